Background: an optimization exercise with open tools, aiming at small area and a short achievable clock period. Do not read the settings as production practice.
RTL that was checked went through simulation tests only; none was proved equivalent to the original.
The runs stand in the order in which they began. Some may have run side by side, so a run need not build on the results above it, and the first need not be the original design.
The series may have gaps, and a smaller design here may also do less where the tests do not look.
The RTL of runs 2, 5, 7, 11, 23, 25, 34, 35 and 38 was laid out without a check of its function.
No activity file was given, so power comes from the tool's default toggle rates.

**design/flow/design.v**
```verilog
module output_timing#(
  parameter HFP_WIDTH=8,
  parameter HSW_WIDTH=4,
  parameter HBP_WIDTH=8,
  parameter HACTIVE_WIDTH=16,
  parameter DATA_WIDTH=8,
  parameter VFP_WIDTH=8,
  parameter VSW_WIDTH=4,
  parameter VBP_WIDTH=8,
  parameter VACTIVE_WIDTH=16
)(
  input                       clk,
  input                       rst_n,
  input                       sync_en,
  input                       hpol_i,
  input [HFP_WIDTH-1:0]       hfp_i,
  input [HSW_WIDTH-1:0]       hsw_i,
  input [HBP_WIDTH-1:0]       hbp_i,
  input [HACTIVE_WIDTH-1:0]   hactive_i,
  input [VFP_WIDTH-1:0]       vfp_i,
  input [VSW_WIDTH-1:0]       vsw_i,
  input [VBP_WIDTH-1:0]       vbp_i,
  input [VACTIVE_WIDTH-1:0]   vactive_i,
  input [DATA_WIDTH-1:0]      datar_i,
  input [DATA_WIDTH-1:0]      datag_i,
  input [DATA_WIDTH-1:0]      datab_i,
  output [DATA_WIDTH-1:0]     datar_o,
  output [DATA_WIDTH-1:0]     datag_o,
  output [DATA_WIDTH-1:0]     datab_o,
  output                      hsync_o,
  output                      vsync_o,
  output                      de_o
);
reg  [HACTIVE_WIDTH:0]  h_cnt_r;
reg                     hsync_r;
reg                     de_r;
wire [HACTIVE_WIDTH:0]  h_cnt_nxt_c;
wire [HACTIVE_WIDTH:0]  htt_c;
wire [HFP_WIDTH:0]      hsw_end_c;
wire [HFP_WIDTH:0]      hbp_end_c;
wire [HFP_WIDTH:0]      hfp_end_c;
assign hfp_end_c =  hfp_i;
assign hsw_end_c = hfp_end_c + hsw_i;
assign hbp_end_c = hsw_end_c + hbp_i;
assign htt_c =  hbp_end_c + hactive_i ;
assign h_cnt_nxt_c = (sync_en)?(h_cnt_r+1'b1):1'b0;
always @(posedge clk)begin
  if(!rst_n)
      h_cnt_r <= {(HACTIVE_WIDTH+1){1'b0}}+1'b1;
  else
      h_cnt_r <= (h_cnt_r<htt_c)?h_cnt_nxt_c:{{(HACTIVE_WIDTH){1'b0}},1'b1};
end
always @(posedge clk)begin
  if(!rst_n)
    hsync_r <= 1'b0;
  else if(sync_en & h_cnt_r < hfp_end_c)
    hsync_r <=1'b0;
  else if(sync_en & h_cnt_r < hsw_end_c)
    hsync_r <= 1'b1;
  else
    hsync_r <= 1'b0;
end
always @(posedge clk)begin
  if(!rst_n)
    de_r <= 1'b0;
  else if(sync_en & h_cnt_r < hbp_end_c )
    de_r <= 1'b0;
  else if(sync_en & h_cnt_r < htt_c)
    de_r <= 1'b1;
  else
    de_r <= 1'b0;
end
assign hsync_o = hsync_r;
assign de_o=de_r;
reg  [VACTIVE_WIDTH:0]  v_cnt_r;
wire [VACTIVE_WIDTH:0]  v_cnt_nxt_c;
wire [VACTIVE_WIDTH:0]  v_cnt_c;
reg                     vsync_r;
wire                    h_end_c;
wire [VACTIVE_WIDTH:0]  vtt_c;
wire [VFP_WIDTH:0]      vsw_end_c;
wire [VFP_WIDTH:0]      vbp_end_c;
wire [VFP_WIDTH:0]      vfp_end_c;
assign h_end_c =( h_cnt_r == htt_c -1'b1) ? 1'b1:1'b0;
assign v_cnt_nxt_c =(h_end_c)?(v_cnt_r+1'b1):v_cnt_r;
assign v_cnt_c = (v_cnt_r < vtt_c)?v_cnt_nxt_c:{{(VACTIVE_WIDTH){1'b0}},{1'b1}};
assign vfp_end_c = vfp_i;
assign vsw_end_c = vfp_end_c + vsw_i;
assign vbp_end_c = vsw_end_c + vbp_i;
assign vtt_c =  vbp_end_c + vactive_i ;
always @ (posedge clk) begin
  if(!rst_n) begin
    v_cnt_r <= {{(VACTIVE_WIDTH){1'b0}},{1'b1}};
    end
  else
      v_cnt_r <= v_cnt_c;
  end
always @(posedge clk) begin
  if(!rst_n)
    vsync_r <= 1'b0;
  else if(v_cnt_r < vfp_end_c+1'b1)
    vsync_r <= 1'b0;
  else if(v_cnt_r < vsw_end_c+1'b1)
    vsync_r <= 1'b1;
  else if(v_cnt_r < vbp_end_c+1'b1)
    vsync_r <= 1'b0;
  else if(v_cnt_r < vtt_c+1'b1)
    vsync_r <= 1'b1;
  else
    vsync_r <= 1'b0;
end
assign vsync_o=vsync_r;
reg[DATA_WIDTH-1:0] datar_r;
reg[DATA_WIDTH-1:0] datag_r;
reg[DATA_WIDTH-1:0] datab_r;
assign datar_o=datar_r;
assign datag_o=datag_r;
assign datab_o=datab_r;
always @ (posedge clk) begin
  if(!rst_n) begin 
    datar_r <={ DATA_WIDTH{1'b0}};
    datag_r <={ DATA_WIDTH{1'b0}};
    datab_r <={ DATA_WIDTH{1'b0}};
    end
  else begin
    datar_r <= datar_i;
    datag_r <= datag_i;
    datab_r <= datab_i;
    end
end
endmodule
```
**design/flow/run.sh**
```bash
#!/bin/bash
# synth_recipe.tcl (not shown) runs the flow's synth.tcl, then flattens the netlist and writes it again
# the make line also repeats each setting of config.mk as NAME=value (left out here)
make -C /OpenROAD-flow-scripts/flow DESIGN_CONFIG=/design/flow/config.mk WORK_HOME=/design/flow/orfs CLKGATE_MAP_FILE= SYNTH_SCRIPT=/design/flow/synth_recipe.tcl finish
```
**design/flow/config.mk**
```make
export PLATFORM = sky130hd
export DESIGN_NAME = output_timing
export DESIGN_NICKNAME = output_timing
export VERILOG_FILES = /design/flow/design.v
export SDC_FILE = /design/flow/constraint.sdc
export NUM_CORES = 4
export LEC_CHECK = 0
export CAP_MARGIN = 20
export CORE_MARGIN = 2
export CORE_UTILIZATION = 40
export SLEW_MARGIN = 20
```
**design/flow/constraint.sdc**
```tcl
create_clock -name core_clock -period 8.0 [get_ports {clk}]
set_input_delay 1.6000 -clock core_clock [delete_from_list [all_inputs] [get_ports {clk}]]
set_output_delay 1.6000 -clock core_clock [all_outputs]
set_load 0.01 [all_outputs]
```
==> reports/results.tsv, run 1 <==
metric	value	unit
critical path's top delay family	simple AND/OR/NAND/NOR gates	
most frequent cells in the layout	ha_1 (148), clkdlybuf4s50_1 (125), xnor2_1 (80)	
min-delay src	v_cnt_r[16]	
measured slew at the worst slew-check pin	720.7	ps
WP data arrival	7820	ps
post-detail-place hpwl	15.79	mm
part of the power in the clock network	23.0	%
IO Count	127	
Post-synth EDFFs	0	
DP Cell Count	1396	
post-CTS setup buffers	0	
TritonCTS clock tree	yes	
Netlist cell types	77	
maximum single-stage delay on the critical path	600	ps
asr flop ratio synth	0	%
clk_skew	9.814	ps
antenna violations before repair	0	
Num CTS Buffers	9	
CTS clk-pin slew, worst paths	60	ps
Rows	52	
most common cell after layout, fill and taps aside	ha_1	
core area	0.02010	mm^2
max_cap viols	0	
total routed wirelength	19.00	mm
Syn Nets	1241	
CP bufs+invs	3	
Setup crit start	vfp_i[0]	
prevailing post-synth register cell	dfxtp_1	
Setup crit end kind	register	
hold path cells	3	
total number of vias	7226	
Comb power frac	60.1	%
share of cells above drive strength 1	8.494	%
number of diodes	0	
Peak VDD IR	0.08631	mV
Final min period	7538	ps
Reg2Reg Depth	13	
CP Max Fanout	4	
initial DRC count	204	
Crit path depth	27	
chip height	146.7	um
post-synthesis mux area share	0.1229	%
post-DR wirelength/cell	13.45	um
simple-gate share of the synthesized area	21.26	%
CTS sink cnt	61	
Switching Share	38.66	%
dpl ws	-8.805	ps
Placer Congestion	0.8156	
P&R area growth vs syn	26.21	%
main combinational cell family by area after synthesis	adder cells	
Layout Nets	1391	
Pint	1.154	mW
RSZ-0062 raised after global routing	false	
H-tree depth	3	
Seq/Total Area, Yosys	14.99	%
Starting Density	40.51	%
Fmax	0.1327	GHz
Clock Latency Late Sink	330	ps
CP startpoint kind	input pin	
vias in the first global route	6882	
largest net degree at the start of global routing	29	
die width	146.7	um
Net Switching	727.4	uW
root buf cell	clkbuf_16	
Total Die Area	0.02152	mm^2
Worst slew margin	51.80	%
setup violators final	0	
Power Density	183.1	mW/mm^2
Clock Tree Buf Depth	2	
Seq pwr share	16.9	%
Final ANT Viol Nets	0	
Slew Limit Fails	0	
Setup Crit Path Kind	input pin to register	
fin cells	1412	
slowest CP cell	or4_1	
leakage	4.784	nW
FF+latch count, synth	61	
total grt overflow	0	
Cell Area, Synth	0.008144	mm^2
post-synthesis adder-cell area fraction	24.21	%
status	finished clean	
period utilization	94.22	%
Residual DRC	0	
Hold Fails Final Rpt	0	
via/cell ratio	5.118	
Compound-Gate Fraction of Synth Area	19.97	%
GRT Overall Usage	17.90	%
Avg Cell Area, Syn	8.251	um^2
RR Startpoint	v_cnt_r[1]	
Min-Delay Path Class	register to register	
# port buffers	125	
post-route worst setup slack	462.2	ps
Crit path top cell by count	ha_1	
first-pass GRT wire length	32.46	mm
Worst EP required	8280	ps
Synth Area in XOR/XNOR	14.01	%
post-synthesis cell count	987	
DR pass1 iterations	4	
synth warn	1	
[path summary, 6_finish.rpt]
path / to / slack (ps)
worst max-delay path: vsync_r / 460
worst min-delay path: v_cnt_r[16] / 610
worst max register to register: vsync_r / 4970
worst min register to register: v_cnt_r[16] / 610
[worst reg2reg max path: cells and delay by family (launching register included)]
kind                     cells  cell delay, ps
AO/OA/AOI/OAI               11            1910
adder cells (fa/ha/maj)      1             300
buffers and inverters        1             170
flip-flops                   1             530
[power groups by stage]
stage          logic [mW]  registers (mW)  clock network, mW
2_1_floorplan       0.811           0.326                  0
3_3_place_gp         1.12           0.325                  0
3_5_place_dp         1.13           0.325                  0
4_1_cts              1.13           0.318              0.444
5_1_grt              1.28           0.319              0.460
6_report             1.13           0.318              0.434
[area by class of cell]
class                   instances  area [um^2]
well taps                     270        337.8
inverters                      77        294.0
flip-flops and latches         61         1221
clock buffers                  11        252.7
clock inverters                 5        82.58
fillers                      1939         9826
repair buffers                168         1587
multi-input cells             820         6504
[sequential cells by signal (all words and copies together), names as in the netlist]
| signal | count |
|---|---|
| datag_r | 8 |
| vsync_r | 1 |
| datar_r | 8 |
| h_cnt_r | 17 |
| datab_r | 8 |
| de_r | 1 |
| hsync_r | 1 |
| v_cnt_r | 17 |
[per-layer routing]
layer	vias to the layer above	GRT usage [%]	share of wire, %
li1	3832	-	-
met1	3285	24.95	50
met2	97	30.14	46
met3	12	1.770	2.8
met4	0	3.689	0.71
met5	-	0	0
[cell usage after synthesis (3+ instances only)]
library cell    n  area share [%]
or3_1           3            0.23
nor3b_1         8            0.74
o21a_1         26             2.4
xnor2_1        81             8.7
nand2b_1       19             1.5
and4_1          9            0.97
ha_1          148              23
nand2_1        50             2.3
o211a_1         3            0.37
a21boi_0        6            0.55
nor3_1         16            0.98
or4_1           5            0.46
o2111ai_1       5            0.54
nand4b_1        3            0.32
a31oi_1         3            0.23
o311ai_0        3            0.32
o21bai_1        5            0.46
xnor3_1         3            0.83
nand4_1        12            0.92
nor4_1          6            0.46
inv_1          76             3.5
and3_1         30             2.3
a21bo_2         7            0.86
clkbuf_1       18            0.83
dfxtp_1        61              15
a31o_2          6            0.65
a21oi_1        56             3.4
fa_1            6             1.5
nand3b_1       11             1.0
o21ai_0        33             2.0
xor2_1         37             4.0
o211ai_1        6            0.55
buf_6           3            0.41
or2_2           3            0.23
a211oi_1        7            0.65
and2_1         27             2.1
nand3_1        37             2.3
nor2_1         51             2.4
buf_2           4            0.25
nor2b_1        18             1.4
a21o_1         33             3.0
[kinds of logic after synthesis]
family / after synthesis
compound gates: 226
fa+ha+maj: 154
xor+xnor: 123
other cells: 1
simple gates: 315
mux: 1
flops: 61
buf+inv: 106
[through the flow]
step / cell area (um^2) / setup TNS, ps / hold WS [ps] / total power [mW] / utilization, %
floorplan: 8144 / 0 / 530.2 / 1.137 / -
global placement: 9925 / 0 / 597.8 / 1.443 / 49.37
detailed placement: 9925 / -8.805 / 607.3 / 1.455 / 49.37
CTS: 10260 / 0 / 615.7 / 1.896 / 51.03
global route: 10280 / 0 / 644.7 / 2.055 / 51.13
finish: 10280 / 0 / 610.4 / 1.882 / 51.13
[repair_timing]
action	4_1_cts	5_1_grt
gates resized for setup	0	4
hold buffers	0	0
setup endpoints to repair	0	1
==> run 2, diff against run 1 <==
==> design/flow/design.v (replaced) <==
module output_timing#(
  parameter HFP_WIDTH=8,
  parameter HSW_WIDTH=4,
  parameter HBP_WIDTH=8,
  parameter HACTIVE_WIDTH=16,
  parameter DATA_WIDTH=8,
  parameter VFP_WIDTH=8,
  parameter VSW_WIDTH=4,
  parameter VBP_WIDTH=8,
  parameter VACTIVE_WIDTH=16
)(
  input                       clk,
  input                       rst_n,
  input                       sync_en,
  input                       hpol_i,
  input [HFP_WIDTH-1:0]       hfp_i,
  input [HSW_WIDTH-1:0]       hsw_i,
  input [HBP_WIDTH-1:0]       hbp_i,
  input [HACTIVE_WIDTH-1:0]   hactive_i,
  input [VFP_WIDTH-1:0]       vfp_i,
  input [VSW_WIDTH-1:0]       vsw_i,
  input [VBP_WIDTH-1:0]       vbp_i,
  input [VACTIVE_WIDTH-1:0]   vactive_i,
  input [DATA_WIDTH-1:0]      datar_i,
  input [DATA_WIDTH-1:0]      datag_i,
  input [DATA_WIDTH-1:0]      datab_i,
  output [DATA_WIDTH-1:0]     datar_o,
  output [DATA_WIDTH-1:0]     datag_o,
  output [DATA_WIDTH-1:0]     datab_o,
  output                      hsync_o,
  output                      vsync_o,
  output                      de_o
);
localparam [1:0] FP = 2'd0, SW = 2'd1, BP = 2'd2, POST = 2'd3;
localparam [1:0] PRE = 2'd0, ACT = 2'd1, END = 2'd2, UNR = 2'd3;
wire [5:0] hlow = hfp_i[3:0] + hbp_i[3:0] + hsw_i;
wire [5:0] vlow = vfp_i[3:0] + vbp_i[3:0] + vsw_i;
reg       hw_r, vw_r;
reg [3:0] hcw_r, vcw_r;
always @(posedge clk) begin
  hw_r  <= (&hfp_i[7:4]) & (&hbp_i[7:4]) & hlow[5];
  hcw_r <= hlow[3:0];
  vw_r  <= (&vfp_i[7:4]) & (&vbp_i[7:4]) & vlow[5];
  vcw_r <= vlow[3:0];
end
wire hfp_z  = ~|hfp_i;
wire hsw_z  = ~|hsw_i;
wire hbp_z  = ~|hbp_i;
wire hact_z = ~|hactive_i;
wire hfp_1  = (hfp_i == 8'd1);
wire hsw_1  = (hsw_i == 4'd1);
wire hbp_1  = (hbp_i == 8'd1);
wire hact_1 = (hactive_i == 16'd1);
reg  [1:0]  hsp_r;    
reg  [7:0]  hsk_r;    
reg         hss_r;    
reg  [1:0]  hep_r;    
reg  [15:0] hke_r;    
reg         hes_r;    
wire [1:0] hp0   = !hfp_z ? FP : !hsw_z ? SW : !hbp_z ? BP : POST;
wire [1:0] hp0n  = (hp0 == FP) ? (!hsw_z ? SW : !hbp_z ? BP : POST)
                 : (hp0 == SW) ? (!hbp_z ? BP : POST) : POST;
wire       hl0_1 = (hp0 == FP) ? hfp_1 : (hp0 == SW) ? hsw_1 : hbp_1;
wire [1:0] hp1   = hl0_1 ? hp0n : hp0;
wire       hs1_s = !hl0_1;
wire       hs_last = hss_r ? (hsk_r == 8'd2) : (hsk_r == 8'd1);
wire [1:0] hsn     = (hsp_r == FP) ? (!hsw_z ? SW : !hbp_z ? BP : POST)
                   : (hsp_r == SW) ? (!hbp_z ? BP : POST) : POST;
wire       hsa_post = (hsp_r == POST) | (hs_last & (hsn == POST));
wire       hc0    = hw_r ? (hcw_r == 4'd0) : (hp0 == POST);
wire       hc1    = hw_r ? (hcw_r == 4'd1) : (!hc0 & (hp1 == POST));
wire [1:0] he0_p  = hc0 ? (hact_z ? END : ACT) : PRE;
wire [1:0] he1_p  = hc0 ? ((hact_z | hact_1) ? END : ACT)
                  : hc1 ? (hact_z ? END : ACT) : PRE;
wire       he1_s  = hc0 | !hc1;
wire        hunr   = (hep_r == UNR);
wire [1:0]  he_p   = hunr ? he1_p : hep_r;
wire        he_s   = hunr ? he1_s : hes_r;
wire [3:0]  he_klo = (hunr & (he1_p == PRE)) ? hcw_r : hke_r[3:0];
wire he_last_lo = (he_klo == {2'b00, he_s, !he_s});
wire he_last    = he_last_lo & ((he_p == PRE) | ~|hke_r[15:4]);
wire h_reach_c  = hw_r ? he_last : hsa_post;
wire h_at_end = (he_p == END);
wire h_end    = ((he_p == ACT) & he_last) | ((he_p == PRE) & h_reach_c & hact_z);
reg hsync_r, de_r;
wire       hs_ld  = !rst_n | h_at_end | !sync_en | hs_last;
wire [1:0] hs_t   = (!rst_n | h_at_end) ? hp1 : !sync_en ? hp0 : hsn;
wire [7:0] hs_len = (hs_t == FP) ? hfp_i : (hs_t == SW) ? {4'd0, hsw_i} : hbp_i;
always @(posedge clk) begin
  if (hs_ld) begin
    hsp_r <= hs_t;
    hsk_r <= hs_len;
    hss_r <= (!rst_n | h_at_end) & hs1_s;
  end else begin
    hsk_r <= hsk_r - 8'd1;
  end
end
wire       he_adv = ((he_p == PRE) & h_reach_c) | ((he_p == ACT) & he_last);
wire       he_ld  = !rst_n | h_at_end | !sync_en | he_adv;
wire [1:0] he_t   = !rst_n ? UNR : h_at_end ? he1_p : !sync_en ? he0_p
                  : ((he_p == ACT) | hact_z) ? END : ACT;
wire       he_ts  = h_at_end & he1_s;
always @(posedge clk) begin
  if (he_ld) begin
    hep_r <= he_t;
    hke_r <= (he_t == PRE) ? {12'd0, hcw_r} : hactive_i;
    hes_r <= he_ts;
  end else begin
    hep_r <= he_p;
    hke_r <= {hke_r[15:4], he_klo} - 16'd1;
    hes_r <= he_s;
  end
end
always @(posedge clk) begin
  hsync_r <= rst_n & sync_en & (hsp_r == SW);
  de_r    <= rst_n & sync_en & (he_p == ACT);
end
assign hsync_o = hsync_r;
assign de_o    = de_r;
wire vfp_z  = ~|vfp_i;
wire vsw_z  = ~|vsw_i;
wire vbp_z  = ~|vbp_i;
wire vact_z = ~|vactive_i;
reg  [1:0]  vsp_r;
reg  [7:0]  vsk_r;
reg  [1:0]  vep_r;    
reg  [15:0] vke_r;
wire [1:0] vp0 = !vfp_z ? FP : !vsw_z ? SW : !vbp_z ? BP : POST;
wire       vs_last = (vsk_r == 8'd1);
wire [1:0] vsn     = (vsp_r == FP) ? (!vsw_z ? SW : !vbp_z ? BP : POST)
                   : (vsp_r == SW) ? (!vbp_z ? BP : POST) : POST;
wire       vsa_post = (vsp_r == POST) | (vs_last & (vsn == POST));
wire       vc0   = vw_r ? (vcw_r == 4'd0) : (vp0 == POST);
wire [1:0] ve0_p = vc0 ? (vact_z ? END : ACT) : PRE;
wire        vunr   = (vep_r == UNR);
wire [1:0]  ve_p   = vunr ? ve0_p : vep_r;
wire [3:0]  ve_klo = (vunr & !vc0) ? vcw_r : vke_r[3:0];
wire ve_last_lo = (ve_klo == 4'd1);
wire ve_last    = ve_last_lo & ((ve_p == PRE) | ~|vke_r[15:4]);
wire v_reach_c  = vw_r ? ve_last : vsa_post;
wire v_last = (ve_p == END) | ((ve_p == ACT) & ve_last)
            | ((ve_p == PRE) & v_reach_c & vact_z);
reg vsync_r;
wire       vs_ld  = !rst_n | v_last | (h_end & vs_last);
wire [1:0] vs_t   = (!rst_n | v_last) ? vp0 : vsn;
wire [7:0] vs_len = (vs_t == FP) ? vfp_i : (vs_t == SW) ? {4'd0, vsw_i} : vbp_i;
always @(posedge clk) begin
  if (vs_ld) begin
    vsp_r <= vs_t;
    vsk_r <= vs_len;
  end else if (h_end) begin
    vsk_r <= vsk_r - 8'd1;
  end
end
wire       ve_ld = !rst_n | v_last | (h_end & (ve_p == PRE) & v_reach_c);
wire [1:0] ve_t  = !rst_n ? UNR : v_last ? ve0_p : ACT;
always @(posedge clk) begin
  if (ve_ld) begin
    vep_r <= ve_t;
    vke_r <= (ve_t == PRE) ? {12'd0, vcw_r} : vactive_i;
  end else if (h_end) begin
    vep_r <= ve_p;
    vke_r <= {vke_r[15:4], ve_klo} - 16'd1;
  end
end
always @(posedge clk) begin
  vsync_r <= rst_n & (vw_r ? (vsp_r != FP) : ((vsp_r == SW) | (ve_p == ACT)));
end
assign vsync_o = vsync_r;
reg [DATA_WIDTH-1:0] datar_r;
reg [DATA_WIDTH-1:0] datag_r;
reg [DATA_WIDTH-1:0] datab_r;
always @(posedge clk) begin
  if (!rst_n) begin
    datar_r <= {DATA_WIDTH{1'b0}};
    datag_r <= {DATA_WIDTH{1'b0}};
    datab_r <= {DATA_WIDTH{1'b0}};
  end else begin
    datar_r <= datar_i;
    datag_r <= datag_i;
    datab_r <= datab_i;
  end
end
assign datar_o = datar_r;
assign datag_o = datag_r;
assign datab_o = datab_r;
endmodule
--- a/design/flow/config.mk
+++ b/design/flow/config.mk
@@ -9,3 +9,4 @@
 export CORE_MARGIN = 2
 export CORE_UTILIZATION = 40
+export SETUP_SLACK_MARGIN = 5
 export SLEW_MARGIN = 20
==> run 2 against run 1 <==
Setup slack improved by 2900 ps. Hold slack got worse by 130 ps. Area after synthesis fell by 27%. Clock power fell by 2%. Routed wire length fell by 4.7%. Non-clock buffer count rose by 63. Combinational power fell by 56%. Critical endpoint is now vsk_r[2]. Critical path depth fell by 12. Synthesized cell count fell by 36%. Die area fell by 27%. Largest cell class unchanged. Via count fell by 19%.
==> reports/results.tsv, run 2 <==
metric	value	unit	change
status	finished clean		unchanged
Hold WS	475.5	ps	was 610.4 ps
Rows	44		was 52
total routed wirelength	18.10	mm	was 19.00 mm
CTS clk-pin slew, worst paths	70	ps	was 60 ps
Switching Share	32.46	%	was 38.66%
FF+latch count, synth	95		was 61
part of the power in the clock network	27.3	%	was 23.0%
Worst slew margin	44.54	%	was 51.80%
Comb power frac	31.7	%	was 60.1%
Layout Nets	975		was 1,391
die width	125.7	um	was 146.7 um
Worst EP required	8180	ps	was 8280 ps
core area	0.01448	mm^2	was 0.02010 mm^2
DR pass1 iterations	5		was 4
Synth top area share	21.64	%	was 22.74%
total number of vias	5843		was 7,226
Final min period	4622	ps	was 7538 ps
Cell Area, Synth	0.005919	mm^2	was 0.008144 mm^2
post-detail-place hpwl	11.98	mm	was 15.79 mm
leakage	3.700	nW	was 4.784 nW
vias in the first global route	5783		was 6,882
post-DR wirelength/cell	17.37	um	was 13.45 um
via/cell ratio	5.607		was 5.118
# port buffers	125		unchanged
CTS sink cnt	95		was 61
WP data arrival	4800	ps	was 7820 ps
most common cell in the netlist	dfxtp_1		was ha_1
first-pass GRT wire length	28.70	mm	was 32.46 mm
Peak VDD IR	0.1445	mV	was 0.08631 mV
Net Switching	503.7	uW	was 727.4 uW
CP Max Fanout	4		unchanged
Setup crit end kind	register		unchanged
share of cells above drive strength 1	34.97	%	was 8.494%
synth top area cells	dfxtp_1 (22%), edfxtp_1 (16%), mux2i_1 (5.1%)		was ha_1 (23%), dfxtp_1 (15%), xnor2_1 (8.7%)
Syn Nets	758		was 1,241
post-synthesis cell count	636		was 987
total grt overflow	0		unchanged
antenna violations before repair	0		unchanged
measured slew at the worst slew-check pin	824.2	ps	was 720.7 ps
chip height	125.7	um	was 146.7 um
Netlist cell types	81		was 77
Starting Density	40.88	%	was 40.51%
RSZ-0062 raised after global routing	true		was false
Reg2Reg Depth	10		was 13
Final ANT Viol Nets	0		unchanged
hold path cells	2		was 3
Avg Cell Area, Syn	9.307	um^2	was 8.251 um^2
Slew Limit Fails	0		unchanged
most common cell after layout, fill and taps aside	clkdlybuf4s50_1		was ha_1
IO Count	127		unchanged
most frequent cells in the layout	clkdlybuf4s50_1 (70), buf_4 (68), dfxtp_1 (64)		was ha_1 (148), clkdlybuf4s50_1 (125), xnor2_1 (80)
Clock Latency Late Sink	350	ps	was 330 ps
Num CTS Buffers	9		unchanged
TritonCTS clock tree	yes		unchanged
Top Registers	hke_r: 16 flops, vke_r: 16 flops		was h_cnt_r: 17 flops, v_cnt_r: 17 flops
CTS Hold Bufs	0		unchanged
Total Die Area	0.01579	mm^2	was 0.02152 mm^2
period utilization	57.77	%	was 94.22%
CP startpoint kind	input pin		unchanged
R2R Setup Slk	4510	ps	was 4970 ps
setup TNS	0	ps	unchanged
Post-synth EDFFs	31		was 0
initial DRC count	358		was 204
Seq pwr share	41.0	%	was 16.9%
Power Density	165.8	mW/mm^2	was 183.1 mW/mm^2
clk_skew	6.849	ps	was 9.814 ps
max_cap viols	0		unchanged
Setup Crit Path Kind	input pin to register		unchanged
setup violators final	0		unchanged
Placer Congestion	0.8459		was 0.8156
root buf cell	clkbuf_16		unchanged
Fmax	0.2164	GHz	was 0.1327 GHz
P&R area growth vs syn	58.11	%	was 26.21%
Seq/Total Area, Yosys	37.37	%	was 14.99%
Pint	1.048	mW	was 1.154 mW
prevailing post-synth register cell	dfxtp_1		unchanged
Clock Tree Buf Depth	2		unchanged
commonest cells in the netlist	dfxtp_1 (64), nand2_1 (62), nor2_1 (47), inv_1 (32), edfxtp_1 (31)		was ha_1 (148), xnor2_1 (81), inv_1 (76), dfxtp_1 (61), a21oi_1 (56)
number of diodes	0		unchanged
Min-Delay Path Class	register to register		unchanged
GRT Overall Usage	22.26	%	was 17.90%
synth warn	1		unchanged
H-tree depth	3		unchanged
Hold Fails Final Rpt	0		unchanged
Residual DRC	0		unchanged
largest net degree at the start of global routing	37		was 29
area leader, netlist	dfxtp_1		was ha_1
asr flop ratio synth	0	%	unchanged
-- run 2: cell types whose count changed after synthesis, moves of 14 or more --
cell,before,now
edfxtp_1,0,31
inv_1,76,32
o21ai_0,33,18
nand3_1,37,16
nand2b_1,19,5
a21o_1,33,1
ha_1,148,12
a21oi_1,56,19
xnor2_1,81,27
mux2i_1,1,30
xor2_1,37,13
o21a_1,26,2
nor4_1,6,23
and3_1,30,3
-- run 2: timing repair --
item                                    4_1_cts  5_1_grt
gates resized for setup                     270       59
gates cloned                                  3        1
pin swaps                                    63       30
buffers inserted                             81       19
endpoints found under the setup margin       97       93
-- run 2: path summary, 6_finish.rpt --
check / start / endpoint
max reg2reg: hke_r[6] / vsk_r[1]
min reg2reg: hes_r / hes_r
min: hes_r / hes_r
max: vbp_i[2] / vsk_r[2]
-- run 2: cells by family after synthesis --
group                    Yosys count  share of synthesized area [%]
multiplexers                      37                          6.468
AND/OR/NAND/NOR                  261                          23.29
flip-flops                        95                          37.37
buffers and inverters             57                          4.375
adder cells (fa/ha/maj)           23                          6.087
XOR/XNOR                          40                          5.918
AO/OA/AOI/OAI                    123                          16.49
-- run 2: area by class of cell --
type / instances / area [um^2]
fill: 1140 / 5120
multi-input combinational: 484 / 4189
timing repair buffer: 231 / 2312
sequential: 95 / 2212
tap: 184 / 230.2
clock buffer: 9 / 225.2
inverter: 32 / 128.9
clock inverter: 7 / 61.31
-- run 2: worst max-delay path, stage by stage --
cell      delay [ps]
buf_8            100
or4_4            550
or2_4            280
o31ai_4          280
mux2i_2          290
inv_2             90
ha_4             180
nand3_2           60
a21oi_2           40
a221oi_2         340
nand2_2          160
buf_6            160
a21oi_4          150
and2b_2          280
a221oi_2         250
-- run 2: power groups by stage --
stage / Sequential, mW / Clock (mW) / Combinational, mW
floorplan: 0.627 / 0 / 0.260
global placement: 0.640 / 0 / 0.370
detailed placement: 0.642 / 0 / 0.376
CTS: 0.634 / 0.432 / 0.459
global route: 0.646 / 0.451 / 0.533
finish: 0.636 / 0.424 / 0.492
-- run 2: stage by stage --
stage | cells | power [mW] | worst slack, ps | instance area, um^2 | utilization (%)
after detailed placement | 922 | 1.018 | 1836 | 7511 | 51.88
after global routing | 1042 | 1.630 | 3323 | 9359 | 64.64
after floorplan | 636 | 0.8865 | 3072 | 6225 | -
final | 1042 | 1.552 | 3378 | 9359 | 64.64
after global placement | 922 | 1.010 | 1878 | 7511 | 51.88
after CTS | 1022 | 1.525 | 3446 | 8999 | 62.15
-- run 2: routing by layer --
layer	global-route usage, %	up-vias	part of all wire [%]
li1	-	2767	-
met1	28.21	2822	42
met2	38.89	209	50
met3	3.951	45	5.0
met4	6.536	0	2.4
met5	0	-	0
==> run 3, diff against run 2 <==
==> design/flow/design.v (replaced) <==
module output_timing#(
  parameter HFP_WIDTH=8,
  parameter HSW_WIDTH=4,
  parameter HBP_WIDTH=8,
  parameter HACTIVE_WIDTH=16,
  parameter DATA_WIDTH=8,
  parameter VFP_WIDTH=8,
  parameter VSW_WIDTH=4,
  parameter VBP_WIDTH=8,
  parameter VACTIVE_WIDTH=16
)(
  input                       clk,
  input                       rst_n,
  input                       sync_en,
  input                       hpol_i,
  input [HFP_WIDTH-1:0]       hfp_i,
  input [HSW_WIDTH-1:0]       hsw_i,
  input [HBP_WIDTH-1:0]       hbp_i,
  input [HACTIVE_WIDTH-1:0]   hactive_i,
  input [VFP_WIDTH-1:0]       vfp_i,
  input [VSW_WIDTH-1:0]       vsw_i,
  input [VBP_WIDTH-1:0]       vbp_i,
  input [VACTIVE_WIDTH-1:0]   vactive_i,
  input [DATA_WIDTH-1:0]      datar_i,
  input [DATA_WIDTH-1:0]      datag_i,
  input [DATA_WIDTH-1:0]      datab_i,
  output [DATA_WIDTH-1:0]     datar_o,
  output [DATA_WIDTH-1:0]     datag_o,
  output [DATA_WIDTH-1:0]     datab_o,
  output                      hsync_o,
  output                      vsync_o,
  output                      de_o
);
localparam [1:0] FP = 2'd0, SW = 2'd1, BP = 2'd2, POST = 2'd3;
localparam [1:0] PRE = 2'd0, ACT = 2'd1, END = 2'd2, UNR = 2'd3;
function [6:0] wrapinfo;
  input [7:0] fp;
  input [3:0] sw;
  input [7:0] bp;
  reg   [5:0] n;
  begin
    n = fp[3:0] + bp[3:0] + sw;
    wrapinfo = {(&fp[7:4]) & (&bp[7:4]) & n[5], n == 6'd32, n == 6'd33, n[3:0]};
  end
endfunction
wire hfp_z = ~|hfp_i;
wire hsw_z = ~|hsw_i;
wire hbp_z = ~|hbp_i;
wire hfp_1 = (hfp_i == 8'd1);
wire hsw_1 = (hsw_i == 4'd1);
wire hbp_1 = (hbp_i == 8'd1);
wire hfp_2 = (hfp_i == 8'd2);
wire hsw_2 = (hsw_i == 4'd2);
wire hbp_2 = (hbp_i == 8'd2);
wire ha_z  = ~|hactive_i;
wire ha_1  = (hactive_i == 16'd1);
wire ha_2  = (hactive_i == 16'd2);
wire [6:0] hwi = wrapinfo(hfp_i, hsw_i, hbp_i);
reg       hw_r, hc0_r, hc1_r, hsw_zr, hbp_zr, ha_zr, ha_1r, ha_2r;
reg [3:0] hcw_r;
always @(posedge clk) begin
  hw_r   <= hwi[6];
  hcw_r  <= hwi[3:0];
  hc0_r  <= (hwi[6] & hwi[5]) | (hfp_z & hsw_z & hbp_z);
  hc1_r  <= (hwi[6] & hwi[4]) | (hfp_1 & hsw_z & hbp_z) | (hfp_z & hsw_1 & hbp_z)
          | (hfp_z & hsw_z & hbp_1);
  hsw_zr <= hsw_z;
  hbp_zr <= hbp_z;
  ha_zr  <= ha_z;
  ha_1r  <= ha_1;
  ha_2r  <= ha_2;
end
wire [1:0] he0_p = hc0_r ? (ha_zr ? END : ACT) : PRE;
wire       he0_l = hc0_r ? ha_1r : (hcw_r == 4'd1);
wire [1:0] he1_p = hc0_r ? ((ha_zr | ha_1r) ? END : ACT)
                 : hc1_r ? (ha_zr ? END : ACT) : PRE;
wire       he1_l = hc0_r ? ha_2r : hc1_r ? ha_1r : (hcw_r == 4'd2);
wire       he1_s = !hc1_r;
reg [1:0] hsp_r;
reg [7:0] hsk_r;
reg       hss_r;     
reg       hsl_r;     
wire [1:0] hp0   = !hfp_z ? FP : !hsw_z ? SW : !hbp_z ? BP : POST;
wire [1:0] hp0n  = !hfp_z ? (!hsw_z ? SW : !hbp_z ? BP : POST)
                 : !hsw_z ? (!hbp_z ? BP : POST) : POST;
wire       hl0_1 = !hfp_z ? hfp_1 : !hsw_z ? hsw_1 : hbp_1;
wire       hl0_2 = !hfp_z ? hfp_2 : !hsw_z ? hsw_2 : hbp_2;
wire       hl0n1 = !hfp_z ? (!hsw_z ? hsw_1 : hbp_1) : hbp_1;
wire [1:0] hp1   = hl0_1 ? hp0n : hp0;
wire       hs1_s = !hl0_1;
wire       hs1_l = hl0_1 ? hl0n1 : hl0_2;
wire [1:0] hsn = (hsp_r == FP) ? (!hsw_zr ? SW : !hbp_zr ? BP : POST)
               : (hsp_r == SW) ? (!hbp_zr ? BP : POST) : POST;
wire       hsa_post = (hsp_r == POST) | (hsl_r & (hsn == POST));
reg [1:0]  hep_r;
reg [15:0] hke_r;
reg        hes_r;
reg        hel_r;
wire        hunr  = (hep_r == UNR);
wire [1:0]  he_p  = hunr ? he1_p : hep_r;
wire        he_s  = hunr ? he1_s : hes_r;
wire        he_l  = hunr ? he1_l : hel_r;
wire [3:0]  he_kl = (hunr & (he1_p == PRE)) ? hcw_r : hke_r[3:0];
wire h_reach_c = hw_r ? he_l : hsa_post;
wire h_at_end  = (he_p == END);
wire h_end     = ((he_p == ACT) & he_l) | ((he_p == PRE) & h_reach_c & ha_zr);
wire       hs_ld = !rst_n | h_at_end | !sync_en | hsl_r;
wire [1:0] hs_t  = (!rst_n | h_at_end) ? hp1 : !sync_en ? hp0 : hsn;
wire [7:0] hs_v  = (hs_t == FP) ? hfp_i : (hs_t == SW) ? {4'd0, hsw_i} : hbp_i;
wire       hs_tl = (!rst_n | h_at_end) ? hs1_l : !sync_en ? hl0_1
                 : (hsn == SW) ? hsw_1 : hbp_1;
always @(posedge clk) begin
  if (hs_ld) begin
    hsp_r <= hs_t;
    hsk_r <= hs_v;
    hss_r <= (!rst_n | h_at_end) & hs1_s;
    hsl_r <= hs_tl;
  end else begin
    hsk_r <= hsk_r - 8'd1;
    hsl_r <= (hsk_r[7:2] == 6'd0) & (hsk_r[1:0] == {1'b1, hss_r});
  end
end
wire       he_go = ((he_p == PRE) & h_reach_c) | ((he_p == ACT) & he_l);
wire       he_ld = !rst_n | h_at_end | !sync_en | he_go;
wire [1:0] he_t  = !rst_n ? UNR : h_at_end ? he1_p : !sync_en ? he0_p
                 : ((he_p == ACT) | ha_zr) ? END : ACT;
wire       he_tl = h_at_end ? he1_l : !sync_en ? he0_l : ha_1;
always @(posedge clk) begin
  if (he_ld) begin
    hep_r <= he_t;
    hke_r <= (he_t == PRE) ? {12'd0, hcw_r} : hactive_i;
    hes_r <= h_at_end & he1_s;
    hel_r <= he_tl;
  end else begin
    hep_r <= he_p;
    hke_r <= {hke_r[15:4], he_kl} - 16'd1;
    hes_r <= he_s;
    hel_r <= (he_kl == {2'b00, 1'b1, he_s}) & ((he_p == PRE) | (hke_r[15:4] == 12'd0));
  end
end
reg hsync_r, de_r;
always @(posedge clk) begin
  hsync_r <= rst_n & sync_en & (hsp_r == SW);
  de_r    <= rst_n & sync_en & (he_p == ACT);
end
assign hsync_o = hsync_r;
assign de_o    = de_r;
wire vfp_z = ~|vfp_i;
wire vsw_z = ~|vsw_i;
wire vbp_z = ~|vbp_i;
wire vfp_1 = (vfp_i == 8'd1);
wire vsw_1 = (vsw_i == 4'd1);
wire vbp_1 = (vbp_i == 8'd1);
wire va_z  = ~|vactive_i;
wire va_1  = (vactive_i == 16'd1);
wire [6:0] vwi = wrapinfo(vfp_i, vsw_i, vbp_i);
reg       vw_r, vc0_r, vsw_zr, vbp_zr, va_zr, va_1r;
reg [3:0] vcw_r;
always @(posedge clk) begin
  vw_r   <= vwi[6];
  vcw_r  <= vwi[3:0];
  vc0_r  <= (vwi[6] & vwi[5]) | (vfp_z & vsw_z & vbp_z);
  vsw_zr <= vsw_z;
  vbp_zr <= vbp_z;
  va_zr  <= va_z;
  va_1r  <= va_1;
end
wire [1:0] ve0_p = vc0_r ? (va_zr ? END : ACT) : PRE;
wire       ve0_l = vc0_r ? va_1r : (vcw_r == 4'd1);
reg [1:0] vsp_r;
reg [7:0] vsk_r;
reg       vsl_r;
wire [1:0] vp0   = !vfp_z ? FP : !vsw_z ? SW : !vbp_z ? BP : POST;
wire       vl0_1 = !vfp_z ? vfp_1 : !vsw_z ? vsw_1 : vbp_1;
wire [1:0] vsn = (vsp_r == FP) ? (!vsw_zr ? SW : !vbp_zr ? BP : POST)
               : (vsp_r == SW) ? (!vbp_zr ? BP : POST) : POST;
wire       vsa_post = (vsp_r == POST) | (vsl_r & (vsn == POST));
reg [1:0]  vep_r;
reg [15:0] vke_r;
reg        vel_r;
wire        vunr  = (vep_r == UNR);
wire [1:0]  ve_p  = vunr ? ve0_p : vep_r;
wire        ve_l  = vunr ? ve0_l : vel_r;
wire [3:0]  ve_kl = (vunr & !vc0_r) ? vcw_r : vke_r[3:0];
wire v_reach_c = vw_r ? ve_l : vsa_post;
wire v_last    = (ve_p == END) | ((ve_p == ACT) & ve_l)
               | ((ve_p == PRE) & v_reach_c & va_zr);
wire       vs_ld = !rst_n | v_last | (h_end & vsl_r);
wire [1:0] vs_t  = (!rst_n | v_last) ? vp0 : vsn;
wire [7:0] vs_v  = (vs_t == FP) ? vfp_i : (vs_t == SW) ? {4'd0, vsw_i} : vbp_i;
wire       vs_tl = (!rst_n | v_last) ? vl0_1 : (vsn == SW) ? vsw_1 : vbp_1;
always @(posedge clk) begin
  if (vs_ld) begin
    vsp_r <= vs_t;
    vsk_r <= vs_v;
    vsl_r <= vs_tl;
  end else if (h_end) begin
    vsk_r <= vsk_r - 8'd1;
    vsl_r <= (vsk_r == 8'd2);
  end
end
wire       ve_ld = !rst_n | v_last | (h_end & (ve_p == PRE) & v_reach_c);
wire [1:0] ve_t  = !rst_n ? UNR : v_last ? ve0_p : ACT;
wire       ve_tl = v_last ? ve0_l : va_1;
always @(posedge clk) begin
  if (ve_ld) begin
    vep_r <= ve_t;
    vke_r <= (ve_t == PRE) ? {12'd0, vcw_r} : vactive_i;
    vel_r <= ve_tl;
  end else if (h_end) begin
    vep_r <= ve_p;
    vke_r <= {vke_r[15:4], ve_kl} - 16'd1;
    vel_r <= (ve_kl == 4'd2) & ((ve_p == PRE) | (vke_r[15:4] == 12'd0));
  end
end
reg vsync_r;
always @(posedge clk) begin
  vsync_r <= rst_n & (vw_r ? (vsp_r != FP) : ((vsp_r == SW) | (ve_p == ACT)));
end
assign vsync_o = vsync_r;
reg [DATA_WIDTH-1:0] datar_r;
reg [DATA_WIDTH-1:0] datag_r;
reg [DATA_WIDTH-1:0] datab_r;
always @(posedge clk) begin
  if (!rst_n) begin
    datar_r <= {DATA_WIDTH{1'b0}};
    datag_r <= {DATA_WIDTH{1'b0}};
    datab_r <= {DATA_WIDTH{1'b0}};
  end else begin
    datar_r <= datar_i;
    datag_r <= datag_i;
    datab_r <= datab_i;
  end
end
assign datar_o = datar_r;
assign datag_o = datag_r;
assign datab_o = datab_r;
endmodule
--- a/design/flow/config.mk
+++ b/design/flow/config.mk
@@ -9,4 +9,3 @@
 export CORE_MARGIN = 2
 export CORE_UTILIZATION = 40
-export SETUP_SLACK_MARGIN = 5
 export SLEW_MARGIN = 20
==> run 3 against run 2 <==
Clock power grew 7.1%. Routed wire length shrank 13%. Critical endpoint is now vsk_r[0]. Area after synthesis grew 7.3%. Largest power group unchanged. Global-route usage shrank 3.2 points. Still clean. Core utilization is 13 points lower. Sequential share of layout area rose by 8.0 points. Via count down 9.2%. Total power grew 17%. Critical path depth shrank 7. Clock skew shrank 0.79 ps. Fmax is 16% higher.
==> reports/results.tsv, run 3 <==
metric	value	unit	change
CP startpoint kind	input pin		unchanged
clk_skew	6.064	ps	was 6.849 ps
CP Cell Sequence	clkdlybuf4s50_1 > or4_1 > nor4_1 > and2_1 > nand2_1 > mux2i_4 > a221oi_1 > a22o_1		was buf_8 > or4_4 > or2_4 > o31ai_4 > mux2i_2 > inv_2 > ha_4 > nand3_2 > a21oi_2 > a221oi_2 > nand2_2 > buf_6 > a21oi_4 > and2b_2 > a221oi_2
commonest cells in the netlist	dfxtp_1 (78), nor2_1 (52), nand2_1 (41), mux2i_1 (35), inv_1 (34)		was dfxtp_1 (64), nand2_1 (62), nor2_1 (47), inv_1 (32), edfxtp_1 (31)
footprint of the multi-input gates	0.003562	mm^2	was 0.004189 mm^2
CTS sink cnt	111		was 95
prevailing post-synth register cell	dfxtp_1		unchanged
setup TNS	0	ps	unchanged
first-pass GRT wire length	25.88	mm	was 28.70 mm
Compound-Gate Fraction of Synth Area	16.73	%	was 16.49%
FILL cells	1433		was 1,140
Fmax	0.2506	GHz	was 0.2164 GHz
maximum single-stage delay on the critical path	560	ps	was 550 ps
most common cell in the netlist	dfxtp_1		unchanged
Min-Delay Path Class	register to register		unchanged
FF+latch count, synth	111		was 95
number of diodes	0		unchanged
post-CTS setup buffers	0		was 81
P&R area growth vs syn	27.01	%	was 58.11%
core area	0.01571	mm^2	was 0.01448 mm^2
post-DR wirelength/cell	15.84	um	was 17.37 um
Hold Fails Final Rpt	0		unchanged
status	finished clean		unchanged
slowest CP cell	or4_1		was or4_4
total power	1.822	mW	was 1.552 mW
TritonCTS clock tree	yes		unchanged
Reg2Reg Depth	7		was 10
post-CTS sizing	0		was 270
DR pass1 iterations	5		unchanged
total routed wirelength	15.72	mm	was 18.10 mm
Worst EP required	8100	ps	was 8180 ps
Reg-to-Reg End	hke_r[13]		was vsk_r[1]
CTS clk-pin slew, worst paths	70	ps	about the same
Final min period	3990	ps	was 4622 ps
Avg Cell Area, Syn	9.680	um^2	was 9.307 um^2
antenna violations before repair	0		unchanged
post-synthesis adder-cell area fraction	5.517	%	was 6.088%
asr flop ratio synth	0	%	unchanged
Netlist cell types	82		was 81
Starting Density	40.41	%	was 40.88%
chip height	130.0	um	was 125.7 um
period utilization	49.88	%	was 57.77%
WP data arrival	4090	ps	was 4800 ps
R2R Setup Slk	4730	ps	was 4510 ps
simple-gate share of the synthesized area	20.28	%	was 23.29%
post-detail-place hpwl	11.99	mm	was 11.98 mm
IO Count	127		unchanged
Power Density	225.9	mW/mm^2	was 165.8 mW/mm^2
# port buffers	125		unchanged
Synth Area in XOR/XNOR	6.207	%	was 5.918%
Util after Layout	51.33	%	was 64.64%
via/cell ratio	5.347		was 5.607
max_cap viols	0		unchanged
CP Max Fanout	8		was 4
Total Die Area	0.01690	mm^2	was 0.01579 mm^2
CTS Hold Bufs	0		unchanged
Setup crit end kind	register		unchanged
Syn Nets	778		was 758
area leader, netlist	dfxtp_1		unchanged
hold path cells	2		unchanged
die width	130.0	um	was 125.7 um
post-synthesis cell count	656		was 636
total number of vias	5304		was 5,843
Peak VDD IR	0.1285	mV	was 0.1445 mV
synth warn	1		unchanged
register area	0.002552	mm^2	was 0.002212 mm^2
Layout Nets	893		was 975
Clock Tree Buf Depth	2		unchanged
Worst slew margin	35.00	%	was 44.54%
Rows	46		was 44
Hold WS	478.4	ps	was 475.5 ps
leakage	2.972	nW	was 3.700 nW
most frequent cells in the layout	clkdlybuf4s50_1 (124), dfxtp_1 (78), nor2_1 (52)		was clkdlybuf4s50_1 (70), buf_4 (68), dfxtp_1 (64)
root buf cell	clkbuf_16		unchanged
measured slew at the worst slew-check pin	972.3	ps	was 824.2 ps
Hold Path Sink	hes_r		unchanged
min-delay src	hes_r		unchanged
main combinational cell family by area after synthesis	simple AND/OR/NAND/NOR gates		unchanged
Slew Limit Fails	0		unchanged
largest net degree at the start of global routing	34		was 37
Post-synth EDFFs	33		was 31
initial DRC count	393		was 358
Num CTS Buffers	9		unchanged
total grt overflow	0		unchanged
share of cells above drive strength 1	5.670	%	was 34.97%
synth top area cells	dfxtp_1 (25%), edfxtp_1 (16%), mux2i_1 (5.5%)		was dfxtp_1 (22%), edfxtp_1 (16%), mux2i_1 (5.1%)
Setup Crit Path Kind	input pin to register		unchanged
Cell Area, Synth	0.006350	mm^2	was 0.005919 mm^2
most common cell after layout, fill and taps aside	clkdlybuf4s50_1		unchanged
RSZ-0062 raised after global routing	false		was true
Clock Latency Late Sink	350	ps	about the same
Residual DRC	0		unchanged
vias in the first global route	5394		was 5,783
Seq/Total Area, Yosys	40.20	%	was 37.37%
Final ANT Viol Nets	0		unchanged
post-synthesis mux area share	7.074	%	was 6.468%
Synth top area share	24.59	%	was 21.64%
setup violators final	0		unchanged
Placer Congestion	0.8373		was 0.8459
GRT Overall Usage	19.05	%	was 22.26%
Top Registers	hke_r: 16 flops, vke_r: 16 flops		unchanged
RR Startpoint	hc0_r		was hke_r[6]
H-tree depth	3		unchanged
-- run 3: worst max-delay path by stage --
| stage | start | endpoint | slack, ps | cells after the start |
|---|---|---|---|---|
| after global routing | vsw_i[0] | vc0_r | 3830 | 12 |
| after detailed placement | rst_n | vke_r[0] | 3230 | 5 |
| final | vfp_i[5] | vsk_r[0] | 4010 | 8 |
| after CTS | rst_n | vke_r[0] | 3620 | 5 |
| after floorplan | hfp_i[1] | hc1_r | 4450 | 7 |
| after global placement | rst_n | vke_r[0] | 3300 | 5 |
-- run 3: cell families (layout without fill, tap and decap cells) --
kind of cell | after synthesis | count (layout)
buf+inv | 56 | 176
fa+ha+maj | 22 | 22
simple gates | 235 | 235
flops | 111 | 111
xor+xnor | 45 | 45
mux | 42 | 42
compound gates | 145 | 145
-- run 3: layout make-up --
class                           count  share of cell area, %
Tap cell                          216                  3.351
Inverter                           34                  1.582
Clock inverter                      1                 0.1086
Multi-Input combinational cell    489                  44.17
Clock buffer                       15                  3.599
Sequential cell                   111                  31.65
Timing Repair Buffer              126                  15.54
-- run 3: per-layer routing --
metal | vias to the layer above | track usage, % | share of wire (%)
met5 | - | 0 | 0
met2 | 133 | 31.94 | 48
met4 | 0 | 6.072 | 1.2
li1 | 2641 | - | -
met1 | 2517 | 24.51 | 46
met3 | 13 | 4.305 | 5.2
-- run 3: per-stage QoR --
stage	setup slack, ps	std cells	cell area, um^2
5_1_grt	3833	992	8065
2_1_floorplan	4454	656	6350
3_3_place_gp	3302	976	7756
4_1_cts	3622	992	8063
6_report	4010	992	8065
3_5_place_dp	3231	976	7764
-- run 3: worst max-delay path, delay by kind of cell --
kind                   cells  cell delay, ps
buffers and inverters      1             460
AND/OR/NAND/NOR            4            1290
AO/OA/AOI/OAI              2             390
multiplexers               1             340
-- run 3: report_power, final --
group | switching [mW] | internal [mW] | total [mW]
combinational | 0.298 | 0.267 | 0.565
clock | 0.203 | 0.251 | 0.454
sequential | 0.0915 | 0.711 | 0.803
total | 0.593 | 1.23 | 1.82
==> run 4, diff against run 3 <==
--- a/design/flow/config.mk
+++ b/design/flow/config.mk
@@ -9,3 +9,4 @@
 export CORE_MARGIN = 2
 export CORE_UTILIZATION = 40
+export SETUP_SLACK_MARGIN = 5
 export SLEW_MARGIN = 20
==> run 4 against run 3 <==
Global-route usage rose by 0.62 points. Cell count rose by 4.0%. Hold slack got worse by 3.1 ps. Setup slack improved by 590 ps. First-iteration DRC count fell by 20%. Area after synthesis did not move. Routed wire length rose by 3.8%. Cell area rose by 8.8%. Largest power group unchanged. Highest routed layer unchanged.
==> reports/results.tsv, run 4 <==
metric	value	unit	change
status	finished clean		unchanged
Post-synth EDFFs	33		unchanged
fin cells	1032		was 992
share of cells above drive strength 1	20.71	%	was 5.670%
clk_skew	8.236	ps	was 6.064 ps
RSZ-0062 raised after global routing	true		was false
largest net degree at the start of global routing	34		unchanged
max_cap viols	0		unchanged
metal2 WL	7.968	mm	was 7.507 mm
setup violators final	0		unchanged
DR pass1 iterations	4		was 5
Residual DRC	0		unchanged
Fmax	0.2943	GHz	was 0.2506 GHz
placed inst area	0.007859	mm^2	was 0.007764 mm^2
Avg Cell Area, Syn	9.680	um^2	unchanged
CP Max Fanout	8		unchanged
Top Registers	hke_r: 16 flops, vke_r: 16 flops		unchanged
post-synthesis mux area share	7.074	%	unchanged
CP startpoint kind	input pin		unchanged
Worst slew margin	46.50	%	was 35.00%
Final min period	3398	ps	was 3990 ps
Compound-Gate Fraction of Synth Area	16.73	%	unchanged
Slew Limit Fails	0		unchanged
Seq/Total Area, Yosys	40.20	%	unchanged
Peak VDD IR	0.1284	mV	was 0.1285 mV
leakage	3.402	nW	was 2.972 nW
post-route cell area	0.008778	mm^2	was 0.008065 mm^2
setup TNS	0	ps	unchanged
Worst EP required	8230	ps	was 8100 ps
measured slew at the worst slew-check pin	796.3	ps	was 972.3 ps
GRT Overall Usage	19.68	%	was 19.05%
P&R area growth vs syn	38.25	%	was 27.01%
WP data arrival	3630	ps	was 4090 ps
Total Die Area	0.01690	mm^2	unchanged
vias in the first global route	5457		was 5,394
Starting Density	40.41	%	unchanged
CP bufs+invs	2		was 1
Power Density	218.5	mW/mm^2	was 225.9 mW/mm^2
first-pass GRT wire length	26.79	mm	was 25.88 mm
FILL cells	1417		was 1,433
post-DR wirelength/cell	15.81	um	was 15.84 um
Min-Delay Path Class	register to register		unchanged
simple-gate share of the synthesized area	20.28	%	unchanged
Setup Crit Path Kind	input pin to register		unchanged
via/cell ratio	5.302		was 5.347
Syn Nets	778		unchanged
number of diodes	0		unchanged
register area	0.002552	mm^2	unchanged
Cell Area, Synth	0.006350	mm^2	unchanged
Placer Congestion	0.8829		was 0.8373
Rows	46		unchanged
# port buffers	125		unchanged
total number of vias	5472		was 5,304
max layer used	met4		unchanged
H-tree depth	3		unchanged
area leader, netlist	dfxtp_1		unchanged
CTS sink cnt	111		unchanged
post-synthesis adder-cell area fraction	5.517	%	unchanged
part of the power in the clock network	24.2	%	was 24.9%
total grt overflow	0		unchanged
main combinational cell family by area after synthesis	simple AND/OR/NAND/NOR gates		unchanged
synth top area cells	dfxtp_1 (25%), edfxtp_1 (16%), mux2i_1 (5.5%)		unchanged
CP Cell Sequence	buf_8 > or4_4 > or4_4 > a221oi_4 > buf_4 > o21ai_4 > a32oi_1 > mux2i_1		was clkdlybuf4s50_1 > or4_1 > nor4_1 > and2_1 > nand2_1 > mux2i_4 > a221oi_1 > a22o_1
Pint	1.281	mW	was 1.229 mW
asr flop ratio synth	0	%	unchanged
total routed wirelength	16.32	mm	was 15.72 mm
core area	0.01571	mm^2	unchanged
slowest CP cell	or4_4		was or4_1
Hold Fails Final Rpt	0		unchanged
Comb power frac	33.8	%	was 31.0%
post-detail-place hpwl	12.04	mm	was 11.99 mm
critical path's top delay family	simple AND/OR/NAND/NOR gates		unchanged
total power	1.918	mW	was 1.822 mW
prevailing post-synth register cell	dfxtp_1		unchanged
post-synthesis cell count	656		unchanged
Seq pwr share	42.0	%	was 44.1%
Switching Share	33.18	%	was 32.53%
die width	130.0	um	unchanged
met3 routed WL	893	um	was 819 um
Clock Tree Buf Depth	2		unchanged
Setup crit end kind	register		unchanged
FF+latch count, synth	111		unchanged
period utilization	42.48	%	was 49.88%
Net Switching	636.4	uW	was 592.7 uW
Synth Area in XOR/XNOR	6.207	%	unchanged
footprint of the multi-input gates	0.003910	mm^2	was 0.003562 mm^2
chip height	130.0	um	unchanged
most frequent cells in the layout	clkdlybuf4s50_1 (81), dfxtp_1 (78), nor2_1 (50)		was clkdlybuf4s50_1 (124), dfxtp_1 (78), nor2_1 (52)
most common cell in the netlist	dfxtp_1		unchanged
commonest cells in the netlist	dfxtp_1 (78), nor2_1 (52), nand2_1 (41), mux2i_1 (35), inv_1 (34)		unchanged
DP Cell Count	977		was 976
synth warn	1		unchanged
antenna violations before repair	0		unchanged
initial DRC count	315		was 393
Synth top area share	24.59	%	unchanged
wl on met1	7.325	mm	was 7.194 mm
root buf cell	clkbuf_16		unchanged
Num CTS Buffers	9		unchanged
Clock Latency Late Sink	350	ps	about the same
IO Count	127		unchanged
Netlist cell types	82		unchanged
Final ANT Viol Nets	0		unchanged
CTS clk-pin slew, worst paths	70	ps	about the same
most common cell after layout, fill and taps aside	clkdlybuf4s50_1		unchanged
TritonCTS clock tree	yes		unchanged
maximum single-stage delay on the critical path	570	ps	was 560 ps
Crit path top cell by count	or4_4		
Layout Nets	933		was 893
-- run 4: cell counts after synthesis --
Identical to the previous run, type by type.
-- run 4: metal layers --
layer | track usage (%) | vias to the layer above
met4 | 4.364 | 0
li1 | - | 2720
met5 | 0 | -
met1 | 25.51 | 2604
met3 | 5.166 | 10
met2 | 33.11 | 138
-- run 4: metrics by stage --
step                worst slack (ps)  utilization, %  hold WS, ps
global placement                3271           50.02        458.7
detailed placement              3220           50.02        467.9
finish                          4602           55.87        475.3
global route                    4554           55.87        528.1
CTS                             4609           54.21        480.0
floorplan                       4571               -        447.3
-- run 4: cells by family after synthesis --
| family | count (synthesis) |
|---|---|
| AND/OR/NAND/NOR | 235 |
| XOR/XNOR | 45 |
| adder cells (fa/ha/maj) | 22 |
| multiplexers | 42 |
| AO/OA/AOI/OAI | 145 |
| flip-flops | 111 |
| buffers and inverters | 56 |
-- run 4: path summary, 6_finish.rpt --
check,startpoint,to,slack [ps],cells after the start
worst min register to register,hes_r,hes_r,480,2
worst min-delay path,hes_r,hes_r,480,2
worst max register to register,vc0_r,vsk_r[6],5190,8
worst max-delay path,hfp_i[3],hsk_r[6],4600,8
-- run 4: layout make-up --
class	instances	share of cell area [%]
Clock buffer	11	3.136
Clock inverter	5	0.3991
Inverter	34	1.454
Multi-Input combinational cell	489	44.54
Sequential cell	111	29.08
Tap cell	216	3.079
Timing Repair Buffer	166	18.32
-- run 4: power by group through the flow --
stage / combinational [mW] / clock [mW] / sequential [mW]
after floorplan: 0.421 / 0 / 0.790
after global placement: 0.563 / 0 / 0.808
after detailed placement: 0.576 / 0 / 0.813
after CTS: 0.613 / 0.481 / 0.803
after global routing: 0.721 / 0.500 / 0.820
final: 0.649 / 0.464 / 0.805
-- run 4: timing repair --
item                                    CTS  global route
pin swaps                                30            32
cloned                                    0             0
hold buffers                              0             0
endpoints found under the setup margin  105            60
buffers inserted                         28            11
resized for setup                       173            47
-- run 4: tightest hold or removal path: cells and delay by family (launching register included) --
family          cells  cell delay [ps]
compound gates      1               70
flops               1              300
simple gates        1               60
==> run 5, diff against run 4 <==
==> design/flow/design.v (replaced) <==
module output_timing#(
  parameter HFP_WIDTH=8,
  parameter HSW_WIDTH=4,
  parameter HBP_WIDTH=8,
  parameter HACTIVE_WIDTH=16,
  parameter DATA_WIDTH=8,
  parameter VFP_WIDTH=8,
  parameter VSW_WIDTH=4,
  parameter VBP_WIDTH=8,
  parameter VACTIVE_WIDTH=16
)(
  input                       clk,
  input                       rst_n,
  input                       sync_en,
  input                       hpol_i,
  input [HFP_WIDTH-1:0]       hfp_i,
  input [HSW_WIDTH-1:0]       hsw_i,
  input [HBP_WIDTH-1:0]       hbp_i,
  input [HACTIVE_WIDTH-1:0]   hactive_i,
  input [VFP_WIDTH-1:0]       vfp_i,
  input [VSW_WIDTH-1:0]       vsw_i,
  input [VBP_WIDTH-1:0]       vbp_i,
  input [VACTIVE_WIDTH-1:0]   vactive_i,
  input [DATA_WIDTH-1:0]      datar_i,
  input [DATA_WIDTH-1:0]      datag_i,
  input [DATA_WIDTH-1:0]      datab_i,
  output [DATA_WIDTH-1:0]     datar_o,
  output [DATA_WIDTH-1:0]     datag_o,
  output [DATA_WIDTH-1:0]     datab_o,
  output                      hsync_o,
  output                      vsync_o,
  output                      de_o
);
localparam [1:0] FP = 2'd0, SW = 2'd1, BP = 2'd2, POST = 2'd3;
localparam [1:0] PRE = 2'd0, ACT = 2'd1, END = 2'd2, UNR = 2'd3;
function [6:0] wrapinfo;
  input [7:0] fp;
  input [3:0] sw;
  input [7:0] bp;
  reg   [3:0] s, k, g, p;
  reg         c2, c3, c4;
  reg   [5:0] n;
  begin
    s  = fp[3:0] ^ bp[3:0] ^ sw;
    k  = (fp[3:0] & bp[3:0]) | (fp[3:0] & sw) | (bp[3:0] & sw);
    g  = {s[3:1] & k[2:0], 1'b0};
    p  = {s[3:1] ^ k[2:0], s[0]};
    c2 = g[1];
    c3 = g[2] | (p[2] & g[1]);
    c4 = g[3] | (p[3] & g[2]) | (p[3] & p[2] & g[1]);
    n  = {k[3] & c4, k[3] ^ c4, p[3] ^ c3, p[2] ^ c2, p[1], p[0]};
    wrapinfo = {(&fp[7:4]) & (&bp[7:4]) & n[5], n == 6'd32, n == 6'd33, n[3:0]};
  end
endfunction
wire hfp_z = ~|hfp_i;
wire hsw_z = ~|hsw_i;
wire hbp_z = ~|hbp_i;
wire hfp_1 = (hfp_i == 8'd1);
wire hsw_1 = (hsw_i == 4'd1);
wire hbp_1 = (hbp_i == 8'd1);
wire hfp_2 = (hfp_i == 8'd2);
wire hsw_2 = (hsw_i == 4'd2);
wire hbp_2 = (hbp_i == 8'd2);
wire ha_z  = ~|hactive_i;
wire ha_1  = (hactive_i == 16'd1);
wire ha_2  = (hactive_i == 16'd2);
wire [6:0] hwi = wrapinfo(hfp_i, hsw_i, hbp_i);
reg       hw_r, hc0_r, hc1_r, ha_zr, ha_1r, ha_2r, hpfp_r, hpsw_r;
reg [3:0] hcw_r;
always @(posedge clk) begin
  hw_r   <= hwi[6];
  hcw_r  <= hwi[3:0];
  hc0_r  <= (hwi[6] & hwi[5]) | (hfp_z & hsw_z & hbp_z);
  hc1_r  <= (hwi[6] & hwi[4]) | (hfp_1 & hsw_z & hbp_z) | (hfp_z & hsw_1 & hbp_z)
          | (hfp_z & hsw_z & hbp_1);
  ha_zr  <= ha_z;
  ha_1r  <= ha_1;
  ha_2r  <= ha_2;
  hpfp_r <= hsw_z & hbp_z;
  hpsw_r <= hbp_z;
end
wire [1:0] he0_p = hc0_r ? (ha_zr ? END : ACT) : PRE;
wire       he0_l = hc0_r ? ha_1r : (hcw_r == 4'd1);
wire [1:0] he1_p = hc0_r ? ((ha_zr | ha_1r) ? END : ACT)
                 : hc1_r ? (ha_zr ? END : ACT) : PRE;
wire       he1_l = hc0_r ? ha_2r : hc1_r ? ha_1r : (hcw_r == 4'd2);
wire       he1_3 = !hc1_r;      
reg [1:0] hsp_r;
reg [7:0] hsk_r;     
reg       hsl_r;     
wire [1:0] hp0   = !hfp_z ? FP : !hsw_z ? SW : !hbp_z ? BP : POST;
wire [1:0] hp0n  = !hfp_z ? (!hsw_z ? SW : !hbp_z ? BP : POST)
                 : !hsw_z ? (!hbp_z ? BP : POST) : POST;
wire       hl0_1 = !hfp_z ? hfp_1 : !hsw_z ? hsw_1 : hbp_1;
wire       hl0_2 = !hfp_z ? hfp_2 : !hsw_z ? hsw_2 : hbp_2;
wire       hl0n1 = !hfp_z ? (!hsw_z ? hsw_1 : hbp_1) : hbp_1;
wire [1:0] hp1   = hl0_1 ? hp0n : hp0;
wire       hs1_3 = !hl0_1;
wire       hs1_l = hl0_1 ? hl0n1 : hl0_2;
wire [1:0] hsn = (hsp_r == FP) ? (!hsw_z ? SW : !hbp_z ? BP : POST)
               : (hsp_r == SW) ? (!hbp_z ? BP : POST) : POST;
wire       hsn_1 = (hsp_r == FP) ? (!hsw_z ? hsw_1 : hbp_1) : hbp_1;
wire       hsa_post = (hsp_r == POST)
                    | (hsl_r & ((hsp_r == BP) | ((hsp_r == FP) & hpfp_r) | ((hsp_r == SW) & hpsw_r)));
wire [7:0] hs_len = (hsp_r == FP) ? hfp_i : (hsp_r == SW) ? {4'd0, hsw_i} : hbp_i;
reg [1:0]  hep_r;
reg [15:0] hke_r;    
reg        hel_r;
wire        hunr  = (hep_r == UNR);
wire [1:0]  he_p  = hunr ? he1_p : hep_r;
wire        he_l  = hunr ? he1_l : hel_r;
wire [15:0] he_k  = {hke_r[15:2], hke_r[1] | hunr, hke_r[0] | (hunr & he1_3)};
wire h_reach_c = hw_r ? he_l : hsa_post;
wire h_at_end  = (he_p == END);
wire h_end     = ((he_p == ACT) & he_l) | ((he_p == PRE) & h_reach_c & ha_zr);
always @(posedge clk) begin
  if (!rst_n | h_at_end) begin
    hsp_r <= hp1;
    hsk_r <= {6'd1, hs1_3};
    hsl_r <= hs1_l;
  end else if (!sync_en) begin
    hsp_r <= hp0;
    hsk_r <= 8'd2;
    hsl_r <= hl0_1;
  end else if (hsl_r) begin
    hsp_r <= hsn;
    hsk_r <= 8'd2;
    hsl_r <= hsn_1;
  end else begin
    hsk_r <= hsk_r + 8'd1;
    hsl_r <= (hsk_r == hs_len);
  end
end
always @(posedge clk) begin
  if (!rst_n) begin
    hep_r <= UNR;
    hke_r <= 16'd0;
  end else if (h_at_end) begin
    hep_r <= he1_p;
    hke_r <= {15'd1, he1_3};
    hel_r <= he1_l;
  end else if (!sync_en) begin
    hep_r <= he0_p;
    hke_r <= 16'd2;
    hel_r <= he0_l;
  end else if ((he_p == PRE) & h_reach_c) begin
    hep_r <= ha_zr ? END : ACT;
    hke_r <= 16'd2;
    hel_r <= ha_1r;
  end else if ((he_p == ACT) & he_l) begin
    hep_r <= END;
  end else begin
    hep_r <= he_p;
    hke_r <= he_k + 16'd1;
    hel_r <= (he_p == PRE) ? (he_k[3:0] == hcw_r) : (he_k == hactive_i);
  end
end
reg hsync_r, de_r;
always @(posedge clk) begin
  hsync_r <= rst_n & sync_en & (hsp_r == SW);
  de_r    <= rst_n & sync_en & (he_p == ACT);
end
assign hsync_o = hsync_r;
assign de_o    = de_r;
wire vfp_z = ~|vfp_i;
wire vsw_z = ~|vsw_i;
wire vbp_z = ~|vbp_i;
wire vfp_1 = (vfp_i == 8'd1);
wire vsw_1 = (vsw_i == 4'd1);
wire vbp_1 = (vbp_i == 8'd1);
wire va_z  = ~|vactive_i;
wire va_1  = (vactive_i == 16'd1);
wire [6:0] vwi = wrapinfo(vfp_i, vsw_i, vbp_i);
reg       vw_r, vc0_r, va_zr, va_1r, vpfp_r, vpsw_r;
reg [3:0] vcw_r;
always @(posedge clk) begin
  vw_r   <= vwi[6];
  vcw_r  <= vwi[3:0];
  vc0_r  <= (vwi[6] & vwi[5]) | (vfp_z & vsw_z & vbp_z);
  va_zr  <= va_z;
  va_1r  <= va_1;
  vpfp_r <= vsw_z & vbp_z;
  vpsw_r <= vbp_z;
end
wire [1:0] ve0_p = vc0_r ? (va_zr ? END : ACT) : PRE;
wire       ve0_l = vc0_r ? va_1r : (vcw_r == 4'd1);
reg [1:0] vsp_r;
reg [7:0] vsk_r;
reg       vsl_r;
wire [1:0] vp0   = !vfp_z ? FP : !vsw_z ? SW : !vbp_z ? BP : POST;
wire       vl0_1 = !vfp_z ? vfp_1 : !vsw_z ? vsw_1 : vbp_1;
wire [1:0] vsn = (vsp_r == FP) ? (!vsw_z ? SW : !vbp_z ? BP : POST)
               : (vsp_r == SW) ? (!vbp_z ? BP : POST) : POST;
wire       vsn_1 = (vsp_r == FP) ? (!vsw_z ? vsw_1 : vbp_1) : vbp_1;
wire       vsa_post = (vsp_r == POST)
                    | (vsl_r & ((vsp_r == BP) | ((vsp_r == FP) & vpfp_r) | ((vsp_r == SW) & vpsw_r)));
wire [7:0] vs_len = (vsp_r == FP) ? vfp_i : (vsp_r == SW) ? {4'd0, vsw_i} : vbp_i;
reg [1:0]  vep_r;
reg [15:0] vke_r;
reg        vel_r;
wire        vunr  = (vep_r == UNR);
wire [1:0]  ve_p  = vunr ? ve0_p : vep_r;
wire        ve_l  = vunr ? ve0_l : vel_r;
wire [15:0] ve_k  = {vke_r[15:2], vke_r[1] | vunr, vke_r[0]};
wire v_reach_c = vw_r ? ve_l : vsa_post;
wire v_last    = (ve_p == END) | ((ve_p == ACT) & ve_l)
               | ((ve_p == PRE) & v_reach_c & va_zr);
always @(posedge clk) begin
  if (!rst_n | v_last) begin
    vsp_r <= vp0;
    vsk_r <= 8'd2;
    vsl_r <= vl0_1;
  end else if (h_end) begin
    if (vsl_r) begin
      vsp_r <= vsn;
      vsk_r <= 8'd2;
      vsl_r <= vsn_1;
    end else begin
      vsk_r <= vsk_r + 8'd1;
      vsl_r <= (vsk_r == vs_len);
    end
  end
end
always @(posedge clk) begin
  if (!rst_n) begin
    vep_r <= UNR;
    vke_r <= 16'd0;
  end else if (v_last) begin
    vep_r <= ve0_p;
    vke_r <= 16'd2;
    vel_r <= ve0_l;
  end else if (h_end) begin
    if ((ve_p == PRE) & v_reach_c) begin
      vep_r <= ACT;
      vke_r <= 16'd2;
      vel_r <= va_1r;
    end else begin
      vep_r <= ve_p;
      vke_r <= ve_k + 16'd1;
      vel_r <= (ve_p == PRE) ? (ve_k[3:0] == vcw_r) : (ve_k == vactive_i);
    end
  end
end
reg vsync_r;
always @(posedge clk) begin
  vsync_r <= rst_n & (vw_r ? (vsp_r != FP) : ((vsp_r == SW) | (ve_p == ACT)));
end
assign vsync_o = vsync_r;
reg [DATA_WIDTH-1:0] datar_r;
reg [DATA_WIDTH-1:0] datag_r;
reg [DATA_WIDTH-1:0] datab_r;
always @(posedge clk) begin
  if (!rst_n) begin
    datar_r <= {DATA_WIDTH{1'b0}};
    datag_r <= {DATA_WIDTH{1'b0}};
    datab_r <= {DATA_WIDTH{1'b0}};
  end else begin
    datar_r <= datar_i;
    datag_r <= datag_i;
    datab_r <= datab_i;
  end
end
assign datar_o = datar_r;
assign datag_o = datag_r;
assign datab_o = datab_r;
endmodule
==> design/flow/flow/run.sh (new file) <==
#!/bin/bash
# Standard ORFS layout, with plain buf_2 cells as the port buffers instead of
# the default delay-buffer cells, and timing repair aiming at 5.5 ns of setup
# slack.  Each tool's log is under orfs/logs/; make's output is in flow_make.log.
set -euo pipefail
bash standard.sh "BUFFER_PORTS_ARGS=-buffer_cell sky130_fd_sc_hd__buf_2" SETUP_SLACK_MARGIN=5.5 finish > flow_make.log 2>&1
==> design/flow/standard.sh (new file) <==
#!/bin/bash
# synth_recipe.tcl (not shown) runs the flow's synth.tcl, then flattens the netlist and writes it again
# the make line also repeats each setting of config.mk as NAME=value (left out here)
make -C /OpenROAD-flow-scripts/flow DESIGN_CONFIG=/design/flow/config.mk WORK_HOME=/design/flow/orfs CLKGATE_MAP_FILE= SYNTH_SCRIPT=/design/flow/synth_recipe.tcl "${@:-finish}"
--- a/design/flow/config.mk
+++ b/design/flow/config.mk
@@ -9,4 +9,3 @@
 export CORE_MARGIN = 2
 export CORE_UTILIZATION = 40
-export SETUP_SLACK_MARGIN = 5
 export SLEW_MARGIN = 20
removed: design/flow/run.sh
==> run 5 against run 4 <==
Count of clock-buffer cells in the layout down 1. Total power down 26%. Combinational power down 43%. Die area down 1.8%. Synthesized cell count up 8.2%. Largest cell class unchanged.
==> reports/results.tsv, run 5 <==
metric	value	unit	change
status	finished clean		unchanged
vias in the first global route	5620		was 5,457
total number of vias	5718		was 5,472
Power Density	177.0	mW/mm^2	was 218.5 mW/mm^2
Switching Share	31.26	%	was 33.18%
largest net degree at the start of global routing	33		was 34
clk_skew	8.166	ps	was 8.236 ps
Peak VDD IR	0.1009	mV	was 0.1284 mV
total routed wirelength	16.29	mm	was 16.32 mm
Hold Fails Final Rpt	0		unchanged
Reg2Reg Depth	5		was 8
commonest cells in the netlist	dfxtp_1 (102), nor2_1 (72), xnor2_1 (59), nand2_1 (42), xor2_1 (33)		was dfxtp_1 (78), nor2_1 (52), nand2_1 (41), mux2i_1 (35), inv_1 (34)
CP Cell Sequence	buf_8 > fa_1 > ha_1 > a21o_1 > a21oi_2 > nor4_4 > or4b_4 > o221ai_2		was buf_8 > or4_4 > or4_4 > a221oi_4 > buf_4 > o21ai_4 > a32oi_1 > mux2i_1
Fmax	0.2962	GHz	was 0.2943 GHz
leakage	3.217	nW	was 3.402 nW
M1 GR Usage	24.40	%	was 25.51%
chip height	128.8	um	was 130.0 um
Placer Congestion	0.8882		was 0.8829
Clock Tree Buf Depth	2		unchanged
area leader, netlist	dfxtp_1		unchanged
post-route worst setup slack	4624	ps	was 4602 ps
setup violators final	0		unchanged
Util after Layout	52.80	%	was 55.87%
M3 GR Usage	2.911	%	was 5.166%
DP Cell Count	997		was 977
die width	128.8	um	was 130.0 um
maximum single-stage delay on the critical path	510	ps	was 570 ps
Slew Limit Fails	0		unchanged
synth warn	1		unchanged
fin cells	1057		was 1,032
placed inst area	0.007086	mm^2	was 0.007859 mm^2
setup TNS	0	ps	unchanged
core area	0.01520	mm^2	was 0.01571 mm^2
Seq pwr share	44.5	%	was 42.0%
most common cell in the netlist	dfxtp_1		unchanged
post-detail-place hpwl	11.76	mm	was 12.04 mm
max_cap viols	0		unchanged
register area	0.002252	mm^2	was 0.002552 mm^2
GRT Overall Usage	19.23	%	was 19.68%
RSZ-0062 raised after global routing	true		unchanged
total grt overflow	0		unchanged
footprint of the multi-input gates	0.003989	mm^2	was 0.003910 mm^2
part of the power in the clock network	29.3	%	was 24.2%
period utilization	42.20	%	was 42.48%
Worst EP required	8270	ps	was 8230 ps
Final ANT Viol Nets	0		unchanged
share of cells above drive strength 1	30.26	%	was 20.71%
most frequent cells in the layout	buf_2 (111), dfxtp_1 (102), nor2_1 (68)		was clkdlybuf4s50_1 (81), dfxtp_1 (78), nor2_1 (50)
CP startpoint kind	input pin		unchanged
Total Die Area	0.01659	mm^2	was 0.01690 mm^2
Residual DRC	0		unchanged
Clock Latency Late Sink	350	ps	about the same
initial DRC count	297		was 315
Syn Nets	830		was 778
Worst slew margin	38.94	%	was 46.50%
total power	1.421	mW	was 1.918 mW
CP Max Fanout	2		was 8
number of diodes	0		unchanged
met2 usage	32.93	%	was 33.11%
H-tree depth	3		unchanged
Setup crit end kind	register		unchanged
CTS clk-pin slew, worst paths	70	ps	about the same
first-pass GRT wire length	26.07	mm	was 26.79 mm
slowest CP cell	or4b_4		was or4_4
Rows	45		was 46
Post-synth EDFFs	7		was 33
min-delay src	hsk_r[0]		was hes_r
Num CTS Buffers	9		unchanged
Reg-to-Reg End	hsp_r[0]		was vsk_r[6]
Net Switching	444.1	uW	was 636.4 uW
# port buffers	125		unchanged
FF+latch count, synth	109		was 111
P&R area growth vs syn	28.82	%	was 38.25%
post-route cell area	0.008026	mm^2	was 0.008778 mm^2
Avg Cell Area, Syn	8.776	um^2	was 9.680 um^2
Cell Area, Synth	0.006231	mm^2	was 0.006350 mm^2
root buf cell	clkbuf_16		unchanged
via/cell ratio	5.410		was 5.302
Pint	976.7	uW	was 1.281 mW
CTS sink cnt	109		was 111
Synth top area share	32.77	%	was 24.59%
most common cell after layout, fill and taps aside	buf_2		was clkdlybuf4s50_1
R2R Setup Slk	5580	ps	was 5190 ps
GR peak layer	met2		unchanged
measured slew at the worst slew-check pin	911.6	ps	was 796.3 ps
asr flop ratio synth	0	%	unchanged
Starting Density	40.99	%	was 40.41%
Layout Nets	984		was 933
RR Startpoint	hc0_r		was vc0_r
Min-Delay Path Class	register to register		unchanged
Setup crit start	hfp_i[2]		was hfp_i[3]
Top Registers	hke_r: 16 flops, vke_r: 16 flops		unchanged
DR pass1 iterations	5		was 4
Seq/Total Area, Yosys	36.14	%	was 40.20%
Hold WS	489.5	ps	was 475.3 ps
Final min period	3376	ps	was 3398 ps
synth top area cells	dfxtp_1 (33%), xnor2_1 (8.3%), xor2_1 (4.6%)		was dfxtp_1 (25%), edfxtp_1 (16%), mux2i_1 (5.5%)
FILL cells	1385		was 1,417
Setup Crit Path Kind	input pin to register		unchanged
Netlist cell types	69		was 82
prevailing post-synth register cell	dfxtp_1		unchanged
post-DR wirelength/cell	15.41	um	was 15.81 um
post-synthesis cell count	710		was 656
dpl ws	4054	ps	was 3220 ps
TritonCTS clock tree	yes		unchanged
WP data arrival	3650	ps	was 3630 ps
IO Count	127		unchanged
crit path to	hc1_r		was hsk_r[6]
antenna violations before repair	0		unchanged
Comb power frac	26.3	%	was 33.8%
[run 5: layer usage]
metal,vias up,part of all wire [%]
met4,0,2.3
met5,-,0
met2,184,48
met3,37,5.0
met1,2663,45
li1,2834,-
[run 5: cell families (layout without fill, tap and decap cells)]
| group | Yosys count | count (layout) | synth area share [%] |
|---|---|---|---|
| buffers and inverters | 59 | 218 | 3.875 |
| AND/OR/NAND/NOR | 291 | 291 | 25.82 |
| flip-flops | 109 | 109 | 36.14 |
| multiplexers | 13 | 13 | 2.108 |
| XOR/XNOR | 92 | 92 | 12.93 |
| AO/OA/AOI/OAI | 126 | 126 | 13.90 |
| adder cells (fa/ha/maj) | 20 | 20 | 5.221 |
[run 5: timing repair]
item	in CTS	in global routing
cloned	0	1
resized for setup	59	21
hold buffers	0	0
pin swaps	22	19
setup buffers	27	16
endpoints found under the setup margin	69	47
[run 5: power groups by stage]
stage	combinational [mW]	sequential, mW	clock (mW)
6_report	0.373	0.632	0.416
5_1_grt	0.414	0.637	0.451
4_1_cts	0.342	0.636	0.431
3_5_place_dp	0.313	0.650	0
3_3_place_gp	0.306	0.648	0
2_1_floorplan	0.246	0.620	0
[run 5: layout make-up]
type	instances	share of cell area (%)
clock buffer	10	2.853
clock inverter	6	0.5612
inverter	32	1.574
multi-input combinational	542	49.70
sequential	109	28.06
tap	188	2.931
timing repair buffer	170	14.33
[run 5: worst min path at each step]
| stage | endpoint | slack [ps] | cells past startpoint |
|---|---|---|---|
| 2_1_floorplan | hsk_r[0] | 450 | 1 |
| 3_3_place_gp | vke_r[1] | 470 | 2 |
| 3_5_place_dp | vke_r[1] | 480 | 2 |
| 4_1_cts | vke_r[1] | 480 | 2 |
| 5_1_grt | vke_r[1] | 500 | 2 |
| 6_report | hsk_r[0] | 490 | 1 |
[run 5: critical path: cells and delay by family]
kind | cells | cell delay (ps)
AO/OA/AOI/OAI | 3 | 320
adder cells (fa/ha/maj) | 2 | 790
buffers and inverters | 1 | 100
AND/OR/NAND/NOR | 2 | 830
==> run 6, diff against run 5 <==
--- a/design/flow/design.v
+++ b/design/flow/design.v
@@ -38,16 +38,7 @@
   input [3:0] sw;
   input [7:0] bp;
-  reg   [3:0] s, k, g, p;
-  reg         c2, c3, c4;
   reg   [5:0] n;
   begin
-    s  = fp[3:0] ^ bp[3:0] ^ sw;
-    k  = (fp[3:0] & bp[3:0]) | (fp[3:0] & sw) | (bp[3:0] & sw);
-    g  = {s[3:1] & k[2:0], 1'b0};
-    p  = {s[3:1] ^ k[2:0], s[0]};
-    c2 = g[1];
-    c3 = g[2] | (p[2] & g[1]);
-    c4 = g[3] | (p[3] & g[2]) | (p[3] & p[2] & g[1]);
-    n  = {k[3] & c4, k[3] ^ c4, p[3] ^ c3, p[2] ^ c2, p[1], p[0]};
+    n = fp[3:0] + bp[3:0] + sw;
     wrapinfo = {(&fp[7:4]) & (&bp[7:4]) & n[5], n == 6'd32, n == 6'd33, n[3:0]};
   end
==> run 6 against run 5 <==
Fmax up 8.0%. Critical path type unchanged. Combinational power up 9.9%. Via count about the same. Area after synthesis down 0.26%. Synthesized cell count up 2.4%. Largest cell class unchanged. Sequential share of layout area up 0.67 points. Critical path depth up 1. Core utilization down 1.2 points. Still clean. Non-clock buffer count down 23.
==> reports/results.tsv, run 6 <==
metric	value	unit	change
status	finished clean		unchanged
Placer Congestion	0.9125		was 0.8882
Clock Latency Late Sink	360	ps	was 350 ps
clk_skew	7.467	ps	was 8.166 ps
Setup Crit Path Kind	input pin to register		unchanged
total routed wirelength	16.08	mm	was 16.29 mm
Switching Share	31.51	%	was 31.26%
# port buffers	125		unchanged
number of diodes	0		unchanged
Rows	45		unchanged
Cell Area, Synth	0.006215	mm^2	was 0.006231 mm^2
Pint	1.018	mW	was 976.7 uW
WP data arrival	3380	ps	was 3650 ps
synth top area cells	dfxtp_1 (33%), xnor2_1 (8.5%), xor2_1 (4.5%)		was dfxtp_1 (33%), xnor2_1 (8.3%), xor2_1 (4.6%)
Setup crit end kind	register		unchanged
most common cell after layout, fill and taps aside	buf_2		unchanged
Peak VDD IR	0.1178	mV	was 0.1009 mV
largest net degree at the start of global routing	32		was 33
total number of vias	5720		was 5,718
antenna violations before repair	0		unchanged
total power	1.486	mW	was 1.421 mW
post-synthesis cell count	727		was 710
IO Count	127		unchanged
Net Switching	468.4	uW	was 444.1 uW
initial DRC count	300		was 297
period utilization	39.07	%	was 42.20%
FILL cells	1431		was 1,385
Power Density	189.5	mW/mm^2	was 177.0 mW/mm^2
Comb power frac	27.6	%	was 26.3%
post-detail-place hpwl	11.91	mm	was 11.76 mm
Avg Cell Area, Syn	8.548	um^2	was 8.776 um^2
H-tree depth	3		unchanged
CP Max Fanout	2		unchanged
Synth top area share	32.86	%	was 32.77%
chip height	128.6	um	was 128.8 um
GRT Overall Usage	19.18	%	was 19.23%
area leader, netlist	dfxtp_1		unchanged
R2R Setup Slk	5650	ps	was 5580 ps
register area	0.002253	mm^2	was 0.002252 mm^2
root buf cell	clkbuf_16		unchanged
Netlist cell types	65		was 69
setup violators final	0		unchanged
total grt overflow	0		unchanged
asr flop ratio synth	0	%	unchanged
Seq pwr share	42.5	%	was 44.5%
Final ANT Viol Nets	0		unchanged
core area	0.01520	mm^2	unchanged
most frequent cells in the layout	buf_2 (111), dfxtp_1 (101), nor2_1 (63)		was buf_2 (111), dfxtp_1 (102), nor2_1 (68)
Post-synth EDFFs	7		unchanged
via/cell ratio	5.479		was 5.410
Starting Density	40.88	%	was 40.99%
most common cell in the netlist	dfxtp_1		unchanged
Residual DRC	0		unchanged
Hold Fails Final Rpt	0		unchanged
share of cells above drive strength 1	26.40	%	was 30.26%
part of the power in the clock network	29.9	%	was 29.3%
CTS Hold Bufs	0		unchanged
Syn Nets	847		was 830
Fmax	0.3199	GHz	was 0.2962 GHz
CTS clk-pin slew, worst paths	70	ps	about the same
Seq/Total Area, Yosys	36.24	%	was 36.14%
vias in the first global route	5539		was 5,620
Worst slew margin	55.03	%	was 38.94%
measured slew at the worst slew-check pin	672.4	ps	was 911.6 ps
Final min period	3126	ps	was 3376 ps
Util after Layout	51.59	%	was 52.80%
Min-Delay Path Class	register to register		unchanged
RSZ-0062 raised after global routing	true		unchanged
Slew Limit Fails	0		unchanged
CTS sink cnt	109		unchanged
post-DR wirelength/cell	15.41	um	about the same
DR pass1 iterations	5		unchanged
prevailing post-synth register cell	dfxtp_1		unchanged
Total Die Area	0.01655	mm^2	was 0.01659 mm^2
setup TNS	0	ps	unchanged
P&R area growth vs syn	26.19	%	was 28.82%
Layout Nets	971		was 984
commonest cells in the netlist	dfxtp_1 (102), nor2_1 (67), xnor2_1 (60), a21oi_1 (45), nand2_1 (45)		was dfxtp_1 (102), nor2_1 (72), xnor2_1 (59), nand2_1 (42), xor2_1 (33)
synth warn	1		unchanged
Hold WS	479.4	ps	was 489.5 ps
TritonCTS clock tree	yes		unchanged
Clock Tree Buf Depth	2		unchanged
die width	128.6	um	was 128.8 um
Num CTS Buffers	9		unchanged
CP startpoint kind	input pin		unchanged
Top Registers	hke_r: 16 flops, vke_r: 16 flops		unchanged
FF+latch count, synth	109		unchanged
Worst EP required	8250	ps	was 8270 ps
footprint of the multi-input gates	0.004060	mm^2	was 0.003989 mm^2
leakage	2.974	nW	was 3.217 nW
max_cap viols	0		unchanged
first-pass GRT wire length	26.04	mm	was 26.07 mm
## run 6: worst max-delay path, stage by stage
cell     delay [ps]
buf_8           100
fa_1            520
ha_4            190
fa_2            350
a21oi_2         170
nor4_2           60
o21ai_1         110
nor4_2           70
a32o_1          210
## run 6: final timing paths
kind | depth (start not counted) | startpoint | endpoint
min | 2 | vke_r[1] | vke_r[1]
max | 9 | hsw_i[1] | hc0_r
max reg2reg | 6 | hc1_r | hke_r[11]
min reg2reg | 2 | vke_r[1] | vke_r[1]
## run 6: final cells by class
| cell class | instances | area share (%) |
|---|---|---|
| clock buffers | 12 | 3.414 |
| clock inverters | 4 | 0.3510 |
| inverters | 20 | 1.069 |
| multi-input cells | 564 | 51.77 |
| flip-flops and latches | 109 | 28.73 |
| well taps | 188 | 2.999 |
| repair buffers | 147 | 11.66 |
## run 6: power by group through the flow
stage	logic, mW	registers [mW]	clock network [mW]
2_1_floorplan	0.265	0.623	0
3_3_place_gp	0.332	0.651	0
3_5_place_dp	0.338	0.653	0
4_1_cts	0.378	0.637	0.457
5_1_grt	0.452	0.638	0.476
6_report	0.410	0.632	0.445
## run 6: cells by family (layout without fill, tap and decap cells)
| family | count (synthesis) | count (layout) | synth area share [%] |
|---|---|---|---|
| AO/OA/AOI/OAI | 150 | 150 | 15.84 |
| AND/OR/NAND/NOR | 291 | 291 | 24.54 |
| multiplexers | 11 | 11 | 1.792 |
| buffers and inverters | 54 | 183 | 3.382 |
| adder cells (fa/ha/maj) | 20 | 20 | 5.235 |
| flip-flops | 109 | 109 | 36.24 |
| XOR/XNOR | 92 | 92 | 12.97 |
## run 6: per-stage QoR
| stage | setup WS, ps | cells | instance area, um^2 |
|---|---|---|---|
| after floorplan | 4587 | 727 | 6381 |
| after global placement | 4215 | 1006 | 7062 |
| after detailed placement | 4151 | 1006 | 7062 |
| after CTS | 4868 | 1036 | 7641 |
| after global routing | 4836 | 1044 | 7843 |
| final | 4874 | 1044 | 7843 |
## run 6: what timing repair did
action                                  in CTS  in global routing
resized for setup                           45                 34
endpoints found under the hold margin        0                  0
setup buffers                               14                  8
endpoints found under the setup margin      67                 40
pin swaps                                   17                 13
## run 6: layer usage
metal,track usage [%],share of wire (%)
met1,25.14,47
met2,31.93,48
met3,4.200,4.4
met4,5.435,1.2
met5,0,0
==> run 7, diff against run 6 <==
--- a/design/flow/design.v
+++ b/design/flow/design.v
@@ -38,8 +38,19 @@
   input [3:0] sw;
   input [7:0] bp;
+  reg   [3:0] s, k;
+  reg   [4:1] g, t;
+  reg   [5:2] c;
   reg   [5:0] n;
   begin
-    n = fp[3:0] + bp[3:0] + sw;
-    wrapinfo = {(&fp[7:4]) & (&bp[7:4]) & n[5], n == 6'd32, n == 6'd33, n[3:0]};
+    s = fp[3:0] ^ bp[3:0] ^ sw;
+    k = (fp[3:0] & bp[3:0]) | (fp[3:0] & sw) | (bp[3:0] & sw);
+    g = {1'b0, s[3:1] & k[2:0]};
+    t = {k[3], s[3:1] | k[2:0]};
+    c[2] = g[1];
+    c[3] = g[2] | (t[2] & g[1]);
+    c[4] = g[3] | (t[3] & g[2]) | (t[3] & t[2] & g[1]);
+    c[5] = (t[4] & g[3]) | (t[4] & t[3] & g[2]) | (t[4] & t[3] & t[2] & g[1]);
+    n = {c[5], k[3] ^ c[4], s[3] ^ k[2] ^ c[3], s[2] ^ k[1] ^ c[2], s[1] ^ k[0], s[0]};
+    wrapinfo = {(&fp[7:4]) & (&bp[7:4]) & c[5], n == 6'd32, n == 6'd33, n[3:0]};
   end
 endfunction
==> run 7 against run 6 <==
Still clean on timing, DRC and antenna. Die area rose by 2.5%. Highest routed layer unchanged. Cell count rose by 6.3%. Critical path depth fell by 2. Routed wire length rose by 2.0%. Critical endpoint is now vsl_r. Setup slack got worse by 31 ps. Clock skew rose by 2.8 ps. Sequential share of layout area fell by 1.7 points. Largest cell class unchanged.
==> reports/results.tsv, run 7 <==
metric	value	unit	change
period utilization	39.46	%	was 39.07%
Layout Nets	1013		was 971
Power Density	191.5	mW/mm^2	was 189.5 mW/mm^2
M1 GR Usage	25.92	%	was 25.14%
Cell Area, Synth	0.006372	mm^2	was 0.006215 mm^2
Netlist cell types	69		was 65
Util after Layout	53.01	%	was 51.59%
total grt overflow	0		unchanged
most common cell after layout, fill and taps aside	buf_2		unchanged
CP Cell Sequence	buf_6 > or4_4 > or4_4 > or2_4 > a21oi_1 > o2111ai_1 > o21ai_1		was buf_8 > fa_1 > ha_4 > fa_2 > a21oi_2 > nor4_2 > o21ai_1 > nor4_2 > a32o_1
max_cap viols	0		unchanged
core area	0.01571	mm^2	was 0.01520 mm^2
Min-Delay Path Class	register to register		unchanged
GR peak layer	met2		unchanged
CP bufs+invs	1		unchanged
synth warn	1		unchanged
CP Max Fanout	2		unchanged
asr flop ratio synth	0	%	unchanged
CTS clk-pin slew, worst paths	80	ps	was 70 ps
FF+latch count, synth	109		unchanged
Starting Density	40.56	%	was 40.88%
post-DR wirelength/cell	14.78	um	was 15.41 um
setup violators final	0		unchanged
Peak VDD IR	0.1228	mV	was 0.1178 mV
Clock Latency Late Sink	360	ps	about the same
FILL cells	1479		was 1,431
die width	130.2	um	was 128.6 um
total number of vias	5833		was 5,720
area leader, netlist	dfxtp_1		unchanged
maximum single-stage delay on the critical path	510	ps	was 520 ps
WP data arrival	3350	ps	was 3380 ps
post-route worst setup slack	4843	ps	was 4874 ps
H-tree depth	3		unchanged
Seq/Total Area, Yosys	35.34	%	was 36.24%
via/cell ratio	5.255		was 5.479
clk_skew	10.30	ps	was 7.467 ps
antenna violations before repair	0		unchanged
initial DRC count	373		was 300
root buf cell	clkbuf_16		unchanged
Num CTS Buffers	9		unchanged
critical path's top delay family	simple AND/OR/NAND/NOR gates		was adder cells
TritonCTS clock tree	yes		unchanged
largest net degree at the start of global routing	20		was 32
fin cells	1110		was 1,044
CTS sink cnt	109		unchanged
Final min period	3157	ps	was 3126 ps
Syn Nets	871		was 847
Placer Congestion	0.8272		was 0.9125
GRT Overall Usage	19.19	%	was 19.18%
vias in the first global route	5356		was 5,539
M3 GR Usage	3.403	%	was 4.200%
total power	1.595	mW	was 1.486 mW
synth top area cells	dfxtp_1 (32%), xor2_1 (7.4%), edfxtp_1 (3.3%)		was dfxtp_1 (33%), xnor2_1 (8.5%), xor2_1 (4.5%)
Hold WS	500.8	ps	was 479.4 ps
IO Count	127		unchanged
Worst slew margin	42.40	%	was 55.03%
post-synthesis cell count	747		was 727
most common cell in the netlist	dfxtp_1		unchanged
prevailing post-synth register cell	dfxtp_1		unchanged
placed inst area	0.007338	mm^2	was 0.007062 mm^2
Post-synth EDFFs	7		unchanged
share of cells above drive strength 1	30.09	%	was 26.40%
post-detail-place hpwl	11.68	mm	was 11.91 mm
met2 usage	31.81	%	was 31.93%
Final ANT Viol Nets	0		unchanged
most frequent cells in the layout	buf_2 (106), dfxtp_1 (102), xor2_1 (54)		was buf_2 (111), dfxtp_1 (101), nor2_1 (63)
Slew Limit Fails	0		unchanged
setup TNS	0	ps	unchanged
Hold Fails Final Rpt	0		unchanged
chip height	130.2	um	was 128.6 um
post-route cell area	0.008329	mm^2	was 0.007843 mm^2
measured slew at the worst slew-check pin	858.3	ps	was 672.4 ps
Setup crit end kind	register		unchanged
Clock Tree Buf Depth	2		unchanged
DP Cell Count	1055		was 1,006
dpl ws	4216	ps	was 4151 ps
CP startpoint kind	input pin		unchanged
register area	0.002252	mm^2	was 0.002253 mm^2
Avg Cell Area, Syn	8.531	um^2	was 8.548 um^2
slowest CP cell	or4_4		was fa_1
status	finished clean		unchanged
Top Registers	hke_r: 16 flops, vke_r: 16 flops		unchanged
Fmax	0.3168	GHz	was 0.3199 GHz
first-pass GRT wire length	26.19	mm	was 26.04 mm
DR pass1 iterations	5		unchanged
number of diodes	0		unchanged
Residual DRC	0		unchanged
Rows	46		was 45
# port buffers	125		unchanged
CTS Hold Bufs	0		unchanged
footprint of the multi-input gates	0.004192	mm^2	was 0.004060 mm^2
Total Die Area	0.01696	mm^2	was 0.01655 mm^2
Synth top area share	32.04	%	was 32.86%
P&R area growth vs syn	30.71	%	was 26.19%
total routed wirelength	16.41	mm	was 16.08 mm
commonest cells in the netlist	dfxtp_1 (102), xor2_1 (54), nor2_1 (52), inv_1 (50), nand2_1 (47)		was dfxtp_1 (102), nor2_1 (67), xnor2_1 (60), a21oi_1 (45), nand2_1 (45)
RSZ-0062 raised after global routing	true		unchanged
Setup Crit Path Kind	input pin to register		unchanged
Crit path top cell by count	or4_4		was nor4_2
leakage	3.412	nW	was 2.974 nW
Worst EP required	8190	ps	was 8250 ps
run 7: cell types whose count changed after synthesis, moves of 7 or more:
cell and change:
inv_1 +30, o2111ai_1 +7, xor2_1 +22, or3_1 +9, nor4_1 -12, nor2_1 -15, a21oi_1 -10, nand3_1 +13
o21ai_0 +7, xnor2_1 -41, nand4_1 -12
run 7: final cells by class:
| cell class | count | area share [%] |
|---|---|---|
| multi-input cells | 555 | 50.32 |
| flip-flops and latches | 109 | 27.04 |
| repair buffers | 164 | 13.35 |
| well taps | 216 | 3.245 |
| clock buffers | 10 | 2.749 |
| inverters | 50 | 2.629 |
| clock inverters | 6 | 0.6610 |
run 7: worst min-delay path: stages, from the launching register on:
cell and delay [ps]:
dfxtp_1 330, o21ai_0 70, a21oi_1 60
run 7: what timing repair did:
| action | in CTS | in global routing |
|---|---|---|
| endpoints found under the setup margin | 73 | 52 |
| gates resized for setup | 64 | 43 |
| gates cloned | 2 | 0 |
| setup buffers | 19 | 18 |
| pin swaps | 30 | 22 |
run 7: path summary, 6_finish.rpt:
check                 start        end  slack [ps]  cells after the start
setup / recovery   vbp_i[4]      vsl_r        4840                      7
hold / removal    hke_r[15]  hke_r[15]         500                      2
setup reg to reg   hcw_r[0]   vke_r[7]        5620                      7
hold reg to reg   hke_r[15]  hke_r[15]         500                      2
run 7: where the power goes:
part / total, mW / internal [mW] / switching, mW
Clock: 0.441 / 0.219 / 0.222
Combinational: 0.504 / 0.237 / 0.267
Sequential: 0.650 / 0.593 / 0.0578
Total: 1.60 / 1.05 / 0.547
run 7: layer usage:
metal	routed length [um]	vias to the layer above
met5	0	-
li1	-	2970
met3	617	19
met1	7680	2728
met4	202	0
met2	7910	116
run 7: logic make-up after synthesis:
kind of cell | after synthesis | synth area share (%)
compound gates | 163 | 17.67
xor+xnor | 73 | 10.03
fa+ha+maj | 24 | 5.890
buf+inv | 84 | 5.321
flops | 109 | 35.34
mux | 17 | 2.768
simple gates | 277 | 22.97
==> run 8, diff against run 7 <==
--- a/design/flow/design.v
+++ b/design/flow/design.v
@@ -38,19 +38,8 @@
   input [3:0] sw;
   input [7:0] bp;
-  reg   [3:0] s, k;
-  reg   [4:1] g, t;
-  reg   [5:2] c;
   reg   [5:0] n;
   begin
-    s = fp[3:0] ^ bp[3:0] ^ sw;
-    k = (fp[3:0] & bp[3:0]) | (fp[3:0] & sw) | (bp[3:0] & sw);
-    g = {1'b0, s[3:1] & k[2:0]};
-    t = {k[3], s[3:1] | k[2:0]};
-    c[2] = g[1];
-    c[3] = g[2] | (t[2] & g[1]);
-    c[4] = g[3] | (t[3] & g[2]) | (t[3] & t[2] & g[1]);
-    c[5] = (t[4] & g[3]) | (t[4] & t[3] & g[2]) | (t[4] & t[3] & t[2] & g[1]);
-    n = {c[5], k[3] ^ c[4], s[3] ^ k[2] ^ c[3], s[2] ^ k[1] ^ c[2], s[1] ^ k[0], s[0]};
-    wrapinfo = {(&fp[7:4]) & (&bp[7:4]) & c[5], n == 6'd32, n == 6'd33, n[3:0]};
+    n = fp[3:0] + bp[3:0] + sw;
+    wrapinfo = {(&fp[7:4]) & (&bp[7:4]) & n[5], n == 6'd32, n == 6'd33, n[3:0]};
   end
 endfunction
==> design/flow/flow/run.sh (replaced) <==
#!/bin/bash
# Standard ORFS layout, with plain buf_2 cells as the port buffers instead of
# the default delay-buffer cells.  Each tool's output is in the ORFS logs under
# orfs/logs/; make's own output is in flow_make.log.
set -euo pipefail
bash standard.sh "BUFFER_PORTS_ARGS=-buffer_cell sky130_fd_sc_hd__buf_2" finish > flow_make.log 2>&1
--- a/design/flow/config.mk
+++ b/design/flow/config.mk
@@ -9,3 +9,4 @@
 export CORE_MARGIN = 2
 export CORE_UTILIZATION = 40
+export SETUP_SLACK_MARGIN = 5
 export SLEW_MARGIN = 20
==> run 8 against run 7 <==
Total power decreased by 11%. Via count down 2.4%. Non-clock buffer count fell by 24. Hold slack lost 21 ps. Synthesized cell count decreased by 2.7%. Clock power down 4%. Sequential power is 2% lower. Count of clock-buffer cells in the layout increased by 1. Routed wire length down 3.6%.
==> reports/results.tsv, run 8 <==
metric	value	unit	change
Avg Cell Area, Syn	8.548	um^2	was 8.531 um^2
post-detail-place hpwl	11.85	mm	was 11.68 mm
total number of vias	5694		was 5,833
Layout Nets	964		was 1,013
Residual DRC	0		unchanged
measured slew at the worst slew-check pin	854.5	ps	was 858.3 ps
Final ANT Viol Nets	0		unchanged
M1 GR Usage	25.17	%	was 25.92%
Post-synth EDFFs	7		unchanged
synth warn	1		unchanged
CTS sink cnt	109		unchanged
total grt overflow	0		unchanged
number of diodes	0		unchanged
simple-gate share of the synthesized area	24.54	%	was 22.97%
Placer Congestion	0.8711		was 0.8272
root buf cell	clkbuf_16		unchanged
most common cell in the netlist	dfxtp_1		unchanged
leakage	2.868	nW	was 3.412 nW
most common cell after layout, fill and taps aside	buf_2		unchanged
post-synthesis mux area share	1.792	%	was 2.769%
TritonCTS clock tree	yes		unchanged
Worst slew margin	42.77	%	was 42.40%
Seq/Total Area, Yosys	36.24	%	was 35.34%
Setup Crit Path Kind	input pin to register		unchanged
Top Registers	hke_r: 16 flops, vke_r: 16 flops		unchanged
Final min period	3217	ps	was 3157 ps
most frequent cells in the layout	buf_2 (116), dfxtp_1 (102), nor2_1 (67)		was buf_2 (106), dfxtp_1 (102), xor2_1 (54)
Util after Layout	49.35	%	was 53.01%
CP Max Fanout	2		unchanged
first-pass GRT wire length	26.11	mm	was 26.19 mm
post-synthesis cell count	727		was 747
Power Density	189.0	mW/mm^2	was 191.5 mW/mm^2
FF+latch count, synth	109		unchanged
status	finished clean		unchanged
WP data arrival	3510	ps	was 3350 ps
H-tree depth	3		unchanged
GRT Overall Usage	19.23	%	was 19.19%
R2R Setup Slk	5170	ps	was 5620 ps
Peak VDD IR	0.1064	mV	was 0.1228 mV
main combinational cell family by area after synthesis	simple AND/OR/NAND/NOR gates		unchanged
Min-Delay Path Class	register to register		unchanged
P&R area growth vs syn	20.72	%	was 30.71%
Cell Area, Synth	0.006215	mm^2	was 0.006372 mm^2
commonest cells in the netlist	dfxtp_1 (102), nor2_1 (67), xnor2_1 (60), a21oi_1 (45), nand2_1 (45)		was dfxtp_1 (102), xor2_1 (54), nor2_1 (52), inv_1 (50), nand2_1 (47)
largest net degree at the start of global routing	32		was 20
Rows	45		was 46
Synth Area in XOR/XNOR	12.97	%	was 10.03%
Starting Density	40.88	%	was 40.56%
core area	0.01520	mm^2	was 0.01571 mm^2
die width	128.6	um	was 130.2 um
Setup crit end kind	register		unchanged
post-synthesis adder-cell area fraction	5.235	%	was 5.890%
initial DRC count	365		was 373
Worst EP required	8290	ps	was 8190 ps
Total Die Area	0.01655	mm^2	was 0.01696 mm^2
CP startpoint kind	input pin		unchanged
total routed wirelength	15.81	mm	was 16.41 mm
# port buffers	125		unchanged
post-route cell area	0.007502	mm^2	was 0.008329 mm^2
FILL cells	1474		was 1,479
placed inst area	0.006967	mm^2	was 0.007338 mm^2
setup violators final	0		unchanged
Compound-Gate Fraction of Synth Area	15.84	%	was 17.67%
GR peak layer	met2		unchanged
CTS Hold Bufs	0		unchanged
Netlist cell types	65		was 69
Hold WS	479.4	ps	was 500.8 ps
max_cap viols	0		unchanged
Fmax	0.3109	GHz	was 0.3168 GHz
DR pass1 iterations	5		unchanged
met2 usage	32.09	%	was 31.81%
share of cells above drive strength 1	22.14	%	was 30.09%
Synth top area share	32.86	%	was 32.04%
chip height	128.6	um	was 130.2 um
min-delay src	vke_r[1]		was hke_r[15]
RSZ-0062 raised after global routing	true		unchanged
Slew Limit Fails	0		unchanged
M3 GR Usage	3.909	%	was 3.403%
Syn Nets	847		was 871
prevailing post-synth register cell	dfxtp_1		unchanged
antenna violations before repair	0		unchanged
asr flop ratio synth	0	%	unchanged
RR Startpoint	hsp_r[0]		was hcw_r[0]
via/cell ratio	5.491		was 5.255
Hold Fails Final Rpt	0		unchanged
area leader, netlist	dfxtp_1		unchanged
period utilization	40.21	%	was 39.46%
Clock Latency Late Sink	350	ps	was 360 ps
vias in the first global route	5542		was 5,356
setup TNS	0	ps	unchanged
IO Count	127		unchanged
synth top area cells	dfxtp_1 (33%), xnor2_1 (8.5%), xor2_1 (4.5%)		was dfxtp_1 (32%), xor2_1 (7.4%), edfxtp_1 (3.3%)
total power	1.418	mW	was 1.595 mW
Clock Tree Buf Depth	2		unchanged
CTS clk-pin slew, worst paths	70	ps	was 80 ps
post-DR wirelength/cell	15.25	um	was 14.78 um
Num CTS Buffers	9		unchanged
Setup crit start	hsw_i[1]		was vbp_i[4]
clk_skew	7.435	ps	was 10.30 ps
[run 8: cells by family (layout without fill, tap and decap cells)]
kind of cell | count (synthesis) | in the layout
buf+inv | 54 | 176
compound gates | 150 | 150
simple gates | 291 | 291
fa+ha+maj | 20 | 20
mux | 11 | 11
xor+xnor | 92 | 92
flops | 109 | 109
[run 8: final cells by class]
class                      instances  area, um^2  share of cell area [%]
tap                              188       235.2                   3.135
sequential                       109        2252                   30.02
clock inverter                     5       36.28                  0.4837
inverter                          20       81.33                   1.084
clock buffer                      11       242.7                   3.235
timing repair buffer             140       794.5                   10.59
multi-input combinational        564        3860                   51.45
[run 8: worst paths after layout]
path	end	cells after the start
min	vke_r[1]	2
min reg2reg	vke_r[1]	2
max reg2reg	vke_r[4]	5
max	hc0_r	9
[run 8: worst max-delay path, cell delays in order]
cell	delay [ps]
buf_8	100
fa_1	530
ha_2	190
fa_2	220
a21oi_2	80
nor4_4	150
o21ai_1	120
nor4_2	360
a32o_1	160
[run 8: power by group]
| part | switching [mW] | leakage (nW) | total, mW | internal [mW] |
|---|---|---|---|---|
| registers | 0.0512 | 0.910 | 0.640 | 0.588 |
| logic | 0.196 | 1.83 | 0.356 | 0.160 |
| clock network | 0.203 | 0.128 | 0.423 | 0.220 |
[run 8: stage by stage]
| step | cells | setup WS [ps] |
|---|---|---|
| 2_1_floorplan | 727 | 4562 |
| 3_3_place_gp | 1006 | 4034 |
| 3_5_place_dp | 1006 | 4016 |
| 4_1_cts | 1026 | 4783 |
| 5_1_grt | 1037 | 4695 |
| 6_report | 1037 | 4783 |
[run 8: repair_timing]
action / 4_1_cts / 5_1_grt
cloned: 0 / 0
pin swaps: 9 / 11
gates resized for setup: 19 / 16
hold endpoints to repair: 0 / 0
setup endpoints to repair: 37 / 36
setup buffers: 4 / 11
[run 8: metal layers]
metal | up-vias | wire length (um)
li1 | 2840 | -
met1 | 2662 | 7243
met2 | 167 | 7500
met3 | 25 | 801
met4 | 0 | 267
met5 | - | 0
==> run 9, diff against run 8 <==
--- a/design/flow/design.v
+++ b/design/flow/design.v
@@ -34,12 +34,43 @@
 localparam [1:0] FP = 2'd0, SW = 2'd1, BP = 2'd2, POST = 2'd3;
 localparam [1:0] PRE = 2'd0, ACT = 2'd1, END = 2'd2, UNR = 2'd3;
-function [6:0] wrapinfo;
+function [7:0] csa;
   input [7:0] fp;
   input [3:0] sw;
   input [7:0] bp;
-  reg   [5:0] n;
   begin
-    n = fp[3:0] + bp[3:0] + sw;
-    wrapinfo = {(&fp[7:4]) & (&bp[7:4]) & n[5], n == 6'd32, n == 6'd33, n[3:0]};
+    csa = {fp[3:0] ^ bp[3:0] ^ sw,
+           (fp[3:0] & bp[3:0]) | (fp[3:0] & sw) | (bp[3:0] & sw)};
+  end
+endfunction
+function eqk;
+  input [7:0] sk;
+  input [5:0] c;
+  reg   [5:0] x, y, g;
+  begin
+    x   = {2'b00, sk[7:4]};
+    y   = {1'b0, sk[3:0], 1'b0};
+    g   = (x & y) | ((x | y) & ~c);
+    eqk = ((x ^ y ^ c) == {g[4:0], 1'b0});
+  end
+endfunction
+function [4:0] wrapinfo;
+  input [7:0] fp;
+  input [3:0] sw;
+  input [7:0] bp;
+  reg   [7:0] sk;
+  reg   [3:0] s, k;
+  reg         g1, g2, g3, t2, t3, c3;
+  begin
+    sk = csa(fp, sw, bp);
+    s  = sk[7:4];
+    k  = sk[3:0];
+    g1 = s[1] & k[0];
+    g2 = s[2] & k[1];
+    g3 = s[3] & k[2];
+    t2 = s[2] | k[1];
+    t3 = s[3] | k[2];
+    c3 = g2 | (t2 & g1);
+    wrapinfo = {(&fp[7:4]) & (&bp[7:4]) & k[3] & (g3 | (t3 & c3)),
+                s[3] ^ k[2] ^ c3, s[2] ^ k[1] ^ g1, s[1] ^ k[0], s[0]};
   end
 endfunction
@@ -56,12 +87,14 @@
 wire ha_1  = (hactive_i == 16'd1);
 wire ha_2  = (hactive_i == 16'd2);
-wire [6:0] hwi = wrapinfo(hfp_i, hsw_i, hbp_i);
+wire [4:0] hwi = wrapinfo(hfp_i, hsw_i, hbp_i);
+wire [7:0] hcs = csa(hfp_i, hsw_i, hbp_i);
+wire       hff = (&hfp_i[7:4]) & (&hbp_i[7:4]);
 reg       hw_r, hc0_r, hc1_r, ha_zr, ha_1r, ha_2r, hpfp_r, hpsw_r;
 reg [3:0] hcw_r;
 always @(posedge clk) begin
-  hw_r   <= hwi[6];
+  hw_r   <= hwi[4];
   hcw_r  <= hwi[3:0];
-  hc0_r  <= (hwi[6] & hwi[5]) | (hfp_z & hsw_z & hbp_z);
-  hc1_r  <= (hwi[6] & hwi[4]) | (hfp_1 & hsw_z & hbp_z) | (hfp_z & hsw_1 & hbp_z)
+  hc0_r  <= (hff & eqk(hcs, 6'd32)) | (hfp_z & hsw_z & hbp_z);
+  hc1_r  <= (hff & eqk(hcs, 6'd33)) | (hfp_1 & hsw_z & hbp_z) | (hfp_z & hsw_1 & hbp_z)
           | (hfp_z & hsw_z & hbp_1);
   ha_zr  <= ha_z;
@@ -162,15 +195,22 @@
 wire va_z  = ~|vactive_i;
 wire va_1  = (vactive_i == 16'd1);
-wire [6:0] vwi = wrapinfo(vfp_i, vsw_i, vbp_i);
-reg       vw_r, vc0_r, va_zr, va_1r, vpfp_r, vpsw_r;
+wire [1:0] vp0   = !vfp_z ? FP : !vsw_z ? SW : !vbp_z ? BP : POST;
+wire       vl0_1 = !vfp_z ? vfp_1 : !vsw_z ? vsw_1 : vbp_1;
+wire [4:0] vwi = wrapinfo(vfp_i, vsw_i, vbp_i);
+wire [7:0] vcs = csa(vfp_i, vsw_i, vbp_i);
+wire       vff = (&vfp_i[7:4]) & (&vbp_i[7:4]);
+reg       vw_r, vc0_r, va_zr, va_1r, vpfp_r, vpsw_r, vl0_1r;
+reg [1:0] vp0_r;
 reg [3:0] vcw_r;
 always @(posedge clk) begin
-  vw_r   <= vwi[6];
+  vw_r   <= vwi[4];
   vcw_r  <= vwi[3:0];
-  vc0_r  <= (vwi[6] & vwi[5]) | (vfp_z & vsw_z & vbp_z);
+  vc0_r  <= (vff & eqk(vcs, 6'd32)) | (vfp_z & vsw_z & vbp_z);
   va_zr  <= va_z;
   va_1r  <= va_1;
   vpfp_r <= vsw_z & vbp_z;
   vpsw_r <= vbp_z;
+  vp0_r  <= vp0;
+  vl0_1r <= vl0_1;
 end
 wire [1:0] ve0_p = vc0_r ? (va_zr ? END : ACT) : PRE;
@@ -179,16 +219,17 @@
 reg [7:0] vsk_r;
 reg       vsl_r;
-wire [1:0] vp0   = !vfp_z ? FP : !vsw_z ? SW : !vbp_z ? BP : POST;
-wire       vl0_1 = !vfp_z ? vfp_1 : !vsw_z ? vsw_1 : vbp_1;
-wire [1:0] vsn = (vsp_r == FP) ? (!vsw_z ? SW : !vbp_z ? BP : POST)
-               : (vsp_r == SW) ? (!vbp_z ? BP : POST) : POST;
-wire       vsn_1 = (vsp_r == FP) ? (!vsw_z ? vsw_1 : vbp_1) : vbp_1;
-wire       vsa_post = (vsp_r == POST)
-                    | (vsl_r & ((vsp_r == BP) | ((vsp_r == FP) & vpfp_r) | ((vsp_r == SW) & vpsw_r)));
-wire [7:0] vs_len = (vsp_r == FP) ? vfp_i : (vsp_r == SW) ? {4'd0, vsw_i} : vbp_i;
+wire       vunr  = (vep_r == UNR);
+wire [1:0] vsp_e = vunr ? vp0_r : vsp_r;
+wire       vsl_e = vunr ? vl0_1r : vsl_r;
+wire [7:0] vsk_e = {vsk_r[7:2], vsk_r[1] | vunr, vsk_r[0]};
+wire [1:0] vsn = (vsp_e == FP) ? (!vsw_z ? SW : !vbp_z ? BP : POST)
+               : (vsp_e == SW) ? (!vbp_z ? BP : POST) : POST;
+wire       vsn_1 = (vsp_e == FP) ? (!vsw_z ? vsw_1 : vbp_1) : vbp_1;
+wire       vsa_post = (vsp_e == POST)
+                    | (vsl_e & ((vsp_e == BP) | ((vsp_e == FP) & vpfp_r) | ((vsp_e == SW) & vpsw_r)));
+wire [7:0] vs_len = (vsp_e == FP) ? vfp_i : (vsp_e == SW) ? {4'd0, vsw_i} : vbp_i;
 reg [1:0]  vep_r;
 reg [15:0] vke_r;
 reg        vel_r;
-wire        vunr  = (vep_r == UNR);
 wire [1:0]  ve_p  = vunr ? ve0_p : vep_r;
 wire        ve_l  = vunr ? ve0_l : vel_r;
@@ -199,15 +240,14 @@
 always @(posedge clk) begin
   if (!rst_n | v_last) begin
-    vsp_r <= vp0;
-    vsk_r <= 8'd2;
-    vsl_r <= vl0_1;
+    vsk_r <= 8'd0;
   end else if (h_end) begin
-    if (vsl_r) begin
+    if (vsl_e) begin
       vsp_r <= vsn;
       vsk_r <= 8'd2;
       vsl_r <= vsn_1;
     end else begin
-      vsk_r <= vsk_r + 8'd1;
-      vsl_r <= (vsk_r == vs_len);
+      vsp_r <= vsp_e;
+      vsk_r <= vsk_e + 8'd1;
+      vsl_r <= (vsk_e == vs_len);
     end
   end
@@ -218,7 +258,6 @@
     vke_r <= 16'd0;
   end else if (v_last) begin
-    vep_r <= ve0_p;
-    vke_r <= 16'd2;
-    vel_r <= ve0_l;
+    vep_r <= UNR;
+    vke_r <= 16'd0;
   end else if (h_end) begin
     if ((ve_p == PRE) & v_reach_c) begin
@@ -235,5 +274,5 @@
 reg vsync_r;
 always @(posedge clk) begin
-  vsync_r <= rst_n & (vw_r ? (vsp_r != FP) : ((vsp_r == SW) | (ve_p == ACT)));
+  vsync_r <= rst_n & (vw_r ? (vsp_e != FP) : ((vsp_e == SW) | (ve_p == ACT)));
 end
 assign vsync_o = vsync_r;
==> design/flow/flow/run.sh (replaced) <==
#!/bin/bash
# Standard ORFS layout, with plain buf_2 cells as the port buffers instead of
# the default delay-buffer cells, and timing repair aiming at 5.5 ns of setup
# slack.  Each tool's log is under orfs/logs/; make's output is in flow_make.log.
set -euo pipefail
bash standard.sh "BUFFER_PORTS_ARGS=-buffer_cell sky130_fd_sc_hd__buf_2" SETUP_SLACK_MARGIN=5.5 finish > flow_make.log 2>&1
--- a/design/flow/config.mk
+++ b/design/flow/config.mk
@@ -9,4 +9,3 @@
 export CORE_MARGIN = 2
 export CORE_UTILIZATION = 40
-export SETUP_SLACK_MARGIN = 5
 export SLEW_MARGIN = 20
==> run 9 against run 8 <==
Combinational power fell by 7.6%. Synthesized cell count shrank 2.8%. Critical path depth fell by 2. Clock skew rose by 1.4 ps. Sequential power down 3.1%. Flip-flop and latch count rose by 3. Register-to-register slack better by 450 ps. Via count down 3.8%. Largest power group unchanged. Global-route usage decreased by 0.87 points. Routed wire length down 5.1%.
==> reports/results.tsv, run 9 <==
metric	value	unit	change
total power	1.384	mW	was 1.418 mW
post-detail-place hpwl	11.42	mm	was 11.85 mm
CP Max Fanout	3		was 2
WP data arrival	3270	ps	was 3510 ps
TritonCTS clock tree	yes		unchanged
DR pass1 iterations	4		was 5
post-DR wirelength/cell	14.31	um	was 15.25 um
CTS clk-pin slew, worst paths	70	ps	about the same
most common cell after layout, fill and taps aside	dfxtp_1		was buf_2
via/cell ratio	5.229		was 5.491
GRT Overall Usage	18.36	%	was 19.23%
Starting Density	41.07	%	was 40.88%
Final ANT Viol Nets	0		unchanged
# port buffers	125		unchanged
Worst slew margin	51.37	%	was 42.77%
CTS Hold Bufs	0		unchanged
Num CTS Buffers	9		unchanged
clk_skew	8.881	ps	was 7.435 ps
Power Density	173.3	mW/mm^2	was 189.0 mW/mm^2
post-route worst setup slack	4988	ps	was 4783 ps
synth warn	1		unchanged
Slew Limit Fails	0		unchanged
DP Cell Count	1015		was 1,006
Seq/Total Area, Yosys	36.90	%	was 36.24%
vias in the first global route	5292		was 5,542
Final min period	3012	ps	was 3217 ps
measured slew at the worst slew-check pin	719.3	ps	was 854.5 ps
asr flop ratio synth	0	%	unchanged
FF+latch count, synth	112		was 109
CP startpoint kind	input pin		unchanged
Total Die Area	0.01668	mm^2	was 0.01655 mm^2
chip height	129.2	um	was 128.6 um
total grt overflow	0		unchanged
die width	129.2	um	was 128.6 um
Placer Congestion	0.8344		was 0.8711
share of cells above drive strength 1	28.67	%	was 22.14%
Cell Area, Synth	0.006266	mm^2	was 0.006215 mm^2
FILL cells	1410		was 1,474
number of diodes	0		unchanged
status	finished clean		unchanged
CP Cell Sequence	buf_8 > fa_2 > ha_1 > xnor2_2 > nor4_2 > nand3_1 > o41ai_2		was buf_8 > fa_1 > ha_2 > fa_2 > a21oi_2 > nor4_4 > o21ai_1 > nor4_2 > a32o_1
Peak VDD IR	0.09889	mV	was 0.1064 mV
footprint of the multi-input gates	0.004056	mm^2	was 0.003860 mm^2
first-pass GRT wire length	24.92	mm	was 26.11 mm
largest net degree at the start of global routing	34		was 32
Residual DRC	0		unchanged
post-synthesis cell count	707		was 727
Hold Fails Final Rpt	0		unchanged
dpl ws	4456	ps	was 4016 ps
prevailing post-synth register cell	dfxtp_1		unchanged
max_cap viols	0		unchanged
Top Registers	hke_r: 16 flops, vke_r: 16 flops		unchanged
initial DRC count	273		was 365
Clock Tree Buf Depth	2		unchanged
Netlist cell types	72		was 65
area leader, netlist	dfxtp_1		unchanged
antenna violations before repair	0		unchanged
commonest cells in the netlist	dfxtp_1 (105), nor2_1 (73), xor2_1 (58), xnor2_1 (38)		was dfxtp_1 (102), nor2_1 (67), xnor2_1 (60), a21oi_1 (45), nand2_1 (45)
total routed wirelength	15.00	mm	was 15.81 mm
core area	0.01526	mm^2	was 0.01520 mm^2
fin cells	1048		was 1,037
Min-Delay Path Class	register to register		unchanged
setup TNS	0	ps	unchanged
CP bufs+invs	1		unchanged
Layout Nets	961		was 964
post-route cell area	0.007989	mm^2	was 0.007502 mm^2
synth top area cells	dfxtp_1 (34%), xor2_1 (8.1%), xnor2_1 (5.3%)		was dfxtp_1 (33%), xnor2_1 (8.5%), xor2_1 (4.5%)
register area	0.002312	mm^2	was 0.002252 mm^2
critical path's top delay family	adder cells		unchanged
Avg Cell Area, Syn	8.863	um^2	was 8.548 um^2
root buf cell	clkbuf_16		unchanged
placed inst area	0.007143	mm^2	was 0.006967 mm^2
slowest CP cell	fa_2		was fa_1
Setup crit end kind	register		unchanged
setup violators final	0		unchanged
Setup Crit Path Kind	input pin to register		unchanged
H-tree depth	3		unchanged
CTS sink cnt	112		was 109
period utilization	37.65	%	was 40.21%
leakage	3.252	nW	was 2.868 nW
RSZ-0062 raised after global routing	true		unchanged
Worst EP required	8250	ps	was 8290 ps
IO Count	127		unchanged
most common cell in the netlist	dfxtp_1		unchanged
maximum single-stage delay on the critical path	610	ps	was 530 ps
P&R area growth vs syn	27.50	%	was 20.72%
total number of vias	5480		was 5,694
Post-synth EDFFs	7		unchanged
Clock Latency Late Sink	360	ps	was 350 ps
Rows	45		unchanged
Synth top area share	33.55	%	was 32.86%
Fmax	0.3320	GHz	was 0.3109 GHz
most frequent cells in the layout	dfxtp_1 (105), buf_2 (103), nor2_1 (69)		was buf_2 (116), dfxtp_1 (102), nor2_1 (67)
Syn Nets	835		was 847
[run 9: changes by cell type after synthesis, sizes merged, moves of 8 or more]
cell    before  now
inv         20   35
xor2        32   58
a21oi       45   29
clkbuf      27   16
nand2       45   37
xnor2       60   38
[run 9: path summary, 6_finish.rpt]
check / start / to / slack [ps] / cells past startpoint
worst max-delay path: hbp_i[2] / hc1_r / 4990 / 7
worst min-delay path: vsk_r[1] / vsk_r[1] / 500 / 2
worst max register to register: vep_r[1] / vsl_r / 5620 / 8
worst min register to register: vsk_r[1] / vsk_r[1] / 500 / 2
[run 9: power breakdown]
part	internal (mW)	switching [mW]
Sequential	0.595	0.0249
Combinational	0.150	0.179
Clock	0.237	0.198
[run 9: metal layers]
metal | track usage, % | vias up | part of all wire (%)
li1 | - | 2719 | -
met1 | 22.89 | 2597 | 44
met2 | 31.58 | 147 | 49
met3 | 3.964 | 17 | 5.3
met4 | 6.074 | 0 | 1.4
met5 | 0 | - | 0
[run 9: kinds of logic (layout without fill, tap and decap cells)]
kind of cell | Yosys count | in the layout | synth area share, %
adder cells (fa/ha/maj) | 28 | 28 | 7.029
multiplexers | 17 | 17 | 2.975
buffers and inverters | 63 | 193 | 3.994
XOR/XNOR | 96 | 96 | 13.42
AO/OA/AOI/OAI | 112 | 112 | 12.04
AND/OR/NAND/NOR | 279 | 279 | 23.64
flip-flops | 112 | 112 | 36.90
[run 9: repair_timing]
item / CTS / global route
hold endpoints to repair: 0 / 0
setup endpoints to repair: 73 / 58
buffers inserted: 17 / 1
pin swaps: 30 / 19
resized for setup: 68 / 39
[run 9: through the flow]
step / utilization (%) / hold WS (ps)
floorplan: - / 469.0
global placement: 46.81 / 484.0
detailed placement: 46.81 / 486.9
CTS: 51.31 / 496.1
global route: 52.36 / 524.4
finish: 52.36 / 496.2
[run 9: cell type report]
class	instances	area share [%]
clock inverter	4	0.3132
sequential	112	28.94
tap	211	3.305
clock buffer	11	3.305
timing repair buffer	143	11.53
multi-input combinational	532	50.78
inverter	35	1.832
[run 9: worst register-to-register path: cells and delay by family (launching register included)]
family	cells	cell delay, ps
compound gates	2	540
simple gates	3	510
flops	1	540
buf+inv	1	180
xor+xnor	1	170
mux	1	240
==> run 10, diff against run 9 <==
==> design/flow/flow/run.sh (replaced) <==
#!/bin/bash
# Standard ORFS layout, with plain buf_2 cells as the port buffers instead of
# the default delay-buffer cells, and timing repair aiming at 5.2 ns of setup
# slack.  Each tool's log is under orfs/logs/; make's output is in flow_make.log.
set -euo pipefail
bash standard.sh "BUFFER_PORTS_ARGS=-buffer_cell sky130_fd_sc_hd__buf_2" SETUP_SLACK_MARGIN=5.2 finish > flow_make.log 2>&1
==> run 10 against run 9 <==
Synthesized cell count unchanged. Still clean on timing, DRC and antenna. Routed wire length rose by 1.4%. Clock skew about the same. Area after synthesis unchanged. Clock power rose by 17%. Combinational power down 1%. Core utilization increased by 0.098 points.
==> reports/results.tsv, run 10 <==
metric	value	unit	change
status	finished clean		unchanged
FILL cells	1419		was 1,410
WP data arrival	3250	ps	was 3270 ps
Util after Layout	52.46	%	was 52.36%
clk_skew	9.132	ps	was 8.881 ps
period utilization	36.83	%	was 37.65%
Clock Latency Late Sink	360	ps	about the same
total power	1.456	mW	was 1.384 mW
initial DRC count	231		was 273
first-pass GRT wire length	24.68	mm	was 24.92 mm
Num CTS Buffers	9		unchanged
Starting Density	41.07	%	unchanged
Cell Area, Synth	0.006266	mm^2	unchanged
Peak VDD IR	0.1167	mV	was 0.09889 mV
Min-Delay Path Class	register to register		unchanged
vias in the first global route	5284		was 5,292
FF+latch count, synth	112		unchanged
antenna violations before repair	0		unchanged
via/cell ratio	5.238		was 5.229
Hold Fails Final Rpt	0		unchanged
post-synthesis cell count	707		unchanged
Top Registers	hke_r: 16 flops, vke_r: 16 flops		unchanged
total routed wirelength	15.21	mm	was 15.00 mm
die width	129.2	um	unchanged
Rows	45		unchanged
post-detail-place hpwl	11.61	mm	was 11.42 mm
area leader, netlist	dfxtp_1		unchanged
CTS clk-pin slew, worst paths	70	ps	about the same
register area	0.002312	mm^2	unchanged
Seq/Total Area, Yosys	36.90	%	unchanged
prevailing post-synth register cell	dfxtp_1		unchanged
measured slew at the worst slew-check pin	788.4	ps	was 719.3 ps
Setup crit end kind	register		unchanged
Avg Cell Area, Syn	8.863	um^2	unchanged
setup TNS	0	ps	unchanged
Setup Crit Path Kind	input pin to register		unchanged
CP Cell Sequence	buf_8 > fa_1 > ha_2 > fa_2 > fa_2		was buf_8 > fa_2 > ha_1 > xnor2_2 > nor4_2 > nand3_1 > o41ai_2
RSZ-0062 raised after global routing	true		unchanged
CTS sink cnt	112		unchanged
DP Cell Count	1015		unchanged
number of diodes	0		unchanged
P&R area growth vs syn	27.74	%	was 27.50%
Total Die Area	0.01668	mm^2	unchanged
synth top area cells	dfxtp_1 (34%), xor2_1 (8.1%), xnor2_1 (5.3%)		unchanged
Final ANT Viol Nets	0		unchanged
max_cap viols	0		unchanged
post-DR wirelength/cell	14.51	um	was 14.31 um
Final min period	2947	ps	was 3012 ps
Worst slew margin	46.88	%	was 51.37%
fin cells	1048		unchanged
total number of vias	5489		was 5,480
total grt overflow	0		unchanged
H-tree depth	3		unchanged
Crit path top cell by count	fa_2		
Synth top area share	33.55	%	unchanged
footprint of the multi-input gates	0.004051	mm^2	was 0.004056 mm^2
root buf cell	clkbuf_16		unchanged
IO Count	127		unchanged
DR pass1 iterations	4		unchanged
Netlist cell types	72		unchanged
Layout Nets	960		was 961
Worst EP required	8300	ps	was 8250 ps
chip height	129.2	um	unchanged
CP Max Fanout	2		was 3
slowest CP cell	fa_2		unchanged
Power Density	181.9	mW/mm^2	was 173.3 mW/mm^2
synth warn	1		unchanged
# port buffers	125		unchanged
Hold WS	501.3	ps	was 496.2 ps
most frequent cells in the layout	buf_2 (106), dfxtp_1 (105), nor2_1 (70)		was dfxtp_1 (105), buf_2 (103), nor2_1 (69)
TritonCTS clock tree	yes		unchanged
most common cell after layout, fill and taps aside	buf_2		was dfxtp_1
largest net degree at the start of global routing	34		unchanged
core area	0.01526	mm^2	unchanged
Slew Limit Fails	0		unchanged
CP startpoint kind	input pin		unchanged
commonest cells in the netlist	dfxtp_1 (105), nor2_1 (73), xor2_1 (58), xnor2_1 (38)		unchanged
maximum single-stage delay on the critical path	520	ps	was 610 ps
Syn Nets	835		unchanged
Clock Tree Buf Depth	2		unchanged
CTS Hold Bufs	0		unchanged
share of cells above drive strength 1	27.48	%	was 28.67%
GRT Overall Usage	18.27	%	was 18.36%
leakage	3.241	nW	was 3.252 nW
Placer Congestion	0.8441		was 0.8344
most common cell in the netlist	dfxtp_1		unchanged
Post-synth EDFFs	7		unchanged
Fmax	0.3394	GHz	was 0.3320 GHz
Residual DRC	0		unchanged
setup violators final	0		unchanged
asr flop ratio synth	0	%	unchanged
run 10: cell counts after synthesis:
Identical to the previous run, type by type.
run 10: stage by stage:
stage               instance area [um^2]  worst slack [ps]
floorplan                           6387              4829
global placement                    7126              4457
detailed placement                  7126              4445
CTS                                 7755              5059
global route                        8004              5032
finish                              8004              5053
run 10: worst paths after layout:
check / start / end / cells after the start / slack (ps)
setup / recovery: vsw_i[1] / vcw_r[3] / 5 / 5050
hold / removal: vsk_r[1] / vsk_r[1] / 2 / 500
setup reg to reg: vep_r[0] / vel_r / 7 / 5360
hold reg to reg: vsk_r[1] / vsk_r[1] / 2 / 500
run 10: cells by family after synthesis:
logic type               share of synthesized area, %
AND/OR/NAND/NOR                                 23.64
AO/OA/AOI/OAI                                   12.04
flip-flops                                      36.90
XOR/XNOR                                        13.42
buffers and inverters                           3.994
adder cells (fa/ha/maj)                         7.029
multiplexers                                    2.975
run 10: routing by layer:
metal / up-vias / share of wire [%] / track usage, %
li1: 2733 / - / -
met1: 2623 / 44 / 22.10
met2: 118 / 52 / 32.66
met3: 15 / 3.6 / 4.129
met4: 0 / 1.1 / 4.923
met5: - / 0 / 0
run 10: repair_timing:
item	in CTS	in global routing
buffers inserted	9	8
gates resized for setup	52	41
pin swaps	23	26
endpoints found under the setup margin	15	23
gates cloned	0	0
run 10: report_power, final:
group / internal [mW] / switching [mW] / total, mW
Clock: 0.304 / 0.205 / 0.509
Sequential: 0.595 / 0.0269 / 0.622
Combinational: 0.148 / 0.177 / 0.325
Total: 1.05 / 0.409 / 1.46
run 10: worst max-delay path: cells and delay by family:
kind	cells	cell delay, ps
fa+ha+maj	4	1550
buf+inv	1	100
run 10: layout make-up:
type | count | area share [%]
clock buffers | 11 | 3.298
clock inverters | 5 | 1.016
inverters | 35 | 1.798
well taps | 211 | 3.298
repair buffers | 142 | 11.08
multi-input cells | 532 | 50.62
flip-flops and latches | 112 | 28.89
==> run 11, diff against run 10 <==
--- a/design/flow/design.v
+++ b/design/flow/design.v
@@ -55,22 +55,10 @@
 endfunction
 function [4:0] wrapinfo;
-  input [7:0] fp;
-  input [3:0] sw;
-  input [7:0] bp;
-  reg   [7:0] sk;
-  reg   [3:0] s, k;
-  reg         g1, g2, g3, t2, t3, c3;
+  input [7:0] sk;
+  input       ff;
+  reg   [5:0] n;
   begin
-    sk = csa(fp, sw, bp);
-    s  = sk[7:4];
-    k  = sk[3:0];
-    g1 = s[1] & k[0];
-    g2 = s[2] & k[1];
-    g3 = s[3] & k[2];
-    t2 = s[2] | k[1];
-    t3 = s[3] | k[2];
-    c3 = g2 | (t2 & g1);
-    wrapinfo = {(&fp[7:4]) & (&bp[7:4]) & k[3] & (g3 | (t3 & c3)),
-                s[3] ^ k[2] ^ c3, s[2] ^ k[1] ^ g1, s[1] ^ k[0], s[0]};
+    n = {2'b00, sk[7:4]} + {1'b0, sk[3:0], 1'b0};
+    wrapinfo = {ff & n[5], n[3:0]};
   end
 endfunction
@@ -87,15 +75,16 @@
 wire ha_1  = (hactive_i == 16'd1);
 wire ha_2  = (hactive_i == 16'd2);
-wire [4:0] hwi = wrapinfo(hfp_i, hsw_i, hbp_i);
 wire [7:0] hcs = csa(hfp_i, hsw_i, hbp_i);
 wire       hff = (&hfp_i[7:4]) & (&hbp_i[7:4]);
-reg       hw_r, hc0_r, hc1_r, ha_zr, ha_1r, ha_2r, hpfp_r, hpsw_r;
-reg [3:0] hcw_r;
-always @(posedge clk) begin
-  hw_r   <= hwi[4];
-  hcw_r  <= hwi[3:0];
+reg       hff_r, hc0_r, hc1_r, hw33_r, hw34_r, ha_zr, ha_1r, ha_2r, hpfp_r, hpsw_r;
+reg [7:0] hcs_r;
+always @(posedge clk) begin
+  hcs_r  <= hcs;
+  hff_r  <= hff;
   hc0_r  <= (hff & eqk(hcs, 6'd32)) | (hfp_z & hsw_z & hbp_z);
   hc1_r  <= (hff & eqk(hcs, 6'd33)) | (hfp_1 & hsw_z & hbp_z) | (hfp_z & hsw_1 & hbp_z)
           | (hfp_z & hsw_z & hbp_1);
+  hw33_r <= hff & eqk(hcs, 6'd33);
+  hw34_r <= hff & eqk(hcs, 6'd34);
   ha_zr  <= ha_z;
   ha_1r  <= ha_1;
@@ -104,9 +93,12 @@
   hpsw_r <= hbp_z;
 end
+wire [4:0] hwi   = wrapinfo(hcs_r, hff_r);
+wire       hw_r  = hwi[4];
+wire [3:0] hcw_r = hwi[3:0];
 wire [1:0] he0_p = hc0_r ? (ha_zr ? END : ACT) : PRE;
-wire       he0_l = hc0_r ? ha_1r : (hcw_r == 4'd1);
+wire       he0_l = hc0_r ? ha_1r : hw33_r;
 wire [1:0] he1_p = hc0_r ? ((ha_zr | ha_1r) ? END : ACT)
                  : hc1_r ? (ha_zr ? END : ACT) : PRE;
-wire       he1_l = hc0_r ? ha_2r : hc1_r ? ha_1r : (hcw_r == 4'd2);
+wire       he1_l = hc0_r ? ha_2r : hc1_r ? ha_1r : hw34_r;
 wire       he1_3 = !hc1_r;      
 reg [1:0] hsp_r;
@@ -135,5 +127,5 @@
 wire        he_l  = hunr ? he1_l : hel_r;
 wire [15:0] he_k  = {hke_r[15:2], hke_r[1] | hunr, hke_r[0] | (hunr & he1_3)};
-wire h_reach_c = hw_r ? he_l : hsa_post;
+wire h_reach_c = he_l | hsa_post;    
 wire h_at_end  = (he_p == END);
 wire h_end     = ((he_p == ACT) & he_l) | ((he_p == PRE) & h_reach_c & ha_zr);
@@ -177,5 +169,5 @@
     hep_r <= he_p;
     hke_r <= he_k + 16'd1;
-    hel_r <= (he_p == PRE) ? (he_k[3:0] == hcw_r) : (he_k == hactive_i);
+    hel_r <= (he_p == PRE) ? (hw_r & (he_k[3:0] == hcw_r)) : (he_k == hactive_i);
   end
 end
@@ -197,14 +189,14 @@
 wire [1:0] vp0   = !vfp_z ? FP : !vsw_z ? SW : !vbp_z ? BP : POST;
 wire       vl0_1 = !vfp_z ? vfp_1 : !vsw_z ? vsw_1 : vbp_1;
-wire [4:0] vwi = wrapinfo(vfp_i, vsw_i, vbp_i);
 wire [7:0] vcs = csa(vfp_i, vsw_i, vbp_i);
 wire       vff = (&vfp_i[7:4]) & (&vbp_i[7:4]);
-reg       vw_r, vc0_r, va_zr, va_1r, vpfp_r, vpsw_r, vl0_1r;
+reg       vff_r, vc0_r, vw33_r, va_zr, va_1r, vpfp_r, vpsw_r, vl0_1r;
 reg [1:0] vp0_r;
-reg [3:0] vcw_r;
-always @(posedge clk) begin
-  vw_r   <= vwi[4];
-  vcw_r  <= vwi[3:0];
+reg [7:0] vcs_r;
+always @(posedge clk) begin
+  vcs_r  <= vcs;
+  vff_r  <= vff;
   vc0_r  <= (vff & eqk(vcs, 6'd32)) | (vfp_z & vsw_z & vbp_z);
+  vw33_r <= vff & eqk(vcs, 6'd33);
   va_zr  <= va_z;
   va_1r  <= va_1;
@@ -214,6 +206,9 @@
   vl0_1r <= vl0_1;
 end
+wire [4:0] vwi   = wrapinfo(vcs_r, vff_r);
+wire       vw_r  = vwi[4];
+wire [3:0] vcw_r = vwi[3:0];
 wire [1:0] ve0_p = vc0_r ? (va_zr ? END : ACT) : PRE;
-wire       ve0_l = vc0_r ? va_1r : (vcw_r == 4'd1);
+wire       ve0_l = vc0_r ? va_1r : vw33_r;
 reg [1:0] vsp_r;
 reg [7:0] vsk_r;
@@ -235,5 +230,5 @@
 wire        ve_l  = vunr ? ve0_l : vel_r;
 wire [15:0] ve_k  = {vke_r[15:2], vke_r[1] | vunr, vke_r[0]};
-wire v_reach_c = vw_r ? ve_l : vsa_post;
+wire v_reach_c = ve_l | vsa_post;
 wire v_last    = (ve_p == END) | ((ve_p == ACT) & ve_l)
                | ((ve_p == PRE) & v_reach_c & va_zr);
@@ -268,5 +263,5 @@
       vep_r <= ve_p;
       vke_r <= ve_k + 16'd1;
-      vel_r <= (ve_p == PRE) ? (ve_k[3:0] == vcw_r) : (ve_k == vactive_i);
+      vel_r <= (ve_p == PRE) ? (vw_r & (ve_k[3:0] == vcw_r)) : (ve_k == vactive_i);
     end
   end
--- a/design/flow/config.mk
+++ b/design/flow/config.mk
@@ -8,4 +8,4 @@
 export CAP_MARGIN = 20
 export CORE_MARGIN = 2
-export CORE_UTILIZATION = 40
+export CORE_UTILIZATION = 60
 export SLEW_MARGIN = 20
==> run 11 against run 10 <==
Still clean. Area after synthesis grew 6.4%. Non-clock buffer count shrank 4. Register-to-register slack gained 20 ps. Synthesized cell count rose by 5.8%. First-iteration DRC count rose by 81%. Clock skew decreased by 1.8 ps. Total power increased by 12%. Combinational power down 25%. Sequential share of layout area up 1.8 points. Sequential power up 5.9%. Critical path type unchanged.
==> reports/results.tsv, run 11 <==
metric	value	unit	change
Peak VDD IR	0.1752	mV	was 0.1167 mV
Worst EP required	8280	ps	was 8300 ps
setup TNS	0	ps	unchanged
critical path's top delay family	simple AND/OR/NAND/NOR gates		was adder cells
Netlist cell types	73		was 72
initial DRC count	419		was 231
Min-Delay Path Class	register to register		unchanged
Clock Latency Late Sink	530	ps	was 360 ps
Post-synth EDFFs	7		unchanged
commonest cells in the netlist	dfxtp_1 (116), nor2_1 (76), xor2_1 (55), inv_1 (47), xnor2_1 (42)		was dfxtp_1 (105), nor2_1 (73), xor2_1 (58), xnor2_1 (38)
asr flop ratio synth	0	%	unchanged
Final ANT Viol Nets	0		unchanged
Slew Limit Fails	0		unchanged
CP bufs+invs	1		unchanged
max_cap viols	0		unchanged
H-tree depth	4		was 3
Rows	38		was 45
Cell Area, Synth	0.006665	mm^2	was 0.006266 mm^2
# port buffers	125		unchanged
share of cells above drive strength 1	24.58	%	was 27.48%
die width	109.4	um	was 129.2 um
total routed wirelength	15.95	mm	was 15.21 mm
total number of vias	5882		was 5,489
first-pass GRT wire length	25.14	mm	was 24.68 mm
CTS Hold Bufs	0		unchanged
Worst slew margin	45.94	%	was 46.88%
antenna violations before repair	0		unchanged
root buf cell	clkbuf_8		was clkbuf_16
slowest CP cell	or4_4		was fa_2
CP Cell Sequence	buf_6 > or4_4 > or4_4 > nor2b_4 > a32oi_1 > o22a_1		was buf_8 > fa_1 > ha_2 > fa_2 > fa_2
vias in the first global route	5482		was 5,284
Setup Crit Path Kind	input pin to register		unchanged
most common cell after layout, fill and taps aside	buf_2		unchanged
DR pass1 iterations	6		was 4
CP Max Fanout	3		was 2
IO Count	127		unchanged
largest net degree at the start of global routing	36		was 34
WP data arrival	3140	ps	was 3250 ps
period utilization	35.75	%	was 36.83%
prevailing post-synth register cell	dfxtp_1		unchanged
P&R area growth vs syn	23.99	%	was 27.74%
Syn Nets	873		was 835
most common cell in the netlist	dfxtp_1		unchanged
Power Density	198.0	mW/mm^2	was 181.9 mW/mm^2
clk_skew	7.298	ps	was 9.132 ps
post-DR wirelength/cell	15.53	um	was 14.51 um
synth warn	1		unchanged
area leader, netlist	dfxtp_1		unchanged
most frequent cells in the layout	buf_2 (118), dfxtp_1 (114), nor2_1 (74)		was buf_2 (106), dfxtp_1 (105), nor2_1 (70)
Crit path top cell by count	or4_4		was fa_2
setup violators final	0		unchanged
Fmax	0.3496	GHz	was 0.3394 GHz
post-detail-place hpwl	11.39	mm	was 11.61 mm
Avg Cell Area, Syn	8.911	um^2	was 8.863 um^2
chip height	109.4	um	was 129.2 um
Residual DRC	0		unchanged
TritonCTS clock tree	yes		unchanged
R2R Setup Slk	5380	ps	was 5360 ps
RSZ-0062 raised after global routing	true		unchanged
Num CTS Buffers	17		was 9
Starting Density	61.48	%	was 41.07%
Total Die Area	0.01197	mm^2	was 0.01668 mm^2
FF+latch count, synth	123		was 112
total grt overflow	0		unchanged
Synth top area share	34.84	%	was 33.55%
Placer Congestion	0.8562		was 0.8441
post-synthesis cell count	748		was 707
CP startpoint kind	input pin		unchanged
Layout Nets	1000		was 960
via/cell ratio	5.727		was 5.238
Util after Layout	76.24	%	was 52.46%
status	finished clean		unchanged
Setup crit end kind	register		unchanged
Hold Fails Final Rpt	0		unchanged
maximum single-stage delay on the critical path	520	ps	about the same
Clock Tree Buf Depth	2		unchanged
measured slew at the worst slew-check pin	804.0	ps	was 788.4 ps
leakage	3.445	nW	was 3.241 nW
number of diodes	0		unchanged
synth top area cells	dfxtp_1 (35%), xor2_1 (7.2%), xnor2_1 (5.5%)		was dfxtp_1 (34%), xor2_1 (8.1%), xnor2_1 (5.3%)
Seq/Total Area, Yosys	38.00	%	was 36.90%
Final min period	2860	ps	was 2947 ps
CTS sink cnt	123		was 112
CTS clk-pin slew, worst paths	60	ps	was 70 ps
core area	0.01084	mm^2	was 0.01526 mm^2
total power	1.636	mW	was 1.456 mW
Top Registers	hke_r: 16 flops, vke_r: 16 flops		unchanged
Hold WS	469.2	ps	was 501.3 ps
GRT Overall Usage	26.81	%	was 18.27%
[run 11: changes by cell type in the layout (fill, tap and decap cells not counted), moves of 7 or more]
cell | previous run | this run
dfxtp_1 | 105 | 114
clkbuf_16 | 10 | 17
buf_2 | 106 | 118
inv_1 | 26 | 45
o31ai_1 | 2 | 9
fa_2 | 9 | 1
[run 11: area by class of cell]
cell class,count,area [um^2]
inverters,47,176.4
clock buffers,20,456.7
clock inverters,11,117.6
repair buffers,138,774.5
flip-flops and latches,123,2535
fillers,793,2576
well taps,140,175.2
multi-input cells,548,4029
[run 11: worst reg2reg max path: stages (launching register included)]
cell	delay, ps
dfxtp_1	520
inv_1	210
o31ai_2	730
nand2_1	190
a21oi_1	300
nand2_1	380
nor2_1	220
[run 11: what timing repair did]
item                                    4_1_cts  5_1_grt
pin swaps                                    10       16
buffers inserted                              6        5
endpoints found under the setup margin       26       33
gates cloned                                  0        0
endpoints found under the hold margin         0        0
resized for setup                            14       28
[run 11: cells by family after synthesis]
family | share of synthesized area (%)
simple gates | 23.07
flops | 38.00
fa+ha+maj | 5.819
xor+xnor | 12.75
buf+inv | 4.599
compound gates | 13.14
mux | 2.628
[run 11: routing by layer]
layer	vias up	track usage, %	part of all wire [%]
met5	-	0	0
met4	0	11.03	1.7
met1	2755	33.58	43
met3	34	6.046	6.3
li1	2889	-	-
met2	204	44.62	49
[run 11: power by group]
part | internal (mW) | switching (mW) | leakage, nW | total, mW
clock network | 0.466 | 0.269 | 0.282 | 0.735
logic | 0.112 | 0.130 | 2.14 | 0.243
registers | 0.642 | 0.0167 | 1.02 | 0.659
total | 1.22 | 0.416 | 3.45 | 1.64
[run 11: path summary, 6_finish.rpt]
check / start / end / cells past startpoint
hold reg to reg: vsk_r[1] / vsk_r[1] / 2
setup / recovery: hfp_i[3] / hsp_r[0] / 6
hold / removal: vsk_r[1] / vsk_r[1] / 2
setup reg to reg: hep_r[0] / hke_r[7] / 6
[run 11: stage by stage]
stage	worst slack (ps)	cells	cell area, um^2
final	5140	1027	8264
after global routing	5082	1027	8264
after CTS	5173	1022	8082
after detailed placement	4515	985	7406
after global placement	4556	985	7406
after floorplan	4753	748	6721
==> run 12, diff against run 11 <==
==> design/flow/design.v: back to that of run 9 <==
==> run 12 against run 11 <==
Still clean. Hold slack better by 38 ps. Register-to-register slack better by 70 ps. Count of clock-buffer cells in the layout is 7 lower. Area after synthesis is 6.0% lower. Global-route usage is 2.0 points lower. Fmax is 2.8% lower. Clock power is 56% lower.
==> reports/results.tsv, run 12 <==
metric	value	unit	change
Num CTS Buffers	9		was 17
footprint of the multi-input gates	0.003946	mm^2	was 0.004029 mm^2
total routed wirelength	14.60	mm	was 15.95 mm
main combinational cell family by area after synthesis	simple AND/OR/NAND/NOR gates		unchanged
Top Registers	hke_r: 16 flops, vke_r: 16 flops		unchanged
Residual DRC	0		unchanged
# port buffers	125		unchanged
Avg Cell Area, Syn	8.863	um^2	was 8.911 um^2
WP data arrival	3260	ps	was 3140 ps
measured slew at the worst slew-check pin	770.3	ps	was 804.0 ps
Hold Path Sink	vsk_r[1]		unchanged
Syn Nets	835		was 873
chip height	106.2	um	was 109.4 um
total grt overflow	0		unchanged
Hold WS	506.9	ps	was 469.2 ps
Setup crit end kind	register		unchanged
Final ANT Viol Nets	0		unchanged
most common cell after layout, fill and taps aside	buf_2		unchanged
CP startpoint kind	input pin		unchanged
initial DRC count	315		was 419
Cell Area, Synth	0.006266	mm^2	was 0.006665 mm^2
prevailing post-synth register cell	dfxtp_1		unchanged
R2R Setup Slk	5450	ps	was 5380 ps
root buf cell	clkbuf_8		unchanged
Total Die Area	0.01128	mm^2	was 0.01197 mm^2
area leader, netlist	dfxtp_1		unchanged
antenna violations before repair	0		unchanged
via/cell ratio	5.724		was 5.727
register area	0.002312	mm^2	was 0.002535 mm^2
Clock Latency Late Sink	370	ps	was 530 ps
CTS Hold Bufs	0		unchanged
Synth Area in XOR/XNOR	13.42	%	was 12.75%
TritonCTS clock tree	yes		unchanged
status	finished clean		unchanged
post-synthesis mux area share	2.975	%	was 2.628%
commonest cells in the netlist	dfxtp_1 (105), nor2_1 (73), xor2_1 (58), xnor2_1 (38)		was dfxtp_1 (116), nor2_1 (76), xor2_1 (55), inv_1 (47), xnor2_1 (42)
share of cells above drive strength 1	26.34	%	was 24.58%
Setup Crit Path Kind	input pin to register		unchanged
post-detail-place hpwl	10.54	mm	was 11.39 mm
CP Max Fanout	3		unchanged
synth warn	1		unchanged
Compound-Gate Fraction of Synth Area	12.04	%	was 13.14%
RSZ-0062 raised after global routing	true		unchanged
Power Density	165.0	mW/mm^2	was 198.0 mW/mm^2
most frequent cells in the layout	buf_2 (108), dfxtp_1 (105), nor2_1 (71)		was buf_2 (118), dfxtp_1 (114), nor2_1 (74)
CTS sink cnt	112		was 123
Netlist cell types	72		was 73
setup TNS	0	ps	unchanged
simple-gate share of the synthesized area	23.64	%	was 23.07%
Worst slew margin	48.10	%	was 45.94%
synth top area cells	dfxtp_1 (34%), xor2_1 (8.1%), xnor2_1 (5.3%)		was dfxtp_1 (35%), xor2_1 (7.2%), xnor2_1 (5.5%)
FILL cells	768		was 793
period utilization	36.77	%	was 35.75%
Seq/Total Area, Yosys	36.90	%	was 38.00%
total number of vias	5581		was 5,882
setup violators final	0		unchanged
GRT Overall Usage	24.81	%	was 26.81%
Post-synth EDFFs	7		unchanged
Rows	37		was 38
H-tree depth	3		was 4
asr flop ratio synth	0	%	unchanged
IO Count	127		unchanged
core area	0.01023	mm^2	was 0.01084 mm^2
first-pass GRT wire length	23.11	mm	was 25.14 mm
Reg-to-Reg End	vel_r		was hke_r[7]
post-DR wirelength/cell	14.97	um	was 15.53 um
most common cell in the netlist	dfxtp_1		unchanged
hold path cells	2		unchanged
leakage	3.159	nW	was 3.445 nW
FF+latch count, synth	112		was 123
Peak VDD IR	0.1022	mV	was 0.1752 mV
CTS clk-pin slew, worst paths	100	ps	was 60 ps
DR pass1 iterations	5		was 6
Synth top area share	33.55	%	was 34.84%
vias in the first global route	5160		was 5,482
clk_skew	8.531	ps	was 7.298 ps
Placer Congestion	0.9288		was 0.8562
post-synthesis cell count	707		was 748
Fmax	0.3400	GHz	was 0.3496 GHz
Min-Delay Path Class	register to register		unchanged
Clock Tree Buf Depth	2		unchanged
RR Startpoint	vep_r[1]		was hep_r[0]
Layout Nets	962		was 1,000
Starting Density	61.24	%	was 61.48%
largest net degree at the start of global routing	34		was 36
Hold Fails Final Rpt	0		unchanged
number of diodes	0		unchanged
max_cap viols	0		unchanged
Worst EP required	8320	ps	was 8280 ps
min-delay src	vsk_r[1]		unchanged
die width	106.2	um	was 109.4 um
Reg2Reg Depth	7		was 6
Slew Limit Fails	0		unchanged
P&R area growth vs syn	22.08	%	was 23.99%
Final min period	2941	ps	was 2860 ps
Util after Layout	74.77	%	was 76.24%
post-synthesis adder-cell area fraction	7.029	%	was 5.819%
## run 12: worst max-delay path by stage
stage	from	endpoint	slack [ps]	cells past startpoint
floorplan	hfp_i[1]	hcw_r[3]	4830	6
global placement	hfp_i[3]	hc1_r	4490	8
detailed placement	hfp_i[3]	hc1_r	4400	8
CTS	hsw_i[3]	hc1_r	5020	8
global route	vsw_i[1]	vcw_r[3]	5040	5
finish	vsw_i[1]	vcw_r[3]	5060	5
## run 12: layout make-up
cell class | instances | area share (%)
clock buffer | 13 | 2.224
inverter | 35 | 1.881
multi-input combinational | 532 | 51.59
sequential | 112 | 30.23
tap | 136 | 2.224
timing repair buffer | 144 | 11.58
clock inverter | 3 | 0.2781
## run 12: report_power, final
group          internal [mW]  leakage, nW  switching, mW
sequential             0.595        0.928         0.0264
clock                  0.142       0.0952          0.182
combinational          0.143         2.14          0.174
## run 12: cell families (layout without fill, tap and decap cells)
| logic type | count (synthesis) | count (layout) |
|---|---|---|
| AND/OR/NAND/NOR | 279 | 279 |
| AO/OA/AOI/OAI | 112 | 112 |
| flip-flops | 112 | 112 |
| XOR/XNOR | 96 | 96 |
| buffers and inverters | 63 | 195 |
| adder cells (fa/ha/maj) | 28 | 28 |
| multiplexers | 17 | 17 |
## run 12: what timing repair did
action / CTS / global route
buffers inserted: 6 / 13
pin swaps: 13 / 22
gates resized for setup: 39 / 34
setup endpoints to repair: 11 / 25
## run 12: per-stage QoR
| stage | setup slack (ps) | area [um^2] | std cells | power, mW |
|---|---|---|---|---|
| detailed placement | 4402 | 7032 | 940 | 0.9101 |
| global placement | 4486 | 7032 | 940 | 0.9005 |
| finish | 5059 | 7650 | 975 | 1.262 |
| floorplan | 4829 | 6387 | 707 | 0.8251 |
| global route | 5035 | 7650 | 975 | 1.324 |
| CTS | 5024 | 7413 | 962 | 1.246 |
## run 12: worst max-delay path: stages
cell and delay (ps):
buf_6 100, fa_1 500, ha_2 200, fa_2 340, fa_2 520
## run 12: metal layers
metal | track usage (%) | share of wire [%] | vias up
li1 | - | - | 2733
met1 | 31.26 | 44 | 2618
met2 | 43.22 | 49 | 209
met3 | 4.782 | 6.0 | 21
met4 | 7.049 | 1.3 | 0
met5 | 0 | 0 | -
==> run 13, diff against run 12 <==
==> design/flow/flow/run.sh (replaced) <==
#!/bin/bash
# Standard ORFS layout, with plain buf_1 cells as the port buffers instead of
# the default delay-buffer cells, and timing repair aiming at 5.2 ns of setup
# slack.  Each tool's log is under orfs/logs/; make's output is in flow_make.log.
set -euo pipefail
bash standard.sh "BUFFER_PORTS_ARGS=-buffer_cell sky130_fd_sc_hd__buf_1" SETUP_SLACK_MARGIN=5.2 finish > flow_make.log 2>&1
==> run 13 against run 12 <==
Still clean on timing, DRC and antenna. Clock power rose by 27%. Cell count rose by 0.41%. Global-route usage rose by 1.5 points. Cell area fell by 0.85%. Synthesized cell count did not move. Hold slack got worse by 1.8 ps. First-iteration DRC count fell by 22%. Count of clock-buffer cells in the layout fell by 3. Total power rose by 6.2%. Clock skew rose by 2.5 ps. Sequential share of layout area rose by 0.26 points. Highest routed layer unchanged.
==> reports/results.tsv, run 13 <==
metric	value	unit	change
fin cells	979		was 975
Seq/Total Area, Yosys	36.90	%	unchanged
Hold WS	505.2	ps	was 506.9 ps
P&R area growth vs syn	21.05	%	was 22.08%
total power	1.341	mW	was 1.262 mW
CP startpoint kind	input pin		unchanged
Synth top area share	33.55	%	unchanged
GRT Overall Usage	26.32	%	was 24.81%
Starting Density	61.24	%	unchanged
total grt overflow	0		unchanged
chip height	106.2	um	unchanged
leakage	2.889	nW	was 3.159 nW
RSZ-0062 raised after global routing	true		unchanged
status	finished clean		unchanged
Net Switching	394.1	uW	was 382.5 uW
first-pass GRT wire length	24.25	mm	was 23.11 mm
Power Density	176.8	mW/mm^2	was 165.0 mW/mm^2
post-DR wirelength/cell	14.98	um	was 14.97 um
Comb power frac	22.8	%	was 25.1%
initial DRC count	245		was 315
Num CTS Buffers	9		unchanged
Fmax	0.3383	GHz	was 0.3400 GHz
Top Registers	hke_r: 16 flops, vke_r: 16 flops		unchanged
Avg Cell Area, Syn	8.863	um^2	unchanged
H-tree depth	3		unchanged
share of cells above drive strength 1	14.00	%	was 26.34%
Rows	37		unchanged
Cell Area, Synth	0.006266	mm^2	unchanged
CTS clk-pin slew, worst paths	100	ps	about the same
prevailing post-synth register cell	dfxtp_1		unchanged
antenna violations before repair	0		unchanged
setup violators final	0		unchanged
part of the power in the clock network	30.8	%	was 25.7%
Syn Nets	835		unchanged
commonest cells in the netlist	dfxtp_1 (105), nor2_1 (73), xor2_1 (58), xnor2_1 (38)		unchanged
Slew Limit Fails	0		unchanged
DR pass1 iterations	4		was 5
CTS sink cnt	112		unchanged
Clock Tree Buf Depth	2		unchanged
FF+latch count, synth	112		unchanged
vias in the first global route	5303		was 5,160
post-detail-place hpwl	10.43	mm	was 10.54 mm
Placer Congestion	0.8952		was 0.9288
die width	106.2	um	unchanged
total routed wirelength	14.67	mm	was 14.60 mm
core area	0.01023	mm^2	unchanged
post-synthesis cell count	707		unchanged
Setup crit end kind	register		unchanged
period utilization	36.95	%	was 36.77%
# port buffers	125		unchanged
Layout Nets	966		was 962
Seq pwr share	46.4	%	was 49.2%
most common cell in the netlist	dfxtp_1		unchanged
placed inst area	0.006875	mm^2	was 0.007032 mm^2
Final ANT Viol Nets	0		unchanged
clk_skew	11.07	ps	was 8.531 ps
largest net degree at the start of global routing	34		unchanged
post-route cell area	0.007585	mm^2	was 0.007650 mm^2
IO Count	127		unchanged
Min-Delay Path Class	register to register		unchanged
Netlist cell types	72		unchanged
WP data arrival	3280	ps	was 3260 ps
DP Cell Count	940		unchanged
Peak VDD IR	0.09914	mV	was 0.1022 mV
via/cell ratio	5.653		was 5.724
most common cell after layout, fill and taps aside	dfxtp_1		was buf_2
Worst slew margin	45.18	%	was 48.10%
setup TNS	0	ps	unchanged
Setup Crit Path Kind	input pin to register		unchanged
Total Die Area	0.01128	mm^2	unchanged
Pint	946.9	uW	was 879.8 uW
CP Max Fanout	2		was 3
root buf cell	clkbuf_8		unchanged
synth top area cells	dfxtp_1 (34%), xor2_1 (8.1%), xnor2_1 (5.3%)		unchanged
total number of vias	5534		was 5,581
area leader, netlist	dfxtp_1		unchanged
measured slew at the worst slew-check pin	810.9	ps	was 770.3 ps
Hold Fails Final Rpt	0		unchanged
Final min period	2956	ps	was 2941 ps
Clock Latency Late Sink	390	ps	was 370 ps
asr flop ratio synth	0	%	unchanged
Worst EP required	8320	ps	about the same
max_cap viols	0		unchanged
synth warn	1		unchanged
most frequent cells in the layout	dfxtp_1 (105), buf_1 (104), nor2_1 (72)		was buf_2 (108), dfxtp_1 (105), nor2_1 (71)
TritonCTS clock tree	yes		unchanged
Post-synth EDFFs	7		unchanged
Switching Share	29.39	%	was 30.30%
number of diodes	0		unchanged
Residual DRC	0		unchanged
[run 13: repair_timing]
item / 4_1_cts / 5_1_grt
hold buffers: 0 / 0
setup buffers: 11 / 12
setup endpoints to repair: 65 / 27
resized for setup: 58 / 37
cloned: 0 / 0
pin swaps: 14 / 19
[run 13: cells by family (layout without fill, tap and decap cells)]
family,Yosys count,in the layout,share of synthesized area [%]
AOI/OAI and AO/OA,112,112,12.04
and+or+nand+nor,279,279,23.64
xor gates and xnor gates,96,96,13.42
muxes,17,17,2.975
adders and majority gates,28,28,7.029
DFF,112,112,36.90
buffers and inverters,63,199,3.994
[run 13: per-stage QoR]
stage / utilization, % / worst slack [ps]
floorplan: - / 4829
global placement: 67.20 / 4252
detailed placement: 67.20 / 4179
CTS: 72.02 / 5059
global route: 74.13 / 5044
finish: 74.13 / 5044
[run 13: per-layer routing]
layer | vias up | routed length (um) | GRT usage [%]
met5 | - | 0 | 0
met2 | 153 | 7182 | 45.05
met1 | 2622 | 6582 | 33.56
li1 | 2736 | - | -
met4 | 0 | 218 | 8.647
met3 | 23 | 686 | 4.844
[run 13: worst max-delay path, stage by stage]
cell	delay, ps
buf_8	100
fa_1	500
ha_2	200
fa_2	340
fa_2	540
[run 13: final timing paths]
check           start       end  slack [ps]  cells after the start
max reg2reg     hc0_r     vel_r        5440                      6
max          vbp_i[1]  vcw_r[3]        5040                      5
min reg2reg  vsk_r[7]  vsk_r[7]         510                      2
min          vsk_r[7]  vsk_r[7]         510                      2
[run 13: power by group through the flow]
stage                     combinational [mW]  clock [mW]  sequential [mW]
final                                  0.305       0.413            0.622
after global routing                   0.339       0.438            0.627
after CTS                              0.287       0.416            0.624
after detailed placement               0.267           0            0.637
after global placement                 0.258           0            0.635
after floorplan                        0.198           0            0.627
[run 13: layout make-up]
type	instances	area, um^2
clock buffers	10	137.6
clock inverters	6	112.6
fillers	764	2646
inverters	35	143.9
multi-input cells	532	3925
flip-flops and latches	112	2312
well taps	136	170.2
repair buffers	148	783.3
==> run 14, diff against run 13 <==
==> design/flow/flow/run.sh (replaced) <==
#!/bin/bash
# Standard ORFS layout, with plain buf_2 cells as the port buffers instead of
# the default delay-buffer cells, and timing repair aiming at 5.0 ns of setup
# slack.  Each tool's log is under orfs/logs/; make's output is in flow_make.log.
set -euo pipefail
bash standard.sh "BUFFER_PORTS_ARGS=-buffer_cell sky130_fd_sc_hd__buf_2" SETUP_SLACK_MARGIN=5.0 finish > flow_make.log 2>&1
==> run 14 against run 13 <==
Count of clock-buffer cells in the layout is the same. Routed wire length grew 0.37%. Die area is the same. Sequential share of layout area grew 0.89 points. Highest routed layer unchanged. Largest power group unchanged. Core utilization shrank 2.1 points. Clock skew grew 3.0 ps. Area after synthesis is the same. Global-route usage shrank 0.50 points. Fmax shrank 2.3%. Synthesized cell count is the same. Largest cell class unchanged. Critical endpoint is now hc1_r. Non-clock buffer count shrank 19.
==> reports/results.tsv, run 14 <==
metric	value	unit	change
Final min period	3026	ps	was 2956 ps
# port buffers	125		unchanged
Final ANT Viol Nets	0		unchanged
leakage	3.039	nW	was 2.889 nW
asr flop ratio synth	0	%	unchanged
H-tree depth	3		unchanged
footprint of the multi-input gates	0.003884	mm^2	was 0.003925 mm^2
period utilization	37.83	%	was 36.95%
commonest cells in the netlist	dfxtp_1 (105), nor2_1 (73), xor2_1 (58), xnor2_1 (38)		unchanged
post-synthesis cell count	707		unchanged
CP bufs+invs	2		was 1
critical path's top delay family	adder cells		unchanged
status	finished clean		unchanged
Setup Crit Path Kind	input pin to register		unchanged
most common cell after layout, fill and taps aside	buf_2		was dfxtp_1
measured slew at the worst slew-check pin	757.6	ps	was 810.9 ps
Fmax	0.3304	GHz	was 0.3383 GHz
die width	106.2	um	unchanged
synth top area cells	dfxtp_1 (34%), xor2_1 (8.1%), xnor2_1 (5.3%)		unchanged
vias in the first global route	5310		was 5,303
Rows	37		unchanged
Layout Nets	947		was 966
Power Density	167.6	mW/mm^2	was 176.8 mW/mm^2
Clock Latency Late Sink	370	ps	was 390 ps
Syn Nets	835		unchanged
register area	0.002312	mm^2	unchanged
number of diodes	0		unchanged
Worst slew margin	48.78	%	was 45.18%
CTS clk-pin slew, worst paths	90	ps	was 100 ps
Synth top area share	33.55	%	unchanged
total power	1.235	mW	was 1.341 mW
Hold Fails Final Rpt	0		unchanged
Cell Area, Synth	0.006266	mm^2	unchanged
total grt overflow	0		unchanged
RSZ-0062 raised after global routing	true		unchanged
setup TNS	0	ps	unchanged
Setup crit end kind	register		unchanged
Starting Density	61.24	%	unchanged
fin cells	960		was 979
Slew Limit Fails	0		unchanged
Placer Congestion	0.9327		was 0.8952
initial DRC count	322		was 245
CTS Hold Bufs	0		unchanged
Netlist cell types	72		unchanged
CP Cell Sequence	buf_8 > inv_4 > fa_2 > ha_4 > xnor2_4 > nor4_4 > nand3_1 > o41ai_2		was buf_8 > fa_1 > ha_2 > fa_2 > fa_2
placed inst area	0.006987	mm^2	was 0.006875 mm^2
prevailing post-synth register cell	dfxtp_1		unchanged
Post-synth EDFFs	7		unchanged
via/cell ratio	5.713		was 5.653
total routed wirelength	14.72	mm	was 14.67 mm
FF+latch count, synth	112		unchanged
first-pass GRT wire length	23.95	mm	was 24.25 mm
clk_skew	14.02	ps	was 11.07 ps
Clock Tree Buf Depth	2		unchanged
setup violators final	0		unchanged
root buf cell	clkbuf_8		unchanged
dpl ws	4356	ps	was 4179 ps
most common cell in the netlist	dfxtp_1		unchanged
synth warn	1		unchanged
area leader, netlist	dfxtp_1		unchanged
chip height	106.2	um	unchanged
WP data arrival	3280	ps	about the same
DP Cell Count	940		unchanged
antenna violations before repair	0		unchanged
Min-Delay Path Class	register to register		unchanged
slowest CP cell	fa_2		unchanged
most frequent cells in the layout	buf_2 (120), dfxtp_1 (105), nor2_1 (73)		was dfxtp_1 (105), buf_1 (104), nor2_1 (72)
P&R area growth vs syn	17.61	%	was 21.05%
IO Count	127		unchanged
largest net degree at the start of global routing	34		unchanged
CP startpoint kind	input pin		unchanged
total number of vias	5484		was 5,534
FILL cells	795		was 764
Worst EP required	8260	ps	was 8320 ps
CTS sink cnt	112		unchanged
TritonCTS clock tree	yes		unchanged
Top Registers	hke_r: 16 flops, vke_r: 16 flops		unchanged
post-route worst setup slack	4974	ps	was 5044 ps
maximum single-stage delay on the critical path	610	ps	was 540 ps
Residual DRC	0		unchanged
Peak VDD IR	0.08642	mV	was 0.09914 mV
share of cells above drive strength 1	22.57	%	was 14.00%
GRT Overall Usage	25.83	%	was 26.32%
core area	0.01023	mm^2	unchanged
post-detail-place hpwl	10.97	mm	was 10.43 mm
post-route cell area	0.007370	mm^2	was 0.007585 mm^2
Avg Cell Area, Syn	8.863	um^2	unchanged
max_cap viols	0		unchanged
Total Die Area	0.01128	mm^2	unchanged
post-DR wirelength/cell	15.34	um	was 14.98 um
Seq/Total Area, Yosys	36.90	%	unchanged
DR pass1 iterations	5		was 4
CP Max Fanout	4		was 2
Num CTS Buffers	9		unchanged
-- run 14: cell counts after synthesis --
Identical to the previous run, type by type.
-- run 14: final timing paths --
| path | cells past startpoint | endpoint | slack [ps] | from |
|---|---|---|---|---|
| setup / recovery | 8 | hc1_r | 4970 | hsw_i[3] |
| hold / removal | 2 | vsk_r[1] | 500 | vsk_r[1] |
| setup reg to reg | 7 | vsl_r | 5160 | vep_r[0] |
| hold reg to reg | 2 | vsk_r[1] | 500 | vsk_r[1] |
-- run 14: cell type report --
class / instances / area share, %
multi-input combinational: 532 / 52.70
clock inverter: 6 / 0.5942
timing repair buffer: 129 / 9.372
inverter: 35 / 1.919
sequential: 112 / 31.38
tap: 136 / 2.309
clock buffer: 10 / 1.732
-- run 14: repair_timing --
item	4_1_cts	5_1_grt
endpoints found under the setup margin	6	11
resized for setup	12	25
pin swaps	6	12
buffers inserted	2	2
-- run 14: per-stage QoR --
stage / util [%] / hold WS (ps)
2_1_floorplan: - / 469.0
3_3_place_gp: 68.29 / 481.5
3_5_place_dp: 68.29 / 488.3
4_1_cts: 70.66 / 503.3
5_1_grt: 72.03 / 546.2
6_report: 72.03 / 502.8
-- run 14: where the power goes --
group          switching (mW)  leakage (nW)  internal [mW]
clock network           0.190        0.0887          0.115
registers              0.0291         0.928          0.595
logic                   0.169          2.02          0.136
-- run 14: layer usage --
layer / global-route usage [%] / part of all wire, %
met2: 44.32 / 49
met5: 0 / 0
met4: 10.15 / 1.7
met1: 32.60 / 43
met3: 3.924 / 5.9
-- run 14: logic make-up (layout without fill, tap and decap cells) --
group           Yosys count  count (layout)  share of synthesized area (%)
simple gates            279             279                          23.64
compound gates          112             112                          12.04
flops                   112             112                          36.90
xor+xnor                 96              96                          13.42
buf+inv                  63             180                          3.994
fa+ha+maj                28              28                          7.029
mux                      17              17                          2.975
-- run 14: worst register-to-register path, cell delays in order, from the launching register on --
cell and delay, ps:
dfxtp_1 540, nand2_4 170, mux2i_4 450, mux2i_1 260, a32oi_1 100, o22a_1 310
a21o_1 330, nor2_1 350
==> run 15, diff against run 14 <==
==> design/flow/flow/run.sh (replaced) <==
#!/bin/bash
# Standard ORFS layout, with plain buf_2 cells as the port buffers instead of
# the default delay-buffer cells, and timing repair aiming at 5.4 ns of setup
# slack.  Each tool's log is under orfs/logs/; make's output is in flow_make.log.
set -euo pipefail
bash standard.sh "BUFFER_PORTS_ARGS=-buffer_cell sky130_fd_sc_hd__buf_2" SETUP_SLACK_MARGIN=5.4 finish > flow_make.log 2>&1
==> run 15 against run 14 <==
Still clean. Critical path depth is 1 lower. Combinational power is 9.2% higher. Cell area is 5.6% higher. Critical path type unchanged. Largest power group unchanged. Highest routed layer unchanged.
==> reports/results.tsv, run 15 <==
metric	value	unit	change
status	finished clean		unchanged
Setup crit end kind	register		unchanged
post-synthesis cell count	707		unchanged
Min-Delay Path Class	register to register		unchanged
total power	1.268	mW	was 1.235 mW
Reg-to-Reg End	vsl_r		unchanged
post-synthesis mux area share	2.975	%	unchanged
CP Max Fanout	2		was 4
DR pass1 iterations	5		unchanged
most common cell in the netlist	dfxtp_1		unchanged
Seq/Total Area, Yosys	36.90	%	unchanged
die width	106.2	um	unchanged
commonest cells in the netlist	dfxtp_1 (105), nor2_1 (73), xor2_1 (58), xnor2_1 (38)		unchanged
total grt overflow	0		unchanged
largest net degree at the start of global routing	34		unchanged
setup violators final	0		unchanged
vias in the first global route	5326		was 5,310
Avg Cell Area, Syn	8.863	um^2	unchanged
simple-gate share of the synthesized area	23.64	%	unchanged
FF+latch count, synth	112		unchanged
post-synthesis adder-cell area fraction	7.029	%	unchanged
post-route worst setup slack	5039	ps	was 4974 ps
hold path cells	2		unchanged
DP Cell Count	941		was 940
Fmax	0.3377	GHz	was 0.3304 GHz
Hold WS	500.7	ps	was 502.8 ps
CP Cell Sequence	buf_8 > fa_2 > ha_4 > fa_2 > inv_2 > fa_2 > inv_1		was buf_8 > inv_4 > fa_2 > ha_4 > xnor2_4 > nor4_4 > nand3_1 > o41ai_2
Slew Limit Fails	0		unchanged
setup TNS	0	ps	unchanged
core area	0.01023	mm^2	unchanged
CP startpoint kind	input pin		unchanged
leakage	3.201	nW	was 3.039 nW
total routed wirelength	15.48	mm	was 14.72 mm
CTS Hold Bufs	0		unchanged
Residual DRC	0		unchanged
synth top area cells	dfxtp_1 (34%), xor2_1 (8.1%), xnor2_1 (5.3%)		unchanged
share of cells above drive strength 1	28.27	%	was 22.57%
Synth top area share	33.55	%	unchanged
Clock Tree Buf Depth	2		unchanged
Reg2Reg Depth	7		unchanged
Final min period	2961	ps	was 3026 ps
main combinational cell family by area after synthesis	simple AND/OR/NAND/NOR gates		unchanged
Hold Fails Final Rpt	0		unchanged
chip height	106.2	um	unchanged
Starting Density	61.24	%	unchanged
critical path's top delay family	adder cells		unchanged
Worst EP required	8290	ps	was 8260 ps
Worst slew margin	47.91	%	was 48.78%
prevailing post-synth register cell	dfxtp_1		unchanged
Syn Nets	835		unchanged
Cell Area, Synth	0.006266	mm^2	unchanged
P&R area growth vs syn	24.18	%	was 17.61%
Netlist cell types	72		unchanged
Hold Path Sink	vsk_r[1]		unchanged
H-tree depth	3		unchanged
RSZ-0062 raised after global routing	true		unchanged
Synth Area in XOR/XNOR	13.42	%	unchanged
Final ANT Viol Nets	0		unchanged
root buf cell	clkbuf_8		unchanged
GRT Overall Usage	26.77	%	was 25.83%
Top Registers	hke_r: 16 flops, vke_r: 16 flops		unchanged
period utilization	37.02	%	was 37.83%
# port buffers	125		unchanged
most common cell after layout, fill and taps aside	dfxtp_1		was buf_2
total number of vias	5619		was 5,484
Clock Latency Late Sink	380	ps	was 370 ps
most frequent cells in the layout	dfxtp_1 (105), buf_2 (104), nor2_1 (71)		was buf_2 (120), dfxtp_1 (105), nor2_1 (73)
Crit path top cell by count	fa_2		
asr flop ratio synth	0	%	unchanged
Placer Congestion	0.8832		was 0.9327
WP data arrival	3250	ps	was 3280 ps
RR Startpoint	vep_r[1]		was vep_r[0]
Power Density	163.0	mW/mm^2	was 167.6 mW/mm^2
post-DR wirelength/cell	15.83	um	was 15.34 um
IO Count	127		unchanged
Peak VDD IR	0.08406	mV	was 0.08642 mV
number of diodes	0		unchanged
CTS clk-pin slew, worst paths	110	ps	was 90 ps
Post-synth EDFFs	7		unchanged
maximum single-stage delay on the critical path	610	ps	about the same
antenna violations before repair	0		unchanged
CTS sink cnt	112		unchanged
Rows	37		unchanged
dpl ws	4464	ps	was 4356 ps
first-pass GRT wire length	24.57	mm	was 23.95 mm
CP bufs+invs	3		was 2
max_cap viols	0		unchanged
synth warn	1		unchanged
Setup Crit Path Kind	input pin to register		unchanged
Compound-Gate Fraction of Synth Area	12.04	%	unchanged
measured slew at the worst slew-check pin	773.2	ps	was 757.6 ps
initial DRC count	236		was 322
slowest CP cell	fa_2		unchanged
clk_skew	16.97	ps	was 14.02 ps
post-detail-place hpwl	10.82	mm	was 10.97 mm
Total Die Area	0.01128	mm^2	unchanged
area leader, netlist	dfxtp_1		unchanged
Num CTS Buffers	9		unchanged
min-delay src	vsk_r[1]		unchanged
R2R Setup Slk	5450	ps	was 5160 ps
via/cell ratio	5.745		was 5.713
TritonCTS clock tree	yes		unchanged
Layout Nets	965		was 947
fin cells	978		was 960
[run 15: worst max path at each step]
stage | from | to | depth (start not counted)
after floorplan | hfp_i[1] | hcw_r[3] | 6
after global placement | hfp_i[3] | hc1_r | 8
after detailed placement | hfp_i[3] | hc1_r | 8
after CTS | hsw_i[3] | hc1_r | 8
after global routing | hfp_i[2] | hc1_r | 8
final | hbp_i[1] | hcw_r[3] | 7
[run 15: per-stage QoR]
step / instance area (um^2) / utilization [%]
after global placement: 7054 / 68.95
final: 7781 / 76.05
after floorplan: 6432 / -
after detailed placement: 7054 / 68.95
after CTS: 7541 / 73.71
after global routing: 7781 / 76.05
[run 15: layout make-up]
type	instances	area [um^2]
clock inverter	6	52.55
inverter	35	146.4
tap	136	170.2
clock buffer	10	127.6
fill	735	2450
timing repair buffer	147	940.9
multi-input combinational	532	4031
sequential	112	2312
[run 15: cells by family (layout without fill, tap and decap cells)]
family | count (synthesis) | after routing
simple gates | 279 | 279
compound gates | 112 | 112
flops | 112 | 112
xor+xnor | 96 | 96
buf+inv | 63 | 198
fa+ha+maj | 28 | 28
mux | 17 | 17
[run 15: timing repair]
action	in CTS	in global routing
resized for setup	56	36
pin swaps	18	16
setup endpoints to repair	45	33
setup buffers	8	13
[run 15: report_power, final]
group	internal [mW]	leakage, nW	switching [mW]
registers	0.595	0.928	0.0251
clock network	0.118	0.0914	0.197
logic	0.151	2.18	0.183
total	0.864	3.20	0.405
[run 15: routing by layer]
layer	up-vias	global-route usage, %	routed length, um
met3	23	3.311	950
met5	-	0	0
met2	218	47.85	7758
li1	2732	-	-
met4	0	9.023	252
met1	2646	33.32	6519
[run 15: tightest hold or removal path, stage by stage (launching register included)]
cell and delay [ps]:
dfxtp_1 320, nor2_1 90, nor3_1 50
==> run 16, diff against run 15 <==
==> design/flow/flow/run.sh (replaced) <==
#!/bin/bash
# Standard ORFS layout, with plain buf_2 cells as the port buffers instead of
# the default delay-buffer cells, and timing repair aiming at 5.0 ns of setup
# slack.  Each tool's log is under orfs/logs/; make's output is in flow_make.log.
set -euo pipefail
bash standard.sh "BUFFER_PORTS_ARGS=-buffer_cell sky130_fd_sc_hd__buf_2" SETUP_SLACK_MARGIN=5.0 finish > flow_make.log 2>&1
--- a/design/flow/config.mk
+++ b/design/flow/config.mk
@@ -9,3 +9,5 @@
 export CORE_MARGIN = 2
 export CORE_UTILIZATION = 60
+export CTS_BUF_LIST = sky130_fd_sc_hd__clkbuf_8
+export CTS_CLUSTER_SIZE = 30
 export SLEW_MARGIN = 20
==> run 16 against run 15 <==
Critical path depth increased by 1. Clock skew decreased by 2.9 ps. Total power decreased by 2.7%. Register-to-register slack got worse by 280 ps. Still clean on timing, DRC and antenna. Critical endpoint is now hc1_r. Cell count decreased by 1.8%. Sequential power increased by 0.6%. Combinational power decreased by 8.4%. Sequential share of layout area increased by 1.7 points. Core utilization decreased by 4.0 points. Area after synthesis unchanged.
==> reports/results.tsv, run 16 <==
metric	value	unit	change
status	finished clean		unchanged
initial DRC count	311		was 236
most frequent cells in the layout	buf_2 (120), dfxtp_1 (105), nor2_1 (73)		was dfxtp_1 (105), buf_2 (104), nor2_1 (71)
total routed wirelength	14.71	mm	was 15.48 mm
Slew Limit Fails	0		unchanged
Min-Delay Path Class	register to register		unchanged
synth warn	1		unchanged
largest net degree at the start of global routing	34		unchanged
CTS clk-pin slew, worst paths	90	ps	was 110 ps
Top Registers	hke_r: 16 flops, vke_r: 16 flops		unchanged
RSZ-0062 raised after global routing	true		unchanged
Total Die Area	0.01128	mm^2	unchanged
leakage	3.043	nW	was 3.201 nW
fin cells	960		was 978
P&R area growth vs syn	17.61	%	was 24.18%
Netlist cell types	72		unchanged
post-DR wirelength/cell	15.32	um	was 15.83 um
DP Cell Count	940		was 941
# port buffers	125		unchanged
CTS Hold Bufs	0		unchanged
Final min period	3021	ps	was 2961 ps
setup TNS	0	ps	unchanged
Power Density	167.4	mW/mm^2	was 163.0 mW/mm^2
Placer Congestion	0.9327		was 0.8832
min-delay src	vsk_r[1]		unchanged
Setup Crit Path Kind	input pin to register		unchanged
Worst EP required	8260	ps	was 8290 ps
period utilization	37.76	%	was 37.02%
Peak VDD IR	0.08643	mV	was 0.08406 mV
setup violators final	0		unchanged
commonest cells in the netlist	dfxtp_1 (105), nor2_1 (73), xor2_1 (58), xnor2_1 (38)		unchanged
antenna violations before repair	0		unchanged
first-pass GRT wire length	23.95	mm	was 24.57 mm
measured slew at the worst slew-check pin	772.0	ps	was 773.2 ps
vias in the first global route	5310		was 5,326
Starting Density	61.24	%	unchanged
total number of vias	5498		was 5,619
Syn Nets	835		unchanged
Clock Latency Late Sink	380	ps	about the same
CP startpoint kind	input pin		unchanged
Residual DRC	0		unchanged
Fmax	0.3310	GHz	was 0.3377 GHz
FILL cells	795		was 735
post-detail-place hpwl	10.97	mm	was 10.82 mm
Final ANT Viol Nets	0		unchanged
asr flop ratio synth	0	%	unchanged
Avg Cell Area, Syn	8.863	um^2	unchanged
total grt overflow	0		unchanged
root buf cell	clkbuf_8		unchanged
Setup crit start	hsw_i[2]		was hbp_i[1]
Seq/Total Area, Yosys	36.90	%	unchanged
FF+latch count, synth	112		unchanged
area leader, netlist	dfxtp_1		unchanged
GRT Overall Usage	25.83	%	was 26.77%
Rows	37		unchanged
share of cells above drive strength 1	22.57	%	was 28.27%
Post-synth EDFFs	7		unchanged
Cell Area, Synth	0.006266	mm^2	unchanged
WP data arrival	3280	ps	was 3250 ps
CTS sink cnt	112		unchanged
Clock Tree Buf Depth	2		unchanged
Setup crit end kind	register		unchanged
synth top area cells	dfxtp_1 (34%), xor2_1 (8.1%), xnor2_1 (5.3%)		unchanged
Num CTS Buffers	9		unchanged
Util after Layout	72.03	%	was 76.05%
DR pass1 iterations	5		unchanged
TritonCTS clock tree	yes		unchanged
H-tree depth	3		unchanged
die width	106.2	um	unchanged
clk_skew	14.04	ps	was 16.97 ps
chip height	106.2	um	unchanged
RR Startpoint	vep_r[0]		was vep_r[1]
CP Max Fanout	4		was 2
Layout Nets	947		was 965
via/cell ratio	5.727		was 5.745
max_cap viols	0		unchanged
post-synthesis cell count	707		unchanged
Synth top area share	33.55	%	unchanged
number of diodes	0		unchanged
IO Count	127		unchanged
prevailing post-synth register cell	dfxtp_1		unchanged
most common cell after layout, fill and taps aside	buf_2		was dfxtp_1
most common cell in the netlist	dfxtp_1		unchanged
core area	0.01023	mm^2	unchanged
Hold Fails Final Rpt	0		unchanged
Worst slew margin	47.81	%	was 47.91%
run 16: cell counts after synthesis:
Identical to the previous run, type by type.
run 16: repair_timing:
item,4_1_cts,5_1_grt
endpoints found under the setup margin,6,11
setup buffers,2,2
pin swaps,6,12
gates resized for setup,12,25
hold endpoints to repair,0,0
run 16: cell type report:
class,count,area (um^2),share of cell area (%)
multi-input cells,532,3884,52.70
flip-flops and latches,112,2312,31.38
repair buffers,129,690.7,9.372
well taps,136,170.2,2.309
inverters,35,141.4,1.919
clock buffers,9,123.9,1.681
clock inverters,7,47.55,0.6452
run 16: logic make-up (layout without fill, tap and decap cells):
logic type	after synthesis	count (layout)	synth area share, %
adders and majority gates	28	28	7.029
buffers and inverters	63	180	3.994
and+or+nand+nor	279	279	23.64
xor gates and xnor gates	96	96	13.42
AOI/OAI and AO/OA	112	112	12.04
DFF	112	112	36.90
muxes	17	17	2.975
run 16: critical path, cell delays in order:
cell and delay, ps:
buf_2 130, fa_2 570, buf_6 120, ha_4 210, xnor2_4 130, nor4_4 260, nand3_1 150, o41ai_2 110
run 16: final timing paths:
check / depth (start not counted) / endpoint / slack, ps
worst max-delay path: 8 / hc1_r / 4980
worst min-delay path: 2 / vsk_r[1] / 500
worst max register to register: 7 / vsl_r / 5170
worst min register to register: 2 / vsk_r[1] / 500
run 16: power breakdown:
part	internal, mW	total [mW]	switching (mW)
clock network	0.114	0.305	0.190
logic	0.136	0.305	0.169
registers	0.595	0.624	0.0290
run 16: metrics by stage:
step	worst slack, ps	total power [mW]	hold WS (ps)	instance area [um^2]
after floorplan	4829	0.8234	469.0	6341
after detailed placement	4356	0.9102	488.3	6987
final	4979	1.234	502.1	7370
after CTS	4987	1.217	503.3	7229
after global placement	4480	0.9007	481.5	6987
after global routing	4908	1.296	546.2	7370
run 16: per-layer routing:
metal / GRT usage (%) / share of wire, % / vias up
met1: 32.60 / 43 / 2564
met3: 3.924 / 6.1 / 23
li1: - / - / 2696
met4: 10.15 / 1.7 / 0
met2: 44.32 / 49 / 215
met5: 0 / 0 / -
==> run 17, diff against run 16 <==
--- a/design/flow/config.mk
+++ b/design/flow/config.mk
@@ -8,6 +8,4 @@
 export CAP_MARGIN = 20
 export CORE_MARGIN = 2
-export CORE_UTILIZATION = 60
-export CTS_BUF_LIST = sky130_fd_sc_hd__clkbuf_8
-export CTS_CLUSTER_SIZE = 30
+export CORE_UTILIZATION = 55
 export SLEW_MARGIN = 20
==> run 17 against run 16 <==
Global-route usage is 1.6 points lower. Routed wire length grew 0.28%. Critical path depth stayed put. Combinational power shrank 4%. Area after synthesis did not move. First-iteration DRC count shrank 7.1%. Highest routed layer unchanged. Register-to-register slack better by 20 ps. Cell area rose by 1.2%. Hold slack gained 14 ps. Synthesized cell count unchanged.
==> reports/results.tsv, run 17 <==
metric	value	unit	change
footprint of the multi-input gates	0.003846	mm^2	was 0.003884 mm^2
commonest cells in the netlist	dfxtp_1 (105), nor2_1 (73), xor2_1 (58), xnor2_1 (38)		unchanged
Hold WS	516.5	ps	was 502.1 ps
CP startpoint kind	input pin		unchanged
Syn Nets	835		unchanged
Peak VDD IR	0.1372	mV	was 0.08643 mV
dpl ws	4513	ps	was 4356 ps
antenna violations before repair	0		unchanged
Seq/Total Area, Yosys	36.90	%	unchanged
post-synthesis cell count	707		unchanged
Setup Crit Path Kind	input pin to register		unchanged
Top Registers	hke_r: 16 flops, vke_r: 16 flops		unchanged
H-tree depth	3		unchanged
Worst slew margin	49.34	%	was 47.81%
most common cell after layout, fill and taps aside	buf_2		unchanged
# port buffers	125		unchanged
FILL cells	918		was 795
total routed wirelength	14.75	mm	was 14.71 mm
min-delay src	vsk_r[1]		unchanged
CP Max Fanout	4		unchanged
die width	110.7	um	was 106.2 um
Slew Limit Fails	0		unchanged
clk_skew	5.398	ps	was 14.04 ps
number of diodes	0		unchanged
Fmax	0.3336	GHz	was 0.3310 GHz
via/cell ratio	5.652		was 5.727
initial DRC count	289		was 311
Residual DRC	0		unchanged
Worst EP required	8090	ps	was 8260 ps
total power	1.351	mW	was 1.234 mW
Hold Fails Final Rpt	0		unchanged
period utilization	37.47	%	was 37.76%
Final min period	2997	ps	was 3021 ps
status	finished clean		unchanged
Starting Density	57.05	%	was 61.24%
post-DR wirelength/cell	15.28	um	was 15.32 um
Final ANT Viol Nets	0		unchanged
post-detail-place hpwl	11.13	mm	was 10.97 mm
setup violators final	0		unchanged
Post-synth EDFFs	7		unchanged
total number of vias	5454		was 5,498
CTS sink cnt	112		unchanged
most frequent cells in the layout	buf_2 (118), dfxtp_1 (105), nor2_1 (73)		was buf_2 (120), dfxtp_1 (105), nor2_1 (73)
Placer Congestion	0.9161		was 0.9327
Num CTS Buffers	9		unchanged
RR Startpoint	vep_r[1]		was vep_r[0]
max layer used	met4		unchanged
Rows	38		was 37
Util after Layout	67.92	%	was 72.03%
CTS Hold Bufs	0		unchanged
Reg2Reg Depth	7		unchanged
hold path cells	2		unchanged
chip height	110.7	um	was 106.2 um
register area	0.002312	mm^2	unchanged
GRT Overall Usage	24.18	%	was 25.83%
Cell Area, Synth	0.006266	mm^2	unchanged
FF+latch count, synth	112		unchanged
setup TNS	0	ps	unchanged
Min-Delay Path Class	register to register		unchanged
vias in the first global route	5263		was 5,310
Layout Nets	948		was 947
Synth top area share	33.55	%	unchanged
DR pass1 iterations	5		unchanged
largest net degree at the start of global routing	34		unchanged
TritonCTS clock tree	yes		unchanged
post-route worst setup slack	5003	ps	was 4979 ps
IO Count	127		unchanged
wl on met1	6.602	mm	was 6.357 mm
P&R area growth vs syn	19.05	%	was 17.61%
leakage	3.077	nW	was 3.043 nW
share of cells above drive strength 1	22.91	%	was 22.57%
Power Density	181.1	mW/mm^2	was 167.4 mW/mm^2
WP data arrival	3090	ps	was 3280 ps
core area	0.01098	mm^2	was 0.01023 mm^2
first-pass GRT wire length	24.85	mm	was 23.95 mm
area leader, netlist	dfxtp_1		unchanged
asr flop ratio synth	0	%	unchanged
Total Die Area	0.01226	mm^2	was 0.01128 mm^2
most common cell in the netlist	dfxtp_1		unchanged
Setup crit end kind	register		unchanged
Clock Latency Late Sink	350	ps	was 380 ps
Avg Cell Area, Syn	8.863	um^2	unchanged
total grt overflow	0		unchanged
Setup crit start	hbp_i[3]		was hsw_i[2]
prevailing post-synth register cell	dfxtp_1		unchanged
synth warn	1		unchanged
Clock Tree Buf Depth	2		unchanged
met3 routed WL	821	um	was 897 um
RSZ-0062 raised after global routing	true		unchanged
synth top area cells	dfxtp_1 (34%), xor2_1 (8.1%), xnor2_1 (5.3%)		unchanged
max_cap viols	0		unchanged
metal2 WL	7.056	mm	was 7.195 mm
measured slew at the worst slew-check pin	749.4	ps	was 772.0 ps
root buf cell	clkbuf_16		was clkbuf_8
Netlist cell types	72		unchanged
CTS clk-pin slew, worst paths	70	ps	was 90 ps
[run 17: cell counts after synthesis]
Identical to the previous run, type by type.
[run 17: layout make-up]
cell class,instances,area share [%]
Clock buffer,11,3.405
Clock inverter,5,0.5032
Inverter,35,1.862
Multi-Input combinational cell,532,51.56
Sequential cell,112,31.00
Tap cell,140,2.348
Timing Repair Buffer,130,9.326
[run 17: final timing paths]
kind | endpoint | slack (ps)
worst max-delay path | hsp_r[0] | 5000
worst min-delay path | vsk_r[1] | 520
worst max register to register | vsp_r[1] | 5190
worst min register to register | vsk_r[1] | 520
[run 17: per-layer routing]
| metal | vias to the layer above | GRT usage, % |
|---|---|---|
| met5 | - | 0 |
| met4 | 0 | 9.083 |
| met3 | 18 | 3.609 |
| met2 | 179 | 40.08 |
| met1 | 2559 | 32.04 |
| li1 | 2698 | - |
[run 17: worst max-delay path: stages]
cell,delay [ps]
buf_4,130
nor4_4,280
and3b_2,260
a211oi_1,90
a211oi_2,370
nand2_2,120
o32ai_1,160
a32oi_1,80
[run 17: per-stage QoR]
| step | cells | cell area [um^2] |
|---|---|---|
| 4_1_cts | 962 | 7318 |
| 2_1_floorplan | 707 | 6341 |
| 3_5_place_dp | 944 | 6992 |
| 3_3_place_gp | 944 | 6992 |
| 5_1_grt | 965 | 7460 |
| 6_report | 965 | 7460 |
[run 17: power breakdown]
group	switching [mW]	internal (mW)
registers	0.0285	0.595
clock network	0.204	0.231
logic	0.164	0.127
total	0.397	0.954
[run 17: cells by family after synthesis]
logic type	Yosys count	share of synthesized area (%)
simple gates	279	23.64
mux	17	2.975
xor+xnor	96	13.42
fa+ha+maj	28	7.029
buf+inv	63	3.994
flops	112	36.90
compound gates	112	12.04
[run 17: timing repair]
item | CTS | global route
gates resized for setup | 5 | 28
endpoints found under the setup margin | 5 | 12
hold endpoints to repair | 0 | 0
pin swaps | 3 | 10
buffers inserted | 2 | 3
==> run 18, diff against run 17 <==
==> design/flow/flow/run.sh (replaced) <==
#!/bin/bash
# Standard ORFS layout, with plain buf_1 cells as the port buffers instead of
# the default delay-buffer cells, and timing repair aiming at 5.0 ns of setup
# slack.  Each tool's log is under orfs/logs/; make's output is in flow_make.log.
set -euo pipefail
bash standard.sh "BUFFER_PORTS_ARGS=-buffer_cell sky130_fd_sc_hd__buf_1" SETUP_SLACK_MARGIN=5.0 finish > flow_make.log 2>&1
--- a/design/flow/config.mk
+++ b/design/flow/config.mk
@@ -8,4 +8,4 @@
 export CAP_MARGIN = 20
 export CORE_MARGIN = 2
-export CORE_UTILIZATION = 55
+export CORE_UTILIZATION = 60
 export SLEW_MARGIN = 20
==> run 18 against run 17 <==
Clock power is 28% lower. Via count is 0.64% higher. Register-to-register slack improved by 40 ps. Critical path depth down 1. Count of clock-buffer cells in the layout fell by 1. Flip-flop and latch count did not move. Die area down 8.0%. Sequential share of layout area grew 1.4 points. Routed wire length decreased by 1.4%. Still clean. Largest power group unchanged.
==> reports/results.tsv, run 18 <==
metric	value	unit	change
Reg2Reg Depth	7		unchanged
FF+latch count, synth	112		unchanged
dpl ws	4213	ps	was 4513 ps
WP data arrival	3310	ps	was 3090 ps
CP Max Fanout	4		unchanged
CP startpoint kind	input pin		unchanged
status	finished clean		unchanged
total grt overflow	0		unchanged
first-pass GRT wire length	23.88	mm	was 24.85 mm
setup violators final	0		unchanged
post-synthesis cell count	707		unchanged
clk_skew	13.36	ps	was 5.398 ps
prevailing post-synth register cell	dfxtp_1		unchanged
area leader, netlist	dfxtp_1		unchanged
Avg Cell Area, Syn	8.863	um^2	unchanged
largest net degree at the start of global routing	34		unchanged
Setup Crit Path Kind	input pin to register		unchanged
RR Startpoint	vep_r[0]		was vep_r[1]
synth warn	1		unchanged
Num CTS Buffers	9		unchanged
via/cell ratio	5.730		was 5.652
Final min period	2993	ps	was 2997 ps
Setup crit end kind	register		unchanged
Seq/Total Area, Yosys	36.90	%	unchanged
Worst EP required	8320	ps	was 8090 ps
Synth top area share	33.55	%	unchanged
Residual DRC	0		unchanged
hold path cells	2		unchanged
chip height	106.2	um	was 110.7 um
FILL cells	851		was 918
initial DRC count	283		was 289
post-route worst setup slack	5007	ps	was 5003 ps
Reg-to-Reg End	vsl_r		was vsp_r[1]
post-detail-place hpwl	11.05	mm	was 11.13 mm
Peak VDD IR	0.1019	mV	was 0.1372 mV
antenna violations before repair	0		unchanged
Total Die Area	0.01128	mm^2	was 0.01226 mm^2
Hold Fails Final Rpt	0		unchanged
Rows	37		was 38
max_cap viols	0		unchanged
Netlist cell types	72		unchanged
vias in the first global route	5268		was 5,263
H-tree depth	3		unchanged
GRT Overall Usage	25.79	%	was 24.18%
core area	0.01023	mm^2	was 0.01098 mm^2
Slew Limit Fails	0		unchanged
DR pass1 iterations	5		unchanged
CTS sink cnt	112		unchanged
Cell Area, Synth	0.006266	mm^2	unchanged
commonest cells in the netlist	dfxtp_1 (105), nor2_1 (73), xor2_1 (58), xnor2_1 (38)		unchanged
number of diodes	0		unchanged
leakage	2.686	nW	was 3.077 nW
Clock Tree Buf Depth	2		unchanged
Min-Delay Path Class	register to register		unchanged
synth top area cells	dfxtp_1 (34%), xor2_1 (8.1%), xnor2_1 (5.3%)		unchanged
IO Count	127		unchanged
die width	106.2	um	was 110.7 um
root buf cell	clkbuf_8		was clkbuf_16
CTS clk-pin slew, worst paths	90	ps	was 70 ps
Top Registers	hke_r: 16 flops, vke_r: 16 flops		unchanged
# port buffers	125		unchanged
total number of vias	5489		was 5,454
post-DR wirelength/cell	15.17	um	was 15.28 um
Post-synth EDFFs	7		unchanged
most common cell in the netlist	dfxtp_1		unchanged
RSZ-0062 raised after global routing	true		unchanged
most frequent cells in the layout	buf_1 (111), dfxtp_1 (105), nor2_1 (73)		was buf_2 (118), dfxtp_1 (105), nor2_1 (73)
Util after Layout	69.82	%	was 67.92%
Hold Path Sink	vsk_r[1]		unchanged
Placer Congestion	0.9243		was 0.9161
most common cell after layout, fill and taps aside	buf_1		was buf_2
Fmax	0.3341	GHz	was 0.3336 GHz
Power Density	170.6	mW/mm^2	was 181.1 mW/mm^2
setup TNS	0	ps	unchanged
share of cells above drive strength 1	8.759	%	was 22.91%
period utilization	37.41	%	was 37.47%
Layout Nets	945		was 948
post-route cell area	0.007143	mm^2	was 0.007460 mm^2
Final ANT Viol Nets	0		unchanged
TritonCTS clock tree	yes		unchanged
asr flop ratio synth	0	%	unchanged
placed inst area	0.006830	mm^2	was 0.006992 mm^2
Syn Nets	835		unchanged
P&R area growth vs syn	14.00	%	was 19.05%
Clock Latency Late Sink	380	ps	was 350 ps
Starting Density	61.24	%	was 57.05%
Worst slew margin	52.07	%	was 49.34%
total routed wirelength	14.53	mm	was 14.75 mm
min-delay src	vsk_r[1]		unchanged
R2R Setup Slk	5230	ps	was 5190 ps
measured slew at the worst slew-check pin	711.4	ps	was 749.4 ps
run 18: stage by stage:
step / total power, mW / cells / hold WS [ps]
floorplan: 0.8234 / 707 / 469.0
global placement: 0.8937 / 940 / 482.4
detailed placement: 0.9036 / 940 / 485.4
CTS: 1.212 / 956 / 498.3
global route: 1.287 / 958 / 529.2
finish: 1.219 / 958 / 494.3
run 18: power by group:
group          switching [mW]  total, mW  internal (mW)
logic                   0.162      0.281          0.119
clock network           0.191      0.314          0.123
registers              0.0294      0.625          0.595
run 18: how the worst max path moves through the flow:
stage               startpoint       end  slack [ps]
finish                hsw_i[2]  hcw_r[3]        5010
global route          hsw_i[2]     hc1_r        4950
CTS                   hfp_i[3]     hc1_r        4970
detailed placement       rst_n  vsp_r[1]        4210
global placement         rst_n  vsp_r[0]        4270
floorplan             hfp_i[1]  hcw_r[3]        4830
run 18: cell families after synthesis:
logic type                 synth area share, %
and+or+nand+nor                          23.64
AOI/OAI and AO/OA                        12.04
DFF                                      36.90
xor gates and xnor gates                 13.42
buffers and inverters                    3.994
adders and majority gates                7.029
muxes                                    2.975
run 18: cell type report:
| type | count | area, um^2 | area share (%) |
|---|---|---|---|
| multi-input cells | 532 | 3824 | 53.53 |
| clock buffers | 10 | 137.6 | 1.927 |
| inverters | 35 | 138.9 | 1.944 |
| repair buffers | 127 | 519.2 | 7.269 |
| clock inverters | 6 | 41.29 | 0.5780 |
| well taps | 136 | 170.2 | 2.382 |
| flip-flops and latches | 112 | 2312 | 32.37 |
run 18: critical path, cell delays in order:
cell	delay, ps
buf_4	140
fa_2	500
buf_4	160
fa_2	370
inv_1	70
fa_1	410
inv_1	60
run 18: routing by layer:
layer | wire [um] | GRT usage (%) | share of wire (%)
met1 | 6419 | 33.31 | 44
met4 | 291 | 9.586 | 2.0
met3 | 773 | 3.556 | 5.3
met5 | 0 | 0 | 0
met2 | 7049 | 43.91 | 49
run 18: timing repair:
action                                  in CTS  in global routing
pin swaps                                    1                  8
gates resized for setup                     11                 32
endpoints found under the setup margin      53                 13
setup buffers                                0                  2
hold buffers                                 0                  0
==> run 19, diff against run 18 <==
==> design/flow/flow/run.sh (replaced) <==
#!/bin/bash
# Standard ORFS layout, with plain buf_1 cells as the port buffers instead of
# the default delay-buffer cells, and timing repair aiming at 5.1 ns of setup
# slack.  Each tool's log is under orfs/logs/; make's output is in flow_make.log.
set -euo pipefail
bash standard.sh "BUFFER_PORTS_ARGS=-buffer_cell sky130_fd_sc_hd__buf_1" SETUP_SLACK_MARGIN=5.1 finish > flow_make.log 2>&1
==> run 19 against run 18 <==
Synthesized cell count is the same. Core utilization grew 3.2 points. Still clean on timing, DRC and antenna. Clock power rose by 19%. Fmax increased by 1.3%. Area after synthesis stayed put. Critical endpoint is now vcw_r[3]. Routed wire length rose by 1.4%.
==> reports/results.tsv, run 19 <==
metric	value	unit	change
status	finished clean		unchanged
largest net degree at the start of global routing	34		unchanged
prevailing post-synth register cell	dfxtp_1		unchanged
Netlist cell types	72		unchanged
Avg Cell Area, Syn	8.863	um^2	unchanged
CP bufs+invs	2		was 4
FILL cells	807		was 851
RR Startpoint	vep_r[1]		was vep_r[0]
period utilization	36.94	%	was 37.41%
Syn Nets	835		unchanged
Synth top area share	33.55	%	unchanged
via/cell ratio	5.733		was 5.730
Layout Nets	955		was 945
total grt overflow	0		unchanged
setup TNS	0	ps	unchanged
part of the power in the clock network	28.7	%	was 25.7%
die width	106.2	um	unchanged
total power	1.298	mW	was 1.219 mW
P&R area growth vs syn	19.29	%	was 14.00%
post-DR wirelength/cell	15.22	um	was 15.17 um
Peak VDD IR	0.08945	mV	was 0.1019 mV
CTS clk-pin slew, worst paths	110	ps	was 90 ps
min-delay src	vsk_r[1]		unchanged
Worst slew margin	50.00	%	was 52.07%
max_cap viols	0		unchanged
Util after Layout	73.06	%	was 69.82%
Top Registers	hke_r: 16 flops, vke_r: 16 flops		unchanged
CP startpoint kind	input pin		unchanged
dpl ws	4204	ps	was 4213 ps
Min-Delay Path Class	register to register		unchanged
FF+latch count, synth	112		unchanged
leakage	2.818	nW	was 2.686 nW
IO Count	127		unchanged
Crit path top cell by count	fa_2		
Seq pwr share	47.9	%	was 51.2%
DP Cell Count	941		was 940
measured slew at the worst slew-check pin	742.1	ps	was 711.4 ps
Reg-to-Reg End	vsl_r		unchanged
R2R Setup Slk	5270	ps	was 5230 ps
Comb power frac	23.3	%	was 23.0%
share of cells above drive strength 1	12.38	%	was 8.759%
CTS Hold Bufs	0		unchanged
Final ANT Viol Nets	0		unchanged
Fmax	0.3384	GHz	was 0.3341 GHz
fin cells	968		was 958
total routed wirelength	14.74	mm	was 14.53 mm
Post-synth EDFFs	7		unchanged
H-tree depth	3		unchanged
asr flop ratio synth	0	%	unchanged
post-route worst setup slack	5045	ps	was 5007 ps
Hold Fails Final Rpt	0		unchanged
CTS sink cnt	112		unchanged
Clock Tree Buf Depth	2		unchanged
synth top area cells	dfxtp_1 (34%), xor2_1 (8.1%), xnor2_1 (5.3%)		unchanged
antenna violations before repair	0		unchanged
Seq/Total Area, Yosys	36.90	%	unchanged
Switching Share	29.57	%	was 31.32%
placed inst area	0.006847	mm^2	was 0.006830 mm^2
Residual DRC	0		unchanged
hold path cells	2		unchanged
clk_skew	16.73	ps	was 13.36 ps
CP Cell Sequence	buf_8 > fa_2 > buf_6 > fa_2 > fa_2		was buf_4 > fa_2 > buf_4 > fa_2 > inv_1 > fa_1 > inv_1
Worst EP required	8310	ps	was 8320 ps
root buf cell	clkbuf_8		unchanged
core area	0.01023	mm^2	unchanged
area leader, netlist	dfxtp_1		unchanged
Slew Limit Fails	0		unchanged
GRT Overall Usage	26.02	%	was 25.79%
Final min period	2956	ps	was 2993 ps
Setup crit end kind	register		unchanged
# port buffers	125		unchanged
Setup Crit Path Kind	input pin to register		unchanged
register area	0.002312	mm^2	unchanged
Starting Density	61.24	%	unchanged
post-detail-place hpwl	10.70	mm	was 11.05 mm
Rows	37		unchanged
slowest CP cell	fa_2		unchanged
Pint	913.9	uW	was 837.1 uW
Placer Congestion	0.8900		was 0.9243
setup violators final	0		unchanged
RSZ-0062 raised after global routing	true		unchanged
Net Switching	383.6	uW	was 381.8 uW
WP data arrival	3270	ps	was 3310 ps
commonest cells in the netlist	dfxtp_1 (105), nor2_1 (73), xor2_1 (58), xnor2_1 (38)		unchanged
Cell Area, Synth	0.006266	mm^2	unchanged
most common cell in the netlist	dfxtp_1		unchanged
Hold Path Sink	vsk_r[1]		unchanged
Hold WS	503.2	ps	was 494.3 ps
CP Max Fanout	3		was 4
number of diodes	0		unchanged
Num CTS Buffers	9		unchanged
Total Die Area	0.01128	mm^2	unchanged
total number of vias	5550		was 5,489
post-synthesis cell count	707		unchanged
vias in the first global route	5328		was 5,268
initial DRC count	270		was 283
first-pass GRT wire length	24.01	mm	was 23.88 mm
critical path's top delay family	adder cells		unchanged
chip height	106.2	um	unchanged
post-route cell area	0.007475	mm^2	was 0.007143 mm^2
footprint of the multi-input gates	0.003921	mm^2	was 0.003824 mm^2
maximum single-stage delay on the critical path	520	ps	was 500 ps
Power Density	173.6	mW/mm^2	was 170.6 mW/mm^2
Reg2Reg Depth	7		unchanged
synth warn	1		unchanged
DR pass1 iterations	5		unchanged
TritonCTS clock tree	yes		unchanged
most frequent cells in the layout	dfxtp_1 (105), buf_1 (105), nor2_1 (72)		was buf_1 (111), dfxtp_1 (105), nor2_1 (73)
Clock Latency Late Sink	380	ps	about the same
## run 19: cell counts after synthesis
No cell type changed its count.
## run 19: layer usage
| layer | track usage (%) | part of all wire (%) | vias to the layer above | wire (um) |
|---|---|---|---|---|
| met4 | 9.774 | 1.9 | 0 | 286 |
| li1 | - | - | 2713 | - |
| met3 | 3.433 | 5.6 | 26 | 831 |
| met5 | 0 | 0 | - | 0 |
| met2 | 45.83 | 49 | 210 | 7276 |
| met1 | 32.42 | 43 | 2601 | 6342 |
## run 19: power by group through the flow
stage	Clock [mW]	Combinational, mW	Sequential [mW]
finish	0.373	0.303	0.622
global route	0.400	0.337	0.626
CTS	0.382	0.283	0.623
detailed placement	0	0.267	0.636
global placement	0	0.258	0.635
floorplan	0	0.197	0.627
## run 19: cell families (layout without fill, tap and decap cells)
logic type,after synthesis,count (layout),synth area share (%)
simple gates,279,279,23.64
compound gates,112,112,12.04
flops,112,112,36.90
xor+xnor,96,96,13.42
buf+inv,63,188,3.994
fa+ha+maj,28,28,7.029
mux,17,17,2.975
## run 19: repair_timing
item,4_1_cts,5_1_grt
pin swaps,11,25
resized for setup,53,45
buffers inserted,5,6
endpoints found under the setup margin,61,23
hold endpoints to repair,0,0
## run 19: final cells by class
cell class	instances	area share, %
Tap cell	136	2.277
Multi-Input combinational cell	532	52.46
Inverter	35	1.892
Clock buffer	10	1.841
Sequential cell	112	30.93
Clock inverter	6	1.205
Timing Repair Buffer	137	9.391
## run 19: worst register-to-register path: stages, from the launching register on
cell and delay, ps:
dfxtp_1 550, nand2_4 160, mux2i_4 420, mux2i_1 270, a32oi_1 80, o22a_1 260, a21o_1 330, nor2_1 330
## run 19: worst max-delay path by stage
stage / start / end / cells after the start
after floorplan: hfp_i[1] / hcw_r[3] / 6
after global placement: rst_n / vsp_r[0] / 4
after detailed placement: rst_n / vsl_r / 4
after CTS: hbp_i[1] / hcw_r[3] / 7
after global routing: hfp_i[2] / hcw_r[3] / 7
final: vsw_i[2] / vcw_r[3] / 5
==> run 20, diff against run 19 <==
==> design/flow/flow/run.sh (replaced) <==
#!/bin/bash
# Standard ORFS layout, with plain buf_2 cells as the port buffers instead of
# the default delay-buffer cells, and timing repair aiming at 5.0 ns of setup
# slack.  Each tool's log is under orfs/logs/; make's output is in flow_make.log.
set -euo pipefail
bash standard.sh "BUFFER_PORTS_ARGS=-buffer_cell sky130_fd_sc_hd__buf_2" SETUP_SLACK_MARGIN=5.0 finish > flow_make.log 2>&1
--- a/design/flow/config.mk
+++ b/design/flow/config.mk
@@ -8,4 +8,4 @@
 export CAP_MARGIN = 20
 export CORE_MARGIN = 2
-export CORE_UTILIZATION = 60
+export CORE_UTILIZATION = 65
 export SLEW_MARGIN = 20
==> run 20 against run 19 <==
Non-clock buffer count is 7 lower. Combinational power is 2% lower. Flip-flop and latch count stayed put. Sequential share of layout area is 0.59 points higher. Critical path type unchanged. Largest power group unchanged.
==> reports/results.tsv, run 20 <==
metric	value	unit	change
antenna violations before repair	0		unchanged
CP Max Fanout	4		was 3
Seq pwr share	50.5	%	was 47.9%
synth warn	1		unchanged
first-pass GRT wire length	23.21	mm	was 24.01 mm
Seq/Total Area, Yosys	36.90	%	unchanged
FF+latch count, synth	112		unchanged
area leader, netlist	dfxtp_1		unchanged
chip height	102.2	um	was 106.2 um
largest net degree at the start of global routing	34		unchanged
Hold Fails Final Rpt	0		unchanged
Net Switching	392.8	uW	was 383.6 uW
Clock Latency Late Sink	370	ps	was 380 ps
RSZ-0062 raised after global routing	true		unchanged
Worst slew margin	54.96	%	was 50.00%
commonest cells in the netlist	dfxtp_1 (105), nor2_1 (73), xor2_1 (58), xnor2_1 (38)		unchanged
core area	0.009284	mm^2	was 0.01023 mm^2
vias in the first global route	5273		was 5,328
CTS clk-pin slew, worst paths	110	ps	about the same
Rows	35		was 37
most common cell after layout, fill and taps aside	buf_2		
H-tree depth	3		unchanged
Setup Crit Path Kind	input pin to register		unchanged
Num CTS Buffers	9		unchanged
Setup crit start	hsw_i[2]		was vsw_i[2]
# port buffers	125		unchanged
Top Registers	hke_r: 16 flops, vke_r: 16 flops		unchanged
CTS sink cnt	112		unchanged
number of diodes	0		unchanged
Netlist cell types	72		unchanged
status	finished clean		unchanged
Min-Delay Path Class	register to register		unchanged
total number of vias	5550		unchanged
CP startpoint kind	input pin		unchanged
period utilization	37.66	%	was 36.94%
Fmax	0.3319	GHz	was 0.3384 GHz
Clock Tree Buf Depth	2		unchanged
Setup crit end kind	register		unchanged
post-route worst setup slack	4987	ps	was 5045 ps
max_cap viols	0		unchanged
total routed wirelength	15.00	mm	was 14.74 mm
Post-synth EDFFs	7		unchanged
post-DR wirelength/cell	15.73	um	was 15.22 um
Switching Share	31.78	%	was 29.57%
CTS Hold Bufs	0		unchanged
RR Startpoint	vep_r[1]		unchanged
prevailing post-synth register cell	dfxtp_1		unchanged
synth top area cells	dfxtp_1 (34%), xor2_1 (8.1%), xnor2_1 (5.3%)		unchanged
most frequent cells in the layout	buf_2 (121), dfxtp_1 (105), nor2_1 (73)		was dfxtp_1 (105), buf_1 (105), nor2_1 (72)
clk_skew	17.58	ps	was 16.73 ps
setup TNS	0	ps	unchanged
Synth top area share	33.55	%	unchanged
post-route cell area	0.007336	mm^2	was 0.007475 mm^2
share of cells above drive strength 1	23.03	%	was 12.38%
setup violators final	0		unchanged
dpl ws	4467	ps	was 4204 ps
Total Die Area	0.01044	mm^2	was 0.01128 mm^2
P&R area growth vs syn	17.07	%	was 19.29%
Comb power frac	24.1	%	was 23.3%
Worst EP required	8260	ps	was 8310 ps
WP data arrival	3270	ps	about the same
Starting Density	67.49	%	was 61.24%
post-detail-place hpwl	10.80	mm	was 10.70 mm
Peak VDD IR	0.1023	mV	was 0.08945 mV
DR pass1 iterations	5		unchanged
Residual DRC	0		unchanged
post-synthesis cell count	707		unchanged
Final min period	3013	ps	was 2956 ps
Power Density	168.4	mW/mm^2	was 173.6 mW/mm^2
TritonCTS clock tree	yes		unchanged
Avg Cell Area, Syn	8.863	um^2	unchanged
IO Count	127		unchanged
asr flop ratio synth	0	%	unchanged
Layout Nets	948		was 955
die width	102.2	um	was 106.2 um
placed inst area	0.006978	mm^2	was 0.006847 mm^2
initial DRC count	269		was 270
Placer Congestion	0.8982		was 0.8900
via/cell ratio	5.818		was 5.733
measured slew at the worst slew-check pin	668.6	ps	was 742.1 ps
Syn Nets	835		unchanged
root buf cell	clkbuf_8		unchanged
min-delay src	vsk_r[1]		unchanged
Pint	842.9	uW	was 913.9 uW
Cell Area, Synth	0.006266	mm^2	unchanged
leakage	3.029	nW	was 2.818 nW
Final ANT Viol Nets	0		unchanged
Slew Limit Fails	0		unchanged
most common cell in the netlist	dfxtp_1		unchanged
GRT Overall Usage	27.38	%	was 26.02%
part of the power in the clock network	25.4	%	was 28.7%
total grt overflow	0		unchanged
==> run 20: cell counts after synthesis <==
No cell type changed its count.
==> run 20: repair_timing <==
item                                    CTS  global route
setup buffers                             2             3
gates resized for setup                   7            24
endpoints found under the setup margin    2            13
pin swaps                                 5            10
==> run 20: final timing paths <==
check	end	slack, ps	cells after the start
hold / removal	vsk_r[1]	510	2
setup reg to reg	vsp_r[1]	5210	7
setup / recovery	hc1_r	4990	8
hold reg to reg	vsk_r[1]	510	2
==> run 20: layout make-up <==
class	instances	area [um^2]
inverter	35	138.9
clock inverter	6	52.55
sequential	112	2312
clock buffer	10	127.6
tap	129	161.4
fill	680	1948
multi-input combinational	532	3855
timing repair buffer	130	688.2
==> run 20: worst max-delay path, cell delays in order <==
cell	delay, ps
buf_6	110
fa_2	590
buf_6	120
ha_4	210
xnor2_2	140
nor4_2	250
nand3_1	150
o41ai_2	100
==> run 20: power groups by stage <==
stage	logic (mW)	clock network [mW]	registers, mW
global route	0.330	0.342	0.628
CTS	0.281	0.318	0.623
floorplan	0.196	0	0.627
global placement	0.263	0	0.635
detailed placement	0.274	0	0.636
finish	0.298	0.314	0.624
==> run 20: cells by family (layout without fill, tap and decap cells) <==
family / Yosys count / count (layout) / synth area share (%)
DFF: 112 / 112 / 36.90
muxes: 17 / 17 / 2.975
AOI/OAI and AO/OA: 112 / 112 / 12.04
xor gates and xnor gates: 96 / 96 / 13.42
buffers and inverters: 63 / 181 / 3.994
adders and majority gates: 28 / 28 / 7.029
and+or+nand+nor: 279 / 279 / 23.64
==> run 20: metal layers <==
metal	track usage, %	up-vias	share of wire [%]
li1	-	2691	-
met1	34.51	2593	42
met2	48.03	240	49
met3	4.651	26	6.9
met4	8.615	0	1.3
met5	0	-	0
==> run 20: metrics by stage <==
| stage | instances | util [%] | power (mW) | hold slack, ps |
|---|---|---|---|---|
| 2_1_floorplan | 707 | - | 0.8234 | 469.0 |
| 3_3_place_gp | 933 | 75.16 | 0.8977 | 483.6 |
| 3_5_place_dp | 933 | 75.16 | 0.9095 | 495.2 |
| 4_1_cts | 951 | 77.66 | 1.222 | 512.8 |
| 5_1_grt | 954 | 79.02 | 1.300 | 539.9 |
| 6_report | 954 | 79.02 | 1.236 | 506.6 |
==> run 21, diff against run 20 <==
--- a/design/flow/config.mk
+++ b/design/flow/config.mk
@@ -8,4 +8,5 @@
 export CAP_MARGIN = 20
 export CORE_MARGIN = 2
-export CORE_UTILIZATION = 65
+export CORE_UTILIZATION = 60
+export GPL_TIMING_DRIVEN = 0
 export SLEW_MARGIN = 20
==> run 21 against run 20 <==
Area after synthesis stayed put. Critical path depth stayed put. Via count is 0.52% higher. Largest power group unchanged. Global-route usage is 1.6 points lower. Register-to-register slack better by 130 ps. Critical path type unchanged. Cell count is 3.2% higher. Total power is 0.60% higher. Critical endpoint unchanged. Synthesized cell count stayed put. Flip-flop and latch count stayed put. Hold slack worse by 3.6 ps. First-iteration DRC count is 3.7% lower. Combinational power is 3% higher.
==> reports/results.tsv, run 21 <==
metric	value	unit	change
most frequent cells in the layout	buf_2 (129), dfxtp_1 (105), nor2_1 (73)		was buf_2 (121), dfxtp_1 (105), nor2_1 (73)
CTS Hold Bufs	0		unchanged
most common cell after layout, fill and taps aside	buf_2		unchanged
root buf cell	clkbuf_8		unchanged
M3 GR Usage	3.801	%	was 4.651%
setup violators final	0		unchanged
commonest cells in the netlist	dfxtp_1 (105), nor2_1 (73), xor2_1 (58), xnor2_1 (38)		unchanged
Util after Layout	72.94	%	was 79.02%
total power	1.243	mW	was 1.236 mW
fin cells	985		was 954
Final min period	2978	ps	was 3013 ps
post-DR wirelength/cell	14.79	um	was 15.73 um
synth warn	1		unchanged
largest net degree at the start of global routing	19		was 34
TritonCTS clock tree	yes		unchanged
Residual DRC	0		unchanged
DR pass1 iterations	4		was 5
number of diodes	0		unchanged
part of the power in the clock network	25.7	%	was 25.4%
setup TNS	0	ps	unchanged
hold path cells	2		unchanged
Fmax	0.3358	GHz	was 0.3319 GHz
Syn Nets	835		unchanged
Clock Tree Buf Depth	2		unchanged
Cell Area, Synth	0.006266	mm^2	unchanged
# port buffers	122		was 125
Net Switching	382.6	uW	was 392.8 uW
DP Cell Count	965		was 933
measured slew at the worst slew-check pin	788.4	ps	was 668.6 ps
CTS clk-pin slew, worst paths	110	ps	about the same
met2 usage	45.51	%	was 48.03%
total routed wirelength	14.56	mm	was 15.00 mm
die width	106.2	um	was 102.2 um
via/cell ratio	5.664		was 5.818
first-pass GRT wire length	23.85	mm	was 23.21 mm
Avg Cell Area, Syn	8.863	um^2	unchanged
M1 GR Usage	31.82	%	was 34.51%
Comb power frac	24.8	%	was 24.1%
CP startpoint kind	input pin		unchanged
Worst slew margin	46.88	%	was 54.96%
H-tree depth	3		unchanged
Clock Latency Late Sink	370	ps	about the same
RR Startpoint	vep_r[1]		unchanged
maximum single-stage delay on the critical path	600	ps	was 590 ps
R2R Setup Slk	5340	ps	was 5210 ps
CP Cell Sequence	buf_4 > fa_2 > inv_2 > ha_4 > xnor2_2 > nor4_2 > nand3_1 > o41ai_2		was buf_6 > fa_2 > buf_6 > ha_4 > xnor2_2 > nor4_2 > nand3_1 > o41ai_2
vias in the first global route	5386		was 5,273
most common cell in the netlist	dfxtp_1		unchanged
Final ANT Viol Nets	0		unchanged
Reg-to-Reg End	vsp_r[1]		unchanged
post-synthesis cell count	707		unchanged
slowest CP cell	fa_2		unchanged
critical path's top delay family	adder cells		unchanged
area leader, netlist	dfxtp_1		unchanged
Setup Crit Path Kind	input pin to register		unchanged
Synth top area share	33.55	%	unchanged
Netlist cell types	72		unchanged
Seq/Total Area, Yosys	36.90	%	unchanged
P&R area growth vs syn	19.09	%	was 17.07%
total number of vias	5579		was 5,550
Peak VDD IR	0.09974	mV	was 0.1023 mV
Power Density	166.6	mW/mm^2	was 168.4 mW/mm^2
status	finished clean		unchanged
Post-synth EDFFs	7		unchanged
Setup crit end kind	register		unchanged
CP Max Fanout	3		was 4
min-delay src	vke_r[1]		was vsk_r[1]
max_cap viols	0		unchanged
Min-Delay Path Class	register to register		unchanged
total grt overflow	0		unchanged
period utilization	37.22	%	was 37.66%
post-detail-place hpwl	11.30	mm	was 10.80 mm
Reg2Reg Depth	9		was 7
antenna violations before repair	0		unchanged
Switching Share	30.78	%	was 31.78%
GR peak layer	met2		unchanged
asr flop ratio synth	0	%	unchanged
Total Die Area	0.01128	mm^2	was 0.01044 mm^2
Layout Nets	972		was 948
chip height	106.2	um	was 102.2 um
IO Count	127		unchanged
prevailing post-synth register cell	dfxtp_1		unchanged
initial DRC count	259		was 269
dpl ws	4459	ps	was 4467 ps
Hold Fails Final Rpt	0		unchanged
GRT Overall Usage	25.77	%	was 27.38%
clk_skew	14.41	ps	was 17.58 ps
CTS sink cnt	112		unchanged
Hold Path Sink	vke_r[1]		was vsk_r[1]
post-route worst setup slack	5022	ps	was 4987 ps
share of cells above drive strength 1	22.85	%	was 23.03%
synth top area cells	dfxtp_1 (34%), xor2_1 (8.1%), xnor2_1 (5.3%)		unchanged
Rows	37		was 35
Starting Density	61.24	%	was 67.49%
Seq pwr share	49.5	%	was 50.5%
Worst EP required	8260	ps	about the same
FILL cells	824		was 680
Slew Limit Fails	0		unchanged
core area	0.01023	mm^2	was 0.009284 mm^2
RSZ-0062 raised after global routing	true		unchanged
CP bufs+invs	2		unchanged
Num CTS Buffers	9		unchanged
leakage	3.092	nW	was 3.029 nW
Pint	860.5	uW	was 842.9 uW
Top Registers	hke_r: 16 flops, vke_r: 16 flops		unchanged
Placer Congestion	0.9017		was 0.8982
FF+latch count, synth	112		unchanged
WP data arrival	3240	ps	was 3270 ps
## run 21: cell counts after synthesis
Identical to the previous run, type by type.
## run 21: layout make-up
type / count / area [um^2] / area share (%)
multi-input combinational: 532 / 3830 / 51.32
sequential: 112 / 2312 / 30.99
timing repair buffer: 126 / 665.6 / 8.920
tap: 136 / 170.2 / 2.280
clock buffer: 11 / 151.4 / 2.029
buffer: 28 / 150.1 / 2.012
inverter: 35 / 141.4 / 1.895
clock inverter: 5 / 41.29 / 0.5533
## run 21: what timing repair did
action,4_1_cts,5_1_grt
gates cloned,0,0
setup buffers,0,4
setup endpoints to repair,3,5
pin swaps,0,9
gates resized for setup,3,24
## run 21: per-stage QoR
step	area [um^2]	hold WS (ps)
detailed placement	7122	489.9
global route	7462	540.3
CTS	7330	506.6
floorplan	6341	469.0
finish	7462	503.0
global placement	7122	483.3
## run 21: tightest hold or removal path, delay by kind of cell (launching register included)
kind / cells / cell delay (ps)
DFF: 1 / 330
and+or+nand+nor: 2 / 140
## run 21: kinds of logic after synthesis
| logic type | after synthesis | synth area share, % |
|---|---|---|
| AND/OR/NAND/NOR | 279 | 23.64 |
| XOR/XNOR | 96 | 13.42 |
| multiplexers | 17 | 2.975 |
| AO/OA/AOI/OAI | 112 | 12.04 |
| buffers and inverters | 63 | 3.994 |
| flip-flops | 112 | 36.90 |
| adder cells (fa/ha/maj) | 28 | 7.029 |
## run 21: routing by layer
layer | wire, um | share of wire (%)
met1 | 6137 | 42
met3 | 1003 | 6.9
met4 | 246 | 1.7
met5 | 0 | 0
met2 | 7176 | 49
## run 21: power groups by stage
stage	Combinational (mW)	Sequential [mW]	Clock, mW
after floorplan	0.196	0.627	0
after detailed placement	0.293	0.628	0
after global routing	0.343	0.619	0.350
after global placement	0.284	0.626	0
final	0.308	0.615	0.320
after CTS	0.296	0.615	0.328
## run 21: worst max-delay path by stage
stage / slack (ps) / end / cells after the start / start
floorplan: 4830 / hcw_r[3] / 6 / hfp_i[1]
global placement: 4480 / hc1_r / 8 / hfp_i[3]
detailed placement: 4460 / hc1_r / 8 / hfp_i[3]
CTS: 4940 / hc1_r / 8 / hfp_i[3]
global route: 4960 / hsp_r[0] / 8 / hbp_i[3]
finish: 5020 / hc1_r / 8 / hbp_i[2]
==> run 22, diff against run 21 <==
==> design/flow/flow/run.sh (replaced) <==
#!/bin/bash
# Standard ORFS layout, with plain buf_2 cells as the port buffers instead of
# the default delay-buffer cells, and timing repair aiming at 4.8 ns of setup
# slack.  Each tool's log is under orfs/logs/; make's output is in flow_make.log.
set -euo pipefail
bash standard.sh "BUFFER_PORTS_ARGS=-buffer_cell sky130_fd_sc_hd__buf_2" SETUP_SLACK_MARGIN=4.8 finish > flow_make.log 2>&1
--- a/design/flow/config.mk
+++ b/design/flow/config.mk
@@ -9,4 +9,3 @@
 export CORE_MARGIN = 2
 export CORE_UTILIZATION = 60
-export GPL_TIMING_DRIVEN = 0
 export SLEW_MARGIN = 20
==> run 22 against run 21 <==
Critical path depth is the same. Global-route usage down 1.0 points. Clock skew increased by 3.3 ps. Fmax down 3.7%. Routed wire length decreased by 4.2%. Register-to-register slack lost 120 ps. Flip-flop and latch count stayed put. Synthesized cell count is the same.
==> reports/results.tsv, run 22 <==
metric	value	unit	change
status	finished clean		unchanged
DP Cell Count	941		was 965
dpl ws	4486	ps	was 4459 ps
Placer Congestion	0.8975		was 0.9017
CTS Hold Bufs	0		unchanged
chip height	106.2	um	unchanged
Util after Layout	70.05	%	was 72.94%
Worst slew margin	47.27	%	was 46.88%
Seq/Total Area, Yosys	36.90	%	unchanged
post-synthesis adder-cell area fraction	7.029	%	unchanged
WP data arrival	3350	ps	was 3240 ps
prevailing post-synth register cell	dfxtp_1		unchanged
post-synthesis mux area share	2.975	%	unchanged
Syn Nets	835		unchanged
Final ANT Viol Nets	0		unchanged
Top Registers	hke_r: 16 flops, vke_r: 16 flops		unchanged
most frequent cells in the layout	buf_2 (125), dfxtp_1 (105), nor2_1 (73)		was buf_2 (129), dfxtp_1 (105), nor2_1 (73)
Net Switching	375.7	uW	was 382.6 uW
Pint	860.1	uW	was 860.5 uW
part of the power in the clock network	27.5	%	was 25.7%
measured slew at the worst slew-check pin	790.9	ps	was 788.4 ps
Slew Limit Fails	0		unchanged
post-detail-place hpwl	10.69	mm	was 11.30 mm
GRT Overall Usage	24.74	%	was 25.77%
total number of vias	5386		was 5,579
Clock Tree Buf Depth	2		unchanged
asr flop ratio synth	0	%	unchanged
Final min period	3093	ps	was 2978 ps
FF+latch count, synth	112		unchanged
core area	0.01023	mm^2	unchanged
synth top area cells	dfxtp_1 (34%), xor2_1 (8.1%), xnor2_1 (5.3%)		unchanged
register area	0.002312	mm^2	unchanged
commonest cells in the netlist	dfxtp_1 (105), nor2_1 (73), xor2_1 (58), xnor2_1 (38)		unchanged
period utilization	38.67	%	was 37.22%
CTS sink cnt	112		unchanged
CTS clk-pin slew, worst paths	110	ps	about the same
Starting Density	61.24	%	unchanged
Compound-Gate Fraction of Synth Area	12.04	%	unchanged
CP Cell Sequence	buf_2 > inv_1 > fa_1 > ha_1 > xnor2_1 > nor4_2 > nand3_1 > o41ai_1		was buf_4 > fa_2 > inv_2 > ha_4 > xnor2_2 > nor4_2 > nand3_1 > o41ai_2
CP startpoint kind	input pin		unchanged
max_cap viols	0		unchanged
via/cell ratio	5.628		was 5.664
number of diodes	0		unchanged
die width	106.2	um	unchanged
placed inst area	0.006958	mm^2	was 0.007122 mm^2
RSZ-0062 raised after global routing	false		was true
total routed wirelength	13.95	mm	was 14.56 mm
antenna violations before repair	0		unchanged
post-route cell area	0.007167	mm^2	was 0.007462 mm^2
TritonCTS clock tree	yes		unchanged
vias in the first global route	5068		was 5,386
P&R area growth vs syn	14.38	%	was 19.09%
post-route worst setup slack	4907	ps	was 5022 ps
Peak VDD IR	0.1150	mV	was 0.09974 mV
maximum single-stage delay on the critical path	620	ps	was 600 ps
total power	1.236	mW	was 1.243 mW
Comb power frac	22.1	%	was 24.8%
IO Count	127		unchanged
Hold Fails Final Rpt	0		unchanged
largest net degree at the start of global routing	34		was 19
synth warn	1		unchanged
first-pass GRT wire length	22.88	mm	was 23.85 mm
area leader, netlist	dfxtp_1		unchanged
Min-Delay Path Class	register to register		unchanged
fin cells	957		was 985
footprint of the multi-input gates	0.003722	mm^2	was 0.003830 mm^2
Layout Nets	944		was 972
H-tree depth	3		unchanged
Fmax	0.3233	GHz	was 0.3358 GHz
Synth Area in XOR/XNOR	13.42	%	unchanged
Residual DRC	0		unchanged
Setup Crit Path Kind	input pin to register		unchanged
post-DR wirelength/cell	14.58	um	was 14.79 um
# port buffers	125		was 122
critical path's top delay family	adder cells		unchanged
Seq pwr share	50.4	%	was 49.5%
Rows	37		unchanged
initial DRC count	236		was 259
Synth top area share	33.55	%	unchanged
setup TNS	0	ps	unchanged
Hold WS	506.4	ps	was 503.0 ps
Clock Latency Late Sink	380	ps	was 370 ps
most common cell after layout, fill and taps aside	buf_2		unchanged
setup violators final	0		unchanged
leakage	3.004	nW	was 3.092 nW
total grt overflow	0		unchanged
Avg Cell Area, Syn	8.863	um^2	unchanged
CP bufs+invs	2		unchanged
Post-synth EDFFs	7		unchanged
FILL cells	853		was 824
share of cells above drive strength 1	19.24	%	was 22.85%
Power Density	172.4	mW/mm^2	was 166.6 mW/mm^2
Switching Share	30.40	%	was 30.78%
Cell Area, Synth	0.006266	mm^2	unchanged
Total Die Area	0.01128	mm^2	unchanged
post-synthesis cell count	707		unchanged
CP Max Fanout	3		unchanged
most common cell in the netlist	dfxtp_1		unchanged
main combinational cell family by area after synthesis	simple AND/OR/NAND/NOR gates		unchanged
simple-gate share of the synthesized area	23.64	%	unchanged
Worst EP required	8250	ps	was 8260 ps
DR pass1 iterations	5		was 4
clk_skew	17.75	ps	was 14.41 ps
slowest CP cell	fa_1		was fa_2
Setup crit end kind	register		unchanged
Num CTS Buffers	9		unchanged
root buf cell	clkbuf_8		unchanged
Netlist cell types	72		unchanged
-- run 22: power by group through the flow --
stage | clock network (mW) | logic, mW | registers (mW)
floorplan | 0 | 0.193 | 0.627
global placement | 0 | 0.262 | 0.635
detailed placement | 0 | 0.271 | 0.636
CTS | 0.349 | 0.273 | 0.623
global route | 0.366 | 0.307 | 0.628
finish | 0.340 | 0.273 | 0.623
-- run 22: worst min-delay path, cell delays in order, from the launching register on --
cell,delay (ps)
dfxtp_1,330
nor2_1,100
nor3_1,50
-- run 22: final timing paths --
path | to | start | cells after the start | slack (ps)
min reg2reg | vsk_r[1] | vsk_r[1] | 2 | 510
max reg2reg | vel_r | hsp_r[1] | 6 | 5220
max | hc1_r | hfp_i[3] | 8 | 4910
min | vsk_r[1] | vsk_r[1] | 2 | 510
-- run 22: layer usage --
| metal | track usage [%] | vias to the layer above | share of wire [%] |
|---|---|---|---|
| met4 | 7.143 | 0 | 0.94 |
| li1 | - | 2688 | - |
| met5 | 0 | - | 0 |
| met3 | 4.660 | 11 | 5.3 |
| met2 | 41.85 | 161 | 48 |
| met1 | 32.31 | 2526 | 46 |
-- run 22: logic make-up after synthesis --
group	count (synthesis)
compound gates	112
xor+xnor	96
fa+ha+maj	28
buf+inv	63
flops	112
mux	17
simple gates	279
-- run 22: what timing repair did --
action	in CTS	in global routing
setup buffers	0	0
endpoints found under the setup margin	0	2
resized for setup	0	2
-- run 22: layout make-up --
cell class	instances	area share (%)
multi-input combinational	532	51.94
sequential	112	32.26
tap	136	2.374
clock buffer	10	1.781
inverter	35	1.833
clock inverter	6	0.9777
timing repair buffer	126	8.834
==> run 23, diff against run 22 <==
--- a/design/flow/design.v
+++ b/design/flow/design.v
@@ -105,8 +105,8 @@
 end
 wire [1:0] he0_p = hc0_r ? (ha_zr ? END : ACT) : PRE;
-wire       he0_l = hc0_r ? ha_1r : (hcw_r == 4'd1);
+wire       he0_l = hc0_r ? ha_1r : (hw_r & (hcw_r == 4'd1));
 wire [1:0] he1_p = hc0_r ? ((ha_zr | ha_1r) ? END : ACT)
                  : hc1_r ? (ha_zr ? END : ACT) : PRE;
-wire       he1_l = hc0_r ? ha_2r : hc1_r ? ha_1r : (hcw_r == 4'd2);
+wire       he1_l = hc0_r ? ha_2r : hc1_r ? ha_1r : (hw_r & (hcw_r == 4'd2));
 wire       he1_3 = !hc1_r;      
 reg [1:0] hsp_r;
@@ -135,5 +135,5 @@
 wire        he_l  = hunr ? he1_l : hel_r;
 wire [15:0] he_k  = {hke_r[15:2], hke_r[1] | hunr, hke_r[0] | (hunr & he1_3)};
-wire h_reach_c = hw_r ? he_l : hsa_post;
+wire h_reach_c = he_l | hsa_post;    
 wire h_at_end  = (he_p == END);
 wire h_end     = ((he_p == ACT) & he_l) | ((he_p == PRE) & h_reach_c & ha_zr);
@@ -177,5 +177,5 @@
     hep_r <= he_p;
     hke_r <= he_k + 16'd1;
-    hel_r <= (he_p == PRE) ? (he_k[3:0] == hcw_r) : (he_k == hactive_i);
+    hel_r <= (he_p == PRE) ? (hw_r & (he_k[3:0] == hcw_r)) : (he_k == hactive_i);
   end
 end
@@ -215,5 +215,5 @@
 end
 wire [1:0] ve0_p = vc0_r ? (va_zr ? END : ACT) : PRE;
-wire       ve0_l = vc0_r ? va_1r : (vcw_r == 4'd1);
+wire       ve0_l = vc0_r ? va_1r : (vw_r & (vcw_r == 4'd1));
 reg [1:0] vsp_r;
 reg [7:0] vsk_r;
@@ -235,5 +235,5 @@
 wire        ve_l  = vunr ? ve0_l : vel_r;
 wire [15:0] ve_k  = {vke_r[15:2], vke_r[1] | vunr, vke_r[0]};
-wire v_reach_c = vw_r ? ve_l : vsa_post;
+wire v_reach_c = ve_l | vsa_post;
 wire v_last    = (ve_p == END) | ((ve_p == ACT) & ve_l)
                | ((ve_p == PRE) & v_reach_c & va_zr);
@@ -268,5 +268,5 @@
       vep_r <= ve_p;
       vke_r <= ve_k + 16'd1;
-      vel_r <= (ve_p == PRE) ? (ve_k[3:0] == vcw_r) : (ve_k == vactive_i);
+      vel_r <= (ve_p == PRE) ? (vw_r & (ve_k[3:0] == vcw_r)) : (ve_k == vactive_i);
     end
   end
==> design/flow/flow/run.sh (replaced) <==
#!/bin/bash
# Standard ORFS layout, with plain buf_1 cells as the port buffers instead of
# the default delay-buffer cells, and timing repair aiming at 5.0 ns of setup
# slack.  Each tool's log is under orfs/logs/; make's output is in flow_make.log.
set -euo pipefail
bash standard.sh "BUFFER_PORTS_ARGS=-buffer_cell sky130_fd_sc_hd__buf_1" SETUP_SLACK_MARGIN=5.0 finish > flow_make.log 2>&1
==> run 23 against run 22 <==
Clock power is 11% higher. Still clean. Cell area is 3.2% higher. Sequential share of layout area is 0.95 points lower. Global-route usage is 1.3 points higher. Synthesized cell count is 5.0% higher. Sequential power hardly changed. Critical path type unchanged.
==> reports/results.tsv, run 23 <==
metric	value	unit	change
slowest CP cell	fa_1		unchanged
P&R area growth vs syn	12.79	%	was 14.38%
prevailing post-synth register cell	dfxtp_1		unchanged
CP startpoint kind	input pin		unchanged
Synth top area share	32.07	%	was 33.55%
Total Die Area	0.01178	mm^2	was 0.01128 mm^2
chip height	108.5	um	was 106.2 um
Post-synth EDFFs	7		unchanged
dpl ws	4443	ps	was 4486 ps
Peak VDD IR	0.2076	mV	was 0.1150 mV
H-tree depth	3		unchanged
FF+latch count, synth	112		unchanged
most common cell after layout, fill and taps aside	buf_1		was buf_2
Num CTS Buffers	9		unchanged
Power Density	169.4	mW/mm^2	was 172.4 mW/mm^2
Final min period	2971	ps	was 3093 ps
setup violators final	0		unchanged
Reg-to-Reg End	vel_r		unchanged
min-delay src	vke_r[15]		was vsk_r[1]
commonest cells in the netlist	dfxtp_1 (105), nor2_1 (49), xor2_1 (47), xnor2_1 (43), nand2_1 (39)		was dfxtp_1 (105), nor2_1 (73), xor2_1 (58), xnor2_1 (38)
hold path cells	2		unchanged
WP data arrival	3270	ps	was 3350 ps
post-route worst setup slack	5029	ps	was 4907 ps
CTS Hold Bufs	0		unchanged
Cell Area, Synth	0.006555	mm^2	was 0.006266 mm^2
root buf cell	clkbuf_8		unchanged
Avg Cell Area, Syn	8.834	um^2	was 8.863 um^2
synth top area cells	dfxtp_1 (32%), xor2_1 (6.3%), xnor2_1 (5.7%)		was dfxtp_1 (34%), xor2_1 (8.1%), xnor2_1 (5.3%)
measured slew at the worst slew-check pin	853.1	ps	was 790.9 ps
RSZ-0062 raised after global routing	false		unchanged
most frequent cells in the layout	buf_1 (116), dfxtp_1 (103), nor2_1 (48)		was buf_2 (125), dfxtp_1 (105), nor2_1 (73)
core area	0.01075	mm^2	was 0.01023 mm^2
Fmax	0.3366	GHz	was 0.3233 GHz
post-synthesis cell count	742		was 707
via/cell ratio	5.878		was 5.628
GRT Overall Usage	26.02	%	was 24.74%
setup TNS	0	ps	unchanged
IO Count	127		unchanged
total number of vias	5831		was 5,386
TritonCTS clock tree	yes		unchanged
# port buffers	125		unchanged
largest net degree at the start of global routing	35		was 34
leakage	2.665	nW	was 3.004 nW
Rows	38		was 37
asr flop ratio synth	0	%	unchanged
number of diodes	0		unchanged
Final ANT Viol Nets	0		unchanged
Comb power frac	20.2	%	was 22.1%
Net Switching	367.1	uW	was 375.7 uW
post-DR wirelength/cell	15.31	um	was 14.58 um
die width	108.5	um	was 106.2 um
total grt overflow	0		unchanged
first-pass GRT wire length	24.55	mm	was 22.88 mm
most common cell in the netlist	dfxtp_1		unchanged
initial DRC count	435		was 236
Crit path top cell by count	fa_1		
Slew Limit Fails	0		unchanged
Pint	885.6	uW	was 860.1 uW
Seq/Total Area, Yosys	35.27	%	was 36.90%
maximum single-stage delay on the critical path	460	ps	was 620 ps
max_cap viols	0		unchanged
share of cells above drive strength 1	7.864	%	was 19.24%
met2 usage	43.13	%	was 41.85%
Syn Nets	870		was 835
Setup crit end kind	register		unchanged
antenna violations before repair	0		unchanged
RR Startpoint	vep_r[1]		was hsp_r[1]
status	finished clean		unchanged
Switching Share	29.30	%	was 30.40%
GR peak layer	met2		unchanged
Crit path depth	6		was 8
CP Max Fanout	5		was 3
R2R Setup Slk	5210	ps	was 5220 ps
post-detail-place hpwl	11.36	mm	was 10.69 mm
clk_skew	18.51	ps	was 17.75 ps
M1 GR Usage	34.78	%	was 32.31%
Clock Tree Buf Depth	2		unchanged
period utilization	37.14	%	was 38.67%
Reg2Reg Depth	7		was 6
area leader, netlist	dfxtp_1		unchanged
Top Registers	hke_r: 16 flops, vke_r: 16 flops		unchanged
part of the power in the clock network	30.3	%	was 27.5%
critical path's top delay family	adder cells		unchanged
Clock Latency Late Sink	400	ps	was 380 ps
CTS sink cnt	112		unchanged
Hold Path Sink	vke_r[15]		was vsk_r[1]
Setup Crit Path Kind	input pin to register		unchanged
vias in the first global route	5222		was 5,068
Residual DRC	0		unchanged
Min-Delay Path Class	register to register		unchanged
total routed wirelength	15.19	mm	was 13.95 mm
DR pass1 iterations	7		was 5
Seq pwr share	49.5	%	was 50.4%
CP Cell Sequence	buf_1 > fa_1 > ha_2 > fa_2 > fa_1 > and2_1		was buf_2 > inv_1 > fa_1 > ha_1 > xnor2_1 > nor4_2 > nand3_1 > o41ai_1
M3 GR Usage	6.088	%	was 4.660%
Hold Fails Final Rpt	0		unchanged
Netlist cell types	76		was 72
CP bufs+invs	1		was 2
Layout Nets	975		was 944
Worst EP required	8290	ps	was 8250 ps
synth warn	1		unchanged
Worst slew margin	42.64	%	was 47.27%
Starting Density	61.00	%	was 61.24%
CTS clk-pin slew, worst paths	110	ps	about the same
Placer Congestion	0.8900		was 0.8975
run 23: cells by family (layout without fill, tap and decap cells):
kind of cell / after synthesis / count (layout) / share of synthesized area (%)
fa+ha+maj: 28 / 28 / 6.719
compound gates: 152 / 152 / 15.65
flops: 112 / 112 / 35.27
xor+xnor: 90 / 90 / 12.03
mux: 13 / 13 / 2.081
simple gates: 279 / 279 / 24.03
buf+inv: 68 / 178 / 4.218
run 23: power by group through the flow:
stage / registers (mW) / logic (mW) / clock network, mW
after global routing: 0.625 / 0.283 / 0.410
after detailed placement: 0.633 / 0.248 / 0
after CTS: 0.620 / 0.251 / 0.387
after floorplan: 0.622 / 0.181 / 0
final: 0.620 / 0.253 / 0.379
after global placement: 0.632 / 0.238 / 0
run 23: area by class of cell:
cell class	instances	area (um^2)
fillers	920	3352
well taps	140	175.2
flip-flops and latches	112	2315
repair buffers	129	510.5
multi-input cells	562	4033
clock inverters	4	55.05
inverters	33	128.9
clock buffers	12	176.4
run 23: per-stage QoR:
| step | util (%) | cell area [um^2] | hold slack, ps | instances | total power [mW] |
|---|---|---|---|---|---|
| finish | 68.81 | 7393 | 509.3 | 992 | 1.253 |
| global route | 68.81 | 7393 | 529.5 | 992 | 1.318 |
| CTS | 68.57 | 7368 | 513.0 | 992 | 1.258 |
| detailed placement | 66.20 | 7113 | 496.1 | 975 | 0.8802 |
| global placement | 66.20 | 7113 | 477.0 | 975 | 0.8701 |
| floorplan | - | 6599 | 463.5 | 742 | 0.8038 |
run 23: worst max-delay path by stage:
| stage | from | end | slack, ps |
|---|---|---|---|
| after floorplan | vfp_i[1] | vw_r | 4810 |
| after global placement | hfp_i[0] | hcw_r[3] | 4460 |
| after detailed placement | hfp_i[0] | hcw_r[3] | 4440 |
| after CTS | hsw_i[1] | hcw_r[3] | 5000 |
| after global routing | vfp_i[0] | vw_r | 5000 |
| final | vfp_i[0] | vw_r | 5030 |
run 23: worst register-to-register path: cells and delay by family (launching register included):
kind	cells	cell delay, ps
DFF	1	630
AOI/OAI and AO/OA	3	710
muxes	1	520
and+or+nand+nor	2	460
buffers and inverters	1	220
run 23: metal layers:
metal,vias up,wire length (um)
met3,15,696
met1,2806,7055
li1,2874,-
met4,0,140
met2,136,7298
met5,-,0
run 23: timing repair:
action | in CTS | in global routing
endpoints found under the setup margin | 28 | 29
setup buffers | 1 | 0
resized for setup | 8 | 10
gates cloned | 0 | 0
pin swaps | 1 | 1
==> run 24, diff against run 23 <==
--- a/design/flow/design.v
+++ b/design/flow/design.v
@@ -105,8 +105,8 @@
 end
 wire [1:0] he0_p = hc0_r ? (ha_zr ? END : ACT) : PRE;
-wire       he0_l = hc0_r ? ha_1r : (hw_r & (hcw_r == 4'd1));
+wire       he0_l = hc0_r ? ha_1r : (hcw_r == 4'd1);
 wire [1:0] he1_p = hc0_r ? ((ha_zr | ha_1r) ? END : ACT)
                  : hc1_r ? (ha_zr ? END : ACT) : PRE;
-wire       he1_l = hc0_r ? ha_2r : hc1_r ? ha_1r : (hw_r & (hcw_r == 4'd2));
+wire       he1_l = hc0_r ? ha_2r : hc1_r ? ha_1r : (hcw_r == 4'd2);
 wire       he1_3 = !hc1_r;      
 reg [1:0] hsp_r;
@@ -135,5 +135,5 @@
 wire        he_l  = hunr ? he1_l : hel_r;
 wire [15:0] he_k  = {hke_r[15:2], hke_r[1] | hunr, hke_r[0] | (hunr & he1_3)};
-wire h_reach_c = he_l | hsa_post;    
+wire h_reach_c = hw_r ? he_l : hsa_post;
 wire h_at_end  = (he_p == END);
 wire h_end     = ((he_p == ACT) & he_l) | ((he_p == PRE) & h_reach_c & ha_zr);
@@ -177,5 +177,5 @@
     hep_r <= he_p;
     hke_r <= he_k + 16'd1;
-    hel_r <= (he_p == PRE) ? (hw_r & (he_k[3:0] == hcw_r)) : (he_k == hactive_i);
+    hel_r <= (he_p == PRE) ? (he_k[3:0] == hcw_r) : (he_k == hactive_i);
   end
 end
@@ -215,5 +215,5 @@
 end
 wire [1:0] ve0_p = vc0_r ? (va_zr ? END : ACT) : PRE;
-wire       ve0_l = vc0_r ? va_1r : (vw_r & (vcw_r == 4'd1));
+wire       ve0_l = vc0_r ? va_1r : (vcw_r == 4'd1);
 reg [1:0] vsp_r;
 reg [7:0] vsk_r;
@@ -235,5 +235,5 @@
 wire        ve_l  = vunr ? ve0_l : vel_r;
 wire [15:0] ve_k  = {vke_r[15:2], vke_r[1] | vunr, vke_r[0]};
-wire v_reach_c = ve_l | vsa_post;
+wire v_reach_c = vw_r ? ve_l : vsa_post;
 wire v_last    = (ve_p == END) | ((ve_p == ACT) & ve_l)
                | ((ve_p == PRE) & v_reach_c & va_zr);
@@ -268,5 +268,5 @@
       vep_r <= ve_p;
       vke_r <= ve_k + 16'd1;
-      vel_r <= (ve_p == PRE) ? (vw_r & (ve_k[3:0] == vcw_r)) : (ve_k == vactive_i);
+      vel_r <= (ve_p == PRE) ? (ve_k[3:0] == vcw_r) : (ve_k == vactive_i);
     end
   end
==> design/flow/flow/run.sh (replaced) <==
#!/bin/bash
# Standard ORFS layout, with plain buf_1 cells as the port buffers instead of
# the default delay-buffer cells, and timing repair aiming at 4.9 ns of setup
# slack.  Each tool's log is under orfs/logs/; make's output is in flow_make.log.
set -euo pipefail
bash standard.sh "BUFFER_PORTS_ARGS=-buffer_cell sky130_fd_sc_hd__buf_1" SETUP_SLACK_MARGIN=4.9 finish > flow_make.log 2>&1
==> run 24 against run 23 <==
Still clean. Fmax shrank 2.3%. Critical path depth is 2 higher. Clock skew is 0.70 ps lower. Register-to-register slack worse by 60 ps. Core utilization is 0.47 points higher. Largest power group unchanged.
==> reports/results.tsv, run 24 <==
metric	value	unit	change
status	finished clean		unchanged
dpl ws	4316	ps	was 4443 ps
asr flop ratio synth	0	%	unchanged
Net Switching	386.1	uW	was 367.1 uW
synth warn	1		unchanged
post-synthesis adder-cell area fraction	7.029	%	was 6.719%
most frequent cells in the layout	buf_1 (118), dfxtp_1 (105), nor2_1 (73)		was buf_1 (116), dfxtp_1 (103), nor2_1 (48)
post-DR wirelength/cell	14.57	um	was 15.31 um
via/cell ratio	5.654		was 5.878
root buf cell	clkbuf_8		unchanged
Synth top area share	33.55	%	was 32.07%
fin cells	960		was 992
leakage	2.672	nW	was 2.665 nW
measured slew at the worst slew-check pin	840.6	ps	was 853.1 ps
Worst EP required	8280	ps	was 8290 ps
post-detail-place hpwl	10.63	mm	was 11.36 mm
Fmax	0.3288	GHz	was 0.3366 GHz
R2R Setup Slk	5150	ps	was 5210 ps
antenna violations before repair	0		unchanged
CTS clk-pin slew, worst paths	120	ps	was 110 ps
initial DRC count	258		was 435
most common cell after layout, fill and taps aside	buf_1		unchanged
Setup crit end kind	register		unchanged
Total Die Area	0.01128	mm^2	was 0.01178 mm^2
Final ANT Viol Nets	0		unchanged
most common cell in the netlist	dfxtp_1		unchanged
Clock Latency Late Sink	390	ps	was 400 ps
Avg Cell Area, Syn	8.863	um^2	was 8.834 um^2
Clock Tree Buf Depth	2		unchanged
maximum single-stage delay on the critical path	620	ps	was 460 ps
# port buffers	125		unchanged
prevailing post-synth register cell	dfxtp_1		unchanged
Residual DRC	0		unchanged
Final min period	3042	ps	was 2971 ps
GRT Overall Usage	25.04	%	was 26.02%
min-delay src	vke_r[1]		was vke_r[15]
total number of vias	5428		was 5,831
Slew Limit Fails	0		unchanged
Rows	37		was 38
Top Registers	hke_r: 16 flops, vke_r: 16 flops		unchanged
number of diodes	0		unchanged
Pint	825.3	uW	was 885.6 uW
main combinational cell family by area after synthesis	simple AND/OR/NAND/NOR gates		unchanged
CTS Hold Bufs	0		unchanged
register area	0.002312	mm^2	was 0.002315 mm^2
Worst slew margin	43.96	%	was 42.64%
DR pass1 iterations	5		was 7
share of cells above drive strength 1	6.796	%	was 7.864%
CP Max Fanout	3		was 5
placed inst area	0.006822	mm^2	was 0.007113 mm^2
post-route worst setup slack	4958	ps	was 5029 ps
largest net degree at the start of global routing	34		was 35
footprint of the multi-input gates	0.003781	mm^2	was 0.004033 mm^2
Reg-to-Reg End	vel_r		unchanged
Hold Path Sink	vke_r[1]		was vke_r[15]
Power Density	170.9	mW/mm^2	was 169.4 mW/mm^2
Starting Density	61.24	%	was 61.00%
RR Startpoint	hc1_r		was vep_r[1]
post-synthesis mux area share	2.975	%	was 2.081%
Hold Fails Final Rpt	0		unchanged
CP Cell Sequence	clkbuf_2 > fa_2 > inv_1 > ha_2 > xnor2_2 > nor4_4 > nand3_1 > o41ai_2		was buf_1 > fa_1 > ha_2 > fa_2 > fa_1 > and2_1
FF+latch count, synth	112		unchanged
Min-Delay Path Class	register to register		unchanged
max_cap viols	0		unchanged
post-synthesis cell count	707		was 742
Seq/Total Area, Yosys	36.90	%	was 35.27%
Syn Nets	835		was 870
Setup Crit Path Kind	input pin to register		unchanged
Switching Share	31.87	%	was 29.30%
TritonCTS clock tree	yes		unchanged
die width	106.2	um	was 108.5 um
Synth Area in XOR/XNOR	13.42	%	was 12.03%
RSZ-0062 raised after global routing	true		was false
vias in the first global route	5117		was 5,222
Compound-Gate Fraction of Synth Area	12.04	%	was 15.65%
Peak VDD IR	0.1125	mV	was 0.2076 mV
post-route cell area	0.007088	mm^2	was 0.007393 mm^2
Layout Nets	947		was 975
slowest CP cell	fa_2		was fa_1
P&R area growth vs syn	13.12	%	was 12.79%
IO Count	127		unchanged
Cell Area, Synth	0.006266	mm^2	was 0.006555 mm^2
Seq pwr share	51.5	%	was 49.5%
first-pass GRT wire length	23.12	mm	was 24.55 mm
CP startpoint kind	input pin		unchanged
clk_skew	17.80	ps	was 18.51 ps
simple-gate share of the synthesized area	23.64	%	was 24.03%
Setup crit start	hbp_i[2]		was vfp_i[0]
total routed wirelength	13.98	mm	was 15.19 mm
chip height	106.2	um	was 108.5 um
WP data arrival	3320	ps	was 3270 ps
period utilization	38.02	%	was 37.14%
setup TNS	0	ps	unchanged
synth top area cells	dfxtp_1 (34%), xor2_1 (8.1%), xnor2_1 (5.3%)		was dfxtp_1 (32%), xor2_1 (6.3%), xnor2_1 (5.7%)
Placer Congestion	0.9100		was 0.8900
Reg2Reg Depth	6		was 7
H-tree depth	3		unchanged
FILL cells	873		was 920
Netlist cell types	72		was 76
Post-synth EDFFs	7		unchanged
commonest cells in the netlist	dfxtp_1 (105), nor2_1 (73), xor2_1 (58), xnor2_1 (38)		was dfxtp_1 (105), nor2_1 (49), xor2_1 (47), xnor2_1 (43), nand2_1 (39)
setup violators final	0		unchanged
DP Cell Count	942		was 975
area leader, netlist	dfxtp_1		unchanged
core area	0.01023	mm^2	was 0.01075 mm^2
hold path cells	2		unchanged
Comb power frac	22.7	%	was 20.2%
Num CTS Buffers	9		unchanged
CTS sink cnt	112		unchanged
total grt overflow	0		unchanged
part of the power in the clock network	25.8	%	was 30.3%
==> run 24: cell types whose count changed after synthesis, moves of 5 or more <==
cell      change
or4_1        -11
o31ai_1      -12
nand2b_1      -8
nor4_1        +7
nor2_1       +24
clkbuf_1      -9
a21oi_1       -9
and3_1        -7
xor2_1       +11
xnor2_1       -5
==> run 24: metal layers <==
metal | share of wire [%] | up-vias | routed length [um] | GRT usage [%]
li1 | - | 2685 | - | -
met1 | 46 | 2554 | 6430 | 32.75
met2 | 47 | 177 | 6525 | 41.94
met3 | 6.1 | 12 | 860 | 4.353
met4 | 1.2 | 0 | 167 | 8.459
met5 | 0 | - | 0 | 0
==> run 24: cells by family (layout without fill, tap and decap cells) <==
logic type	Yosys count	in the layout
AOI/OAI and AO/OA	112	112
xor gates and xnor gates	96	96
adders and majority gates	28	28
buffers and inverters	63	180
DFF	112	112
muxes	17	17
and+or+nand+nor	279	279
==> run 24: power groups by stage <==
| stage | Clock [mW] | Sequential, mW | Combinational [mW] |
|---|---|---|---|
| 2_1_floorplan | 0 | 0.627 | 0.194 |
| 5_1_grt | 0.340 | 0.629 | 0.308 |
| 3_5_place_dp | 0 | 0.637 | 0.264 |
| 4_1_cts | 0.321 | 0.624 | 0.268 |
| 3_3_place_gp | 0 | 0.636 | 0.255 |
| 6_report | 0.313 | 0.624 | 0.275 |
==> run 24: per-stage QoR <==
stage	power, mW	utilization (%)	hold slack (ps)
4_1_cts	1.213	68.51	506.0
5_1_grt	1.277	69.28	531.4
6_report	1.211	69.28	503.4
3_5_place_dp	0.9010	66.67	488.5
2_1_floorplan	0.8209	-	469.0
3_3_place_gp	0.8905	66.67	483.0
==> run 24: worst max path at each step <==
stage	slack [ps]	end
6_report	4960	hc1_r
5_1_grt	4870	hc1_r
4_1_cts	4870	hc1_r
3_5_place_dp	4320	hc1_r
3_3_place_gp	4340	hc1_r
2_1_floorplan	4820	hcw_r[3]
==> run 24: critical path, delay by kind of cell <==
family,cells,cell delay (ps)
buf+inv,2,190
xor+xnor,1,160
fa+ha+maj,2,820
simple gates,2,450
compound gates,1,90
==> run 24: layout make-up <==
| class | count | area share (%) |
|---|---|---|
| inverters | 35 | 1.959 |
| clock buffers | 9 | 1.748 |
| well taps | 136 | 2.401 |
| repair buffers | 129 | 7.202 |
| multi-input cells | 532 | 53.35 |
| clock inverters | 7 | 0.7237 |
| flip-flops and latches | 112 | 32.62 |
==> run 24: what timing repair did <==
action	CTS	global route
buffers inserted	0	2
resized for setup	3	17
endpoints found under the setup margin	3	6
pin swaps	0	6
==> run 25, diff against run 24 <==
--- a/design/flow/design.v
+++ b/design/flow/design.v
@@ -105,8 +105,8 @@
 end
 wire [1:0] he0_p = hc0_r ? (ha_zr ? END : ACT) : PRE;
-wire       he0_l = hc0_r ? ha_1r : (hcw_r == 4'd1);
+wire       he0_l = hc0_r ? ha_1r : (hw_r & (hcw_r == 4'd1));
 wire [1:0] he1_p = hc0_r ? ((ha_zr | ha_1r) ? END : ACT)
                  : hc1_r ? (ha_zr ? END : ACT) : PRE;
-wire       he1_l = hc0_r ? ha_2r : hc1_r ? ha_1r : (hcw_r == 4'd2);
+wire       he1_l = hc0_r ? ha_2r : hc1_r ? ha_1r : (hw_r & (hcw_r == 4'd2));
 wire       he1_3 = !hc1_r;      
 reg [1:0] hsp_r;
@@ -135,5 +135,5 @@
 wire        he_l  = hunr ? he1_l : hel_r;
 wire [15:0] he_k  = {hke_r[15:2], hke_r[1] | hunr, hke_r[0] | (hunr & he1_3)};
-wire h_reach_c = hw_r ? he_l : hsa_post;
+wire h_reach_c = he_l | hsa_post;    
 wire h_at_end  = (he_p == END);
 wire h_end     = ((he_p == ACT) & he_l) | ((he_p == PRE) & h_reach_c & ha_zr);
@@ -177,5 +177,5 @@
     hep_r <= he_p;
     hke_r <= he_k + 16'd1;
-    hel_r <= (he_p == PRE) ? (he_k[3:0] == hcw_r) : (he_k == hactive_i);
+    hel_r <= (he_p == PRE) ? (hw_r & (he_k[3:0] == hcw_r)) : (he_k == hactive_i);
   end
 end
@@ -215,5 +215,5 @@
 end
 wire [1:0] ve0_p = vc0_r ? (va_zr ? END : ACT) : PRE;
-wire       ve0_l = vc0_r ? va_1r : (vcw_r == 4'd1);
+wire       ve0_l = vc0_r ? va_1r : (vw_r & (vcw_r == 4'd1));
 reg [1:0] vsp_r;
 reg [7:0] vsk_r;
@@ -235,5 +235,5 @@
 wire        ve_l  = vunr ? ve0_l : vel_r;
 wire [15:0] ve_k  = {vke_r[15:2], vke_r[1] | vunr, vke_r[0]};
-wire v_reach_c = vw_r ? ve_l : vsa_post;
+wire v_reach_c = ve_l | vsa_post;
 wire v_last    = (ve_p == END) | ((ve_p == ACT) & ve_l)
                | ((ve_p == PRE) & v_reach_c & va_zr);
@@ -268,5 +268,5 @@
       vep_r <= ve_p;
       vke_r <= ve_k + 16'd1;
-      vel_r <= (ve_p == PRE) ? (ve_k[3:0] == vcw_r) : (ve_k == vactive_i);
+      vel_r <= (ve_p == PRE) ? (vw_r & (ve_k[3:0] == vcw_r)) : (ve_k == vactive_i);
     end
   end
==> design/flow/flow/run.sh (replaced) <==
#!/bin/bash
# Standard ORFS layout, with plain buf_1 cells as the port buffers instead of
# the default delay-buffer cells, and timing repair aiming at 5.0 ns of setup
# slack.  Each tool's log is under orfs/logs/; make's output is in flow_make.log.
set -euo pipefail
bash standard.sh "BUFFER_PORTS_ARGS=-buffer_cell sky130_fd_sc_hd__buf_1" SETUP_SLACK_MARGIN=5.0 finish > flow_make.log 2>&1
--- a/design/flow/config.mk
+++ b/design/flow/config.mk
@@ -8,4 +8,4 @@
 export CAP_MARGIN = 20
 export CORE_MARGIN = 2
-export CORE_UTILIZATION = 60
+export CORE_UTILIZATION = 65
 export SLEW_MARGIN = 20
==> run 25 against run 24 <==
Still clean on timing, DRC and antenna. Area after synthesis grew 4.6%. Combinational power shrank 6%. Hold slack gained 8.9 ps. Sequential share of layout area shrank 1.4 points. Highest routed layer unchanged. First-iteration DRC count grew 77%. Largest power group unchanged.
==> reports/results.tsv, run 25 <==
metric	value	unit	change
Setup crit end kind	register		unchanged
FF+latch count, synth	112		unchanged
total routed wirelength	15.33	mm	was 13.98 mm
most common cell in the netlist	dfxtp_1		unchanged
prevailing post-synth register cell	dfxtp_1		unchanged
area leader, netlist	dfxtp_1		unchanged
Rows	36		was 37
Residual DRC	0		unchanged
M3 GR Usage	4.825	%	was 4.353%
chip height	104.4	um	was 106.2 um
vias in the first global route	5631		was 5,117
Placer Congestion	0.9036		was 0.9100
antenna violations before repair	0		unchanged
Final min period	3021	ps	was 3042 ps
Power Density	165.0	mW/mm^2	was 170.9 mW/mm^2
Final ANT Viol Nets	0		unchanged
CP Max Fanout	5		was 3
Hold WS	512.3	ps	was 503.4 ps
met2 usage	48.51	%	was 41.94%
Seq/Total Area, Yosys	35.27	%	was 36.90%
RSZ-0062 raised after global routing	true		unchanged
Clock Tree Buf Depth	2		unchanged
clk_skew	12.11	ps	was 17.80 ps
Total Die Area	0.01090	mm^2	was 0.01128 mm^2
IO Count	127		unchanged
first-pass GRT wire length	25.79	mm	was 23.12 mm
Fmax	0.3311	GHz	was 0.3288 GHz
core area	0.009774	mm^2	was 0.01023 mm^2
Top Registers	hke_r: 16 flops, vke_r: 16 flops		unchanged
Peak VDD IR	0.1476	mV	was 0.1125 mV
Synth top area share	32.07	%	was 33.55%
post-synthesis cell count	742		was 707
Starting Density	67.06	%	was 61.24%
CP startpoint kind	input pin		unchanged
Post-synth EDFFs	7		unchanged
die width	104.4	um	was 106.2 um
root buf cell	clkbuf_8		unchanged
M1 GR Usage	36.30	%	was 32.75%
leakage	2.669	nW	was 2.672 nW
setup violators final	0		unchanged
most frequent cells in the layout	buf_1 (118), dfxtp_1 (105), nor2_1 (48)		was buf_1 (118), dfxtp_1 (105), nor2_1 (73)
Net Switching	371.2	uW	was 386.1 uW
share of cells above drive strength 1	8.294	%	was 6.796%
maximum single-stage delay on the critical path	480	ps	was 620 ps
total number of vias	5932		was 5,428
Syn Nets	870		was 835
Switching Share	30.38	%	was 31.87%
P&R area growth vs syn	12.94	%	was 13.12%
via/cell ratio	5.998		was 5.654
Clock Latency Late Sink	380	ps	was 390 ps
TritonCTS clock tree	yes		unchanged
asr flop ratio synth	0	%	unchanged
slowest CP cell	fa_1		was fa_2
number of diodes	0		unchanged
R2R Setup Slk	5160	ps	was 5150 ps
critical path's top delay family	adder cells		unchanged
synth warn	1		unchanged
total power	1.222	mW	was 1.211 mW
largest net degree at the start of global routing	46		was 34
Hold Fails Final Rpt	0		unchanged
initial DRC count	457		was 258
GRT Overall Usage	28.07	%	was 25.04%
Setup Crit Path Kind	input pin to register		unchanged
Min-Delay Path Class	register to register		unchanged
DR pass1 iterations	5		unchanged
synth top area cells	dfxtp_1 (32%), xor2_1 (6.3%), xnor2_1 (5.7%)		was dfxtp_1 (34%), xor2_1 (8.1%), xnor2_1 (5.3%)
part of the power in the clock network	28.2	%	was 25.8%
# port buffers	125		unchanged
CTS sink cnt	112		unchanged
total grt overflow	0		unchanged
Worst slew margin	44.03	%	was 43.96%
Comb power frac	21.1	%	was 22.7%
max_cap viols	0		unchanged
measured slew at the worst slew-check pin	832.4	ps	was 840.6 ps
Layout Nets	979		was 947
commonest cells in the netlist	dfxtp_1 (105), nor2_1 (49), xor2_1 (47), xnor2_1 (43), nand2_1 (39)		was dfxtp_1 (105), nor2_1 (73), xor2_1 (58), xnor2_1 (38)
WP data arrival	3350	ps	was 3320 ps
Avg Cell Area, Syn	8.834	um^2	was 8.863 um^2
CTS Hold Bufs	0		unchanged
Num CTS Buffers	9		unchanged
post-DR wirelength/cell	15.50	um	was 14.57 um
status	finished clean		unchanged
CTS clk-pin slew, worst paths	100	ps	was 120 ps
H-tree depth	3		unchanged
most common cell after layout, fill and taps aside	buf_1		unchanged
CP Cell Sequence	buf_1 > fa_1 > ha_2 > fa_2 > inv_1 > fa_2 > inv_1		was clkbuf_2 > fa_2 > inv_1 > ha_2 > xnor2_2 > nor4_4 > nand3_1 > o41ai_2
Worst EP required	8330	ps	was 8280 ps
Pint	850.6	uW	was 825.3 uW
CP bufs+invs	3		was 2
Cell Area, Synth	0.006555	mm^2	was 0.006266 mm^2
GR peak layer	met2		unchanged
Slew Limit Fails	0		unchanged
period utilization	37.76	%	was 38.02%
setup TNS	0	ps	unchanged
Seq pwr share	50.7	%	was 51.5%
post-detail-place hpwl	11.47	mm	was 10.63 mm
Netlist cell types	76		was 72
-- run 25: cell count changes after synthesis, moves of 8 or more --
| cell | previous run | this run |
|---|---|---|
| xor2_1 | 58 | 47 |
| nand2b_1 | 5 | 13 |
| nor2_1 | 73 | 49 |
| a21oi_1 | 27 | 36 |
| o31ai_1 | 2 | 14 |
| or4_1 | 5 | 16 |
| clkbuf_1 | 16 | 25 |
-- run 25: logic make-up after synthesis --
logic type | after synthesis | share of synthesized area, %
xor+xnor | 90 | 12.03
mux | 13 | 2.081
compound gates | 152 | 15.65
simple gates | 279 | 24.03
flops | 112 | 35.27
buf+inv | 68 | 4.218
fa+ha+maj | 28 | 6.719
-- run 25: what timing repair did --
item                       4_1_cts  5_1_grt
setup endpoints to repair       20       30
resized for setup                6       14
pin swaps                        0        7
buffers inserted                 0        5
-- run 25: layer usage --
layer  up-vias  routed length, um
met3        18                930
li1       2887                  -
met1      2790               6595
met4         0                168
met2       237               7632
met5         -                  0
-- run 25: power by group through the flow --
| stage | clock, mW | combinational [mW] | sequential (mW) |
|---|---|---|---|
| floorplan | 0 | 0.181 | 0.622 |
| global placement | 0 | 0.237 | 0.631 |
| detailed placement | 0 | 0.248 | 0.632 |
| CTS | 0.351 | 0.251 | 0.619 |
| global route | 0.369 | 0.288 | 0.625 |
| finish | 0.344 | 0.258 | 0.620 |
-- run 25: per-stage QoR --
| step | area [um^2] | utilization (%) | setup slack, ps | std cells |
|---|---|---|---|---|
| floorplan | 6599 | - | 4815 | 742 |
| global placement | 7104 | 72.68 | 4467 | 968 |
| detailed placement | 7104 | 72.68 | 4419 | 968 |
| CTS | 7331 | 75.00 | 4954 | 984 |
| global route | 7403 | 75.74 | 4945 | 989 |
| finish | 7403 | 75.74 | 4980 | 989 |
-- run 25: area by class of cell --
| type | instances | area (um^2) |
|---|---|---|
| well taps | 133 | 166.4 |
| clock buffers | 11 | 162.7 |
| flip-flops and latches | 112 | 2312 |
| clock inverters | 5 | 45.04 |
| fillers | 775 | 2371 |
| inverters | 33 | 128.9 |
| multi-input cells | 562 | 4050 |
| repair buffers | 133 | 538.0 |
-- run 25: worst paths after layout --
kind / from / end / cells after the start
setup / recovery: hbp_i[1] / hcw_r[3] / 7
hold / removal: vsk_r[5] / vsk_r[5] / 2
setup reg to reg: vep_r[0] / vsl_r / 7
hold reg to reg: vsk_r[5] / vsk_r[5] / 2
-- run 25: tightest hold or removal path, delay by kind of cell (launching register included) --
| family | cells | cell delay [ps] |
|---|---|---|
| flops | 1 | 340 |
| compound gates | 2 | 130 |
==> run 26, diff against run 25 <==
--- a/design/flow/design.v
+++ b/design/flow/design.v
@@ -105,8 +105,8 @@
 end
 wire [1:0] he0_p = hc0_r ? (ha_zr ? END : ACT) : PRE;
-wire       he0_l = hc0_r ? ha_1r : (hw_r & (hcw_r == 4'd1));
+wire       he0_l = hc0_r ? ha_1r : (hcw_r == 4'd1);
 wire [1:0] he1_p = hc0_r ? ((ha_zr | ha_1r) ? END : ACT)
                  : hc1_r ? (ha_zr ? END : ACT) : PRE;
-wire       he1_l = hc0_r ? ha_2r : hc1_r ? ha_1r : (hw_r & (hcw_r == 4'd2));
+wire       he1_l = hc0_r ? ha_2r : hc1_r ? ha_1r : (hcw_r == 4'd2);
 wire       he1_3 = !hc1_r;      
 reg [1:0] hsp_r;
@@ -135,5 +135,5 @@
 wire        he_l  = hunr ? he1_l : hel_r;
 wire [15:0] he_k  = {hke_r[15:2], hke_r[1] | hunr, hke_r[0] | (hunr & he1_3)};
-wire h_reach_c = he_l | hsa_post;    
+wire h_reach_c = hw_r ? he_l : hsa_post;
 wire h_at_end  = (he_p == END);
 wire h_end     = ((he_p == ACT) & he_l) | ((he_p == PRE) & h_reach_c & ha_zr);
@@ -177,5 +177,5 @@
     hep_r <= he_p;
     hke_r <= he_k + 16'd1;
-    hel_r <= (he_p == PRE) ? (hw_r & (he_k[3:0] == hcw_r)) : (he_k == hactive_i);
+    hel_r <= (he_p == PRE) ? (he_k[3:0] == hcw_r) : (he_k == hactive_i);
   end
 end
@@ -215,5 +215,5 @@
 end
 wire [1:0] ve0_p = vc0_r ? (va_zr ? END : ACT) : PRE;
-wire       ve0_l = vc0_r ? va_1r : (vw_r & (vcw_r == 4'd1));
+wire       ve0_l = vc0_r ? va_1r : (vcw_r == 4'd1);
 reg [1:0] vsp_r;
 reg [7:0] vsk_r;
@@ -235,5 +235,5 @@
 wire        ve_l  = vunr ? ve0_l : vel_r;
 wire [15:0] ve_k  = {vke_r[15:2], vke_r[1] | vunr, vke_r[0]};
-wire v_reach_c = ve_l | vsa_post;
+wire v_reach_c = vw_r ? ve_l : vsa_post;
 wire v_last    = (ve_p == END) | ((ve_p == ACT) & ve_l)
                | ((ve_p == PRE) & v_reach_c & va_zr);
@@ -268,5 +268,5 @@
       vep_r <= ve_p;
       vke_r <= ve_k + 16'd1;
-      vel_r <= (ve_p == PRE) ? (vw_r & (ve_k[3:0] == vcw_r)) : (ve_k == vactive_i);
+      vel_r <= (ve_p == PRE) ? (ve_k[3:0] == vcw_r) : (ve_k == vactive_i);
     end
   end
==> run 26 against run 25 <==
Register-to-register slack better by 50 ps. Core utilization is 0.81 points higher. Die area is 4.2% lower. Count of clock-buffer cells in the layout is 2 lower. Highest routed layer unchanged. Via count is 9.6% lower. Synthesized cell count is 4.7% lower. Clock power is 6.1% lower. Non-clock buffer count is 7 lower. Critical path depth is 2 lower. Combinational power is 7.8% higher. Total power is 0.22% higher. Still clean.
==> reports/results.tsv, run 26 <==
metric	value	unit	change
root buf cell	clkbuf_8		unchanged
measured slew at the worst slew-check pin	769.5	ps	was 832.4 ps
via/cell ratio	5.646		was 5.998
Seq/Total Area, Yosys	36.90	%	was 35.27%
Comb power frac	22.7	%	was 21.1%
Placer Congestion	0.9036		unchanged
Cell Area, Synth	0.006266	mm^2	was 0.006555 mm^2
Residual DRC	0		unchanged
Total Die Area	0.01044	mm^2	was 0.01090 mm^2
TritonCTS clock tree	yes		unchanged
post-route worst setup slack	5016	ps	was 4980 ps
IO Count	127		unchanged
Worst EP required	8310	ps	was 8330 ps
Layout Nets	944		was 979
Setup crit end kind	register		unchanged
WP data arrival	3290	ps	was 3350 ps
setup violators final	0		unchanged
share of cells above drive strength 1	8.283	%	was 8.294%
first-pass GRT wire length	22.45	mm	was 25.79 mm
Switching Share	32.08	%	was 30.38%
total power	1.225	mW	was 1.222 mW
CTS sink cnt	112		unchanged
footprint of the multi-input gates	0.003812	mm^2	was 0.004050 mm^2
GRT Overall Usage	26.60	%	was 28.07%
Min-Delay Path Class	register to register		unchanged
vias in the first global route	5078		was 5,631
number of diodes	0		unchanged
area leader, netlist	dfxtp_1		unchanged
Worst slew margin	48.70	%	was 44.03%
synth top area cells	dfxtp_1 (34%), xor2_1 (8.1%), xnor2_1 (5.3%)		was dfxtp_1 (32%), xor2_1 (6.3%), xnor2_1 (5.7%)
Slew Limit Fails	0		unchanged
prevailing post-synth register cell	dfxtp_1		unchanged
Pint	831.7	uW	was 850.6 uW
status	finished clean		unchanged
clk_skew	19.03	ps	was 12.11 ps
dpl ws	4182	ps	was 4419 ps
leakage	2.667	nW	was 2.669 nW
most common cell after layout, fill and taps aside	buf_1		unchanged
FILL cells	723		was 775
# port buffers	125		unchanged
H-tree depth	3		unchanged
Avg Cell Area, Syn	8.863	um^2	was 8.834 um^2
synth warn	1		unchanged
total routed wirelength	13.88	mm	was 15.33 mm
Rows	35		was 36
asr flop ratio synth	0	%	unchanged
CP startpoint kind	input pin		unchanged
placed inst area	0.006822	mm^2	was 0.007104 mm^2
Syn Nets	835		was 870
most frequent cells in the layout	buf_1 (113), dfxtp_1 (105), nor2_1 (73)		was buf_1 (118), dfxtp_1 (105), nor2_1 (48)
Net Switching	392.8	uW	was 371.2 uW
total number of vias	5364		was 5,932
Final ANT Viol Nets	0		unchanged
antenna violations before repair	0		unchanged
min-delay src	vsk_r[1]		was vsk_r[5]
post-synthesis cell count	707		was 742
core area	0.009284	mm^2	was 0.009774 mm^2
Hold Fails Final Rpt	0		unchanged
Peak VDD IR	0.08986	mV	was 0.1476 mV
Power Density	172.3	mW/mm^2	was 165.0 mW/mm^2
Starting Density	67.49	%	was 67.06%
RSZ-0062 raised after global routing	true		unchanged
initial DRC count	212		was 457
P&R area growth vs syn	13.42	%	was 12.94%
Post-synth EDFFs	7		unchanged
Clock Tree Buf Depth	2		unchanged
chip height	102.2	um	was 104.4 um
post-detail-place hpwl	10.65	mm	was 11.47 mm
Clock Latency Late Sink	380	ps	about the same
Seq pwr share	50.9	%	was 50.7%
FF+latch count, synth	112		unchanged
CP Max Fanout	3		was 5
max_cap viols	0		unchanged
Synth top area share	33.55	%	was 32.07%
Netlist cell types	72		was 76
period utilization	37.29	%	was 37.76%
R2R Setup Slk	5210	ps	was 5160 ps
Setup Crit Path Kind	input pin to register		unchanged
post-route cell area	0.007107	mm^2	was 0.007403 mm^2
post-DR wirelength/cell	14.61	um	was 15.50 um
part of the power in the clock network	26.4	%	was 28.2%
register area	0.002312	mm^2	unchanged
setup TNS	0	ps	unchanged
Top Registers	hke_r: 16 flops, vke_r: 16 flops		unchanged
RR Startpoint	hc0_r		was vep_r[0]
CTS Hold Bufs	0		unchanged
Final min period	2984	ps	was 3021 ps
Fmax	0.3352	GHz	was 0.3311 GHz
Setup crit start	vbp_i[1]		was hbp_i[1]
largest net degree at the start of global routing	34		was 46
DR pass1 iterations	5		unchanged
Num CTS Buffers	9		unchanged
commonest cells in the netlist	dfxtp_1 (105), nor2_1 (73), xor2_1 (58), xnor2_1 (38)		was dfxtp_1 (105), nor2_1 (49), xor2_1 (47), xnor2_1 (43), nand2_1 (39)
most common cell in the netlist	dfxtp_1		unchanged
die width	102.2	um	was 104.4 um
total grt overflow	0		unchanged
CTS clk-pin slew, worst paths	110	ps	was 100 ps
## run 26: worst paths after layout
| check | end | cells past startpoint |
|---|---|---|
| worst max-delay path | vcw_r[3] | 5 |
| worst min-delay path | vsk_r[1] | 2 |
| worst max register to register | vsp_r[0] | 6 |
| worst min register to register | vsk_r[1] | 2 |
## run 26: what timing repair did
action / in CTS / in global routing
pin swaps: 3 / 8
gates resized for setup: 10 / 22
setup buffers: 0 / 1
endpoints found under the setup margin: 54 / 12
endpoints found under the hold margin: 0 / 0
## run 26: final cells by class
cell class / count / share of cell area, %
flip-flops and latches: 112 / 32.54
clock inverters: 7 / 0.8627
clock buffers: 9 / 1.743
multi-input cells: 532 / 53.64
inverters: 35 / 1.954
well taps: 129 / 2.271
repair buffers: 126 / 6.989
## run 26: kinds of logic after synthesis
family / synth area share, %
compound gates: 12.04
flops: 36.90
buf+inv: 3.994
simple gates: 23.64
fa+ha+maj: 7.029
mux: 2.975
xor+xnor: 13.42
## run 26: layer usage
metal / vias to the layer above / part of all wire, % / GRT usage (%)
met1: 2501 / 44 / 33.79
met4: 0 / 1.2 / 9.744
met2: 153 / 50 / 46.46
met3: 15 / 5.1 / 3.420
met5: - / 0 / 0
li1: 2695 / - / -
## run 26: worst max-delay path, stage by stage
cell and delay (ps):
clkbuf_2 120, fa_1 510, ha_2 190, fa_2 330, fa_2 540
## run 26: power by group through the flow
stage | Clock (mW) | Combinational (mW) | Sequential, mW
2_1_floorplan | 0 | 0.196 | 0.627
6_report | 0.323 | 0.278 | 0.624
3_5_place_dp | 0 | 0.266 | 0.636
5_1_grt | 0.350 | 0.312 | 0.628
3_3_place_gp | 0 | 0.256 | 0.635
4_1_cts | 0.328 | 0.269 | 0.623
## run 26: through the flow
| step | utilization (%) | cells | hold slack [ps] |
|---|---|---|---|
| finish | 76.55 | 950 | 505.0 |
| global route | 76.55 | 950 | 518.8 |
| CTS | 75.74 | 949 | 504.3 |
| detailed placement | 73.48 | 933 | 488.2 |
| global placement | 73.48 | 933 | 483.4 |
| floorplan | - | 707 | 469.0 |
==> run 27, diff against run 26 <==
==> design/flow/design.v: back to that of run 6 <==
==> run 27 against run 26 <==
Via count up 6.7%. Combinational power up 24%. Register-to-register slack worse by 30 ps. Sequential power up 3%. Routed wire length up 7.2%. Cell count up 2.1%. Die area down 0.79%. Largest power group unchanged.
==> reports/results.tsv, run 27 <==
metric	value	unit	change
status	finished clean		unchanged
Hold Fails Final Rpt	0		unchanged
Placer Congestion	0.9297		was 0.9036
Total Die Area	0.01036	mm^2	was 0.01044 mm^2
most common cell in the netlist	dfxtp_1		unchanged
CTS sink cnt	109		was 112
largest net degree at the start of global routing	32		was 34
DP Cell Count	948		was 933
Clock Latency Late Sink	370	ps	was 380 ps
prevailing post-synth register cell	dfxtp_1		unchanged
most common cell after layout, fill and taps aside	buf_1		unchanged
Setup Crit Path Kind	input pin to register		unchanged
fin cells	970		was 950
CP startpoint kind	input pin		unchanged
clk_skew	19.63	ps	was 19.03 ps
root buf cell	clkbuf_8		unchanged
GRT Overall Usage	27.98	%	was 26.60%
period utilization	40.23	%	was 37.29%
Avg Cell Area, Syn	8.548	um^2	was 8.863 um^2
post-detail-place hpwl	11.12	mm	was 10.65 mm
antenna violations before repair	0		unchanged
Hold Path Sink	vke_r[1]		was vsk_r[1]
CTS Hold Bufs	0		unchanged
leakage	2.463	nW	was 2.667 nW
post-route cell area	0.007131	mm^2	was 0.007107 mm^2
Hold WS	524.1	ps	was 505.0 ps
Peak VDD IR	0.1220	mV	was 0.08986 mV
Power Density	185.2	mW/mm^2	was 172.3 mW/mm^2
critical path's top delay family	adder cells		unchanged
most frequent cells in the layout	buf_1 (113), dfxtp_1 (102), nor2_1 (67)		was buf_1 (113), dfxtp_1 (105), nor2_1 (73)
share of cells above drive strength 1	8.205	%	was 8.283%
Min-Delay Path Class	register to register		unchanged
measured slew at the worst slew-check pin	782.2	ps	was 769.5 ps
CTS clk-pin slew, worst paths	110	ps	about the same
post-synthesis cell count	727		was 707
min-delay src	vke_r[1]		was vsk_r[1]
placed inst area	0.006744	mm^2	was 0.006822 mm^2
chip height	101.8	um	was 102.2 um
part of the power in the clock network	25.5	%	was 26.4%
Seq pwr share	48.4	%	was 50.9%
Worst EP required	8300	ps	was 8310 ps
hold path cells	2		unchanged
CP bufs+invs	2		was 1
Synth top area share	32.86	%	was 33.55%
Comb power frac	26.0	%	was 22.7%
via/cell ratio	5.902		was 5.646
Reg-to-Reg End	vke_r[1]		was vsp_r[0]
P&R area growth vs syn	14.74	%	was 13.42%
# port buffers	125		unchanged
synth warn	1		unchanged
area leader, netlist	dfxtp_1		unchanged
Syn Nets	847		was 835
total grt overflow	0		unchanged
max_cap viols	0		unchanged
R2R Setup Slk	5180	ps	was 5210 ps
vias in the first global route	5197		was 5,078
slowest CP cell	fa_1		was fa_2
CP Cell Sequence	buf_2 > fa_1 > ha_4 > fa_2 > buf_4 > xor2_1 > nor4_2 > a32o_1		was clkbuf_2 > fa_1 > ha_2 > fa_2 > fa_2
RSZ-0062 raised after global routing	true		unchanged
Fmax	0.3107	GHz	was 0.3352 GHz
Netlist cell types	65		was 72
Top Registers	hke_r: 16 flops, vke_r: 16 flops		unchanged
total routed wirelength	14.89	mm	was 13.88 mm
Layout Nets	956		was 944
Switching Share	32.76	%	was 32.08%
asr flop ratio synth	0	%	unchanged
CP Max Fanout	6		was 3
Slew Limit Fails	0		unchanged
post-DR wirelength/cell	15.35	um	was 14.61 um
first-pass GRT wire length	23.45	mm	was 22.45 mm
synth top area cells	dfxtp_1 (33%), xnor2_1 (8.5%), xor2_1 (4.5%)		was dfxtp_1 (34%), xor2_1 (8.1%), xnor2_1 (5.3%)
initial DRC count	263		was 212
H-tree depth	3		unchanged
RR Startpoint	hep_r[0]		was hc0_r
Post-synth EDFFs	7		unchanged
Cell Area, Synth	0.006215	mm^2	was 0.006266 mm^2
number of diodes	0		unchanged
Worst slew margin	47.45	%	was 48.70%
DR pass1 iterations	7		was 5
FF+latch count, synth	109		was 112
Final ANT Viol Nets	0		unchanged
Residual DRC	0		unchanged
Rows	35		unchanged
setup violators final	0		unchanged
Num CTS Buffers	9		unchanged
Clock Tree Buf Depth	2		unchanged
Pint	887.9	uW	was 831.7 uW
post-route worst setup slack	4782	ps	was 5016 ps
total number of vias	5725		was 5,364
setup TNS	0	ps	unchanged
TritonCTS clock tree	yes		unchanged
Seq/Total Area, Yosys	36.24	%	was 36.90%
dpl ws	3891	ps	was 4182 ps
core area	0.009240	mm^2	was 0.009284 mm^2
Starting Density	67.26	%	was 67.49%
Net Switching	432.7	uW	was 392.8 uW
Setup crit end kind	register		unchanged
commonest cells in the netlist	dfxtp_1 (102), nor2_1 (67), xnor2_1 (60), a21oi_1 (45), nand2_1 (45)		was dfxtp_1 (105), nor2_1 (73), xor2_1 (58), xnor2_1 (38)
WP data arrival	3520	ps	was 3290 ps
Final min period	3218	ps	was 2984 ps
Reg2Reg Depth	6		unchanged
die width	101.8	um	was 102.2 um
maximum single-stage delay on the critical path	480	ps	was 540 ps
IO Count	127		unchanged
## run 27: worst register-to-register path: stages, from the launching register on
cell      delay [ps]
dfxtp_1          530
and2_1           290
mux2_2           400
a22oi_2          610
or2_2            470
nor4_1            90
a311oi_1         320
## run 27: worst max-delay path by stage
stage,start,cells past startpoint,endpoint,slack [ps]
5_1_grt,hsw_i[1],9,hc0_r,4650
3_5_place_dp,hfp_i[0],11,hc0_r,3890
2_1_floorplan,hfp_i[0],11,hc0_r,4560
4_1_cts,hsw_i[1],9,hc0_r,4710
3_3_place_gp,hfp_i[0],11,hc0_r,3930
6_report,hbp_i[1],8,hc0_r,4780
## run 27: final cells by class
| type | count | area (um^2) |
|---|---|---|
| sequential | 109 | 2252 |
| clock inverter | 4 | 35.03 |
| clock buffer | 12 | 176.4 |
| inverter | 20 | 81.33 |
| timing repair buffer | 132 | 571.8 |
| tap | 129 | 161.4 |
| multi-input combinational | 564 | 3852 |
| fill | 716 | 2110 |
## run 27: logic make-up (layout without fill, tap and decap cells)
group | count (synthesis) | in the layout | share of synthesized area [%]
fa+ha+maj | 20 | 20 | 5.235
flops | 109 | 109 | 36.24
xor+xnor | 92 | 92 | 12.97
compound gates | 150 | 150 | 15.84
mux | 11 | 11 | 1.792
simple gates | 291 | 291 | 24.54
buf+inv | 54 | 168 | 3.382
## run 27: routing by layer
layer  vias to the layer above  wire length [um]  GRT usage (%)
met5                         -                 0              0
met4                         0               178          9.356
met3                        21               759          3.934
met2                       209              7485          47.72
met1                      2655              6462          36.43
li1                       2840                 -              -
## run 27: timing repair
item / 4_1_cts / 5_1_grt
resized for setup: 26 / 14
setup buffers: 3 / 3
setup endpoints to repair: 36 / 26
pin swaps: 9 / 5
## run 27: stage by stage
step,utilization (%),power (mW)
after floorplan,-,0.8785
after global placement,72.99,0.9576
after detailed placement,72.99,0.9708
after CTS,76.29,1.315
after global routing,77.17,1.396
final,77.17,1.321
## run 27: power by group through the flow
stage | Sequential [mW] | Clock (mW) | Combinational, mW
6_report | 0.640 | 0.337 | 0.344
5_1_grt | 0.646 | 0.369 | 0.381
4_1_cts | 0.640 | 0.344 | 0.330
3_5_place_dp | 0.653 | 0 | 0.318
3_3_place_gp | 0.651 | 0 | 0.307
2_1_floorplan | 0.623 | 0 | 0.255
==> run 28, diff against run 27 <==
==> design/flow/design.v: back to that of run 9 <==
--- a/design/flow/config.mk
+++ b/design/flow/config.mk
@@ -8,4 +8,4 @@
 export CAP_MARGIN = 20
 export CORE_MARGIN = 2
-export CORE_UTILIZATION = 65
+export CORE_UTILIZATION = 70
 export SLEW_MARGIN = 20
==> run 28 against run 27 <==
Still clean. Setup slack improved by 190 ps. Hold slack got worse by 22 ps. Combinational power down 18%. Clock power barely moved. Largest cell class unchanged.
==> reports/results.tsv, run 28 <==
metric	value	unit	change
Worst slew margin	52.04	%	was 47.45%
initial DRC count	246		was 263
# port buffers	125		unchanged
M3 GR Usage	3.262	%	was 3.934%
CP startpoint kind	input pin		unchanged
Peak VDD IR	0.1338	mV	was 0.1220 mV
measured slew at the worst slew-check pin	711.9	ps	was 782.2 ps
antenna violations before repair	0		unchanged
Final ANT Viol Nets	0		unchanged
Avg Cell Area, Syn	8.863	um^2	was 8.548 um^2
H-tree depth	3		unchanged
chip height	98.61	um	was 101.8 um
total routed wirelength	13.95	mm	was 14.89 mm
Clock Tree Buf Depth	2		unchanged
IO Count	127		unchanged
GRT Overall Usage	28.23	%	was 27.98%
die width	98.61	um	was 101.8 um
Power Density	173.9	mW/mm^2	was 185.2 mW/mm^2
WP data arrival	3280	ps	was 3520 ps
setup violators final	0		unchanged
main combinational cell family by area after synthesis	simple AND/OR/NAND/NOR gates		unchanged
CTS Hold Bufs	0		unchanged
post-synthesis adder-cell area fraction	7.029	%	was 5.235%
post-DR wirelength/cell	15.00	um	was 15.35 um
CP Max Fanout	3		was 6
Layout Nets	945		was 956
Hold WS	502.4	ps	was 524.1 ps
Top Registers	hke_r: 16 flops, vke_r: 16 flops		unchanged
Synth Area in XOR/XNOR	13.42	%	was 12.97%
synth warn	1		unchanged
largest net degree at the start of global routing	34		was 32
FILL cells	573		was 716
Residual DRC	0		unchanged
met2 usage	50.03	%	was 47.72%
Starting Density	71.85	%	was 67.26%
area leader, netlist	dfxtp_1		unchanged
DR pass1 iterations	5		was 7
Worst EP required	8250	ps	was 8300 ps
period utilization	37.91	%	was 40.23%
most frequent cells in the layout	buf_1 (110), dfxtp_1 (105), nor2_1 (73)		was buf_1 (113), dfxtp_1 (102), nor2_1 (67)
via/cell ratio	5.928		was 5.902
total number of vias	5513		was 5,725
post-detail-place hpwl	10.50	mm	was 11.12 mm
post-synthesis cell count	707		was 727
prevailing post-synth register cell	dfxtp_1		unchanged
simple-gate share of the synthesized area	23.64	%	was 24.54%
max_cap viols	0		unchanged
setup TNS	0	ps	unchanged
RSZ-0062 raised after global routing	true		unchanged
GR peak layer	met2		unchanged
leakage	2.692	nW	was 2.463 nW
CTS clk-pin slew, worst paths	100	ps	was 110 ps
P&R area growth vs syn	13.88	%	was 14.74%
total grt overflow	0		unchanged
Cell Area, Synth	0.006266	mm^2	was 0.006215 mm^2
FF+latch count, synth	112		was 109
Final min period	3032	ps	was 3218 ps
post-synthesis mux area share	2.975	%	was 1.792%
synth top area cells	dfxtp_1 (34%), xor2_1 (8.1%), xnor2_1 (5.3%)		was dfxtp_1 (33%), xnor2_1 (8.5%), xor2_1 (4.5%)
commonest cells in the netlist	dfxtp_1 (105), nor2_1 (73), xor2_1 (58), xnor2_1 (38)		was dfxtp_1 (102), nor2_1 (67), xnor2_1 (60), a21oi_1 (45), nand2_1 (45)
root buf cell	clkbuf_8		unchanged
Placer Congestion	0.9183		was 0.9297
Clock Latency Late Sink	370	ps	about the same
Hold Fails Final Rpt	0		unchanged
Slew Limit Fails	0		unchanged
most common cell after layout, fill and taps aside	buf_1		unchanged
Post-synth EDFFs	7		unchanged
CTS sink cnt	112		was 109
most common cell in the netlist	dfxtp_1		unchanged
M1 GR Usage	35.81	%	was 36.43%
Synth top area share	33.55	%	was 32.86%
number of diodes	0		unchanged
Compound-Gate Fraction of Synth Area	12.04	%	was 15.84%
Min-Delay Path Class	register to register		unchanged
Fmax	0.3298	GHz	was 0.3107 GHz
clk_skew	19.26	ps	was 19.63 ps
TritonCTS clock tree	yes		unchanged
core area	0.008721	mm^2	was 0.009240 mm^2
Total Die Area	0.009724	mm^2	was 0.01036 mm^2
asr flop ratio synth	0	%	unchanged
Rows	34		was 35
Num CTS Buffers	9		unchanged
Netlist cell types	72		was 65
register area	0.002312	mm^2	was 0.002252 mm^2
Setup crit end kind	register		unchanged
Seq/Total Area, Yosys	36.90	%	was 36.24%
status	finished clean		unchanged
share of cells above drive strength 1	8.516	%	was 8.205%
footprint of the multi-input gates	0.003817	mm^2	was 0.003852 mm^2
vias in the first global route	5195		was 5,197
first-pass GRT wire length	23.07	mm	was 23.45 mm
Setup Crit Path Kind	input pin to register		unchanged
Syn Nets	835		was 847
run 28: power breakdown:
group	internal, mW	total [mW]	switching [mW]
clock	0.149	0.336	0.187
combinational	0.118	0.281	0.163
sequential	0.595	0.623	0.0284
total	0.862	1.24	0.378
run 28: layout make-up:
class	instances	area share, %
multi-input cells	532	53.50
flip-flops and latches	112	32.40
repair buffers	127	7.505
inverters	35	1.946
well taps	108	1.894
clock buffers	11	1.841
clock inverters	5	0.9118
run 28: repair_timing:
action | in CTS | in global routing
gates cloned | 0 | 0
setup buffers | 1 | 1
resized for setup | 13 | 37
pin swaps | 4 | 12
setup endpoints to repair | 54 | 15
run 28: logic make-up after synthesis:
logic type,count (synthesis)
XOR/XNOR,96
AND/OR/NAND/NOR,279
flip-flops,112
AO/OA/AOI/OAI,112
adder cells (fa/ha/maj),28
buffers and inverters,63
multiplexers,17
run 28: per-stage QoR:
stage	power (mW)	cells	area, um^2	util [%]	worst slack (ps)
floorplan	0.8234	707	6341	-	4829
global placement	0.8894	912	6795	77.92	4332
detailed placement	0.9011	912	6795	77.92	4216
CTS	1.235	929	7036	80.67	4928
global route	1.299	930	7136	81.82	4942
finish	1.241	930	7136	81.82	4968
run 28: per-layer routing:
metal  routed length, um  up-vias
met2                7023      200
met3                 770       20
met4                 205        0
met1                5947     2588
met5                   0        -
li1                    -     2705
run 28: worst max-delay path: stages:
cell	delay, ps
clkbuf_2	120
inv_1	70
fa_2	570
ha_1	250
xnor2_1	150
nor4_2	250
nand3_1	160
o41ai_2	110
run 28: final timing paths:
path | startpoint | slack (ps) | endpoint | cells past startpoint
setup / recovery | hbp_i[3] | 4970 | hc1_r | 8
hold / removal | vsk_r[1] | 500 | vsk_r[1] | 2
setup reg to reg | vep_r[1] | 5270 | vsp_r[1] | 6
hold reg to reg | vsk_r[1] | 500 | vsk_r[1] | 2
==> run 29, diff against run 28 <==
==> design/flow/flow/run.sh (replaced) <==
#!/bin/bash
# Standard ORFS layout, with plain buf_1 cells as the port buffers instead of
# the default delay-buffer cells, and timing repair aiming at 5.2 ns of setup
# slack.  Each tool's log is under orfs/logs/; make's output is in flow_make.log.
set -euo pipefail
bash standard.sh "BUFFER_PORTS_ARGS=-buffer_cell sky130_fd_sc_hd__buf_1" SETUP_SLACK_MARGIN=5.2 finish > flow_make.log 2>&1
--- a/design/flow/config.mk
+++ b/design/flow/config.mk
@@ -8,4 +8,4 @@
 export CAP_MARGIN = 20
 export CORE_MARGIN = 2
-export CORE_UTILIZATION = 70
+export CORE_UTILIZATION = 65
 export SLEW_MARGIN = 20
==> run 29 against run 28 <==
Still clean on timing, DRC and antenna. Register-to-register slack improved by 90 ps. Sequential share of layout area fell by 1.5 points. Cell count rose by 3.7%. Non-clock buffer count rose by 13. Fmax rose by 2.6%. Sequential power barely moved. Combinational power rose by 12%. Via count rose by 1.1%. Cell area rose by 4.9%. Global-route usage fell by 0.13 points. Core utilization fell by 1.2 points.
==> reports/results.tsv, run 29 <==
metric	value	unit	change
status	finished clean		unchanged
Avg Cell Area, Syn	8.863	um^2	unchanged
Placer Congestion	0.9183		unchanged
CP startpoint kind	input pin		unchanged
total grt overflow	0		unchanged
# port buffers	125		unchanged
CP bufs+invs	2		unchanged
CTS clk-pin slew, worst paths	110	ps	was 100 ps
maximum single-stage delay on the critical path	640	ps	was 570 ps
RSZ-0062 raised after global routing	true		unchanged
Layout Nets	958		was 945
Slew Limit Fails	0		unchanged
Clock Tree Buf Depth	2		unchanged
core area	0.009284	mm^2	was 0.008721 mm^2
CTS sink cnt	112		unchanged
Min-Delay Path Class	register to register		unchanged
synth top area cells	dfxtp_1 (34%), xor2_1 (8.1%), xnor2_1 (5.3%)		unchanged
Reg-to-Reg End	vsk_r[3]		was vsp_r[1]
Total Die Area	0.01044	mm^2	was 0.009724 mm^2
most common cell in the netlist	dfxtp_1		unchanged
share of cells above drive strength 1	13.29	%	was 8.516%
Clock Latency Late Sink	390	ps	was 370 ps
root buf cell	clkbuf_8		unchanged
number of diodes	0		unchanged
Power Density	169.9	mW/mm^2	was 173.9 mW/mm^2
max_cap viols	0		unchanged
CP Cell Sequence	buf_8 > fa_2 > inv_2 > ha_4 > xnor2_4 > nor4_4 > nand3_1 > o41ai_2		was clkbuf_2 > inv_1 > fa_2 > ha_1 > xnor2_1 > nor4_2 > nand3_1 > o41ai_2
FF+latch count, synth	112		unchanged
total routed wirelength	15.03	mm	was 13.95 mm
setup TNS	0	ps	unchanged
measured slew at the worst slew-check pin	811.5	ps	was 711.9 ps
IO Count	127		unchanged
Peak VDD IR	0.1480	mV	was 0.1338 mV
Final min period	2957	ps	was 3032 ps
Num CTS Buffers	9		unchanged
leakage	2.816	nW	was 2.692 nW
hold path cells	2		unchanged
Synth top area share	33.55	%	unchanged
Seq/Total Area, Yosys	36.90	%	unchanged
setup violators final	0		unchanged
Fmax	0.3382	GHz	was 0.3298 GHz
clk_skew	14.01	ps	was 19.26 ps
min-delay src	vsk_r[1]		unchanged
first-pass GRT wire length	23.56	mm	was 23.07 mm
Rows	35		was 34
asr flop ratio synth	0	%	unchanged
post-DR wirelength/cell	15.59	um	was 15.00 um
Hold Fails Final Rpt	0		unchanged
Cell Area, Synth	0.006266	mm^2	unchanged
Worst EP required	8290	ps	was 8250 ps
critical path's top delay family	adder cells		unchanged
WP data arrival	3250	ps	was 3280 ps
CP Max Fanout	3		unchanged
most frequent cells in the layout	buf_1 (106), dfxtp_1 (105), nor2_1 (71)		was buf_1 (110), dfxtp_1 (105), nor2_1 (73)
chip height	102.2	um	was 98.61 um
H-tree depth	3		unchanged
Starting Density	67.49	%	was 71.85%
post-synthesis cell count	707		unchanged
RR Startpoint	hc0_r		was vep_r[1]
slowest CP cell	fa_2		unchanged
post-detail-place hpwl	10.57	mm	was 10.50 mm
initial DRC count	274		was 246
Util after Layout	80.66	%	was 81.82%
area leader, netlist	dfxtp_1		unchanged
Residual DRC	0		unchanged
DR pass1 iterations	5		unchanged
antenna violations before repair	0		unchanged
prevailing post-synth register cell	dfxtp_1		unchanged
TritonCTS clock tree	yes		unchanged
Setup crit end kind	register		unchanged
Reg2Reg Depth	7		was 6
GRT Overall Usage	28.10	%	was 28.23%
Top Registers	hke_r: 16 flops, vke_r: 16 flops		unchanged
Hold Path Sink	vsk_r[1]		unchanged
synth warn	1		unchanged
die width	102.2	um	was 98.61 um
total number of vias	5573		was 5,513
most common cell after layout, fill and taps aside	buf_1		unchanged
FILL cells	634		was 573
Worst slew margin	45.33	%	was 52.04%
Post-synth EDFFs	7		unchanged
CTS Hold Bufs	0		unchanged
Setup Crit Path Kind	input pin to register		unchanged
via/cell ratio	5.781		was 5.928
Syn Nets	835		unchanged
Netlist cell types	72		unchanged
vias in the first global route	5200		was 5,195
R2R Setup Slk	5360	ps	was 5270 ps
Hold WS	502.2	ps	was 502.4 ps
period utilization	36.96	%	was 37.91%
commonest cells in the netlist	dfxtp_1 (105), nor2_1 (73), xor2_1 (58), xnor2_1 (38)		unchanged
P&R area growth vs syn	19.51	%	was 13.88%
largest net degree at the start of global routing	34		unchanged
Final ANT Viol Nets	0		unchanged
==> run 29: cell counts after synthesis <==
Identical to the previous run, type by type.
==> run 29: logic make-up after synthesis <==
logic type | Yosys count | synth area share [%]
AOI/OAI and AO/OA | 112 | 12.04
and+or+nand+nor | 279 | 23.64
buffers and inverters | 63 | 3.994
xor gates and xnor gates | 96 | 13.42
muxes | 17 | 2.975
adders and majority gates | 28 | 7.029
DFF | 112 | 36.90
==> run 29: cell type report <==
| type | instances | area, um^2 | area share, % |
|---|---|---|---|
| inverter | 35 | 141.4 | 1.888 |
| clock inverter | 7 | 70.07 | 0.9357 |
| tap | 129 | 161.4 | 2.155 |
| sequential | 112 | 2312 | 30.88 |
| multi-input combinational | 532 | 3976 | 53.10 |
| timing repair buffer | 140 | 703.2 | 9.390 |
| clock buffer | 9 | 123.9 | 1.654 |
==> run 29: stage by stage <==
step,std cells,area (um^2),total power [mW],setup slack (ps)
6_report,964,7488,1.273,5043
5_1_grt,964,7488,1.333,5033
4_1_cts,956,7278,1.246,5099
3_5_place_dp,933,6867,0.9038,4193
3_3_place_gp,933,6867,0.8912,4293
2_1_floorplan,707,6387,0.8251,4829
==> run 29: worst max-delay path by stage <==
stage                  start       end  slack (ps)  cells after the start
finish              hsw_i[2]     hc1_r        5040                      8
global route        hsw_i[2]     hc1_r        5030                      8
CTS                 hsw_i[2]     hc1_r        5100                      8
detailed placement     rst_n  vsp_r[1]        4190                      4
global placement       rst_n  vsp_r[0]        4290                      4
floorplan           hfp_i[1]  hcw_r[3]        4830                      6
==> run 29: what timing repair did <==
action                                  4_1_cts  5_1_grt
resized for setup                            60       30
endpoints found under the setup margin       64       26
pin swaps                                    13       21
buffers inserted                              7        8
hold endpoints to repair                      0        0
==> run 29: worst min-delay path: stages (launching register included) <==
cell     delay [ps]
dfxtp_1         320
nor2_1           90
nor3_1           50
==> run 29: metal layers <==
layer | share of wire, % | GRT usage (%) | vias up
met5 | 0 | 0 | -
met3 | 5.5 | 5.677 | 32
met4 | 2.1 | 7.487 | 0
met2 | 50 | 49.19 | 213
met1 | 42 | 35.50 | 2607
li1 | - | - | 2721
==> run 29: power by group <==
group,total (mW),internal [mW],leakage [nW],switching [mW]
sequential,0.622,0.595,0.928,0.0268
clock,0.335,0.124,0.101,0.210
combinational,0.316,0.137,1.79,0.179
total,1.27,0.856,2.82,0.417
==> run 30, diff against run 29 <==
==> design/flow/flow/run.sh (replaced) <==
#!/bin/bash
# Standard ORFS layout, with plain buf_1 cells as the port buffers instead of
# the default delay-buffer cells, and timing repair aiming at 5.0 ns of setup
# slack.  Each tool's log is under orfs/logs/; make's output is in flow_make.log.
set -euo pipefail
bash standard.sh "BUFFER_PORTS_ARGS=-buffer_cell sky130_fd_sc_hd__buf_1" SETUP_SLACK_MARGIN=5.0 finish > flow_make.log 2>&1
--- a/design/flow/config.mk
+++ b/design/flow/config.mk
@@ -6,4 +6,5 @@
 export NUM_CORES = 4
 export LEC_CHECK = 0
+export ABC_AREA = 1
 export CAP_MARGIN = 20
 export CORE_MARGIN = 2
==> run 30 against run 29 <==
Synthesized cell count up 56%. Clock power down 3%. Total power down 1.1%. Largest cell class unchanged. Setup slack worse by 66 ps. Core utilization down 6.5 points. Hold slack worse by 9.9 ps. Via count up 26%. Largest power group unchanged.
==> reports/results.tsv, run 30 <==
metric	value	unit	change
P&R area growth vs syn	10.95	%	was 19.51%
Min-Delay Path Class	register to register		unchanged
CP startpoint kind	input pin		unchanged
Residual DRC	0		unchanged
number of diodes	0		unchanged
Setup Crit Path Kind	input pin to register		unchanged
fin cells	1356		was 964
Peak VDD IR	0.1697	mV	was 0.1480 mV
area leader, netlist	dfxtp_1		unchanged
post-detail-place hpwl	12.87	mm	was 10.57 mm
post-synthesis cell count	1101		was 707
H-tree depth	3		unchanged
period utilization	37.78	%	was 36.96%
met2 usage	47.27	%	was 49.19%
Cell Area, Synth	0.007244	mm^2	was 0.006266 mm^2
vias in the first global route	6134		was 5,200
Num CTS Buffers	9		unchanged
max_cap viols	0		unchanged
DP Cell Count	1338		was 933
Slew Limit Fails	0		unchanged
Total Die Area	0.01201	mm^2	was 0.01044 mm^2
GRT Overall Usage	28.26	%	was 28.10%
CTS sink cnt	112		unchanged
Worst slew margin	55.22	%	was 45.33%
Avg Cell Area, Syn	6.580	um^2	was 8.863 um^2
chip height	109.6	um	was 102.2 um
Hold Fails Final Rpt	0		unchanged
GR peak layer	met2		unchanged
synth warn	1		unchanged
M3 GR Usage	5.157	%	was 5.677%
setup violators final	0		unchanged
TritonCTS clock tree	yes		unchanged
measured slew at the worst slew-check pin	669.2	ps	was 811.5 ps
first-pass GRT wire length	27.31	mm	was 23.56 mm
Syn Nets	1229		was 835
maximum single-stage delay on the critical path	480	ps	was 640 ps
CTS clk-pin slew, worst paths	100	ps	was 110 ps
setup TNS	0	ps	unchanged
R2R Setup Slk	5340	ps	was 5360 ps
synth top area cells	dfxtp_1 (29%), nand2_1 (16%), inv_1 (9.2%)		was dfxtp_1 (34%), xor2_1 (8.1%), xnor2_1 (5.3%)
status	finished clean		unchanged
die width	109.6	um	was 102.2 um
# port buffers	125		unchanged
Power Density	156.6	mW/mm^2	was 169.9 mW/mm^2
dpl ws	4469	ps	was 4193 ps
most common cell after layout, fill and taps aside	nand2_1		was buf_1
share of cells above drive strength 1	5.839	%	was 13.29%
most frequent cells in the layout	nand2_1 (300), inv_1 (173), nand3_1 (119)		was buf_1 (106), dfxtp_1 (105), nor2_1 (71)
clk_skew	14.68	ps	was 14.01 ps
Layout Nets	1339		was 958
RSZ-0062 raised after global routing	true		unchanged
Worst EP required	8290	ps	about the same
IO Count	127		unchanged
Post-synth EDFFs	7		unchanged
Seq/Total Area, Yosys	31.92	%	was 36.90%
CP Cell Sequence	buf_1 > inv_2 > fa_2 > ha_2 > or2_4 > nor3_4 > nand3_2 > o32ai_2		was buf_8 > fa_2 > inv_2 > ha_4 > xnor2_4 > nor4_4 > nand3_1 > o41ai_2
Top Registers	hke_r: 16 flops, vke_r: 16 flops		unchanged
CP Max Fanout	3		unchanged
CTS Hold Bufs	0		unchanged
core area	0.01084	mm^2	was 0.009284 mm^2
total number of vias	7034		was 5,573
FF+latch count, synth	112		unchanged
via/cell ratio	5.187		was 5.781
Final min period	3022	ps	was 2957 ps
slowest CP cell	fa_2		unchanged
Clock Latency Late Sink	390	ps	about the same
Placer Congestion	0.9229		was 0.9183
Netlist cell types	46		was 72
largest net degree at the start of global routing	41		was 34
Synth top area share	29.02	%	was 33.55%
Starting Density	66.83	%	was 67.49%
asr flop ratio synth	0	%	unchanged
leakage	3.678	nW	was 2.816 nW
initial DRC count	360		was 274
Rows	38		was 35
post-route worst setup slack	4978	ps	was 5043 ps
total power	1.259	mW	was 1.273 mW
most common cell in the netlist	nand2_1		was dfxtp_1
commonest cells in the netlist	nand2_1 (300), inv_1 (177), nand3_1 (120), dfxtp_1 (105), nor2_1 (101)		was dfxtp_1 (105), nor2_1 (73), xor2_1 (58), xnor2_1 (38)
antenna violations before repair	0		unchanged
post-DR wirelength/cell	12.40	um	was 15.59 um
Hold WS	492.3	ps	was 502.2 ps
Fmax	0.3309	GHz	was 0.3382 GHz
total routed wirelength	16.81	mm	was 15.03 mm
DR pass1 iterations	6		was 5
Setup crit end kind	register		unchanged
prevailing post-synth register cell	dfxtp_1		unchanged
WP data arrival	3310	ps	was 3250 ps
root buf cell	clkbuf_8		unchanged
M1 GR Usage	37.96	%	was 35.50%
Final ANT Viol Nets	0		unchanged
total grt overflow	0		unchanged
Clock Tree Buf Depth	2		unchanged
-- run 30: cell types whose count changed after synthesis, moves of 24 or more --
cell,change
nand3_1,+99
and2_1,-31
xor2_1,-26
inv_1,+142
nand2_1,+265
nor2_1,+28
a21oi_1,+24
-- run 30: cell families (layout without fill, tap and decap cells) --
family	count (synthesis)	after routing	share of synthesized area, %
adders and majority gates	28	28	6.079
and+or+nand+nor	609	609	36.53
AOI/OAI and AO/OA	94	95	7.530
DFF	112	112	31.92
xor gates and xnor gates	48	48	5.803
buffers and inverters	210	324	12.14
-- run 30: where the power goes --
| group | switching (mW) | total [mW] | internal [mW] | leakage [nW] |
|---|---|---|---|---|
| Sequential | 0.0224 | 0.616 | 0.594 | 0.928 |
| Clock | 0.198 | 0.326 | 0.128 | 0.0964 |
| Combinational | 0.201 | 0.317 | 0.116 | 2.65 |
| Total | 0.421 | 1.26 | 0.838 | 3.68 |
-- run 30: timing repair --
action                     CTS  global route
buffers inserted             1             0
hold endpoints to repair     0             0
gates resized for setup      9            12
gates cloned                 0             1
pin swaps                    2             3
setup endpoints to repair    8            10
-- run 30: final timing paths --
check	depth (start not counted)	startpoint	endpoint
min	2	vke_r[1]	vke_r[1]
max	8	hsw_i[3]	hc0_r
min reg2reg	2	vke_r[1]	vke_r[1]
max reg2reg	8	hsp_r[1]	vsl_r
-- run 30: layer usage --
metal	part of all wire (%)	vias up
met5	0	-
met4	0.86	0
met3	5.9	14
met2	48	177
met1	45	3151
li1	-	3692
-- run 30: cell type report --
class,count,area [um^2]
multi-input combinational,780,4165
fill,973,2803
sequential,112,2312
inverter,180,696.9
timing repair buffer,128,500.5
tap,140,175.2
clock buffer,11,141.4
clock inverter,5,46.29
-- run 30: worst max-delay path: cells and delay by family --
family | cells | cell delay [ps]
adders and majority gates | 2 | 660
buffers and inverters | 2 | 210
and+or+nand+nor | 3 | 570
AOI/OAI and AO/OA | 1 | 280
-- run 30: through the flow --
step / area, um^2 / utilization (%)
CTS: 7974 / 73.56
global route: 8038 / 74.15
finish: 8038 / 74.15
detailed placement: 7749 / 71.48
global placement: 7749 / 71.48
floorplan: 7279 / -
==> run 31, diff against run 30 <==
==> design/flow/flow/run.sh (replaced) <==
#!/bin/bash
# Standard ORFS layout, with plain buf_1 cells as the port buffers instead of
# the default delay-buffer cells, and timing repair aiming at 5.3 ns of setup
# slack.  Each tool's log is under orfs/logs/; make's output is in flow_make.log.
set -euo pipefail
bash standard.sh "BUFFER_PORTS_ARGS=-buffer_cell sky130_fd_sc_hd__buf_1" SETUP_SLACK_MARGIN=5.3 finish > flow_make.log 2>&1
==> run 31 against run 30 <==
Synthesized cell count stayed put. Sequential power hardly changed. Register-to-register slack better by 130 ps. Routed wire length is 6.8% higher. Total power is 2.0% higher. Fmax is 2.3% higher. Critical path type unchanged.
==> reports/results.tsv, run 31 <==
metric	value	unit	change
Peak VDD IR	0.1088	mV	was 0.1697 mV
Syn Nets	1229		unchanged
most frequent cells in the layout	nand2_1 (294), inv_1 (171), nand3_1 (118)		was nand2_1 (300), inv_1 (173), nand3_1 (119)
Power Density	154.1	mW/mm^2	was 156.6 mW/mm^2
Layout Nets	1354		was 1,339
Seq/Total Area, Yosys	31.92	%	unchanged
Fmax	0.3386	GHz	was 0.3309 GHz
Num CTS Buffers	9		unchanged
period utilization	36.92	%	was 37.78%
area leader, netlist	dfxtp_1		unchanged
RSZ-0062 raised after global routing	true		unchanged
Avg Cell Area, Syn	6.580	um^2	unchanged
Setup Crit Path Kind	input pin to register		unchanged
post-route worst setup slack	5046	ps	was 4978 ps
P&R area growth vs syn	14.99	%	was 10.95%
total number of vias	7338		was 7,034
Reg2Reg Depth	9		was 8
number of diodes	0		unchanged
Post-synth EDFFs	7		unchanged
setup violators final	0		unchanged
synth warn	1		unchanged
Worst slew margin	61.30	%	was 55.22%
Final ANT Viol Nets	0		unchanged
asr flop ratio synth	0	%	unchanged
H-tree depth	3		unchanged
Pint	841.1	uW	was 837.6 uW
commonest cells in the netlist	nand2_1 (300), inv_1 (177), nand3_1 (120), dfxtp_1 (105), nor2_1 (101)		unchanged
Starting Density	66.83	%	unchanged
post-synthesis cell count	1101		unchanged
Comb power frac	26.6	%	was 25.1%
Netlist cell types	46		unchanged
Setup crit start	vfp_i[1]		was hsw_i[3]
Util after Layout	76.85	%	was 74.15%
Net Switching	442.5	uW	was 421.1 uW
R2R Setup Slk	5470	ps	was 5340 ps
Top Registers	hke_r: 16 flops, vke_r: 16 flops		unchanged
CTS sink cnt	112		unchanged
synth top area cells	dfxtp_1 (29%), nand2_1 (16%), inv_1 (9.2%)		unchanged
via/cell ratio	5.352		was 5.187
most common cell in the netlist	nand2_1		unchanged
share of cells above drive strength 1	9.586	%	was 5.839%
dpl ws	4511	ps	was 4469 ps
Total Die Area	0.01201	mm^2	unchanged
post-route cell area	0.008330	mm^2	was 0.008038 mm^2
core area	0.01084	mm^2	unchanged
Seq pwr share	48.1	%	was 49.0%
prevailing post-synth register cell	dfxtp_1		unchanged
WP data arrival	3240	ps	was 3310 ps
leakage	3.799	nW	was 3.678 nW
Placer Congestion	0.9348		was 0.9229
IO Count	127		unchanged
FILL cells	906		was 973
Slew Limit Fails	0		unchanged
largest net degree at the start of global routing	41		unchanged
max_cap viols	0		unchanged
post-DR wirelength/cell	13.09	um	was 12.40 um
Switching Share	34.47	%	was 33.45%
Min-Delay Path Class	register to register		unchanged
root buf cell	clkbuf_8		unchanged
RR Startpoint	vep_r[0]		was hsp_r[1]
CP Cell Sequence	buf_8 > fa_1 > ha_2 > fa_2 > fa_2 > and2_1		was buf_1 > inv_2 > fa_2 > ha_2 > or2_4 > nor3_4 > nand3_2 > o32ai_2
Setup crit end kind	register		unchanged
Final min period	2954	ps	was 3022 ps
maximum single-stage delay on the critical path	490	ps	was 480 ps
total power	1.284	mW	was 1.259 mW
post-detail-place hpwl	12.90	mm	was 12.87 mm
crit path to	vw_r		was hc0_r
CTS clk-pin slew, worst paths	100	ps	about the same
total routed wirelength	17.95	mm	was 16.81 mm
CP bufs+invs	1		was 2
measured slew at the worst slew-check pin	575.2	ps	was 669.2 ps
clk_skew	15.15	ps	was 14.68 ps
Rows	38		unchanged
vias in the first global route	6347		was 6,134
total grt overflow	0		unchanged
DR pass1 iterations	5		was 6
Crit path top cell by count	fa_2		
antenna violations before repair	0		unchanged
die width	109.6	um	unchanged
most common cell after layout, fill and taps aside	nand2_1		unchanged
Reg-to-Reg End	vsp_r[1]		was vsl_r
placed inst area	0.007789	mm^2	was 0.007749 mm^2
CP startpoint kind	input pin		unchanged
Clock Latency Late Sink	400	ps	was 390 ps
status	finished clean		unchanged
# port buffers	125		unchanged
Crit path depth	6		was 8
Worst EP required	8290	ps	about the same
part of the power in the clock network	25.4	%	was 25.9%
setup TNS	0	ps	unchanged
Cell Area, Synth	0.007244	mm^2	unchanged
GRT Overall Usage	29.07	%	was 28.26%
Hold Fails Final Rpt	0		unchanged
first-pass GRT wire length	27.79	mm	was 27.31 mm
critical path's top delay family	adder cells		unchanged
slowest CP cell	fa_1		was fa_2
Residual DRC	0		unchanged
initial DRC count	480		was 360
chip height	109.6	um	unchanged
Clock Tree Buf Depth	2		unchanged
Synth top area share	29.02	%	unchanged
CP Max Fanout	2		was 3
FF+latch count, synth	112		unchanged
TritonCTS clock tree	yes		unchanged
## run 31: cell count changes in the layout (fill, tap and decap cells not counted), sizes merged
cell,delta
clkbuf,-3
inv,+2
buf,+17
clkinv,-2
clkinvlp,+1
## run 31: timing repair
item / in CTS / in global routing
gates resized for setup: 43 / 23
hold buffers: 0 / 0
setup buffers: 6 / 10
cloned: 1 / 0
endpoints found under the hold margin: 0 / 0
pin swaps: 14 / 9
setup endpoints to repair: 40 / 40
## run 31: cell families after synthesis
family | share of synthesized area, %
compound gates | 7.530
xor+xnor | 5.803
fa+ha+maj | 6.079
buf+inv | 12.14
flops | 31.92
simple gates | 36.53
## run 31: layout make-up
class	instances	area [um^2]	share of cell area [%]
tap	140	175.2	2.103
inverter	180	698.2	8.381
multi-input combinational	780	4278	51.35
timing repair buffer	143	690.7	8.291
clock inverter	6	48.80	0.5858
clock buffer	10	127.6	1.532
sequential	112	2312	27.76
## run 31: worst reg2reg max path, delay by kind of cell, from the launching register on
family / cells / cell delay, ps
DFF: 1 / 420
AOI/OAI and AO/OA: 3 / 660
and+or+nand+nor: 5 / 870
buffers and inverters: 1 / 310
## run 31: worst min-delay path by stage
stage                     cells after the start        end  slack (ps)      start
final                                         2   vke_r[1]         490   vke_r[1]
after floorplan                               2  hke_r[14]         460  hke_r[14]
after global routing                          2   vke_r[1]         530   vke_r[1]
after CTS                                     2   vke_r[1]         500   vke_r[1]
after detailed placement                      2   vke_r[1]         490   vke_r[1]
after global placement                        2   vke_r[1]         470   vke_r[1]
## run 31: power groups by stage
stage / Clock, mW / Combinational [mW] / Sequential (mW)
after floorplan: 0 / 0.230 / 0.625
after global placement: 0 / 0.297 / 0.629
after detailed placement: 0 / 0.305 / 0.631
after CTS: 0.328 / 0.320 / 0.618
after global routing: 0.349 / 0.384 / 0.621
final: 0.326 / 0.341 / 0.617
## run 31: stage by stage
| step | std cells | hold slack, ps |
|---|---|---|
| final | 1371 | 494.2 |
| after global routing | 1371 | 533.1 |
| after CTS | 1361 | 499.4 |
| after detailed placement | 1338 | 485.4 |
| after global placement | 1338 | 472.1 |
| after floorplan | 1101 | 457.0 |
## run 31: metal layers
layer  GRT usage, %  part of all wire, %  vias up
met4          10.58                  1.8        0
met5              0                    0        -
met1          36.66                   43     3302
li1               -                    -     3729
met3          3.972                  5.8       36
met2          50.66                   49      271
==> run 32, diff against run 31 <==
==> design/flow/flow/run.sh (replaced) <==
#!/bin/bash
# Standard ORFS layout, with plain buf_1 cells as the port buffers instead of
# the default delay-buffer cells, and timing repair aiming at 5.0 ns of setup
# slack.  Each tool's log is under orfs/logs/; make's output is in flow_make.log.
set -euo pipefail
bash standard.sh "BUFFER_PORTS_ARGS=-buffer_cell sky130_fd_sc_hd__buf_1" SETUP_SLACK_MARGIN=5.0 finish > flow_make.log 2>&1
--- a/design/flow/config.mk
+++ b/design/flow/config.mk
@@ -6,7 +6,7 @@
 export NUM_CORES = 4
 export LEC_CHECK = 0
-export ABC_AREA = 1
 export CAP_MARGIN = 20
 export CORE_MARGIN = 2
 export CORE_UTILIZATION = 65
+export CTS_CLUSTER_SIZE = 30
 export SLEW_MARGIN = 20
==> run 32 against run 31 <==
Cell area shrank 15%. Total power shrank 4.6%. Routed wire length is 23% lower. Die area fell by 13%. Core utilization fell by 0.30 points. Sequential power rose by 1%. Critical path depth decreased by 1. Largest power group unchanged. Fmax fell by 1.0%.
==> reports/results.tsv, run 32 <==
metric	value	unit	change
DR pass1 iterations	5		unchanged
post-DR wirelength/cell	14.61	um	was 13.09 um
Synth top area share	33.55	%	was 29.02%
TritonCTS clock tree	yes		unchanged
Seq/Total Area, Yosys	36.90	%	was 31.92%
P&R area growth vs syn	13.42	%	was 14.99%
simple-gate share of the synthesized area	23.64	%	was 36.53%
Clock Latency Late Sink	380	ps	was 400 ps
CTS clk-pin slew, worst paths	110	ps	was 100 ps
FF+latch count, synth	112		unchanged
share of cells above drive strength 1	8.283	%	was 9.586%
core area	0.009284	mm^2	was 0.01084 mm^2
Netlist cell types	72		was 46
total power	1.225	mW	was 1.284 mW
FILL cells	723		was 906
prevailing post-synth register cell	dfxtp_1		unchanged
Post-synth EDFFs	7		unchanged
Top Registers	hke_r: 16 flops, vke_r: 16 flops		unchanged
Util after Layout	76.55	%	was 76.85%
Clock Tree Buf Depth	2		unchanged
chip height	102.2	um	was 109.6 um
antenna violations before repair	0		unchanged
post-synthesis cell count	707		was 1,101
post-synthesis mux area share	2.975	%	was 0%
max_cap viols	0		unchanged
Hold Fails Final Rpt	0		unchanged
Layout Nets	944		was 1,354
Final ANT Viol Nets	0		unchanged
total grt overflow	0		unchanged
first-pass GRT wire length	22.45	mm	was 27.79 mm
setup TNS	0	ps	unchanged
post-route cell area	0.007107	mm^2	was 0.008330 mm^2
post-detail-place hpwl	10.65	mm	was 12.90 mm
WP data arrival	3290	ps	was 3240 ps
Synth Area in XOR/XNOR	13.42	%	was 5.803%
asr flop ratio synth	0	%	unchanged
vias in the first global route	5078		was 6,347
Num CTS Buffers	9		unchanged
IO Count	127		unchanged
Total Die Area	0.01044	mm^2	was 0.01201 mm^2
post-synthesis adder-cell area fraction	7.029	%	was 6.079%
Slew Limit Fails	0		unchanged
CTS Hold Bufs	0		unchanged
measured slew at the worst slew-check pin	769.5	ps	was 575.2 ps
most frequent cells in the layout	buf_1 (113), dfxtp_1 (105), nor2_1 (73)		was nand2_1 (294), inv_1 (171), nand3_1 (118)
number of diodes	0		unchanged
H-tree depth	3		unchanged
die width	102.2	um	was 109.6 um
commonest cells in the netlist	dfxtp_1 (105), nor2_1 (73), xor2_1 (58), xnor2_1 (38)		was nand2_1 (300), inv_1 (177), nand3_1 (120), dfxtp_1 (105), nor2_1 (101)
largest net degree at the start of global routing	34		was 41
area leader, netlist	dfxtp_1		unchanged
period utilization	37.29	%	was 36.92%
clk_skew	19.03	ps	was 15.15 ps
Avg Cell Area, Syn	8.863	um^2	was 6.580 um^2
CP startpoint kind	input pin		unchanged
Compound-Gate Fraction of Synth Area	12.04	%	was 7.530%
CP Max Fanout	3		was 2
Peak VDD IR	0.08986	mV	was 0.1088 mV
Residual DRC	0		unchanged
initial DRC count	212		was 480
leakage	2.667	nW	was 3.799 nW
status	finished clean		unchanged
most common cell in the netlist	dfxtp_1		was nand2_1
Worst EP required	8310	ps	was 8290 ps
most common cell after layout, fill and taps aside	buf_1		was nand2_1
Placer Congestion	0.9036		was 0.9348
Setup Crit Path Kind	input pin to register		unchanged
Worst slew margin	48.70	%	was 61.30%
Final min period	2984	ps	was 2954 ps
total number of vias	5364		was 7,338
placed inst area	0.006822	mm^2	was 0.007789 mm^2
Syn Nets	835		was 1,229
RSZ-0062 raised after global routing	true		unchanged
Setup crit end kind	register		unchanged
# port buffers	125		unchanged
CTS sink cnt	112		unchanged
Rows	35		was 38
Hold WS	505.0	ps	was 494.2 ps
root buf cell	clkbuf_8		unchanged
GRT Overall Usage	26.60	%	was 29.07%
via/cell ratio	5.646		was 5.352
R2R Setup Slk	5210	ps	was 5470 ps
main combinational cell family by area after synthesis	simple AND/OR/NAND/NOR gates		unchanged
Starting Density	67.49	%	was 66.83%
total routed wirelength	13.88	mm	was 17.95 mm
Cell Area, Synth	0.006266	mm^2	was 0.007244 mm^2
synth top area cells	dfxtp_1 (34%), xor2_1 (8.1%), xnor2_1 (5.3%)		was dfxtp_1 (29%), nand2_1 (16%), inv_1 (9.2%)
Min-Delay Path Class	register to register		unchanged
Fmax	0.3352	GHz	was 0.3386 GHz
synth warn	1		unchanged
setup violators final	0		unchanged
Power Density	172.3	mW/mm^2	was 154.1 mW/mm^2
-- run 32: final timing paths --
| path | to | start | cells after the start |
|---|---|---|---|
| worst max-delay path | vcw_r[3] | vbp_i[1] | 5 |
| worst min-delay path | vsk_r[1] | vsk_r[1] | 2 |
| worst max register to register | vsp_r[0] | hc0_r | 6 |
| worst min register to register | vsk_r[1] | vsk_r[1] | 2 |
-- run 32: through the flow --
step / setup WS (ps) / instances
final: 5016 / 950
after global routing: 4943 / 950
after CTS: 4949 / 949
after detailed placement: 4182 / 933
after global placement: 4299 / 933
after floorplan: 4829 / 707
-- run 32: layout make-up --
type | count | area [um^2] | share of cell area, %
Clock buffer | 9 | 123.9 | 1.743
Inverter | 35 | 138.9 | 1.954
Tap cell | 129 | 161.4 | 2.271
Sequential cell | 112 | 2312 | 32.54
Multi-Input combinational cell | 532 | 3812 | 53.64
Timing Repair Buffer | 126 | 496.7 | 6.989
Clock inverter | 7 | 61.31 | 0.8627
-- run 32: timing repair --
| item | in CTS | in global routing |
|---|---|---|
| gates resized for setup | 10 | 22 |
| buffers inserted | 0 | 1 |
| endpoints found under the setup margin | 54 | 12 |
| pin swaps | 3 | 8 |
| endpoints found under the hold margin | 0 | 0 |
-- run 32: routing by layer --
| layer | vias up | track usage, % | wire length, um |
|---|---|---|---|
| li1 | 2695 | - | - |
| met4 | 0 | 9.744 | 168 |
| met3 | 15 | 3.420 | 701 |
| met1 | 2501 | 33.79 | 6102 |
| met2 | 153 | 46.46 | 6908 |
| met5 | - | 0 | 0 |
-- run 32: where the power goes --
part | switching (mW) | internal, mW | total, mW
Combinational | 0.161 | 0.116 | 0.278
Sequential | 0.0285 | 0.595 | 0.624
Clock | 0.203 | 0.120 | 0.323
-- run 32: logic make-up after synthesis --
family | Yosys count
AND/OR/NAND/NOR | 279
AO/OA/AOI/OAI | 112
flip-flops | 112
XOR/XNOR | 96
buffers and inverters | 63
adder cells (fa/ha/maj) | 28
multiplexers | 17
-- run 32: critical path, stage by stage --
cell and delay [ps]:
clkbuf_2 120, fa_1 510, ha_2 190, fa_2 330
fa_2 540
==> run 33, diff against run 32 <==
--- a/design/flow/config.mk
+++ b/design/flow/config.mk
@@ -9,4 +9,4 @@
 export CORE_MARGIN = 2
 export CORE_UTILIZATION = 65
-export CTS_CLUSTER_SIZE = 30
+export GPL_ROUTABILITY_DRIVEN = 0
 export SLEW_MARGIN = 20
==> run 33 against run 32 <==
Still clean. Register-to-register slack improved by 40 ps. Clock power rose by 2%. Die area unchanged. Setup slack gained 11 ps. First-iteration DRC count decreased by 6.6%. Cell count up 0.11%. Global-route usage rose by 1.4 points. Routed wire length is 3.5% higher. Via count increased by 3.6%. Count of clock-buffer cells in the layout is 2 higher. Critical endpoint is now hcw_r[3]. Highest routed layer unchanged.
==> reports/results.tsv, run 33 <==
metric	value	unit	change
number of diodes	0		unchanged
slowest CP cell	fa_2		unchanged
post-synthesis cell count	707		unchanged
first-pass GRT wire length	23.36	mm	was 22.45 mm
met2 usage	49.34	%	was 46.46%
max_cap viols	0		unchanged
RSZ-0062 raised after global routing	true		unchanged
FILL cells	665		was 723
post-detail-place hpwl	10.72	mm	was 10.65 mm
maximum single-stage delay on the critical path	580	ps	was 540 ps
CTS sink cnt	112		unchanged
area leader, netlist	dfxtp_1		unchanged
chip height	102.2	um	unchanged
M1 GR Usage	34.25	%	was 33.79%
Peak VDD IR	0.1225	mV	was 0.08986 mV
Top Registers	hke_r: 16 flops, vke_r: 16 flops		unchanged
GR peak layer	met2		unchanged
root buf cell	clkbuf_8		unchanged
dpl ws	4124	ps	was 4182 ps
share of cells above drive strength 1	9.124	%	was 8.283%
Starting Density	67.49	%	unchanged
CTS Hold Bufs	0		unchanged
Final min period	2973	ps	was 2984 ps
P&R area growth vs syn	14.44	%	was 13.42%
antenna violations before repair	0		unchanged
most common cell in the netlist	dfxtp_1		unchanged
setup violators final	0		unchanged
measured slew at the worst slew-check pin	676.7	ps	was 769.5 ps
critical path's top delay family	adder cells		unchanged
Power Density	173.1	mW/mm^2	was 172.3 mW/mm^2
Seq/Total Area, Yosys	36.90	%	unchanged
Worst slew margin	54.41	%	was 48.70%
Cell Area, Synth	0.006266	mm^2	unchanged
GRT Overall Usage	27.95	%	was 26.60%
Slew Limit Fails	0		unchanged
period utilization	37.16	%	was 37.29%
Total Die Area	0.01044	mm^2	unchanged
setup TNS	0	ps	unchanged
# port buffers	125		unchanged
Synth top area share	33.55	%	unchanged
status	finished clean		unchanged
FF+latch count, synth	112		unchanged
post-route worst setup slack	5028	ps	was 5016 ps
CP Cell Sequence	buf_4 > fa_2 > ha_4 > fa_2 > inv_2 > fa_1 > inv_1		was clkbuf_2 > fa_1 > ha_2 > fa_2 > fa_2
DP Cell Count	933		unchanged
H-tree depth	3		unchanged
prevailing post-synth register cell	dfxtp_1		unchanged
commonest cells in the netlist	dfxtp_1 (105), nor2_1 (73), xor2_1 (58), xnor2_1 (38)		unchanged
largest net degree at the start of global routing	34		unchanged
initial DRC count	198		was 212
synth warn	1		unchanged
Residual DRC	0		unchanged
clk_skew	16.02	ps	was 19.03 ps
synth top area cells	dfxtp_1 (34%), xor2_1 (8.1%), xnor2_1 (5.3%)		unchanged
total routed wirelength	14.36	mm	was 13.88 mm
core area	0.009284	mm^2	unchanged
DR pass1 iterations	5		unchanged
Fmax	0.3364	GHz	was 0.3352 GHz
Layout Nets	945		was 944
Clock Tree Buf Depth	2		unchanged
Num CTS Buffers	9		unchanged
Final ANT Viol Nets	0		unchanged
IO Count	127		unchanged
Crit path top cell by count	fa_2		unchanged
fin cells	951		was 950
WP data arrival	3270	ps	was 3290 ps
Syn Nets	835		unchanged
via/cell ratio	5.844		was 5.646
die width	102.2	um	unchanged
vias in the first global route	5229		was 5,078
total number of vias	5558		was 5,364
Setup crit end kind	register		unchanged
most common cell after layout, fill and taps aside	buf_1		unchanged
total grt overflow	0		unchanged
asr flop ratio synth	0	%	unchanged
CP startpoint kind	input pin		unchanged
post-DR wirelength/cell	15.10	um	was 14.61 um
Rows	35		unchanged
CTS clk-pin slew, worst paths	110	ps	about the same
CP Max Fanout	4		was 3
M3 GR Usage	5.746	%	was 3.420%
Worst EP required	8300	ps	was 8310 ps
Hold WS	500.0	ps	was 505.0 ps
Min-Delay Path Class	register to register		unchanged
most frequent cells in the layout	buf_1 (110), dfxtp_1 (105), nor2_1 (73)		was buf_1 (113), dfxtp_1 (105), nor2_1 (73)
Avg Cell Area, Syn	8.863	um^2	unchanged
leakage	2.696	nW	was 2.667 nW
Hold Fails Final Rpt	0		unchanged
Setup Crit Path Kind	input pin to register		unchanged
Netlist cell types	72		unchanged
CP bufs+invs	3		was 1
Post-synth EDFFs	7		unchanged
Clock Latency Late Sink	380	ps	about the same
TritonCTS clock tree	yes		unchanged
[run 33: cell counts after synthesis]
No cell type changed its count.
[run 33: what timing repair did]
action	CTS	global route
pin swaps	5	7
endpoints found under the setup margin	60	12
endpoints found under the hold margin	0	0
gates resized for setup	20	31
buffers inserted	2	0
[run 33: cell type report]
cell class	count	area, um^2	area share, %
inverters	35	138.9	1.937
multi-input cells	532	3844	53.60
flip-flops and latches	112	2312	32.25
clock buffers	11	141.4	1.972
repair buffers	127	524.3	7.311
clock inverters	5	48.80	0.6805
well taps	129	161.4	2.251
[run 33: cell families (layout without fill, tap and decap cells)]
group / Yosys count / after routing / synth area share, %
buffers and inverters: 63 / 178 / 3.994
AOI/OAI and AO/OA: 112 / 112 / 12.04
DFF: 112 / 112 / 36.90
adders and majority gates: 28 / 28 / 7.029
muxes: 17 / 17 / 2.975
xor gates and xnor gates: 96 / 96 / 13.42
and+or+nand+nor: 279 / 279 / 23.64
[run 33: worst paths after layout]
kind / startpoint / end / slack [ps] / cells after the start
hold reg to reg: vsk_r[1] / vsk_r[1] / 500 / 2
setup / recovery: hsw_i[1] / hcw_r[3] / 5030 / 7
hold / removal: vsk_r[1] / vsk_r[1] / 500 / 2
setup reg to reg: vep_r[1] / vsp_r[0] / 5250 / 6
[run 33: tightest hold or removal path, cell delays in order (launching register included)]
cell,delay [ps]
dfxtp_1,320
nor2_1,90
nor3_1,50
[run 33: per-layer routing]
layer / vias up / part of all wire, % / wire length [um]
met3: 22 / 7.3 / 1048
met5: - / 0 / 0
met4: 0 / 1.5 / 222
li1: 2700 / - / -
met2: 235 / 50 / 7216
met1: 2601 / 41 / 5874
[run 33: power breakdown]
group / internal (mW) / total, mW / leakage, nW / switching [mW]
clock: 0.129 / 0.328 / 0.0979 / 0.199
sequential: 0.595 / 0.624 / 0.928 / 0.0288
combinational: 0.122 / 0.289 / 1.67 / 0.167
total: 0.846 / 1.24 / 2.70 / 0.395
[run 33: per-stage QoR]
stage | utilization (%) | power (mW) | instance area (um^2)
2_1_floorplan | - | 0.8234 | 6341
3_3_place_gp | 73.48 | 0.8908 | 6822
3_5_place_dp | 73.48 | 0.9032 | 6822
4_1_cts | 76.39 | 1.235 | 7092
5_1_grt | 77.24 | 1.302 | 7171
6_report | 77.24 | 1.241 | 7171
==> run 34, diff against run 33 <==
--- a/design/flow/design.v
+++ b/design/flow/design.v
@@ -33,5 +33,5 @@
 );
 localparam [1:0] FP = 2'd0, SW = 2'd1, BP = 2'd2, POST = 2'd3;
-localparam [1:0] PRE = 2'd0, ACT = 2'd1, END = 2'd2, UNR = 2'd3;
+localparam [1:0] PRE = 2'd0, ACT = 2'd1, END = 2'd2;
 function [7:0] csa;
   input [7:0] fp;
@@ -55,22 +55,10 @@
 endfunction
 function [4:0] wrapinfo;
-  input [7:0] fp;
-  input [3:0] sw;
-  input [7:0] bp;
-  reg   [7:0] sk;
-  reg   [3:0] s, k;
-  reg         g1, g2, g3, t2, t3, c3;
+  input [7:0] sk;
+  input       ff;
+  reg   [5:0] n;
   begin
-    sk = csa(fp, sw, bp);
-    s  = sk[7:4];
-    k  = sk[3:0];
-    g1 = s[1] & k[0];
-    g2 = s[2] & k[1];
-    g3 = s[3] & k[2];
-    t2 = s[2] | k[1];
-    t3 = s[3] | k[2];
-    c3 = g2 | (t2 & g1);
-    wrapinfo = {(&fp[7:4]) & (&bp[7:4]) & k[3] & (g3 | (t3 & c3)),
-                s[3] ^ k[2] ^ c3, s[2] ^ k[1] ^ g1, s[1] ^ k[0], s[0]};
+    n = {2'b00, sk[7:4]} + {1'b0, sk[3:0], 1'b0};
+    wrapinfo = {ff & n[5], n[3:0]};
   end
 endfunction
@@ -87,15 +75,16 @@
 wire ha_1  = (hactive_i == 16'd1);
 wire ha_2  = (hactive_i == 16'd2);
-wire [4:0] hwi = wrapinfo(hfp_i, hsw_i, hbp_i);
 wire [7:0] hcs = csa(hfp_i, hsw_i, hbp_i);
 wire       hff = (&hfp_i[7:4]) & (&hbp_i[7:4]);
-reg       hw_r, hc0_r, hc1_r, ha_zr, ha_1r, ha_2r, hpfp_r, hpsw_r;
-reg [3:0] hcw_r;
-always @(posedge clk) begin
-  hw_r   <= hwi[4];
-  hcw_r  <= hwi[3:0];
+reg       hff_r, hc0_r, hc1_r, hw33_r, hw34_r, ha_zr, ha_1r, ha_2r, hpfp_r, hpsw_r;
+reg [7:0] hcs_r;
+always @(posedge clk) begin
+  hcs_r  <= hcs;
+  hff_r  <= hff;
   hc0_r  <= (hff & eqk(hcs, 6'd32)) | (hfp_z & hsw_z & hbp_z);
   hc1_r  <= (hff & eqk(hcs, 6'd33)) | (hfp_1 & hsw_z & hbp_z) | (hfp_z & hsw_1 & hbp_z)
           | (hfp_z & hsw_z & hbp_1);
+  hw33_r <= hff & eqk(hcs, 6'd33);
+  hw34_r <= hff & eqk(hcs, 6'd34);
   ha_zr  <= ha_z;
   ha_1r  <= ha_1;
@@ -104,9 +93,12 @@
   hpsw_r <= hbp_z;
 end
+wire [4:0] hwi   = wrapinfo(hcs_r, hff_r);
+wire       hw_r  = hwi[4];
+wire [3:0] hcw_r = hwi[3:0];
 wire [1:0] he0_p = hc0_r ? (ha_zr ? END : ACT) : PRE;
-wire       he0_l = hc0_r ? ha_1r : (hcw_r == 4'd1);
+wire       he0_l = hc0_r ? ha_1r : hw33_r;
 wire [1:0] he1_p = hc0_r ? ((ha_zr | ha_1r) ? END : ACT)
                  : hc1_r ? (ha_zr ? END : ACT) : PRE;
-wire       he1_l = hc0_r ? ha_2r : hc1_r ? ha_1r : (hcw_r == 4'd2);
+wire       he1_l = hc0_r ? ha_2r : hc1_r ? ha_1r : hw34_r;
 wire       he1_3 = !hc1_r;      
 reg [1:0] hsp_r;
@@ -131,9 +123,10 @@
 reg [15:0] hke_r;    
 reg        hel_r;
-wire        hunr  = (hep_r == UNR);
+reg         hu_r;    
+wire        hunr  = hu_r;
 wire [1:0]  he_p  = hunr ? he1_p : hep_r;
 wire        he_l  = hunr ? he1_l : hel_r;
 wire [15:0] he_k  = {hke_r[15:2], hke_r[1] | hunr, hke_r[0] | (hunr & he1_3)};
-wire h_reach_c = hw_r ? he_l : hsa_post;
+wire h_reach_c = he_l | hsa_post;    
 wire h_at_end  = (he_p == END);
 wire h_end     = ((he_p == ACT) & he_l) | ((he_p == PRE) & h_reach_c & ha_zr);
@@ -157,6 +150,9 @@
 end
 always @(posedge clk) begin
+  hu_r <= !rst_n;
+end
+always @(posedge clk) begin
   if (!rst_n) begin
-    hep_r <= UNR;
+    hep_r <= PRE;
     hke_r <= 16'd0;
   end else if (h_at_end) begin
@@ -177,5 +173,5 @@
     hep_r <= he_p;
     hke_r <= he_k + 16'd1;
-    hel_r <= (he_p == PRE) ? (he_k[3:0] == hcw_r) : (he_k == hactive_i);
+    hel_r <= (he_p == PRE) ? (hw_r & (he_k[3:0] == hcw_r)) : (he_k == hactive_i);
   end
 end
@@ -197,14 +193,14 @@
 wire [1:0] vp0   = !vfp_z ? FP : !vsw_z ? SW : !vbp_z ? BP : POST;
 wire       vl0_1 = !vfp_z ? vfp_1 : !vsw_z ? vsw_1 : vbp_1;
-wire [4:0] vwi = wrapinfo(vfp_i, vsw_i, vbp_i);
 wire [7:0] vcs = csa(vfp_i, vsw_i, vbp_i);
 wire       vff = (&vfp_i[7:4]) & (&vbp_i[7:4]);
-reg       vw_r, vc0_r, va_zr, va_1r, vpfp_r, vpsw_r, vl0_1r;
+reg       vff_r, vc0_r, vw33_r, va_zr, va_1r, vpfp_r, vpsw_r, vl0_1r;
 reg [1:0] vp0_r;
-reg [3:0] vcw_r;
-always @(posedge clk) begin
-  vw_r   <= vwi[4];
-  vcw_r  <= vwi[3:0];
+reg [7:0] vcs_r;
+always @(posedge clk) begin
+  vcs_r  <= vcs;
+  vff_r  <= vff;
   vc0_r  <= (vff & eqk(vcs, 6'd32)) | (vfp_z & vsw_z & vbp_z);
+  vw33_r <= vff & eqk(vcs, 6'd33);
   va_zr  <= va_z;
   va_1r  <= va_1;
@@ -214,10 +210,14 @@
   vl0_1r <= vl0_1;
 end
+wire [4:0] vwi   = wrapinfo(vcs_r, vff_r);
+wire       vw_r  = vwi[4];
+wire [3:0] vcw_r = vwi[3:0];
 wire [1:0] ve0_p = vc0_r ? (va_zr ? END : ACT) : PRE;
-wire       ve0_l = vc0_r ? va_1r : (vcw_r == 4'd1);
+wire       ve0_l = vc0_r ? va_1r : vw33_r;
 reg [1:0] vsp_r;
 reg [7:0] vsk_r;
 reg       vsl_r;
-wire       vunr  = (vep_r == UNR);
+reg        vu_r;    
+wire       vunr  = vu_r;
 wire [1:0] vsp_e = vunr ? vp0_r : vsp_r;
 wire       vsl_e = vunr ? vl0_1r : vsl_r;
@@ -235,5 +235,5 @@
 wire        ve_l  = vunr ? ve0_l : vel_r;
 wire [15:0] ve_k  = {vke_r[15:2], vke_r[1] | vunr, vke_r[0]};
-wire v_reach_c = vw_r ? ve_l : vsa_post;
+wire v_reach_c = ve_l | vsa_post;
 wire v_last    = (ve_p == END) | ((ve_p == ACT) & ve_l)
                | ((ve_p == PRE) & v_reach_c & va_zr);
@@ -254,9 +254,12 @@
 end
 always @(posedge clk) begin
-  if (!rst_n) begin
-    vep_r <= UNR;
-    vke_r <= 16'd0;
-  end else if (v_last) begin
-    vep_r <= UNR;
+  if (!rst_n | v_last)
+    vu_r <= 1'b1;
+  else if (h_end)
+    vu_r <= 1'b0;
+end
+always @(posedge clk) begin
+  if (!rst_n | v_last) begin
+    vep_r <= PRE;
     vke_r <= 16'd0;
   end else if (h_end) begin
@@ -268,5 +271,5 @@
       vep_r <= ve_p;
       vke_r <= ve_k + 16'd1;
-      vel_r <= (ve_p == PRE) ? (ve_k[3:0] == vcw_r) : (ve_k == vactive_i);
+      vel_r <= (ve_p == PRE) ? (vw_r & (ve_k[3:0] == vcw_r)) : (ve_k == vactive_i);
     end
   end
--- a/design/flow/config.mk
+++ b/design/flow/config.mk
@@ -9,4 +9,3 @@
 export CORE_MARGIN = 2
 export CORE_UTILIZATION = 65
-export GPL_ROUTABILITY_DRIVEN = 0
 export SLEW_MARGIN = 20
==> run 34 against run 33 <==
Cell count increased by 14%. Core utilization increased by 0.67 points. Non-clock buffer count increased by 3. Synthesized cell count increased by 17%. Count of clock-buffer cells in the layout increased by 15. Fmax decreased by 1.5%. Sequential share of layout area decreased by 0.40 points. First-iteration DRC count increased to 2.7 times the previous value. Cell area increased by 13%. Via count increased by 15%. Register-to-register slack got worse by 140 ps. Largest cell class unchanged.
==> reports/results.tsv, run 34 <==
metric	value	unit	change
most frequent cells in the layout	buf_1 (121), dfxtp_1 (118), nor2_1 (84)		was buf_1 (110), dfxtp_1 (105), nor2_1 (73)
setup violators final	0		unchanged
IO Count	127		unchanged
TritonCTS clock tree	yes		unchanged
FF+latch count, synth	125		was 112
Clock Latency Late Sink	520	ps	was 380 ps
CP Cell Sequence	buf_4 > inv_8 > fa_1 > ha_1 > xnor2_2 > nor4b_2 > nor3b_2 > a41oi_1 > o21ai_1		was buf_4 > fa_2 > ha_4 > fa_2 > inv_2 > fa_1 > inv_1
total grt overflow	0		unchanged
GRT Overall Usage	29.02	%	was 27.95%
CTS sink cnt	125		was 112
post-route cell area	0.008079	mm^2	was 0.007171 mm^2
Seq/Total Area, Yosys	36.77	%	was 36.90%
slowest CP cell	fa_1		was fa_2
Setup Crit Path Kind	input pin to register		unchanged
P&R area growth vs syn	15.47	%	was 14.44%
WP data arrival	3470	ps	was 3270 ps
Power Density	194.0	mW/mm^2	was 173.1 mW/mm^2
synth top area cells	dfxtp_1 (34%), xnor2_1 (6.6%), nor2_1 (4.5%)		was dfxtp_1 (34%), xor2_1 (8.1%), xnor2_1 (5.3%)
antenna violations before repair	0		unchanged
most common cell in the netlist	dfxtp_1		unchanged
Setup crit end kind	register		unchanged
most common cell after layout, fill and taps aside	buf_1		unchanged
asr flop ratio synth	0	%	unchanged
Total Die Area	0.01161	mm^2	was 0.01044 mm^2
Slew Limit Fails	0		unchanged
area leader, netlist	dfxtp_1		unchanged
Cell Area, Synth	0.006997	mm^2	was 0.006266 mm^2
number of diodes	0		unchanged
Netlist cell types	72		unchanged
initial DRC count	543		was 198
synth warn	1		unchanged
first-pass GRT wire length	27.17	mm	was 23.36 mm
core area	0.01037	mm^2	was 0.009284 mm^2
measured slew at the worst slew-check pin	781.0	ps	was 676.7 ps
CP startpoint kind	input pin		unchanged
chip height	107.8	um	was 102.2 um
clk_skew	6.880	ps	was 16.02 ps
Top Registers	hke_r: 16 flops, vke_r: 16 flops		unchanged
dpl ws	4166	ps	was 4124 ps
Worst EP required	8450	ps	was 8300 ps
post-detail-place hpwl	12.18	mm	was 10.72 mm
largest net degree at the start of global routing	32		was 34
total power	1.567	mW	was 1.241 mW
die width	107.8	um	was 102.2 um
CP bufs+invs	2		was 3
metal2 WL	8.496	mm	was 7.216 mm
Post-synth EDFFs	7		unchanged
Peak VDD IR	0.1837	mV	was 0.1225 mV
vias in the first global route	6121		was 5,229
share of cells above drive strength 1	6.992	%	was 9.124%
total routed wirelength	16.75	mm	was 14.36 mm
period utilization	37.73	%	was 37.16%
# port buffers	125		unchanged
Clock Tree Buf Depth	2		unchanged
total number of vias	6412		was 5,558
Min-Delay Path Class	register to register		unchanged
leakage	2.963	nW	was 2.696 nW
Starting Density	67.47	%	was 67.49%
Layout Nets	1057		was 945
max layer used	met4		unchanged
Synth top area share	33.76	%	was 33.55%
prevailing post-synth register cell	dfxtp_1		unchanged
wl on met1	6.861	mm	was 5.874 mm
post-route worst setup slack	4982	ps	was 5028 ps
status	finished clean		unchanged
Worst slew margin	47.46	%	was 54.41%
via/cell ratio	5.937		was 5.844
Final min period	3018	ps	was 2973 ps
Syn Nets	950		was 835
maximum single-stage delay on the critical path	480	ps	was 580 ps
Final ANT Viol Nets	0		unchanged
met3 routed WL	1.051	mm	was 1.048 mm
Rows	37		was 35
CP Max Fanout	3		was 4
Fmax	0.3313	GHz	was 0.3364 GHz
DR pass1 iterations	7		was 5
post-synthesis cell count	825		was 707
critical path's top delay family	adder cells		unchanged
CTS clk-pin slew, worst paths	50	ps	was 110 ps
Hold Fails Final Rpt	0		unchanged
Avg Cell Area, Syn	8.481	um^2	was 8.863 um^2
setup TNS	0	ps	unchanged
placed inst area	0.007462	mm^2	was 0.006822 mm^2
Placer Congestion	0.9301		
Num CTS Buffers	17		was 9
max_cap viols	0		unchanged
RSZ-0062 raised after global routing	true		unchanged
Residual DRC	0		unchanged
H-tree depth	4		was 3
post-DR wirelength/cell	15.50	um	was 15.10 um
commonest cells in the netlist	dfxtp_1 (118), nor2_1 (84), nand2_1 (57), inv_1 (55), xnor2_1 (53)		was dfxtp_1 (105), nor2_1 (73), xor2_1 (58), xnor2_1 (38)
root buf cell	clkbuf_8		unchanged
==> run 34: cell types whose count changed after synthesis, moves of 6 or more <==
| cell | previous run | this run |
|---|---|---|
| inv_1 | 35 | 55 |
| nand2_1 | 35 | 57 |
| xor2_1 | 58 | 33 |
| nor2_1 | 73 | 84 |
| a31oi_1 | 4 | 19 |
| nand3_1 | 21 | 51 |
| xnor2_1 | 38 | 53 |
| dfxtp_1 | 105 | 118 |
| a221oi_1 | 0 | 10 |
| nor4_1 | 25 | 15 |
| nor3_1 | 17 | 23 |
==> run 34: cell families after synthesis <==
family                   after synthesis  synth area share, %
multiplexers                          13                1.949
adder cells (fa/ha/maj)               25                5.544
flip-flops                           125                36.77
AND/OR/NAND/NOR                      335                24.54
buffers and inverters                 97                5.812
XOR/XNOR                              86                10.77
AO/OA/AOI/OAI                        144                14.63
==> run 34: worst paths after layout <==
kind,startpoint,to,slack [ps],cells past startpoint
max reg2reg,vu_r,vsp_r[1],5110,5
max,hbp_i[3],hc1_r,4980,9
min reg2reg,vep_r[1],vep_r[1],480,2
min,vep_r[1],vep_r[1],480,2
==> run 34: metrics by stage <==
step,util (%),cells,hold slack [ps]
after floorplan,-,825,442.4
after global placement,71.96,1045,457.5
after detailed placement,71.96,1045,466.5
after CTS,77.45,1077,474.5
after global routing,77.91,1080,510.5
final,77.91,1080,478.5
==> run 34: repair_timing <==
item | 4_1_cts | 5_1_grt
hold buffers | 0 | 0
pin swaps | 1 | 5
gates resized for setup | 4 | 15
cloned | 0 | 0
endpoints found under the setup margin | 19 | 18
buffers inserted | 1 | 3
==> run 34: area by class of cell <==
cell class | instances | area, um^2
clock buffer | 26 | 520.5
clock inverter | 5 | 27.53
fill | 759 | 2291
inverter | 55 | 214.0
multi-input combinational | 603 | 4054
sequential | 125 | 2572
tap | 136 | 170.2
timing repair buffer | 130 | 520.5
==> run 34: report_power, final <==
group	total [mW]	internal, mW	switching (mW)
sequential	0.667	0.651	0.0165
combinational	0.202	0.0886	0.113
clock	0.698	0.439	0.260
total	1.57	1.18	0.389
==> run 34: metal layers <==
metal / up-vias / track usage [%]
met2: 260 / 51.44
met3: 37 / 6.295
li1: 3121 / -
met1: 2994 / 34.45
met5: - / 0
met4: 0 / 10.35
==> run 34: tightest hold or removal path: stages, from the launching register on <==
cell,delay [ps]
dfxtp_1,310
inv_1,60
a211oi_1,60
==> run 35, diff against run 34 <==
--- a/design/flow/design.v
+++ b/design/flow/design.v
@@ -33,5 +33,5 @@
 );
 localparam [1:0] FP = 2'd0, SW = 2'd1, BP = 2'd2, POST = 2'd3;
-localparam [1:0] PRE = 2'd0, ACT = 2'd1, END = 2'd2;
+localparam [1:0] PRE = 2'd0, ACT = 2'd1, END = 2'd2, UNR = 2'd3;
 function [7:0] csa;
   input [7:0] fp;
@@ -123,6 +123,5 @@
 reg [15:0] hke_r;    
 reg        hel_r;
-reg         hu_r;    
-wire        hunr  = hu_r;
+wire        hunr  = (hep_r == UNR);
 wire [1:0]  he_p  = hunr ? he1_p : hep_r;
 wire        he_l  = hunr ? he1_l : hel_r;
@@ -150,9 +149,6 @@
 end
 always @(posedge clk) begin
-  hu_r <= !rst_n;
-end
-always @(posedge clk) begin
   if (!rst_n) begin
-    hep_r <= PRE;
+    hep_r <= UNR;
     hke_r <= 16'd0;
   end else if (h_at_end) begin
@@ -218,6 +214,5 @@
 reg [7:0] vsk_r;
 reg       vsl_r;
-reg        vu_r;    
-wire       vunr  = vu_r;
+wire       vunr  = (vep_r == UNR);
 wire [1:0] vsp_e = vunr ? vp0_r : vsp_r;
 wire       vsl_e = vunr ? vl0_1r : vsl_r;
@@ -254,12 +249,9 @@
 end
 always @(posedge clk) begin
-  if (!rst_n | v_last)
-    vu_r <= 1'b1;
-  else if (h_end)
-    vu_r <= 1'b0;
-end
-always @(posedge clk) begin
-  if (!rst_n | v_last) begin
-    vep_r <= PRE;
+  if (!rst_n) begin
+    vep_r <= UNR;
+    vke_r <= 16'd0;
+  end else if (v_last) begin
+    vep_r <= UNR;
     vke_r <= 16'd0;
   end else if (h_end) begin
==> run 35 against run 34 <==
Global-route usage rose by 0.28 points. Largest cell class unchanged. Cell area fell by 2.4%. Still clean. Critical path type unchanged. Flip-flop and latch count is 2 lower. Area after synthesis shrank 4.7%. Cell count down 6.3%. Clock power up 18%. Via count is 7.5% lower. Critical endpoint is now hsp_r[0]. Core utilization up 2.0 points. Sequential power down 1%.
==> reports/results.tsv, run 35 <==
metric	value	unit	change
via/cell ratio	5.859		was 5.937
measured slew at the worst slew-check pin	1112	ps	was 781.0 ps
synth warn	1		unchanged
Synth top area share	34.84	%	was 33.76%
Residual DRC	0		unchanged
most common cell in the netlist	dfxtp_1		unchanged
total routed wirelength	15.84	mm	was 16.75 mm
vias in the first global route	5796		was 6,121
Power Density	214.9	mW/mm^2	was 194.0 mW/mm^2
Rows	36		was 37
post-synthesis cell count	748		was 825
WP data arrival	3230	ps	was 3470 ps
Netlist cell types	73		was 72
part of the power in the clock network	48.5	%	was 44.6%
Slew Limit Fails	0		unchanged
R2R Setup Slk	5220	ps	was 5110 ps
most frequent cells in the layout	buf_1 (124), dfxtp_1 (116), nor2_1 (75)		was buf_1 (121), dfxtp_1 (118), nor2_1 (84)
chip height	105.3	um	was 107.8 um
number of diodes	0		unchanged
P&R area growth vs syn	18.27	%	was 15.47%
max_cap viols	0		unchanged
period utilization	36.81	%	was 37.73%
Compound-Gate Fraction of Synth Area	13.14	%	was 14.63%
Comb power frac	12.7	%	was 12.9%
# port buffers	125		unchanged
clk_skew	7.029	ps	was 6.880 ps
Pint	1.267	mW	was 1.178 mW
CP startpoint kind	input pin		unchanged
Clock Latency Late Sink	520	ps	about the same
setup violators final	0		unchanged
largest net degree at the start of global routing	36		was 32
Cell Area, Synth	0.006665	mm^2	was 0.006997 mm^2
Placer Congestion	0.8924		was 0.9301
Total Die Area	0.01108	mm^2	was 0.01161 mm^2
Layout Nets	992		was 1,057
root buf cell	clkbuf_8		unchanged
placed inst area	0.007217	mm^2	was 0.007462 mm^2
die width	105.3	um	was 107.8 um
Setup Crit Path Kind	input pin to register		unchanged
setup TNS	0	ps	unchanged
Clock Tree Buf Depth	2		unchanged
Final min period	2945	ps	was 3018 ps
GRT Overall Usage	29.30	%	was 29.02%
Final ANT Viol Nets	0		unchanged
DR pass1 iterations	5		was 7
Setup crit end kind	register		unchanged
Hold Fails Final Rpt	0		unchanged
post-synthesis adder-cell area fraction	5.819	%	was 5.544%
TritonCTS clock tree	yes		unchanged
Seq pwr share	38.9	%	was 42.6%
post-DR wirelength/cell	15.66	um	was 15.50 um
Synth Area in XOR/XNOR	12.75	%	was 10.77%
post-detail-place hpwl	11.41	mm	was 12.18 mm
FILL cells	668		was 759
Worst slew margin	25.38	%	was 47.46%
status	finished clean		unchanged
Post-synth EDFFs	7		unchanged
total number of vias	5929		was 6,412
most common cell after layout, fill and taps aside	buf_1		unchanged
Net Switching	426.9	uW	was 389.1 uW
main combinational cell family by area after synthesis	simple AND/OR/NAND/NOR gates		unchanged
prevailing post-synth register cell	dfxtp_1		unchanged
asr flop ratio synth	0	%	unchanged
initial DRC count	270		was 543
core area	0.009864	mm^2	was 0.01037 mm^2
post-route cell area	0.007883	mm^2	was 0.008079 mm^2
total grt overflow	0		unchanged
total power	1.694	mW	was 1.567 mW
Starting Density	67.57	%	was 67.47%
Peak VDD IR	0.1485	mV	was 0.1837 mV
Avg Cell Area, Syn	8.911	um^2	was 8.481 um^2
first-pass GRT wire length	26.35	mm	was 27.17 mm
CP Max Fanout	5		was 3
CTS clk-pin slew, worst paths	60	ps	was 50 ps
Min-Delay Path Class	register to register		unchanged
IO Count	127		unchanged
RSZ-0062 raised after global routing	false		was true
area leader, netlist	dfxtp_1		unchanged
share of cells above drive strength 1	7.053	%	was 6.992%
simple-gate share of the synthesized area	23.07	%	was 24.54%
synth top area cells	dfxtp_1 (35%), xor2_1 (7.2%), xnor2_1 (5.5%)		was dfxtp_1 (34%), xnor2_1 (6.6%), nor2_1 (4.5%)
antenna violations before repair	0		unchanged
post-synthesis mux area share	2.628	%	was 1.949%
Fmax	0.3396	GHz	was 0.3313 GHz
leakage	3.035	nW	was 2.963 nW
Seq/Total Area, Yosys	38.00	%	was 36.77%
Switching Share	25.20	%	was 24.83%
Top Registers	hke_r: 16 flops, vke_r: 16 flops		unchanged
H-tree depth	4		unchanged
CTS sink cnt	123		was 125
Num CTS Buffers	17		unchanged
commonest cells in the netlist	dfxtp_1 (116), nor2_1 (76), xor2_1 (55), inv_1 (47), xnor2_1 (42)		was dfxtp_1 (118), nor2_1 (84), nand2_1 (57), inv_1 (55), xnor2_1 (53)
Worst EP required	8280	ps	was 8450 ps
FF+latch count, synth	123		was 125
Syn Nets	873		was 950
-- run 35: changes by cell type in the layout (fill, tap and decap cells not counted), moves of 5 or more --
cell / change
a221oi_1: -8
a31oi_1: -12
clkinv_4: +5
inv_1: -5
nand2_1: -25
nand3_1: -28
nand4_1: +5
nor2_1: -9
nor3_1: -5
xnor2_1: -10
xor2_1: +22
-- run 35: path summary, 6_finish.rpt --
path / end / startpoint / depth (start not counted)
setup reg to reg: vsk_r[2] / hep_r[1] / 6
setup / recovery: hsp_r[0] / hfp_i[3] / 6
hold / removal: vsk_r[1] / vsk_r[1] / 2
hold reg to reg: vsk_r[1] / vsk_r[1] / 2
-- run 35: cell type report --
type	instances	area (um^2)	share of cell area (%)
well taps	133	166.4	2.111
repair buffers	130	508.0	6.444
multi-input cells	548	3860	48.97
flip-flops and latches	123	2532	32.13
inverters	47	176.4	2.238
clock inverters	12	186.4	2.365
clock buffers	19	452.9	5.746
-- run 35: cell families (layout without fill, tap and decap cells) --
| family | after synthesis | in the layout |
|---|---|---|
| AOI/OAI and AO/OA | 125 | 125 |
| xor gates and xnor gates | 97 | 97 |
| adders and majority gates | 25 | 25 |
| buffers and inverters | 77 | 208 |
| DFF | 123 | 123 |
| muxes | 17 | 17 |
| and+or+nand+nor | 284 | 284 |
-- run 35: power by group through the flow --
stage	sequential, mW	clock [mW]	combinational (mW)
after floorplan	0.666	0	0.147
after global placement	0.670	0	0.200
after detailed placement	0.671	0	0.210
after CTS	0.659	0.826	0.214
after global routing	0.661	0.857	0.239
final	0.659	0.821	0.214
-- run 35: stage by stage --
stage	setup slack (ps)	utilization, %	hold WS (ps)	cells
floorplan	4753	-	431.6	748
global placement	4557	73.16	452.0	979
detailed placement	4537	73.16	448.8	979
CTS	5036	79.64	459.9	1010
global route	5007	79.91	503.6	1012
finish	5055	79.91	459.2	1012
-- run 35: timing repair --
| item | CTS | global route |
|---|---|---|
| endpoints found under the setup margin | 0 | 8 |
| hold buffers | 0 | 0 |
| setup buffers | 0 | 2 |
| gates resized for setup | 0 | 3 |
-- run 35: layer usage --
| metal | track usage, % | share of wire, % | vias to the layer above |
|---|---|---|---|
| met5 | 0 | 0 | - |
| li1 | - | - | 2881 |
| met3 | 6.184 | 6.4 | 39 |
| met2 | 49.91 | 49 | 226 |
| met1 | 35.85 | 42 | 2783 |
| met4 | 12.38 | 2.7 | 0 |
-- run 35: worst max-delay path, cell delays in order --
cell     delay (ps)
buf_1           110
or4_4           540
or4_4           480
nor2b_4         170
a32oi_1         110
o22a_1          200
==> run 36, diff against run 35 <==
==> design/flow/design.v: back to that of run 9 <==
--- a/design/flow/config.mk
+++ b/design/flow/config.mk
@@ -10,2 +10,3 @@
 export CORE_UTILIZATION = 65
 export SLEW_MARGIN = 20
+export TNS_END_PERCENT = 50
==> run 36 against run 35 <==
Fmax down 2.9%. First-iteration DRC count down 23%. Critical path type unchanged. Register-to-register slack about the same. Critical path depth up 1. Die area down 5.8%. Via count down 7.5%. Cell count down 6.0%. Flip-flop and latch count down 11.
==> reports/results.tsv, run 36 <==
metric	value	unit	change
status	finished clean		unchanged
largest net degree at the start of global routing	34		was 36
Min-Delay Path Class	register to register		unchanged
root buf cell	clkbuf_8		unchanged
Post-synth EDFFs	7		unchanged
IO Count	127		unchanged
CP Max Fanout	4		was 5
setup TNS	0	ps	unchanged
WP data arrival	3360	ps	was 3230 ps
P&R area growth vs syn	12.98	%	was 18.27%
Fmax	0.3296	GHz	was 0.3396 GHz
Peak VDD IR	0.1026	mV	was 0.1485 mV
antenna violations before repair	0		unchanged
area leader, netlist	dfxtp_1		unchanged
most frequent cells in the layout	buf_1 (117), dfxtp_1 (105), nor2_1 (73)		was buf_1 (124), dfxtp_1 (116), nor2_1 (75)
measured slew at the worst slew-check pin	655.8	ps	was 1112 ps
max_cap viols	0		unchanged
Total Die Area	0.01044	mm^2	was 0.01108 mm^2
Num CTS Buffers	9		was 17
Starting Density	67.49	%	was 67.57%
# port buffers	125		unchanged
CP startpoint kind	input pin		unchanged
Placer Congestion	0.9114		was 0.8924
slowest CP cell	fa_2		was or4_4
prevailing post-synth register cell	dfxtp_1		unchanged
dpl ws	4212	ps	was 4537 ps
RSZ-0062 raised after global routing	true		was false
leakage	2.655	nW	was 3.035 nW
DR pass1 iterations	4		was 5
Setup Crit Path Kind	input pin to register		unchanged
CP Cell Sequence	buf_1 > fa_2 > buf_4 > fa_2 > inv_1 > fa_1 > inv_1		was buf_1 > or4_4 > or4_4 > nor2b_4 > a32oi_1 > o22a_1
initial DRC count	208		was 270
H-tree depth	3		was 4
Worst slew margin	55.66	%	was 25.38%
Final ANT Viol Nets	0		unchanged
synth warn	1		unchanged
Hold Fails Final Rpt	0		unchanged
Worst EP required	8330	ps	was 8280 ps
CTS sink cnt	112		was 123
die width	102.2	um	was 105.3 um
first-pass GRT wire length	23.22	mm	was 26.35 mm
period utilization	37.93	%	was 36.81%
Layout Nets	945		was 992
setup violators final	0		unchanged
Rows	35		was 36
Reg2Reg Depth	7		was 6
clk_skew	13.72	ps	was 7.029 ps
Clock Latency Late Sink	370	ps	was 520 ps
total number of vias	5486		was 5,929
CTS clk-pin slew, worst paths	110	ps	was 60 ps
Residual DRC	0		unchanged
post-synthesis cell count	707		was 748
Power Density	171.6	mW/mm^2	was 214.9 mW/mm^2
Top Registers	hke_r: 16 flops, vke_r: 16 flops		unchanged
Avg Cell Area, Syn	8.863	um^2	was 8.911 um^2
chip height	102.2	um	was 105.3 um
Seq/Total Area, Yosys	36.90	%	was 38.00%
synth top area cells	dfxtp_1 (34%), xor2_1 (8.1%), xnor2_1 (5.3%)		was dfxtp_1 (35%), xor2_1 (7.2%), xnor2_1 (5.5%)
most common cell after layout, fill and taps aside	buf_1		unchanged
commonest cells in the netlist	dfxtp_1 (105), nor2_1 (73), xor2_1 (58), xnor2_1 (38)		was dfxtp_1 (116), nor2_1 (76), xor2_1 (55), inv_1 (47), xnor2_1 (42)
number of diodes	0		unchanged
asr flop ratio synth	0	%	unchanged
TritonCTS clock tree	yes		unchanged
Synth top area share	33.55	%	was 34.84%
most common cell in the netlist	dfxtp_1		unchanged
post-DR wirelength/cell	14.78	um	was 15.66 um
Slew Limit Fails	0		unchanged
total grt overflow	0		unchanged
FF+latch count, synth	112		was 123
Hold WS	503.6	ps	was 459.2 ps
Netlist cell types	72		was 73
Final min period	3034	ps	was 2945 ps
GRT Overall Usage	27.64	%	was 29.30%
hold path cells	2		unchanged
post-detail-place hpwl	10.71	mm	was 11.41 mm
via/cell ratio	5.769		was 5.859
total routed wirelength	14.06	mm	was 15.84 mm
Cell Area, Synth	0.006266	mm^2	was 0.006665 mm^2
share of cells above drive strength 1	6.691	%	was 7.053%
core area	0.009284	mm^2	was 0.009864 mm^2
maximum single-stage delay on the critical path	510	ps	was 540 ps
post-route worst setup slack	4966	ps	was 5055 ps
Setup crit end kind	register		unchanged
vias in the first global route	5154		was 5,796
Syn Nets	835		was 873
Clock Tree Buf Depth	2		unchanged
## run 36: changes by cell type in the layout (fill, tap and decap cells not counted), sizes merged, moves of 6 or more
cell	delta
clkbuf	-7
dfxtp	-11
inv	-10
nor4	+6
o31ai	-6
## run 36: logic make-up after synthesis
family | count (synthesis) | share of synthesized area [%]
buffers and inverters | 63 | 3.994
AO/OA/AOI/OAI | 112 | 12.04
multiplexers | 17 | 2.975
XOR/XNOR | 96 | 13.42
adder cells (fa/ha/maj) | 28 | 7.029
flip-flops | 112 | 36.90
AND/OR/NAND/NOR | 279 | 23.64
## run 36: where the power goes
part	internal, mW	leakage, nW	switching [mW]
combinational	0.115	1.64	0.159
clock	0.119	0.0896	0.198
sequential	0.595	0.928	0.0293
## run 36: repair_timing
action                     CTS  global route
pin swaps                    5             0
setup buffers                2             0
resized for setup           14            11
hold buffers                 0             0
cloned                       0             0
setup endpoints to repair   44            15
## run 36: path summary, 6_finish.rpt
kind	from	to	slack [ps]
worst max-delay path	hsw_i[2]	hcw_r[3]	4970
worst min-delay path	vsk_r[1]	vsk_r[1]	500
worst max register to register	vep_r[1]	vsp_r[1]	5220
worst min register to register	vsk_r[1]	vsk_r[1]	500
## run 36: stage by stage
stage / cell area, um^2 / instances / total power [mW] / util [%]
global placement: 6803 / 933 / 0.8877 / 73.27
detailed placement: 6803 / 933 / 0.8982 / 73.27
global route: 7079 / 951 / 1.279 / 76.25
floorplan: 6322 / 707 / 0.8230 / -
CTS: 7049 / 951 / 1.214 / 75.93
finish: 7079 / 951 / 1.215 / 76.25
## run 36: final cells by class
cell class	count	area [um^2]
Timing Repair Buffer	127	496.7
Fill cell	712	2205
Clock buffer	10	127.6
Clock inverter	6	50.05
Multi-Input combinational cell	532	3800
Tap cell	129	161.4
Inverter	35	131.4
Sequential cell	112	2312
## run 36: worst max-delay path, delay by kind of cell
family | cells | cell delay, ps
fa+ha+maj | 3 | 1270
buf+inv | 4 | 500
## run 36: metal layers
| layer | up-vias | GRT usage, % | share of wire, % |
|---|---|---|---|
| met5 | - | 0 | 0 |
| met4 | 0 | 10.05 | 1.9 |
| met3 | 29 | 3.694 | 5.4 |
| met2 | 181 | 47.77 | 49 |
| met1 | 2574 | 35.49 | 44 |
| li1 | 2702 | - | - |
==> run 37, diff against run 36 <==
--- a/design/flow/config.mk
+++ b/design/flow/config.mk
@@ -9,4 +9,4 @@
 export CORE_MARGIN = 2
 export CORE_UTILIZATION = 65
+export PLACE_DENSITY = 0.7
 export SLEW_MARGIN = 20
-export TNS_END_PERCENT = 50
==> run 37 against run 36 <==
Flip-flop and latch count unchanged. First-iteration DRC count increased by 1.9%. Critical path depth decreased by 2. Clock power increased by 2%. Register-to-register slack about the same. Die area unchanged. Sequential share of layout area decreased by 0.13 points. Setup slack improved by 51 ps. Critical path type unchanged.
==> reports/results.tsv, run 37 <==
metric	value	unit	change
synth top area cells	dfxtp_1 (34%), xor2_1 (8.1%), xnor2_1 (5.3%)		unchanged
Peak VDD IR	0.08986	mV	was 0.1026 mV
post-route worst setup slack	5016	ps	was 4966 ps
CP Max Fanout	3		was 4
Setup Crit Path Kind	input pin to register		unchanged
GRT Overall Usage	26.60	%	was 27.64%
setup TNS	0	ps	unchanged
Total Die Area	0.01044	mm^2	unchanged
most common cell after layout, fill and taps aside	buf_1		unchanged
root buf cell	clkbuf_8		unchanged
min-delay src	vsk_r[1]		unchanged
Synth top area share	33.55	%	unchanged
post-DR wirelength/cell	14.61	um	was 14.78 um
CTS clk-pin slew, worst paths	110	ps	about the same
Final ANT Viol Nets	0		unchanged
CP startpoint kind	input pin		unchanged
CTS Hold Bufs	0		unchanged
Reg-to-Reg End	vsp_r[0]		was vsp_r[1]
Post-synth EDFFs	7		unchanged
R2R Setup Slk	5210	ps	was 5220 ps
IO Count	127		unchanged
max_cap viols	0		unchanged
Num CTS Buffers	9		unchanged
FILL cells	723		was 712
post-detail-place hpwl	10.65	mm	was 10.71 mm
Clock Latency Late Sink	380	ps	was 370 ps
Fmax	0.3352	GHz	was 0.3296 GHz
die width	102.2	um	unchanged
Slew Limit Fails	0		unchanged
RR Startpoint	hc0_r		was vep_r[1]
post-synthesis cell count	707		unchanged
first-pass GRT wire length	22.45	mm	was 23.22 mm
total grt overflow	0		unchanged
measured slew at the worst slew-check pin	769.5	ps	was 655.8 ps
CTS sink cnt	112		unchanged
number of diodes	0		unchanged
Residual DRC	0		unchanged
P&R area growth vs syn	13.42	%	was 12.98%
Top Registers	hke_r: 16 flops, vke_r: 16 flops		unchanged
prevailing post-synth register cell	dfxtp_1		unchanged
largest net degree at the start of global routing	34		unchanged
Starting Density	67.49	%	unchanged
Placer Congestion	0.9036		was 0.9114
Syn Nets	835		unchanged
hold path cells	2		unchanged
core area	0.009284	mm^2	unchanged
leakage	2.667	nW	was 2.655 nW
TritonCTS clock tree	yes		unchanged
setup violators final	0		unchanged
Power Density	172.3	mW/mm^2	was 171.6 mW/mm^2
H-tree depth	3		unchanged
Clock Tree Buf Depth	2		unchanged
via/cell ratio	5.646		was 5.769
total routed wirelength	13.88	mm	was 14.06 mm
Reg2Reg Depth	6		was 7
Final min period	2984	ps	was 3034 ps
most frequent cells in the layout	buf_1 (113), dfxtp_1 (105), nor2_1 (73)		was buf_1 (117), dfxtp_1 (105), nor2_1 (73)
dpl ws	4182	ps	was 4212 ps
# port buffers	125		unchanged
WP data arrival	3290	ps	was 3360 ps
area leader, netlist	dfxtp_1		unchanged
Netlist cell types	72		unchanged
Hold Fails Final Rpt	0		unchanged
asr flop ratio synth	0	%	unchanged
FF+latch count, synth	112		unchanged
Worst slew margin	48.70	%	was 55.66%
most common cell in the netlist	dfxtp_1		unchanged
status	finished clean		unchanged
vias in the first global route	5078		was 5,154
initial DRC count	212		was 208
antenna violations before repair	0		unchanged
DR pass1 iterations	5		was 4
Avg Cell Area, Syn	8.863	um^2	unchanged
Min-Delay Path Class	register to register		unchanged
Rows	35		unchanged
Worst EP required	8310	ps	was 8330 ps
Seq/Total Area, Yosys	36.90	%	unchanged
Hold Path Sink	vsk_r[1]		unchanged
RSZ-0062 raised after global routing	true		unchanged
chip height	102.2	um	unchanged
Setup crit end kind	register		unchanged
share of cells above drive strength 1	8.283	%	was 6.691%
period utilization	37.29	%	was 37.93%
clk_skew	19.03	ps	was 13.72 ps
Layout Nets	944		was 945
commonest cells in the netlist	dfxtp_1 (105), nor2_1 (73), xor2_1 (58), xnor2_1 (38)		unchanged
Cell Area, Synth	0.006266	mm^2	unchanged
synth warn	1		unchanged
total number of vias	5364		was 5,486
run 37: changes by cell type in the layout (fill, tap and decap cells not counted), sizes merged:
cell	change
clkbuf	+3
clkinv	+1
buf	-5
run 37: cell type report:
cell class / count / area [um^2] / area share (%)
multi-input cells: 532 / 3812 / 53.64
repair buffers: 126 / 496.7 / 6.989
well taps: 129 / 161.4 / 2.271
flip-flops and latches: 112 / 2312 / 32.54
inverters: 35 / 138.9 / 1.954
clock buffers: 9 / 123.9 / 1.743
clock inverters: 7 / 61.31 / 0.8627
run 37: worst max path at each step:
stage | endpoint | from | slack, ps
after global placement | vsp_r[0] | rst_n | 4300
final | vcw_r[3] | vbp_i[1] | 5020
after CTS | hc1_r | hsw_i[3] | 4950
after global routing | hc1_r | hbp_i[2] | 4940
after detailed placement | vsp_r[0] | rst_n | 4180
after floorplan | hcw_r[3] | hfp_i[1] | 4830
run 37: metal layers:
| metal | share of wire (%) | vias up | global-route usage, % |
|---|---|---|---|
| li1 | - | 2695 | - |
| met1 | 44 | 2501 | 33.79 |
| met2 | 50 | 153 | 46.46 |
| met3 | 5.1 | 15 | 3.420 |
| met4 | 1.2 | 0 | 9.744 |
| met5 | 0 | - | 0 |
run 37: cells by family after synthesis:
logic type / count (synthesis) / share of synthesized area [%]
and+or+nand+nor: 279 / 23.64
AOI/OAI and AO/OA: 112 / 12.04
DFF: 112 / 36.90
xor gates and xnor gates: 96 / 13.42
buffers and inverters: 63 / 3.994
adders and majority gates: 28 / 7.029
muxes: 17 / 2.975
run 37: repair_timing:
action,4_1_cts,5_1_grt
pin swaps,3,8
endpoints found under the setup margin,54,12
buffers inserted,0,1
gates resized for setup,10,22
run 37: critical path: stages:
cell and delay (ps):
clkbuf_2 120, fa_1 510, ha_2 190, fa_2 330, fa_2 540
run 37: through the flow:
step	std cells	hold WS, ps	utilization [%]	power [mW]	area (um^2)
CTS	949	504.3	75.74	1.221	7032
global placement	933	483.4	73.48	0.8909	6822
detailed placement	933	488.2	73.48	0.9019	6822
finish	950	505.0	76.55	1.225	7107
global route	950	518.8	76.55	1.290	7107
floorplan	707	469.0	-	0.8234	6341
run 37: where the power goes:
part / internal [mW] / switching, mW / leakage (nW)
Combinational: 0.116 / 0.161 / 1.64
Sequential: 0.595 / 0.0285 / 0.928
Clock: 0.120 / 0.203 / 0.0940
==> run 38, diff against run 37 <==
==> design/flow/design.v: back to that of run 11 <==
==> design/flow/flow/run.sh (replaced) <==
#!/bin/bash
# Standard ORFS layout, with plain buf_1 cells as the port buffers instead of
# the default delay-buffer cells, and timing repair aiming at 5.5 ns of setup
# slack.  Each tool's log is under orfs/logs/; make's output is in flow_make.log.
set -euo pipefail
bash standard.sh "BUFFER_PORTS_ARGS=-buffer_cell sky130_fd_sc_hd__buf_1" SETUP_SLACK_MARGIN=5.5 finish > flow_make.log 2>&1
--- a/design/flow/config.mk
+++ b/design/flow/config.mk
@@ -9,4 +9,3 @@
 export CORE_MARGIN = 2
 export CORE_UTILIZATION = 65
-export PLACE_DENSITY = 0.7
 export SLEW_MARGIN = 20
==> run 38 against run 37 <==
Die area increased by 6.1%. Synthesized cell count rose by 5.8%. Global-route usage grew 3.8 points. Clock skew shrank 11 ps. Flip-flop and latch count is 11 higher. Hold slack worse by 45 ps. Area after synthesis rose by 6.4%. Via count grew 18%. Cell count is 9.2% higher. Routed wire length up 35%. Critical path type unchanged.
==> reports/results.tsv, run 38 <==
metric	value	unit	change
status	finished clean		unchanged
Worst EP required	8440	ps	was 8310 ps
prevailing post-synth register cell	dfxtp_1		unchanged
Top Registers	hke_r: 16 flops, vke_r: 16 flops		unchanged
P&R area growth vs syn	28.44	%	was 13.42%
synth warn	1		unchanged
root buf cell	clkbuf_8		unchanged
FILL cells	520		was 723
total number of vias	6316		was 5,364
Post-synth EDFFs	7		unchanged
Netlist cell types	73		was 72
CTS Hold Bufs	0		unchanged
Slew Limit Fails	0		unchanged
# port buffers	125		unchanged
total grt overflow	0		unchanged
Hold Fails Final Rpt	0		unchanged
most common cell in the netlist	dfxtp_1		unchanged
post-synthesis cell count	748		was 707
share of cells above drive strength 1	19.80	%	was 8.283%
Clock Latency Late Sink	530	ps	was 380 ps
Avg Cell Area, Syn	8.911	um^2	was 8.863 um^2
Fmax	0.3385	GHz	was 0.3352 GHz
Setup crit end kind	register		unchanged
largest net degree at the start of global routing	36		was 34
DR pass1 iterations	5		unchanged
total routed wirelength	18.68	mm	was 13.88 mm
setup TNS	0	ps	unchanged
dpl ws	4524	ps	was 4182 ps
most frequent cells in the layout	dfxtp_1 (103), buf_1 (83), nor2_1 (74)		was buf_1 (113), dfxtp_1 (105), nor2_1 (73)
Setup Crit Path Kind	input pin to register		unchanged
synth top area cells	dfxtp_1 (35%), xor2_1 (7.2%), xnor2_1 (5.5%)		was dfxtp_1 (34%), xor2_1 (8.1%), xnor2_1 (5.3%)
Final min period	2954	ps	was 2984 ps
Seq/Total Area, Yosys	38.00	%	was 36.90%
number of diodes	0		unchanged
Placer Congestion	0.9106		was 0.9036
max layer used	met4		unchanged
Synth top area share	34.84	%	was 33.55%
vias in the first global route	5895		was 5,078
measured slew at the worst slew-check pin	772.6	ps	was 769.5 ps
commonest cells in the netlist	dfxtp_1 (116), nor2_1 (76), xor2_1 (55), inv_1 (47), xnor2_1 (42)		was dfxtp_1 (105), nor2_1 (73), xor2_1 (58), xnor2_1 (38)
initial DRC count	469		was 212
Starting Density	67.57	%	was 67.49%
CTS clk-pin slew, worst paths	60	ps	was 110 ps
IO Count	127		unchanged
metal2 WL	9.492	mm	was 6.908 mm
antenna violations before repair	0		unchanged
GRT Overall Usage	30.38	%	was 26.60%
max_cap viols	0		unchanged
Clock Tree Buf Depth	2		unchanged
RSZ-0062 raised after global routing	true		unchanged
Rows	36		was 35
Worst slew margin	48.05	%	was 48.70%
fin cells	1037		was 950
TritonCTS clock tree	yes		unchanged
wl on met1	7.514	mm	was 6.102 mm
Residual DRC	0		unchanged
clk_skew	8.286	ps	was 19.03 ps
post-detail-place hpwl	11.59	mm	was 10.65 mm
asr flop ratio synth	0	%	unchanged
Min-Delay Path Class	register to register		unchanged
Power Density	201.4	mW/mm^2	was 172.3 mW/mm^2
most common cell after layout, fill and taps aside	dfxtp_1		was buf_1
CP startpoint kind	input pin		unchanged
CTS sink cnt	123		was 112
Final ANT Viol Nets	0		unchanged
die width	105.3	um	was 102.2 um
Total Die Area	0.01108	mm^2	was 0.01044 mm^2
via/cell ratio	6.091		was 5.646
CP Max Fanout	3		unchanged
area leader, netlist	dfxtp_1		unchanged
H-tree depth	4		was 3
WP data arrival	3400	ps	was 3290 ps
met3 routed WL	1.159	mm	was 701 um
setup violators final	0		unchanged
FF+latch count, synth	123		was 112
Num CTS Buffers	17		was 9
Peak VDD IR	0.1302	mV	was 0.08986 mV
core area	0.009864	mm^2	was 0.009284 mm^2
post-route worst setup slack	5046	ps	was 5016 ps
Layout Nets	1017		was 944
chip height	105.3	um	was 102.2 um
Syn Nets	873		was 835
period utilization	36.92	%	was 37.29%
post-DR wirelength/cell	18.01	um	was 14.61 um
Cell Area, Synth	0.006665	mm^2	was 0.006266 mm^2
leakage	3.374	nW	was 2.667 nW
DP Cell Count	978		was 933
first-pass GRT wire length	27.29	mm	was 22.45 mm
run 38: cell types whose count changed after synthesis, sizes merged, moves of 3 or more:
cell / before / now
xor2: 58 / 55
inv: 35 / 47
o211ai: 1 / 4
and3: 7 / 12
nand2: 37 / 33
nor2: 73 / 76
or3: 5 / 2
dfxtp: 105 / 116
nor4: 25 / 19
o31ai: 4 / 10
a31oi: 4 / 7
xnor2: 38 / 42
a311oi: 0 / 3
or4b: 1 / 4
run 38: power by group:
group / switching, mW / total, mW / internal, mW
Sequential: 0.0184 / 0.661 / 0.642
Clock: 0.292 / 0.801 / 0.509
Combinational: 0.144 / 0.263 / 0.119
Total: 0.455 / 1.72 / 1.27
run 38: worst paths after layout:
path | start | end | slack, ps | depth (start not counted)
setup / recovery | hbp_i[4] | hsl_r | 5050 | 8
hold / removal | vsk_r[1] | vsk_r[1] | 460 | 2
setup reg to reg | hep_r[0] | vsk_r[5] | 5610 | 6
hold reg to reg | vsk_r[1] | vsk_r[1] | 460 | 2
run 38: cells by family (layout without fill, tap and decap cells):
kind of cell    after synthesis  count (layout)  share of synthesized area [%]
buf+inv                      77             233                          4.599
fa+ha+maj                    25              25                          5.819
simple gates                284             284                          23.07
xor+xnor                     97              97                          12.75
mux                          17              17                          2.628
flops                       123             123                          38.00
compound gates              125             125                          13.14
run 38: metal layers:
| metal | track usage (%) | vias to the layer above |
|---|---|---|
| li1 | - | 2942 |
| met1 | 37.08 | 3005 |
| met2 | 52.07 | 310 |
| met3 | 7.236 | 59 |
| met4 | 11.14 | 0 |
| met5 | 0 | - |
run 38: worst max-delay path, stage by stage:
cell and delay (ps):
clkbuf_2 110, or4_4 550, nor4_4 370, buf_4 190, a22oi_1 80, o21ai_0 230
a41oi_1 70, a211oi_1 200
run 38: repair_timing:
item,CTS,global route
gates resized for setup,78,45
setup endpoints to repair,74,78
buffers inserted,11,16
cloned,0,1
pin swaps,14,21
run 38: per-stage QoR:
stage          hold WS, ps  total power [mW]  util (%)  instance area [um^2]
2_1_floorplan        432.9            0.8160         -                  6769
3_3_place_gp         451.6            0.8734     73.86                  7286
3_5_place_dp         458.3            0.8827     73.86                  7286
4_1_cts              466.7             1.696     83.35                  8222
5_1_grt              484.5             1.781     86.78                  8561
6_report             459.6             1.725     86.78                  8561
run 38: final cells by class:
type	instances	area, um^2	area share [%]
repair buffers	155	907.1	10.60
multi-input cells	548	4135	48.30
well taps	133	166.4	1.944
clock inverters	10	123.9	1.447
inverters	47	176.4	2.061
clock buffers	21	503.0	5.875
flip-flops and latches	123	2549	29.77
==> run 39, diff against run 38 <==
==> design/flow/design.v: back to that of run 9 <==
==> run 39 against run 38 <==
Critical path depth unchanged. Cell area down 8.3%. Global-route usage up 2.5 points. Non-clock buffer count down 3. Clock skew up 11 ps. First-iteration DRC count up 8.3%. Via count down 3.9%. Sequential share of layout area down 0.26 points. Sequential power down 5.7%. Synthesized cell count down 5.5%. Cell count down 5.9%. Largest cell class unchanged. Largest power group is now registers.
==> reports/results.tsv, run 39 <==
metric	value	unit	change
status	finished clean		unchanged
H-tree depth	3		was 4
TritonCTS clock tree	yes		unchanged
Seq/Total Area, Yosys	36.90	%	was 38.00%
Post-synth EDFFs	7		unchanged
Setup crit end kind	register		unchanged
Top Registers	hke_r: 16 flops, vke_r: 16 flops		unchanged
Rows	35		was 36
Reg2Reg Depth	7		was 6
Power Density	168.4	mW/mm^2	was 201.4 mW/mm^2
die width	102.2	um	was 105.3 um
synth top area cells	dfxtp_1 (34%), xor2_1 (8.1%), xnor2_1 (5.3%)		was dfxtp_1 (35%), xor2_1 (7.2%), xnor2_1 (5.5%)
Layout Nets	970		was 1,017
via/cell ratio	6.216		was 6.091
most common cell after layout, fill and taps aside	dfxtp_1		unchanged
CTS clk-pin slew, worst paths	100	ps	was 60 ps
M3 GR Usage	6.224	%	was 7.236%
CP Max Fanout	4		was 3
WP data arrival	3070	ps	was 3400 ps
Clock Tree Buf Depth	2		unchanged
total grt overflow	0		unchanged
Num CTS Buffers	9		was 17
GR peak layer	met2		unchanged
Netlist cell types	72		was 73
Avg Cell Area, Syn	8.863	um^2	was 8.911 um^2
Clock Latency Late Sink	390	ps	was 530 ps
area leader, netlist	dfxtp_1		unchanged
initial DRC count	508		was 469
leakage	2.999	nW	was 3.374 nW
post-DR wirelength/cell	18.89	um	was 18.01 um
setup violators final	0		unchanged
Synth top area share	33.55	%	was 34.84%
GRT Overall Usage	32.90	%	was 30.38%
post-detail-place hpwl	11.29	mm	was 11.59 mm
largest net degree at the start of global routing	34		was 36
most frequent cells in the layout	dfxtp_1 (102), buf_1 (86), nor2_1 (68)		was dfxtp_1 (103), buf_1 (83), nor2_1 (74)
prevailing post-synth register cell	dfxtp_1		unchanged
Util after Layout	84.53	%	was 86.78%
commonest cells in the netlist	dfxtp_1 (105), nor2_1 (73), xor2_1 (58), xnor2_1 (38)		was dfxtp_1 (116), nor2_1 (76), xor2_1 (55), inv_1 (47), xnor2_1 (42)
RR Startpoint	vep_r[1]		was hep_r[0]
number of diodes	0		unchanged
Setup crit start	hbp_i[4]		unchanged
CTS Hold Bufs	0		unchanged
FILL cells	558		was 520
asr flop ratio synth	0	%	unchanged
synth warn	1		unchanged
Worst EP required	8110	ps	was 8440 ps
core area	0.009284	mm^2	was 0.009864 mm^2
DR pass1 iterations	6		was 5
CTS sink cnt	112		was 123
setup TNS	0	ps	unchanged
max_cap viols	0		unchanged
chip height	102.2	um	was 105.3 um
Final ANT Viol Nets	0		unchanged
Peak VDD IR	0.09211	mV	was 0.1302 mV
Syn Nets	835		was 873
total routed wirelength	18.44	mm	was 18.68 mm
post-synthesis cell count	707		was 748
Worst slew margin	37.28	%	was 48.05%
FF+latch count, synth	112		was 123
root buf cell	clkbuf_8		unchanged
Starting Density	67.49	%	was 67.57%
Hold WS	511.6	ps	was 459.6 ps
Total Die Area	0.01044	mm^2	was 0.01108 mm^2
antenna violations before repair	0		unchanged
total number of vias	6067		was 6,316
CP startpoint kind	input pin		unchanged
Residual DRC	0		unchanged
measured slew at the worst slew-check pin	927.7	ps	was 772.6 ps
Placer Congestion	0.9815		was 0.9106
total power	1.322	mW	was 1.725 mW
P&R area growth vs syn	25.24	%	was 28.44%
Min-Delay Path Class	register to register		unchanged
RSZ-0062 raised after global routing	true		unchanged
crit path to	hsp_r[0]		was hsl_r
Setup Crit Path Kind	input pin to register		unchanged
Hold Fails Final Rpt	0		unchanged
Fmax	0.3389	GHz	was 0.3385 GHz
IO Count	127		unchanged
share of cells above drive strength 1	20.78	%	was 19.80%
Cell Area, Synth	0.006266	mm^2	was 0.006665 mm^2
M1 GR Usage	38.81	%	was 37.08%
Reg-to-Reg End	vsp_r[1]		was vsk_r[5]
Slew Limit Fails	0		unchanged
first-pass GRT wire length	26.97	mm	was 27.29 mm
vias in the first global route	5741		was 5,895
R2R Setup Slk	5510	ps	was 5610 ps
clk_skew	19.65	ps	was 8.286 ps
met2 usage	57.54	%	was 52.07%
period utilization	36.89	%	was 36.92%
most common cell in the netlist	dfxtp_1		unchanged
# port buffers	125		unchanged
Final min period	2951	ps	was 2954 ps
-- run 39: how the worst min path moves through the flow --
stage | from | to | slack [ps] | depth (start not counted)
global placement | vsk_r[1] | vsk_r[1] | 480 | 2
detailed placement | vsk_r[1] | vsk_r[1] | 490 | 2
global route | vke_r[1] | vke_r[1] | 540 | 2
finish | vke_r[1] | vke_r[1] | 510 | 2
CTS | vke_r[1] | vke_r[1] | 510 | 2
floorplan | vsk_r[7] | vsk_r[7] | 470 | 2
-- run 39: kinds of logic after synthesis --
family                   share of synthesized area, %
AO/OA/AOI/OAI                                   12.04
XOR/XNOR                                        13.42
adder cells (fa/ha/maj)                         7.029
buffers and inverters                           3.994
flip-flops                                      36.90
multiplexers                                    2.975
AND/OR/NAND/NOR                                 23.64
-- run 39: critical path: stages --
cell      delay (ps)
buf_8            100
nor4_4           310
and3b_2          290
a211oi_4          80
a211oi_4         260
nand2_2          140
o32ai_2          150
a32oi_1          130
-- run 39: metrics by stage --
stage,instance area (um^2),cells,setup slack [ps]
floorplan,6445,707,4829
detailed placement,6884,933,4209
CTS,7545,969,5077
finish,7848,976,5049
global placement,6884,933,4320
global route,7848,976,4913
-- run 39: repair_timing --
action                                  CTS  global route
endpoints found under the setup margin   79            56
buffers inserted                         20             7
pin swaps                                30            27
gates cloned                              0             0
hold endpoints to repair                  0             0
gates resized for setup                  98            78
-- run 39: area by class of cell --
| type | instances | area (um^2) | area share, % |
|---|---|---|---|
| multi-input combinational | 532 | 4128 | 52.60 |
| sequential | 112 | 2316 | 29.51 |
| timing repair buffer | 152 | 895.9 | 11.42 |
| tap | 129 | 161.4 | 2.057 |
| inverter | 35 | 148.9 | 1.897 |
| clock buffer | 11 | 131.4 | 1.674 |
| clock inverter | 5 | 66.31 | 0.8450 |
-- run 39: routing by layer --
layer  vias up  routed length (um)
met5         -                   0
met4         0                1061
met3       112                1601
met2       399                8971
met1      2809                6801
li1       2747                   -
-- run 39: report_power, final --
group          leakage, nW  total (mW)  internal [mW]  switching [mW]
sequential           0.928       0.623          0.596          0.0277
combinational         1.98       0.352          0.150           0.202
clock               0.0956       0.347          0.149           0.198

## afterwards: timing with drivers on the ports
Ports are ideal in the flow. The routed layouts listed here were re-timed in OpenROAD.
Step 1: set_driving_cell puts a clkbuf_16 on clk and a buf_2 on each other input, an assumption about the parent block.
Step 2 times the ports against the registers' clock, not the clock port: input delays grow and output delays shrink by t, the midpoint of the rising clock arrivals with the driver on.
Three values: ideal, step 1, step 2; two values: the first two.
run | shift t [ns] | setup WS [ns] | worst hold slack (ns)
run 1 | 0.361 | 0.462 / 0.474 / 0.112 | 0.610 / 0.610 / 0.610
run 2 | 0.386 | 3.378 / 3.375 / 2.989 | 0.475 / 0.475 / 0.475
run 3 | 0.390 | 4.010 / 4.018 / 3.628 | 0.478 / 0.478 / 0.478
run 4 | 0.385 | 4.602 / 4.606 / 4.221 | 0.475 / 0.475 / 0.475
run 5 | 0.384 | 4.624 / 4.623 / 4.239 | 0.490 / 0.490 / 0.490
run 6 | 0.395 | 4.874 / 4.878 / 4.483 | 0.479 / 0.479 / 0.479
run 7 | 0.391 | 4.843 / 4.850 / 4.459 | 0.501 / 0.501 / 0.501
run 8 | 0.386 | 4.783 / 4.784 / 4.398 | 0.479 / 0.479 / 0.479
run 9 | 0.392 | 4.988 / 4.989 / 4.598 | 0.496 / 0.496 / 0.496
run 10 | 0.391 | 5.053 / 5.054 / 4.664 | 0.501 / 0.501 / 0.501
run 11 | 0.558 | 5.140 / 5.139 / 4.581 | 0.469 / 0.469 / 0.469
run 12 | 0.398 | 5.059 / 5.051 / 4.653 | 0.507 / 0.507 / 0.507
run 13 | 0.415 | 5.044 / 5.040 / 4.624 | 0.505 / 0.505 / 0.505
run 14 | 0.403 | 4.974 / 4.957 / 4.554 | 0.503 / 0.503 / 0.503
run 15 | 0.409 | 5.039 / 5.010 / 4.601 | 0.501 / 0.501 / 0.501
run 16 | 0.403 | 4.979 / 4.963 / 4.560 | 0.502 / 0.502 / 0.502
run 17 | 0.392 | 5.003 / 5.022 / 4.630 | 0.517 / 0.517 / 0.517
run 18 | 0.404 | 5.007 / 5.016 / 4.612 | 0.494 / 0.494 / 0.494
run 19 | 0.406 | 5.045 / 5.039 / 4.633 | 0.503 / 0.503 / 0.503
run 20 | 0.392 | 4.987 / 4.985 / 4.593 | 0.507 / 0.507 / 0.507
run 21 | 0.398 | 5.022 / 5.014 / 4.616 | 0.503 / 0.503 / 0.503
run 22 | 0.413 | 4.907 / 4.911 / 4.498 | 0.506 / 0.506 / 0.506
run 23 | 0.428 | 5.029 / 5.042 / 4.614 | 0.509 / 0.509 / 0.509
run 24 | 0.421 | 4.958 / 4.971 / 4.550 | 0.503 / 0.503 / 0.503
run 25 | 0.409 | 4.979 / 4.987 / 4.578 | 0.512 / 0.512 / 0.512
run 26 | 0.406 | 5.016 / 5.031 / 4.625 | 0.505 / 0.505 / 0.505
run 27 | 0.390 | 4.782 / 4.783 / 4.393 | 0.524 / 0.524 / 0.524
run 28 | 0.390 | 4.968 / 4.955 / 4.565 | 0.502 / 0.502 / 0.502
run 29 | 0.413 | 5.043 / 5.035 / 4.622 | 0.502 / 0.502 / 0.502
run 30 | 0.417 | 4.978 / 4.989 / 4.571 | 0.492 / 0.492 / 0.492
run 31 | 0.422 | 5.046 / 5.040 / 4.618 | 0.494 / 0.494 / 0.494
run 32 | 0.406 | 5.016 / 5.031 / 4.625 | 0.505 / 0.505 / 0.505
run 33 | 0.411 | 5.027 / 5.033 / 4.622 | 0.500 / 0.500 / 0.500
run 34 | 0.550 | 4.982 / 4.990 / 4.441 | 0.479 / 0.479 / 0.479
run 35 | 0.558 | 5.055 / 5.066 / 4.509 | 0.459 / 0.459 / 0.459
run 36 | 0.402 | 4.966 / 4.974 / 4.572 | 0.504 / 0.504 / 0.504
run 37 | 0.406 | 5.016 / 5.031 / 4.625 | 0.505 / 0.505 / 0.505
run 38 | 0.566 | 5.046 / 5.047 / 4.481 | 0.460 / 0.460 / 0.460
run 39 | 0.420 | 5.049 / 5.027 / 4.607 | 0.512 / 0.512 / 0.512
After both steps setup and hold are still met in every run listed. The setup slack of run 38, which loses most, moves by +0.001 ns with the drivers and by -0.565 ns with both steps.
